From an optimization exercise on the open Yosys and OpenROAD flow, aimed at small area and a short achievable clock period; shortcuts taken in it are not production practice. RTL that was checked went through simulation tests only; none was proved equivalent to the original. Order is by start time. A run may have started before the one above it ended, and the first run may already hold edits. Some runs may be left out. An edit can pass the tests and still lose a function that they never use. No functional check of the RTL was part of run 15.

### flow/run.sh
#!/bin/bash
# synth_recipe.tcl (not shown) runs the flow's synth.tcl, then flattens the netlist and writes it again
# the make line also repeats each setting of config.mk as NAME=value (left out here)
make -C /OpenROAD-flow-scripts/flow DESIGN_CONFIG=/design/flow/config.mk WORK_HOME=/design/flow/orfs CLKGATE_MAP_FILE= SYNTH_SCRIPT=/design/flow/synth_recipe.tcl finish
### flow/config.mk
export PLATFORM = sky130hd
export DESIGN_NAME = booth2multiplier
export DESIGN_NICKNAME = booth2multiplier
export VERILOG_FILES = /design/flow/design.v
export SDC_FILE = /design/flow/constraint.sdc
export NUM_CORES = 4
export LEC_CHECK = 0
export CAP_MARGIN = 20
export CORE_MARGIN = 2
export CORE_UTILIZATION = 30
export SLEW_MARGIN = 20
### flow/constraint.sdc
create_clock -name core_clock -period 13.0 [get_ports {clk}]
set_input_delay 2.6000 -clock core_clock [delete_from_list [all_inputs] [get_ports {clk}]]
set_output_delay 2.6000 -clock core_clock [all_outputs]
set_load 0.01 [all_outputs]
### flow/design.v
`timescale 1ns/1ps
module booth2multiplier #(
    parameter bit_width = 32
    )(
    input wire [bit_width-1:0] A,    
    input wire [bit_width-1:0] B,    
    input wire clk, reset_n,
    output wire [2*bit_width-1:0] OUT
);
reg [bit_width:0] extended_multiplier;
reg [bit_width+1:0] extended_multiplicand;
reg [bit_width+1:0] neg_multiplicand;
reg [bit_width+1:0] PP;
reg [bit_width+4:0] sign_extended_PP;
reg [2:0] recoded_bits;
reg [2*bit_width-1:0] ff_out;
reg [2*bit_width-1:0] product;
integer i;
always @(posedge clk) begin
    if(~reset_n) begin
        ff_out <= {2*bit_width{1'b0}};
    end else begin
        ff_out <= product;
    end 
end
assign OUT = ff_out;
always @(*) begin
    extended_multiplier = {B, 1'b0};     
    extended_multiplicand = {A[bit_width-1], A[bit_width-1], A};     
    neg_multiplicand = ~extended_multiplicand +1;    
    product = 0;
    for (i=0; i<(bit_width/2); i=i+1) begin
        recoded_bits = extended_multiplier[2:0];     
        PP = 0;
        sign_extended_PP = 0;
        case (recoded_bits)
            3'b000, 3'b111:PP = 0;
            3'b001, 3'b010:PP = extended_multiplicand;
            3'b011:PP = {A[bit_width-1], A, 1'b0};
            3'b100:PP = {neg_multiplicand[bit_width:0], 1'b0};
            3'b101, 3'b110:PP = neg_multiplicand;
        endcase
        if (i == 0) begin
            sign_extended_PP = {~PP[bit_width+1], PP[bit_width+1], PP[bit_width+1], PP};   
        end else if (i == (bit_width/2)-1) begin
            sign_extended_PP = {2'b0, ~PP[bit_width+1], PP};   
        end else begin
            sign_extended_PP = {1'b0, 1'b1, ~PP[bit_width+1], PP};     
        end
        product = product + (sign_extended_PP << (2*i));     
        extended_multiplier = extended_multiplier  >>> 2;    
    end
end
endmodule
==> flow_metrics.py, run 1 <==
metrics = {
    "global_route": {
        "grt_pass1_vias": 41600,
        "grt-ovfl-total": 0,
        "grt_max_degree": 65,
        "grt.total_usage_pct": 38.7,
        "antenna_found_initial": 20,
        "grt_pass1_wl_mm": 344,
    },
    "cts": {
        "cts_resized": 0,
        "postCtsSetupBuffers": 0,
        "cts.path.max_buffers": 2,
        "numCtsBuffers": 9,
        "cts_tree": "done",
        "postCtsHoldBufs": 0,
        "cts_max_level": 3,
        "path_clk_slew_ns": 0.07,
        "root_buffer": "clkbuf_16",
        "cts_sinks": 64,
    },
    "sta": {
        "fmax_mhz": 79.5,
        "totalNegativeSetupSlack_ns": 0,
        "timing.final.crit_share_pct": 96.8,
        "setup_viol": 0,
        "layout_min_cycle_time_ns": 12.59,
        "slew_violations": 0,
        "worst_pin_slew_ns": 1.25,
        "rsz0062_at_grt": "no",
        "hold_viol": 0,
        "relSlewSlack_pct": 16.4,
    },
    "finish": {
        "top_register": "ff_out",
        "final_nets": 5728,
        "area_delta_synth_final_pct": 10.1,
        "drive_above_1_share_pct": 9.38,
        "largestRegisters": "ff_out (64)",
        "fillers": 13300,
        "largest_reg_flops": 64,
        "final_common_cell": "nand2_1",
        "mostFrequentLayoutCells": "519 x nand2_1, 500 x o21ai_0, 454 x inv_1",
    },
    "synth": {
        "synth_top_cell_area_share_pct": 23.4,
        "yosys.area.top_type": "fa_1",
        "syn_inst": 5154,
        "synthDistinctLibCells": 83,
        "yosysWarnings": 1,
        "netlist_area_um2": 37200,
        "synth_edf_count": 0,
        "postSynthRegisterBits": 64,
        "syn_area_per_cell_um2": 7.23,
        "synth_ff_type": "dfxtp_1",
        "synth_nets": 5868,
        "synth_area_leaders": "fa_1 23%, ha_1 7.2%, o21ai_0 6.7%",
        "ys_seq_area_share_pct": 3.44,
        "async_reset_ff_share_pct": 0,
    },
    "run_status": {
        "status": "finished clean",
    },
    "place": {
        "hpwl_mm": 188,
        "io_buffers": 129,
        "place.gp.congestion": 1.08,
    },
    "setup_path": {
        "worst_setup_path_end_kind": "register",
        "critPathCapture": "ff_out[43]$_SDFF_PN0_",
        "startpoint": "A[0]",
        "crit_path_start_kind": "primary input",
        "worstPathRequired_ns": 13.23,
        "cp.arrival_ns": 12.82,
        "crit_fanout": 13,
        "critical_path_class": "primary input to register",
    },
    "job": {
        "drv_cap": 0,
    },
    "route": {
        "drt_first_pass_iters": 6,
        "vias": 44200,
        "drtAntennaViolNets": 0,
        "wl_per_cell_um": 38.1,
        "drt_iter0_markers": 8631,
        "drt-vias-per-instance": 6.64,
        "wirelength_mm": 254,
        "drc": 0,
    },
    "floorplan": {
        "dieArea_um2": 127000,
        "io_pins": 130,
        "rows": 129,
        "die_y_um": 356,
        "coreArea_um2": 123000,
        "start_util_pct": 30.2,
        "die_x_um": 356,
    },
    "worst_hold_path": {
        "hold_class": "primary input to register",
    },
}
-- layer usage --
metal	part of all wire, %	global-route usage (%)	up-vias
li1	-	-	17700
met1	36	48.1	21400
met2	40	54.4	4048
met3	14	12.4	1079
met4	11	31.4	4
met5	0.011	0	-
-- worst max-delay path, stage by stage --
cell and delay (ns):
clkdlybuf4s50_1 0.67, or2_2 0.44, or4_1 0.57, or3_1 0.53, or3_4 0.41, xor2_2 0.55, buf_4 0.40, a221oi_1 0.14
a31oi_1 0.44, fa_1 0.48, inv_1 0.07, fa_1 0.43, fa_1 0.49, inv_1 0.05, fa_1 0.70, ha_1 0.30
ha_1 0.27, ha_1 0.27, inv_1 0.11, a2111oi_0 0.37, o21ai_0 0.25, a2111o_1 0.68, a21boi_0 0.67, a211oi_1 0.23
buf_4 0.22, o21ai_0 0.22, xnor2_1 0.16, nor2_1 0.05
-- per-stage QoR --
step / hold WS (ns) / std cells / instance area (µm²) / util, % / worst slack (ns)
6_report: 3.07 / 6660 / 41000 / 33.2 / 0.414
5_1_grt: 3.10 / 6656 / 41000 / 33.2 / 0.183
4_1_cts: 3.03 / 6656 / 41000 / 33.2 / 0.844
3_5_place_dp: 3.34 / 6640 / 40600 / 32.9 / 0.470
3_3_place_gp: 3.34 / 6640 / 40600 / 32.9 / 0.598
2_1_floorplan: 2.90 / 5154 / 37200 / - / 2.19
-- area by class of cell --
type                    instances  area [µm²]  area share (%)
diodes                          4        10.0          0.0244
clock buffers                  10         239           0.583
clock inverters                 6         115           0.281
inverters                     469        1760            4.29
multi-input cells            4042       32200            78.5
flip-flops and latches         64        1280            3.13
well taps                    1637        2050            5.00
repair buffers                428        3350            8.16
-- cells by family after synthesis --
| family | synth area share (%) |
|---|---|
| xor+xnor | 7.69 |
| mux | 1.93 |
| flops | 3.44 |
| simple gates | 12.9 |
| buf+inv | 10.7 |
| fa+ha+maj | 30.5 |
| compound gates | 32.8 |
-- synth_stat cells, types with 9 or more instances --
cell	n
a21o_1	94
a22o_1	13
inv_1	455
o21ai_0	500
o22a_1	22
dfxtp_1	64
a21oi_1	431
a211oi_1	21
xnor2_1	238
mux2_2	22
fa_1	435
clkinv_1	10
o31ai_1	10
or2_2	22
clkbuf_1	475
o221ai_1	52
nand2_1	519
ha_1	213
a32oi_1	9
xor2_1	82
nand2b_1	16
buf_2	15
a211o_1	11
nand3_1	26
mux2i_1	47
o21ai_1	22
a22oi_1	90
a221oi_1	189
o211ai_1	29
a2bb2oi_1	14
nor2_1	429
or3_1	16
nor3_1	21
nand4_1	14
a221o_1	121
a31oi_1	33
buf_1	82
o22ai_1	129
o21bai_1	17
and2_1	27
-- worst min path at each step --
stage / from / to / slack [ns] / cells past startpoint
final: B[31] / ff_out[63]$_SDFF_PN0_ / 3.07 / 6
after global routing: reset_n / ff_out[54]$_SDFF_PN0_ / 3.10 / 3
after CTS: B[31] / ff_out[63]$_SDFF_PN0_ / 3.03 / 6
after detailed placement: ff_out[5]$_SDFF_PN0_ / OUT[5] / 3.34 / 1
after global placement: ff_out[3]$_SDFF_PN0_ / OUT[3] / 3.34 / 1
after floorplan: ff_out[0]$_SDFF_PN0_ / OUT[0] / 2.90 / 0
Power of run 1 is left out: the tool's default activity adds up to more than one toggle a clock period on the data nets, which glitch-free logic cannot reach.
## Run 2: large edit since run 1, in outline
flow/design.v: 54 -> 1995 lines; modules unchanged: 0
  booth2multiplier: edited, 53 -> 1986 lines, shown in part
  fa: new, 4 lines
  ha: new, 4 lines
==> module booth2multiplier, changes in run 2, first 38 of 2023 lines <==
@@ -6,48 +6,1981 @@
     input wire clk, reset_n,
     output wire [2*bit_width-1:0] OUT
 );
-reg [bit_width:0] extended_multiplier;
-reg [bit_width+1:0] extended_multiplicand;
-reg [bit_width+1:0] neg_multiplicand;
-reg [bit_width+1:0] PP;
-reg [bit_width+4:0] sign_extended_PP;
-reg [2:0] recoded_bits;
-reg [2*bit_width-1:0] ff_out;
-reg [2*bit_width-1:0] product;
-integer i;
+wire one0 = (B[0] ^ 1'b0) & reset_n;
+wire two0 = ((B[0] & 1'b0 & ~B[1]) | (~B[0] & ~1'b0 & B[1])) & reset_n;
+wire neg0 = B[1] & reset_n;
+wire [32:0] x0;
+assign x0[0] = ((one0 & A[0]) | (two0 & 1'b0)) ^ neg0;
+assign x0[1] = ((one0 & A[1]) | (two0 & A[0])) ^ neg0;
+assign x0[2] = ((one0 & A[2]) | (two0 & A[1])) ^ neg0;
+assign x0[3] = ((one0 & A[3]) | (two0 & A[2])) ^ neg0;
+assign x0[4] = ((one0 & A[4]) | (two0 & A[3])) ^ neg0;
+assign x0[5] = ((one0 & A[5]) | (two0 & A[4])) ^ neg0;
+assign x0[6] = ((one0 & A[6]) | (two0 & A[5])) ^ neg0;
+assign x0[7] = ((one0 & A[7]) | (two0 & A[6])) ^ neg0;
+assign x0[8] = ((one0 & A[8]) | (two0 & A[7])) ^ neg0;
+assign x0[9] = ((one0 & A[9]) | (two0 & A[8])) ^ neg0;
+assign x0[10] = ((one0 & A[10]) | (two0 & A[9])) ^ neg0;
+assign x0[11] = ((one0 & A[11]) | (two0 & A[10])) ^ neg0;
+assign x0[12] = ((one0 & A[12]) | (two0 & A[11])) ^ neg0;
+assign x0[13] = ((one0 & A[13]) | (two0 & A[12])) ^ neg0;
+assign x0[14] = ((one0 & A[14]) | (two0 & A[13])) ^ neg0;
+assign x0[15] = ((one0 & A[15]) | (two0 & A[14])) ^ neg0;
+assign x0[16] = ((one0 & A[16]) | (two0 & A[15])) ^ neg0;
+assign x0[17] = ((one0 & A[17]) | (two0 & A[16])) ^ neg0;
+assign x0[18] = ((one0 & A[18]) | (two0 & A[17])) ^ neg0;
+assign x0[19] = ((one0 & A[19]) | (two0 & A[18])) ^ neg0;
+assign x0[20] = ((one0 & A[20]) | (two0 & A[19])) ^ neg0;
==> module fa as of run 2 <==
module fa (input wire a, b, ci, output wire s, co);
assign s = a ^ b ^ ci;
assign co = (a & b) | (a & ci) | (b & ci);
endmodule
==> module ha as of run 2 <==
module ha (input wire a, b, output wire s, co);
assign s = a ^ b;
assign co = a & b;
endmodule
--- a/flow/config.mk
+++ b/flow/config.mk
@@ -7,5 +7,7 @@
 export LEC_CHECK = 0
 export CAP_MARGIN = 20
 export CORE_MARGIN = 2
-export CORE_UTILIZATION = 30
+export CORE_UTILIZATION = 45
+export SETUP_SLACK_MARGIN = 4
 export SLEW_MARGIN = 20
+export SYNTH_HIERARCHICAL = 1
==> run 2 against run 1 <==
  * Utilization grew 20 points
  * Die area shrank 56%
  * Still clean on timing, DRC and antenna
  * Critical endpoint is now ff_out[63]$_DFF_P_
  * Design area shrank 29%
  * Clock-buffer cell count grew 2
==> flow_metrics.py, run 2 <==
metrics = {
    "worst_hold_path": {
        "hold_class": "primary input to register",
        "min_to": "ff_out[0]$_DFF_P_",
        "worstHoldStart": "B[1]",
        "whs_path_depth": 3,
    },
    "sta": {
        "fmax_mhz": 112,
        "whs_ns": 2.88,
        "totalNegativeSetupSlack_ns": 0,
        "timing.final.crit_share_pct": 68.9,
        "fin_ws_ns": 4.04,
        "rsz0062_at_grt": "yes",
        "hold_viol": 0,
        "setup_viol": 0,
        "slew_violations": 0,
        "worst_pin_slew_ns": 1.21,
        "relSlewSlack_pct": 19.2,
        "layout_min_cycle_time_ns": 8.96,
    },
    "synth": {
        "synth_area_leaders": "fa_1 36%, xnor2_1 19%, a22oi_1 15%",
        "synth_top_cell_area_share_pct": 35.8,
        "synthTopCellsByCount": "526 x xnor2_1, 493 x a22oi_1, 439 x fa_1",
        "netlist_area_um2": 24500,
        "postSynthRegisterBits": 64,
        "ys_seq_area_share_pct": 5.22,
        "synth_ff_type": "dfxtp_1",
        "yosys.area.top_type": "fa_1",
        "synthDistinctLibCells": 71,
        "synth_edf_count": 0,
        "async_reset_ff_share_pct": 0,
        "yosysWarnings": 7,
        "yosysMostFrequentCell": "xnor2_1",
        "syn_inst": 2489,
        "synth_nets": 3148,
        "syn_area_per_cell_um2": 9.86,
    },
    "finish": {
        "area_delta_synth_final_pct": 17.9,
        "fillers": 4699,
        "top_register": "ff_out",
        "drive_above_1_share_pct": 18.3,
        "mostFrequentLayoutCells": "513 x xnor2_1, 454 x a22oi_1, 369 x fa_1",
        "final_cell_area_um2": 28900,
        "final_common_cell": "xnor2_1",
        "largest_reg_flops": 64,
        "final_nets": 3162,
        "largestRegisters": "ff_out (64)",
    },
    "setup_path": {
        "path_buf_inv": 3,
        "cp.arrival_ns": 9.25,
        "crit_fanout": 20,
        "worstPathRequired_ns": 13.29,
        "crit_chain": "dlygate4sd2_1, a22oi_1, xnor2_1, fa_1, fa_1, fa_1, fa_2, fa_2, fa_2, ha_4, ha_4, nand2_2, nor2_4, nand2_2, a211oi_4, buf_12, o2111ai_4, buf_4, nand3_2, nand2_1, a311oi_2",
        "max_stage_delay_ns": 0.99,
        "critPathTopFamily": "adder cells",
        "worst_setup_path_end_kind": "register",
        "crit_path_start_kind": "primary input",
        "critical_path_class": "primary input to register",
        "slowest_stage": "dlygate4sd2_1",
    },
    "floorplan": {
        "start_util_pct": 45.5,
        "dieArea_um2": 56400,
        "coreArea_um2": 53900,
        "die_x_um": 238,
        "die_y_um": 238,
        "rows": 85,
        "io_pins": 130,
    },
    "global_route": {
        "grt_pass1_vias": 21800,
        "grt_pass1_wl_mm": 134,
        "grt.total_usage_pct": 31.6,
        "grt_max_degree": 48,
        "grt-ovfl-total": 0,
        "antenna_found_initial": 0,
    },
    "cts": {
        "cts_tree": "done",
        "numCtsBuffers": 9,
        "cts_sinks": 64,
        "cts.path.max_buffers": 2,
        "postCtsHoldBufs": 0,
        "path_clk_slew_ns": 0.06,
        "cts_max_level": 3,
        "root_buffer": "clkbuf_16",
    },
    "place": {
        "place.gp.congestion": 0.978,
        "pre_cts_ws_ns": 2.00,
        "hpwl_mm": 60.4,
        "io_buffers": 129,
        "place_area_um2": 26100,
    },
    "route": {
        "drt_iter0_markers": 2548,
        "wirelength_mm": 89.7,
        "drc": 0,
        "top_layer": "met4",
        "met3_length_mm": 11.2,
        "wl_per_cell_um": 28.0,
        "wl_met1_mm": 34.7,
        "vias": 21000,
        "drt-vias-per-instance": 6.56,
        "drtAntennaViolNets": 0,
        "met2WireLength_mm": 39.8,
        "drt_first_pass_iters": 8,
    },
    "job": {
        "drv_cap": 0,
    },
    "run_status": {
        "status": "finished clean",
    },
}
[run 2: worst max-delay path by stage]
stage | to | startpoint | slack [ns] | cells past startpoint
CTS | ff_out[63]$_DFF_P_ | B[22] | 3.99 | 24
floorplan | ff_out[58]$_DFF_P_ | reset_n | 4.01 | 22
detailed placement | ff_out[63]$_DFF_P_ | B[11] | 2.00 | 23
global route | ff_out[58]$_DFF_P_ | B[28] | 3.89 | 25
finish | ff_out[63]$_DFF_P_ | A[24] | 4.04 | 21
global placement | ff_out[58]$_DFF_P_ | B[11] | 2.05 | 23
[run 2: logic make-up after synthesis]
| family | Yosys count | share of synthesized area (%) |
|---|---|---|
| xor+xnor | 539 | 19.2 |
| buf+inv | 374 | 5.74 |
| flops | 64 | 5.22 |
| compound gates | 631 | 19.3 |
| simple gates | 243 | 5.05 |
| fa+ha+maj | 593 | 43.7 |
| mux | 45 | 1.84 |
[run 2: Yosys stat by module (local to each module, per instance)]
module / cells inside / copies in the design / cell area, µm² / flops+latches
booth2multiplier: 1994 / 1 / 15100 / 64
fa: 1 / 434 / 20.0 / 0
ha: 1 / 61 / 12.5 / 0
[run 2: worst min-delay path, delay by kind of cell]
kind / cells / cell delay, ns
simple gates: 1 / 0.21
buf+inv: 1 / 0.34
xor+xnor: 1 / 0.07
[run 2: layout make-up]
class / instances / area [µm²] / area share (%)
Clock buffer: 12 / 246 / 0.852
Antenna cell: 1 / 2.50 / 0.00865
Sequential cell: 64 / 1280 / 4.43
Inverter: 80 / 327 / 1.13
Multi-Input combinational cell: 2058 / 23200 / 80.1
Clock inverter: 4 / 20.0 / 0.0692
Timing Repair Buffer: 290 / 3000 / 10.4
Tap cell: 696 / 871 / 3.01
[run 2: stage by stage]
stage | utilization (%) | std cells
final | 53.7 | 3205
after floorplan | - | 2489
after global routing | 53.7 | 3204
after detailed placement | 48.5 | 3089
after global placement | 48.5 | 3089
after CTS | 51.3 | 3169
[run 2: repair_timing]
action,in CTS,in global routing
gates cloned,8,5
buffers inserted,56,30
resized for setup,196,187
pin swaps,23,108
endpoints found under the setup margin,46,32
[run 2: per-layer routing]
layer	global-route usage (%)	up-vias
li1	-	8600
met1	41.9	10700
met2	47.3	1483
met3	10.0	263
met4	13.9	0
met5	0	-
Power of run 2 is left out for the same reason.
==> run 3: changes to the inputs <==
--- a/flow/config.mk
+++ b/flow/config.mk
@@ -7,7 +7,6 @@
 export LEC_CHECK = 0
 export CAP_MARGIN = 20
 export CORE_MARGIN = 2
-export CORE_UTILIZATION = 45
-export SETUP_SLACK_MARGIN = 4
+export CORE_UTILIZATION = 30
 export SLEW_MARGIN = 20
 export SYNTH_HIERARCHICAL = 1
==> run 3 against run 2 <==
  * Die area grew 49%
  * Global-route usage shrank 10 points
  * Synthesized cell count is the same
  * Still clean
==> flow_metrics.py, run 3 <==
metrics = {
    "setup_path": {
        "critical_path_class": "primary input to register",
        "crit_chain": "buf_2, buf_4, nor2b_2, a22oi_1, xnor2_1, fa_1, fa_1, fa_1, fa_1, fa_1, fa_1, ha_1, ha_1, nand2_1, nor2_1, nand2_1, a211oi_4, o211ai_1, a21oi_2, nor4b_1, a211o_1",
        "crit_top_cell": "fa_1",
        "crit_path_start_kind": "primary input",
        "worstPathRequired_ns": 13.28,
        "slowest_stage": "nor2b_2",
        "cp.arrival_ns": 10.45,
        "max_stage_delay_ns": 0.98,
        "worst_setup_path_end_kind": "register",
        "crit_cells": 21,
        "crit_fanout": 78,
        "path_buf_inv": 2,
        "critPathTopFamily": "adder cells",
    },
    "floorplan": {
        "die_y_um": 290,
        "start_util_pct": 30.4,
        "rows": 104,
        "dieArea_um2": 84100,
        "io_pins": 130,
        "coreArea_um2": 80800,
        "die_x_um": 290,
    },
    "cts": {
        "cts.path.max_buffers": 2,
        "root_buffer": "clkbuf_16",
        "cts_sinks": 64,
        "path_clk_slew_ns": 0.08,
        "numCtsBuffers": 9,
        "postCtsHoldBufs": 0,
        "cts_resized": 0,
        "cts_max_level": 3,
        "cts_tree": "done",
        "postCtsSetupBuffers": 0,
    },
    "finish": {
        "area_delta_synth_final_pct": 10.0,
        "final_common_cell": "xnor2_1",
        "n_antenna_cell": 0,
        "final_nets": 3078,
        "fillers": 8220,
        "mostFrequentLayoutCells": "526 x xnor2_1, 493 x a22oi_1, 439 x fa_1",
        "top_register": "ff_out",
        "largest_reg_flops": 64,
        "drive_above_1_share_pct": 6.69,
        "fin_cells": 3483,
        "seqCellArea_um2": 1280,
        "largestRegisters": "ff_out (64)",
        "multiInputGateArea_um2": 21900,
    },
    "sta": {
        "rsz0062_at_grt": "no",
        "hold_viol": 0,
        "whs_ns": 3.00,
        "fmax_mhz": 98.4,
        "relSlewSlack_pct": 25.4,
        "setup_viol": 0,
        "slew_violations": 0,
        "timing.final.crit_share_pct": 78.2,
        "layout_min_cycle_time_ns": 10.16,
        "totalNegativeSetupSlack_ns": 0,
        "worst_pin_slew_ns": 1.11,
    },
    "synth": {
        "synth_compound_area_share_pct": 19.3,
        "yosysWarnings": 7,
        "yosys.area.top_type": "fa_1",
        "synth_area_leaders": "fa_1 36%, xnor2_1 19%, a22oi_1 15%",
        "synth_top_cell_area_share_pct": 35.8,
        "ys_seq_area_share_pct": 5.22,
        "synth_xor_area_share_pct": 19.2,
        "synth_ff_type": "dfxtp_1",
        "synth_edf_count": 0,
        "synth_nets": 3148,
        "synthTopCellsByCount": "526 x xnor2_1, 493 x a22oi_1, 439 x fa_1",
        "syn_area_per_cell_um2": 9.86,
        "synth_top_family_by_area": "adder cells",
        "postSynthRegisterBits": 64,
        "async_reset_ff_share_pct": 0,
        "synth_mux_area_share_pct": 1.84,
        "yosys.area_share.simple_pct": 5.05,
        "synthDistinctLibCells": 71,
        "synth_fa_ha_area_share_pct": 43.7,
        "netlist_area_um2": 24500,
        "yosysMostFrequentCell": "xnor2_1",
        "syn_inst": 2489,
    },
    "place": {
        "hpwl_mm": 63.5,
        "io_buffers": 129,
        "dp_cells": 3468,
        "place.gp.congestion": 0.910,
    },
    "route": {
        "wl_per_cell_um": 25.9,
        "drt_first_pass_iters": 6,
        "drtAntennaViolNets": 0,
        "drt-vias-per-instance": 5.87,
        "wirelength_mm": 90.0,
        "vias": 20500,
        "drt_iter0_markers": 2468,
        "drc": 0,
    },
    "job": {
        "drv_cap": 0,
    },
    "global_route": {
        "antenna_found_initial": 5,
        "grt_max_degree": 79,
        "grt-ovfl-total": 0,
        "grt_pass1_vias": 21100,
        "grt_pass1_wl_mm": 136,
        "grt.total_usage_pct": 21.2,
    },
    "run_status": {
        "status": "finished clean",
    },
    "worst_hold_path": {
        "hold_class": "primary input to register",
        "whs_path_depth": 5,
    },
}
-- run 3: cells by family after synthesis --
family | count (synthesis)
xor gates and xnor gates | 539
adders and majority gates | 593
buffers and inverters | 374
DFF | 64
and+or+nand+nor | 243
AOI/OAI and AO/OA | 631
muxes | 45
-- run 3: per-stage QoR --
stage                     util [%]  area [µm²]  setup WS (ns)
final                         33.4       27000           2.84
after global routing          33.4       27000           2.48
after CTS                     33.4       27000           2.94
after detailed placement      33.1       26700           2.53
after global placement        33.1       26700           2.67
after floorplan                  -       24500           3.95
-- run 3: layout make-up --
cell class	count	share of cell area, %
Sequential cell	64	4.74
Tap cell	1060	4.91
Clock buffer	11	0.899
Clock inverter	4	0.204
Timing Repair Buffer	213	6.99
Inverter	80	1.11
Multi-Input combinational cell	2051	81.1
-- run 3: worst min-delay path: cells and delay by family --
| kind | cells | cell delay, ns |
|---|---|---|
| compound gates | 1 | 0.09 |
| buf+inv | 1 | 0.20 |
| fa+ha+maj | 1 | 0.18 |
| xor+xnor | 1 | 0.14 |
| simple gates | 1 | 0.14 |
-- run 3: per-layer routing --
| layer | GRT usage, % | vias up | wire length [µm] |
|---|---|---|---|
| met5 | 0 | - | 40 |
| met4 | 7.80 | 6 | 3540 |
| met3 | 6.59 | 228 | 11100 |
| met2 | 32.5 | 1454 | 39700 |
| met1 | 28.0 | 10400 | 35700 |
| li1 | - | 8414 | - |
-- run 3: per-module statistics from Yosys (local to each module, per instance) --
module,cells inside,copies in the design
booth2multiplier,1994,1
fa,1,434
ha,1,61
-- run 3: final timing paths --
check | from | to | slack (ns)
hold / removal | reset_n | ff_out[63]$_DFF_P_ | 3.00
setup / recovery | reset_n | ff_out[52]$_DFF_P_ | 2.84
Power of run 3 is left out for the same reason.
==> run 4: changes to the inputs <==
--- a/flow/design.v
+++ b/flow/design.v
@@ -7,9 +7,9 @@
     input wire clk, reset_n,
     output wire [2*bit_width-1:0] OUT
 );
-wire one0 = (B[0] ^ 1'b0) & reset_n;
-wire two0 = ((B[0] & 1'b0 & ~B[1]) | (~B[0] & ~1'b0 & B[1])) & reset_n;
-wire neg0 = B[1] & reset_n;
+wire one0 = (B[0] ^ 1'b0) & 1'b1;
+wire two0 = ((B[0] & 1'b0 & ~B[1]) | (~B[0] & ~1'b0 & B[1])) & 1'b1;
+wire neg0 = B[1] & 1'b1;
 wire [32:0] x0;
 assign x0[0] = ((one0 & A[0]) | (two0 & 1'b0)) ^ neg0;
 assign x0[1] = ((one0 & A[1]) | (two0 & A[0])) ^ neg0;
@@ -44,9 +44,9 @@
 assign x0[30] = ((one0 & A[30]) | (two0 & A[29])) ^ neg0;
 assign x0[31] = ((one0 & A[31]) | (two0 & A[30])) ^ neg0;
 assign x0[32] = ((one0 & A[31]) | (two0 & A[31])) ^ neg0;
-wire one1 = (B[2] ^ B[1]) & reset_n;
-wire two1 = ((B[2] & B[1] & ~B[3]) | (~B[2] & ~B[1] & B[3])) & reset_n;
-wire neg1 = B[3] & reset_n;
+wire one1 = (B[2] ^ B[1]) & 1'b1;
+wire two1 = ((B[2] & B[1] & ~B[3]) | (~B[2] & ~B[1] & B[3])) & 1'b1;
+wire neg1 = B[3] & 1'b1;
 wire [32:0] x1;
 assign x1[0] = ((one1 & A[0]) | (two1 & 1'b0)) ^ neg1;
 assign x1[1] = ((one1 & A[1]) | (two1 & A[0])) ^ neg1;
@@ -81,9 +81,9 @@
 assign x1[30] = ((one1 & A[30]) | (two1 & A[29])) ^ neg1;
 assign x1[31] = ((one1 & A[31]) | (two1 & A[30])) ^ neg1;
 assign x1[32] = ((one1 & A[31]) | (two1 & A[31])) ^ neg1;
-wire one2 = (B[4] ^ B[3]) & reset_n;
-wire two2 = ((B[4] & B[3] & ~B[5]) | (~B[4] & ~B[3] & B[5])) & reset_n;
-wire neg2 = B[5] & reset_n;
+wire one2 = (B[4] ^ B[3]) & 1'b1;
+wire two2 = ((B[4] & B[3] & ~B[5]) | (~B[4] & ~B[3] & B[5])) & 1'b1;
+wire neg2 = B[5] & 1'b1;
 wire [32:0] x2;
 assign x2[0] = ((one2 & A[0]) | (two2 & 1'b0)) ^ neg2;
 assign x2[1] = ((one2 & A[1]) | (two2 & A[0])) ^ neg2;
@@ -118,9 +118,9 @@
 assign x2[30] = ((one2 & A[30]) | (two2 & A[29])) ^ neg2;
 assign x2[31] = ((one2 & A[31]) | (two2 & A[30])) ^ neg2;
 assign x2[32] = ((one2 & A[31]) | (two2 & A[31])) ^ neg2;
-wire one3 = (B[6] ^ B[5]) & reset_n;
-wire two3 = ((B[6] & B[5] & ~B[7]) | (~B[6] & ~B[5] & B[7])) & reset_n;
-wire neg3 = B[7] & reset_n;
+wire one3 = (B[6] ^ B[5]) & 1'b1;
+wire two3 = ((B[6] & B[5] & ~B[7]) | (~B[6] & ~B[5] & B[7])) & 1'b1;
+wire neg3 = B[7] & 1'b1;
 wire [32:0] x3;
 assign x3[0] = ((one3 & A[0]) | (two3 & 1'b0)) ^ neg3;
 assign x3[1] = ((one3 & A[1]) | (two3 & A[0])) ^ neg3;
@@ -155,9 +155,9 @@
 assign x3[30] = ((one3 & A[30]) | (two3 & A[29])) ^ neg3;
 assign x3[31] = ((one3 & A[31]) | (two3 & A[30])) ^ neg3;
 assign x3[32] = ((one3 & A[31]) | (two3 & A[31])) ^ neg3;
-wire one4 = (B[8] ^ B[7]) & reset_n;
-wire two4 = ((B[8] & B[7] & ~B[9]) | (~B[8] & ~B[7] & B[9])) & reset_n;
-wire neg4 = B[9] & reset_n;
+wire one4 = (B[8] ^ B[7]) & 1'b1;
+wire two4 = ((B[8] & B[7] & ~B[9]) | (~B[8] & ~B[7] & B[9])) & 1'b1;
+wire neg4 = B[9] & 1'b1;
 wire [32:0] x4;
 assign x4[0] = ((one4 & A[0]) | (two4 & 1'b0)) ^ neg4;
 assign x4[1] = ((one4 & A[1]) | (two4 & A[0])) ^ neg4;
@@ -192,9 +192,9 @@
 assign x4[30] = ((one4 & A[30]) | (two4 & A[29])) ^ neg4;
 assign x4[31] = ((one4 & A[31]) | (two4 & A[30])) ^ neg4;
 assign x4[32] = ((one4 & A[31]) | (two4 & A[31])) ^ neg4;
-wire one5 = (B[10] ^ B[9]) & reset_n;
-wire two5 = ((B[10] & B[9] & ~B[11]) | (~B[10] & ~B[9] & B[11])) & reset_n;
-wire neg5 = B[11] & reset_n;
+wire one5 = (B[10] ^ B[9]) & 1'b1;
+wire two5 = ((B[10] & B[9] & ~B[11]) | (~B[10] & ~B[9] & B[11])) & 1'b1;
+wire neg5 = B[11] & 1'b1;
 wire [32:0] x5;
 assign x5[0] = ((one5 & A[0]) | (two5 & 1'b0)) ^ neg5;
 assign x5[1] = ((one5 & A[1]) | (two5 & A[0])) ^ neg5;
@@ -229,9 +229,9 @@
 assign x5[30] = ((one5 & A[30]) | (two5 & A[29])) ^ neg5;
 assign x5[31] = ((one5 & A[31]) | (two5 & A[30])) ^ neg5;
 assign x5[32] = ((one5 & A[31]) | (two5 & A[31])) ^ neg5;
-wire one6 = (B[12] ^ B[11]) & reset_n;
-wire two6 = ((B[12] & B[11] & ~B[13]) | (~B[12] & ~B[11] & B[13])) & reset_n;
-wire neg6 = B[13] & reset_n;
+wire one6 = (B[12] ^ B[11]) & 1'b1;
+wire two6 = ((B[12] & B[11] & ~B[13]) | (~B[12] & ~B[11] & B[13])) & 1'b1;
+wire neg6 = B[13] & 1'b1;
 wire [32:0] x6;
 assign x6[0] = ((one6 & A[0]) | (two6 & 1'b0)) ^ neg6;
 assign x6[1] = ((one6 & A[1]) | (two6 & A[0])) ^ neg6;
@@ -266,9 +266,9 @@
 assign x6[30] = ((one6 & A[30]) | (two6 & A[29])) ^ neg6;
 assign x6[31] = ((one6 & A[31]) | (two6 & A[30])) ^ neg6;
 assign x6[32] = ((one6 & A[31]) | (two6 & A[31])) ^ neg6;
-wire one7 = (B[14] ^ B[13]) & reset_n;
-wire two7 = ((B[14] & B[13] & ~B[15]) | (~B[14] & ~B[13] & B[15])) & reset_n;
-wire neg7 = B[15] & reset_n;
+wire one7 = (B[14] ^ B[13]) & 1'b1;
+wire two7 = ((B[14] & B[13] & ~B[15]) | (~B[14] & ~B[13] & B[15])) & 1'b1;
+wire neg7 = B[15] & 1'b1;
 wire [32:0] x7;
 assign x7[0] = ((one7 & A[0]) | (two7 & 1'b0)) ^ neg7;
 assign x7[1] = ((one7 & A[1]) | (two7 & A[0])) ^ neg7;
@@ -303,9 +303,9 @@
 assign x7[30] = ((one7 & A[30]) | (two7 & A[29])) ^ neg7;
 assign x7[31] = ((one7 & A[31]) | (two7 & A[30])) ^ neg7;
 assign x7[32] = ((one7 & A[31]) | (two7 & A[31])) ^ neg7;
-wire one8 = (B[16] ^ B[15]) & reset_n;
-wire two8 = ((B[16] & B[15] & ~B[17]) | (~B[16] & ~B[15] & B[17])) & reset_n;
-wire neg8 = B[17] & reset_n;
+wire one8 = (B[16] ^ B[15]) & 1'b1;
+wire two8 = ((B[16] & B[15] & ~B[17]) | (~B[16] & ~B[15] & B[17])) & 1'b1;
+wire neg8 = B[17] & 1'b1;
 wire [32:0] x8;
 assign x8[0] = ((one8 & A[0]) | (two8 & 1'b0)) ^ neg8;
 assign x8[1] = ((one8 & A[1]) | (two8 & A[0])) ^ neg8;
@@ -340,9 +340,9 @@
 assign x8[30] = ((one8 & A[30]) | (two8 & A[29])) ^ neg8;
 assign x8[31] = ((one8 & A[31]) | (two8 & A[30])) ^ neg8;
 assign x8[32] = ((one8 & A[31]) | (two8 & A[31])) ^ neg8;
-wire one9 = (B[18] ^ B[17]) & reset_n;
-wire two9 = ((B[18] & B[17] & ~B[19]) | (~B[18] & ~B[17] & B[19])) & reset_n;
-wire neg9 = B[19] & reset_n;
+wire one9 = (B[18] ^ B[17]) & 1'b1;
+wire two9 = ((B[18] & B[17] & ~B[19]) | (~B[18] & ~B[17] & B[19])) & 1'b1;
+wire neg9 = B[19] & 1'b1;
 wire [32:0] x9;
 assign x9[0] = ((one9 & A[0]) | (two9 & 1'b0)) ^ neg9;
 assign x9[1] = ((one9 & A[1]) | (two9 & A[0])) ^ neg9;
@@ -377,9 +377,9 @@
 assign x9[30] = ((one9 & A[30]) | (two9 & A[29])) ^ neg9;
 assign x9[31] = ((one9 & A[31]) | (two9 & A[30])) ^ neg9;
 assign x9[32] = ((one9 & A[31]) | (two9 & A[31])) ^ neg9;
-wire one10 = (B[20] ^ B[19]) & reset_n;
-wire two10 = ((B[20] & B[19] & ~B[21]) | (~B[20] & ~B[19] & B[21])) & reset_n;
-wire neg10 = B[21] & reset_n;
+wire one10 = (B[20] ^ B[19]) & 1'b1;
+wire two10 = ((B[20] & B[19] & ~B[21]) | (~B[20] & ~B[19] & B[21])) & 1'b1;
+wire neg10 = B[21] & 1'b1;
 wire [32:0] x10;
 assign x10[0] = ((one10 & A[0]) | (two10 & 1'b0)) ^ neg10;
 assign x10[1] = ((one10 & A[1]) | (two10 & A[0])) ^ neg10;
@@ -414,9 +414,9 @@
 assign x10[30] = ((one10 & A[30]) | (two10 & A[29])) ^ neg10;
 assign x10[31] = ((one10 & A[31]) | (two10 & A[30])) ^ neg10;
 assign x10[32] = ((one10 & A[31]) | (two10 & A[31])) ^ neg10;
-wire one11 = (B[22] ^ B[21]) & reset_n;
-wire two11 = ((B[22] & B[21] & ~B[23]) | (~B[22] & ~B[21] & B[23])) & reset_n;
-wire neg11 = B[23] & reset_n;
+wire one11 = (B[22] ^ B[21]) & 1'b1;
+wire two11 = ((B[22] & B[21] & ~B[23]) | (~B[22] & ~B[21] & B[23])) & 1'b1;
+wire neg11 = B[23] & 1'b1;
 wire [32:0] x11;
 assign x11[0] = ((one11 & A[0]) | (two11 & 1'b0)) ^ neg11;
 assign x11[1] = ((one11 & A[1]) | (two11 & A[0])) ^ neg11;
@@ -451,9 +451,9 @@
 assign x11[30] = ((one11 & A[30]) | (two11 & A[29])) ^ neg11;
 assign x11[31] = ((one11 & A[31]) | (two11 & A[30])) ^ neg11;
 assign x11[32] = ((one11 & A[31]) | (two11 & A[31])) ^ neg11;
-wire one12 = (B[24] ^ B[23]) & reset_n;
-wire two12 = ((B[24] & B[23] & ~B[25]) | (~B[24] & ~B[23] & B[25])) & reset_n;
-wire neg12 = B[25] & reset_n;
+wire one12 = (B[24] ^ B[23]) & 1'b1;
+wire two12 = ((B[24] & B[23] & ~B[25]) | (~B[24] & ~B[23] & B[25])) & 1'b1;
+wire neg12 = B[25] & 1'b1;
 wire [32:0] x12;
 assign x12[0] = ((one12 & A[0]) | (two12 & 1'b0)) ^ neg12;
 assign x12[1] = ((one12 & A[1]) | (two12 & A[0])) ^ neg12;
@@ -488,9 +488,9 @@
 assign x12[30] = ((one12 & A[30]) | (two12 & A[29])) ^ neg12;
 assign x12[31] = ((one12 & A[31]) | (two12 & A[30])) ^ neg12;
 assign x12[32] = ((one12 & A[31]) | (two12 & A[31])) ^ neg12;
-wire one13 = (B[26] ^ B[25]) & reset_n;
-wire two13 = ((B[26] & B[25] & ~B[27]) | (~B[26] & ~B[25] & B[27])) & reset_n;
-wire neg13 = B[27] & reset_n;
+wire one13 = (B[26] ^ B[25]) & 1'b1;
+wire two13 = ((B[26] & B[25] & ~B[27]) | (~B[26] & ~B[25] & B[27])) & 1'b1;
+wire neg13 = B[27] & 1'b1;
 wire [32:0] x13;
 assign x13[0] = ((one13 & A[0]) | (two13 & 1'b0)) ^ neg13;
 assign x13[1] = ((one13 & A[1]) | (two13 & A[0])) ^ neg13;
@@ -525,9 +525,9 @@
 assign x13[30] = ((one13 & A[30]) | (two13 & A[29])) ^ neg13;
 assign x13[31] = ((one13 & A[31]) | (two13 & A[30])) ^ neg13;
 assign x13[32] = ((one13 & A[31]) | (two13 & A[31])) ^ neg13;
-wire one14 = (B[28] ^ B[27]) & reset_n;
-wire two14 = ((B[28] & B[27] & ~B[29]) | (~B[28] & ~B[27] & B[29])) & reset_n;
-wire neg14 = B[29] & reset_n;
+wire one14 = (B[28] ^ B[27]) & 1'b1;
+wire two14 = ((B[28] & B[27] & ~B[29]) | (~B[28] & ~B[27] & B[29])) & 1'b1;
+wire neg14 = B[29] & 1'b1;
 wire [32:0] x14;
 assign x14[0] = ((one14 & A[0]) | (two14 & 1'b0)) ^ neg14;
 assign x14[1] = ((one14 & A[1]) | (two14 & A[0])) ^ neg14;
@@ -562,9 +562,9 @@
 assign x14[30] = ((one14 & A[30]) | (two14 & A[29])) ^ neg14;
 assign x14[31] = ((one14 & A[31]) | (two14 & A[30])) ^ neg14;
 assign x14[32] = ((one14 & A[31]) | (two14 & A[31])) ^ neg14;
-wire one15 = (B[30] ^ B[29]) & reset_n;
-wire two15 = ((B[30] & B[29] & ~B[31]) | (~B[30] & ~B[29] & B[31])) & reset_n;
-wire neg15 = B[31] & reset_n;
+wire one15 = (B[30] ^ B[29]) & 1'b1;
+wire two15 = ((B[30] & B[29] & ~B[31]) | (~B[30] & ~B[29] & B[31])) & 1'b1;
+wire neg15 = B[31] & 1'b1;
 wire [32:0] x15;
 assign x15[0] = ((one15 & A[0]) | (two15 & 1'b0)) ^ neg15;
 assign x15[1] = ((one15 & A[1]) | (two15 & A[0])) ^ neg15;
@@ -1981,7 +1981,8 @@
 wire [63:0] product = p ^ carry ^ {1'b1, 63'd0};
 reg [63:0] ff_out;
 always @(posedge clk) begin
-    ff_out <= product;   
+    if (~reset_n) ff_out <= 64'd0;
+    else ff_out <= product;
 end
 assign OUT = ff_out;
 endmodule
--- a/flow/config.mk
+++ b/flow/config.mk
@@ -7,6 +7,7 @@
 export LEC_CHECK = 0
 export CAP_MARGIN = 20
 export CORE_MARGIN = 2
-export CORE_UTILIZATION = 30
+export CORE_UTILIZATION = 45
+export SETUP_SLACK_MARGIN = 4
 export SLEW_MARGIN = 20
 export SYNTH_HIERARCHICAL = 1
==> run 4 against run 3 <==
  * Still clean
  * Design area increased by 11%
  * Non-clock buffer count up 118
  * Maximum frequency rose by 11%
  * Routed wire length grew 17%
  * Die area down 34%
  * Critical path depth unchanged
  * Synthesized area decreased by 1.8%
  * Flip-flop and latch count unchanged
  * Sequential share of layout area fell by 0.46 points
  * Utilization increased by 23 points
  * Via count grew 9.2%
  * Hold slack better by 0.022 ns
  * Largest cell class unchanged
==> flow_metrics.py, run 4 <==
metrics = {
    "finish": {
        "area_delta_synth_final_pct": 24.1,
        "largestRegisters": "ff_out (64)",
        "drive_above_1_share_pct": 23.3,
        "largest_reg_flops": 64,
        "top_register": "ff_out",
        "mostFrequentLayoutCells": "490 x xnor2_1, 403 x a22oi_1, 351 x fa_1",
        "final_common_cell": "xnor2_1",
        "final_nets": 3196,
        "fin_cells": 3231,
        "final_cell_area_um2": 29900,
    },
    "sta": {
        "totalNegativeSetupSlack_ns": 0,
        "hold_viol": 0,
        "relSlewSlack_pct": 32.1,
        "slew_violations": 0,
        "fmax_mhz": 109,
        "whs_ns": 3.02,
        "worst_pin_slew_ns": 1.02,
        "layout_min_cycle_time_ns": 9.19,
        "rsz0062_at_grt": "yes",
        "setup_viol": 0,
        "timing.final.crit_share_pct": 70.7,
    },
    "global_route": {
        "grt_pass1_wl_mm": 153,
        "grt-ovfl-total": 0,
        "antenna_found_initial": 4,
        "grt_use_met2_pct": 53.5,
        "met3_usage_pct": 13.0,
        "met1_usage_pct": 49.1,
        "grt_max_degree": 51,
        "grt.total_usage_pct": 37.4,
        "grt.busiest_layer": "met2",
        "grt_pass1_vias": 22800,
    },
    "synth": {
        "yosysMostFrequentCell": "xnor2_1",
        "synth_nets": 3111,
        "yosysWarnings": 7,
        "postSynthRegisterBits": 64,
        "syn_area_per_cell_um2": 9.83,
        "synth_top_cell_area_share_pct": 36.5,
        "async_reset_ff_share_pct": 0,
        "synthTopCellsByCount": "512 x xnor2_1, 465 x a22oi_1, 439 x fa_1",
        "synth_ff_type": "dfxtp_1",
        "synth_edf_count": 0,
        "yosys.area.top_type": "fa_1",
        "synthDistinctLibCells": 63,
        "syn_inst": 2452,
        "synth_area_leaders": "fa_1 36%, xnor2_1 19%, a22oi_1 14%",
        "ys_seq_area_share_pct": 5.31,
        "netlist_area_um2": 24100,
    },
    "floorplan": {
        "rows": 84,
        "io_pins": 130,
        "coreArea_um2": 52800,
        "die_y_um": 235,
        "start_util_pct": 45.7,
        "dieArea_um2": 55400,
        "die_x_um": 235,
    },
    "route": {
        "drt_first_pass_iters": 9,
        "drt-vias-per-instance": 6.92,
        "drtAntennaViolNets": 0,
        "drc": 0,
        "wirelength_mm": 105,
        "drt_iter0_markers": 3348,
        "vias": 22300,
        "wl_per_cell_um": 32.7,
    },
    "cts": {
        "path_clk_slew_ns": 0.06,
        "cts_max_level": 3,
        "cts_sinks": 64,
        "cts_tree": "done",
        "cts.path.max_buffers": 2,
        "postCtsHoldBufs": 0,
        "root_buffer": "clkbuf_16",
        "numCtsBuffers": 9,
    },
    "place": {
        "hpwl_mm": 61.1,
        "io_buffers": 129,
        "place_area_um2": 25600,
        "dp_cells": 3053,
        "place.gp.congestion": 0.943,
    },
    "job": {
        "drv_cap": 0,
    },
    "setup_path": {
        "crit_path_start_kind": "primary input",
        "worstPathRequired_ns": 13.28,
        "crit_fanout": 17,
        "worst_setup_path_end_kind": "register",
        "crit_chain": "clkdlybuf4s15_2, buf_6, a22oi_1, xnor2_1, fa_1, fa_1, fa_1, fa_2, fa_2, fa_2, ha_4, ha_4, and3_4, o211ai_1, nand3_2, a221o_2, a32oi_4, a21oi_4, or2_4, a211o_1, and4_1",
        "slowest_stage": "fa_1",
        "cp.arrival_ns": 9.47,
        "max_stage_delay_ns": 0.56,
        "path_buf_inv": 2,
        "critPathTopFamily": "adder cells",
        "critical_path_class": "primary input to register",
    },
    "worst_hold_path": {
        "whs_path_depth": 4,
        "worstHoldStart": "B[1]",
        "hold_class": "primary input to register",
        "min_to": "ff_out[0]$_SDFF_PN0_",
    },
    "run_status": {
        "status": "finished clean",
    },
}
[run 4: cell types whose count changed after synthesis, sizes merged, moves of 21 or more]
cell / previous run / this run
mux2i: 45 / 4
buf: 43 / 6
clkbuf: 251 / 276
inv: 80 / 59
nand2b: 6 / 37
a22oi: 493 / 465
and2: 35 / 12
o21ai: 34 / 62
nor2b: 49 / 6
[run 4: final cells by class]
| type | count | area (µm²) |
|---|---|---|
| inverter | 59 | 244 |
| multi-input combinational | 2072 | 23600 |
| clock buffer | 10 | 229 |
| timing repair buffer | 331 | 3690 |
| fill | 4516 | 22800 |
| antenna | 1 | 2.50 |
| sequential | 64 | 1280 |
| clock inverter | 6 | 60.1 |
| tap | 688 | 861 |
[run 4: logic make-up after synthesis]
logic type	share of synthesized area (%)
flip-flops	5.31
AND/OR/NAND/NOR	5.62
multiplexers	0.867
AO/OA/AOI/OAI	19.2
adder cells (fa/ha/maj)	44.4
buffers and inverters	5.31
XOR/XNOR	19.3
[run 4: Yosys stat by module, one instance, submodules excluded]
module / cells / copies in the design / flip-flops and latches
booth2multiplier: 1957 / 1 / 64
fa: 1 / 434 / 0
ha: 1 / 61 / 0
[run 4: tightest hold or removal path, delay by kind of cell]
kind	cells	cell delay, ns
buf+inv	2	0.49
xor+xnor	1	0.17
simple gates	1	0.10
[run 4: worst max-delay path by stage]
stage / startpoint / end / slack [ns] / cells after the start
6_report: A[7] / ff_out[60]$_SDFF_PN0_ / 3.81 / 21
5_1_grt: B[23] / ff_out[54]$_SDFF_PN0_ / 3.74 / 25
4_1_cts: B[23] / ff_out[60]$_SDFF_PN0_ / 3.88 / 25
3_3_place_gp: B[23] / ff_out[60]$_SDFF_PN0_ / 2.07 / 24
2_1_floorplan: B[19] / ff_out[60]$_SDFF_PN0_ / 3.99 / 24
3_5_place_dp: B[23] / ff_out[62]$_SDFF_PN0_ / 1.88 / 24
[run 4: per-layer routing]
layer | up-vias | share of wire (%)
li1 | 8696 | -
met1 | 11100 | 37
met2 | 2056 | 41
met3 | 508 | 15
met4 | 6 | 6.8
met5 | - | 0.037
[run 4: through the flow]
stage	utilization [%]	setup slack (ns)
after detailed placement	48.6	1.88
after global routing	56.7	3.74
after floorplan	-	3.99
after global placement	48.6	2.07
final	56.7	3.81
after CTS	55.3	3.88
[run 4: repair_timing]
| action | 4_1_cts | 5_1_grt |
|---|---|---|
| gates cloned | 36 | 1 |
| setup endpoints to repair | 39 | 30 |
| setup buffers | 104 | 20 |
| pin swaps | 135 | 84 |
| gates resized for setup | 412 | 128 |
Power of run 4 is left out for the same reason.
==> run 5: changes to the inputs <==
--- a/flow/config.mk
+++ b/flow/config.mk
@@ -8,6 +8,6 @@
 export CAP_MARGIN = 20
 export CORE_MARGIN = 2
 export CORE_UTILIZATION = 45
-export SETUP_SLACK_MARGIN = 4
+export SETUP_SLACK_MARGIN = 5
 export SLEW_MARGIN = 20
 export SYNTH_HIERARCHICAL = 1
==> run 5 against run 4 <==
  * Routed wire length is 4.1% higher
  * Global-route usage is 1.6 points higher
  * Maximum frequency is 2.0% higher
  * Critical endpoint is now ff_out[62]$_SDFF_PN0_
  * Design area is 5.0% higher
==> flow_metrics.py, run 5 <==
metrics = {
    "synth": {
        "async_reset_ff_share_pct": 0,
        "synth_ff_type": "dfxtp_1",
        "synth_area_leaders": "fa_1 36%, xnor2_1 19%, a22oi_1 14%",
        "synth_nets": 3111,
        "synth_top_cell_area_share_pct": 36.5,
        "synthTopCellsByCount": "512 x xnor2_1, 465 x a22oi_1, 439 x fa_1",
        "syn_inst": 2452,
        "yosys.area.top_type": "fa_1",
        "netlist_area_um2": 24100,
        "yosysWarnings": 7,
        "ys_seq_area_share_pct": 5.31,
        "postSynthRegisterBits": 64,
        "synth_edf_count": 0,
        "syn_area_per_cell_um2": 9.83,
        "synthDistinctLibCells": 63,
        "yosysMostFrequentCell": "xnor2_1",
    },
    "sta": {
        "totalNegativeSetupSlack_ns": 0,
        "relSlewSlack_pct": 35.2,
        "worst_pin_slew_ns": 0.972,
        "fin_ws_ns": 3.99,
        "slew_violations": 0,
        "layout_min_cycle_time_ns": 9.01,
        "timing.final.crit_share_pct": 69.3,
        "rsz0062_at_grt": "yes",
        "fmax_mhz": 111,
        "hold_viol": 0,
        "setup_viol": 0,
    },
    "global_route": {
        "grt_pass1_vias": 23400,
        "antenna_found_initial": 7,
        "grt.total_usage_pct": 39.1,
        "grt_pass1_wl_mm": 158,
        "grt-ovfl-total": 0,
        "grt_max_degree": 64,
    },
    "floorplan": {
        "io_pins": 130,
        "start_util_pct": 45.7,
        "coreArea_um2": 52800,
        "rows": 84,
        "dieArea_um2": 55400,
        "die_y_um": 235,
        "die_x_um": 235,
    },
    "route": {
        "vias": 22900,
        "drt_first_pass_iters": 10,
        "drc": 0,
        "wl_per_cell_um": 33.6,
        "drt_iter0_markers": 3578,
        "drt-vias-per-instance": 7.01,
        "drtAntennaViolNets": 0,
        "wirelength_mm": 110,
    },
    "cts": {
        "numCtsBuffers": 9,
        "root_buffer": "clkbuf_16",
        "cts_sinks": 64,
        "path_clk_slew_ns": 0.07,
        "cts_tree": "done",
        "cts.path.max_buffers": 2,
        "postCtsHoldBufs": 0,
        "cts_max_level": 3,
    },
    "finish": {
        "largest_reg_flops": 64,
        "fillers": 4268,
        "final_common_cell": "xnor2_1",
        "area_delta_synth_final_pct": 30.3,
        "top_register": "ff_out",
        "drive_above_1_share_pct": 30.6,
        "mostFrequentLayoutCells": "467 x xnor2_1, 347 x a22oi_1, 324 x fa_1",
        "largestRegisters": "ff_out (64)",
        "final_nets": 3233,
    },
    "place": {
        "pre_cts_ws_ns": 2.35,
        "io_buffers": 129,
        "hpwl_mm": 60.9,
        "place.gp.congestion": 0.909,
    },
    "worst_hold_path": {
        "hold_class": "primary input to register",
    },
    "setup_path": {
        "crit_path_start_kind": "primary input",
        "cp.arrival_ns": 9.36,
        "crit_fanout": 8,
        "worstPathRequired_ns": 13.35,
        "worst_setup_path_end_kind": "register",
        "critical_path_class": "primary input to register",
    },
    "job": {
        "drv_cap": 0,
    },
    "run_status": {
        "status": "finished clean",
    },
}
[run 5: cell counts after synthesis]
Identical to the previous run, type by type.
[run 5: cells by family after synthesis]
family                     synth area share, %
xor gates and xnor gates                  19.3
AOI/OAI and AO/OA                         19.2
buffers and inverters                     5.31
DFF                                       5.31
muxes                                    0.867
and+or+nand+nor                           5.62
adders and majority gates                 44.4
[run 5: final timing paths]
kind | startpoint | endpoint | depth (start not counted)
max | B[10] | ff_out[62]$_SDFF_PN0_ | 24
min | reset_n | ff_out[38]$_SDFF_PN0_ | 4
[run 5: layout make-up]
type / count / area, µm² / share of cell area, %
clock buffer: 9 / 225 / 0.717
clock inverter: 7 / 78.8 / 0.251
antenna: 4 / 10.0 / 0.0319
sequential: 64 / 1280 / 4.08
inverter: 59 / 254 / 0.808
multi-input combinational: 2075 / 24500 / 78.1
timing repair buffer: 365 / 4170 / 13.3
tap: 688 / 861 / 2.74
[run 5: worst max-delay path, cell delays in order]
cell and delay, ns:
clkdlybuf4s15_2 0.24, inv_1 0.09, ha_4 0.20, mux2_8 0.39
a22oi_1 0.22, xnor2_1 0.21, fa_1 0.49, fa_2 0.68
fa_1 0.49, fa_1 0.53, fa_1 0.60, ha_4 0.22
ha_4 0.26, and4_4 0.21, and3_4 0.22, and4_4 0.33
and2_4 0.17, nand4_1 0.11, buf_6 0.20, a21oi_4 0.21
buf_12 0.13, o21ai_4 0.07, a2111o_1 0.37, nand3_1 0.08
[run 5: per-layer routing]
layer / routed length, µm / GRT usage (%) / up-vias
li1: - / - / 8788
met1: 37700 / 45.4 / 11500
met2: 46900 / 56.8 / 2010
met3: 16600 / 19.6 / 612
met4: 8560 / 25.1 / 6
met5: 172 / 1.99 / -
[run 5: through the flow]
stage	utilization, %	hold WS (ns)	instance area (µm²)	std cells
2_1_floorplan	-	2.75	25800	2452
3_3_place_gp	50.2	3.18	26500	3038
3_5_place_dp	50.2	3.19	26500	3038
4_1_cts	56.5	2.76	29800	3205
5_1_grt	59.5	2.81	31400	3268
6_report	59.5	2.80	31400	3271
[run 5: timing repair]
item	CTS	global route
setup buffers	117	60
setup endpoints to repair	48	41
cloned	34	2
pin swaps	103	142
gates resized for setup	312	240
[run 5: per-module statistics from Yosys, one instance, submodules excluded]
module,cells inside,flops+latches
booth2multiplier,1957,64
fa,1,0
ha,1,0
Power of run 5 is left out for the same reason.
## Run 6: large edit since run 5, in outline
flow/design.v: 1996 -> 5044 lines; modules unchanged: 2
  booth2multiplier: edited, 1987 -> 5027 lines, shown in part
  g_a21oi: new, 1 line
  g_inv: new, 1 line
  g_nand2: new, 1 line
  g_nor2: new, 1 line
  g_o21ai: new, 1 line
  g_o22ai: new, 1 line
  g_xnor2: new, 1 line
  g_xor2: new, 1 line
==> module booth2multiplier as of run 6, first 82 of 5027 lines <==
module booth2multiplier #(
    parameter bit_width = 32
    )(
    input wire [bit_width-1:0] A,    
    input wire [bit_width-1:0] B,    
    input wire clk, reset_n,
    output wire [2*bit_width-1:0] OUT
);
wire n1;
g_inv u_n1 (.a(A[0]), .y(n1));
wire n2;
g_inv u_n2 (.a(A[0]), .y(n2));
wire n3;
g_inv u_n3 (.a(A[1]), .y(n3));
wire n4;
g_inv u_n4 (.a(A[1]), .y(n4));
wire n5;
g_inv u_n5 (.a(A[2]), .y(n5));
wire n6;
g_inv u_n6 (.a(A[2]), .y(n6));
wire n7;
g_inv u_n7 (.a(A[3]), .y(n7));
wire n8;
g_inv u_n8 (.a(A[3]), .y(n8));
wire n9;
g_inv u_n9 (.a(A[4]), .y(n9));
wire n10;
g_inv u_n10 (.a(A[4]), .y(n10));
wire n11;
g_inv u_n11 (.a(A[5]), .y(n11));
wire n12;
g_inv u_n12 (.a(A[5]), .y(n12));
wire n13;
g_inv u_n13 (.a(A[6]), .y(n13));
wire n14;
g_inv u_n14 (.a(A[6]), .y(n14));
wire n15;
g_inv u_n15 (.a(A[7]), .y(n15));
wire n16;
g_inv u_n16 (.a(A[7]), .y(n16));
wire n17;
g_inv u_n17 (.a(A[8]), .y(n17));
wire n18;
g_inv u_n18 (.a(A[8]), .y(n18));
wire n19;
g_inv u_n19 (.a(A[9]), .y(n19));
wire n20;
g_inv u_n20 (.a(A[9]), .y(n20));
wire n21;
g_inv u_n21 (.a(A[10]), .y(n21));
wire n22;
g_inv u_n22 (.a(A[10]), .y(n22));
wire n23;
g_inv u_n23 (.a(A[11]), .y(n23));
wire n24;
g_inv u_n24 (.a(A[11]), .y(n24));
wire n25;
g_inv u_n25 (.a(A[12]), .y(n25));
wire n26;
g_inv u_n26 (.a(A[12]), .y(n26));
wire n27;
g_inv u_n27 (.a(A[13]), .y(n27));
wire n28;
g_inv u_n28 (.a(A[13]), .y(n28));
wire n29;
g_inv u_n29 (.a(A[14]), .y(n29));
wire n30;
g_inv u_n30 (.a(A[14]), .y(n30));
wire n31;
g_inv u_n31 (.a(A[15]), .y(n31));
wire n32;
g_inv u_n32 (.a(A[15]), .y(n32));
wire n33;
g_inv u_n33 (.a(A[16]), .y(n33));
wire n34;
g_inv u_n34 (.a(A[16]), .y(n34));
wire n35;
g_inv u_n35 (.a(A[17]), .y(n35));
wire n36;
g_inv u_n36 (.a(A[17]), .y(n36));
wire n37;
g_inv u_n37 (.a(A[18]), .y(n37));
==> module g_a21oi as of run 6 <==
module g_a21oi (input wire a, b, c, output wire y); assign y = ~((a & b) | c); endmodule
==> module g_inv as of run 6 <==
module g_inv (input wire a, output wire y); assign y = ~a; endmodule
==> module g_nand2 as of run 6 <==
module g_nand2 (input wire a, b, output wire y); assign y = ~(a & b); endmodule
==> module g_nor2 as of run 6 <==
module g_nor2 (input wire a, b, output wire y); assign y = ~(a | b); endmodule
==> module g_o21ai as of run 6 <==
module g_o21ai (input wire a, b, c, output wire y); assign y = ~((a | b) & c); endmodule
==> module g_o22ai as of run 6 <==
module g_o22ai (input wire a, b, c, d, output wire y); assign y = ~((a | b) & (c | d)); endmodule
==> module g_xnor2 as of run 6 <==
module g_xnor2 (input wire a, b, output wire y); assign y = ~(a ^ b); endmodule
==> module g_xor2 as of run 6 <==
module g_xor2 (input wire a, b, output wire y); assign y = a ^ b; endmodule
==> run 6 against run 5 <==
  * Final cell count up 14%
  * Synthesized area down 1.9%
  * Synthesized cell count up 4.8%
  * Sequential share of layout area down 0.071 points
  * Design area up 1.8%
  * Die area down 1.9%
  * Utilization up 1.7 points
  * Global-route usage down 4.4 points
  * Clock-buffer cell count unchanged
  * Worst setup slack better by 0.99 ns
  * Hold slack worse by 0.20 ns
  * Maximum frequency up 12%
==> flow_metrics.py, run 6 <==
metrics = {
    "synth": {
        "syn_area_per_cell_um2": 9.20,
        "synth_nets": 3130,
        "postSynthRegisterBits": 64,
        "synth_top_cell_area_share_pct": 36.7,
        "yosys.area.top_type": "fa_1",
        "yosysWarnings": 7,
        "syn_inst": 2569,
        "async_reset_ff_share_pct": 0,
        "yosysMostFrequentCell": "xnor2_1",
        "synth_area_leaders": "fa_1 37%, xnor2_1 22%, o22ai_1 14%",
        "ys_seq_area_share_pct": 5.42,
        "synthDistinctLibCells": 12,
        "synthTopCellsByCount": "595 x xnor2_1, 512 x o22ai_1, 434 x fa_1",
        "synth_edf_count": 0,
        "synth_ff_type": "dfxtp_1",
        "netlist_area_um2": 23600,
    },
    "cts": {
        "numCtsBuffers": 9,
        "cts_tree": "done",
        "root_buffer": "clkbuf_16",
        "cts_sinks": 64,
        "path_clk_slew_ns": 0.07,
        "cts_max_level": 3,
        "cts.path.max_buffers": 2,
    },
    "finish": {
        "final_nets": 3582,
        "drive_above_1_share_pct": 28.4,
        "mostFrequentLayoutCells": "529 x xnor2_1, 471 x o22ai_1, 375 x fa_1",
        "fillers": 4349,
        "largestRegisters": "ff_out (64)",
        "final_cell_area_um2": 32000,
        "n_antenna_cell": 0,
        "final_common_cell": "xnor2_1",
        "area_delta_synth_final_pct": 35.2,
        "fin_cells": 3714,
        "top_register": "ff_out",
        "largest_reg_flops": 64,
    },
    "place": {
        "place.gp.congestion": 0.979,
        "hpwl_mm": 68.4,
        "place_area_um2": 26300,
        "io_buffers": 129,
        "dp_cells": 3393,
    },
    "setup_path": {
        "worstPathRequired_ns": 13.24,
        "worst_setup_path_end_kind": "register",
        "crit_chain": "buf_6, xor2_4, buf_12, nand2_4, o22ai_2, xnor2_2, fa_2, fa_2, fa_2, fa_1, fa_1, ha_4, nor2_4, nor2_4, a21oi_2, buf_6, o21ai_4, a21oi_2, o21ai_4, buf_12, buf_4, a21oi_2, xor2_1, nor2_1",
        "crit_path_start_kind": "primary input",
        "max_stage_delay_ns": 0.67,
        "critical_path_class": "primary input to register",
        "crit_fanout": 7,
        "cp.arrival_ns": 8.26,
        "startpoint": "B[4]",
        "critPathCapture": "ff_out[31]$_DFF_P_",
        "slowest_stage": "fa_2",
    },
    "job": {
        "drv_cap": 0,
    },
    "sta": {
        "timing.final.crit_share_pct": 61.7,
        "whs_ns": 2.59,
        "setup_viol": 0,
        "worst_pin_slew_ns": 0.979,
        "slew_violations": 0,
        "relSlewSlack_pct": 34.3,
        "hold_viol": 0,
        "totalNegativeSetupSlack_ns": 0,
        "rsz0062_at_grt": "yes",
        "layout_min_cycle_time_ns": 8.02,
        "fmax_mhz": 125,
    },
    "route": {
        "wl_per_cell_um": 25.6,
        "drt-vias-per-instance": 6.16,
        "drc": 0,
        "drt_first_pass_iters": 8,
        "drt_iter0_markers": 2546,
        "wirelength_mm": 95.2,
        "drtAntennaViolNets": 0,
        "vias": 22900,
    },
    "floorplan": {
        "die_x_um": 233,
        "rows": 84,
        "io_pins": 130,
        "dieArea_um2": 54400,
        "start_util_pct": 45.3,
        "coreArea_um2": 52200,
        "die_y_um": 233,
    },
    "global_route": {
        "grt_pass1_vias": 23200,
        "grt_pass1_wl_mm": 140,
        "antenna_found_initial": 0,
        "grt.total_usage_pct": 34.7,
        "grt_max_degree": 25,
        "grt-ovfl-total": 0,
    },
    "worst_hold_path": {
        "hold_class": "primary input to register",
    },
    "run_status": {
        "status": "finished clean",
    },
}
run 6: cell count changes in the layout (fill, tap and decap cells not counted), moves of 56 or more:
| cell | delta |
|---|---|
| nor2_1 | +117 |
| buf_4 | +96 |
| fa_2 | -56 |
| o21ai_1 | +58 |
| inv_1 | +158 |
| xnor2_1 | +62 |
| o22ai_1 | +471 |
| xor2_1 | +84 |
| clkinvlp_4 | +64 |
| a22oi_1 | -347 |
| a22oi_2 | -118 |
run 6: per-stage QoR:
| step | setup slack [ns] | utilization, % |
|---|---|---|
| finish | 4.98 | 61.2 |
| global route | 4.81 | 61.2 |
| CTS | 5.00 | 57.6 |
| detailed placement | 2.52 | 50.3 |
| global placement | 2.54 | 50.3 |
| floorplan | 4.98 | - |
run 6: critical path: cells and delay by family:
kind	cells	cell delay, ns
fa+ha+maj	6	2.86
xor+xnor	3	0.90
buf+inv	5	0.74
simple gates	4	0.41
compound gates	6	0.72
run 6: layer usage:
| metal | up-vias | routed length (µm) | share of wire, % | track usage (%) |
|---|---|---|---|---|
| met5 | - | 0 | 0 | 0 |
| met4 | 0 | 8270 | 8.7 | 23.5 |
| met3 | 406 | 8100 | 8.5 | 5.96 |
| met2 | 1391 | 45300 | 48 | 58.1 |
| met1 | 11400 | 33600 | 35 | 40.8 |
| li1 | 9711 | - | - | - |
run 6: cell families after synthesis:
family / Yosys count / synth area share (%)
xor gates and xnor gates: 714 / 26.4
buffers and inverters: 260 / 4.13
and+or+nand+nor: 354 / 5.62
other: 1 / 0.0159
adders and majority gates: 495 / 40.0
AOI/OAI and AO/OA: 681 / 18.4
DFF: 64 / 5.42
run 6: how the worst min path moves through the flow:
stage,startpoint,endpoint,depth (start not counted)
CTS,B[1],ff_out[0]$_DFF_P_,4
global route,B[1],ff_out[0]$_DFF_P_,4
detailed placement,ff_out[7]$_DFF_P_,OUT[7],1
finish,B[1],ff_out[0]$_DFF_P_,4
global placement,ff_out[60]$_DFF_P_,OUT[60],1
floorplan,B[1],ff_out[0]$_DFF_P_,3
run 6: Yosys stat by module, one instance, submodules excluded:
module	flip-flops and latches	times used	area, µm²
g_o22ai	0	512	6.26
g_a21oi	0	80	8.76
g_xor2	0	119	8.76
ha	0	61	12.5
booth2multiplier	64	1	1280
g_nor2	0	205	3.75
g_inv	0	260	3.75
fa	0	434	20.0
g_o21ai	0	89	5.00
g_xnor2	0	595	8.76
g_nand2	0	149	3.75
run 6: layout make-up:
| type | instances | area, µm² | area share, % |
|---|---|---|---|
| Multi-Input combinational cell | 2249 | 24100 | 75.5 |
| Timing Repair Buffer | 432 | 4160 | 13.0 |
| Sequential cell | 64 | 1280 | 4.01 |
| Inverter | 260 | 1220 | 3.82 |
| Tap cell | 688 | 861 | 2.69 |
| Clock buffer | 9 | 225 | 0.704 |
| Clock inverter | 7 | 52.6 | 0.164 |
| Timing Repair inverter | 5 | 27.5 | 0.0861 |
run 6: what timing repair did:
item                                    CTS  global route
pin swaps                               104           141
gates cloned                              4             7
buffers inserted                        206            88
gates resized for setup                 536           284
endpoints found under the setup margin   47            45
hold buffers                              0             0
Power of run 6 is left out for the same reason.
==> run 7: too many edits to list; what changed since run 6 <==
flow/design.v: 5044 -> 5014 lines; modules unchanged: 10
  booth2multiplier: edited, 5027 -> 4997 lines, shown in part
==> module booth2multiplier, changes in run 7, first 52 of 7362 lines <==
@@ -439,4586 +439,4556 @@
 wire n216;
 g_o22ai u_n216 (.a(n149), .b(n63), .c(n150), .d(n63), .y(n216));
 wire n217;
-g_xnor2 u_n217 (.a(n216), .b(n151), .y(n217));
+g_xor2 u_n217 (.a(n216), .b(n151), .y(n217));
 wire n218;
-g_inv u_n218 (.a(n217), .y(n218));
+g_xor2 u_n218 (.a(B[5]), .b(B[4]), .y(n218));
 wire n219;
-g_xor2 u_n219 (.a(B[5]), .b(B[4]), .y(n219));
+g_xnor2 u_n219 (.a(B[4]), .b(B[3]), .y(n219));
 wire n220;
-g_xnor2 u_n220 (.a(B[4]), .b(B[3]), .y(n220));
+g_nand2 u_n220 (.a(n219), .b(n218), .y(n220));
 wire n221;
-g_nand2 u_n221 (.a(n220), .b(n219), .y(n221));
+g_inv u_n221 (.a(B[5]), .y(n221));
 wire n222;
-g_inv u_n222 (.a(B[5]), .y(n222));
+g_xnor2 u_n222 (.a(B[4]), .b(B[3]), .y(n222));
 wire n223;
-g_xnor2 u_n223 (.a(B[4]), .b(B[3]), .y(n223));
+g_nand2 u_n223 (.a(n222), .b(n218), .y(n223));
 wire n224;
-g_nand2 u_n224 (.a(n223), .b(n219), .y(n224));
+g_inv u_n224 (.a(B[5]), .y(n224));
 wire n225;
-g_inv u_n225 (.a(B[5]), .y(n225));
+g_xnor2 u_n225 (.a(B[4]), .b(B[3]), .y(n225));
 wire n226;
-g_xnor2 u_n226 (.a(B[4]), .b(B[3]), .y(n226));
+g_nand2 u_n226 (.a(n225), .b(n218), .y(n226));
 wire n227;
-g_nand2 u_n227 (.a(n226), .b(n219), .y(n227));
+g_inv u_n227 (.a(B[5]), .y(n227));
 wire n228;
-g_inv u_n228 (.a(B[5]), .y(n228));
+g_nor2 u_n228 (.a(n219), .b(n1), .y(n228));
 wire n229;
-g_nor2 u_n229 (.a(n220), .b(n1), .y(n229));
+g_xnor2 u_n229 (.a(n228), .b(n221), .y(n229));
 wire n230;
-g_xnor2 u_n230 (.a(n229), .b(n222), .y(n230));
+g_o22ai u_n230 (.a(n219), .b(n3), .c(n220), .d(n1), .y(n230));
 wire n231;
-g_o22ai u_n231 (.a(n220), .b(n3), .c(n221), .d(n1), .y(n231));
+g_xnor2 u_n231 (.a(n230), .b(n221), .y(n231));
 wire n232;
-g_xnor2 u_n232 (.a(n231), .b(n222), .y(n232));
+g_o22ai u_n232 (.a(n219), .b(n5), .c(n220), .d(n3), .y(n232));
 wire n233;
--- a/flow/config.mk
+++ b/flow/config.mk
@@ -8,6 +8,5 @@
 export CAP_MARGIN = 20
 export CORE_MARGIN = 2
 export CORE_UTILIZATION = 45
-export SETUP_SLACK_MARGIN = 5
 export SLEW_MARGIN = 20
 export SYNTH_HIERARCHICAL = 1
==> run 7 against run 6 <==
  * Still clean
  * Clock-buffer cell count grew 2
  * Design area shrank 18%
  * Critical path depth shrank 2
  * Via count shrank 8.5%
  * Synthesized area shrank 0.24%
  * Final cell count shrank 8.3%
  * Non-clock buffer count shrank 277
  * Synthesized cell count shrank 0.58%
  * Critical path type unchanged
  * Largest cell class unchanged
==> flow_metrics.py, run 7 <==
metrics = {
    "run_status": {
        "status": "finished clean",
    },
    "finish": {
        "mostFrequentLayoutCells": "574 x xnor2_1, 512 x o22ai_1, 434 x fa_1",
        "fillers": 4841,
        "area_delta_synth_final_pct": 11.3,
        "drive_above_1_share_pct": 4.66,
        "n_antenna_cell": 0,
        "final_cell_area_um2": 26300,
        "final_nets": 3281,
        "final_common_cell": "xnor2_1",
        "largest_reg_flops": 64,
        "top_register": "ff_out",
        "largestRegisters": "ff_out (64)",
    },
    "floorplan": {
        "die_x_um": 233,
        "start_util_pct": 45.7,
        "coreArea_um2": 51600,
        "io_pins": 130,
        "rows": 83,
        "dieArea_um2": 54300,
        "die_y_um": 233,
    },
    "global_route": {
        "grt_pass1_wl_mm": 131,
        "grt.total_usage_pct": 32.6,
        "grt_max_degree": 25,
        "antenna_found_initial": 0,
        "grt_pass1_vias": 21600,
        "grt-ovfl-total": 0,
    },
    "synth": {
        "syn_area_per_cell_um2": 9.24,
        "yosysMostFrequentCell": "xnor2_1",
        "synth_edf_count": 0,
        "ys_seq_area_share_pct": 5.43,
        "yosysWarnings": 7,
        "synth_nets": 3115,
        "synthDistinctLibCells": 12,
        "synth_top_cell_area_share_pct": 36.8,
        "syn_inst": 2554,
        "postSynthRegisterBits": 64,
        "synth_ff_type": "dfxtp_1",
        "async_reset_ff_share_pct": 0,
        "yosys.area.top_type": "fa_1",
        "synthTopCellsByCount": "580 x xnor2_1, 512 x o22ai_1, 434 x fa_1",
        "synth_area_leaders": "fa_1 37%, xnor2_1 22%, o22ai_1 14%",
        "netlist_area_um2": 23600,
    },
    "sta": {
        "slew_violations": 0,
        "relSlewSlack_pct": 23.1,
        "rsz0062_at_grt": "no",
        "totalNegativeSetupSlack_ns": 0,
        "worst_pin_slew_ns": 1.14,
        "fin_ws_ns": 2.44,
        "layout_min_cycle_time_ns": 10.56,
        "whs_ns": 3.20,
        "hold_viol": 0,
        "setup_viol": 0,
        "fmax_mhz": 94.7,
        "timing.final.crit_share_pct": 81.2,
    },
    "cts": {
        "postCtsHoldBufs": 0,
        "cts.path.max_buffers": 2,
        "path_clk_slew_ns": 0.07,
        "root_buffer": "clkbuf_16",
        "cts_tree": "done",
        "cts_max_level": 3,
        "postCtsSetupBuffers": 0,
        "numCtsBuffers": 9,
        "cts_resized": 0,
        "cts_sinks": 64,
    },
    "route": {
        "drtAntennaViolNets": 0,
        "vias": 20900,
        "drt_first_pass_iters": 8,
        "wl_per_cell_um": 25.6,
        "drt-vias-per-instance": 6.15,
        "drc": 0,
        "wirelength_mm": 87.1,
        "drt_iter0_markers": 2192,
    },
    "setup_path": {
        "crit_path_start_kind": "primary input",
        "worstPathRequired_ns": 13.26,
        "worst_setup_path_end_kind": "register",
        "cp.arrival_ns": 10.82,
        "crit_fanout": 12,
        "critical_path_class": "primary input to register",
    },
    "place": {
        "pre_cts_ws_ns": 1.74,
        "hpwl_mm": 68.7,
        "place.gp.congestion": 0.938,
        "place_area_um2": 25900,
        "io_buffers": 129,
    },
    "job": {
        "drv_cap": 0,
    },
    "worst_hold_path": {
        "hold_class": "primary input to register",
    },
}
==> run 7: layout make-up <==
cell class	instances	area, µm²	area share, %
multi-input cells	2245	21400	81.6
repair buffers	155	1490	5.66
flip-flops and latches	64	1280	4.88
inverters	245	920	3.50
well taps	680	851	3.24
clock buffers	11	233	0.886
clock inverters	5	57.6	0.219
==> run 7: critical path, cell delays in order <==
cell and delay [ns]:
clkdlybuf4s50_1 0.74, xnor2_1 0.99, nand2_1 0.50, o22ai_1 0.30, xnor2_1 0.18, fa_1 0.51, fa_1 0.55, fa_1 0.45
fa_1 0.53, fa_1 0.41, ha_1 0.34, nor2_1 0.08, nor2_1 0.20, nand2_1 0.13, nor2_1 0.20, nand2_1 0.09
o21ai_2 0.58, a21oi_2 0.21, o21ai_1 0.82, a21oi_2 0.13, xor2_1 0.19, nor2_1 0.06
==> run 7: kinds of logic after synthesis <==
family / share of synthesized area [%]
compound gates: 18.4
simple gates: 5.63
fa+ha+maj: 40.1
other cells: 0.0159
flops: 5.43
xor+xnor: 26.5
buf+inv: 3.90
==> run 7: Yosys stat by module, one instance, submodules excluded, a selection <==
module	flops+latches	cells	times used
g_xnor2	0	1	580
ha	0	1	61
g_a21oi	0	1	80
g_o22ai	0	1	512
g_nor2	0	1	205
g_inv	0	1	245
g_xor2	0	1	134
g_nand2	0	1	149
==> run 7: worst paths after layout <==
kind	from	endpoint	slack [ns]	cells past startpoint
min	reset_n	ff_out[15]$_DFF_P_	3.20	3
max	B[1]	ff_out[50]$_DFF_P_	2.44	22
==> run 7: per-layer routing <==
layer / routed length [µm] / vias up / global-route usage [%]
li1: - / 9081 / -
met1: 32500 / 10400 / 39.5
met2: 40600 / 1198 / 53.3
met3: 7160 / 286 / 5.50
met4: 6860 / 0 / 22.1
met5: 0 / - / 0
==> run 7: per-stage QoR <==
stage | util (%) | std cells
after global placement | 50.2 | 3389
final | 50.9 | 3405
after detailed placement | 50.3 | 3389
after CTS | 50.8 | 3405
after floorplan | - | 2554
after global routing | 50.9 | 3405
Power of run 7 is left out for the same reason.
==> run 8: changes to the inputs <==
--- a/flow/config.mk
+++ b/flow/config.mk
@@ -7,6 +7,7 @@
 export LEC_CHECK = 0
 export CAP_MARGIN = 20
 export CORE_MARGIN = 2
-export CORE_UTILIZATION = 45
+export CORE_UTILIZATION = 60
+export SETUP_SLACK_MARGIN = 4.3
 export SLEW_MARGIN = 20
 export SYNTH_HIERARCHICAL = 1
==> run 8 against run 7 <==
  * Flip-flop and latch count stayed put
  * Design area is 9.7% higher
  * First-iteration DRC count is 30% higher
  * Hold slack worse by 0.44 ns
  * Routed wire length is 2.0% lower
  * Final cell count is 0.94% lower
  * Via count is 5.8% higher
  * Critical path depth is 1 lower
  * Die area is 25% lower
==> flow_metrics.py, run 8 <==
metrics = {
    "synth": {
        "yosys.area.top_type": "fa_1",
        "synth_ff_type": "dfxtp_1",
        "synthTopCellsByCount": "580 x xnor2_1, 512 x o22ai_1, 434 x fa_1",
        "synth_area_leaders": "fa_1 37%, xnor2_1 22%, o22ai_1 14%",
        "synth_top_cell_area_share_pct": 36.8,
        "yosysMostFrequentCell": "xnor2_1",
        "synth_nets": 3115,
        "syn_inst": 2554,
        "postSynthRegisterBits": 64,
        "syn_area_per_cell_um2": 9.24,
        "ys_seq_area_share_pct": 5.43,
        "synth_edf_count": 0,
        "yosysWarnings": 7,
        "async_reset_ff_share_pct": 0,
        "netlist_area_um2": 23600,
        "synthDistinctLibCells": 12,
    },
    "global_route": {
        "grt_max_degree": 25,
        "grt-ovfl-total": 0,
        "grt_pass1_wl_mm": 126,
        "grt.total_usage_pct": 40.3,
        "grt_pass1_vias": 21700,
        "antenna_found_initial": 0,
    },
    "sta": {
        "worst_pin_slew_ns": 0.943,
        "relSlewSlack_pct": 36.7,
        "hold_viol": 0,
        "layout_min_cycle_time_ns": 8.67,
        "rsz0062_at_grt": "yes",
        "fmax_mhz": 115,
        "setup_viol": 0,
        "timing.final.crit_share_pct": 66.7,
        "totalNegativeSetupSlack_ns": 0,
        "slew_violations": 0,
        "whs_ns": 2.76,
    },
    "floorplan": {
        "start_util_pct": 60.9,
        "dieArea_um2": 40900,
        "io_pins": 130,
        "rows": 72,
        "coreArea_um2": 38700,
        "die_x_um": 202,
        "die_y_um": 202,
    },
    "setup_path": {
        "cp.arrival_ns": 8.91,
        "worstPathRequired_ns": 13.24,
        "crit_path_start_kind": "primary input",
        "critical_path_class": "primary input to register",
        "worst_setup_path_end_kind": "register",
        "crit_fanout": 10,
    },
    "finish": {
        "final_core_util_pct": 74.4,
        "final_nets": 3411,
        "n_antenna_cell": 0,
        "final_common_cell": "xnor2_1",
        "area_delta_synth_final_pct": 22.1,
        "largest_reg_flops": 64,
        "drive_above_1_share_pct": 16.2,
        "top_register": "ff_out",
        "mostFrequentLayoutCells": "544 x xnor2_1, 496 x o22ai_1, 430 x fa_1",
        "largestRegisters": "ff_out (64)",
    },
    "route": {
        "drt-vias-per-instance": 6.56,
        "drc": 0,
        "wl_per_cell_um": 25.3,
        "drt_iter0_markers": 2847,
        "drtAntennaViolNets": 0,
        "vias": 22100,
        "drt_first_pass_iters": 5,
        "wirelength_mm": 85.4,
    },
    "cts": {
        "root_buffer": "clkbuf_16",
        "postCtsHoldBufs": 0,
        "cts.path.max_buffers": 2,
        "numCtsBuffers": 9,
        "cts_tree": "done",
        "cts_max_level": 3,
        "cts_sinks": 64,
        "path_clk_slew_ns": 0.06,
    },
    "place": {
        "io_buffers": 129,
        "hpwl_mm": 65.1,
        "place.gp.congestion": 1.01,
    },
    "job": {
        "drv_cap": 0,
    },
    "worst_hold_path": {
        "hold_class": "primary input to register",
    },
    "run_status": {
        "status": "finished clean",
    },
}
-- run 8: cell counts after synthesis --
No cell type changed its count.
-- run 8: critical path: stages --
cell and delay [ns]:
clkdlybuf4s15_2 0.60, xor2_2 0.48, nand2_4 0.22, o22ai_1 0.22
xnor2_1 0.12, fa_1 0.44, fa_1 0.48, fa_1 0.45
fa_1 0.39, fa_1 0.50, fa_1 0.43, ha_1 0.38
nor2_2 0.09, nor2_2 0.22, nand2_1 0.13, nor2_2 0.18
nand2_1 0.12, o21ai_4 0.30, a21oi_2 0.09, xor2_1 0.17
nor2_1 0.29
-- run 8: worst paths after layout --
kind / from / endpoint / cells past startpoint
worst max-delay path: B[23] / ff_out[43]$_DFF_P_ / 21
worst min-delay path: B[1] / ff_out[0]$_DFF_P_ / 4
-- run 8: cell families (layout without fill, tap and decap cells) --
kind of cell | Yosys count | count (layout) | share of synthesized area (%)
compound gates | 681 | 681 | 18.4
xor+xnor | 714 | 714 | 26.5
fa+ha+maj | 495 | 495 | 40.1
buf+inv | 245 | 546 | 3.90
flops | 64 | 64 | 5.43
other cells | 1 | 1 | 0.0159
simple gates | 354 | 354 | 5.63
-- run 8: final cells by class --
class / count / area [µm²]
multi-input cells: 2245 / 22700
fillers: 2847 / 9930
repair buffers: 283 / 2750
flip-flops and latches: 64 / 1280
inverters: 245 / 1050
well taps: 518 / 648
clock buffers: 9 / 225
clock inverters: 7 / 125
repair inverters: 2 / 12.5
-- run 8: Yosys stat by module (local to each module, per instance) --
module / cells inside / copies in the design
g_o21ai: 1 / 89
g_nand2: 1 / 149
g_xor2: 1 / 134
g_xnor2: 1 / 580
booth2multiplier: 65 / 1
g_o22ai: 1 / 512
ha: 1 / 61
fa: 1 / 434
g_inv: 1 / 245
g_nor2: 1 / 205
g_a21oi: 1 / 80
-- run 8: per-stage QoR --
step | worst slack, ns | area (µm²) | cells
floorplan | 4.42 | 23600 | 2554
global placement | 1.83 | 25700 | 3224
detailed placement | 2.10 | 25700 | 3224
CTS | 4.30 | 27100 | 3260
global route | 4.14 | 28800 | 3373
finish | 4.33 | 28800 | 3373
-- run 8: repair_timing --
item	CTS	global route
cloned	0	2
pin swaps	15	19
buffers inserted	20	111
setup endpoints to repair	46	29
resized for setup	200	169
-- run 8: per-layer routing --
metal  vias to the layer above  share of wire [%]  GRT usage [%]
li1                       9352                  -              -
met4                         0                6.8           20.4
met5                         -                  0              0
met1                     10700                 36           52.4
met3                       395                 12           7.80
met2                      1649                 45           64.7
Power of run 8 is left out for the same reason.
==> run 9: changes to the inputs <==
--- a/flow/config.mk
+++ b/flow/config.mk
@@ -7,7 +7,7 @@
 export LEC_CHECK = 0
 export CAP_MARGIN = 20
 export CORE_MARGIN = 2
-export CORE_UTILIZATION = 60
+export CORE_UTILIZATION = 45
 export SETUP_SLACK_MARGIN = 4.3
 export SLEW_MARGIN = 20
 export SYNTH_HIERARCHICAL = 1
==> run 9 against run 8 <==
  * Still clean
  * Synthesized cell count did not move
  * Clock-buffer cell count rose by 2
  * Flip-flop and latch count did not move
  * First-iteration DRC count fell by 26%
  * Hold slack improved by 0.081 ns
  * Routed wire length rose by 4.6%
  * Global-route usage fell by 7.3 points
  * Utilization fell by 19 points
  * Die area rose by 33%
  * Synthesized area did not move
  * Via count fell by 2.4%
  * Final cell count rose by 4.6%
  * Largest cell class unchanged
==> flow_metrics.py, run 9 <==
metrics = {
    "route": {
        "drt_iter0_markers": 2112,
        "drt-vias-per-instance": 6.12,
        "drt_first_pass_iters": 7,
        "drc": 0,
        "wirelength_mm": 89.3,
        "wl_per_cell_um": 25.3,
        "drtAntennaViolNets": 0,
        "vias": 21600,
    },
    "sta": {
        "rsz0062_at_grt": "yes",
        "totalNegativeSetupSlack_ns": 0,
        "fmax_mhz": 115,
        "timing.final.crit_share_pct": 66.9,
        "relSlewSlack_pct": 38.3,
        "layout_min_cycle_time_ns": 8.70,
        "slew_violations": 0,
        "worst_pin_slew_ns": 0.919,
        "setup_viol": 0,
        "hold_viol": 0,
    },
    "synth": {
        "ys_seq_area_share_pct": 5.43,
        "synthDistinctLibCells": 12,
        "yosysWarnings": 7,
        "syn_area_per_cell_um2": 9.24,
        "synth_area_leaders": "fa_1 37%, xnor2_1 22%, o22ai_1 14%",
        "synth_ff_type": "dfxtp_1",
        "synth_edf_count": 0,
        "async_reset_ff_share_pct": 0,
        "syn_inst": 2554,
        "netlist_area_um2": 23600,
        "postSynthRegisterBits": 64,
        "synthTopCellsByCount": "580 x xnor2_1, 512 x o22ai_1, 434 x fa_1",
        "synth_top_cell_area_share_pct": 36.8,
        "synth_nets": 3115,
        "yosys.area.top_type": "fa_1",
        "yosysMostFrequentCell": "xnor2_1",
    },
    "cts": {
        "root_buffer": "clkbuf_16",
        "cts_tree": "done",
        "cts.path.max_buffers": 2,
        "cts_max_level": 3,
        "numCtsBuffers": 9,
        "path_clk_slew_ns": 0.06,
        "postCtsHoldBufs": 0,
        "cts_sinks": 64,
    },
    "finish": {
        "mostFrequentLayoutCells": "548 x xnor2_1, 504 x o22ai_1, 431 x fa_1",
        "largest_reg_flops": 64,
        "final_nets": 3404,
        "largestRegisters": "ff_out (64)",
        "final_common_cell": "xnor2_1",
        "area_delta_synth_final_pct": 21.6,
        "drive_above_1_share_pct": 15.0,
        "fillers": 4600,
        "top_register": "ff_out",
    },
    "setup_path": {
        "crit_chain": "clkdlybuf4s18_2, xor2_4, nand2_2, o22ai_1, xnor2_1, fa_1, fa_1, fa_1, fa_1, fa_1, fa_1, ha_1, nor2_4, o21ai_2, a21oi_2, o21ai_1, a21oi_2, o21ai_4, a21oi_2, xor2_1, nor2_1",
        "worstPathRequired_ns": 13.23,
        "crit_fanout": 11,
        "cp.arrival_ns": 8.93,
        "max_stage_delay_ns": 0.55,
        "crit_top_cell": "fa_1",
        "slowest_stage": "fa_1",
        "crit_cells": 21,
        "critPathTopFamily": "adder cells",
        "critical_path_class": "primary input to register",
        "crit_path_start_kind": "primary input",
        "worst_setup_path_end_kind": "register",
        "path_buf_inv": 1,
    },
    "floorplan": {
        "coreArea_um2": 51600,
        "die_y_um": 233,
        "dieArea_um2": 54300,
        "io_pins": 130,
        "start_util_pct": 45.7,
        "rows": 83,
        "die_x_um": 233,
    },
    "global_route": {
        "grt_max_degree": 25,
        "grt.total_usage_pct": 33.1,
        "grt-ovfl-total": 0,
        "antenna_found_initial": 1,
        "grt_pass1_wl_mm": 133,
        "grt_pass1_vias": 22000,
    },
    "place": {
        "place.gp.congestion": 0.938,
        "io_buffers": 129,
        "hpwl_mm": 68.7,
    },
    "worst_hold_path": {
        "whs_path_depth": 4,
        "hold_class": "primary input to register",
    },
    "run_status": {
        "status": "finished clean",
    },
    "job": {
        "drv_cap": 0,
    },
}
[run 9: cell counts after synthesis]
No cell type changed its count.
[run 9: worst paths after layout]
kind	start	to	slack [ns]
max	B[2]	ff_out[44]$_DFF_P_	4.30
min	B[1]	ff_out[0]$_DFF_P_	2.84
[run 9: timing repair]
action                     in CTS  in global routing
buffers inserted               29                 94
setup endpoints to repair      45                 32
resized for setup             216                119
pin swaps                      16                 24
[run 9: kinds of logic (layout without fill, tap and decap cells)]
kind of cell,after synthesis,count (layout),share of synthesized area [%]
buf+inv,245,539,3.90
fa+ha+maj,495,495,40.1
other cells,1,2,0.0159
flops,64,64,5.43
xor+xnor,714,714,26.5
simple gates,354,354,5.63
compound gates,681,681,18.4
[run 9: final cells by class]
cell class | instances | area (µm²) | share of cell area (%)
antenna | 1 | 2.50 | 0.00873
clock buffer | 11 | 233 | 0.812
clock inverter | 5 | 57.6 | 0.201
inverter | 245 | 1050 | 3.68
multi-input combinational | 2245 | 22500 | 78.6
sequential | 64 | 1280 | 4.47
tap | 680 | 851 | 2.97
timing repair buffer | 278 | 2650 | 9.26
[run 9: per-stage QoR]
| stage | hold WS (ns) | util, % | area, µm² | setup WS (ns) | cells |
|---|---|---|---|---|---|
| final | 2.84 | 55.6 | 28700 | 4.30 | 3529 |
| after global routing | 2.86 | 55.6 | 28700 | 4.22 | 3528 |
| after CTS | 2.82 | 53.0 | 27300 | 4.31 | 3434 |
| after floorplan | 2.76 | - | 23600 | 4.42 | 2554 |
| after detailed placement | 3.33 | 50.3 | 25900 | 1.74 | 3389 |
| after global placement | 3.34 | 50.2 | 25900 | 1.60 | 3389 |
[run 9: routing by layer]
metal | routed length, µm | global-route usage [%] | share of wire [%] | vias up
met2 | 42400 | 54.8 | 47 | 1197
li1 | - | - | - | 9344
met3 | 7460 | 5.78 | 8.3 | 292
met4 | 6540 | 21.2 | 7.3 | 0
met1 | 33000 | 39.8 | 37 | 10800
met5 | 0 | 0 | 0 | -
[run 9: modules after synthesis (local to each module, per instance)]
module | flops+latches | cells | times used
g_nand2 | 0 | 1 | 149
booth2multiplier | 64 | 65 | 1
g_o21ai | 0 | 1 | 89
g_o22ai | 0 | 1 | 512
g_inv | 0 | 1 | 245
ha | 0 | 1 | 61
g_xnor2 | 0 | 1 | 580
g_a21oi | 0 | 1 | 80
g_xor2 | 0 | 1 | 134
g_nor2 | 0 | 1 | 205
fa | 0 | 1 | 434
Power of run 9 is left out for the same reason.
==> run 10: changes to the inputs <==
==> flow/flow/run.sh (new file) <==
#!/bin/bash
# The standard layout (standard.sh, all ORFS steps from synthesis to
# finish), except that the port buffers placed before global placement are
# sky130_fd_sc_hd__buf_1 cells instead of the default delay-buffer cell; the
# resizer upsizes them where timing needs it.  Full output in flow_standard.log.
set -euo pipefail
bash standard.sh "BUFFER_PORTS_ARGS=-buffer_cell sky130_fd_sc_hd__buf_1" finish > flow_standard.log 2>&1
==> flow/standard.sh (new file) <==
#!/bin/bash
# synth_recipe.tcl (not shown) runs the flow's synth.tcl, then flattens the netlist and writes it again
# the make line also repeats each setting of config.mk as NAME=value (left out here)
make -C /OpenROAD-flow-scripts/flow DESIGN_CONFIG=/design/flow/config.mk WORK_HOME=/design/flow/orfs CLKGATE_MAP_FILE= SYNTH_SCRIPT=/design/flow/synth_recipe.tcl "${@:-finish}"
removed: flow/run.sh
==> run 10 against run 9 <==
  * Still clean on timing, DRC and antenna
  * Clock-buffer cell count down 1
  * Critical path depth shrank 1
  * Global-route usage fell by 0.88 points
  * Synthesized cell count stayed put
  * Routed wire length decreased by 3.3%
  * Critical path type unchanged
  * Critical endpoint is now ff_out[43]$_DFF_P_
==> flow_metrics.py, run 10 <==
metrics = {
    "finish": {
        "mostFrequentLayoutCells": "550 x xnor2_1, 511 x o22ai_1, 434 x fa_1",
        "final_nets": 3296,
        "n_antenna_cell": 0,
        "largestRegisters": "ff_out (64)",
        "top_register": "ff_out",
        "largest_reg_flops": 64,
        "fillers": 4798,
        "drive_above_1_share_pct": 9.64,
        "area_delta_synth_final_pct": 12.7,
        "multiInputGateArea_um2": 22300,
        "final_common_cell": "xnor2_1",
        "seqCellArea_um2": 1280,
    },
    "global_route": {
        "grt_pass1_wl_mm": 130,
        "grt-ovfl-total": 0,
        "met1_usage_pct": 38.6,
        "grt_use_met2_pct": 52.9,
        "met3_usage_pct": 6.50,
        "grt_pass1_vias": 21500,
        "antenna_found_initial": 1,
        "grt.total_usage_pct": 32.2,
        "grt_max_degree": 25,
        "grt.busiest_layer": "met2",
    },
    "floorplan": {
        "die_x_um": 233,
        "rows": 83,
        "io_pins": 130,
        "dieArea_um2": 54300,
        "coreArea_um2": 51600,
        "die_y_um": 233,
        "start_util_pct": 45.7,
    },
    "synth": {
        "synth_area_leaders": "fa_1 37%, xnor2_1 22%, o22ai_1 14%",
        "synth_edf_count": 0,
        "synth_ff_type": "dfxtp_1",
        "synth_nets": 3115,
        "postSynthRegisterBits": 64,
        "synthDistinctLibCells": 12,
        "yosys.area.top_type": "fa_1",
        "synth_top_cell_area_share_pct": 36.8,
        "async_reset_ff_share_pct": 0,
        "syn_inst": 2554,
        "syn_area_per_cell_um2": 9.24,
        "yosysWarnings": 7,
        "ys_seq_area_share_pct": 5.43,
        "netlist_area_um2": 23600,
        "yosysMostFrequentCell": "xnor2_1",
        "synthTopCellsByCount": "580 x xnor2_1, 512 x o22ai_1, 434 x fa_1",
    },
    "sta": {
        "rsz0062_at_grt": "yes",
        "totalNegativeSetupSlack_ns": 0,
        "hold_viol": 0,
        "layout_min_cycle_time_ns": 8.69,
        "worst_pin_slew_ns": 0.988,
        "timing.final.crit_share_pct": 66.8,
        "setup_viol": 0,
        "relSlewSlack_pct": 33.6,
        "fmax_mhz": 115,
        "slew_violations": 0,
    },
    "cts": {
        "cts_max_level": 3,
        "cts_sinks": 64,
        "postCtsHoldBufs": 0,
        "root_buffer": "clkbuf_16",
        "cts_tree": "done",
        "cts.path.max_buffers": 2,
        "path_clk_slew_ns": 0.06,
        "numCtsBuffers": 9,
    },
    "route": {
        "drt_first_pass_iters": 6,
        "wirelength_mm": 86.4,
        "wl_per_cell_um": 25.3,
        "drc": 0,
        "vias": 21000,
        "drt_iter0_markers": 2023,
        "drt-vias-per-instance": 6.13,
        "drtAntennaViolNets": 0,
    },
    "worst_hold_path": {
        "hold_class": "primary input to register",
        "whs_path_depth": 4,
    },
    "job": {
        "drv_cap": 0,
    },
    "setup_path": {
        "cp.arrival_ns": 8.97,
        "crit_path_start_kind": "primary input",
        "crit_fanout": 16,
        "worst_setup_path_end_kind": "register",
        "worstPathRequired_ns": 13.29,
        "critical_path_class": "primary input to register",
    },
    "place": {
        "place.gp.congestion": 0.957,
        "io_buffers": 129,
        "hpwl_mm": 68.1,
    },
    "run_status": {
        "status": "finished clean",
    },
}
-- run 10: cell counts after synthesis --
Identical to the previous run, type by type.
-- run 10: logic make-up after synthesis --
family	synth area share (%)
xor gates and xnor gates	26.5
and+or+nand+nor	5.63
AOI/OAI and AO/OA	18.4
buffers and inverters	3.90
adders and majority gates	40.1
other	0.0159
DFF	5.43
-- run 10: final timing paths --
path	startpoint	to	slack, ns
worst max-delay path	A[22]	ff_out[43]$_DFF_P_	4.31
worst min-delay path	B[1]	ff_out[0]$_DFF_P_	2.73
-- run 10: per-module statistics from Yosys (local to each module, per instance) --
module	area [µm²]	flops+latches
g_xnor2	8.76	0
g_nand2	3.75	0
g_a21oi	8.76	0
ha	12.5	0
g_xor2	8.76	0
g_inv	3.75	0
fa	20.0	0
booth2multiplier	1280	64
g_o22ai	6.26	0
g_nor2	3.75	0
g_o21ai	5.00	0
-- run 10: what timing repair did --
action                     4_1_cts  5_1_grt
buffers inserted                 1       19
setup endpoints to repair       43       30
resized for setup              121       71
hold endpoints to repair         0        0
pin swaps                        2       12
-- run 10: stage by stage --
step	hold WS [ns]	std cells	util (%)	setup slack, ns	area [µm²]
detailed placement	2.98	3384	48.6	2.28	25100
CTS	2.69	3401	50.5	4.29	26100
global placement	2.99	3384	48.6	2.38	25100
floorplan	2.76	2554	-	4.42	23600
finish	2.73	3420	51.5	4.31	26600
global route	2.75	3420	51.5	4.24	26600
-- run 10: final cells by class --
cell class	instances	area share (%)
clock buffer	10	0.899
clock inverter	6	0.344
inverter	245	3.56
multi-input combinational	2245	83.9
sequential	64	4.82
tap	680	3.20
timing repair buffer	170	3.30
-- run 10: routing by layer --
metal	wire, µm	vias to the layer above	part of all wire, %
met5	13	-	0.015
met4	6160	2	7.1
met3	7050	249	8.2
met2	40900	1086	47
met1	32200	10500	37
li1	-	9136	-
-- run 10: critical path, stage by stage --
cell	delay (ns)
buf_1	0.08
inv_1	0.54
o22ai_1	0.21
xnor2_1	0.41
fa_1	0.55
fa_1	0.47
fa_1	0.46
fa_1	0.46
fa_1	0.61
fa_1	0.45
ha_1	0.35
nor2_1	0.08
nor2_2	0.23
nand2_1	0.15
nor2_1	0.21
nand2_1	0.25
o21ai_4	0.35
a21oi_2	0.09
xor2_1	0.17
nor2_1	0.21
Power of run 10 is left out for the same reason.
==> run 11: changes to the inputs <==
==> flow/run.sh (new file) <==
#!/bin/bash
# synth_recipe.tcl (not shown) runs the flow's synth.tcl, then flattens the netlist and writes it again
# the make line also repeats each setting of config.mk as NAME=value (left out here)
make -C /OpenROAD-flow-scripts/flow DESIGN_CONFIG=/design/flow/config.mk WORK_HOME=/design/flow/orfs CLKGATE_MAP_FILE= SYNTH_SCRIPT=/design/flow/synth_recipe.tcl finish
--- a/flow/config.mk
+++ b/flow/config.mk
@@ -8,6 +8,6 @@
 export CAP_MARGIN = 20
 export CORE_MARGIN = 2
 export CORE_UTILIZATION = 45
-export SETUP_SLACK_MARGIN = 4.3
+export SETUP_SLACK_MARGIN = 3.8
 export SLEW_MARGIN = 20
 export SYNTH_HIERARCHICAL = 1
removed: flow/flow/run.sh
removed: flow/standard.sh
==> run 11 against run 10 <==
  * Hold slack improved by 0.29 ns
  * Largest cell class unchanged
  * Global-route usage up 0.59 points
  * Synthesized cell count did not move
  * Via count is 0.30% higher
==> flow_metrics.py, run 11 <==
metrics = {
    "run_status": {
        "status": "finished clean",
    },
    "synth": {
        "netlist_area_um2": 23600,
        "yosys.area.top_type": "fa_1",
        "syn_area_per_cell_um2": 9.24,
        "yosysWarnings": 7,
        "syn_inst": 2554,
        "synthDistinctLibCells": 12,
        "synth_ff_type": "dfxtp_1",
        "ys_seq_area_share_pct": 5.43,
        "synth_nets": 3115,
        "synthTopCellsByCount": "580 x xnor2_1, 512 x o22ai_1, 434 x fa_1",
        "synth_top_cell_area_share_pct": 36.8,
        "yosysMostFrequentCell": "xnor2_1",
        "postSynthRegisterBits": 64,
        "async_reset_ff_share_pct": 0,
        "synth_area_leaders": "fa_1 37%, xnor2_1 22%, o22ai_1 14%",
        "synth_edf_count": 0,
    },
    "finish": {
        "final_cell_area_um2": 27000,
        "multiInputGateArea_um2": 22100,
        "n_antenna_cell": 0,
        "final_nets": 3296,
        "drive_above_1_share_pct": 7.99,
        "largestRegisters": "ff_out (64)",
        "largest_reg_flops": 64,
        "mostFrequentLayoutCells": "553 x xnor2_1, 512 x o22ai_1, 434 x fa_1",
        "fillers": 4777,
        "top_register": "ff_out",
        "seqCellArea_um2": 1280,
        "area_delta_synth_final_pct": 14.6,
        "final_common_cell": "xnor2_1",
        "final_core_util_pct": 52.4,
    },
    "sta": {
        "hold_viol": 0,
        "timing.final.crit_share_pct": 69.9,
        "totalNegativeSetupSlack_ns": 0,
        "rsz0062_at_grt": "yes",
        "fmax_mhz": 110,
        "relSlewSlack_pct": 33.6,
        "setup_viol": 0,
        "worst_pin_slew_ns": 0.995,
        "layout_min_cycle_time_ns": 9.09,
        "slew_violations": 0,
    },
    "route": {
        "drt_first_pass_iters": 6,
        "vias": 21000,
        "drtAntennaViolNets": 0,
        "wl_per_cell_um": 25.6,
        "drc": 0,
        "wirelength_mm": 87.5,
        "drt-vias-per-instance": 6.15,
        "drt_iter0_markers": 2258,
    },
    "global_route": {
        "grt.busiest_layer": "met2",
        "grt.total_usage_pct": 32.8,
        "grt-ovfl-total": 0,
        "antenna_found_initial": 0,
        "grt_max_degree": 25,
        "met1_usage_pct": 39.7,
        "met3_usage_pct": 5.80,
        "grt_pass1_vias": 21700,
        "grt_pass1_wl_mm": 132,
        "grt_use_met2_pct": 53.8,
    },
    "worst_hold_path": {
        "hold_class": "primary input to register",
        "whs_path_depth": 4,
    },
    "place": {
        "hpwl_mm": 68.7,
        "place.gp.congestion": 0.938,
        "io_buffers": 129,
        "place_area_um2": 25900,
    },
    "setup_path": {
        "critical_path_class": "primary input to register",
        "worstPathRequired_ns": 13.28,
        "crit_path_start_kind": "primary input",
        "worst_setup_path_end_kind": "register",
        "cp.arrival_ns": 9.37,
        "crit_fanout": 12,
    },
    "floorplan": {
        "io_pins": 130,
        "coreArea_um2": 51600,
        "rows": 83,
        "start_util_pct": 45.7,
        "die_y_um": 233,
        "die_x_um": 233,
        "dieArea_um2": 54300,
    },
    "cts": {
        "cts_tree": "done",
        "postCtsHoldBufs": 0,
        "cts_sinks": 64,
        "root_buffer": "clkbuf_16",
        "numCtsBuffers": 9,
        "path_clk_slew_ns": 0.06,
        "cts_max_level": 3,
        "cts.path.max_buffers": 2,
    },
    "job": {
        "drv_cap": 0,
    },
}
[run 11: cell counts after synthesis]
Identical to the previous run, type by type.
[run 11: cell families (layout without fill, tap and decap cells)]
kind of cell	Yosys count	in the layout	share of synthesized area [%]
other	1	1	0.0159
AO/OA/AOI/OAI	681	681	18.4
buffers and inverters	245	431	3.90
AND/OR/NAND/NOR	354	354	5.63
XOR/XNOR	714	714	26.5
flip-flops	64	64	5.43
adder cells (fa/ha/maj)	495	495	40.1
[run 11: layer usage]
layer  part of all wire (%)  routed length [µm]
met5                      0                   0
met4                    7.4                6520
met3                    8.0                7030
met2                     47               41300
met1                     37               32600
[run 11: what timing repair did]
item                       4_1_cts  5_1_grt
setup endpoints to repair       37       29
hold endpoints to repair         0        0
resized for setup              104       55
setup buffers                    5       10
pin swaps                        5        5
[run 11: final timing paths]
check	start	end	slack, ns
worst max-delay path	B[19]	ff_out[43]$_DFF_P_	3.91
worst min-delay path	B[1]	ff_out[0]$_DFF_P_	3.02
[run 11: Yosys stat by module (local to each module, per instance)]
module            times used  cells  area (µm²)  flops+latches
booth2multiplier           1     65        1280             64
fa                       434      1        20.0              0
ha                        61      1        12.5              0
g_a21oi                   80      1        8.76              0
g_xnor2                  580      1        8.76              0
g_xor2                   134      1        8.76              0
g_o22ai                  512      1        6.26              0
g_o21ai                   89      1        5.00              0
g_inv                    245      1        3.75              0
g_nand2                  149      1        3.75              0
g_nor2                   205      1        3.75              0
[run 11: critical path, stage by stage]
cell and delay (ns):
clkdlybuf4s50_1 0.45, buf_4 0.28, xnor2_1 0.16, buf_4 0.27, nand2_2 0.26, o22ai_1 0.24
xnor2_1 0.12, fa_1 0.42, fa_1 0.49, fa_1 0.40, fa_1 0.48, fa_1 0.55
fa_1 0.47, ha_1 0.36, nor2_1 0.08, nor2_2 0.22, nand2_1 0.15, nor2_1 0.22
nand2_1 0.26, o21ai_4 0.37, a21oi_2 0.10, xor2_1 0.17, nor2_1 0.21
[run 11: final cells by class]
type                            count  area share (%)
Multi-Input combinational cell   2245            81.7
Sequential cell                    64            4.74
Tap cell                          680            3.15
Inverter                          245            3.44
Clock inverter                      5           0.213
Timing Repair Buffer              170            5.89
Clock buffer                       11           0.861
[run 11: per-stage QoR]
step	hold WS, ns	setup slack, ns	cells
after floorplan	2.76	4.42	2554
after global placement	3.34	1.60	3389
after detailed placement	3.33	1.74	3389
after CTS	3.03	3.81	3410
after global routing	3.05	3.79	3420
final	3.02	3.91	3420
Power of run 11 is left out for the same reason.
==> run 12: too many edits to list; what changed since run 11 <==
flow/design.v: 5014 -> 5010 lines; modules unchanged: 10
  booth2multiplier: edited, 4997 -> 4993 lines, shown in part
==> module booth2multiplier, changes in run 12, first 62 of 8674 lines <==
@@ -7,4988 +7,4984 @@
     output wire [2*bit_width-1:0] OUT
 );
 wire n1;
-g_inv u_n1 (.a(A[0]), .y(n1));
+g_xor2 u_n1 (.a(B[1]), .b(B[0]), .y(n1));
 wire n2;
-g_inv u_n2 (.a(A[0]), .y(n2));
+g_inv u_n2 (.a(B[0]), .y(n2));
 wire n3;
-g_inv u_n3 (.a(A[1]), .y(n3));
+g_nand2 u_n3 (.a(n2), .b(n1), .y(n3));
 wire n4;
-g_inv u_n4 (.a(A[1]), .y(n4));
+g_inv u_n4 (.a(B[1]), .y(n4));
 wire n5;
-g_inv u_n5 (.a(A[2]), .y(n5));
+g_inv u_n5 (.a(B[0]), .y(n5));
 wire n6;
-g_inv u_n6 (.a(A[2]), .y(n6));
+g_nand2 u_n6 (.a(n5), .b(n1), .y(n6));
 wire n7;
-g_inv u_n7 (.a(A[3]), .y(n7));
+g_inv u_n7 (.a(B[1]), .y(n7));
 wire n8;
-g_inv u_n8 (.a(A[3]), .y(n8));
+g_inv u_n8 (.a(B[0]), .y(n8));
 wire n9;
-g_inv u_n9 (.a(A[4]), .y(n9));
+g_nand2 u_n9 (.a(n8), .b(n1), .y(n9));
 wire n10;
-g_inv u_n10 (.a(A[4]), .y(n10));
+g_inv u_n10 (.a(B[1]), .y(n10));
 wire n11;
-g_inv u_n11 (.a(A[5]), .y(n11));
+g_xor2 u_n11 (.a(A[0]), .b(n4), .y(n11));
 wire n12;
-g_inv u_n12 (.a(A[5]), .y(n12));
+g_o22ai u_n12 (.a(n2), .b(n11), .c(n3), .d(n4), .y(n12));
 wire n13;
-g_inv u_n13 (.a(A[6]), .y(n13));
+g_xor2 u_n13 (.a(A[1]), .b(n4), .y(n13));
 wire n14;
-g_inv u_n14 (.a(A[6]), .y(n14));
+g_o22ai u_n14 (.a(n2), .b(n13), .c(n3), .d(n11), .y(n14));
 wire n15;
-g_inv u_n15 (.a(A[7]), .y(n15));
+g_xor2 u_n15 (.a(A[2]), .b(n4), .y(n15));
 wire n16;
-g_inv u_n16 (.a(A[7]), .y(n16));
+g_o22ai u_n16 (.a(n2), .b(n15), .c(n3), .d(n13), .y(n16));
 wire n17;
-g_inv u_n17 (.a(A[8]), .y(n17));
+g_xor2 u_n17 (.a(A[3]), .b(n4), .y(n17));
 wire n18;
-g_inv u_n18 (.a(A[8]), .y(n18));
+g_o22ai u_n18 (.a(n2), .b(n17), .c(n3), .d(n15), .y(n18));
 wire n19;
-g_inv u_n19 (.a(A[9]), .y(n19));
+g_xor2 u_n19 (.a(A[4]), .b(n4), .y(n19));
 wire n20;
-g_inv u_n20 (.a(A[9]), .y(n20));
removed: flow/run.sh
==> flow/flow/run.sh (new file) <==
#!/bin/bash
# The standard layout (standard.sh, all ORFS steps from synthesis to
# finish), except that the port buffers placed before global placement are
# sky130_fd_sc_hd__buf_1 cells instead of the default delay-buffer cell; the
# resizer upsizes them where timing needs it.  Full output in flow_standard.log.
set -euo pipefail
bash standard.sh "BUFFER_PORTS_ARGS=-buffer_cell sky130_fd_sc_hd__buf_1" finish > flow_standard.log 2>&1
==> flow/standard.sh (new file) <==
#!/bin/bash
# synth_recipe.tcl (not shown) runs the flow's synth.tcl, then flattens the netlist and writes it again
# the make line also repeats each setting of config.mk as NAME=value (left out here)
make -C /OpenROAD-flow-scripts/flow DESIGN_CONFIG=/design/flow/config.mk WORK_HOME=/design/flow/orfs CLKGATE_MAP_FILE= SYNTH_SCRIPT=/design/flow/synth_recipe.tcl "${@:-finish}"
--- a/flow/config.mk
+++ b/flow/config.mk
@@ -8,6 +8,6 @@
 export CAP_MARGIN = 20
 export CORE_MARGIN = 2
 export CORE_UTILIZATION = 45
-export SETUP_SLACK_MARGIN = 3.8
+export SETUP_SLACK_MARGIN = 4.3
 export SLEW_MARGIN = 20
 export SYNTH_HIERARCHICAL = 1
==> run 12 against run 11 <==
  * Still clean
  * Die area grew 0.47%
  * Final cell count grew 1.3%
  * Synthesized area grew 0.48%
  * Maximum frequency grew 5.7%
  * Critical path type unchanged
  * Largest cell class unchanged
==> flow_metrics.py, run 12 <==
metrics = {
    "global_route": {
        "grt_pass1_wl_mm": 131,
        "grt_use_met2_pct": 51.8,
        "antenna_found_initial": 5,
        "met3_usage_pct": 5.91,
        "grt_max_degree": 33,
        "grt.total_usage_pct": 32.7,
        "grt_pass1_vias": 21900,
        "grt-ovfl-total": 0,
        "grt.busiest_layer": "met2",
        "met1_usage_pct": 42.2,
    },
    "setup_path": {
        "worstPathRequired_ns": 13.26,
        "path_buf_inv": 2,
        "max_stage_delay_ns": 0.54,
        "crit_top_cell": "fa_1",
        "crit_chain": "buf_2, xor2_2, nand2_2, o22ai_1, fa_1, fa_1, fa_1, fa_1, fa_1, ha_1, nor2_1, nor2_1, nand2_1, nor2_4, nand2_1, o21ai_2, buf_4, a21oi_4, o21ai_4, a21oi_4, o21ai_1, xor2_1, nor2_1",
        "crit_cells": 23,
        "crit_path_start_kind": "primary input",
        "worst_setup_path_end_kind": "register",
        "slowest_stage": "fa_1",
        "critPathTopFamily": "adder cells",
        "critical_path_class": "primary input to register",
        "crit_fanout": 11,
        "cp.arrival_ns": 8.86,
    },
    "finish": {
        "largestRegisters": "ff_out (64)",
        "fillers": 4903,
        "final_common_cell": "xor2_1",
        "largest_reg_flops": 64,
        "mostFrequentLayoutCells": "653 x xor2_1, 519 x o22ai_1, 434 x fa_1",
        "drive_above_1_share_pct": 12.6,
        "seqCellArea_um2": 1280,
        "final_nets": 3326,
        "top_register": "ff_out",
        "area_delta_synth_final_pct": 14.3,
        "final_core_util_pct": 51.8,
        "multiInputGateArea_um2": 22800,
    },
    "synth": {
        "yosysMostFrequentCell": "xor2_1",
        "synth_area_leaders": "fa_1 37%, xor2_1 25%, o22ai_1 14%",
        "postSynthRegisterBits": 64,
        "synth_compound_area_share_pct": 18.8,
        "synthTopCellsByCount": "663 x xor2_1, 528 x o22ai_1, 434 x fa_1",
        "synth_ff_type": "dfxtp_1",
        "netlist_area_um2": 23700,
        "synth_mux_area_share_pct": 0,
        "async_reset_ff_share_pct": 0,
        "synth_edf_count": 0,
        "yosys.area_share.simple_pct": 6.30,
        "ys_seq_area_share_pct": 5.41,
        "synth_top_family_by_area": "adder cells",
        "synthDistinctLibCells": 12,
        "synth_xor_area_share_pct": 27.0,
        "syn_area_per_cell_um2": 9.29,
        "synth_nets": 3113,
        "yosys.area.top_type": "fa_1",
        "synth_fa_ha_area_share_pct": 39.9,
        "yosysWarnings": 7,
        "syn_inst": 2552,
        "synth_top_cell_area_share_pct": 36.7,
    },
    "sta": {
        "fin_ws_ns": 4.40,
        "relSlewSlack_pct": 28.1,
        "hold_viol": 0,
        "totalNegativeSetupSlack_ns": 0,
        "setup_viol": 0,
        "rsz0062_at_grt": "yes",
        "slew_violations": 0,
        "worst_pin_slew_ns": 1.08,
        "layout_min_cycle_time_ns": 8.60,
        "fmax_mhz": 116,
        "timing.final.crit_share_pct": 66.1,
    },
    "place": {
        "place.gp.congestion": 0.993,
        "hpwl_mm": 69.9,
        "io_buffers": 129,
        "pre_cts_ws_ns": 2.47,
    },
    "cts": {
        "postCtsHoldBufs": 0,
        "path_clk_slew_ns": 0.07,
        "cts_max_level": 3,
        "root_buffer": "clkbuf_16",
        "cts_tree": "done",
        "numCtsBuffers": 9,
        "cts_sinks": 64,
        "cts.path.max_buffers": 2,
    },
    "floorplan": {
        "start_util_pct": 45.3,
        "die_x_um": 233,
        "die_y_um": 233,
        "io_pins": 130,
        "dieArea_um2": 54500,
        "rows": 84,
        "coreArea_um2": 52300,
    },
    "worst_hold_path": {
        "whs_path_depth": 7,
        "hold_class": "primary input to register",
    },
    "route": {
        "wl_per_cell_um": 25.7,
        "wirelength_mm": 88.9,
        "drtAntennaViolNets": 0,
        "drt_iter0_markers": 1915,
        "vias": 21500,
        "drc": 0,
        "drt-vias-per-instance": 6.21,
        "drt_first_pass_iters": 6,
    },
    "job": {
        "drv_cap": 0,
    },
    "run_status": {
        "status": "finished clean",
    },
}
run 12: changes by cell type after synthesis:
cell     previous run  this run
inv_1             245       167
nand2_1           149       209
nor2_1            205       189
o22ai_1           512       528
xnor2_1           580        67
xor2_1            134       663
run 12: cell families after synthesis:
kind of cell / Yosys count
fa+ha+maj: 495
compound gates: 697
flops: 64
simple gates: 398
other cells: 1
xor+xnor: 730
buf+inv: 167
run 12: final cells by class:
| type | instances | area share [%] |
|---|---|---|
| inverter | 167 | 2.35 |
| antenna | 5 | 0.0462 |
| multi-input combinational | 2321 | 84.3 |
| tap | 688 | 3.18 |
| clock buffer | 9 | 0.831 |
| sequential | 64 | 4.73 |
| timing repair buffer | 202 | 4.28 |
| clock inverter | 7 | 0.291 |
run 12: modules after synthesis, one instance, submodules excluded, excerpt:
| module | times used | area, µm² |
|---|---|---|
| g_o22ai | 528 | 6.26 |
| g_inv | 167 | 3.75 |
| g_xnor2 | 67 | 8.76 |
| fa | 434 | 20.0 |
| ha | 61 | 12.5 |
| g_a21oi | 80 | 8.76 |
| g_nand2 | 209 | 3.75 |
| g_xor2 | 663 | 8.76 |
| g_o21ai | 89 | 5.00 |
| booth2multiplier | 1 | 1280 |
run 12: final timing paths:
| path | startpoint | end | slack (ns) |
|---|---|---|---|
| max | B[23] | ff_out[63]$_DFF_P_ | 4.40 |
| min | B[1] | ff_out[0]$_DFF_P_ | 3.03 |
run 12: metrics by stage:
step	hold WS [ns]	cells	instance area (µm²)
finish	3.03	3463	27100
global route	3.06	3463	27100
CTS	3.17	3424	26200
detailed placement	2.99	3408	25400
global placement	2.99	3408	25400
floorplan	2.88	2552	23700
run 12: metal layers:
layer  share of wire, %  vias to the layer above
met5                  0                        -
met4                6.4                        0
met3                9.1                      288
met2                 45                     1205
met1                 39                    10700
li1                   -                     9318
run 12: what timing repair did:
action / CTS / global route
resized for setup: 123 / 122
setup buffers: 0 / 34
endpoints found under the setup margin: 35 / 33
pin swaps: 0 / 12
Power of run 12 is left out for the same reason.
==> run 13: changes to the inputs <==
==> flow/design.v: back to that of run 7 <==
--- a/flow/config.mk
+++ b/flow/config.mk
@@ -8,6 +8,6 @@
 export CAP_MARGIN = 20
 export CORE_MARGIN = 2
 export CORE_UTILIZATION = 45
-export SETUP_SLACK_MARGIN = 4.3
+export SETUP_SLACK_MARGIN = 5
 export SLEW_MARGIN = 20
 export SYNTH_HIERARCHICAL = 1
==> run 13 against run 12 <==
  * Still clean
  * Worst setup slack better by 0.69 ns
  * Design area up 13%
  * Synthesized cell count hardly changed
==> flow_metrics.py, run 13 <==
metrics = {
    "run_status": {
        "status": "finished clean",
    },
    "cts": {
        "cts_max_level": 3,
        "cts_sinks": 64,
        "numCtsBuffers": 9,
        "path_clk_slew_ns": 0.06,
        "cts_tree": "done",
        "cts.path.max_buffers": 2,
        "root_buffer": "clkbuf_16",
    },
    "synth": {
        "syn_area_per_cell_um2": 9.24,
        "yosysMostFrequentCell": "xnor2_1",
        "yosys.area_share.simple_pct": 5.63,
        "synth_nets": 3115,
        "yosysWarnings": 7,
        "synth_compound_area_share_pct": 18.4,
        "synth_top_cell_area_share_pct": 36.8,
        "ys_seq_area_share_pct": 5.43,
        "synth_ff_type": "dfxtp_1",
        "synthTopCellsByCount": "580 x xnor2_1, 512 x o22ai_1, 434 x fa_1",
        "synth_xor_area_share_pct": 26.5,
        "synth_edf_count": 0,
        "synth_mux_area_share_pct": 0,
        "synth_fa_ha_area_share_pct": 40.1,
        "netlist_area_um2": 23600,
        "async_reset_ff_share_pct": 0,
        "postSynthRegisterBits": 64,
        "yosys.area.top_type": "fa_1",
        "synth_area_leaders": "fa_1 37%, xnor2_1 22%, o22ai_1 14%",
        "syn_inst": 2554,
        "synth_top_family_by_area": "adder cells",
        "synthDistinctLibCells": 12,
    },
    "finish": {
        "seqCellArea_um2": 1280,
        "largest_reg_flops": 64,
        "largestRegisters": "ff_out (64)",
        "top_register": "ff_out",
        "final_nets": 3486,
        "n_antenna_cell": 0,
        "mostFrequentLayoutCells": "522 x xnor2_1, 470 x o22ai_1, 406 x fa_1",
        "drive_above_1_share_pct": 23.9,
        "multiInputGateArea_um2": 23900,
        "area_delta_synth_final_pct": 29.5,
        "final_common_cell": "xnor2_1",
        "fillers": 4248,
    },
    "setup_path": {
        "worstPathRequired_ns": 13.24,
        "crit_path_start_kind": "primary input",
        "max_stage_delay_ns": 0.66,
        "crit_chain": "buf_1, buf_12, xor2_4, buf_4, nand2_4, o22ai_1, xnor2_1, fa_1, fa_2, fa_1, fa_1, fa_2, ha_4, nor2_2, nor2_4, nand2_2, nor2_4, buf_4, a21oi_2, o21ai_1, a21oi_2, xor2_1, nor2_1",
        "crit_top_cell": "fa_1",
        "critical_path_class": "primary input to register",
        "cp.arrival_ns": 8.15,
        "crit_fanout": 11,
        "worst_setup_path_end_kind": "register",
        "slowest_stage": "fa_2",
    },
    "global_route": {
        "grt.total_usage_pct": 31.8,
        "grt_max_degree": 25,
        "grt-ovfl-total": 0,
        "grt_pass1_wl_mm": 130,
        "grt_pass1_vias": 22000,
        "antenna_found_initial": 0,
    },
    "sta": {
        "rsz0062_at_grt": "yes",
        "hold_viol": 0,
        "totalNegativeSetupSlack_ns": 0,
        "layout_min_cycle_time_ns": 7.91,
        "relSlewSlack_pct": 34.2,
        "setup_viol": 0,
        "timing.final.crit_share_pct": 60.8,
        "worst_pin_slew_ns": 0.980,
        "fmax_mhz": 126,
        "slew_violations": 0,
    },
    "place": {
        "place.gp.congestion": 0.953,
        "io_buffers": 129,
        "hpwl_mm": 65.7,
    },
    "route": {
        "drt_first_pass_iters": 6,
        "drt-vias-per-instance": 6.17,
        "vias": 22300,
        "wirelength_mm": 90.8,
        "wl_per_cell_um": 25.1,
        "drt_iter0_markers": 2332,
        "drtAntennaViolNets": 0,
        "drc": 0,
    },
    "floorplan": {
        "die_x_um": 233,
        "dieArea_um2": 54300,
        "die_y_um": 233,
        "coreArea_um2": 51600,
        "start_util_pct": 45.7,
        "rows": 83,
        "io_pins": 130,
    },
    "worst_hold_path": {
        "hold_class": "primary input to register",
    },
    "job": {
        "drv_cap": 0,
    },
}
-- run 13: per-layer routing --
layer | up-vias | track usage, % | part of all wire, %
met2 | 1379 | 53.1 | 48
li1 | 9518 | - | -
met5 | - | 0 | 0
met4 | 0 | 16.6 | 7.0
met1 | 11000 | 38.9 | 37
met3 | 383 | 6.30 | 8.7
-- run 13: cell type report --
class	count	area share [%]
clock inverters	6	0.217
multi-input cells	2247	78.2
inverters	245	3.66
clock buffers	10	0.783
flip-flops and latches	64	4.20
well taps	680	2.79
repair buffers	358	10.2
-- run 13: repair_timing --
item	CTS	global route
pin swaps	51	77
gates resized for setup	276	278
setup endpoints to repair	46	44
buffers inserted	108	110
hold buffers	0	0
gates cloned	0	2
-- run 13: worst paths after layout --
kind / from / to / slack [ns] / cells after the start
worst min-delay path: B[1] / ff_out[0]$_DFF_P_ / 2.65 / 4
worst max-delay path: B[17] / ff_out[55]$_DFF_P_ / 5.09 / 23
-- run 13: per-module statistics from Yosys (local to each module, per instance), excerpt --
module,flip-flops and latches,cells,area (µm²)
fa,0,1,20.0
booth2multiplier,64,65,1280
g_xor2,0,1,8.76
ha,0,1,12.5
g_a21oi,0,1,8.76
g_xnor2,0,1,8.76
g_inv,0,1,3.75
g_nand2,0,1,3.75
g_o21ai,0,1,5.00
g_nor2,0,1,3.75
-- run 13: cell families after synthesis --
logic type	count (synthesis)
buffers and inverters	245
AOI/OAI and AO/OA	681
other	1
DFF	64
and+or+nand+nor	354
adders and majority gates	495
xor gates and xnor gates	714
-- run 13: worst max-delay path, delay by kind of cell --
family                   cells  cell delay, ns
XOR/XNOR                     3            0.56
adder cells (fa/ha/maj)      6            3.02
AND/OR/NAND/NOR              6            0.65
AO/OA/AOI/OAI                4            0.67
buffers and inverters        4            0.62
-- run 13: stage by stage --
step                      cell area (µm²)  hold WS, ns  instances  util, %  setup slack (ns)
final                               30500         2.65       3610     59.2              5.09
after global routing                30500         2.67       3610     59.2              4.90
after CTS                           28000         2.72       3498     54.3              5.00
after detailed placement            25400         2.98       3374     49.2              3.27
after global placement              25400         2.99       3374     49.2              3.37
after floorplan                     24000         2.76       2554        -              4.98
Power of run 13 is left out for the same reason.
==> run 14: changes to the inputs <==
--- a/flow/config.mk
+++ b/flow/config.mk
@@ -8,6 +8,6 @@
 export CAP_MARGIN = 20
 export CORE_MARGIN = 2
 export CORE_UTILIZATION = 45
-export SETUP_SLACK_MARGIN = 5
+export SETUP_SLACK_MARGIN = 4.0
 export SLEW_MARGIN = 20
 export SYNTH_HIERARCHICAL = 1
==> run 14 against run 13 <==
  * Still clean on timing, DRC and antenna
  * Hold slack gained 0.12 ns
  * Routed wire length shrank 4.8%
  * Critical path depth shrank 3
  * Global-route usage grew 0.45 points
  * Maximum frequency shrank 11%
  * Synthesized cell count is the same
  * Non-clock buffer count shrank 195
  * First-iteration DRC count shrank 13%
  * Largest cell class unchanged
==> flow_metrics.py, run 14 <==
metrics = {
    "finish": {
        "final_nets": 3289,
        "area_delta_synth_final_pct": 11.2,
        "fin_cells": 3413,
        "n_antenna_cell": 0,
        "top_register": "ff_out",
        "seqCellArea_um2": 1280,
        "multiInputGateArea_um2": 22100,
        "drive_above_1_share_pct": 8.31,
        "largestRegisters": "ff_out (64)",
        "largest_reg_flops": 64,
        "fillers": 4840,
        "mostFrequentLayoutCells": "551 x xnor2_1, 512 x o22ai_1, 434 x fa_1",
        "final_common_cell": "xnor2_1",
    },
    "worst_hold_path": {
        "whs_path_depth": 4,
        "hold_class": "primary input to register",
        "min_to": "ff_out[0]$_DFF_P_",
        "worstHoldStart": "B[1]",
    },
    "sta": {
        "timing.final.crit_share_pct": 68.2,
        "slew_violations": 0,
        "worst_pin_slew_ns": 0.986,
        "setup_viol": 0,
        "fmax_mhz": 113,
        "hold_viol": 0,
        "layout_min_cycle_time_ns": 8.87,
        "rsz0062_at_grt": "no",
        "totalNegativeSetupSlack_ns": 0,
        "relSlewSlack_pct": 33.9,
    },
    "synth": {
        "synth_edf_count": 0,
        "syn_inst": 2554,
        "synth_top_cell_area_share_pct": 36.8,
        "syn_area_per_cell_um2": 9.24,
        "synth_area_leaders": "fa_1 37%, xnor2_1 22%, o22ai_1 14%",
        "yosysWarnings": 7,
        "yosys.area.top_type": "fa_1",
        "netlist_area_um2": 23600,
        "yosysMostFrequentCell": "xnor2_1",
        "synth_nets": 3115,
        "async_reset_ff_share_pct": 0,
        "ys_seq_area_share_pct": 5.43,
        "synth_ff_type": "dfxtp_1",
        "postSynthRegisterBits": 64,
        "synthTopCellsByCount": "580 x xnor2_1, 512 x o22ai_1, 434 x fa_1",
        "synthDistinctLibCells": 12,
    },
    "route": {
        "drt_iter0_markers": 2024,
        "vias": 21000,
        "drc": 0,
        "wirelength_mm": 86.4,
        "drt-vias-per-instance": 6.14,
        "drtAntennaViolNets": 0,
        "wl_per_cell_um": 25.3,
        "drt_first_pass_iters": 5,
    },
    "setup_path": {
        "cp.arrival_ns": 9.15,
        "worst_setup_path_end_kind": "register",
        "worstPathRequired_ns": 13.28,
        "max_stage_delay_ns": 0.84,
        "critPathTopFamily": "adder cells",
        "path_buf_inv": 1,
        "slowest_stage": "xnor2_2",
        "crit_fanout": 12,
        "crit_path_start_kind": "primary input",
        "critical_path_class": "primary input to register",
        "crit_chain": "buf_2, xnor2_2, nand2_1, o22ai_1, xnor2_1, fa_1, fa_1, fa_1, fa_1, ha_1, nand2_1, o21ai_1, a21oi_2, o21ai_1, a21oi_2, o21ai_1, a21oi_2, o21ai_1, xor2_1, nor2_1",
        "startpoint": "B[25]",
    },
    "cts": {
        "cts_sinks": 64,
        "cts_max_level": 3,
        "cts_tree": "done",
        "root_buffer": "clkbuf_16",
        "cts.path.max_buffers": 2,
        "numCtsBuffers": 9,
        "path_clk_slew_ns": 0.09,
    },
    "global_route": {
        "grt_pass1_wl_mm": 130,
        "grt_pass1_vias": 21400,
        "grt-ovfl-total": 0,
        "met1_usage_pct": 39.1,
        "grt.total_usage_pct": 32.2,
        "grt_use_met2_pct": 53.2,
        "grt.busiest_layer": "met2",
        "antenna_found_initial": 2,
        "grt_max_degree": 25,
        "met3_usage_pct": 6.16,
    },
    "floorplan": {
        "coreArea_um2": 51600,
        "start_util_pct": 45.7,
        "die_x_um": 233,
        "rows": 83,
        "io_pins": 130,
        "dieArea_um2": 54300,
        "die_y_um": 233,
    },
    "place": {
        "dp_cells": 3384,
        "place.gp.congestion": 0.957,
        "io_buffers": 129,
        "hpwl_mm": 68.1,
    },
    "run_status": {
        "status": "finished clean",
    },
    "job": {
        "drv_cap": 0,
    },
}
==> run 14: routing by layer <==
metal  up-vias  wire [µm]
met3       238       7530
met1     10500      31700
met5         -         23
met2      1106      41400
met4         4       5840
li1       9114          -
==> run 14: cell type report <==
cell class | instances | area share (%)
inverters | 245 | 3.52
flip-flops and latches | 64 | 4.88
clock buffers | 10 | 0.911
well taps | 680 | 3.24
multi-input cells | 2245 | 84.1
repair buffers | 163 | 3.01
clock inverters | 6 | 0.348
==> run 14: stage by stage <==
step / utilization (%) / hold slack [ns] / instance area (µm²) / setup slack, ns
4_1_cts: 50.0 / 2.75 / 25800 / 4.01
3_3_place_gp: 48.6 / 2.99 / 25100 / 2.38
6_report: 50.8 / 2.77 / 26200 / 4.13
5_1_grt: 50.8 / 2.78 / 26200 / 4.00
3_5_place_dp: 48.6 / 2.98 / 25100 / 2.28
2_1_floorplan: - / 2.76 / 23600 / 4.42
==> run 14: how the worst max path moves through the flow <==
stage | endpoint | cells past startpoint | slack (ns)
2_1_floorplan | ff_out[63]$_DFF_P_ | 22 | 4.42
3_3_place_gp | ff_out[63]$_DFF_P_ | 23 | 2.38
3_5_place_dp | ff_out[63]$_DFF_P_ | 24 | 2.28
4_1_cts | ff_out[44]$_DFF_P_ | 21 | 4.01
5_1_grt | ff_out[61]$_DFF_P_ | 22 | 4.00
6_report | ff_out[63]$_DFF_P_ | 20 | 4.13
==> run 14: cell families after synthesis <==
logic type      after synthesis  share of synthesized area, %
flops                        64                          5.43
other cells                   1                        0.0159
compound gates              681                          18.4
simple gates                354                          5.63
xor+xnor                    714                          26.5
fa+ha+maj                   495                          40.1
buf+inv                     245                          3.90
==> run 14: per-module statistics from Yosys (local to each module, per instance) <==
module,cells,copies in the design,flip-flops and latches
g_inv,1,245,0
g_nor2,1,205,0
g_o22ai,1,512,0
ha,1,61,0
g_nand2,1,149,0
g_o21ai,1,89,0
booth2multiplier,65,1,64
g_xnor2,1,580,0
g_a21oi,1,80,0
fa,1,434,0
g_xor2,1,134,0
==> run 14: what timing repair did <==
action | CTS | global route
hold buffers | 0 | 0
pin swaps | 1 | 5
endpoints found under the setup margin | 35 | 27
gates resized for setup | 68 | 66
setup buffers | 1 | 12
Power of run 14 is left out for the same reason.
## Run 15: large edit since run 14, in outline
flow/design.v: 5014 -> 4854 lines; modules unchanged: 10
  booth2multiplier: edited, 4997 -> 4837 lines, shown in part
==> module booth2multiplier, changes in run 15, first 70 of 8534 lines <==
@@ -9,4986 +9,4826 @@
 wire n1;
 g_inv u_n1 (.a(A[0]), .y(n1));
 wire n2;
-g_inv u_n2 (.a(A[0]), .y(n2));
+g_inv u_n2 (.a(A[1]), .y(n2));
 wire n3;
-g_inv u_n3 (.a(A[1]), .y(n3));
+g_inv u_n3 (.a(A[2]), .y(n3));
 wire n4;
-g_inv u_n4 (.a(A[1]), .y(n4));
+g_inv u_n4 (.a(A[3]), .y(n4));
 wire n5;
-g_inv u_n5 (.a(A[2]), .y(n5));
+g_inv u_n5 (.a(A[4]), .y(n5));
 wire n6;
-g_inv u_n6 (.a(A[2]), .y(n6));
+g_inv u_n6 (.a(A[5]), .y(n6));
 wire n7;
-g_inv u_n7 (.a(A[3]), .y(n7));
+g_inv u_n7 (.a(A[6]), .y(n7));
 wire n8;
-g_inv u_n8 (.a(A[3]), .y(n8));
+g_inv u_n8 (.a(A[7]), .y(n8));
 wire n9;
-g_inv u_n9 (.a(A[4]), .y(n9));
+g_inv u_n9 (.a(A[8]), .y(n9));
 wire n10;
-g_inv u_n10 (.a(A[4]), .y(n10));
+g_inv u_n10 (.a(A[9]), .y(n10));
 wire n11;
-g_inv u_n11 (.a(A[5]), .y(n11));
+g_inv u_n11 (.a(A[10]), .y(n11));
 wire n12;
-g_inv u_n12 (.a(A[5]), .y(n12));
+g_inv u_n12 (.a(A[11]), .y(n12));
 wire n13;
-g_inv u_n13 (.a(A[6]), .y(n13));
+g_inv u_n13 (.a(A[12]), .y(n13));
 wire n14;
-g_inv u_n14 (.a(A[6]), .y(n14));
+g_inv u_n14 (.a(A[13]), .y(n14));
 wire n15;
-g_inv u_n15 (.a(A[7]), .y(n15));
+g_inv u_n15 (.a(A[14]), .y(n15));
 wire n16;
-g_inv u_n16 (.a(A[7]), .y(n16));
+g_inv u_n16 (.a(A[15]), .y(n16));
 wire n17;
-g_inv u_n17 (.a(A[8]), .y(n17));
+g_inv u_n17 (.a(A[16]), .y(n17));
 wire n18;
-g_inv u_n18 (.a(A[8]), .y(n18));
+g_inv u_n18 (.a(A[17]), .y(n18));
 wire n19;
-g_inv u_n19 (.a(A[9]), .y(n19));
+g_inv u_n19 (.a(A[18]), .y(n19));
 wire n20;
-g_inv u_n20 (.a(A[9]), .y(n20));
+g_inv u_n20 (.a(A[19]), .y(n20));
 wire n21;
-g_inv u_n21 (.a(A[10]), .y(n21));
+g_inv u_n21 (.a(A[20]), .y(n21));
 wire n22;
-g_inv u_n22 (.a(A[10]), .y(n22));
+g_inv u_n22 (.a(A[21]), .y(n22));
 wire n23;
-g_inv u_n23 (.a(A[11]), .y(n23));
+g_inv u_n23 (.a(A[22]), .y(n23));
 wire n24;
--- a/flow/config.mk
+++ b/flow/config.mk
@@ -8,6 +8,6 @@
 export CAP_MARGIN = 20
 export CORE_MARGIN = 2
 export CORE_UTILIZATION = 45
-export SETUP_SLACK_MARGIN = 4.0
+export SETUP_SLACK_MARGIN = 4.3
 export SLEW_MARGIN = 20
 export SYNTH_HIERARCHICAL = 1
==> run 15 against run 14 <==
  * Still clean
  * Utilization grew 1.4 points
  * Clock-buffer cell count grew 2
  * Synthesized cell count shrank 3.1%
  * Design area grew 2.0%
  * Sequential share of layout area shrank 0.097 points
  * Synthesized area shrank 1.6%
  * Final cell count grew 0.59%
  * Non-clock buffer count grew 95
  * Global-route usage grew 1.7 points
==> flow_metrics.py, run 15 <==
metrics = {
    "place": {
        "place.gp.congestion": 0.966,
        "pre_cts_ws_ns": 2.02,
        "place_area_um2": 25100,
        "hpwl_mm": 64.0,
        "io_buffers": 129,
    },
    "route": {
        "vias": 21600,
        "drt_iter0_markers": 2771,
        "drt-vias-per-instance": 6.30,
        "drtAntennaViolNets": 0,
        "wl_per_cell_um": 26.1,
        "wirelength_mm": 89.5,
        "drt_first_pass_iters": 6,
        "drc": 0,
    },
    "setup_path": {
        "max_stage_delay_ns": 0.50,
        "crit_top_cell": "fa_1",
        "path_buf_inv": 2,
        "critPathTopFamily": "adder cells",
        "worst_setup_path_end_kind": "register",
        "crit_chain": "buf_2, xnor2_2, buf_4, nand2_4, o22ai_1, xnor2_1, fa_1, fa_1, fa_1, fa_1, fa_1, fa_1, ha_1, nand2_1, o21ai_1, a21oi_2, o21ai_2, a21oi_2, o21ai_1, a21oi_4, o21ai_1, xnor2_1, nor2_1",
        "cp.arrival_ns": 8.83,
        "slowest_stage": "fa_1",
        "crit_fanout": 18,
        "critical_path_class": "primary input to register",
        "worstPathRequired_ns": 13.26,
        "crit_path_start_kind": "primary input",
    },
    "finish": {
        "final_nets": 3307,
        "fillers": 4736,
        "area_delta_synth_final_pct": 15.3,
        "final_cell_area_um2": 26800,
        "mostFrequentLayoutCells": "540 x xnor2_1, 512 x o22ai_1, 433 x fa_1",
        "top_register": "ff_out",
        "drive_above_1_share_pct": 12.7,
        "final_common_cell": "xnor2_1",
        "largestRegisters": "ff_out (64)",
        "largest_reg_flops": 64,
    },
    "cts": {
        "root_buffer": "clkbuf_16",
        "cts_sinks": 64,
        "numCtsBuffers": 9,
        "path_clk_slew_ns": 0.07,
        "cts_max_level": 3,
        "cts.path.max_buffers": 2,
        "cts_tree": "done",
    },
    "synth": {
        "synth_ff_type": "dfxtp_1",
        "synth_area_leaders": "fa_1 37%, xnor2_1 21%, o22ai_1 14%",
        "synthTopCellsByCount": "565 x xnor2_1, 512 x o22ai_1, 434 x fa_1",
        "synth_top_cell_area_share_pct": 37.4,
        "async_reset_ff_share_pct": 0,
        "yosys.area.top_type": "fa_1",
        "syn_area_per_cell_um2": 9.38,
        "netlist_area_um2": 23200,
        "postSynthRegisterBits": 64,
        "synth_edf_count": 0,
        "yosysWarnings": 7,
        "syn_inst": 2474,
        "yosysMostFrequentCell": "xnor2_1",
        "synthDistinctLibCells": 12,
        "ys_seq_area_share_pct": 5.52,
        "synth_nets": 3035,
    },
    "floorplan": {
        "die_y_um": 231,
        "coreArea_um2": 51200,
        "rows": 83,
        "die_x_um": 231,
        "io_pins": 130,
        "dieArea_um2": 53400,
        "start_util_pct": 45.3,
    },
    "sta": {
        "layout_min_cycle_time_ns": 8.57,
        "slew_violations": 0,
        "fmax_mhz": 117,
        "worst_pin_slew_ns": 0.989,
        "rsz0062_at_grt": "no",
        "fin_ws_ns": 4.43,
        "setup_viol": 0,
        "totalNegativeSetupSlack_ns": 0,
        "hold_viol": 0,
        "relSlewSlack_pct": 34.0,
        "timing.final.crit_share_pct": 65.9,
    },
    "job": {
        "drv_cap": 0,
    },
    "worst_hold_path": {
        "hold_class": "primary input to register",
    },
    "global_route": {
        "antenna_found_initial": 3,
        "grt_pass1_wl_mm": 136,
        "grt-ovfl-total": 0,
        "grt_max_degree": 49,
        "grt_pass1_vias": 22800,
        "grt.total_usage_pct": 33.9,
    },
    "run_status": {
        "status": "finished clean",
    },
}
## run 15: cell count changes in the layout (fill, tap and decap cells not counted), moves of 6 or more
cell and change:
buf_4 +89, inv_1 -70, nand2_4 +22, nand2_1 -21, clkinvlp_4 +19, nand2_2 -17, xnor2_1 -11, xnor2_4 -6
## run 15: path summary, 6_finish.rpt
path | start | endpoint | slack, ns | cells past startpoint
worst max-delay path | B[27] | ff_out[62]$_DFF_P_ | 4.43 | 23
worst min-delay path | B[1] | ff_out[0]$_DFF_P_ | 2.73 | 4
## run 15: modules after synthesis (local to each module, per instance), excerpt
| module | cells | flip-flops and latches | area (µm²) |
|---|---|---|---|
| booth2multiplier | 65 | 64 | 1280 |
| fa | 1 | 0 | 20.0 |
| ha | 1 | 0 | 12.5 |
| g_xnor2 | 1 | 0 | 8.76 |
| g_a21oi | 1 | 0 | 8.76 |
| g_xor2 | 1 | 0 | 8.76 |
| g_o22ai | 1 | 0 | 6.26 |
| g_o21ai | 1 | 0 | 5.00 |
| g_inv | 1 | 0 | 3.75 |
| g_nand2 | 1 | 0 | 3.75 |
## run 15: worst min-delay path, delay by kind of cell
kind | cells | cell delay (ns)
xor+xnor | 1 | 0.11
simple gates | 1 | 0.04
buf+inv | 2 | 0.32
## run 15: layout make-up
| cell class | count | area, µm² | area share [%] |
|---|---|---|---|
| multi-input combinational | 2214 | 21900 | 82.0 |
| timing repair buffer | 258 | 1550 | 5.80 |
| sequential | 64 | 1280 | 4.79 |
| tap | 680 | 851 | 3.18 |
| inverter | 196 | 818 | 3.06 |
| clock buffer | 12 | 246 | 0.921 |
| clock inverter | 4 | 52.6 | 0.196 |
| timing repair inverter | 3 | 17.5 | 0.0655 |
| antenna | 2 | 5.00 | 0.0187 |
## run 15: logic make-up (layout without fill, tap and decap cells)
kind of cell               Yosys count  in the layout  synth area share (%)
and+or+nand+nor                    338            338                  5.47
DFF                                 64             64                  5.52
other                                1              3                0.0162
buffers and inverters              196            473                  3.17
xor gates and xnor gates           699            699                  26.4
AOI/OAI and AO/OA                  681            681                  18.7
adders and majority gates          495            495                  40.7
## run 15: per-stage QoR
step	cells	hold slack, ns	util (%)
6_report	3433	2.73	52.3
5_1_grt	3432	2.75	52.3
4_1_cts	3392	2.73	51.0
3_5_place_dp	3339	2.98	49.1
3_3_place_gp	3339	2.99	49.1
2_1_floorplan	2474	2.76	-
## run 15: routing by layer
layer  GRT usage [%]  wire [µm]  vias up
li1                -          -     9100
met1            40.8      32300    10800
met2            54.9      42300     1407
met3            8.10       8750      374
met4            20.9       6170        4
met5               0         30        -
## run 15: what timing repair did
item | 4_1_cts | 5_1_grt
endpoints found under the setup margin | 45 | 27
resized for setup | 84 | 79
hold buffers | 0 | 0
pin swaps | 15 | 6
setup buffers | 36 | 36
cloned | 1 | 2
Power of run 15 is left out for the same reason.
## Run 16: large edit since run 15, in outline
flow/design.v: 4854 -> 4876 lines; modules unchanged: 10
  booth2multiplier: edited, 4837 -> 4859 lines, shown in part
==> module booth2multiplier, changes in run 16, first 59 of 7353 lines <==
@@ -7,4828 +7,4850 @@
     output wire [2*bit_width-1:0] OUT
 );
 wire n1;
-g_inv u_n1 (.a(A[0]), .y(n1));
+g_nand2 u_n1 (.a(A[0]), .b(reset_n), .y(n1));
 wire n2;
-g_inv u_n2 (.a(A[1]), .y(n2));
+g_nand2 u_n2 (.a(A[0]), .b(reset_n), .y(n2));
 wire n3;
-g_inv u_n3 (.a(A[2]), .y(n3));
+g_nand2 u_n3 (.a(A[1]), .b(reset_n), .y(n3));
 wire n4;
-g_inv u_n4 (.a(A[3]), .y(n4));
+g_nand2 u_n4 (.a(A[1]), .b(reset_n), .y(n4));
 wire n5;
-g_inv u_n5 (.a(A[4]), .y(n5));
+g_nand2 u_n5 (.a(A[2]), .b(reset_n), .y(n5));
 wire n6;
-g_inv u_n6 (.a(A[5]), .y(n6));
+g_nand2 u_n6 (.a(A[2]), .b(reset_n), .y(n6));
 wire n7;
-g_inv u_n7 (.a(A[6]), .y(n7));
+g_nand2 u_n7 (.a(A[3]), .b(reset_n), .y(n7));
 wire n8;
-g_inv u_n8 (.a(A[7]), .y(n8));
+g_nand2 u_n8 (.a(A[3]), .b(reset_n), .y(n8));
 wire n9;
-g_inv u_n9 (.a(A[8]), .y(n9));
+g_nand2 u_n9 (.a(A[4]), .b(reset_n), .y(n9));
 wire n10;
-g_inv u_n10 (.a(A[9]), .y(n10));
+g_nand2 u_n10 (.a(A[4]), .b(reset_n), .y(n10));
 wire n11;
-g_inv u_n11 (.a(A[10]), .y(n11));
+g_nand2 u_n11 (.a(A[5]), .b(reset_n), .y(n11));
 wire n12;
-g_inv u_n12 (.a(A[11]), .y(n12));
+g_nand2 u_n12 (.a(A[5]), .b(reset_n), .y(n12));
 wire n13;
-g_inv u_n13 (.a(A[12]), .y(n13));
+g_nand2 u_n13 (.a(A[6]), .b(reset_n), .y(n13));
 wire n14;
-g_inv u_n14 (.a(A[13]), .y(n14));
+g_nand2 u_n14 (.a(A[6]), .b(reset_n), .y(n14));
 wire n15;
-g_inv u_n15 (.a(A[14]), .y(n15));
+g_nand2 u_n15 (.a(A[7]), .b(reset_n), .y(n15));
 wire n16;
-g_inv u_n16 (.a(A[15]), .y(n16));
+g_nand2 u_n16 (.a(A[7]), .b(reset_n), .y(n16));
 wire n17;
-g_inv u_n17 (.a(A[16]), .y(n17));
+g_nand2 u_n17 (.a(A[8]), .b(reset_n), .y(n17));
 wire n18;
-g_inv u_n18 (.a(A[17]), .y(n18));
+g_nand2 u_n18 (.a(A[8]), .b(reset_n), .y(n18));
 wire n19;
-g_inv u_n19 (.a(A[18]), .y(n19));
==> run 16 against run 15 <==
  * Die area up 0.49%
  * Sequential share of layout area up 0.082 points
  * Global-route usage down 2.6 points
  * Via count down 3.6%
  * Design area down 1.7%
  * Critical path depth down 3
  * Largest cell class unchanged
  * Synthesized cell count up 0.44%
  * Flip-flop and latch count unchanged
  * Maximum frequency up 0.36%
  * First-iteration DRC count down 21%
  * Critical endpoint is now ff_out[40]$_DFF_P_
==> flow_metrics.py, run 16 <==
metrics = {
    "route": {
        "drc": 0,
        "drt_first_pass_iters": 6,
        "wirelength_mm": 84.2,
        "wl_per_cell_um": 25.1,
        "vias": 20900,
        "drtAntennaViolNets": 0,
        "drt-vias-per-instance": 6.22,
        "drt_iter0_markers": 2189,
    },
    "worst_hold_path": {
        "hold_class": "primary input to register",
        "whs_path_depth": 2,
        "worstHoldStart": "B[1]",
        "min_to": "ff_out[0]$_DFF_P_",
    },
    "synth": {
        "synth_ff_type": "dfxtp_1",
        "synth_area_leaders": "fa_1 37%, xnor2_1 22%, o22ai_1 14%",
        "synth_nets": 3046,
        "synth_edf_count": 0,
        "synthDistinctLibCells": 12,
        "netlist_area_um2": 23300,
        "async_reset_ff_share_pct": 0,
        "yosysMostFrequentCell": "xnor2_1",
        "synth_top_cell_area_share_pct": 37.2,
        "synthTopCellsByCount": "599 x xnor2_1, 512 x o22ai_1, 434 x fa_1",
        "syn_inst": 2485,
        "yosysWarnings": 7,
        "yosys.area.top_type": "fa_1",
        "syn_area_per_cell_um2": 9.39,
        "postSynthRegisterBits": 64,
        "ys_seq_area_share_pct": 5.49,
    },
    "sta": {
        "slew_violations": 0,
        "hold_viol": 0,
        "layout_min_cycle_time_ns": 8.54,
        "relSlewSlack_pct": 24.2,
        "fmax_mhz": 117,
        "whs_ns": 2.71,
        "rsz0062_at_grt": "no",
        "setup_viol": 0,
        "worst_pin_slew_ns": 1.13,
        "timing.final.crit_share_pct": 65.7,
        "totalNegativeSetupSlack_ns": 0,
    },
    "global_route": {
        "grt_pass1_vias": 21100,
        "grt-ovfl-total": 0,
        "grt.total_usage_pct": 31.3,
        "grt_max_degree": 32,
        "grt_pass1_wl_mm": 126,
        "antenna_found_initial": 0,
    },
    "floorplan": {
        "dieArea_um2": 53700,
        "start_util_pct": 45.5,
        "die_y_um": 232,
        "io_pins": 130,
        "coreArea_um2": 51300,
        "die_x_um": 232,
        "rows": 83,
    },
    "finish": {
        "final_cell_area_um2": 26300,
        "top_register": "ff_out",
        "mostFrequentLayoutCells": "572 x xnor2_1, 512 x o22ai_1, 434 x fa_1",
        "final_nets": 3230,
        "largest_reg_flops": 64,
        "drive_above_1_share_pct": 10.9,
        "largestRegisters": "ff_out (64)",
        "area_delta_synth_final_pct": 12.8,
        "fillers": 4846,
        "final_core_util_pct": 51.3,
        "n_antenna_cell": 0,
        "multiInputGateArea_um2": 22300,
        "final_common_cell": "xnor2_1",
        "seqCellArea_um2": 1280,
    },
    "cts": {
        "cts_tree": "done",
        "cts.path.max_buffers": 2,
        "cts_sinks": 64,
        "numCtsBuffers": 9,
        "path_clk_slew_ns": 0.07,
        "postCtsHoldBufs": 0,
        "root_buffer": "clkbuf_16",
        "cts_max_level": 3,
    },
    "place": {
        "io_buffers": 129,
        "place_area_um2": 24900,
        "hpwl_mm": 65.5,
        "place.gp.congestion": 0.967,
    },
    "setup_path": {
        "cp.arrival_ns": 8.81,
        "worstPathRequired_ns": 13.28,
        "crit_path_start_kind": "primary input",
        "crit_fanout": 12,
        "critical_path_class": "primary input to register",
        "worst_setup_path_end_kind": "register",
    },
    "run_status": {
        "status": "finished clean",
    },
    "job": {
        "drv_cap": 0,
    },
}
==> run 16: cell count changes after synthesis <==
cell	before	now
inv_1	196	176
nor2_1	205	141
nand2_1	133	213
xor2_1	134	115
xnor2_1	565	599
==> run 16: cell type report <==
cell class / instances / area share (%)
clock buffer: 9 / 0.856
clock inverter: 7 / 0.476
inverter: 176 / 2.51
multi-input combinational: 2245 / 84.7
sequential: 64 / 4.87
tap: 680 / 3.23
timing repair buffer: 173 / 3.37
==> run 16: worst max-delay path by stage <==
stage | start | endpoint | slack (ns)
floorplan | B[1] | ff_out[61]$_DFF_P_ | 4.55
global placement | B[17] | ff_out[62]$_DFF_P_ | 2.33
detailed placement | B[1] | ff_out[61]$_DFF_P_ | 2.43
CTS | reset_n | ff_out[40]$_DFF_P_ | 4.29
global route | B[9] | ff_out[61]$_DFF_P_ | 4.28
finish | B[21] | ff_out[40]$_DFF_P_ | 4.46
==> run 16: stage by stage <==
stage          setup slack, ns  instances
2_1_floorplan             4.55       2485
3_3_place_gp              2.33       3316
3_5_place_dp              2.43       3316
4_1_cts                   4.29       3343
5_1_grt                   4.28       3354
6_report                  4.46       3354
==> run 16: logic make-up (layout without fill, tap and decap cells) <==
logic type | Yosys count | in the layout | synth area share (%)
XOR/XNOR | 714 | 714 | 26.8
flip-flops | 64 | 64 | 5.49
AO/OA/AOI/OAI | 681 | 681 | 18.6
buffers and inverters | 176 | 365 | 2.83
other | 1 | 1 | 0.0161
AND/OR/NAND/NOR | 354 | 354 | 5.70
adder cells (fa/ha/maj) | 495 | 495 | 40.5
==> run 16: what timing repair did <==
action / in CTS / in global routing
pin swaps: 11 / 8
setup endpoints to repair: 38 / 27
setup buffers: 11 / 11
resized for setup: 137 / 73
==> run 16: modules after synthesis, one instance, submodules excluded <==
module	cells inside	cell area, µm²	times used	flip-flops and latches
g_xor2	1	8.76	115	0
g_o22ai	1	6.26	512	0
booth2multiplier	65	1280	1	64
g_nand2	1	3.75	213	0
fa	1	20.0	434	0
g_a21oi	1	8.76	80	0
g_inv	1	3.75	176	0
g_o21ai	1	5.00	89	0
g_nor2	1	3.75	141	0
ha	1	12.5	61	0
g_xnor2	1	8.76	599	0
==> run 16: routing by layer <==
layer  GRT usage (%)  part of all wire [%]  vias to the layer above
met3            4.60                   7.8                      282
met5               0                     0                        -
met4            16.1                   5.8                        0
li1                -                     -                     8990
met2            53.1                    49                     1225
met1            38.5                    37                    10400
==> run 16: worst max-delay path: stages <==
cell and delay [ns]:
clkdlybuf4s15_2 0.50, xnor2_1 0.18, buf_4 0.23, nand2_1 0.31
o22ai_1 0.25, xnor2_1 0.11, fa_1 0.46, fa_1 0.46
fa_1 0.49, fa_1 0.41, fa_1 0.43, fa_1 0.57
ha_1 0.37, nor2_1 0.07, nor2_1 0.22, nand2_1 0.16
o21ai_2 0.37, inv_1 0.14, o21ai_4 0.16, xor2_1 0.31
Power of run 16 is left out for the same reason.
## Run 17: large edit since run 16, in outline
flow/design.v: 4876 -> 4716 lines; modules unchanged: 10
  booth2multiplier: edited, 4859 -> 4699 lines, shown in part
==> module booth2multiplier, changes in run 17, first 51 of 7281 lines <==
@@ -9,4848 +9,4688 @@
 wire n1;
 g_nand2 u_n1 (.a(A[0]), .b(reset_n), .y(n1));
 wire n2;
-g_nand2 u_n2 (.a(A[0]), .b(reset_n), .y(n2));
+g_nand2 u_n2 (.a(A[1]), .b(reset_n), .y(n2));
 wire n3;
-g_nand2 u_n3 (.a(A[1]), .b(reset_n), .y(n3));
+g_nand2 u_n3 (.a(A[2]), .b(reset_n), .y(n3));
 wire n4;
-g_nand2 u_n4 (.a(A[1]), .b(reset_n), .y(n4));
+g_nand2 u_n4 (.a(A[3]), .b(reset_n), .y(n4));
 wire n5;
-g_nand2 u_n5 (.a(A[2]), .b(reset_n), .y(n5));
+g_nand2 u_n5 (.a(A[4]), .b(reset_n), .y(n5));
 wire n6;
-g_nand2 u_n6 (.a(A[2]), .b(reset_n), .y(n6));
+g_nand2 u_n6 (.a(A[5]), .b(reset_n), .y(n6));
 wire n7;
-g_nand2 u_n7 (.a(A[3]), .b(reset_n), .y(n7));
+g_nand2 u_n7 (.a(A[6]), .b(reset_n), .y(n7));
 wire n8;
-g_nand2 u_n8 (.a(A[3]), .b(reset_n), .y(n8));
+g_nand2 u_n8 (.a(A[7]), .b(reset_n), .y(n8));
 wire n9;
-g_nand2 u_n9 (.a(A[4]), .b(reset_n), .y(n9));
+g_nand2 u_n9 (.a(A[8]), .b(reset_n), .y(n9));
 wire n10;
-g_nand2 u_n10 (.a(A[4]), .b(reset_n), .y(n10));
+g_nand2 u_n10 (.a(A[9]), .b(reset_n), .y(n10));
 wire n11;
-g_nand2 u_n11 (.a(A[5]), .b(reset_n), .y(n11));
+g_nand2 u_n11 (.a(A[10]), .b(reset_n), .y(n11));
 wire n12;
-g_nand2 u_n12 (.a(A[5]), .b(reset_n), .y(n12));
+g_nand2 u_n12 (.a(A[11]), .b(reset_n), .y(n12));
 wire n13;
-g_nand2 u_n13 (.a(A[6]), .b(reset_n), .y(n13));
+g_nand2 u_n13 (.a(A[12]), .b(reset_n), .y(n13));
 wire n14;
-g_nand2 u_n14 (.a(A[6]), .b(reset_n), .y(n14));
+g_nand2 u_n14 (.a(A[13]), .b(reset_n), .y(n14));
 wire n15;
-g_nand2 u_n15 (.a(A[7]), .b(reset_n), .y(n15));
+g_nand2 u_n15 (.a(A[14]), .b(reset_n), .y(n15));
 wire n16;
-g_nand2 u_n16 (.a(A[7]), .b(reset_n), .y(n16));
+g_nand2 u_n16 (.a(A[15]), .b(reset_n), .y(n16));
 wire n17;
-g_nand2 u_n17 (.a(A[8]), .b(reset_n), .y(n17));
+g_nand2 u_n17 (.a(A[16]), .b(reset_n), .y(n17));
==> run 17 against run 16 <==
  * Maximum frequency up 0.27%
  * Die area decreased by 1.6%
  * Design area fell by 0.40%
  * Synthesized area fell by 1.6%
  * First-iteration DRC count is 8.5% higher
  * Critical path depth rose by 2
  * Flip-flop and latch count did not move
  * Clock-buffer cell count grew 4
  * Utilization rose by 0.84 points
  * Hold slack got worse by 0.064 ns
==> flow_metrics.py, run 17 <==
metrics = {
    "sta": {
        "relSlewSlack_pct": 28.5,
        "timing.final.crit_share_pct": 65.5,
        "rsz0062_at_grt": "yes",
        "layout_min_cycle_time_ns": 8.52,
        "slew_violations": 0,
        "totalNegativeSetupSlack_ns": 0,
        "hold_viol": 0,
        "worst_pin_slew_ns": 1.07,
        "setup_viol": 0,
        "fmax_mhz": 117,
        "whs_ns": 2.65,
    },
    "synth": {
        "synth_ff_type": "dfxtp_1",
        "synth_xor_area_share_pct": 26.7,
        "synth_edf_count": 0,
        "postSynthRegisterBits": 64,
        "synth_nets": 2966,
        "yosysMostFrequentCell": "xnor2_1",
        "synth_top_cell_area_share_pct": 37.9,
        "synth_compound_area_share_pct": 18.9,
        "netlist_area_um2": 23000,
        "syn_inst": 2405,
        "yosysWarnings": 7,
        "syn_area_per_cell_um2": 9.54,
        "ys_seq_area_share_pct": 5.58,
        "async_reset_ff_share_pct": 0,
        "synthDistinctLibCells": 12,
        "yosys.area_share.simple_pct": 5.00,
        "synth_mux_area_share_pct": 0,
        "synthTopCellsByCount": "584 x xnor2_1, 512 x o22ai_1, 434 x fa_1",
        "yosys.area.top_type": "fa_1",
        "synth_area_leaders": "fa_1 38%, xnor2_1 22%, o22ai_1 14%",
        "synth_fa_ha_area_share_pct": 41.2,
        "synth_top_family_by_area": "adder cells",
    },
    "route": {
        "drtAntennaViolNets": 0,
        "drt_iter0_markers": 2374,
        "vias": 20800,
        "drt_first_pass_iters": 6,
        "drc": 0,
        "wirelength_mm": 83.2,
        "wl_per_cell_um": 25.1,
        "drt-vias-per-instance": 6.28,
    },
    "place": {
        "dp_cells": 3256,
        "io_buffers": 129,
        "place.gp.congestion": 0.976,
        "place_area_um2": 24800,
        "hpwl_mm": 60.3,
    },
    "finish": {
        "largest_reg_flops": 64,
        "largestRegisters": "ff_out (64)",
        "final_nets": 3196,
        "fin_cells": 3316,
        "mostFrequentLayoutCells": "563 x xnor2_1, 512 x o22ai_1, 433 x fa_1",
        "final_common_cell": "xnor2_1",
        "area_delta_synth_final_pct": 14.2,
        "fillers": 4667,
        "drive_above_1_share_pct": 11.7,
        "top_register": "ff_out",
        "final_cell_area_um2": 26200,
    },
    "global_route": {
        "grt_pass1_wl_mm": 127,
        "grt-ovfl-total": 0,
        "antenna_found_initial": 4,
        "grt_pass1_vias": 21000,
        "grt.total_usage_pct": 31.2,
        "grt_max_degree": 40,
    },
    "setup_path": {
        "crit_chain": "buf_2, xnor2_1, buf_6, nand2_4, o22ai_1, xnor2_1, fa_1, fa_1, fa_1, fa_1, fa_1, fa_1, ha_1, nor2_1, nor2_1, nand2_1, nor2_4, nand2_1, nor2_1, a21oi_4, o21ai_1, xor2_1",
        "crit_path_start_kind": "primary input",
        "crit_fanout": 17,
        "critical_path_class": "primary input to register",
        "worst_setup_path_end_kind": "register",
        "startpoint": "B[11]",
        "crit_top_cell": "fa_1",
        "cp.arrival_ns": 8.84,
        "worstPathRequired_ns": 13.32,
        "slowest_stage": "fa_1",
        "critPathCapture": "ff_out[61]$_DFF_P_",
        "max_stage_delay_ns": 0.53,
    },
    "floorplan": {
        "rows": 82,
        "io_pins": 130,
        "coreArea_um2": 50300,
        "die_x_um": 230,
        "start_util_pct": 45.7,
        "dieArea_um2": 52800,
        "die_y_um": 230,
    },
    "cts": {
        "numCtsBuffers": 9,
        "cts.path.max_buffers": 2,
        "cts_max_level": 3,
        "path_clk_slew_ns": 0.06,
        "root_buffer": "clkbuf_16",
        "cts_sinks": 64,
        "cts_tree": "done",
        "postCtsHoldBufs": 0,
    },
    "run_status": {
        "status": "finished clean",
    },
    "worst_hold_path": {
        "hold_class": "primary input to register",
    },
    "job": {
        "drv_cap": 0,
    },
}
## run 17: cell types whose count changed in the layout (fill, tap and decap cells not counted), sizes merged, moves of 5 or more
cell      change
clkbuf       +11
clkinvlp      +5
buf          +43
xnor2        -15
inv          -25
nand2        -48
## run 17: Yosys stat by module, one instance, submodules excluded
module / flops+latches / times used / cells inside
g_xor2: 0 / 115 / 1
booth2multiplier: 64 / 1 / 65
g_inv: 0 / 159 / 1
g_o21ai: 0 / 89 / 1
g_o22ai: 0 / 512 / 1
fa: 0 / 434 / 1
ha: 0 / 61 / 1
g_a21oi: 0 / 80 / 1
g_nor2: 0 / 141 / 1
g_nand2: 0 / 165 / 1
g_xnor2: 0 / 584 / 1
## run 17: through the flow
stage,setup slack (ns),utilization (%)
6_report,4.48,52.1
3_5_place_dp,2.24,49.4
2_1_floorplan,4.34,-
5_1_grt,4.29,52.1
3_3_place_gp,2.32,49.4
4_1_cts,4.30,51.0
## run 17: layout make-up
type	count	area [µm²]	share of cell area, %
Multi-Input combinational cell	2182	21900	83.4
Timing Repair Buffer	219	1290	4.93
Sequential cell	64	1280	4.89
Tap cell	672	841	3.21
Inverter	159	616	2.35
Clock buffer	13	250	0.955
Clock inverter	3	65.1	0.248
Antenna cell	4	10.0	0.0382
## run 17: logic make-up (layout without fill, tap and decap cells)
kind of cell	Yosys count	after routing
xor gates and xnor gates	699	699
other	1	5
and+or+nand+nor	306	306
AOI/OAI and AO/OA	681	681
buffers and inverters	159	394
DFF	64	64
adders and majority gates	495	495
## run 17: what timing repair did
action                     CTS  global route
setup endpoints to repair   41            27
cloned                       0             1
pin swaps                   12             5
resized for setup           86            86
buffers inserted            18            21
## run 17: how the worst min path moves through the flow
stage,startpoint,to,slack [ns],cells after the start
floorplan,B[1],ff_out[0]$_DFF_P_,2.69,1
global placement,ff_out[17]$_DFF_P_,OUT[17],2.99,1
detailed placement,ff_out[51]$_DFF_P_,OUT[51],2.98,1
CTS,B[1],ff_out[0]$_DFF_P_,2.60,2
global route,B[1],ff_out[0]$_DFF_P_,2.67,2
finish,B[1],ff_out[0]$_DFF_P_,2.65,2
## run 17: worst max-delay path: cells and delay by family
| family | cells | cell delay [ns] |
|---|---|---|
| adder cells (fa/ha/maj) | 7 | 2.98 |
| AND/OR/NAND/NOR | 7 | 1.58 |
| XOR/XNOR | 3 | 0.72 |
| buffers and inverters | 2 | 0.47 |
| AO/OA/AOI/OAI | 3 | 0.47 |
## run 17: per-layer routing
layer	wire length (µm)	vias up	track usage, %
li1	-	8848	-
met1	31500	10300	41.1
met2	38300	1366	49.5
met3	9680	287	8.05
met4	3760	0	11.8
met5	0	-	0
Power of run 17 is left out for the same reason.
--- run 18: outline of the changes from run 17 ---
flow/design.v: 4716 -> 4620 lines; modules unchanged: 10
  booth2multiplier: edited, 4699 -> 4603 lines, shown in part
==> module booth2multiplier, changes in run 18, first 50 of 6942 lines <==
@@ -79,4618 +79,4522 @@
 wire n36;
 g_inv u_n36 (.a(B[1]), .y(n36));
 wire n37;
-g_inv u_n37 (.a(B[0]), .y(n37));
+g_nor2 u_n37 (.a(n34), .b(n1), .y(n37));
 wire n38;
-g_nand2 u_n38 (.a(n37), .b(n33), .y(n38));
+g_xnor2 u_n38 (.a(n37), .b(n36), .y(n38));
 wire n39;
-g_inv u_n39 (.a(B[1]), .y(n39));
+g_o22ai u_n39 (.a(n34), .b(n2), .c(n35), .d(n1), .y(n39));
 wire n40;
-g_nor2 u_n40 (.a(n34), .b(n1), .y(n40));
+g_xnor2 u_n40 (.a(n39), .b(n36), .y(n40));
 wire n41;
-g_xnor2 u_n41 (.a(n40), .b(n36), .y(n41));
+g_o22ai u_n41 (.a(n34), .b(n3), .c(n35), .d(n2), .y(n41));
 wire n42;
-g_o22ai u_n42 (.a(n34), .b(n2), .c(n35), .d(n1), .y(n42));
+g_xnor2 u_n42 (.a(n41), .b(n36), .y(n42));
 wire n43;
-g_xnor2 u_n43 (.a(n42), .b(n36), .y(n43));
+g_o22ai u_n43 (.a(n34), .b(n4), .c(n35), .d(n3), .y(n43));
 wire n44;
-g_o22ai u_n44 (.a(n34), .b(n3), .c(n35), .d(n2), .y(n44));
+g_xnor2 u_n44 (.a(n43), .b(n36), .y(n44));
 wire n45;
-g_xnor2 u_n45 (.a(n44), .b(n36), .y(n45));
+g_o22ai u_n45 (.a(n34), .b(n5), .c(n35), .d(n4), .y(n45));
 wire n46;
-g_o22ai u_n46 (.a(n34), .b(n4), .c(n35), .d(n3), .y(n46));
+g_xnor2 u_n46 (.a(n45), .b(n36), .y(n46));
 wire n47;
-g_xnor2 u_n47 (.a(n46), .b(n36), .y(n47));
+g_o22ai u_n47 (.a(n34), .b(n6), .c(n35), .d(n5), .y(n47));
 wire n48;
-g_o22ai u_n48 (.a(n34), .b(n5), .c(n35), .d(n4), .y(n48));
+g_xnor2 u_n48 (.a(n47), .b(n36), .y(n48));
 wire n49;
-g_xnor2 u_n49 (.a(n48), .b(n36), .y(n49));
+g_o22ai u_n49 (.a(n34), .b(n7), .c(n35), .d(n6), .y(n49));
 wire n50;
-g_o22ai u_n50 (.a(n34), .b(n6), .c(n35), .d(n5), .y(n50));
+g_xnor2 u_n50 (.a(n49), .b(n36), .y(n50));
 wire n51;
-g_xnor2 u_n51 (.a(n50), .b(n36), .y(n51));
+g_o22ai u_n51 (.a(n34), .b(n8), .c(n35), .d(n7), .y(n51));
 wire n52;
-g_o22ai u_n52 (.a(n34), .b(n7), .c(n35), .d(n6), .y(n52));
==> run 18 against run 17 <==
  * Synthesized cell count down 2.0%
  * Via count up 2.9%
  * Critical path depth unchanged
  * Sequential share of layout area about the same
  * Global-route usage up 2.3 points
==> flow_metrics.py, run 18 <==
metrics = {
    "finish": {
        "top_register": "ff_out",
        "largestRegisters": "ff_out (64)",
        "final_common_cell": "xnor2_1",
        "n_antenna_cell": 0,
        "mostFrequentLayoutCells": "552 x xnor2_1, 512 x o22ai_1, 434 x fa_1",
        "final_nets": 3139,
        "drive_above_1_share_pct": 11.0,
        "fin_cells": 3255,
        "area_delta_synth_final_pct": 16.0,
        "largest_reg_flops": 64,
    },
    "job": {
        "drv_cap": 0,
    },
    "setup_path": {
        "critical_path_class": "primary input to register",
        "slowest_stage": "fa_1",
        "crit_chain": "buf_1, clkbuf_16, buf_4, nand2_8, o22ai_1, xnor2_1, fa_1, fa_1, fa_1, fa_1, fa_1, fa_1, ha_1, nor2_1, nor2_4, a21oi_4, buf_4, o21ai_4, a21oi_4, o21ai_4, a21oi_2, xnor2_1",
        "crit_path_start_kind": "primary input",
        "max_stage_delay_ns": 0.57,
        "cp.arrival_ns": 9.00,
        "worst_setup_path_end_kind": "register",
        "crit_fanout": 32,
        "worstPathRequired_ns": 13.33,
        "crit_top_cell": "fa_1",
    },
    "sta": {
        "rsz0062_at_grt": "yes",
        "timing.final.crit_share_pct": 66.7,
        "layout_min_cycle_time_ns": 8.67,
        "hold_viol": 0,
        "fmax_mhz": 115,
        "setup_viol": 0,
        "whs_ns": 2.67,
        "slew_violations": 0,
        "fin_ws_ns": 4.33,
        "totalNegativeSetupSlack_ns": 0,
        "relSlewSlack_pct": 30.3,
        "worst_pin_slew_ns": 1.04,
    },
    "synth": {
        "synth_nets": 2918,
        "synth_edf_count": 0,
        "synth_fa_ha_area_share_pct": 41.6,
        "yosysWarnings": 7,
        "yosysMostFrequentCell": "xnor2_1",
        "syn_area_per_cell_um2": 9.63,
        "synthDistinctLibCells": 12,
        "synth_mux_area_share_pct": 0,
        "synth_top_cell_area_share_pct": 38.3,
        "synth_area_leaders": "fa_1 38%, xnor2_1 22%, o22ai_1 14%",
        "synth_xor_area_share_pct": 26.4,
        "async_reset_ff_share_pct": 0,
        "synth_compound_area_share_pct": 19.2,
        "synthTopCellsByCount": "569 x xnor2_1, 512 x o22ai_1, 434 x fa_1",
        "yosys.area_share.simple_pct": 4.80,
        "synth_ff_type": "dfxtp_1",
        "postSynthRegisterBits": 64,
        "netlist_area_um2": 22700,
        "synth_top_family_by_area": "adder cells",
        "yosys.area.top_type": "fa_1",
        "ys_seq_area_share_pct": 5.64,
        "syn_inst": 2357,
    },
    "route": {
        "drt_first_pass_iters": 6,
        "drc": 0,
        "drt_iter0_markers": 2716,
        "drtAntennaViolNets": 0,
        "vias": 21400,
        "wirelength_mm": 88.3,
        "wl_per_cell_um": 27.1,
        "drt-vias-per-instance": 6.59,
    },
    "global_route": {
        "antenna_found_initial": 1,
        "met3_usage_pct": 8.86,
        "met1_usage_pct": 41.7,
        "grt_pass1_vias": 22300,
        "grt.busiest_layer": "met2",
        "grt-ovfl-total": 0,
        "grt_pass1_wl_mm": 134,
        "grt_use_met2_pct": 51.7,
        "grt.total_usage_pct": 33.6,
        "grt_max_degree": 35,
    },
    "floorplan": {
        "die_x_um": 229,
        "io_pins": 130,
        "rows": 82,
        "start_util_pct": 45.4,
        "coreArea_um2": 50000,
        "dieArea_um2": 52300,
        "die_y_um": 229,
    },
    "cts": {
        "cts_sinks": 64,
        "numCtsBuffers": 9,
        "cts_max_level": 3,
        "cts.path.max_buffers": 2,
        "cts_tree": "done",
        "root_buffer": "clkbuf_16",
        "path_clk_slew_ns": 0.07,
    },
    "worst_hold_path": {
        "hold_class": "primary input to register",
        "worstHoldStart": "B[1]",
        "min_to": "ff_out[0]$_DFF_P_",
        "whs_path_depth": 2,
    },
    "place": {
        "dp_cells": 3205,
        "io_buffers": 129,
        "hpwl_mm": 55.4,
        "pre_cts_ws_ns": 2.37,
        "place.gp.congestion": 0.959,
    },
    "run_status": {
        "status": "finished clean",
    },
}
## run 18: changes by cell type after synthesis, sizes merged
cell / delta
inv: -17
xnor2: -15
nand2: -16
## run 18: logic make-up after synthesis
group / count (synthesis)
XOR/XNOR: 684
buffers and inverters: 142
other: 1
AO/OA/AOI/OAI: 681
flip-flops: 64
adder cells (fa/ha/maj): 495
AND/OR/NAND/NOR: 290
## run 18: how the worst max path moves through the flow
stage	slack, ns	end	start
2_1_floorplan	4.32	ff_out[61]$_DFF_P_	B[29]
3_3_place_gp	2.45	ff_out[62]$_DFF_P_	B[1]
3_5_place_dp	2.37	ff_out[61]$_DFF_P_	B[3]
4_1_cts	4.26	ff_out[61]$_DFF_P_	B[22]
5_1_grt	4.22	ff_out[61]$_DFF_P_	reset_n
6_report	4.33	ff_out[49]$_DFF_P_	reset_n
## run 18: layout make-up
class                   instances  area, µm²
flip-flops and latches         64       1280
multi-input cells            2154      22000
repair buffers                207       1380
clock inverters                 5       55.1
well taps                     672        841
fillers                      4540      23600
clock buffers                  11        253
inverters                     142        559
## run 18: metal layers
| layer | share of wire, % | wire (µm) |
|---|---|---|
| met5 | 0.015 | 13 |
| met4 | 7.3 | 6460 |
| met3 | 12 | 10800 |
| met2 | 45 | 39700 |
| met1 | 35 | 31300 |
## run 18: metrics by stage
stage               instance area [µm²]  utilization (%)
global route                      26300             52.7
floorplan                         23000                -
finish                            26300             52.7
CTS                               25800             51.7
detailed placement                24700             49.5
global placement                  24700             49.5
## run 18: worst max-delay path: cells and delay by family
kind	cells	cell delay (ns)
adder cells (fa/ha/maj)	7	3.37
AO/OA/AOI/OAI	6	1.23
buffers and inverters	4	0.93
AND/OR/NAND/NOR	3	0.56
XOR/XNOR	2	0.26
## run 18: Yosys stat by module, one instance, submodules excluded
module | cells | copies in the design | cell area (µm²)
booth2multiplier | 65 | 1 | 1280
fa | 1 | 434 | 20.0
g_a21oi | 1 | 80 | 8.76
g_inv | 1 | 142 | 3.75
g_nand2 | 1 | 149 | 3.75
g_nor2 | 1 | 141 | 3.75
g_o21ai | 1 | 89 | 5.00
g_o22ai | 1 | 512 | 6.26
g_xnor2 | 1 | 569 | 8.76
g_xor2 | 1 | 115 | 8.76
ha | 1 | 61 | 12.5
## run 18: repair_timing
| item | 4_1_cts | 5_1_grt |
|---|---|---|
| resized for setup | 124 | 69 |
| pin swaps | 4 | 3 |
| hold buffers | 0 | 0 |
| setup endpoints to repair | 43 | 32 |
| setup buffers | 14 | 16 |
| cloned | 3 | 1 |
Power of run 18 is left out for the same reason.
==> run 19: changes to the inputs <==
==> flow/design.v: back to that of run 17 <==
--- a/flow/config.mk
+++ b/flow/config.mk
@@ -8,6 +8,6 @@
 export CAP_MARGIN = 20
 export CORE_MARGIN = 2
 export CORE_UTILIZATION = 45
-export SETUP_SLACK_MARGIN = 4.3
+export SETUP_SLACK_MARGIN = 4.6
 export SLEW_MARGIN = 20
 export SYNTH_HIERARCHICAL = 1
==> run 19 against run 18 <==
  * Still clean on timing, DRC and antenna
  * Via count fell by 2.3%
  * Global-route usage fell by 1.7 points
  * Hold slack got worse by 0.071 ns
  * Utilization rose by 1.7 points
  * Critical endpoint is now ff_out[62]$_DFF_P_
==> flow_metrics.py, run 19 <==
metrics = {
    "floorplan": {
        "start_util_pct": 45.7,
        "die_x_um": 230,
        "coreArea_um2": 50300,
        "dieArea_um2": 52800,
        "die_y_um": 230,
        "io_pins": 130,
        "rows": 82,
    },
    "sta": {
        "worst_pin_slew_ns": 1.02,
        "whs_ns": 2.60,
        "totalNegativeSetupSlack_ns": 0,
        "hold_viol": 0,
        "setup_viol": 0,
        "timing.final.crit_share_pct": 63.4,
        "fmax_mhz": 121,
        "layout_min_cycle_time_ns": 8.25,
        "relSlewSlack_pct": 31.9,
        "slew_violations": 0,
        "rsz0062_at_grt": "no",
    },
    "global_route": {
        "grt.busiest_layer": "met2",
        "met3_usage_pct": 8.49,
        "grt_max_degree": 49,
        "grt_pass1_wl_mm": 129,
        "grt-ovfl-total": 0,
        "met1_usage_pct": 42.3,
        "grt_use_met2_pct": 48.5,
        "antenna_found_initial": 2,
        "grt.total_usage_pct": 31.9,
        "grt_pass1_vias": 21700,
    },
    "synth": {
        "synth_ff_type": "dfxtp_1",
        "yosysMostFrequentCell": "xnor2_1",
        "syn_area_per_cell_um2": 9.54,
        "synth_top_cell_area_share_pct": 37.9,
        "synthDistinctLibCells": 12,
        "synth_nets": 2966,
        "synth_area_leaders": "fa_1 38%, xnor2_1 22%, o22ai_1 14%",
        "synth_edf_count": 0,
        "yosys.area.top_type": "fa_1",
        "netlist_area_um2": 23000,
        "postSynthRegisterBits": 64,
        "synthTopCellsByCount": "584 x xnor2_1, 512 x o22ai_1, 434 x fa_1",
        "yosysWarnings": 7,
        "syn_inst": 2405,
        "ys_seq_area_share_pct": 5.58,
        "async_reset_ff_share_pct": 0,
    },
    "worst_hold_path": {
        "hold_class": "primary input to register",
        "worstHoldStart": "B[1]",
    },
    "finish": {
        "drive_above_1_share_pct": 15.4,
        "top_register": "ff_out",
        "area_delta_synth_final_pct": 19.1,
        "fin_cells": 3368,
        "largestRegisters": "ff_out (64)",
        "final_common_cell": "xnor2_1",
        "final_nets": 3251,
        "largest_reg_flops": 64,
        "mostFrequentLayoutCells": "555 x xnor2_1, 504 x o22ai_1, 431 x fa_1",
    },
    "setup_path": {
        "startpoint": "reset_n",
        "critical_path_class": "primary input to register",
        "crit_path_start_kind": "primary input",
        "crit_fanout": 32,
        "worst_setup_path_end_kind": "register",
        "cp.arrival_ns": 8.53,
        "worstPathRequired_ns": 13.28,
    },
    "cts": {
        "numCtsBuffers": 9,
        "postCtsHoldBufs": 0,
        "cts_tree": "done",
        "cts.path.max_buffers": 2,
        "root_buffer": "clkbuf_16",
        "path_clk_slew_ns": 0.07,
        "cts_max_level": 3,
        "cts_sinks": 64,
    },
    "route": {
        "drc": 0,
        "drt_first_pass_iters": 7,
        "vias": 21000,
        "drtAntennaViolNets": 0,
        "wirelength_mm": 84.8,
        "drt_iter0_markers": 2377,
        "drt-vias-per-instance": 6.22,
        "wl_per_cell_um": 25.2,
    },
    "place": {
        "io_buffers": 129,
        "place.gp.congestion": 0.942,
        "dp_cells": 3249,
        "hpwl_mm": 60.9,
    },
    "job": {
        "drv_cap": 0,
    },
    "run_status": {
        "status": "finished clean",
    },
}
[run 19: cell types whose count changed in the layout (fill, tap and decap cells not counted), sizes merged, moves of 4 or more]
cell      previous run  this run
buf                198       256
nand2              149       165
clkbuf              20        29
clkinvlp             9        25
inv                133       137
xnor2              572       584
[run 19: final timing paths]
check / to / slack [ns] / depth (start not counted)
setup / recovery: ff_out[62]$_DFF_P_ / 4.75 / 22
hold / removal: ff_out[0]$_DFF_P_ / 2.60 / 2
[run 19: what timing repair did]
item	in CTS	in global routing
setup endpoints to repair	45	32
buffers inserted	46	54
gates cloned	0	2
pin swaps	23	10
gates resized for setup	123	174
[run 19: layout make-up]
| cell class | instances | area, µm² |
|---|---|---|
| Fill cell | 4610 | 22900 |
| Multi-Input combinational cell | 2182 | 22300 |
| Timing Repair Buffer | 274 | 2010 |
| Sequential cell | 64 | 1280 |
| Tap cell | 672 | 841 |
| Inverter | 159 | 679 |
| Clock buffer | 11 | 243 |
| Clock inverter | 5 | 32.5 |
| Antenna cell | 1 | 2.50 |
[run 19: worst max-delay path, cell delays in order]
cell and delay (ns):
clkbuf_2 0.17, clkbuf_16 0.22, nand2_1 0.10, buf_8 0.29
o22ai_1 0.15, xnor2_1 0.26, fa_1 0.50, fa_1 0.44
fa_1 0.53, fa_1 0.44, fa_1 0.52, fa_1 0.43
ha_1 0.34, nor2_2 0.17, nor2_1 0.13, a21oi_2 0.17
inv_1 0.08, a21oi_4 0.32, o21ai_4 0.18, a21oi_4 0.20
o21ai_1 0.11, xor2_1 0.16
[run 19: routing by layer]
| metal | part of all wire [%] | vias to the layer above | wire [µm] |
|---|---|---|---|
| li1 | - | 8962 | - |
| met1 | 39 | 10500 | 33000 |
| met2 | 46 | 1270 | 38900 |
| met3 | 11 | 220 | 9160 |
| met4 | 4.5 | 2 | 3800 |
| met5 | 0.0094 | - | 8 |
[run 19: cell families after synthesis]
| group | after synthesis | share of synthesized area, % |
|---|---|---|
| XOR/XNOR | 699 | 26.7 |
| flip-flops | 64 | 5.58 |
| adder cells (fa/ha/maj) | 495 | 41.2 |
| other | 1 | 0.0163 |
| AND/OR/NAND/NOR | 306 | 5.00 |
| AO/OA/AOI/OAI | 681 | 18.9 |
| buffers and inverters | 159 | 2.60 |
[run 19: per-module statistics from Yosys, one instance, submodules excluded]
module,copies in the design,flops+latches,cells,area (µm²)
g_inv,159,0,1,3.75
booth2multiplier,1,64,65,1280
g_nor2,141,0,1,3.75
g_o21ai,89,0,1,5.00
g_o22ai,512,0,1,6.26
g_nand2,165,0,1,3.75
fa,434,0,1,20.0
g_xor2,115,0,1,8.76
g_a21oi,80,0,1,8.76
ha,61,0,1,12.5
g_xnor2,584,0,1,8.76
[run 19: metrics by stage]
stage / area (µm²) / setup slack [ns] / util (%)
final: 27300 / 4.75 / 54.4
after global routing: 27300 / 4.52 / 54.4
after CTS: 26000 / 4.57 / 51.8
after detailed placement: 25000 / 2.29 / 49.7
after global placement: 25000 / 2.34 / 49.6
after floorplan: 23300 / 4.64 / -
Power of run 19 is left out for the same reason.
==> run 20: changes to the inputs <==
--- a/flow/design.v
+++ b/flow/design.v
@@ -3856,842 +3856,628 @@
 wire n3409;
 g_a21oi u_n3409 (.a(n3408), .b(n3406), .c(n3407), .y(n3409));
 wire n3410;
-g_o21ai u_n3410 (.a(n3238), .b(n3409), .c(n3237), .y(n3410));
+g_o21ai u_n3410 (.a(n3238), .b(n3234), .c(n3237), .y(n3410));
 wire n3411;
-g_inv u_n3411 (.a(n3240), .y(n3411));
+g_nor2 u_n3411 (.a(n3238), .b(n3235), .y(n3411));
 wire n3412;
-g_inv u_n3412 (.a(n3241), .y(n3412));
+g_a21oi u_n3412 (.a(n3411), .b(n3406), .c(n3410), .y(n3412));
 wire n3413;
-g_a21oi u_n3413 (.a(n3412), .b(n3410), .c(n3411), .y(n3413));
+g_o21ai u_n3413 (.a(n3241), .b(n3237), .c(n3240), .y(n3413));
 wire n3414;
-g_o21ai u_n3414 (.a(n3244), .b(n3413), .c(n3243), .y(n3414));
+g_nor2 u_n3414 (.a(n3241), .b(n3238), .y(n3414));
 wire n3415;
-g_inv u_n3415 (.a(n3246), .y(n3415));
+g_inv u_n3415 (.a(n3234), .y(n3415));
 wire n3416;
-g_inv u_n3416 (.a(n3247), .y(n3416));
+g_inv u_n3416 (.a(n3235), .y(n3416));
 wire n3417;
-g_a21oi u_n3417 (.a(n3416), .b(n3414), .c(n3415), .y(n3417));
+g_a21oi u_n3417 (.a(n3414), .b(n3415), .c(n3413), .y(n3417));
 wire n3418;
-g_o21ai u_n3418 (.a(n3250), .b(n3417), .c(n3249), .y(n3418));
+g_nand2 u_n3418 (.a(n3414), .b(n3416), .y(n3418));
 wire n3419;
-g_inv u_n3419 (.a(n3252), .y(n3419));
+g_inv u_n3419 (.a(n3417), .y(n3419));
 wire n3420;
-g_inv u_n3420 (.a(n3253), .y(n3420));
+g_inv u_n3420 (.a(n3418), .y(n3420));
 wire n3421;
-g_a21oi u_n3421 (.a(n3420), .b(n3418), .c(n3419), .y(n3421));
+g_a21oi u_n3421 (.a(n3420), .b(n3406), .c(n3419), .y(n3421));
 wire n3422;
-g_o21ai u_n3422 (.a(n3256), .b(n3252), .c(n3255), .y(n3422));
+g_o21ai u_n3422 (.a(n3244), .b(n3421), .c(n3243), .y(n3422));
 wire n3423;
-g_nor2 u_n3423 (.a(n3256), .b(n3253), .y(n3423));
+g_o21ai u_n3423 (.a(n3247), .b(n3243), .c(n3246), .y(n3423));
 wire n3424;
-g_a21oi u_n3424 (.a(n3423), .b(n3418), .c(n3422), .y(n3424));
+g_nor2 u_n3424 (.a(n3247), .b(n3244), .y(n3424));
 wire n3425;
-g_o21ai u_n3425 (.a(n3259), .b(n3255), .c(n3258), .y(n3425));
+g_inv u_n3425 (.a(n3423), .y(n3425));
 wire n3426;
-g_nor2 u_n3426 (.a(n3259), .b(n3256), .y(n3426));
+g_inv u_n3426 (.a(n3424), .y(n3426));
 wire n3427;
-g_inv u_n3427 (.a(n3252), .y(n3427));
+g_o21ai u_n3427 (.a(n3426), .b(n3421), .c(n3425), .y(n3427));
 wire n3428;
-g_inv u_n3428 (.a(n3253), .y(n3428));
+g_inv u_n3428 (.a(n3249), .y(n3428));
 wire n3429;
-g_a21oi u_n3429 (.a(n3426), .b(n3427), .c(n3425), .y(n3429));
+g_inv u_n3429 (.a(n3250), .y(n3429));
 wire n3430;
-g_nand2 u_n3430 (.a(n3426), .b(n3428), .y(n3430));
+g_a21oi u_n3430 (.a(n3429), .b(n3427), .c(n3428), .y(n3430));
 wire n3431;
-g_inv u_n3431 (.a(n3429), .y(n3431));
+g_o21ai u_n3431 (.a(n3253), .b(n3249), .c(n3252), .y(n3431));
 wire n3432;
-g_inv u_n3432 (.a(n3430), .y(n3432));
+g_nor2 u_n3432 (.a(n3253), .b(n3250), .y(n3432));
 wire n3433;
-g_a21oi u_n3433 (.a(n3432), .b(n3418), .c(n3431), .y(n3433));
+g_a21oi u_n3433 (.a(n3432), .b(n3427), .c(n3431), .y(n3433));
 wire n3434;
-g_inv u_n3434 (.a(n3261), .y(n3434));
+g_o21ai u_n3434 (.a(n3256), .b(n3433), .c(n3255), .y(n3434));
 wire n3435;
-g_inv u_n3435 (.a(n3262), .y(n3435));
+g_o21ai u_n3435 (.a(n3259), .b(n3255), .c(n3258), .y(n3435));
 wire n3436;
-g_a21oi u_n3436 (.a(n3435), .b(n3425), .c(n3434), .y(n3436));
+g_nor2 u_n3436 (.a(n3259), .b(n3256), .y(n3436));
 wire n3437;
-g_nand2 u_n3437 (.a(n3435), .b(n3426), .y(n3437));
+g_inv u_n3437 (.a(n3435), .y(n3437));
 wire n3438;
-g_o21ai u_n3438 (.a(n3437), .b(n3252), .c(n3436), .y(n3438));
+g_inv u_n3438 (.a(n3436), .y(n3438));
 wire n3439;
-g_nor2 u_n3439 (.a(n3437), .b(n3253), .y(n3439));
+g_o21ai u_n3439 (.a(n3438), .b(n3433), .c(n3437), .y(n3439));
 wire n3440;
-g_a21oi u_n3440 (.a(n3439), .b(n3418), .c(n3438), .y(n3440));
+g_inv u_n3440 (.a(n3261), .y(n3440));
 wire n3441;
-g_o21ai u_n3441 (.a(n3265), .b(n3261), .c(n3264), .y(n3441));
+g_inv u_n3441 (.a(n3262), .y(n3441));
 wire n3442;
-g_nor2 u_n3442 (.a(n3265), .b(n3262), .y(n3442));
+g_a21oi u_n3442 (.a(n3441), .b(n3435), .c(n3440), .y(n3442));
 wire n3443;
-g_a21oi u_n3443 (.a(n3442), .b(n3425), .c(n3441), .y(n3443));
+g_nand2 u_n3443 (.a(n3441), .b(n3436), .y(n3443));
 wire n3444;
-g_nand2 u_n3444 (.a(n3442), .b(n3426), .y(n3444));
+g_o21ai u_n3444 (.a(n3443), .b(n3433), .c(n3442), .y(n3444));
 wire n3445;
-g_o21ai u_n3445 (.a(n3253), .b(n3249), .c(n3252), .y(n3445));
+g_o21ai u_n3445 (.a(n3265), .b(n3261), .c(n3264), .y(n3445));
 wire n3446;
-g_nor2 u_n3446 (.a(n3253), .b(n3250), .y(n3446));
+g_nor2 u_n3446 (.a(n3265), .b(n3262), .y(n3446));
 wire n3447;
-g_inv u_n3447 (.a(n3445), .y(n3447));
+g_a21oi u_n3447 (.a(n3446), .b(n3435), .c(n3445), .y(n3447));
 wire n3448;
-g_inv u_n3448 (.a(n3446), .y(n3448));
+g_nand2 u_n3448 (.a(n3446), .b(n3436), .y(n3448));
 wire n3449;
-g_o21ai u_n3449 (.a(n3444), .b(n3447), .c(n3443), .y(n3449));
+g_o21ai u_n3449 (.a(n3448), .b(n3433), .c(n3447), .y(n3449));
 wire n3450;
-g_nor2 u_n3450 (.a(n3444), .b(n3448), .y(n3450));
+g_inv u_n3450 (.a(n3267), .y(n3450));
 wire n3451;
-g_inv u_n3451 (.a(n3449), .y(n3451));
+g_inv u_n3451 (.a(n3268), .y(n3451));
 wire n3452;
-g_inv u_n3452 (.a(n3450), .y(n3452));
+g_a21oi u_n3452 (.a(n3451), .b(n3449), .c(n3450), .y(n3452));
 wire n3453;
-g_o21ai u_n3453 (.a(n3452), .b(n3417), .c(n3451), .y(n3453));
+g_o21ai u_n3453 (.a(n3271), .b(n3267), .c(n3270), .y(n3453));
 wire n3454;
-g_inv u_n3454 (.a(n3267), .y(n3454));
+g_nor2 u_n3454 (.a(n3271), .b(n3268), .y(n3454));
 wire n3455;
-g_inv u_n3455 (.a(n3268), .y(n3455));
+g_a21oi u_n3455 (.a(n3454), .b(n3449), .c(n3453), .y(n3455));
 wire n3456;
-g_a21oi u_n3456 (.a(n3455), .b(n3453), .c(n3454), .y(n3456));
+g_inv u_n3456 (.a(n3273), .y(n3456));
 wire n3457;
-g_o21ai u_n3457 (.a(n3271), .b(n3267), .c(n3270), .y(n3457));
+g_inv u_n3457 (.a(n3274), .y(n3457));
 wire n3458;
-g_nor2 u_n3458 (.a(n3271), .b(n3268), .y(n3458));
+g_a21oi u_n3458 (.a(n3457), .b(n3453), .c(n3456), .y(n3458));
 wire n3459;
-g_a21oi u_n3459 (.a(n3458), .b(n3453), .c(n3457), .y(n3459));
+g_nand2 u_n3459 (.a(n3457), .b(n3454), .y(n3459));
 wire n3460;
-g_inv u_n3460 (.a(n3273), .y(n3460));
+g_inv u_n3460 (.a(n3458), .y(n3460));
 wire n3461;
-g_inv u_n3461 (.a(n3274), .y(n3461));
+g_inv u_n3461 (.a(n3459), .y(n3461));
 wire n3462;
-g_a21oi u_n3462 (.a(n3461), .b(n3457), .c(n3460), .y(n3462));
+g_a21oi u_n3462 (.a(n3461), .b(n3449), .c(n3460), .y(n3462));
 wire n3463;
-g_nand2 u_n3463 (.a(n3461), .b(n3458), .y(n3463));
+g_o21ai u_n3463 (.a(n3277), .b(n3273), .c(n3276), .y(n3463));
 wire n3464;
-g_inv u_n3464 (.a(n3462), .y(n3464));
+g_nor2 u_n3464 (.a(n3277), .b(n3274), .y(n3464));
 wire n3465;
-g_inv u_n3465 (.a(n3463), .y(n3465));
+g_a21oi u_n3465 (.a(n3464), .b(n3453), .c(n3463), .y(n3465));
 wire n3466;
-g_a21oi u_n3466 (.a(n3465), .b(n3453), .c(n3464), .y(n3466));
+g_nand2 u_n3466 (.a(n3464), .b(n3454), .y(n3466));
 wire n3467;
-g_o21ai u_n3467 (.a(n3277), .b(n3273), .c(n3276), .y(n3467));
+g_inv u_n3467 (.a(n3465), .y(n3467));
 wire n3468;
-g_nor2 u_n3468 (.a(n3277), .b(n3274), .y(n3468));
+g_inv u_n3468 (.a(n3466), .y(n3468));
 wire n3469;
-g_a21oi u_n3469 (.a(n3468), .b(n3457), .c(n3467), .y(n3469));
+g_a21oi u_n3469 (.a(n3468), .b(n3449), .c(n3467), .y(n3469));
 wire n3470;
-g_nand2 u_n3470 (.a(n3468), .b(n3458), .y(n3470));
+g_o21ai u_n3470 (.a(n3280), .b(n3469), .c(n3279), .y(n3470));
 wire n3471;
-g_inv u_n3471 (.a(n3469), .y(n3471));
+g_o21ai u_n3471 (.a(n3283), .b(n3279), .c(n3282), .y(n3471));
 wire n3472;
-g_inv u_n3472 (.a(n3470), .y(n3472));
+g_nor2 u_n3472 (.a(n3283), .b(n3280), .y(n3472));
 wire n3473;
-g_a21oi u_n3473 (.a(n3472), .b(n3453), .c(n3471), .y(n3473));
+g_inv u_n3473 (.a(n3471), .y(n3473));
 wire n3474;
-g_o21ai u_n3474 (.a(n3280), .b(n3469), .c(n3279), .y(n3474));
+g_inv u_n3474 (.a(n3472), .y(n3474));
 wire n3475;
-g_nor2 u_n3475 (.a(n3280), .b(n3470), .y(n3475));
+g_o21ai u_n3475 (.a(n3474), .b(n3469), .c(n3473), .y(n3475));
 wire n3476;
-g_a21oi u_n3476 (.a(n3475), .b(n3449), .c(n3474), .y(n3476));
+g_inv u_n3476 (.a(n3285), .y(n3476));
 wire n3477;
-g_nand2 u_n3477 (.a(n3475), .b(n3450), .y(n3477));
+g_inv u_n3477 (.a(n3286), .y(n3477));
 wire n3478;
-g_o21ai u_n3478 (.a(n3477), .b(n3417), .c(n3476), .y(n3478));
+g_a21oi u_n3478 (.a(n3477), .b(n3475), .c(n3476), .y(n3478));
 wire n3479;
-g_inv u_n3479 (.a(n3282), .y(n3479));
+g_o21ai u_n3479 (.a(n3289), .b(n3285), .c(n3288), .y(n3479));
 wire n3480;
-g_inv u_n3480 (.a(n3283), .y(n3480));
+g_nor2 u_n3480 (.a(n3289), .b(n3286), .y(n3480));
 wire n3481;
-g_a21oi u_n3481 (.a(n3480), .b(n3478), .c(n3479), .y(n3481));
+g_a21oi u_n3481 (.a(n3480), .b(n3475), .c(n3479), .y(n3481));
 wire n3482;
-g_o21ai u_n3482 (.a(n3286), .b(n3282), .c(n3285), .y(n3482));
+g_inv u_n3482 (.a(n3291), .y(n3482));
 wire n3483;
-g_nor2 u_n3483 (.a(n3286), .b(n3283), .y(n3483));
+g_inv u_n3483 (.a(n3292), .y(n3483));
 wire n3484;
-g_a21oi u_n3484 (.a(n3483), .b(n3478), .c(n3482), .y(n3484));
+g_a21oi u_n3484 (.a(n3483), .b(n3479), .c(n3482), .y(n3484));
 wire n3485;
-g_o21ai u_n3485 (.a(n3289), .b(n3285), .c(n3288), .y(n3485));
+g_nand2 u_n3485 (.a(n3483), .b(n3480), .y(n3485));
 wire n3486;
-g_nor2 u_n3486 (.a(n3289), .b(n3286), .y(n3486));
+g_inv u_n3486 (.a(n3484), .y(n3486));
 wire n3487;
-g_inv u_n3487 (.a(n3282), .y(n3487));
+g_inv u_n3487 (.a(n3485), .y(n3487));
 wire n3488;
-g_inv u_n3488 (.a(n3283), .y(n3488));
+g_a21oi u_n3488 (.a(n3487), .b(n3475), .c(n3486), .y(n3488));
 wire n3489;
-g_a21oi u_n3489 (.a(n3486), .b(n3487), .c(n3485), .y(n3489));
+g_o21ai u_n3489 (.a(n3295), .b(n3291), .c(n3294), .y(n3489));
 wire n3490;
-g_nand2 u_n3490 (.a(n3486), .b(n3488), .y(n3490));
+g_nor2 u_n3490 (.a(n3295), .b(n3292), .y(n3490));
 wire n3491;
-g_inv u_n3491 (.a(n3489), .y(n3491));
+g_a21oi u_n3491 (.a(n3490), .b(n3479), .c(n3489), .y(n3491));
 wire n3492;
-g_inv u_n3492 (.a(n3490), .y(n3492));
+g_nand2 u_n3492 (.a(n3490), .b(n3480), .y(n3492));
 wire n3493;
-g_a21oi u_n3493 (.a(n3492), .b(n3478), .c(n3491), .y(n3493));
+g_inv u_n3493 (.a(n3491), .y(n3493));
 wire n3494;
-g_o21ai u_n3494 (.a(n3292), .b(n3489), .c(n3291), .y(n3494));
+g_inv u_n3494 (.a(n3492), .y(n3494));
 wire n3495;
-g_nor2 u_n3495 (.a(n3292), .b(n3490), .y(n3495));
+g_a21oi u_n3495 (.a(n3494), .b(n3475), .c(n3493), .y(n3495));
 wire n3496;
-g_a21oi u_n3496 (.a(n3495), .b(n3478), .c(n3494), .y(n3496));
+g_inv u_n3496 (.a(n3297), .y(n3496));
 wire n3497;
-g_o21ai u_n3497 (.a(n3295), .b(n3496), .c(n3294), .y(n3497));
+g_inv u_n3497 (.a(n3298), .y(n3497));
 wire n3498;
-g_o21ai u_n3498 (.a(n3298), .b(n3294), .c(n3297), .y(n3498));
+g_a21oi u_n3498 (.a(n3497), .b(n3489), .c(n3496), .y(n3498));
 wire n3499;
-g_nor2 u_n3499 (.a(n3298), .b(n3295), .y(n3499));
+g_nand2 u_n3499 (.a(n3497), .b(n3490), .y(n3499));
 wire n3500;
-g_inv u_n3500 (.a(n3498), .y(n3500));
+g_a21oi u_n3500 (.a(n3480), .b(n3471), .c(n3479), .y(n3500));
 wire n3501;
-g_inv u_n3501 (.a(n3499), .y(n3501));
+g_nand2 u_n3501 (.a(n3480), .b(n3472), .y(n3501));
 wire n3502;
-g_o21ai u_n3502 (.a(n3501), .b(n3496), .c(n3500), .y(n3502));
+g_o21ai u_n3502 (.a(n3499), .b(n3500), .c(n3498), .y(n3502));
 wire n3503;
-g_o21ai u_n3503 (.a(n3301), .b(n3297), .c(n3300), .y(n3503));
+g_nor2 u_n3503 (.a(n3499), .b(n3501), .y(n3503));
 wire n3504;
-g_nor2 u_n3504 (.a(n3301), .b(n3298), .y(n3504));
+g_inv u_n3504 (.a(n3469), .y(n3504));
 wire n3505;
-g_inv u_n3505 (.a(n3294), .y(n3505));
+g_a21oi u_n3505 (.a(n3503), .b(n3504), .c(n3502), .y(n3505));
 wire n3506;
-g_inv u_n3506 (.a(n3295), .y(n3506));
+g_o21ai u_n3506 (.a(n3301), .b(n3505), .c(n3300), .y(n3506));
 wire n3507;
-g_a21oi u_n3507 (.a(n3504), .b(n3505), .c(n3503), .y(n3507));
+g_inv u_n3507 (.a(n3303), .y(n3507));
 wire n3508;
-g_nand2 u_n3508 (.a(n3504), .b(n3506), .y(n3508));
+g_inv u_n3508 (.a(n3304), .y(n3508));
 wire n3509;
-g_o21ai u_n3509 (.a(n3508), .b(n3496), .c(n3507), .y(n3509));
+g_a21oi u_n3509 (.a(n3508), .b(n3506), .c(n3507), .y(n3509));
 wire n3510;
-g_o21ai u_n3510 (.a(n3304), .b(n3507), .c(n3303), .y(n3510));
+g_o21ai u_n3510 (.a(n3307), .b(n3303), .c(n3306), .y(n3510));
 wire n3511;
-g_nor2 u_n3511 (.a(n3304), .b(n3508), .y(n3511));
+g_nor2 u_n3511 (.a(n3307), .b(n3304), .y(n3511));
 wire n3512;
-g_inv u_n3512 (.a(n3510), .y(n3512));
+g_a21oi u_n3512 (.a(n3511), .b(n3506), .c(n3510), .y(n3512));
 wire n3513;
-g_inv u_n3513 (.a(n3511), .y(n3513));
+g_inv u_n3513 (.a(n3309), .y(n3513));
 wire n3514;
-g_o21ai u_n3514 (.a(n3513), .b(n3496), .c(n3512), .y(n3514));
+g_inv u_n3514 (.a(n3310), .y(n3514));
 wire n3515;
-g_o21ai u_n3515 (.a(n3307), .b(n3303), .c(n3306), .y(n3515));
+g_a21oi u_n3515 (.a(n3514), .b(n3510), .c(n3513), .y(n3515));
 wire n3516;
-g_nor2 u_n3516 (.a(n3307), .b(n3304), .y(n3516));
+g_nand2 u_n3516 (.a(n3514), .b(n3511), .y(n3516));
 wire n3517;
-g_o21ai u_n3517 (.a(n3295), .b(n3291), .c(n3294), .y(n3517));
+g_inv u_n3517 (.a(n3515), .y(n3517));
 wire n3518;
-g_nor2 u_n3518 (.a(n3295), .b(n3292), .y(n3518));
+g_inv u_n3518 (.a(n3516), .y(n3518));
 wire n3519;
-g_a21oi u_n3519 (.a(n3504), .b(n3517), .c(n3503), .y(n3519));
+g_a21oi u_n3519 (.a(n3518), .b(n3506), .c(n3517), .y(n3519));
 wire n3520;
-g_nand2 u_n3520 (.a(n3504), .b(n3518), .y(n3520));
+g_o21ai u_n3520 (.a(n3313), .b(n3309), .c(n3312), .y(n3520));
 wire n3521;
-g_inv u_n3521 (.a(n3515), .y(n3521));
+g_nor2 u_n3521 (.a(n3313), .b(n3310), .y(n3521));
 wire n3522;
-g_inv u_n3522 (.a(n3516), .y(n3522));
+g_a21oi u_n3522 (.a(n3521), .b(n3510), .c(n3520), .y(n3522));
 wire n3523;
-g_o21ai u_n3523 (.a(n3522), .b(n3519), .c(n3521), .y(n3523));
+g_nand2 u_n3523 (.a(n3521), .b(n3511), .y(n3523));
 wire n3524;
-g_nor2 u_n3524 (.a(n3522), .b(n3520), .y(n3524));
+g_inv u_n3524 (.a(n3522), .y(n3524));
 wire n3525;
 g_inv u_n3525 (.a(n3523), .y(n3525));
 wire n3526;
-g_inv u_n3526 (.a(n3524), .y(n3526));
+g_a21oi u_n3526 (.a(n3525), .b(n3506), .c(n3524), .y(n3526));
 wire n3527;
-g_o21ai u_n3527 (.a(n3526), .b(n3493), .c(n3525), .y(n3527));
+g_o21ai u_n3527 (.a(n3523), .b(n3300), .c(n3522), .y(n3527));
 wire n3528;
-g_inv u_n3528 (.a(n3309), .y(n3528));
+g_nor2 u_n3528 (.a(n3523), .b(n3301), .y(n3528));
 wire n3529;
-g_inv u_n3529 (.a(n3310), .y(n3529));
+g_inv u_n3529 (.a(n3315), .y(n3529));
 wire n3530;
-g_a21oi u_n3530 (.a(n3529), .b(n3515), .c(n3528), .y(n3530));
+g_inv u_n3530 (.a(n3316), .y(n3530));
 wire n3531;
-g_nand2 u_n3531 (.a(n3529), .b(n3516), .y(n3531));
+g_a21oi u_n3531 (.a(n3530), .b(n3527), .c(n3529), .y(n3531));
 wire n3532;
-g_o21ai u_n3532 (.a(n3531), .b(n3519), .c(n3530), .y(n3532));
+g_nand2 u_n3532 (.a(n3530), .b(n3528), .y(n3532));
 wire n3533;
-g_nor2 u_n3533 (.a(n3531), .b(n3520), .y(n3533));
+g_o21ai u_n3533 (.a(n3532), .b(n3505), .c(n3531), .y(n3533));
 wire n3534;
-g_inv u_n3534 (.a(n3532), .y(n3534));
+g_inv u_n3534 (.a(n3318), .y(n3534));
 wire n3535;
-g_inv u_n3535 (.a(n3533), .y(n3535));
+g_inv u_n3535 (.a(n3319), .y(n3535));
 wire n3536;
-g_o21ai u_n3536 (.a(n3535), .b(n3493), .c(n3534), .y(n3536));
+g_a21oi u_n3536 (.a(n3535), .b(n3533), .c(n3534), .y(n3536));
 wire n3537;
-g_o21ai u_n3537 (.a(n3313), .b(n3309), .c(n3312), .y(n3537));
+g_o21ai u_n3537 (.a(n3322), .b(n3318), .c(n3321), .y(n3537));
 wire n3538;
-g_nor2 u_n3538 (.a(n3313), .b(n3310), .y(n3538));
+g_nor2 u_n3538 (.a(n3322), .b(n3319), .y(n3538));
 wire n3539;
-g_a21oi u_n3539 (.a(n3538), .b(n3515), .c(n3537), .y(n3539));
+g_a21oi u_n3539 (.a(n3538), .b(n3533), .c(n3537), .y(n3539));
 wire n3540;
-g_nand2 u_n3540 (.a(n3538), .b(n3516), .y(n3540));
+g_o21ai u_n3540 (.a(n3325), .b(n3321), .c(n3324), .y(n3540));
 wire n3541;
-g_o21ai u_n3541 (.a(n3540), .b(n3519), .c(n3539), .y(n3541));
+g_nor2 u_n3541 (.a(n3325), .b(n3322), .y(n3541));
 wire n3542;
-g_nor2 u_n3542 (.a(n3540), .b(n3520), .y(n3542));
+g_inv u_n3542 (.a(n3318), .y(n3542));
 wire n3543;
-g_inv u_n3543 (.a(n3541), .y(n3543));
+g_inv u_n3543 (.a(n3319), .y(n3543));
 wire n3544;
-g_inv u_n3544 (.a(n3542), .y(n3544));
+g_a21oi u_n3544 (.a(n3541), .b(n3542), .c(n3540), .y(n3544));
 wire n3545;
-g_o21ai u_n3545 (.a(n3544), .b(n3493), .c(n3543), .y(n3545));
+g_nand2 u_n3545 (.a(n3541), .b(n3543), .y(n3545));
 wire n3546;
-g_inv u_n3546 (.a(n3315), .y(n3546));
+g_inv u_n3546 (.a(n3544), .y(n3546));
 wire n3547;
-g_inv u_n3547 (.a(n3316), .y(n3547));
+g_inv u_n3547 (.a(n3545), .y(n3547));
 wire n3548;
-g_a21oi u_n3548 (.a(n3547), .b(n3541), .c(n3546), .y(n3548));
+g_a21oi u_n3548 (.a(n3547), .b(n3533), .c(n3546), .y(n3548));
 wire n3549;
-g_nand2 u_n3549 (.a(n3547), .b(n3542), .y(n3549));
+g_o21ai u_n3549 (.a(n3328), .b(n3544), .c(n3327), .y(n3549));
 wire n3550;
-g_o21ai u_n3550 (.a(n3549), .b(n3493), .c(n3548), .y(n3550));
+g_nor2 u_n3550 (.a(n3328), .b(n3545), .y(n3550));
 wire n3551;
-g_o21ai u_n3551 (.a(n3319), .b(n3315), .c(n3318), .y(n3551));
+g_a21oi u_n3551 (.a(n3550), .b(n3533), .c(n3549), .y(n3551));
 wire n3552;
-g_nor2 u_n3552 (.a(n3319), .b(n3316), .y(n3552));
+g_o21ai u_n3552 (.a(n3331), .b(n3327), .c(n3330), .y(n3552));
 wire n3553;
-g_a21oi u_n3553 (.a(n3552), .b(n3541), .c(n3551), .y(n3553));
+g_nor2 u_n3553 (.a(n3331), .b(n3328), .y(n3553));
 wire n3554;
-g_nand2 u_n3554 (.a(n3552), .b(n3542), .y(n3554));
+g_o21ai u_n3554 (.a(n3319), .b(n3315), .c(n3318), .y(n3554));
 wire n3555;
-g_o21ai u_n3555 (.a(n3283), .b(n3279), .c(n3282), .y(n3555));
+g_nor2 u_n3555 (.a(n3319), .b(n3316), .y(n3555));
 wire n3556;
-g_nor2 u_n3556 (.a(n3283), .b(n3280), .y(n3556));
+g_a21oi u_n3556 (.a(n3541), .b(n3554), .c(n3540), .y(n3556));
 wire n3557;
-g_a21oi u_n3557 (.a(n3486), .b(n3555), .c(n3485), .y(n3557));
+g_nand2 u_n3557 (.a(n3541), .b(n3555), .y(n3557));
 wire n3558;
-g_nand2 u_n3558 (.a(n3486), .b(n3556), .y(n3558));
+g_inv u_n3558 (.a(n3552), .y(n3558));
 wire n3559;
-g_o21ai u_n3559 (.a(n3558), .b(n3469), .c(n3557), .y(n3559));
+g_inv u_n3559 (.a(n3553), .y(n3559));
 wire n3560;
-g_nor2 u_n3560 (.a(n3558), .b(n3470), .y(n3560));
+g_o21ai u_n3560 (.a(n3559), .b(n3556), .c(n3558), .y(n3560));
 wire n3561;
-g_o21ai u_n3561 (.a(n3247), .b(n3243), .c(n3246), .y(n3561));
+g_nor2 u_n3561 (.a(n3559), .b(n3557), .y(n3561));
 wire n3562;
-g_nor2 u_n3562 (.a(n3247), .b(n3244), .y(n3562));
+g_a21oi u_n3562 (.a(n3561), .b(n3527), .c(n3560), .y(n3562));
 wire n3563;
-g_a21oi u_n3563 (.a(n3446), .b(n3561), .c(n3445), .y(n3563));
+g_nand2 u_n3563 (.a(n3561), .b(n3528), .y(n3563));
 wire n3564;
-g_nand2 u_n3564 (.a(n3446), .b(n3562), .y(n3564));
+g_o21ai u_n3564 (.a(n3563), .b(n3505), .c(n3562), .y(n3564));
 wire n3565;
-g_o21ai u_n3565 (.a(n3444), .b(n3563), .c(n3443), .y(n3565));
+g_inv u_n3565 (.a(n3333), .y(n3565));
 wire n3566;
-g_nor2 u_n3566 (.a(n3444), .b(n3564), .y(n3566));
+g_inv u_n3566 (.a(n3334), .y(n3566));
 wire n3567;
-g_a21oi u_n3567 (.a(n3560), .b(n3565), .c(n3559), .y(n3567));
+g_a21oi u_n3567 (.a(n3566), .b(n3564), .c(n3565), .y(n3567));
 wire n3568;
-g_nand2 u_n3568 (.a(n3560), .b(n3566), .y(n3568));
+g_o21ai u_n3568 (.a(n3337), .b(n3333), .c(n3336), .y(n3568));
 wire n3569;
-g_o21ai u_n3569 (.a(n3241), .b(n3237), .c(n3240), .y(n3569));
+g_nor2 u_n3569 (.a(n3337), .b(n3334), .y(n3569));
 wire n3570;
-g_nor2 u_n3570 (.a(n3241), .b(n3238), .y(n3570));
+g_a21oi u_n3570 (.a(n3569), .b(n3564), .c(n3568), .y(n3570));
 wire n3571;
-g_o21ai u_n3571 (.a(n3235), .b(n3231), .c(n3234), .y(n3571));
+g_o21ai u_n3571 (.a(n3340), .b(n3570), .c(n3339), .y(n3571));
 wire n3572;
-g_nor2 u_n3572 (.a(n3235), .b(n3232), .y(n3572));
+g_o21ai u_n3572 (.a(n3343), .b(n3339), .c(n3342), .y(n3572));
 wire n3573;
-g_a21oi u_n3573 (.a(n3570), .b(n3571), .c(n3569), .y(n3573));
+g_nor2 u_n3573 (.a(n3343), .b(n3340), .y(n3573));
 wire n3574;
-g_nand2 u_n3574 (.a(n3570), .b(n3572), .y(n3574));
+g_inv u_n3574 (.a(n3572), .y(n3574));
 wire n3575;
-g_o21ai u_n3575 (.a(n3229), .b(n3225), .c(n3228), .y(n3575));
+g_inv u_n3575 (.a(n3573), .y(n3575));
 wire n3576;
-g_nor2 u_n3576 (.a(n3229), .b(n3226), .y(n3576));
+g_o21ai u_n3576 (.a(n3575), .b(n3570), .c(n3574), .y(n3576));
 wire n3577;
-g_o21ai u_n3577 (.a(n3223), .b(n3219), .c(n3222), .y(n3577));
+g_inv u_n3577 (.a(n3345), .y(n3577));
 wire n3578;
-g_nor2 u_n3578 (.a(n3223), .b(n3220), .y(n3578));
+g_inv u_n3578 (.a(n3346), .y(n3578));
 wire n3579;
-g_a21oi u_n3579 (.a(n3576), .b(n3577), .c(n3575), .y(n3579));
+g_a21oi u_n3579 (.a(n3578), .b(n3572), .c(n3577), .y(n3579));
 wire n3580;
-g_nand2 u_n3580 (.a(n3576), .b(n3578), .y(n3580));
+g_nand2 u_n3580 (.a(n3578), .b(n3573), .y(n3580));
 wire n3581;
-g_o21ai u_n3581 (.a(n3574), .b(n3579), .c(n3573), .y(n3581));
+g_o21ai u_n3581 (.a(n3580), .b(n3570), .c(n3579), .y(n3581));
 wire n3582;
-g_nor2 u_n3582 (.a(n3574), .b(n3580), .y(n3582));
+g_o21ai u_n3582 (.a(n3349), .b(n3345), .c(n3348), .y(n3582));
 wire n3583;
-g_o21ai u_n3583 (.a(n3217), .b(n3213), .c(n3216), .y(n3583));
+g_nor2 u_n3583 (.a(n3349), .b(n3346), .y(n3583));
 wire n3584;
-g_nor2 u_n3584 (.a(n3217), .b(n3214), .y(n3584));
+g_a21oi u_n3584 (.a(n3583), .b(n3572), .c(n3582), .y(n3584));
 wire n3585;
-g_o21ai u_n3585 (.a(n3211), .b(n3207), .c(n3210), .y(n3585));
+g_nand2 u_n3585 (.a(n3583), .b(n3573), .y(n3585));
 wire n3586;
-g_nor2 u_n3586 (.a(n3211), .b(n3208), .y(n3586));
+g_o21ai u_n3586 (.a(n3585), .b(n3570), .c(n3584), .y(n3586));
 wire n3587;
-g_a21oi u_n3587 (.a(n3584), .b(n3585), .c(n3583), .y(n3587));
+g_o21ai u_n3587 (.a(n3352), .b(n3584), .c(n3351), .y(n3587));
 wire n3588;
-g_nand2 u_n3588 (.a(n3584), .b(n3586), .y(n3588));
+g_nor2 u_n3588 (.a(n3352), .b(n3585), .y(n3588));
 wire n3589;
-g_o21ai u_n3589 (.a(n3205), .b(n3201), .c(n3204), .y(n3589));
+g_a21oi u_n3589 (.a(n3588), .b(n3568), .c(n3587), .y(n3589));
 wire n3590;
-g_nor2 u_n3590 (.a(n3205), .b(n3202), .y(n3590));
+g_nand2 u_n3590 (.a(n3588), .b(n3569), .y(n3590));
 wire n3591;
-g_a21oi u_n3591 (.a(n3590), .b(n3384), .c(n3589), .y(n3591));
+g_inv u_n3591 (.a(n3589), .y(n3591));
 wire n3592;
-g_o21ai u_n3592 (.a(n3588), .b(n3591), .c(n3587), .y(n3592));
+g_inv u_n3592 (.a(n3590), .y(n3592));
 wire n3593;
-g_a21oi u_n3593 (.a(n3582), .b(n3592), .c(n3581), .y(n3593));
+g_a21oi u_n3593 (.a(n3592), .b(n3564), .c(n3591), .y(n3593));
 wire n3594;
-g_o21ai u_n3594 (.a(n3568), .b(n3593), .c(n3567), .y(n3594));
+g_o21ai u_n3594 (.a(n3355), .b(n3593), .c(n3354), .y(n3594));
 wire n3595;
-g_inv u_n3595 (.a(n3553), .y(n3595));
+g_o21ai u_n3595 (.a(n3358), .b(n3354), .c(n3357), .y(n3595));
 wire n3596;
-g_inv u_n3596 (.a(n3554), .y(n3596));
+g_nor2 u_n3596 (.a(n3358), .b(n3355), .y(n3596));
 wire n3597;
-g_a21oi u_n3597 (.a(n3596), .b(n3594), .c(n3595), .y(n3597));
+g_inv u_n3597 (.a(n3595), .y(n3597));
 wire n3598;
-g_inv u_n3598 (.a(n3321), .y(n3598));
+g_inv u_n3598 (.a(n3596), .y(n3598));
 wire n3599;
-g_inv u_n3599 (.a(n3322), .y(n3599));
+g_o21ai u_n3599 (.a(n3598), .b(n3593), .c(n3597), .y(n3599));
 wire n3600;
-g_a21oi u_n3600 (.a(n3599), .b(n3551), .c(n3598), .y(n3600));
+g_o21ai u_n3600 (.a(n3361), .b(n3357), .c(n3360), .y(n3600));
 wire n3601;
-g_nand2 u_n3601 (.a(n3599), .b(n3552), .y(n3601));
+g_nor2 u_n3601 (.a(n3361), .b(n3358), .y(n3601));
 wire n3602;
-g_inv u_n3602 (.a(n3600), .y(n3602));
+g_inv u_n3602 (.a(n3354), .y(n3602));
 wire n3603;
-g_inv u_n3603 (.a(n3601), .y(n3603));
+g_inv u_n3603 (.a(n3355), .y(n3603));
 wire n3604;
-g_a21oi u_n3604 (.a(n3603), .b(n3541), .c(n3602), .y(n3604));
+g_a21oi u_n3604 (.a(n3601), .b(n3602), .c(n3600), .y(n3604));
 wire n3605;
-g_nand2 u_n3605 (.a(n3603), .b(n3542), .y(n3605));
+g_nand2 u_n3605 (.a(n3601), .b(n3603), .y(n3605));
 wire n3606;
-g_inv u_n3606 (.a(n3604), .y(n3606));
+g_o21ai u_n3606 (.a(n3605), .b(n3593), .c(n3604), .y(n3606));
 wire n3607;
-g_inv u_n3607 (.a(n3605), .y(n3607));
+g_o21ai u_n3607 (.a(n3364), .b(n3604), .c(n3363), .y(n3607));
 wire n3608;
-g_a21oi u_n3608 (.a(n3607), .b(n3594), .c(n3606), .y(n3608));
+g_nor2 u_n3608 (.a(n3364), .b(n3605), .y(n3608));
 wire n3609;
-g_o21ai u_n3609 (.a(n3325), .b(n3321), .c(n3324), .y(n3609));
+g_inv u_n3609 (.a(n3607), .y(n3609));
 wire n3610;
-g_nor2 u_n3610 (.a(n3325), .b(n3322), .y(n3610));
+g_inv u_n3610 (.a(n3608), .y(n3610));
 wire n3611;
-g_a21oi u_n3611 (.a(n3610), .b(n3551), .c(n3609), .y(n3611));
+g_o21ai u_n3611 (.a(n3610), .b(n3593), .c(n3609), .y(n3611));
 wire n3612;
-g_nand2 u_n3612 (.a(n3610), .b(n3552), .y(n3612));
+g_o21ai u_n3612 (.a(n3367), .b(n3363), .c(n3366), .y(n3612));
 wire n3613;
-g_inv u_n3613 (.a(n3611), .y(n3613));
+g_nor2 u_n3613 (.a(n3367), .b(n3364), .y(n3613));
 wire n3614;
-g_inv u_n3614 (.a(n3612), .y(n3614));
+g_o21ai u_n3614 (.a(n3355), .b(n3351), .c(n3354), .y(n3614));
 wire n3615;
-g_a21oi u_n3615 (.a(n3614), .b(n3541), .c(n3613), .y(n3615));
+g_nor2 u_n3615 (.a(n3355), .b(n3352), .y(n3615));
 wire n3616;
-g_nand2 u_n3616 (.a(n3614), .b(n3542), .y(n3616));
+g_a21oi u_n3616 (.a(n3601), .b(n3614), .c(n3600), .y(n3616));
 wire n3617;
-g_inv u_n3617 (.a(n3615), .y(n3617));
+g_nand2 u_n3617 (.a(n3601), .b(n3615), .y(n3617));
 wire n3618;
-g_inv u_n3618 (.a(n3616), .y(n3618));
+g_o21ai u_n3618 (.a(n3617), .b(n3584), .c(n3616), .y(n3618));
 wire n3619;
-g_a21oi u_n3619 (.a(n3618), .b(n3594), .c(n3617), .y(n3619));
+g_nor2 u_n3619 (.a(n3617), .b(n3585), .y(n3619));
 wire n3620;
-g_o21ai u_n3620 (.a(n3328), .b(n3611), .c(n3327), .y(n3620));
+g_a21oi u_n3620 (.a(n3613), .b(n3618), .c(n3612), .y(n3620));
 wire n3621;
-g_nor2 u_n3621 (.a(n3328), .b(n3612), .y(n3621));
+g_nand2 u_n3621 (.a(n3613), .b(n3619), .y(n3621));
 wire n3622;
-g_a21oi u_n3622 (.a(n3621), .b(n3545), .c(n3620), .y(n3622));
+g_inv u_n3622 (.a(n3568), .y(n3622));
 wire n3623;
-g_o21ai u_n3623 (.a(n3331), .b(n3327), .c(n3330), .y(n3623));
+g_inv u_n3623 (.a(n3569), .y(n3623));
 wire n3624;
-g_nor2 u_n3624 (.a(n3331), .b(n3328), .y(n3624));
+g_o21ai u_n3624 (.a(n3621), .b(n3622), .c(n3620), .y(n3624));
 wire n3625;
-g_inv u_n3625 (.a(n3623), .y(n3625));
+g_nor2 u_n3625 (.a(n3621), .b(n3623), .y(n3625));
 wire n3626;
-g_inv u_n3626 (.a(n3624), .y(n3626));
+g_a21oi u_n3626 (.a(n3625), .b(n3564), .c(n3624), .y(n3626));
 wire n3627;
-g_o21ai u_n3627 (.a(n3626), .b(n3611), .c(n3625), .y(n3627));
+g_o21ai u_n3627 (.a(n3370), .b(n3626), .c(n3369), .y(n3627));
 wire n3628;
-g_nor2 u_n3628 (.a(n3626), .b(n3612), .y(n3628));
+g_o21ai u_n3628 (.a(n3373), .b(n3369), .c(n3372), .y(n3628));
 wire n3629;
-g_a21oi u_n3629 (.a(n3628), .b(n3545), .c(n3627), .y(n3629));
+g_nor2 u_n3629 (.a(n3373), .b(n3370), .y(n3629));
 wire n3630;
-g_inv u_n3630 (.a(n3333), .y(n3630));
+g_inv u_n3630 (.a(n3628), .y(n3630));
 wire n3631;
-g_inv u_n3631 (.a(n3334), .y(n3631));
+g_inv u_n3631 (.a(n3629), .y(n3631));
 wire n3632;
-g_a21oi u_n3632 (.a(n3631), .b(n3623), .c(n3630), .y(n3632));
+g_o21ai u_n3632 (.a(n3631), .b(n3626), .c(n3630), .y(n3632));
 wire n3633;
-g_nand2 u_n3633 (.a(n3631), .b(n3624), .y(n3633));
+g_inv u_n3633 (.a(n3375), .y(n3633));
 wire n3634;
-g_o21ai u_n3634 (.a(n3633), .b(n3611), .c(n3632), .y(n3634));
+g_inv u_n3634 (.a(n3376), .y(n3634));
 wire n3635;
-g_nor2 u_n3635 (.a(n3633), .b(n3612), .y(n3635));
+g_a21oi u_n3635 (.a(n3634), .b(n3628), .c(n3633), .y(n3635));
 wire n3636;
-g_a21oi u_n3636 (.a(n3635), .b(n3545), .c(n3634), .y(n3636));
+g_nand2 u_n3636 (.a(n3634), .b(n3629), .y(n3636));
 wire n3637;
-g_o21ai u_n3637 (.a(n3337), .b(n3333), .c(n3336), .y(n3637));
+g_o21ai u_n3637 (.a(n3636), .b(n3626), .c(n3635), .y(n3637));
 wire n3638;
-g_nor2 u_n3638 (.a(n3337), .b(n3334), .y(n3638));
+g_o21ai u_n3638 (.a(n3379), .b(n3375), .c(n3378), .y(n3638));
 wire n3639;
-g_a21oi u_n3639 (.a(n3638), .b(n3623), .c(n3637), .y(n3639));
+g_nor2 u_n3639 (.a(n3379), .b(n3376), .y(n3639));
 wire n3640;
-g_nand2 u_n3640 (.a(n3638), .b(n3624), .y(n3640));
+g_a21oi u_n3640 (.a(n3639), .b(n3628), .c(n3638), .y(n3640));
 wire n3641;
-g_o21ai u_n3641 (.a(n3640), .b(n3611), .c(n3639), .y(n3641));
+g_nand2 u_n3641 (.a(n3639), .b(n3629), .y(n3641));
 wire n3642;
-g_nor2 u_n3642 (.a(n3640), .b(n3612), .y(n3642));
+g_o21ai u_n3642 (.a(n3641), .b(n3626), .c(n3640), .y(n3642));
 wire n3643;
-g_a21oi u_n3643 (.a(n3642), .b(n3545), .c(n3641), .y(n3643));
+g_inv u_n3643 (.a(n3381), .y(n3643));
 wire n3644;
-g_inv u_n3644 (.a(n3539), .y(n3644));
+g_inv u_n3644 (.a(n3382), .y(n3644));
 wire n3645;
-g_inv u_n3645 (.a(n3540), .y(n3645));
+g_a21oi u_n3645 (.a(n3644), .b(n3638), .c(n3643), .y(n3645));
 wire n3646;
-g_a21oi u_n3646 (.a(n3642), .b(n3644), .c(n3641), .y(n3646));
+g_nand2 u_n3646 (.a(n3644), .b(n3639), .y(n3646));
 wire n3647;
-g_nand2 u_n3647 (.a(n3642), .b(n3645), .y(n3647));
+g_a21oi u_n3647 (.a(n3629), .b(n3612), .c(n3628), .y(n3647));
 wire n3648;
-g_o21ai u_n3648 (.a(n3340), .b(n3646), .c(n3339), .y(n3648));
+g_nand2 u_n3648 (.a(n3629), .b(n3613), .y(n3648));
 wire n3649;
-g_nor2 u_n3649 (.a(n3340), .b(n3647), .y(n3649));
+g_o21ai u_n3649 (.a(n3646), .b(n3647), .c(n3645), .y(n3649));
 wire n3650;
-g_a21oi u_n3650 (.a(n3649), .b(n3509), .c(n3648), .y(n3650));
+g_nor2 u_n3650 (.a(n3646), .b(n3648), .y(n3650));
 wire n3651;
-g_o21ai u_n3651 (.a(n3343), .b(n3339), .c(n3342), .y(n3651));
+g_a21oi u_n3651 (.a(n3650), .b(n3618), .c(n3649), .y(n3651));
 wire n3652;
-g_nor2 u_n3652 (.a(n3343), .b(n3340), .y(n3652));
+g_nand2 u_n3652 (.a(n3650), .b(n3619), .y(n3652));
 wire n3653;
-g_inv u_n3653 (.a(n3651), .y(n3653));
+g_o21ai u_n3653 (.a(n3652), .b(n3336), .c(n3651), .y(n3653));
 wire n3654;
-g_inv u_n3654 (.a(n3652), .y(n3654));
+g_nor2 u_n3654 (.a(n3652), .b(n3337), .y(n3654));
 wire n3655;
-g_o21ai u_n3655 (.a(n3654), .b(n3646), .c(n3653), .y(n3655));
+g_inv u_n3655 (.a(n3653), .y(n3655));
 wire n3656;
-g_nor2 u_n3656 (.a(n3654), .b(n3647), .y(n3656));
+g_inv u_n3656 (.a(n3654), .y(n3656));
 wire n3657;
-g_a21oi u_n3657 (.a(n3656), .b(n3509), .c(n3655), .y(n3657));
+g_o21ai u_n3657 (.a(n3656), .b(n3567), .c(n3655), .y(n3657));
 wire n3658;
-g_inv u_n3658 (.a(n3345), .y(n3658));
+g_xnor2 u_n3658 (.a(n43), .b(n3197), .y(n3658));
 wire n3659;
-g_inv u_n3659 (.a(n3346), .y(n3659));
+g_xor2 u_n3659 (.a(n3200), .b(n3384), .y(n3659));
 wire n3660;
-g_a21oi u_n3660 (.a(n3659), .b(n3651), .c(n3658), .y(n3660));
+g_xor2 u_n3660 (.a(n3203), .b(n3386), .y(n3660));
 wire n3661;
-g_nand2 u_n3661 (.a(n3659), .b(n3652), .y(n3661));
+g_xnor2 u_n3661 (.a(n3206), .b(n3389), .y(n3661));
 wire n3662;
-g_o21ai u_n3662 (.a(n3661), .b(n3646), .c(n3660), .y(n3662));
+g_xor2 u_n3662 (.a(n3209), .b(n3390), .y(n3662));
 wire n3663;
-g_nor2 u_n3663 (.a(n3661), .b(n3647), .y(n3663));
+g_xnor2 u_n3663 (.a(n3212), .b(n3393), .y(n3663));
 wire n3664;
-g_a21oi u_n3664 (.a(n3663), .b(n3509), .c(n3662), .y(n3664));
+g_xor2 u_n3664 (.a(n3215), .b(n3394), .y(n3664));
 wire n3665;
-g_o21ai u_n3665 (.a(n3349), .b(n3345), .c(n3348), .y(n3665));
+g_xnor2 u_n3665 (.a(n3218), .b(n3397), .y(n3665));
 wire n3666;
-g_nor2 u_n3666 (.a(n3349), .b(n3346), .y(n3666));
+g_xor2 u_n3666 (.a(n3221), .b(n3398), .y(n3666));
 wire n3667;
-g_a21oi u_n3667 (.a(n3666), .b(n3651), .c(n3665), .y(n3667));
+g_xnor2 u_n3667 (.a(n3224), .b(n3401), .y(n3667));
 wire n3668;
-g_nand2 u_n3668 (.a(n3666), .b(n3652), .y(n3668));
+g_xor2 u_n3668 (.a(n3227), .b(n3402), .y(n3668));
 wire n3669;
-g_o21ai u_n3669 (.a(n3668), .b(n3646), .c(n3667), .y(n3669));
+g_xnor2 u_n3669 (.a(n3230), .b(n3405), .y(n3669));
 wire n3670;
-g_nor2 u_n3670 (.a(n3668), .b(n3647), .y(n3670));
+g_xor2 u_n3670 (.a(n3233), .b(n3406), .y(n3670));
 wire n3671;
-g_a21oi u_n3671 (.a(n3670), .b(n3509), .c(n3669), .y(n3671));
+g_xnor2 u_n3671 (.a(n3236), .b(n3409), .y(n3671));
 wire n3672;
-g_o21ai u_n3672 (.a(n3352), .b(n3667), .c(n3351), .y(n3672));
+g_xnor2 u_n3672 (.a(n3239), .b(n3412), .y(n3672));
 wire n3673;
-g_nor2 u_n3673 (.a(n3352), .b(n3668), .y(n3673));
+g_xnor2 u_n3673 (.a(n3242), .b(n3421), .y(n3673));
 wire n3674;
-g_a21oi u_n3674 (.a(n3642), .b(n3537), .c(n3641), .y(n3674));
+g_xor2 u_n3674 (.a(n3245), .b(n3422), .y(n3674));
 wire n3675;
-g_nand2 u_n3675 (.a(n3642), .b(n3538), .y(n3675));
+g_xor2 u_n3675 (.a(n3248), .b(n3427), .y(n3675));
 wire n3676;
-g_inv u_n3676 (.a(n3672), .y(n3676));
+g_xnor2 u_n3676 (.a(n3251), .b(n3430), .y(n3676));
 wire n3677;
-g_inv u_n3677 (.a(n3673), .y(n3677));
+g_xnor2 u_n3677 (.a(n3254), .b(n3433), .y(n3677));
 wire n3678;
-g_o21ai u_n3678 (.a(n3677), .b(n3674), .c(n3676), .y(n3678));
+g_xor2 u_n3678 (.a(n3257), .b(n3434), .y(n3678));
 wire n3679;
-g_nor2 u_n3679 (.a(n3677), .b(n3675), .y(n3679));
+g_xor2 u_n3679 (.a(n3260), .b(n3439), .y(n3679));
 wire n3680;
-g_a21oi u_n3680 (.a(n3679), .b(n3527), .c(n3678), .y(n3680));
+g_xor2 u_n3680 (.a(n3263), .b(n3444), .y(n3680));
 wire n3681;
-g_o21ai u_n3681 (.a(n3355), .b(n3351), .c(n3354), .y(n3681));
+g_xor2 u_n3681 (.a(n3266), .b(n3449), .y(n3681));
 wire n3682;
-g_nor2 u_n3682 (.a(n3355), .b(n3352), .y(n3682));
+g_xnor2 u_n3682 (.a(n3269), .b(n3452), .y(n3682));
 wire n3683;
-g_inv u_n3683 (.a(n3681), .y(n3683));
+g_xnor2 u_n3683 (.a(n3272), .b(n3455), .y(n3683));
 wire n3684;
-g_inv u_n3684 (.a(n3682), .y(n3684));
+g_xnor2 u_n3684 (.a(n3275), .b(n3462), .y(n3684));
 wire n3685;
-g_o21ai u_n3685 (.a(n3684), .b(n3667), .c(n3683), .y(n3685));
+g_xnor2 u_n3685 (.a(n3278), .b(n3469), .y(n3685));
 wire n3686;
-g_nor2 u_n3686 (.a(n3684), .b(n3668), .y(n3686));
+g_xor2 u_n3686 (.a(n3281), .b(n3470), .y(n3686));
 wire n3687;
-g_inv u_n3687 (.a(n3685), .y(n3687));
+g_xor2 u_n3687 (.a(n3284), .b(n3475), .y(n3687));
 wire n3688;
-g_inv u_n3688 (.a(n3686), .y(n3688));
+g_xnor2 u_n3688 (.a(n3287), .b(n3478), .y(n3688));
 wire n3689;
-g_o21ai u_n3689 (.a(n3688), .b(n3674), .c(n3687), .y(n3689));
+g_xnor2 u_n3689 (.a(n3290), .b(n3481), .y(n3689));
 wire n3690;
-g_nor2 u_n3690 (.a(n3688), .b(n3675), .y(n3690));
+g_xnor2 u_n3690 (.a(n3293), .b(n3488), .y(n3690));
 wire n3691;
-g_a21oi u_n3691 (.a(n3690), .b(n3527), .c(n3689), .y(n3691));
+g_xnor2 u_n3691 (.a(n3296), .b(n3495), .y(n3691));
 wire n3692;
-g_inv u_n3692 (.a(n3357), .y(n3692));
+g_xnor2 u_n3692 (.a(n3299), .b(n3505), .y(n3692));
 wire n3693;
-g_inv u_n3693 (.a(n3358), .y(n3693));
+g_xor2 u_n3693 (.a(n3302), .b(n3506), .y(n3693));
 wire n3694;
-g_a21oi u_n3694 (.a(n3693), .b(n3681), .c(n3692), .y(n3694));
+g_xnor2 u_n3694 (.a(n3305), .b(n3509), .y(n3694));
 wire n3695;
-g_nand2 u_n3695 (.a(n3693), .b(n3682), .y(n3695));
+g_xnor2 u_n3695 (.a(n3308), .b(n3512), .y(n3695));
 wire n3696;
-g_o21ai u_n3696 (.a(n3695), .b(n3667), .c(n3694), .y(n3696));
+g_xnor2 u_n3696 (.a(n3311), .b(n3519), .y(n3696));
 wire n3697;
-g_nor2 u_n3697 (.a(n3695), .b(n3668), .y(n3697));
+g_xnor2 u_n3697 (.a(n3314), .b(n3526), .y(n3697));
 wire n3698;
-g_inv u_n3698 (.a(n3696), .y(n3698));
+g_xor2 u_n3698 (.a(n3317), .b(n3533), .y(n3698));
 wire n3699;
-g_inv u_n3699 (.a(n3697), .y(n3699));
+g_xnor2 u_n3699 (.a(n3320), .b(n3536), .y(n3699));
 wire n3700;
-g_o21ai u_n3700 (.a(n3699), .b(n3674), .c(n3698), .y(n3700));
+g_xnor2 u_n3700 (.a(n3323), .b(n3539), .y(n3700));
 wire n3701;
-g_nor2 u_n3701 (.a(n3699), .b(n3675), .y(n3701));
+g_xnor2 u_n3701 (.a(n3326), .b(n3548), .y(n3701));
 wire n3702;
-g_a21oi u_n3702 (.a(n3701), .b(n3527), .c(n3700), .y(n3702));
+g_xnor2 u_n3702 (.a(n3329), .b(n3551), .y(n3702));
 wire n3703;
-g_o21ai u_n3703 (.a(n3361), .b(n3357), .c(n3360), .y(n3703));
+g_xor2 u_n3703 (.a(n3332), .b(n3564), .y(n3703));
 wire n3704;
-g_nor2 u_n3704 (.a(n3361), .b(n3358), .y(n3704));
+g_xnor2 u_n3704 (.a(n3335), .b(n3567), .y(n3704));
 wire n3705;
-g_a21oi u_n3705 (.a(n3704), .b(n3681), .c(n3703), .y(n3705));
+g_xnor2 u_n3705 (.a(n3338), .b(n3570), .y(n3705));
 wire n3706;
-g_nand2 u_n3706 (.a(n3704), .b(n3682), .y(n3706));
+g_xor2 u_n3706 (.a(n3341), .b(n3571), .y(n3706));
 wire n3707;
-g_o21ai u_n3707 (.a(n3706), .b(n3667), .c(n3705), .y(n3707));
+g_xor2 u_n3707 (.a(n3344), .b(n3576), .y(n3707));
 wire n3708;
-g_nor2 u_n3708 (.a(n3706), .b(n3668), .y(n3708));
+g_xor2 u_n3708 (.a(n3347), .b(n3581), .y(n3708));
 wire n3709;
-g_inv u_n3709 (.a(n3707), .y(n3709));
+g_xor2 u_n3709 (.a(n3350), .b(n3586), .y(n3709));
 wire n3710;
-g_inv u_n3710 (.a(n3708), .y(n3710));
+g_xnor2 u_n3710 (.a(n3353), .b(n3593), .y(n3710));
 wire n3711;
-g_o21ai u_n3711 (.a(n3710), .b(n3674), .c(n3709), .y(n3711));
+g_xor2 u_n3711 (.a(n3356), .b(n3594), .y(n3711));
 wire n3712;
-g_nor2 u_n3712 (.a(n3710), .b(n3675), .y(n3712));
+g_xor2 u_n3712 (.a(n3359), .b(n3599), .y(n3712));
 wire n3713;
-g_a21oi u_n3713 (.a(n3712), .b(n3527), .c(n3711), .y(n3713));
+g_xor2 u_n3713 (.a(n3362), .b(n3606), .y(n3713));
 wire n3714;
-g_inv u_n3714 (.a(n3363), .y(n3714));
+g_xor2 u_n3714 (.a(n3365), .b(n3611), .y(n3714));
 wire n3715;
-g_inv u_n3715 (.a(n3364), .y(n3715));
+g_xnor2 u_n3715 (.a(n3368), .b(n3626), .y(n3715));
 wire n3716;
-g_a21oi u_n3716 (.a(n3715), .b(n3707), .c(n3714), .y(n3716));
+g_xor2 u_n3716 (.a(n3371), .b(n3627), .y(n3716));
 wire n3717;
-g_nand2 u_n3717 (.a(n3715), .b(n3708), .y(n3717));
+g_xor2 u_n3717 (.a(n3374), .b(n3632), .y(n3717));
 wire n3718;
-g_inv u_n3718 (.a(n3312), .y(n3718));
+g_xor2 u_n3718 (.a(n3377), .b(n3637), .y(n3718));
 wire n3719;
-g_inv u_n3719 (.a(n3313), .y(n3719));
+g_xor2 u_n3719 (.a(n3380), .b(n3642), .y(n3719));
 wire n3720;
-g_a21oi u_n3720 (.a(n3642), .b(n3718), .c(n3641), .y(n3720));
-wire n3721;
-g_nand2 u_n3721 (.a(n3642), .b(n3719), .y(n3721));
-wire n3722;
-g_o21ai u_n3722 (.a(n3717), .b(n3720), .c(n3716), .y(n3722));
-wire n3723;
-g_nor2 u_n3723 (.a(n3717), .b(n3721), .y(n3723));
-wire n3724;
-g_a21oi u_n3724 (.a(n3723), .b(n3536), .c(n3722), .y(n3724));
-wire n3725;
-g_o21ai u_n3725 (.a(n3367), .b(n3363), .c(n3366), .y(n3725));
-wire n3726;
-g_nor2 u_n3726 (.a(n3367), .b(n3364), .y(n3726));
-wire n3727;
-g_a21oi u_n3727 (.a(n3726), .b(n3707), .c(n3725), .y(n3727));
-wire n3728;
-g_nand2 u_n3728 (.a(n3726), .b(n3708), .y(n3728));
-wire n3729;
-g_o21ai u_n3729 (.a(n3728), .b(n3720), .c(n3727), .y(n3729));
-wire n3730;
-g_nor2 u_n3730 (.a(n3728), .b(n3721), .y(n3730));
-wire n3731;
-g_a21oi u_n3731 (.a(n3730), .b(n3536), .c(n3729), .y(n3731));
-wire n3732;
-g_inv u_n3732 (.a(n3369), .y(n3732));
-wire n3733;
-g_inv u_n3733 (.a(n3370), .y(n3733));
-wire n3734;
-g_a21oi u_n3734 (.a(n3733), .b(n3725), .c(n3732), .y(n3734));
-wire n3735;
-g_nand2 u_n3735 (.a(n3733), .b(n3726), .y(n3735));
-wire n3736;
-g_inv u_n3736 (.a(n3734), .y(n3736));
-wire n3737;
-g_inv u_n3737 (.a(n3735), .y(n3737));
-wire n3738;
-g_a21oi u_n3738 (.a(n3737), .b(n3707), .c(n3736), .y(n3738));
-wire n3739;
-g_nand2 u_n3739 (.a(n3737), .b(n3708), .y(n3739));
-wire n3740;
-g_o21ai u_n3740 (.a(n3739), .b(n3720), .c(n3738), .y(n3740));
-wire n3741;
-g_nor2 u_n3741 (.a(n3739), .b(n3721), .y(n3741));
-wire n3742;
-g_a21oi u_n3742 (.a(n3741), .b(n3536), .c(n3740), .y(n3742));
-wire n3743;
-g_o21ai u_n3743 (.a(n3373), .b(n3369), .c(n3372), .y(n3743));
-wire n3744;
-g_nor2 u_n3744 (.a(n3373), .b(n3370), .y(n3744));
-wire n3745;
-g_a21oi u_n3745 (.a(n3744), .b(n3725), .c(n3743), .y(n3745));
-wire n3746;
-g_nand2 u_n3746 (.a(n3744), .b(n3726), .y(n3746));
-wire n3747;
-g_inv u_n3747 (.a(n3745), .y(n3747));
-wire n3748;
-g_inv u_n3748 (.a(n3746), .y(n3748));
-wire n3749;
-g_a21oi u_n3749 (.a(n3748), .b(n3707), .c(n3747), .y(n3749));
-wire n3750;
-g_nand2 u_n3750 (.a(n3748), .b(n3708), .y(n3750));
-wire n3751;
-g_o21ai u_n3751 (.a(n3750), .b(n3720), .c(n3749), .y(n3751));
-wire n3752;
-g_nor2 u_n3752 (.a(n3750), .b(n3721), .y(n3752));
-wire n3753;
-g_a21oi u_n3753 (.a(n3752), .b(n3536), .c(n3751), .y(n3753));
-wire n3754;
-g_o21ai u_n3754 (.a(n3376), .b(n3753), .c(n3375), .y(n3754));
-wire n3755;
-g_o21ai u_n3755 (.a(n3379), .b(n3375), .c(n3378), .y(n3755));
-wire n3756;
-g_nor2 u_n3756 (.a(n3379), .b(n3376), .y(n3756));
-wire n3757;
-g_inv u_n3757 (.a(n3755), .y(n3757));
-wire n3758;
-g_inv u_n3758 (.a(n3756), .y(n3758));
-wire n3759;
-g_o21ai u_n3759 (.a(n3758), .b(n3753), .c(n3757), .y(n3759));
-wire n3760;
-g_inv u_n3760 (.a(n3381), .y(n3760));
-wire n3761;
-g_inv u_n3761 (.a(n3382), .y(n3761));
-wire n3762;
-g_a21oi u_n3762 (.a(n3761), .b(n3755), .c(n3760), .y(n3762));
-wire n3763;
-g_nand2 u_n3763 (.a(n3761), .b(n3756), .y(n3763));
-wire n3764;
-g_o21ai u_n3764 (.a(n3763), .b(n3753), .c(n3762), .y(n3764));
-wire n3765;
-g_xnor2 u_n3765 (.a(n43), .b(n3197), .y(n3765));
-wire n3766;
-g_xor2 u_n3766 (.a(n3200), .b(n3384), .y(n3766));
-wire n3767;
-g_xor2 u_n3767 (.a(n3203), .b(n3386), .y(n3767));
-wire n3768;
-g_xnor2 u_n3768 (.a(n3206), .b(n3389), .y(n3768));
-wire n3769;
-g_xor2 u_n3769 (.a(n3209), .b(n3390), .y(n3769));
-wire n3770;
-g_xnor2 u_n3770 (.a(n3212), .b(n3393), .y(n3770));
-wire n3771;
-g_xor2 u_n3771 (.a(n3215), .b(n3394), .y(n3771));
-wire n3772;
-g_xnor2 u_n3772 (.a(n3218), .b(n3397), .y(n3772));
-wire n3773;
-g_xor2 u_n3773 (.a(n3221), .b(n3398), .y(n3773));
-wire n3774;
-g_xnor2 u_n3774 (.a(n3224), .b(n3401), .y(n3774));
-wire n3775;
-g_xor2 u_n3775 (.a(n3227), .b(n3402), .y(n3775));
-wire n3776;
-g_xnor2 u_n3776 (.a(n3230), .b(n3405), .y(n3776));
-wire n3777;
-g_xor2 u_n3777 (.a(n3233), .b(n3406), .y(n3777));
-wire n3778;
-g_xnor2 u_n3778 (.a(n3236), .b(n3409), .y(n3778));
-wire n3779;
-g_xor2 u_n3779 (.a(n3239), .b(n3410), .y(n3779));
-wire n3780;
-g_xnor2 u_n3780 (.a(n3242), .b(n3413), .y(n3780));
-wire n3781;
-g_xor2 u_n3781 (.a(n3245), .b(n3414), .y(n3781));
-wire n3782;
-g_xnor2 u_n3782 (.a(n3248), .b(n3417), .y(n3782));
-wire n3783;
-g_xor2 u_n3783 (.a(n3251), .b(n3418), .y(n3783));
-wire n3784;
-g_xnor2 u_n3784 (.a(n3254), .b(n3421), .y(n3784));
-wire n3785;
-g_xnor2 u_n3785 (.a(n3257), .b(n3424), .y(n3785));
-wire n3786;
-g_xnor2 u_n3786 (.a(n3260), .b(n3433), .y(n3786));
-wire n3787;
-g_xnor2 u_n3787 (.a(n3263), .b(n3440), .y(n3787));
-wire n3788;
-g_xor2 u_n3788 (.a(n3266), .b(n3453), .y(n3788));
-wire n3789;
-g_xnor2 u_n3789 (.a(n3269), .b(n3456), .y(n3789));
-wire n3790;
-g_xnor2 u_n3790 (.a(n3272), .b(n3459), .y(n3790));
-wire n3791;
-g_xnor2 u_n3791 (.a(n3275), .b(n3466), .y(n3791));
-wire n3792;
-g_xnor2 u_n3792 (.a(n3278), .b(n3473), .y(n3792));
-wire n3793;
-g_xor2 u_n3793 (.a(n3281), .b(n3478), .y(n3793));
-wire n3794;
-g_xnor2 u_n3794 (.a(n3284), .b(n3481), .y(n3794));
-wire n3795;
-g_xnor2 u_n3795 (.a(n3287), .b(n3484), .y(n3795));
-wire n3796;
-g_xnor2 u_n3796 (.a(n3290), .b(n3493), .y(n3796));
-wire n3797;
-g_xnor2 u_n3797 (.a(n3293), .b(n3496), .y(n3797));
-wire n3798;
-g_xor2 u_n3798 (.a(n3296), .b(n3497), .y(n3798));
-wire n3799;
-g_xor2 u_n3799 (.a(n3299), .b(n3502), .y(n3799));
-wire n3800;
-g_xor2 u_n3800 (.a(n3302), .b(n3509), .y(n3800));
-wire n3801;
-g_xor2 u_n3801 (.a(n3305), .b(n3514), .y(n3801));
-wire n3802;
-g_xor2 u_n3802 (.a(n3308), .b(n3527), .y(n3802));
-wire n3803;
-g_xor2 u_n3803 (.a(n3311), .b(n3536), .y(n3803));
-wire n3804;
-g_xor2 u_n3804 (.a(n3314), .b(n3545), .y(n3804));
-wire n3805;
-g_xor2 u_n3805 (.a(n3317), .b(n3550), .y(n3805));
-wire n3806;
-g_xnor2 u_n3806 (.a(n3320), .b(n3597), .y(n3806));
-wire n3807;
-g_xnor2 u_n3807 (.a(n3323), .b(n3608), .y(n3807));
-wire n3808;
-g_xnor2 u_n3808 (.a(n3326), .b(n3619), .y(n3808));
-wire n3809;
-g_xnor2 u_n3809 (.a(n3329), .b(n3622), .y(n3809));
-wire n3810;
-g_xnor2 u_n3810 (.a(n3332), .b(n3629), .y(n3810));
-wire n3811;
-g_xnor2 u_n3811 (.a(n3335), .b(n3636), .y(n3811));
-wire n3812;
-g_xnor2 u_n3812 (.a(n3338), .b(n3643), .y(n3812));
-wire n3813;
-g_xnor2 u_n3813 (.a(n3341), .b(n3650), .y(n3813));
-wire n3814;
-g_xnor2 u_n3814 (.a(n3344), .b(n3657), .y(n3814));
-wire n3815;
-g_xnor2 u_n3815 (.a(n3347), .b(n3664), .y(n3815));
-wire n3816;
-g_xnor2 u_n3816 (.a(n3350), .b(n3671), .y(n3816));
-wire n3817;
-g_xnor2 u_n3817 (.a(n3353), .b(n3680), .y(n3817));
-wire n3818;
-g_xnor2 u_n3818 (.a(n3356), .b(n3691), .y(n3818));
-wire n3819;
-g_xnor2 u_n3819 (.a(n3359), .b(n3702), .y(n3819));
-wire n3820;
-g_xnor2 u_n3820 (.a(n3362), .b(n3713), .y(n3820));
-wire n3821;
-g_xnor2 u_n3821 (.a(n3365), .b(n3724), .y(n3821));
-wire n3822;
-g_xnor2 u_n3822 (.a(n3368), .b(n3731), .y(n3822));
-wire n3823;
-g_xnor2 u_n3823 (.a(n3371), .b(n3742), .y(n3823));
-wire n3824;
-g_xnor2 u_n3824 (.a(n3374), .b(n3753), .y(n3824));
-wire n3825;
-g_xor2 u_n3825 (.a(n3377), .b(n3754), .y(n3825));
-wire n3826;
-g_xor2 u_n3826 (.a(n3380), .b(n3759), .y(n3826));
-wire n3827;
-g_xnor2 u_n3827 (.a(c3195), .b(n3764), .y(n3827));
-wire [63:0] product = {n3827, n3826, n3825, n3824, n3823, n3822, n3821, n3820, n3819, n3818, n3817, n3816, n3815, n3814, n3813, n3812, n3811, n3810, n3809, n3808, n3807, n3806, n3805, n3804, n3803, n3802, n3801, n3800, n3799, n3798, n3797, n3796, n3795, n3794, n3793, n3792, n3791, n3790, n3789, n3788, n3787, n3786, n3785, n3784, n3783, n3782, n3781, n3780, n3779, n3778, n3777, n3776, n3775, n3774, n3773, n3772, n3771, n3770, n3769, n3768, n3767, n3766, n3765, n3196};
+g_xnor2 u_n3720 (.a(c3195), .b(n3657), .y(n3720));
+wire [63:0] product = {n3720, n3719, n3718, n3717, n3716, n3715, n3714, n3713, n3712, n3711, n3710, n3709, n3708, n3707, n3706, n3705, n3704, n3703, n3702, n3701, n3700, n3699, n3698, n3697, n3696, n3695, n3694, n3693, n3692, n3691, n3690, n3689, n3688, n3687, n3686, n3685, n3684, n3683, n3682, n3681, n3680, n3679, n3678, n3677, n3676, n3675, n3674, n3673, n3672, n3671, n3670, n3669, n3668, n3667, n3666, n3665, n3664, n3663, n3662, n3661, n3660, n3659, n3658, n3196};
 reg [63:0] ff_out;
 always @(posedge clk) begin
     ff_out <= product;   
--- a/flow/config.mk
+++ b/flow/config.mk
@@ -8,6 +8,6 @@
 export CAP_MARGIN = 20
 export CORE_MARGIN = 2
 export CORE_UTILIZATION = 45
-export SETUP_SLACK_MARGIN = 4.6
+export SETUP_SLACK_MARGIN = 4.3
 export SLEW_MARGIN = 20
 export SYNTH_HIERARCHICAL = 1
==> run 20 against run 19 <==
  * Routed wire length fell by 5.6%
  * Largest cell class unchanged
  * Synthesized area fell by 2.4%
  * First-iteration DRC count down 1.6%
  * Non-clock buffer count fell by 37
  * Critical path type unchanged
  * Via count decreased by 3.3%
==> flow_metrics.py, run 20 <==
metrics = {
    "run_status": {
        "status": "finished clean",
    },
    "synth": {
        "synthTopCellsByCount": "576 x xnor2_1, 512 x o22ai_1, 434 x fa_1",
        "yosys.area.top_type": "fa_1",
        "synth_xor_area_share_pct": 27.3,
        "syn_inst": 2298,
        "synth_top_cell_area_share_pct": 38.8,
        "async_reset_ff_share_pct": 0,
        "synth_fa_ha_area_share_pct": 42.2,
        "yosysMostFrequentCell": "xnor2_1",
        "synth_edf_count": 0,
        "postSynthRegisterBits": 64,
        "synthDistinctLibCells": 12,
        "synth_area_leaders": "fa_1 39%, xnor2_1 23%, o22ai_1 14%",
        "synth_compound_area_share_pct": 18.0,
        "synth_top_family_by_area": "adder cells",
        "netlist_area_um2": 22400,
        "synth_mux_area_share_pct": 0,
        "ys_seq_area_share_pct": 5.72,
        "yosysWarnings": 7,
        "synth_ff_type": "dfxtp_1",
        "synth_nets": 2859,
        "syn_area_per_cell_um2": 9.75,
        "yosys.area_share.simple_pct": 4.44,
    },
    "finish": {
        "final_nets": 3107,
        "final_core_util_pct": 51.9,
        "n_antenna_cell": 0,
        "area_delta_synth_final_pct": 13.7,
        "drive_above_1_share_pct": 10.4,
        "largest_reg_flops": 64,
        "largestRegisters": "ff_out (64)",
        "mostFrequentLayoutCells": "564 x xnor2_1, 512 x o22ai_1, 434 x fa_1",
        "final_common_cell": "xnor2_1",
        "top_register": "ff_out",
    },
    "floorplan": {
        "coreArea_um2": 49100,
        "rows": 81,
        "start_util_pct": 45.7,
        "dieArea_um2": 51600,
        "die_y_um": 227,
        "die_x_um": 227,
        "io_pins": 130,
    },
    "setup_path": {
        "critical_path_class": "primary input to register",
        "crit_path_start_kind": "primary input",
        "critPathTopFamily": "adder cells",
        "crit_cells": 22,
        "startpoint": "B[26]",
        "crit_chain": "buf_1, xor2_1, nand2_2, o22ai_1, xnor2_1, fa_1, fa_1, fa_1, fa_1, fa_1, fa_1, ha_1, nor2_1, o21ai_1, a21oi_2, o21ai_1, a21oi_4, o21ai_4, buf_12, a21oi_4, o21ai_1, xor2_1",
        "crit_top_cell": "fa_1",
        "worst_setup_path_end_kind": "register",
        "path_buf_inv": 2,
        "max_stage_delay_ns": 0.67,
        "slowest_stage": "fa_1",
        "crit_fanout": 16,
        "worstPathRequired_ns": 13.27,
        "cp.arrival_ns": 8.74,
        "critPathCapture": "ff_out[59]$_DFF_P_",
    },
    "route": {
        "drt_first_pass_iters": 6,
        "wirelength_mm": 80.0,
        "vias": 20300,
        "drc": 0,
        "drtAntennaViolNets": 0,
        "drt-vias-per-instance": 6.30,
        "drt_iter0_markers": 2340,
        "wl_per_cell_um": 24.9,
    },
    "sta": {
        "layout_min_cycle_time_ns": 8.47,
        "rsz0062_at_grt": "no",
        "fmax_mhz": 118,
        "relSlewSlack_pct": 26.2,
        "timing.final.crit_share_pct": 65.1,
        "worst_pin_slew_ns": 1.11,
        "slew_violations": 0,
        "hold_viol": 0,
        "setup_viol": 0,
        "totalNegativeSetupSlack_ns": 0,
    },
    "global_route": {
        "met3_usage_pct": 8.09,
        "antenna_found_initial": 1,
        "grt.busiest_layer": "met2",
        "grt-ovfl-total": 0,
        "grt.total_usage_pct": 31.6,
        "grt_pass1_wl_mm": 123,
        "grt_use_met2_pct": 48.6,
        "grt_max_degree": 49,
        "met1_usage_pct": 42.1,
        "grt_pass1_vias": 21000,
    },
    "worst_hold_path": {
        "worstHoldStart": "B[1]",
        "hold_class": "primary input to register",
    },
    "cts": {
        "cts_max_level": 3,
        "numCtsBuffers": 9,
        "cts_tree": "done",
        "postCtsHoldBufs": 0,
        "cts_sinks": 64,
        "path_clk_slew_ns": 0.06,
        "cts.path.max_buffers": 2,
        "root_buffer": "clkbuf_16",
    },
    "place": {
        "hpwl_mm": 56.1,
        "place.gp.congestion": 0.983,
        "io_buffers": 129,
    },
    "job": {
        "drv_cap": 0,
    },
}
[run 20: cell types whose count changed after synthesis]
cell / delta
a21oi_2: -23
inv_1: -21
nand2_1: -13
nor2_1: -28
o21ai_1: -22
xnor2_1: -8
xor2_1: +8
[run 20: metal layers]
layer	vias up	share of wire, %
met1	10000	38
met5	-	0.016
met4	2	4.1
met3	229	13
met2	1446	45
li1	8545	-
[run 20: layout make-up]
type | count | area, µm²
Multi-Input combinational cell | 2096 | 21100
Clock buffer | 9 | 225
Tap cell | 664 | 831
Clock inverter | 7 | 105
Timing Repair Buffer | 237 | 1410
Inverter | 138 | 552
Fill cell | 4612 | 23600
Sequential cell | 64 | 1280
[run 20: kinds of logic (layout without fill, tap and decap cells)]
| kind of cell | Yosys count | count (layout) |
|---|---|---|
| buffers and inverters | 138 | 391 |
| AND/OR/NAND/NOR | 265 | 265 |
| AO/OA/AOI/OAI | 636 | 636 |
| flip-flops | 64 | 64 |
| other | 1 | 1 |
| adder cells (fa/ha/maj) | 495 | 495 |
| XOR/XNOR | 699 | 699 |
[run 20: timing repair]
action                     in CTS  in global routing
pin swaps                       7                  5
setup endpoints to repair      34                 31
setup buffers                  14                 30
resized for setup              59                 66
cloned                          0                  0
[run 20: per-module statistics from Yosys, one instance, submodules excluded]
| module | flops+latches | cells inside | area [µm²] |
|---|---|---|---|
| g_a21oi | 0 | 1 | 8.76 |
| fa | 0 | 1 | 20.0 |
| ha | 0 | 1 | 12.5 |
| g_o22ai | 0 | 1 | 6.26 |
| booth2multiplier | 64 | 65 | 1280 |
| g_nor2 | 0 | 1 | 3.75 |
| g_nand2 | 0 | 1 | 3.75 |
| g_inv | 0 | 1 | 3.75 |
| g_xor2 | 0 | 1 | 8.76 |
| g_o21ai | 0 | 1 | 5.00 |
| g_xnor2 | 0 | 1 | 8.76 |
[run 20: worst min path at each step]
stage | cells after the start | slack, ns | endpoint
after floorplan | 1 | 2.69 | ff_out[0]$_DFF_P_
after global placement | 1 | 2.99 | OUT[26]
after detailed placement | 1 | 2.99 | OUT[26]
after CTS | 2 | 2.63 | ff_out[0]$_DFF_P_
after global routing | 2 | 2.65 | ff_out[0]$_DFF_P_
final | 2 | 2.66 | ff_out[0]$_DFF_P_
[run 20: through the flow]
stage	hold WS, ns	area [µm²]	cells	worst slack (ns)
finish	2.66	25500	3215	4.53
global route	2.65	25500	3215	4.28
CTS	2.63	24900	3184	4.31
detailed placement	2.99	24300	3154	2.49
global placement	2.99	24300	3154	2.69
floorplan	2.69	22500	2298	4.31
Power of run 20 is left out for the same reason.
==> run 21: changes to the inputs <==
--- a/flow/config.mk
+++ b/flow/config.mk
@@ -7,7 +7,7 @@
 export LEC_CHECK = 0
 export CAP_MARGIN = 20
 export CORE_MARGIN = 2
-export CORE_UTILIZATION = 45
+export CORE_UTILIZATION = 55
 export SETUP_SLACK_MARGIN = 4.3
 export SLEW_MARGIN = 20
 export SYNTH_HIERARCHICAL = 1
==> run 21 against run 20 <==
  * Flip-flop and latch count stayed put
  * Via count is 0.55% lower
  * First-iteration DRC count is 1.5% lower
  * Non-clock buffer count is 9 lower
==> flow_metrics.py, run 21 <==
metrics = {
    "setup_path": {
        "path_buf_inv": 4,
        "cp.arrival_ns": 8.71,
        "crit_path_start_kind": "primary input",
        "crit_cells": 23,
        "critical_path_class": "primary input to register",
        "worstPathRequired_ns": 13.27,
        "crit_fanout": 32,
        "max_stage_delay_ns": 0.51,
        "slowest_stage": "fa_1",
        "crit_top_cell": "fa_1",
        "critPathTopFamily": "adder cells",
        "crit_chain": "buf_1, buf_12, nand2_1, buf_4, o22ai_1, xnor2_1, fa_1, fa_1, fa_1, fa_1, fa_1, fa_1, ha_1, nor2_1, o21ai_1, a21oi_2, o21ai_1, a21oi_4, o21ai_4, buf_12, a21oi_2, o21ai_1, xor2_1",
        "worst_setup_path_end_kind": "register",
    },
    "cts": {
        "numCtsBuffers": 9,
        "cts_tree": "done",
        "cts_max_level": 3,
        "postCtsHoldBufs": 0,
        "path_clk_slew_ns": 0.07,
        "root_buffer": "clkbuf_16",
        "cts.path.max_buffers": 2,
        "cts_sinks": 64,
    },
    "global_route": {
        "grt_pass1_vias": 20400,
        "grt.total_usage_pct": 37.5,
        "antenna_found_initial": 3,
        "grt_pass1_wl_mm": 120,
        "grt-ovfl-total": 0,
        "grt_max_degree": 49,
    },
    "finish": {
        "fillers": 3412,
        "final_common_cell": "xnor2_1",
        "largestRegisters": "ff_out (64)",
        "top_register": "ff_out",
        "final_nets": 3098,
        "area_delta_synth_final_pct": 13.0,
        "mostFrequentLayoutCells": "563 x xnor2_1, 512 x o22ai_1, 434 x fa_1",
        "fin_cells": 3069,
        "drive_above_1_share_pct": 10.3,
        "largest_reg_flops": 64,
    },
    "sta": {
        "hold_viol": 0,
        "setup_viol": 0,
        "worst_pin_slew_ns": 1.14,
        "totalNegativeSetupSlack_ns": 0,
        "fin_ws_ns": 4.55,
        "layout_min_cycle_time_ns": 8.45,
        "rsz0062_at_grt": "yes",
        "timing.final.crit_share_pct": 65.0,
        "relSlewSlack_pct": 24.2,
        "slew_violations": 0,
        "fmax_mhz": 118,
    },
    "route": {
        "vias": 20200,
        "drtAntennaViolNets": 0,
        "wl_per_cell_um": 25.3,
        "drt_first_pass_iters": 6,
        "drt-vias-per-instance": 6.57,
        "wirelength_mm": 77.6,
        "drc": 0,
        "drt_iter0_markers": 2306,
    },
    "floorplan": {
        "die_x_um": 206,
        "io_pins": 130,
        "dieArea_um2": 42400,
        "coreArea_um2": 40000,
        "die_y_um": 206,
        "start_util_pct": 56.0,
        "rows": 73,
    },
    "synth": {
        "postSynthRegisterBits": 64,
        "synth_top_cell_area_share_pct": 38.8,
        "async_reset_ff_share_pct": 0,
        "synth_area_leaders": "fa_1 39%, xnor2_1 23%, o22ai_1 14%",
        "synthDistinctLibCells": 12,
        "yosysMostFrequentCell": "xnor2_1",
        "ys_seq_area_share_pct": 5.72,
        "yosysWarnings": 7,
        "netlist_area_um2": 22400,
        "synth_edf_count": 0,
        "yosys.area.top_type": "fa_1",
        "synth_ff_type": "dfxtp_1",
        "synth_nets": 2859,
        "synthTopCellsByCount": "576 x xnor2_1, 512 x o22ai_1, 434 x fa_1",
        "syn_inst": 2298,
        "syn_area_per_cell_um2": 9.75,
    },
    "place": {
        "pre_cts_ws_ns": 2.35,
        "hpwl_mm": 54.6,
        "place.gp.congestion": 0.916,
        "dp_cells": 3010,
        "io_buffers": 129,
    },
    "worst_hold_path": {
        "hold_class": "primary input to register",
        "worstHoldStart": "B[1]",
        "min_to": "ff_out[0]$_DFF_P_",
        "whs_path_depth": 2,
    },
    "run_status": {
        "status": "finished clean",
    },
    "job": {
        "drv_cap": 0,
    },
}
==> run 21: cell types whose count changed in the layout (fill, tap and decap cells not counted), moves of 3 or more <==
cell and change:
buf_12 +3, buf_4 -15, buf_6 +3, clkinv_2 +4, diode_2 +3, nand2_1 -6
nand2_8 +4
==> run 21: cell families (layout without fill, tap and decap cells) <==
kind of cell    count (synthesis)  count (layout)  synth area share (%)
compound gates                636             636                  18.0
xor+xnor                      699             699                  27.3
fa+ha+maj                     495             495                  42.2
buf+inv                       138             381                  2.31
flops                          64              64                  5.72
other cells                     1               4                0.0167
simple gates                  265             265                  4.44
==> run 21: per-layer routing <==
metal / vias up / wire length, µm / global-route usage [%]
li1: 8520 / - / -
met1: 10100 / 29900 / 50.2
met2: 1331 / 35300 / 57.8
met3: 234 / 9140 / 9.29
met4: 0 / 3210 / 16.8
met5: - / 0 / 0
==> run 21: worst max-delay path by stage <==
| stage | startpoint | end | slack [ns] |
|---|---|---|---|
| final | reset_n | ff_out[57]$_DFF_P_ | 4.55 |
| after global routing | B[17] | ff_out[55]$_DFF_P_ | 4.28 |
| after CTS | B[0] | ff_out[61]$_DFF_P_ | 4.30 |
| after detailed placement | B[5] | ff_out[61]$_DFF_P_ | 2.35 |
| after global placement | B[5] | ff_out[60]$_DFF_P_ | 2.34 |
| after floorplan | B[9] | ff_out[59]$_DFF_P_ | 4.31 |
==> run 21: stage by stage <==
step                util [%]  cell area, µm²  hold slack (ns)
CTS                     61.6           24600             2.61
finish                  63.3           25300             2.63
global route            63.3           25300             2.64
detailed placement      60.2           24100             2.99
floorplan                  -           22500             2.69
global placement        60.1           24100             2.99
==> run 21: what timing repair did <==
item | in CTS | in global routing
gates resized for setup | 55 | 87
buffers inserted | 6 | 35
endpoints found under the setup margin | 35 | 33
pin swaps | 4 | 6
==> run 21: layout make-up <==
class	instances	area (µm²)	share of cell area (%)
Multi-Input combinational cell	2096	21200	83.6
Timing Repair Buffer	228	1410	5.55
Clock buffer	9	225	0.890
Clock inverter	6	37.5	0.148
Antenna cell	3	7.51	0.0297
Sequential cell	64	1280	5.06
Inverter	138	548	2.16
Tap cell	525	657	2.59
==> run 21: Yosys stat by module (local to each module, per instance) <==
module | cells | times used | flops+latches | area, µm²
g_inv | 1 | 138 | 0 | 3.75
booth2multiplier | 65 | 1 | 64 | 1280
g_a21oi | 1 | 57 | 0 | 8.76
g_xor2 | 1 | 123 | 0 | 8.76
g_nand2 | 1 | 152 | 0 | 3.75
fa | 1 | 434 | 0 | 20.0
g_nor2 | 1 | 113 | 0 | 3.75
g_xnor2 | 1 | 576 | 0 | 8.76
ha | 1 | 61 | 0 | 12.5
g_o21ai | 1 | 67 | 0 | 5.00
g_o22ai | 1 | 512 | 0 | 6.26
Power of run 21 is left out for the same reason.
==> run 22: changes to the inputs <==
--- a/flow/design.v
+++ b/flow/design.v
@@ -3826,658 +3826,650 @@
 wire n3394;
 g_o21ai u_n3394 (.a(n3214), .b(n3393), .c(n3213), .y(n3394));
 wire n3395;
-g_inv u_n3395 (.a(n3216), .y(n3395));
+g_inv u_n3395 (.a(n3394), .y(n3395));
 wire n3396;
-g_inv u_n3396 (.a(n3217), .y(n3396));
+g_o21ai u_n3396 (.a(n3217), .b(n3395), .c(n3216), .y(n3396));
 wire n3397;
-g_a21oi u_n3397 (.a(n3396), .b(n3394), .c(n3395), .y(n3397));
+g_inv u_n3397 (.a(n3219), .y(n3397));
 wire n3398;
-g_o21ai u_n3398 (.a(n3220), .b(n3397), .c(n3219), .y(n3398));
+g_inv u_n3398 (.a(n3220), .y(n3398));
 wire n3399;
-g_inv u_n3399 (.a(n3222), .y(n3399));
+g_a21oi u_n3399 (.a(n3398), .b(n3396), .c(n3397), .y(n3399));
 wire n3400;
-g_inv u_n3400 (.a(n3223), .y(n3400));
+g_o21ai u_n3400 (.a(n3223), .b(n3399), .c(n3222), .y(n3400));
 wire n3401;
-g_a21oi u_n3401 (.a(n3400), .b(n3398), .c(n3399), .y(n3401));
+g_inv u_n3401 (.a(n3225), .y(n3401));
 wire n3402;
-g_o21ai u_n3402 (.a(n3226), .b(n3401), .c(n3225), .y(n3402));
+g_inv u_n3402 (.a(n3226), .y(n3402));
 wire n3403;
-g_inv u_n3403 (.a(n3228), .y(n3403));
+g_a21oi u_n3403 (.a(n3402), .b(n3400), .c(n3401), .y(n3403));
 wire n3404;
-g_inv u_n3404 (.a(n3229), .y(n3404));
+g_o21ai u_n3404 (.a(n3229), .b(n3403), .c(n3228), .y(n3404));
 wire n3405;
-g_a21oi u_n3405 (.a(n3404), .b(n3402), .c(n3403), .y(n3405));
+g_inv u_n3405 (.a(n3231), .y(n3405));
 wire n3406;
-g_o21ai u_n3406 (.a(n3232), .b(n3405), .c(n3231), .y(n3406));
+g_inv u_n3406 (.a(n3232), .y(n3406));
 wire n3407;
-g_inv u_n3407 (.a(n3234), .y(n3407));
+g_a21oi u_n3407 (.a(n3406), .b(n3404), .c(n3405), .y(n3407));
 wire n3408;
-g_inv u_n3408 (.a(n3235), .y(n3408));
+g_o21ai u_n3408 (.a(n3235), .b(n3407), .c(n3234), .y(n3408));
 wire n3409;
-g_a21oi u_n3409 (.a(n3408), .b(n3406), .c(n3407), .y(n3409));
+g_inv u_n3409 (.a(n3237), .y(n3409));
 wire n3410;
-g_o21ai u_n3410 (.a(n3238), .b(n3234), .c(n3237), .y(n3410));
+g_inv u_n3410 (.a(n3238), .y(n3410));
 wire n3411;
-g_nor2 u_n3411 (.a(n3238), .b(n3235), .y(n3411));
+g_a21oi u_n3411 (.a(n3410), .b(n3408), .c(n3409), .y(n3411));
 wire n3412;
-g_a21oi u_n3412 (.a(n3411), .b(n3406), .c(n3410), .y(n3412));
+g_o21ai u_n3412 (.a(n3241), .b(n3411), .c(n3240), .y(n3412));
 wire n3413;
-g_o21ai u_n3413 (.a(n3241), .b(n3237), .c(n3240), .y(n3413));
+g_o21ai u_n3413 (.a(n3244), .b(n3240), .c(n3243), .y(n3413));
 wire n3414;
-g_nor2 u_n3414 (.a(n3241), .b(n3238), .y(n3414));
+g_nor2 u_n3414 (.a(n3244), .b(n3241), .y(n3414));
 wire n3415;
-g_inv u_n3415 (.a(n3234), .y(n3415));
+g_inv u_n3415 (.a(n3413), .y(n3415));
 wire n3416;
-g_inv u_n3416 (.a(n3235), .y(n3416));
+g_inv u_n3416 (.a(n3414), .y(n3416));
 wire n3417;
-g_a21oi u_n3417 (.a(n3414), .b(n3415), .c(n3413), .y(n3417));
+g_o21ai u_n3417 (.a(n3416), .b(n3411), .c(n3415), .y(n3417));
 wire n3418;
-g_nand2 u_n3418 (.a(n3414), .b(n3416), .y(n3418));
+g_o21ai u_n3418 (.a(n3247), .b(n3243), .c(n3246), .y(n3418));
 wire n3419;
-g_inv u_n3419 (.a(n3417), .y(n3419));
+g_nor2 u_n3419 (.a(n3247), .b(n3244), .y(n3419));
 wire n3420;
-g_inv u_n3420 (.a(n3418), .y(n3420));
+g_inv u_n3420 (.a(n3240), .y(n3420));
 wire n3421;
-g_a21oi u_n3421 (.a(n3420), .b(n3406), .c(n3419), .y(n3421));
+g_inv u_n3421 (.a(n3241), .y(n3421));
 wire n3422;
-g_o21ai u_n3422 (.a(n3244), .b(n3421), .c(n3243), .y(n3422));
+g_a21oi u_n3422 (.a(n3419), .b(n3420), .c(n3418), .y(n3422));
 wire n3423;
-g_o21ai u_n3423 (.a(n3247), .b(n3243), .c(n3246), .y(n3423));
+g_nand2 u_n3423 (.a(n3419), .b(n3421), .y(n3423));
 wire n3424;
-g_nor2 u_n3424 (.a(n3247), .b(n3244), .y(n3424));
+g_o21ai u_n3424 (.a(n3423), .b(n3411), .c(n3422), .y(n3424));
 wire n3425;
-g_inv u_n3425 (.a(n3423), .y(n3425));
+g_inv u_n3425 (.a(n3249), .y(n3425));
 wire n3426;
-g_inv u_n3426 (.a(n3424), .y(n3426));
+g_inv u_n3426 (.a(n3250), .y(n3426));
 wire n3427;
-g_o21ai u_n3427 (.a(n3426), .b(n3421), .c(n3425), .y(n3427));
+g_a21oi u_n3427 (.a(n3426), .b(n3424), .c(n3425), .y(n3427));
 wire n3428;
-g_inv u_n3428 (.a(n3249), .y(n3428));
+g_o21ai u_n3428 (.a(n3253), .b(n3427), .c(n3252), .y(n3428));
 wire n3429;
-g_inv u_n3429 (.a(n3250), .y(n3429));
+g_o21ai u_n3429 (.a(n3256), .b(n3252), .c(n3255), .y(n3429));
 wire n3430;
-g_a21oi u_n3430 (.a(n3429), .b(n3427), .c(n3428), .y(n3430));
+g_nor2 u_n3430 (.a(n3256), .b(n3253), .y(n3430));
 wire n3431;
-g_o21ai u_n3431 (.a(n3253), .b(n3249), .c(n3252), .y(n3431));
+g_inv u_n3431 (.a(n3429), .y(n3431));
 wire n3432;
-g_nor2 u_n3432 (.a(n3253), .b(n3250), .y(n3432));
+g_inv u_n3432 (.a(n3430), .y(n3432));
 wire n3433;
-g_a21oi u_n3433 (.a(n3432), .b(n3427), .c(n3431), .y(n3433));
+g_o21ai u_n3433 (.a(n3432), .b(n3427), .c(n3431), .y(n3433));
 wire n3434;
-g_o21ai u_n3434 (.a(n3256), .b(n3433), .c(n3255), .y(n3434));
+g_o21ai u_n3434 (.a(n3259), .b(n3255), .c(n3258), .y(n3434));
 wire n3435;
-g_o21ai u_n3435 (.a(n3259), .b(n3255), .c(n3258), .y(n3435));
+g_nor2 u_n3435 (.a(n3259), .b(n3256), .y(n3435));
 wire n3436;
-g_nor2 u_n3436 (.a(n3259), .b(n3256), .y(n3436));
+g_inv u_n3436 (.a(n3252), .y(n3436));
 wire n3437;
-g_inv u_n3437 (.a(n3435), .y(n3437));
+g_inv u_n3437 (.a(n3253), .y(n3437));
 wire n3438;
-g_inv u_n3438 (.a(n3436), .y(n3438));
+g_a21oi u_n3438 (.a(n3435), .b(n3436), .c(n3434), .y(n3438));
 wire n3439;
-g_o21ai u_n3439 (.a(n3438), .b(n3433), .c(n3437), .y(n3439));
+g_nand2 u_n3439 (.a(n3435), .b(n3437), .y(n3439));
 wire n3440;
-g_inv u_n3440 (.a(n3261), .y(n3440));
+g_o21ai u_n3440 (.a(n3439), .b(n3427), .c(n3438), .y(n3440));
 wire n3441;
-g_inv u_n3441 (.a(n3262), .y(n3441));
+g_inv u_n3441 (.a(n3261), .y(n3441));
 wire n3442;
-g_a21oi u_n3442 (.a(n3441), .b(n3435), .c(n3440), .y(n3442));
+g_inv u_n3442 (.a(n3262), .y(n3442));
 wire n3443;
-g_nand2 u_n3443 (.a(n3441), .b(n3436), .y(n3443));
+g_a21oi u_n3443 (.a(n3442), .b(n3440), .c(n3441), .y(n3443));
 wire n3444;
-g_o21ai u_n3444 (.a(n3443), .b(n3433), .c(n3442), .y(n3444));
+g_o21ai u_n3444 (.a(n3265), .b(n3261), .c(n3264), .y(n3444));
 wire n3445;
-g_o21ai u_n3445 (.a(n3265), .b(n3261), .c(n3264), .y(n3445));
+g_nor2 u_n3445 (.a(n3265), .b(n3262), .y(n3445));
 wire n3446;
-g_nor2 u_n3446 (.a(n3265), .b(n3262), .y(n3446));
+g_a21oi u_n3446 (.a(n3445), .b(n3440), .c(n3444), .y(n3446));
 wire n3447;
-g_a21oi u_n3447 (.a(n3446), .b(n3435), .c(n3445), .y(n3447));
+g_o21ai u_n3447 (.a(n3268), .b(n3446), .c(n3267), .y(n3447));
 wire n3448;
-g_nand2 u_n3448 (.a(n3446), .b(n3436), .y(n3448));
+g_o21ai u_n3448 (.a(n3271), .b(n3267), .c(n3270), .y(n3448));
 wire n3449;
-g_o21ai u_n3449 (.a(n3448), .b(n3433), .c(n3447), .y(n3449));
+g_nor2 u_n3449 (.a(n3271), .b(n3268), .y(n3449));
 wire n3450;
-g_inv u_n3450 (.a(n3267), .y(n3450));
+g_inv u_n3450 (.a(n3448), .y(n3450));
 wire n3451;
-g_inv u_n3451 (.a(n3268), .y(n3451));
+g_inv u_n3451 (.a(n3449), .y(n3451));
 wire n3452;
-g_a21oi u_n3452 (.a(n3451), .b(n3449), .c(n3450), .y(n3452));
+g_o21ai u_n3452 (.a(n3451), .b(n3446), .c(n3450), .y(n3452));
 wire n3453;
-g_o21ai u_n3453 (.a(n3271), .b(n3267), .c(n3270), .y(n3453));
+g_inv u_n3453 (.a(n3273), .y(n3453));
 wire n3454;
-g_nor2 u_n3454 (.a(n3271), .b(n3268), .y(n3454));
+g_inv u_n3454 (.a(n3274), .y(n3454));
 wire n3455;
-g_a21oi u_n3455 (.a(n3454), .b(n3449), .c(n3453), .y(n3455));
+g_a21oi u_n3455 (.a(n3454), .b(n3448), .c(n3453), .y(n3455));
 wire n3456;
-g_inv u_n3456 (.a(n3273), .y(n3456));
+g_nand2 u_n3456 (.a(n3454), .b(n3449), .y(n3456));
 wire n3457;
-g_inv u_n3457 (.a(n3274), .y(n3457));
+g_o21ai u_n3457 (.a(n3456), .b(n3446), .c(n3455), .y(n3457));
 wire n3458;
-g_a21oi u_n3458 (.a(n3457), .b(n3453), .c(n3456), .y(n3458));
+g_o21ai u_n3458 (.a(n3277), .b(n3273), .c(n3276), .y(n3458));
 wire n3459;
-g_nand2 u_n3459 (.a(n3457), .b(n3454), .y(n3459));
+g_nor2 u_n3459 (.a(n3277), .b(n3274), .y(n3459));
 wire n3460;
-g_inv u_n3460 (.a(n3458), .y(n3460));
+g_a21oi u_n3460 (.a(n3459), .b(n3448), .c(n3458), .y(n3460));
 wire n3461;
-g_inv u_n3461 (.a(n3459), .y(n3461));
+g_nand2 u_n3461 (.a(n3459), .b(n3449), .y(n3461));
 wire n3462;
-g_a21oi u_n3462 (.a(n3461), .b(n3449), .c(n3460), .y(n3462));
+g_o21ai u_n3462 (.a(n3461), .b(n3446), .c(n3460), .y(n3462));
 wire n3463;
-g_o21ai u_n3463 (.a(n3277), .b(n3273), .c(n3276), .y(n3463));
+g_inv u_n3463 (.a(n3279), .y(n3463));
 wire n3464;
-g_nor2 u_n3464 (.a(n3277), .b(n3274), .y(n3464));
+g_inv u_n3464 (.a(n3280), .y(n3464));
 wire n3465;
-g_a21oi u_n3465 (.a(n3464), .b(n3453), .c(n3463), .y(n3465));
+g_a21oi u_n3465 (.a(n3464), .b(n3462), .c(n3463), .y(n3465));
 wire n3466;
-g_nand2 u_n3466 (.a(n3464), .b(n3454), .y(n3466));
+g_o21ai u_n3466 (.a(n3283), .b(n3465), .c(n3282), .y(n3466));
 wire n3467;
-g_inv u_n3467 (.a(n3465), .y(n3467));
+g_o21ai u_n3467 (.a(n3286), .b(n3282), .c(n3285), .y(n3467));
 wire n3468;
-g_inv u_n3468 (.a(n3466), .y(n3468));
+g_nor2 u_n3468 (.a(n3286), .b(n3283), .y(n3468));
 wire n3469;
-g_a21oi u_n3469 (.a(n3468), .b(n3449), .c(n3467), .y(n3469));
+g_inv u_n3469 (.a(n3467), .y(n3469));
 wire n3470;
-g_o21ai u_n3470 (.a(n3280), .b(n3469), .c(n3279), .y(n3470));
+g_inv u_n3470 (.a(n3468), .y(n3470));
 wire n3471;
-g_o21ai u_n3471 (.a(n3283), .b(n3279), .c(n3282), .y(n3471));
+g_o21ai u_n3471 (.a(n3470), .b(n3465), .c(n3469), .y(n3471));
 wire n3472;
-g_nor2 u_n3472 (.a(n3283), .b(n3280), .y(n3472));
+g_o21ai u_n3472 (.a(n3289), .b(n3285), .c(n3288), .y(n3472));
 wire n3473;
-g_inv u_n3473 (.a(n3471), .y(n3473));
+g_nor2 u_n3473 (.a(n3289), .b(n3286), .y(n3473));
 wire n3474;
-g_inv u_n3474 (.a(n3472), .y(n3474));
+g_inv u_n3474 (.a(n3282), .y(n3474));
 wire n3475;
-g_o21ai u_n3475 (.a(n3474), .b(n3469), .c(n3473), .y(n3475));
+g_inv u_n3475 (.a(n3283), .y(n3475));
 wire n3476;
-g_inv u_n3476 (.a(n3285), .y(n3476));
+g_a21oi u_n3476 (.a(n3473), .b(n3474), .c(n3472), .y(n3476));
 wire n3477;
-g_inv u_n3477 (.a(n3286), .y(n3477));
+g_nand2 u_n3477 (.a(n3473), .b(n3475), .y(n3477));
 wire n3478;
-g_a21oi u_n3478 (.a(n3477), .b(n3475), .c(n3476), .y(n3478));
+g_o21ai u_n3478 (.a(n3477), .b(n3465), .c(n3476), .y(n3478));
 wire n3479;
-g_o21ai u_n3479 (.a(n3289), .b(n3285), .c(n3288), .y(n3479));
+g_o21ai u_n3479 (.a(n3292), .b(n3476), .c(n3291), .y(n3479));
 wire n3480;
-g_nor2 u_n3480 (.a(n3289), .b(n3286), .y(n3480));
+g_nor2 u_n3480 (.a(n3292), .b(n3477), .y(n3480));
 wire n3481;
-g_a21oi u_n3481 (.a(n3480), .b(n3475), .c(n3479), .y(n3481));
+g_inv u_n3481 (.a(n3479), .y(n3481));
 wire n3482;
-g_inv u_n3482 (.a(n3291), .y(n3482));
+g_inv u_n3482 (.a(n3480), .y(n3482));
 wire n3483;
-g_inv u_n3483 (.a(n3292), .y(n3483));
+g_o21ai u_n3483 (.a(n3482), .b(n3465), .c(n3481), .y(n3483));
 wire n3484;
-g_a21oi u_n3484 (.a(n3483), .b(n3479), .c(n3482), .y(n3484));
+g_o21ai u_n3484 (.a(n3295), .b(n3291), .c(n3294), .y(n3484));
 wire n3485;
-g_nand2 u_n3485 (.a(n3483), .b(n3480), .y(n3485));
+g_nor2 u_n3485 (.a(n3295), .b(n3292), .y(n3485));
 wire n3486;
-g_inv u_n3486 (.a(n3484), .y(n3486));
+g_o21ai u_n3486 (.a(n3283), .b(n3279), .c(n3282), .y(n3486));
 wire n3487;
-g_inv u_n3487 (.a(n3485), .y(n3487));
+g_nor2 u_n3487 (.a(n3283), .b(n3280), .y(n3487));
 wire n3488;
-g_a21oi u_n3488 (.a(n3487), .b(n3475), .c(n3486), .y(n3488));
+g_a21oi u_n3488 (.a(n3473), .b(n3486), .c(n3472), .y(n3488));
 wire n3489;
-g_o21ai u_n3489 (.a(n3295), .b(n3291), .c(n3294), .y(n3489));
+g_nand2 u_n3489 (.a(n3473), .b(n3487), .y(n3489));
 wire n3490;
-g_nor2 u_n3490 (.a(n3295), .b(n3292), .y(n3490));
+g_inv u_n3490 (.a(n3484), .y(n3490));
 wire n3491;
-g_a21oi u_n3491 (.a(n3490), .b(n3479), .c(n3489), .y(n3491));
+g_inv u_n3491 (.a(n3485), .y(n3491));
 wire n3492;
-g_nand2 u_n3492 (.a(n3490), .b(n3480), .y(n3492));
+g_o21ai u_n3492 (.a(n3491), .b(n3488), .c(n3490), .y(n3492));
 wire n3493;
-g_inv u_n3493 (.a(n3491), .y(n3493));
+g_nor2 u_n3493 (.a(n3491), .b(n3489), .y(n3493));
 wire n3494;
-g_inv u_n3494 (.a(n3492), .y(n3494));
+g_a21oi u_n3494 (.a(n3493), .b(n3462), .c(n3492), .y(n3494));
 wire n3495;
-g_a21oi u_n3495 (.a(n3494), .b(n3475), .c(n3493), .y(n3495));
+g_o21ai u_n3495 (.a(n3298), .b(n3494), .c(n3297), .y(n3495));
 wire n3496;
-g_inv u_n3496 (.a(n3297), .y(n3496));
+g_o21ai u_n3496 (.a(n3301), .b(n3297), .c(n3300), .y(n3496));
 wire n3497;
-g_inv u_n3497 (.a(n3298), .y(n3497));
+g_nor2 u_n3497 (.a(n3301), .b(n3298), .y(n3497));
 wire n3498;
-g_a21oi u_n3498 (.a(n3497), .b(n3489), .c(n3496), .y(n3498));
+g_inv u_n3498 (.a(n3496), .y(n3498));
 wire n3499;
-g_nand2 u_n3499 (.a(n3497), .b(n3490), .y(n3499));
+g_inv u_n3499 (.a(n3497), .y(n3499));
 wire n3500;
-g_a21oi u_n3500 (.a(n3480), .b(n3471), .c(n3479), .y(n3500));
+g_o21ai u_n3500 (.a(n3499), .b(n3494), .c(n3498), .y(n3500));
 wire n3501;
-g_nand2 u_n3501 (.a(n3480), .b(n3472), .y(n3501));
+g_inv u_n3501 (.a(n3303), .y(n3501));
 wire n3502;
-g_o21ai u_n3502 (.a(n3499), .b(n3500), .c(n3498), .y(n3502));
+g_inv u_n3502 (.a(n3304), .y(n3502));
 wire n3503;
-g_nor2 u_n3503 (.a(n3499), .b(n3501), .y(n3503));
+g_a21oi u_n3503 (.a(n3502), .b(n3500), .c(n3501), .y(n3503));
 wire n3504;
-g_inv u_n3504 (.a(n3469), .y(n3504));
+g_o21ai u_n3504 (.a(n3307), .b(n3303), .c(n3306), .y(n3504));
 wire n3505;
-g_a21oi u_n3505 (.a(n3503), .b(n3504), .c(n3502), .y(n3505));
+g_nor2 u_n3505 (.a(n3307), .b(n3304), .y(n3505));
 wire n3506;
-g_o21ai u_n3506 (.a(n3301), .b(n3505), .c(n3300), .y(n3506));
+g_a21oi u_n3506 (.a(n3505), .b(n3500), .c(n3504), .y(n3506));
 wire n3507;
-g_inv u_n3507 (.a(n3303), .y(n3507));
+g_inv u_n3507 (.a(n3309), .y(n3507));
 wire n3508;
-g_inv u_n3508 (.a(n3304), .y(n3508));
+g_inv u_n3508 (.a(n3310), .y(n3508));
 wire n3509;
-g_a21oi u_n3509 (.a(n3508), .b(n3506), .c(n3507), .y(n3509));
+g_a21oi u_n3509 (.a(n3508), .b(n3504), .c(n3507), .y(n3509));
 wire n3510;
-g_o21ai u_n3510 (.a(n3307), .b(n3303), .c(n3306), .y(n3510));
+g_nand2 u_n3510 (.a(n3508), .b(n3505), .y(n3510));
 wire n3511;
-g_nor2 u_n3511 (.a(n3307), .b(n3304), .y(n3511));
+g_inv u_n3511 (.a(n3509), .y(n3511));
 wire n3512;
-g_a21oi u_n3512 (.a(n3511), .b(n3506), .c(n3510), .y(n3512));
+g_inv u_n3512 (.a(n3510), .y(n3512));
 wire n3513;
-g_inv u_n3513 (.a(n3309), .y(n3513));
+g_a21oi u_n3513 (.a(n3512), .b(n3500), .c(n3511), .y(n3513));
 wire n3514;
-g_inv u_n3514 (.a(n3310), .y(n3514));
+g_o21ai u_n3514 (.a(n3313), .b(n3309), .c(n3312), .y(n3514));
 wire n3515;
-g_a21oi u_n3515 (.a(n3514), .b(n3510), .c(n3513), .y(n3515));
+g_nor2 u_n3515 (.a(n3313), .b(n3310), .y(n3515));
 wire n3516;
-g_nand2 u_n3516 (.a(n3514), .b(n3511), .y(n3516));
+g_a21oi u_n3516 (.a(n3515), .b(n3504), .c(n3514), .y(n3516));
 wire n3517;
-g_inv u_n3517 (.a(n3515), .y(n3517));
+g_nand2 u_n3517 (.a(n3515), .b(n3505), .y(n3517));
 wire n3518;
 g_inv u_n3518 (.a(n3516), .y(n3518));
 wire n3519;
-g_a21oi u_n3519 (.a(n3518), .b(n3506), .c(n3517), .y(n3519));
+g_inv u_n3519 (.a(n3517), .y(n3519));
 wire n3520;
-g_o21ai u_n3520 (.a(n3313), .b(n3309), .c(n3312), .y(n3520));
+g_a21oi u_n3520 (.a(n3519), .b(n3500), .c(n3518), .y(n3520));
 wire n3521;
-g_nor2 u_n3521 (.a(n3313), .b(n3310), .y(n3521));
+g_inv u_n3521 (.a(n3496), .y(n3521));
 wire n3522;
-g_a21oi u_n3522 (.a(n3521), .b(n3510), .c(n3520), .y(n3522));
+g_inv u_n3522 (.a(n3497), .y(n3522));
 wire n3523;
-g_nand2 u_n3523 (.a(n3521), .b(n3511), .y(n3523));
+g_o21ai u_n3523 (.a(n3517), .b(n3521), .c(n3516), .y(n3523));
 wire n3524;
-g_inv u_n3524 (.a(n3522), .y(n3524));
+g_nor2 u_n3524 (.a(n3517), .b(n3522), .y(n3524));
 wire n3525;
-g_inv u_n3525 (.a(n3523), .y(n3525));
+g_inv u_n3525 (.a(n3315), .y(n3525));
 wire n3526;
-g_a21oi u_n3526 (.a(n3525), .b(n3506), .c(n3524), .y(n3526));
+g_inv u_n3526 (.a(n3316), .y(n3526));
 wire n3527;
-g_o21ai u_n3527 (.a(n3523), .b(n3300), .c(n3522), .y(n3527));
+g_a21oi u_n3527 (.a(n3526), .b(n3523), .c(n3525), .y(n3527));
 wire n3528;
-g_nor2 u_n3528 (.a(n3523), .b(n3301), .y(n3528));
+g_nand2 u_n3528 (.a(n3526), .b(n3524), .y(n3528));
 wire n3529;
-g_inv u_n3529 (.a(n3315), .y(n3529));
+g_o21ai u_n3529 (.a(n3528), .b(n3494), .c(n3527), .y(n3529));
 wire n3530;
-g_inv u_n3530 (.a(n3316), .y(n3530));
+g_inv u_n3530 (.a(n3318), .y(n3530));
 wire n3531;
-g_a21oi u_n3531 (.a(n3530), .b(n3527), .c(n3529), .y(n3531));
+g_inv u_n3531 (.a(n3319), .y(n3531));
 wire n3532;
-g_nand2 u_n3532 (.a(n3530), .b(n3528), .y(n3532));
+g_a21oi u_n3532 (.a(n3531), .b(n3529), .c(n3530), .y(n3532));
 wire n3533;
-g_o21ai u_n3533 (.a(n3532), .b(n3505), .c(n3531), .y(n3533));
+g_o21ai u_n3533 (.a(n3322), .b(n3318), .c(n3321), .y(n3533));
 wire n3534;
-g_inv u_n3534 (.a(n3318), .y(n3534));
+g_nor2 u_n3534 (.a(n3322), .b(n3319), .y(n3534));
 wire n3535;
-g_inv u_n3535 (.a(n3319), .y(n3535));
+g_a21oi u_n3535 (.a(n3534), .b(n3529), .c(n3533), .y(n3535));
 wire n3536;
-g_a21oi u_n3536 (.a(n3535), .b(n3533), .c(n3534), .y(n3536));
+g_o21ai u_n3536 (.a(n3325), .b(n3321), .c(n3324), .y(n3536));
 wire n3537;
-g_o21ai u_n3537 (.a(n3322), .b(n3318), .c(n3321), .y(n3537));
+g_nor2 u_n3537 (.a(n3325), .b(n3322), .y(n3537));
 wire n3538;
-g_nor2 u_n3538 (.a(n3322), .b(n3319), .y(n3538));
+g_inv u_n3538 (.a(n3318), .y(n3538));
 wire n3539;
-g_a21oi u_n3539 (.a(n3538), .b(n3533), .c(n3537), .y(n3539));
+g_inv u_n3539 (.a(n3319), .y(n3539));
 wire n3540;
-g_o21ai u_n3540 (.a(n3325), .b(n3321), .c(n3324), .y(n3540));
+g_a21oi u_n3540 (.a(n3537), .b(n3538), .c(n3536), .y(n3540));
 wire n3541;
-g_nor2 u_n3541 (.a(n3325), .b(n3322), .y(n3541));
+g_nand2 u_n3541 (.a(n3537), .b(n3539), .y(n3541));
 wire n3542;
-g_inv u_n3542 (.a(n3318), .y(n3542));
+g_inv u_n3542 (.a(n3540), .y(n3542));
 wire n3543;
-g_inv u_n3543 (.a(n3319), .y(n3543));
+g_inv u_n3543 (.a(n3541), .y(n3543));
 wire n3544;
-g_a21oi u_n3544 (.a(n3541), .b(n3542), .c(n3540), .y(n3544));
+g_a21oi u_n3544 (.a(n3543), .b(n3529), .c(n3542), .y(n3544));
 wire n3545;
-g_nand2 u_n3545 (.a(n3541), .b(n3543), .y(n3545));
+g_o21ai u_n3545 (.a(n3328), .b(n3540), .c(n3327), .y(n3545));
 wire n3546;
-g_inv u_n3546 (.a(n3544), .y(n3546));
+g_nor2 u_n3546 (.a(n3328), .b(n3541), .y(n3546));
 wire n3547;
-g_inv u_n3547 (.a(n3545), .y(n3547));
+g_a21oi u_n3547 (.a(n3546), .b(n3529), .c(n3545), .y(n3547));
 wire n3548;
-g_a21oi u_n3548 (.a(n3547), .b(n3533), .c(n3546), .y(n3548));
+g_o21ai u_n3548 (.a(n3331), .b(n3327), .c(n3330), .y(n3548));
 wire n3549;
-g_o21ai u_n3549 (.a(n3328), .b(n3544), .c(n3327), .y(n3549));
+g_nor2 u_n3549 (.a(n3331), .b(n3328), .y(n3549));
 wire n3550;
-g_nor2 u_n3550 (.a(n3328), .b(n3545), .y(n3550));
+g_o21ai u_n3550 (.a(n3319), .b(n3315), .c(n3318), .y(n3550));
 wire n3551;
-g_a21oi u_n3551 (.a(n3550), .b(n3533), .c(n3549), .y(n3551));
+g_nor2 u_n3551 (.a(n3319), .b(n3316), .y(n3551));
 wire n3552;
-g_o21ai u_n3552 (.a(n3331), .b(n3327), .c(n3330), .y(n3552));
+g_a21oi u_n3552 (.a(n3537), .b(n3550), .c(n3536), .y(n3552));
 wire n3553;
-g_nor2 u_n3553 (.a(n3331), .b(n3328), .y(n3553));
+g_nand2 u_n3553 (.a(n3537), .b(n3551), .y(n3553));
 wire n3554;
-g_o21ai u_n3554 (.a(n3319), .b(n3315), .c(n3318), .y(n3554));
+g_inv u_n3554 (.a(n3548), .y(n3554));
 wire n3555;
-g_nor2 u_n3555 (.a(n3319), .b(n3316), .y(n3555));
+g_inv u_n3555 (.a(n3549), .y(n3555));
 wire n3556;
-g_a21oi u_n3556 (.a(n3541), .b(n3554), .c(n3540), .y(n3556));
+g_o21ai u_n3556 (.a(n3555), .b(n3552), .c(n3554), .y(n3556));
 wire n3557;
-g_nand2 u_n3557 (.a(n3541), .b(n3555), .y(n3557));
+g_nor2 u_n3557 (.a(n3555), .b(n3553), .y(n3557));
 wire n3558;
-g_inv u_n3558 (.a(n3552), .y(n3558));
+g_a21oi u_n3558 (.a(n3557), .b(n3523), .c(n3556), .y(n3558));
 wire n3559;
-g_inv u_n3559 (.a(n3553), .y(n3559));
+g_nand2 u_n3559 (.a(n3557), .b(n3524), .y(n3559));
 wire n3560;
-g_o21ai u_n3560 (.a(n3559), .b(n3556), .c(n3558), .y(n3560));
+g_o21ai u_n3560 (.a(n3559), .b(n3494), .c(n3558), .y(n3560));
 wire n3561;
-g_nor2 u_n3561 (.a(n3559), .b(n3557), .y(n3561));
+g_inv u_n3561 (.a(n3333), .y(n3561));
 wire n3562;
-g_a21oi u_n3562 (.a(n3561), .b(n3527), .c(n3560), .y(n3562));
+g_inv u_n3562 (.a(n3334), .y(n3562));
 wire n3563;
-g_nand2 u_n3563 (.a(n3561), .b(n3528), .y(n3563));
+g_a21oi u_n3563 (.a(n3562), .b(n3560), .c(n3561), .y(n3563));
 wire n3564;
-g_o21ai u_n3564 (.a(n3563), .b(n3505), .c(n3562), .y(n3564));
+g_o21ai u_n3564 (.a(n3337), .b(n3333), .c(n3336), .y(n3564));
 wire n3565;
-g_inv u_n3565 (.a(n3333), .y(n3565));
+g_nor2 u_n3565 (.a(n3337), .b(n3334), .y(n3565));
 wire n3566;
-g_inv u_n3566 (.a(n3334), .y(n3566));
+g_a21oi u_n3566 (.a(n3565), .b(n3560), .c(n3564), .y(n3566));
 wire n3567;
-g_a21oi u_n3567 (.a(n3566), .b(n3564), .c(n3565), .y(n3567));
+g_o21ai u_n3567 (.a(n3340), .b(n3566), .c(n3339), .y(n3567));
 wire n3568;
-g_o21ai u_n3568 (.a(n3337), .b(n3333), .c(n3336), .y(n3568));
+g_o21ai u_n3568 (.a(n3343), .b(n3339), .c(n3342), .y(n3568));
 wire n3569;
-g_nor2 u_n3569 (.a(n3337), .b(n3334), .y(n3569));
+g_nor2 u_n3569 (.a(n3343), .b(n3340), .y(n3569));
 wire n3570;
-g_a21oi u_n3570 (.a(n3569), .b(n3564), .c(n3568), .y(n3570));
+g_inv u_n3570 (.a(n3568), .y(n3570));
 wire n3571;
-g_o21ai u_n3571 (.a(n3340), .b(n3570), .c(n3339), .y(n3571));
+g_inv u_n3571 (.a(n3569), .y(n3571));
 wire n3572;
-g_o21ai u_n3572 (.a(n3343), .b(n3339), .c(n3342), .y(n3572));
+g_o21ai u_n3572 (.a(n3571), .b(n3566), .c(n3570), .y(n3572));
 wire n3573;
-g_nor2 u_n3573 (.a(n3343), .b(n3340), .y(n3573));
+g_inv u_n3573 (.a(n3345), .y(n3573));
 wire n3574;
-g_inv u_n3574 (.a(n3572), .y(n3574));
+g_inv u_n3574 (.a(n3346), .y(n3574));
 wire n3575;
-g_inv u_n3575 (.a(n3573), .y(n3575));
+g_a21oi u_n3575 (.a(n3574), .b(n3568), .c(n3573), .y(n3575));
 wire n3576;
-g_o21ai u_n3576 (.a(n3575), .b(n3570), .c(n3574), .y(n3576));
+g_nand2 u_n3576 (.a(n3574), .b(n3569), .y(n3576));
 wire n3577;
-g_inv u_n3577 (.a(n3345), .y(n3577));
+g_o21ai u_n3577 (.a(n3576), .b(n3566), .c(n3575), .y(n3577));
 wire n3578;
-g_inv u_n3578 (.a(n3346), .y(n3578));
+g_o21ai u_n3578 (.a(n3349), .b(n3345), .c(n3348), .y(n3578));
 wire n3579;
-g_a21oi u_n3579 (.a(n3578), .b(n3572), .c(n3577), .y(n3579));
+g_nor2 u_n3579 (.a(n3349), .b(n3346), .y(n3579));
 wire n3580;
-g_nand2 u_n3580 (.a(n3578), .b(n3573), .y(n3580));
+g_a21oi u_n3580 (.a(n3579), .b(n3568), .c(n3578), .y(n3580));
 wire n3581;
-g_o21ai u_n3581 (.a(n3580), .b(n3570), .c(n3579), .y(n3581));
+g_nand2 u_n3581 (.a(n3579), .b(n3569), .y(n3581));
 wire n3582;
-g_o21ai u_n3582 (.a(n3349), .b(n3345), .c(n3348), .y(n3582));
+g_o21ai u_n3582 (.a(n3581), .b(n3566), .c(n3580), .y(n3582));
 wire n3583;
-g_nor2 u_n3583 (.a(n3349), .b(n3346), .y(n3583));
+g_o21ai u_n3583 (.a(n3352), .b(n3580), .c(n3351), .y(n3583));
 wire n3584;
-g_a21oi u_n3584 (.a(n3583), .b(n3572), .c(n3582), .y(n3584));
+g_nor2 u_n3584 (.a(n3352), .b(n3581), .y(n3584));
 wire n3585;
-g_nand2 u_n3585 (.a(n3583), .b(n3573), .y(n3585));
+g_a21oi u_n3585 (.a(n3584), .b(n3564), .c(n3583), .y(n3585));
 wire n3586;
-g_o21ai u_n3586 (.a(n3585), .b(n3570), .c(n3584), .y(n3586));
+g_nand2 u_n3586 (.a(n3584), .b(n3565), .y(n3586));
 wire n3587;
-g_o21ai u_n3587 (.a(n3352), .b(n3584), .c(n3351), .y(n3587));
+g_inv u_n3587 (.a(n3585), .y(n3587));
 wire n3588;
-g_nor2 u_n3588 (.a(n3352), .b(n3585), .y(n3588));
+g_inv u_n3588 (.a(n3586), .y(n3588));
 wire n3589;
-g_a21oi u_n3589 (.a(n3588), .b(n3568), .c(n3587), .y(n3589));
+g_a21oi u_n3589 (.a(n3588), .b(n3560), .c(n3587), .y(n3589));
 wire n3590;
-g_nand2 u_n3590 (.a(n3588), .b(n3569), .y(n3590));
+g_o21ai u_n3590 (.a(n3355), .b(n3589), .c(n3354), .y(n3590));
 wire n3591;
-g_inv u_n3591 (.a(n3589), .y(n3591));
+g_o21ai u_n3591 (.a(n3358), .b(n3354), .c(n3357), .y(n3591));
 wire n3592;
-g_inv u_n3592 (.a(n3590), .y(n3592));
+g_nor2 u_n3592 (.a(n3358), .b(n3355), .y(n3592));
 wire n3593;
-g_a21oi u_n3593 (.a(n3592), .b(n3564), .c(n3591), .y(n3593));
+g_inv u_n3593 (.a(n3591), .y(n3593));
 wire n3594;
-g_o21ai u_n3594 (.a(n3355), .b(n3593), .c(n3354), .y(n3594));
+g_inv u_n3594 (.a(n3592), .y(n3594));
 wire n3595;
-g_o21ai u_n3595 (.a(n3358), .b(n3354), .c(n3357), .y(n3595));
+g_o21ai u_n3595 (.a(n3594), .b(n3589), .c(n3593), .y(n3595));
 wire n3596;
-g_nor2 u_n3596 (.a(n3358), .b(n3355), .y(n3596));
+g_o21ai u_n3596 (.a(n3361), .b(n3357), .c(n3360), .y(n3596));
 wire n3597;
-g_inv u_n3597 (.a(n3595), .y(n3597));
+g_nor2 u_n3597 (.a(n3361), .b(n3358), .y(n3597));
 wire n3598;
-g_inv u_n3598 (.a(n3596), .y(n3598));
+g_inv u_n3598 (.a(n3354), .y(n3598));
 wire n3599;
-g_o21ai u_n3599 (.a(n3598), .b(n3593), .c(n3597), .y(n3599));
+g_inv u_n3599 (.a(n3355), .y(n3599));
 wire n3600;
-g_o21ai u_n3600 (.a(n3361), .b(n3357), .c(n3360), .y(n3600));
+g_a21oi u_n3600 (.a(n3597), .b(n3598), .c(n3596), .y(n3600));
 wire n3601;
-g_nor2 u_n3601 (.a(n3361), .b(n3358), .y(n3601));
+g_nand2 u_n3601 (.a(n3597), .b(n3599), .y(n3601));
 wire n3602;
-g_inv u_n3602 (.a(n3354), .y(n3602));
+g_o21ai u_n3602 (.a(n3601), .b(n3589), .c(n3600), .y(n3602));
 wire n3603;
-g_inv u_n3603 (.a(n3355), .y(n3603));
+g_o21ai u_n3603 (.a(n3364), .b(n3600), .c(n3363), .y(n3603));
 wire n3604;
-g_a21oi u_n3604 (.a(n3601), .b(n3602), .c(n3600), .y(n3604));
+g_nor2 u_n3604 (.a(n3364), .b(n3601), .y(n3604));
 wire n3605;
-g_nand2 u_n3605 (.a(n3601), .b(n3603), .y(n3605));
+g_inv u_n3605 (.a(n3603), .y(n3605));
 wire n3606;
-g_o21ai u_n3606 (.a(n3605), .b(n3593), .c(n3604), .y(n3606));
+g_inv u_n3606 (.a(n3604), .y(n3606));
 wire n3607;
-g_o21ai u_n3607 (.a(n3364), .b(n3604), .c(n3363), .y(n3607));
+g_o21ai u_n3607 (.a(n3606), .b(n3589), .c(n3605), .y(n3607));
 wire n3608;
-g_nor2 u_n3608 (.a(n3364), .b(n3605), .y(n3608));
+g_o21ai u_n3608 (.a(n3367), .b(n3363), .c(n3366), .y(n3608));
 wire n3609;
-g_inv u_n3609 (.a(n3607), .y(n3609));
+g_nor2 u_n3609 (.a(n3367), .b(n3364), .y(n3609));
 wire n3610;
-g_inv u_n3610 (.a(n3608), .y(n3610));
+g_o21ai u_n3610 (.a(n3355), .b(n3351), .c(n3354), .y(n3610));
 wire n3611;
-g_o21ai u_n3611 (.a(n3610), .b(n3593), .c(n3609), .y(n3611));
+g_nor2 u_n3611 (.a(n3355), .b(n3352), .y(n3611));
 wire n3612;
-g_o21ai u_n3612 (.a(n3367), .b(n3363), .c(n3366), .y(n3612));
+g_a21oi u_n3612 (.a(n3597), .b(n3610), .c(n3596), .y(n3612));
 wire n3613;
-g_nor2 u_n3613 (.a(n3367), .b(n3364), .y(n3613));
+g_nand2 u_n3613 (.a(n3597), .b(n3611), .y(n3613));
 wire n3614;
-g_o21ai u_n3614 (.a(n3355), .b(n3351), .c(n3354), .y(n3614));
+g_o21ai u_n3614 (.a(n3613), .b(n3580), .c(n3612), .y(n3614));
 wire n3615;
-g_nor2 u_n3615 (.a(n3355), .b(n3352), .y(n3615));
+g_nor2 u_n3615 (.a(n3613), .b(n3581), .y(n3615));
 wire n3616;
-g_a21oi u_n3616 (.a(n3601), .b(n3614), .c(n3600), .y(n3616));
+g_a21oi u_n3616 (.a(n3609), .b(n3614), .c(n3608), .y(n3616));
 wire n3617;
-g_nand2 u_n3617 (.a(n3601), .b(n3615), .y(n3617));
+g_nand2 u_n3617 (.a(n3609), .b(n3615), .y(n3617));
 wire n3618;
-g_o21ai u_n3618 (.a(n3617), .b(n3584), .c(n3616), .y(n3618));
+g_inv u_n3618 (.a(n3564), .y(n3618));
 wire n3619;
-g_nor2 u_n3619 (.a(n3617), .b(n3585), .y(n3619));
+g_inv u_n3619 (.a(n3565), .y(n3619));
 wire n3620;
-g_a21oi u_n3620 (.a(n3613), .b(n3618), .c(n3612), .y(n3620));
+g_o21ai u_n3620 (.a(n3617), .b(n3618), .c(n3616), .y(n3620));
 wire n3621;
-g_nand2 u_n3621 (.a(n3613), .b(n3619), .y(n3621));
+g_nor2 u_n3621 (.a(n3617), .b(n3619), .y(n3621));
 wire n3622;
-g_inv u_n3622 (.a(n3568), .y(n3622));
+g_a21oi u_n3622 (.a(n3621), .b(n3560), .c(n3620), .y(n3622));
 wire n3623;
-g_inv u_n3623 (.a(n3569), .y(n3623));
+g_o21ai u_n3623 (.a(n3370), .b(n3622), .c(n3369), .y(n3623));
 wire n3624;
-g_o21ai u_n3624 (.a(n3621), .b(n3622), .c(n3620), .y(n3624));
+g_o21ai u_n3624 (.a(n3373), .b(n3369), .c(n3372), .y(n3624));
 wire n3625;
-g_nor2 u_n3625 (.a(n3621), .b(n3623), .y(n3625));
+g_nor2 u_n3625 (.a(n3373), .b(n3370), .y(n3625));
 wire n3626;
-g_a21oi u_n3626 (.a(n3625), .b(n3564), .c(n3624), .y(n3626));
+g_inv u_n3626 (.a(n3624), .y(n3626));
 wire n3627;
-g_o21ai u_n3627 (.a(n3370), .b(n3626), .c(n3369), .y(n3627));
+g_inv u_n3627 (.a(n3625), .y(n3627));
 wire n3628;
-g_o21ai u_n3628 (.a(n3373), .b(n3369), .c(n3372), .y(n3628));
+g_o21ai u_n3628 (.a(n3627), .b(n3622), .c(n3626), .y(n3628));
 wire n3629;
-g_nor2 u_n3629 (.a(n3373), .b(n3370), .y(n3629));
+g_inv u_n3629 (.a(n3375), .y(n3629));
 wire n3630;
-g_inv u_n3630 (.a(n3628), .y(n3630));
+g_inv u_n3630 (.a(n3376), .y(n3630));
 wire n3631;
-g_inv u_n3631 (.a(n3629), .y(n3631));
+g_a21oi u_n3631 (.a(n3630), .b(n3624), .c(n3629), .y(n3631));
 wire n3632;
-g_o21ai u_n3632 (.a(n3631), .b(n3626), .c(n3630), .y(n3632));
+g_nand2 u_n3632 (.a(n3630), .b(n3625), .y(n3632));
 wire n3633;
-g_inv u_n3633 (.a(n3375), .y(n3633));
+g_o21ai u_n3633 (.a(n3632), .b(n3622), .c(n3631), .y(n3633));
 wire n3634;
-g_inv u_n3634 (.a(n3376), .y(n3634));
+g_o21ai u_n3634 (.a(n3379), .b(n3375), .c(n3378), .y(n3634));
 wire n3635;
-g_a21oi u_n3635 (.a(n3634), .b(n3628), .c(n3633), .y(n3635));
+g_nor2 u_n3635 (.a(n3379), .b(n3376), .y(n3635));
 wire n3636;
-g_nand2 u_n3636 (.a(n3634), .b(n3629), .y(n3636));
+g_a21oi u_n3636 (.a(n3635), .b(n3624), .c(n3634), .y(n3636));
 wire n3637;
-g_o21ai u_n3637 (.a(n3636), .b(n3626), .c(n3635), .y(n3637));
+g_nand2 u_n3637 (.a(n3635), .b(n3625), .y(n3637));
 wire n3638;
-g_o21ai u_n3638 (.a(n3379), .b(n3375), .c(n3378), .y(n3638));
+g_o21ai u_n3638 (.a(n3637), .b(n3622), .c(n3636), .y(n3638));
 wire n3639;
-g_nor2 u_n3639 (.a(n3379), .b(n3376), .y(n3639));
+g_inv u_n3639 (.a(n3381), .y(n3639));
 wire n3640;
-g_a21oi u_n3640 (.a(n3639), .b(n3628), .c(n3638), .y(n3640));
+g_inv u_n3640 (.a(n3382), .y(n3640));
 wire n3641;
-g_nand2 u_n3641 (.a(n3639), .b(n3629), .y(n3641));
+g_a21oi u_n3641 (.a(n3640), .b(n3634), .c(n3639), .y(n3641));
 wire n3642;
-g_o21ai u_n3642 (.a(n3641), .b(n3626), .c(n3640), .y(n3642));
+g_nand2 u_n3642 (.a(n3640), .b(n3635), .y(n3642));
 wire n3643;
-g_inv u_n3643 (.a(n3381), .y(n3643));
+g_a21oi u_n3643 (.a(n3625), .b(n3608), .c(n3624), .y(n3643));
 wire n3644;
-g_inv u_n3644 (.a(n3382), .y(n3644));
+g_nand2 u_n3644 (.a(n3625), .b(n3609), .y(n3644));
 wire n3645;
-g_a21oi u_n3645 (.a(n3644), .b(n3638), .c(n3643), .y(n3645));
+g_o21ai u_n3645 (.a(n3642), .b(n3643), .c(n3641), .y(n3645));
 wire n3646;
-g_nand2 u_n3646 (.a(n3644), .b(n3639), .y(n3646));
+g_nor2 u_n3646 (.a(n3642), .b(n3644), .y(n3646));
 wire n3647;
-g_a21oi u_n3647 (.a(n3629), .b(n3612), .c(n3628), .y(n3647));
+g_a21oi u_n3647 (.a(n3646), .b(n3614), .c(n3645), .y(n3647));
 wire n3648;
-g_nand2 u_n3648 (.a(n3629), .b(n3613), .y(n3648));
+g_nand2 u_n3648 (.a(n3646), .b(n3615), .y(n3648));
 wire n3649;
-g_o21ai u_n3649 (.a(n3646), .b(n3647), .c(n3645), .y(n3649));
+g_o21ai u_n3649 (.a(n3648), .b(n3336), .c(n3647), .y(n3649));
 wire n3650;
-g_nor2 u_n3650 (.a(n3646), .b(n3648), .y(n3650));
+g_nor2 u_n3650 (.a(n3648), .b(n3337), .y(n3650));
 wire n3651;
-g_a21oi u_n3651 (.a(n3650), .b(n3618), .c(n3649), .y(n3651));
+g_inv u_n3651 (.a(n3649), .y(n3651));
 wire n3652;
-g_nand2 u_n3652 (.a(n3650), .b(n3619), .y(n3652));
+g_inv u_n3652 (.a(n3650), .y(n3652));
 wire n3653;
-g_o21ai u_n3653 (.a(n3652), .b(n3336), .c(n3651), .y(n3653));
+g_o21ai u_n3653 (.a(n3652), .b(n3563), .c(n3651), .y(n3653));
 wire n3654;
-g_nor2 u_n3654 (.a(n3652), .b(n3337), .y(n3654));
+g_xnor2 u_n3654 (.a(n43), .b(n3197), .y(n3654));
 wire n3655;
-g_inv u_n3655 (.a(n3653), .y(n3655));
+g_xor2 u_n3655 (.a(n3200), .b(n3384), .y(n3655));
 wire n3656;
-g_inv u_n3656 (.a(n3654), .y(n3656));
+g_xor2 u_n3656 (.a(n3203), .b(n3386), .y(n3656));
 wire n3657;
-g_o21ai u_n3657 (.a(n3656), .b(n3567), .c(n3655), .y(n3657));
+g_xnor2 u_n3657 (.a(n3206), .b(n3389), .y(n3657));
 wire n3658;
-g_xnor2 u_n3658 (.a(n43), .b(n3197), .y(n3658));
+g_xor2 u_n3658 (.a(n3209), .b(n3390), .y(n3658));
 wire n3659;
-g_xor2 u_n3659 (.a(n3200), .b(n3384), .y(n3659));
+g_xnor2 u_n3659 (.a(n3212), .b(n3393), .y(n3659));
 wire n3660;
-g_xor2 u_n3660 (.a(n3203), .b(n3386), .y(n3660));
+g_xor2 u_n3660 (.a(n3215), .b(n3394), .y(n3660));
 wire n3661;
-g_xnor2 u_n3661 (.a(n3206), .b(n3389), .y(n3661));
+g_xor2 u_n3661 (.a(n3218), .b(n3396), .y(n3661));
 wire n3662;
-g_xor2 u_n3662 (.a(n3209), .b(n3390), .y(n3662));
+g_xnor2 u_n3662 (.a(n3221), .b(n3399), .y(n3662));
 wire n3663;
-g_xnor2 u_n3663 (.a(n3212), .b(n3393), .y(n3663));
+g_xor2 u_n3663 (.a(n3224), .b(n3400), .y(n3663));
 wire n3664;
-g_xor2 u_n3664 (.a(n3215), .b(n3394), .y(n3664));
+g_xnor2 u_n3664 (.a(n3227), .b(n3403), .y(n3664));
 wire n3665;
-g_xnor2 u_n3665 (.a(n3218), .b(n3397), .y(n3665));
+g_xor2 u_n3665 (.a(n3230), .b(n3404), .y(n3665));
 wire n3666;
-g_xor2 u_n3666 (.a(n3221), .b(n3398), .y(n3666));
+g_xnor2 u_n3666 (.a(n3233), .b(n3407), .y(n3666));
 wire n3667;
-g_xnor2 u_n3667 (.a(n3224), .b(n3401), .y(n3667));
+g_xor2 u_n3667 (.a(n3236), .b(n3408), .y(n3667));
 wire n3668;
-g_xor2 u_n3668 (.a(n3227), .b(n3402), .y(n3668));
+g_xnor2 u_n3668 (.a(n3239), .b(n3411), .y(n3668));
 wire n3669;
-g_xnor2 u_n3669 (.a(n3230), .b(n3405), .y(n3669));
+g_xor2 u_n3669 (.a(n3242), .b(n3412), .y(n3669));
 wire n3670;
-g_xor2 u_n3670 (.a(n3233), .b(n3406), .y(n3670));
+g_xor2 u_n3670 (.a(n3245), .b(n3417), .y(n3670));
 wire n3671;
-g_xnor2 u_n3671 (.a(n3236), .b(n3409), .y(n3671));
+g_xor2 u_n3671 (.a(n3248), .b(n3424), .y(n3671));
 wire n3672;
-g_xnor2 u_n3672 (.a(n3239), .b(n3412), .y(n3672));
+g_xnor2 u_n3672 (.a(n3251), .b(n3427), .y(n3672));
 wire n3673;
-g_xnor2 u_n3673 (.a(n3242), .b(n3421), .y(n3673));
+g_xor2 u_n3673 (.a(n3254), .b(n3428), .y(n3673));
 wire n3674;
-g_xor2 u_n3674 (.a(n3245), .b(n3422), .y(n3674));
+g_xor2 u_n3674 (.a(n3257), .b(n3433), .y(n3674));
 wire n3675;
-g_xor2 u_n3675 (.a(n3248), .b(n3427), .y(n3675));
+g_xor2 u_n3675 (.a(n3260), .b(n3440), .y(n3675));
 wire n3676;
-g_xnor2 u_n3676 (.a(n3251), .b(n3430), .y(n3676));
+g_xnor2 u_n3676 (.a(n3263), .b(n3443), .y(n3676));
 wire n3677;
-g_xnor2 u_n3677 (.a(n3254), .b(n3433), .y(n3677));
+g_xnor2 u_n3677 (.a(n3266), .b(n3446), .y(n3677));
 wire n3678;
-g_xor2 u_n3678 (.a(n3257), .b(n3434), .y(n3678));
+g_xor2 u_n3678 (.a(n3269), .b(n3447), .y(n3678));
 wire n3679;
-g_xor2 u_n3679 (.a(n3260), .b(n3439), .y(n3679));
+g_xor2 u_n3679 (.a(n3272), .b(n3452), .y(n3679));
 wire n3680;
-g_xor2 u_n3680 (.a(n3263), .b(n3444), .y(n3680));
+g_xor2 u_n3680 (.a(n3275), .b(n3457), .y(n3680));
 wire n3681;
-g_xor2 u_n3681 (.a(n3266), .b(n3449), .y(n3681));
+g_xor2 u_n3681 (.a(n3278), .b(n3462), .y(n3681));
 wire n3682;
-g_xnor2 u_n3682 (.a(n3269), .b(n3452), .y(n3682));
+g_xnor2 u_n3682 (.a(n3281), .b(n3465), .y(n3682));
 wire n3683;
-g_xnor2 u_n3683 (.a(n3272), .b(n3455), .y(n3683));
+g_xor2 u_n3683 (.a(n3284), .b(n3466), .y(n3683));
 wire n3684;
-g_xnor2 u_n3684 (.a(n3275), .b(n3462), .y(n3684));
+g_xor2 u_n3684 (.a(n3287), .b(n3471), .y(n3684));
 wire n3685;
-g_xnor2 u_n3685 (.a(n3278), .b(n3469), .y(n3685));
+g_xor2 u_n3685 (.a(n3290), .b(n3478), .y(n3685));
 wire n3686;
-g_xor2 u_n3686 (.a(n3281), .b(n3470), .y(n3686));
+g_xor2 u_n3686 (.a(n3293), .b(n3483), .y(n3686));
 wire n3687;
-g_xor2 u_n3687 (.a(n3284), .b(n3475), .y(n3687));
+g_xnor2 u_n3687 (.a(n3296), .b(n3494), .y(n3687));
 wire n3688;
-g_xnor2 u_n3688 (.a(n3287), .b(n3478), .y(n3688));
+g_xor2 u_n3688 (.a(n3299), .b(n3495), .y(n3688));
 wire n3689;
-g_xnor2 u_n3689 (.a(n3290), .b(n3481), .y(n3689));
+g_xor2 u_n3689 (.a(n3302), .b(n3500), .y(n3689));
 wire n3690;
-g_xnor2 u_n3690 (.a(n3293), .b(n3488), .y(n3690));
+g_xnor2 u_n3690 (.a(n3305), .b(n3503), .y(n3690));
 wire n3691;
-g_xnor2 u_n3691 (.a(n3296), .b(n3495), .y(n3691));
+g_xnor2 u_n3691 (.a(n3308), .b(n3506), .y(n3691));
 wire n3692;
-g_xnor2 u_n3692 (.a(n3299), .b(n3505), .y(n3692));
+g_xnor2 u_n3692 (.a(n3311), .b(n3513), .y(n3692));
 wire n3693;
-g_xor2 u_n3693 (.a(n3302), .b(n3506), .y(n3693));
+g_xnor2 u_n3693 (.a(n3314), .b(n3520), .y(n3693));
 wire n3694;
-g_xnor2 u_n3694 (.a(n3305), .b(n3509), .y(n3694));
+g_xor2 u_n3694 (.a(n3317), .b(n3529), .y(n3694));
 wire n3695;
-g_xnor2 u_n3695 (.a(n3308), .b(n3512), .y(n3695));
+g_xnor2 u_n3695 (.a(n3320), .b(n3532), .y(n3695));
 wire n3696;
-g_xnor2 u_n3696 (.a(n3311), .b(n3519), .y(n3696));
+g_xnor2 u_n3696 (.a(n3323), .b(n3535), .y(n3696));
 wire n3697;
-g_xnor2 u_n3697 (.a(n3314), .b(n3526), .y(n3697));
+g_xnor2 u_n3697 (.a(n3326), .b(n3544), .y(n3697));
 wire n3698;
-g_xor2 u_n3698 (.a(n3317), .b(n3533), .y(n3698));
+g_xnor2 u_n3698 (.a(n3329), .b(n3547), .y(n3698));
 wire n3699;
-g_xnor2 u_n3699 (.a(n3320), .b(n3536), .y(n3699));
+g_xor2 u_n3699 (.a(n3332), .b(n3560), .y(n3699));
 wire n3700;
-g_xnor2 u_n3700 (.a(n3323), .b(n3539), .y(n3700));
+g_xnor2 u_n3700 (.a(n3335), .b(n3563), .y(n3700));
 wire n3701;
-g_xnor2 u_n3701 (.a(n3326), .b(n3548), .y(n3701));
+g_xnor2 u_n3701 (.a(n3338), .b(n3566), .y(n3701));
 wire n3702;
-g_xnor2 u_n3702 (.a(n3329), .b(n3551), .y(n3702));
+g_xor2 u_n3702 (.a(n3341), .b(n3567), .y(n3702));
 wire n3703;
-g_xor2 u_n3703 (.a(n3332), .b(n3564), .y(n3703));
+g_xor2 u_n3703 (.a(n3344), .b(n3572), .y(n3703));
 wire n3704;
-g_xnor2 u_n3704 (.a(n3335), .b(n3567), .y(n3704));
+g_xor2 u_n3704 (.a(n3347), .b(n3577), .y(n3704));
 wire n3705;
-g_xnor2 u_n3705 (.a(n3338), .b(n3570), .y(n3705));
+g_xor2 u_n3705 (.a(n3350), .b(n3582), .y(n3705));
 wire n3706;
-g_xor2 u_n3706 (.a(n3341), .b(n3571), .y(n3706));
+g_xnor2 u_n3706 (.a(n3353), .b(n3589), .y(n3706));
 wire n3707;
-g_xor2 u_n3707 (.a(n3344), .b(n3576), .y(n3707));
+g_xor2 u_n3707 (.a(n3356), .b(n3590), .y(n3707));
 wire n3708;
-g_xor2 u_n3708 (.a(n3347), .b(n3581), .y(n3708));
+g_xor2 u_n3708 (.a(n3359), .b(n3595), .y(n3708));
 wire n3709;
-g_xor2 u_n3709 (.a(n3350), .b(n3586), .y(n3709));
+g_xor2 u_n3709 (.a(n3362), .b(n3602), .y(n3709));
 wire n3710;
-g_xnor2 u_n3710 (.a(n3353), .b(n3593), .y(n3710));
+g_xor2 u_n3710 (.a(n3365), .b(n3607), .y(n3710));
 wire n3711;
-g_xor2 u_n3711 (.a(n3356), .b(n3594), .y(n3711));
+g_xnor2 u_n3711 (.a(n3368), .b(n3622), .y(n3711));
 wire n3712;
-g_xor2 u_n3712 (.a(n3359), .b(n3599), .y(n3712));
+g_xor2 u_n3712 (.a(n3371), .b(n3623), .y(n3712));
 wire n3713;
-g_xor2 u_n3713 (.a(n3362), .b(n3606), .y(n3713));
+g_xor2 u_n3713 (.a(n3374), .b(n3628), .y(n3713));
 wire n3714;
-g_xor2 u_n3714 (.a(n3365), .b(n3611), .y(n3714));
+g_xor2 u_n3714 (.a(n3377), .b(n3633), .y(n3714));
 wire n3715;
-g_xnor2 u_n3715 (.a(n3368), .b(n3626), .y(n3715));
+g_xor2 u_n3715 (.a(n3380), .b(n3638), .y(n3715));
 wire n3716;
-g_xor2 u_n3716 (.a(n3371), .b(n3627), .y(n3716));
-wire n3717;
-g_xor2 u_n3717 (.a(n3374), .b(n3632), .y(n3717));
-wire n3718;
-g_xor2 u_n3718 (.a(n3377), .b(n3637), .y(n3718));
-wire n3719;
-g_xor2 u_n3719 (.a(n3380), .b(n3642), .y(n3719));
-wire n3720;
-g_xnor2 u_n3720 (.a(c3195), .b(n3657), .y(n3720));
-wire [63:0] product = {n3720, n3719, n3718, n3717, n3716, n3715, n3714, n3713, n3712, n3711, n3710, n3709, n3708, n3707, n3706, n3705, n3704, n3703, n3702, n3701, n3700, n3699, n3698, n3697, n3696, n3695, n3694, n3693, n3692, n3691, n3690, n3689, n3688, n3687, n3686, n3685, n3684, n3683, n3682, n3681, n3680, n3679, n3678, n3677, n3676, n3675, n3674, n3673, n3672, n3671, n3670, n3669, n3668, n3667, n3666, n3665, n3664, n3663, n3662, n3661, n3660, n3659, n3658, n3196};
+g_xnor2 u_n3716 (.a(c3195), .b(n3653), .y(n3716));
+wire [63:0] product = {n3716, n3715, n3714, n3713, n3712, n3711, n3710, n3709, n3708, n3707, n3706, n3705, n3704, n3703, n3702, n3701, n3700, n3699, n3698, n3697, n3696, n3695, n3694, n3693, n3692, n3691, n3690, n3689, n3688, n3687, n3686, n3685, n3684, n3683, n3682, n3681, n3680, n3679, n3678, n3677, n3676, n3675, n3674, n3673, n3672, n3671, n3670, n3669, n3668, n3667, n3666, n3665, n3664, n3663, n3662, n3661, n3660, n3659, n3658, n3657, n3656, n3655, n3654, n3196};
 reg [63:0] ff_out;
 always @(posedge clk) begin
     ff_out <= product;   
--- a/flow/config.mk
+++ b/flow/config.mk
@@ -7,7 +7,7 @@
 export LEC_CHECK = 0
 export CAP_MARGIN = 20
 export CORE_MARGIN = 2
-export CORE_UTILIZATION = 55
+export CORE_UTILIZATION = 45
 export SETUP_SLACK_MARGIN = 4.3
 export SLEW_MARGIN = 20
 export SYNTH_HIERARCHICAL = 1
==> run 22 against run 21 <==
  * Synthesized area decreased by 0.26%
  * Largest cell class unchanged
  * Non-clock buffer count unchanged
  * Clock-buffer cell count is the same
  * Flip-flop and latch count unchanged
  * Utilization fell by 11 points
  * Critical path type unchanged
  * Routed wire length up 2.0%
  * Via count is essentially flat
  * Design area increased by 0.79%
  * Maximum frequency fell by 0.51%
  * Final cell count rose by 4.4%
  * Global-route usage decreased by 6.1 points
==> flow_metrics.py, run 22 <==
metrics = {
    "route": {
        "wl_per_cell_um": 24.7,
        "wirelength_mm": 79.1,
        "drt_iter0_markers": 2348,
        "drtAntennaViolNets": 0,
        "drt_first_pass_iters": 9,
        "vias": 20200,
        "drc": 0,
        "drt-vias-per-instance": 6.29,
    },
    "global_route": {
        "grt.total_usage_pct": 31.4,
        "grt_pass1_vias": 20300,
        "grt-ovfl-total": 0,
        "grt_pass1_wl_mm": 122,
        "antenna_found_initial": 1,
        "grt_max_degree": 49,
    },
    "setup_path": {
        "worst_setup_path_end_kind": "register",
        "crit_fanout": 18,
        "critPathCapture": "ff_out[63]$_DFF_P_",
        "startpoint": "reset_n",
        "cp.arrival_ns": 8.77,
        "worstPathRequired_ns": 13.28,
        "crit_path_start_kind": "primary input",
        "critical_path_class": "primary input to register",
    },
    "cts": {
        "cts.path.max_buffers": 2,
        "cts_tree": "done",
        "postCtsHoldBufs": 0,
        "numCtsBuffers": 9,
        "cts_max_level": 3,
        "root_buffer": "clkbuf_16",
        "path_clk_slew_ns": 0.08,
        "cts_sinks": 64,
    },
    "sta": {
        "layout_min_cycle_time_ns": 8.49,
        "timing.final.crit_share_pct": 65.3,
        "slew_violations": 0,
        "relSlewSlack_pct": 24.5,
        "setup_viol": 0,
        "fmax_mhz": 118,
        "hold_viol": 0,
        "totalNegativeSetupSlack_ns": 0,
        "rsz0062_at_grt": "no",
        "worst_pin_slew_ns": 1.13,
    },
    "finish": {
        "fillers": 4460,
        "final_common_cell": "xnor2_1",
        "mostFrequentLayoutCells": "558 x xnor2_1, 512 x o22ai_1, 433 x fa_1",
        "top_register": "ff_out",
        "area_delta_synth_final_pct": 14.2,
        "largest_reg_flops": 64,
        "drive_above_1_share_pct": 10.3,
        "largestRegisters": "ff_out (64)",
        "final_core_util_pct": 52.1,
        "final_nets": 3094,
    },
    "floorplan": {
        "start_util_pct": 45.7,
        "die_x_um": 227,
        "die_y_um": 227,
        "io_pins": 130,
        "coreArea_um2": 49000,
        "rows": 81,
        "dieArea_um2": 51500,
    },
    "synth": {
        "syn_area_per_cell_um2": 9.74,
        "syn_inst": 2294,
        "postSynthRegisterBits": 64,
        "yosysWarnings": 7,
        "netlist_area_um2": 22400,
        "async_reset_ff_share_pct": 0,
        "yosys.area.top_type": "fa_1",
        "synth_ff_type": "dfxtp_1",
        "synth_edf_count": 0,
        "yosysMostFrequentCell": "xnor2_1",
        "synth_area_leaders": "fa_1 39%, xnor2_1 22%, o22ai_1 14%",
        "ys_seq_area_share_pct": 5.73,
        "synth_top_cell_area_share_pct": 38.9,
        "synth_nets": 2855,
        "synthTopCellsByCount": "568 x xnor2_1, 512 x o22ai_1, 434 x fa_1",
        "synthDistinctLibCells": 12,
    },
    "run_status": {
        "status": "finished clean",
    },
    "job": {
        "drv_cap": 0,
    },
    "place": {
        "io_buffers": 129,
        "hpwl_mm": 57.6,
        "place.gp.congestion": 0.944,
    },
    "worst_hold_path": {
        "hold_class": "primary input to register",
    },
}
[run 22: worst min-delay path by stage]
| stage | cells after the start | to | startpoint |
|---|---|---|---|
| after detailed placement | 1 | OUT[25] | ff_out[25]$_DFF_P_ |
| after global routing | 2 | ff_out[0]$_DFF_P_ | B[1] |
| final | 2 | ff_out[0]$_DFF_P_ | B[1] |
| after floorplan | 1 | ff_out[0]$_DFF_P_ | B[1] |
| after global placement | 1 | OUT[38] | ff_out[38]$_DFF_P_ |
| after CTS | 2 | ff_out[0]$_DFF_P_ | B[1] |
[run 22: worst max-delay path: stages]
cell	delay (ns)
clkbuf_2	0.16
buf_12	0.18
nand2_4	0.23
buf_4	0.32
o22ai_1	0.14
xnor2_1	0.30
fa_1	0.48
fa_1	0.49
fa_1	0.48
fa_1	0.40
fa_1	0.51
fa_1	0.41
ha_1	0.33
nor2_1	0.19
nor2_1	0.13
a21oi_2	0.14
o21ai_1	0.11
a21oi_4	0.35
o21ai_4	0.10
buf_12	0.16
buf_4	0.13
a21oi_2	0.15
o21ai_1	0.10
xnor2_1	0.12
[run 22: metal layers]
layer  GRT usage, %  part of all wire (%)  up-vias
li1               -                     -     8506
met1           42.3                    39    10000
met2           47.1                    44     1375
met3           8.64                    13      238
met4           13.7                   4.3        0
met5              0                     0        -
[run 22: kinds of logic (layout without fill, tap and decap cells)]
| family | count (synthesis) | in the layout | synth area share [%] |
|---|---|---|---|
| other | 1 | 3 | 0.0168 |
| adder cells (fa/ha/maj) | 495 | 495 | 42.3 |
| AND/OR/NAND/NOR | 264 | 264 | 4.43 |
| AO/OA/AOI/OAI | 635 | 635 | 17.9 |
| XOR/XNOR | 699 | 699 | 27.4 |
| flip-flops | 64 | 64 | 5.73 |
| buffers and inverters | 136 | 380 | 2.28 |
[run 22: final cells by class]
| class | instances | area [µm²] | area share (%) |
|---|---|---|---|
| clock buffers | 9 | 225 | 0.883 |
| clock inverters | 7 | 104 | 0.407 |
| repair buffers | 228 | 1420 | 5.56 |
| inverters | 136 | 526 | 2.06 |
| flip-flops and latches | 64 | 1280 | 5.02 |
| well taps | 664 | 831 | 3.26 |
| diodes | 2 | 5.00 | 0.0196 |
| multi-input cells | 2094 | 21100 | 82.8 |
[run 22: per-module statistics from Yosys (local to each module, per instance), a selection]
module / times used / cells / area, µm²
booth2multiplier: 1 / 65 / 1280
fa: 434 / 1 / 20.0
g_a21oi: 46 / 1 / 8.76
g_inv: 136 / 1 / 3.75
g_nand2: 149 / 1 / 3.75
g_nor2: 115 / 1 / 3.75
g_o21ai: 77 / 1 / 5.00
g_o22ai: 512 / 1 / 6.26
ha: 61 / 1 / 12.5
[run 22: what timing repair did]
item | in CTS | in global routing
resized for setup | 76 | 88
endpoints found under the setup margin | 35 | 28
pin swaps | 7 | 6
setup buffers | 10 | 24
gates cloned | 0 | 2
[run 22: metrics by stage]
step / instance area [µm²] / setup slack [ns] / hold slack, ns / cells
2_1_floorplan: 22400 / 4.30 / 2.69 / 2294
3_3_place_gp: 24200 / 2.47 / 2.99 / 3150
3_5_place_dp: 24200 / 2.32 / 2.98 / 3150
4_1_cts: 24900 / 4.29 / 2.52 / 3176
5_1_grt: 25500 / 4.25 / 2.60 / 3203
6_report: 25500 / 4.51 / 2.59 / 3204
Power of run 22 is left out for the same reason.
==> run 23: changes to the inputs <==
==> flow/design.v: back to that of run 20 <==
--- a/flow/config.mk
+++ b/flow/config.mk
@@ -8,6 +8,6 @@
 export CAP_MARGIN = 20
 export CORE_MARGIN = 2
 export CORE_UTILIZATION = 45
-export SETUP_SLACK_MARGIN = 4.3
+export SETUP_SLACK_MARGIN = 4.6
 export SLEW_MARGIN = 20
 export SYNTH_HIERARCHICAL = 1
==> run 23 against run 22 <==
  * Still clean
  * Synthesized area rose by 0.26%
  * Global-route usage is 0.89 points higher
  * Non-clock buffer count increased by 45
  * Hold slack better by 0.025 ns
  * Routed wire length increased by 3.3%
  * Final cell count up 1.5%
  * Critical path depth is 2 lower
  * Via count up 1.3%
  * Flip-flop and latch count stayed put
  * Critical path type unchanged
  * Critical endpoint is now ff_out[61]$_DFF_P_
  * Largest cell class unchanged
  * Highest routed layer unchanged
==> flow_metrics.py, run 23 <==
metrics = {
    "route": {
        "drc": 0,
        "vias": 20400,
        "drtAntennaViolNets": 0,
        "drt_iter0_markers": 2006,
        "drt-vias-per-instance": 6.28,
        "wirelength_mm": 81.7,
        "wl_per_cell_um": 25.1,
        "drt_first_pass_iters": 5,
    },
    "run_status": {
        "status": "finished clean",
    },
    "global_route": {
        "grt-ovfl-total": 0,
        "grt_pass1_vias": 21100,
        "grt.total_usage_pct": 32.3,
        "antenna_found_initial": 1,
        "grt_max_degree": 49,
        "grt_pass1_wl_mm": 125,
    },
    "sta": {
        "setup_viol": 0,
        "timing.final.crit_share_pct": 63.1,
        "whs_ns": 2.62,
        "relSlewSlack_pct": 34.0,
        "slew_violations": 0,
        "fmax_mhz": 122,
        "layout_min_cycle_time_ns": 8.21,
        "rsz0062_at_grt": "no",
        "hold_viol": 0,
        "totalNegativeSetupSlack_ns": 0,
        "worst_pin_slew_ns": 0.990,
    },
    "synth": {
        "netlist_area_um2": 22400,
        "yosysMostFrequentCell": "xnor2_1",
        "postSynthRegisterBits": 64,
        "synthTopCellsByCount": "576 x xnor2_1, 512 x o22ai_1, 434 x fa_1",
        "syn_inst": 2298,
        "synth_ff_type": "dfxtp_1",
        "synth_area_leaders": "fa_1 39%, xnor2_1 23%, o22ai_1 14%",
        "syn_area_per_cell_um2": 9.75,
        "synth_nets": 2859,
        "async_reset_ff_share_pct": 0,
        "synthDistinctLibCells": 12,
        "yosysWarnings": 7,
        "synth_top_cell_area_share_pct": 38.8,
        "synth_edf_count": 0,
        "yosys.area.top_type": "fa_1",
        "ys_seq_area_share_pct": 5.72,
    },
    "setup_path": {
        "slowest_stage": "fa_1",
        "max_stage_delay_ns": 0.55,
        "path_buf_inv": 2,
        "crit_top_cell": "fa_1",
        "crit_path_start_kind": "primary input",
        "worst_setup_path_end_kind": "register",
        "worstPathRequired_ns": 13.27,
        "critPathTopFamily": "adder cells",
        "cp.arrival_ns": 8.48,
        "critical_path_class": "primary input to register",
        "crit_fanout": 16,
        "crit_chain": "clkbuf_4, xor2_1, nand2_4, o22ai_2, xnor2_1, fa_1, fa_1, fa_1, fa_1, fa_1, fa_1, ha_1, nor2_1, o21ai_1, a21oi_2, o21ai_1, a21oi_4, o21ai_4, buf_12, a21oi_4, o21ai_1, xor2_1",
    },
    "finish": {
        "final_common_cell": "xnor2_1",
        "top_register": "ff_out",
        "mostFrequentLayoutCells": "544 x xnor2_1, 509 x o22ai_1, 434 x fa_1",
        "area_delta_synth_final_pct": 19.1,
        "final_core_util_pct": 54.4,
        "largest_reg_flops": 64,
        "largestRegisters": "ff_out (64)",
        "final_nets": 3143,
        "fillers": 4438,
        "drive_above_1_share_pct": 14.0,
        "final_cell_area_um2": 26700,
    },
    "place": {
        "place_area_um2": 24300,
        "place.gp.congestion": 0.915,
        "hpwl_mm": 57.6,
        "io_buffers": 129,
    },
    "cts": {
        "cts_tree": "done",
        "numCtsBuffers": 9,
        "root_buffer": "clkbuf_16",
        "path_clk_slew_ns": 0.07,
        "cts_max_level": 3,
        "cts_sinks": 64,
        "cts.path.max_buffers": 2,
        "postCtsHoldBufs": 0,
    },
    "floorplan": {
        "rows": 81,
        "start_util_pct": 45.7,
        "die_y_um": 227,
        "die_x_um": 227,
        "dieArea_um2": 51600,
        "io_pins": 130,
        "coreArea_um2": 49100,
    },
    "worst_hold_path": {
        "min_to": "ff_out[0]$_DFF_P_",
        "worstHoldStart": "B[1]",
        "whs_path_depth": 2,
        "hold_class": "primary input to register",
    },
    "job": {
        "drv_cap": 0,
    },
}
==> run 23: cell types whose count changed in the layout (fill, tap and decap cells not counted), moves of 12 or more <==
cell	change
nand2_1	+12
xor2_1	-14
buf_4	+20
xnor2_1	-14
inv_1	-15
xnor2_4	+15
clkinvlp_4	+17
==> run 23: cells by family after synthesis <==
logic type | after synthesis | share of synthesized area [%]
AO/OA/AOI/OAI | 636 | 18.0
XOR/XNOR | 699 | 27.3
adder cells (fa/ha/maj) | 495 | 42.2
buffers and inverters | 138 | 2.31
flip-flops | 64 | 5.72
other | 1 | 0.0167
AND/OR/NAND/NOR | 265 | 4.44
==> run 23: repair_timing <==
| item | 4_1_cts | 5_1_grt |
|---|---|---|
| buffers inserted | 58 | 31 |
| setup endpoints to repair | 40 | 28 |
| gates cloned | 0 | 1 |
| pin swaps | 20 | 7 |
| resized for setup | 136 | 128 |
==> run 23: layout make-up <==
class                           instances  area [µm²]  share of cell area [%]
Multi-Input combinational cell       2096       21600                    81.0
Timing Repair Buffer                  273        2040                    7.63
Sequential cell                        64        1280                    4.80
Tap cell                              664         831                    3.11
Inverter                              138         593                    2.22
Clock buffer                            9         225                   0.844
Clock inverter                          7         103                   0.384
Antenna cell                            1        2.50                 0.00937
==> run 23: modules after synthesis (local to each module, per instance), excerpt <==
module	copies in the design	flip-flops and latches	cells
g_o22ai	512	0	1
g_o21ai	67	0	1
g_xor2	123	0	1
g_nand2	152	0	1
booth2multiplier	1	64	65
fa	434	0	1
g_inv	138	0	1
g_xnor2	576	0	1
g_nor2	113	0	1
g_a21oi	57	0	1
==> run 23: layer usage <==
| layer | routed length [µm] | track usage, % |
|---|---|---|
| met1 | 31500 | 42.1 |
| met2 | 36800 | 49.3 |
| met3 | 9530 | 9.18 |
| met4 | 3840 | 15.9 |
| met5 | 0 | 0 |
==> run 23: worst max path at each step <==
stage	depth (start not counted)	from	endpoint
floorplan	24	B[1]	ff_out[59]$_DFF_P_
CTS	21	B[23]	ff_out[61]$_DFF_P_
global route	24	reset_n	ff_out[62]$_DFF_P_
finish	22	B[23]	ff_out[61]$_DFF_P_
detailed placement	25	B[9]	ff_out[49]$_DFF_P_
global placement	25	B[9]	ff_out[52]$_DFF_P_
==> run 23: metrics by stage <==
step           instances  setup slack (ns)
2_1_floorplan       2298              4.62
3_5_place_dp        3142              2.41
4_1_cts             3216              4.60
5_1_grt             3252              4.58
3_3_place_gp        3142              2.17
6_report            3252              4.79
Power of run 23 is left out for the same reason.
==> run 24: changes to the inputs <==
--- a/flow/config.mk
+++ b/flow/config.mk
@@ -8,6 +8,6 @@
 export CAP_MARGIN = 20
 export CORE_MARGIN = 2
 export CORE_UTILIZATION = 45
-export SETUP_SLACK_MARGIN = 4.6
+export SETUP_SLACK_MARGIN = 4.0
 export SLEW_MARGIN = 20
 export SYNTH_HIERARCHICAL = 1
==> run 24 against run 23 <==
  * Critical path depth stayed put
  * Still clean
  * Flip-flop and latch count unchanged
  * Largest cell class unchanged
  * Design area fell by 7.1%
  * Non-clock buffer count decreased by 70
  * Clock-buffer cell count unchanged
  * Critical path type unchanged
  * Maximum frequency down 6.2%
  * First-iteration DRC count is 17% higher
  * Hold slack worse by 0.062 ns
==> flow_metrics.py, run 24 <==
metrics = {
    "floorplan": {
        "start_util_pct": 45.7,
        "io_pins": 130,
        "die_x_um": 227,
        "die_y_um": 227,
        "dieArea_um2": 51600,
        "rows": 81,
        "coreArea_um2": 49100,
    },
    "route": {
        "drtAntennaViolNets": 0,
        "drc": 0,
        "drt_iter0_markers": 2345,
        "drt-vias-per-instance": 6.24,
        "wirelength_mm": 78.4,
        "vias": 19800,
        "wl_per_cell_um": 24.6,
        "drt_first_pass_iters": 6,
    },
    "global_route": {
        "grt_max_degree": 49,
        "met3_usage_pct": 8.44,
        "antenna_found_initial": 2,
        "grt.busiest_layer": "met2",
        "grt.total_usage_pct": 31.0,
        "met1_usage_pct": 42.0,
        "grt_pass1_wl_mm": 121,
        "grt-ovfl-total": 0,
        "grt_pass1_vias": 20500,
        "grt_use_met2_pct": 47.3,
    },
    "setup_path": {
        "critPathTopFamily": "adder cells",
        "path_buf_inv": 2,
        "crit_cells": 22,
        "worstPathRequired_ns": 13.32,
        "worst_setup_path_end_kind": "register",
        "crit_fanout": 17,
        "crit_chain": "buf_1, xnor2_1, buf_4, nand2_4, o22ai_1, xnor2_1, fa_1, fa_1, fa_1, fa_1, fa_1, fa_1, ha_1, nor2_1, nor2_1, nand2_1, nor2_1, nand2_1, o21ai_4, a21oi_2, o21ai_1, xor2_1",
        "crit_top_cell": "fa_1",
        "cp.arrival_ns": 9.07,
        "crit_path_start_kind": "primary input",
        "max_stage_delay_ns": 0.51,
        "critical_path_class": "primary input to register",
        "slowest_stage": "fa_1",
    },
    "job": {
        "drv_cap": 0,
    },
    "sta": {
        "setup_viol": 0,
        "fmax_mhz": 114,
        "relSlewSlack_pct": 23.0,
        "slew_violations": 0,
        "rsz0062_at_grt": "yes",
        "totalNegativeSetupSlack_ns": 0,
        "layout_min_cycle_time_ns": 8.75,
        "timing.final.crit_share_pct": 67.3,
        "worst_pin_slew_ns": 1.15,
        "hold_viol": 0,
    },
    "synth": {
        "yosysMostFrequentCell": "xnor2_1",
        "synthTopCellsByCount": "576 x xnor2_1, 512 x o22ai_1, 434 x fa_1",
        "synth_area_leaders": "fa_1 39%, xnor2_1 23%, o22ai_1 14%",
        "synth_nets": 2859,
        "async_reset_ff_share_pct": 0,
        "synth_edf_count": 0,
        "ys_seq_area_share_pct": 5.72,
        "syn_area_per_cell_um2": 9.75,
        "yosysWarnings": 7,
        "synth_ff_type": "dfxtp_1",
        "postSynthRegisterBits": 64,
        "synthDistinctLibCells": 12,
        "yosys.area.top_type": "fa_1",
        "syn_inst": 2298,
        "netlist_area_um2": 22400,
        "synth_top_cell_area_share_pct": 38.8,
    },
    "finish": {
        "largest_reg_flops": 64,
        "mostFrequentLayoutCells": "576 x xnor2_1, 512 x o22ai_1, 434 x fa_1",
        "fin_cells": 3182,
        "final_common_cell": "xnor2_1",
        "top_register": "ff_out",
        "final_nets": 3073,
        "area_delta_synth_final_pct": 10.7,
        "largestRegisters": "ff_out (64)",
        "drive_above_1_share_pct": 7.83,
    },
    "cts": {
        "cts_tree": "done",
        "numCtsBuffers": 9,
        "cts_sinks": 64,
        "path_clk_slew_ns": 0.07,
        "root_buffer": "clkbuf_16",
        "cts_max_level": 3,
        "cts.path.max_buffers": 2,
        "postCtsHoldBufs": 0,
    },
    "place": {
        "place.gp.congestion": 0.939,
        "dp_cells": 3157,
        "hpwl_mm": 56.7,
        "io_buffers": 129,
    },
    "run_status": {
        "status": "finished clean",
    },
    "worst_hold_path": {
        "hold_class": "primary input to register",
        "whs_path_depth": 2,
    },
}
## run 24: worst paths after layout
path / slack (ns) / end / startpoint
max: 4.25 / ff_out[54]$_DFF_P_ / B[12]
min: 2.56 / ff_out[0]$_DFF_P_ / B[1]
## run 24: final cells by class
class | count | area, µm²
sequential | 64 | 1280
inverter | 138 | 526
tap | 664 | 831
timing repair buffer | 203 | 1080
clock inverter | 7 | 104
multi-input combinational | 2096 | 20800
fill | 4578 | 24200
antenna | 1 | 2.50
clock buffer | 9 | 225
## run 24: kinds of logic (layout without fill, tap and decap cells)
kind of cell	Yosys count	after routing	share of synthesized area [%]
buf+inv	138	357	2.31
compound gates	636	636	18.0
other cells	1	2	0.0167
xor+xnor	699	699	27.3
flops	64	64	5.72
fa+ha+maj	495	495	42.2
simple gates	265	265	4.44
## run 24: routing by layer
| layer | part of all wire (%) | wire, µm |
|---|---|---|
| met5 | 0.013 | 10 |
| met4 | 3.8 | 3010 |
| met3 | 12 | 9780 |
| met2 | 45 | 35300 |
| met1 | 39 | 30300 |
## run 24: what timing repair did
action / in CTS / in global routing
setup endpoints to repair: 28 / 33
gates resized for setup: 19 / 41
setup buffers: 0 / 7
pin swaps: 0 / 3
cloned: 0 / 0
## run 24: per-module statistics from Yosys (local to each module, per instance)
| module | flops+latches | times used |
|---|---|---|
| g_inv | 0 | 138 |
| booth2multiplier | 64 | 1 |
| g_xor2 | 0 | 123 |
| g_xnor2 | 0 | 576 |
| g_o21ai | 0 | 67 |
| g_nor2 | 0 | 113 |
| g_nand2 | 0 | 152 |
| fa | 0 | 434 |
| g_a21oi | 0 | 57 |
| ha | 0 | 61 |
| g_o22ai | 0 | 512 |
## run 24: per-stage QoR
| stage | instance area, µm² | util (%) | hold WS (ns) | setup slack (ns) |
|---|---|---|---|---|
| after floorplan | 22400 | - | 2.69 | 4.24 |
| after global placement | 24200 | 49.4 | 2.99 | 2.81 |
| final | 24800 | 50.6 | 2.56 | 4.25 |
| after global routing | 24800 | 50.6 | 2.56 | 3.99 |
| after CTS | 24600 | 50.2 | 2.54 | 4.02 |
| after detailed placement | 24200 | 49.4 | 2.98 | 2.76 |
Power of run 24 is left out for the same reason.

[static timing again, ports no longer ideal]
Ports are ideal in the flow. The routed layouts listed here were re-timed in OpenROAD.
Step 1 sets driving cells, clkbuf_16 on the clock port and buf_2 on the other inputs (assumed; they add their load-dependent delay and slew).
Step 2 adds t to the input delays and takes it off the output delays; t is the mean of the earliest and latest rising clock arrival at the registers after step 1. Input paths then give back, and output paths get back, about the clock's delay inside the block.
Slacks: no drivers / after step 1 / after step 2; pairs: no drivers / after step 1.
run	t (ns)	setup slack, ns	clock arrival spread, ns	cell pins on the clock port's net
run 1	0.419	0.414 / 0.447 / 0.028	0.011 / 0.012	1
run 2	0.451	4.039 / 4.092 / 3.641	0.010 / 0.010	1
run 3	0.455	2.839 / 2.872 / 2.417	0.038 / 0.039	1
run 4	0.449	3.813 / 3.796 / 3.347	0.008 / 0.007	1
run 5	0.482	3.990 / 3.903 / 3.420	0.023 / 0.023	1
run 6	0.436	4.984 / 4.992 / 4.556	0.015 / 0.016	1
run 7	0.435	2.445 / 2.435 / 2.000	0.019 / 0.018	1
run 8	0.416	4.334 / 4.361 / 3.944	0.022 / 0.021	1
run 9	0.436	4.300 / 4.330 / 3.894	0.018 / 0.018	1
run 10	0.443	4.312 / 4.344 / 3.901	0.033 / 0.033	1
run 11	0.436	3.914 / 3.942 / 3.506	0.018 / 0.018	1
run 12	0.446	4.402 / 4.418 / 3.972	0.018 / 0.018	1
run 13	0.433	5.094 / 5.119 / 4.686	0.010 / 0.010	1
run 14	0.444	4.130 / 4.154 / 3.711	0.036 / 0.035	1
run 15	0.462	4.430 / 4.465 / 4.003	0.027 / 0.028	1
run 16	0.457	4.461 / 4.501 / 4.044	0.037 / 0.037	1
run 17	0.453	4.484 / 4.526 / 4.074	0.015 / 0.015	1
run 18	0.453	4.326 / 4.349 / 3.897	0.015 / 0.015	1
run 19	0.449	4.752 / 4.790 / 4.342	0.014 / 0.013	1
run 20	0.451	4.532 / 4.557 / 4.106	0.028 / 0.028	1
run 21	0.458	4.554 / 4.568 / 4.111	0.033 / 0.033	1
run 22	0.450	4.510 / 4.550 / 4.100	0.025 / 0.025	1
run 23	0.454	4.791 / 4.794 / 4.341	0.026 / 0.025	1
run 24	0.460	4.250 / 4.282 / 3.822	0.032 / 0.032	1
After both steps setup and hold are still met in every run listed. For run 5, which loses most, drivers alone change the setup slack by -0.087 ns; drivers and shift together by -0.570 ns.
